This design comes from an exercise in tuning for small area and a short achievable clock period on the open sky130 flow, not from production work. At most, simulation tests tie the RTL to the original design; equivalence was not proved. Runs are listed by start time; runs that overlapped did not see each other's results, and the first one shown may already differ from the original design. The series may have gaps, and a smaller design here may also do less where the tests do not look. No functional check of the RTL was part of runs 3 to 8, 11, 12, 14, 19, 23, 33, 36, 37, 48 to 50 and 57. Power is estimated from default activity; no workload was simulated.

==> flow/design.v <==
`timescale 1ns / 1ps
module quant_pre(
    input         clk,
    input         rst,
    input  [31:0] i_max,
    input  [31:0] i_activation,
    output [31:0] o_unit,
    output [31:0] o_activation
);
    reg [31:0] r_unit;
    reg [31:0] r_activation;
    always@(posedge clk or posedge rst) begin
        if (rst) begin
		    r_unit       <= 32'd0;
			r_activation <= 32'd0;
        end else begin
            if (i_activation[30:23] > i_max[30:23]) begin 
                r_unit <= 32'h80000000; 
                r_activation <= 32'hff000000; 
            end else if (i_activation[30:23] < (i_max[30:23] - 8'd8)) begin 
                r_unit <= 32'h00000008;
                r_activation <= 32'd0;
            end else begin
                r_unit <= {2'd1, i_max[22:0], 7'd0};
                case (i_max[30:23] - i_activation[30:23])
                    8'd8:    r_activation <= {9'd1, i_activation[22:0]};
                    8'd7:    r_activation <= {8'd1, i_activation[22:0], 1'd0};
                    8'd6:    r_activation <= {7'd1, i_activation[22:0], 2'd0};
                    8'd5:    r_activation <= {6'd1, i_activation[22:0], 3'd0};
                    8'd4:    r_activation <= {5'd1, i_activation[22:0], 4'd0};
                    8'd3:    r_activation <= {4'd1, i_activation[22:0], 5'd0};
                    8'd2:    r_activation <= {3'd1, i_activation[22:0], 6'd0};
                    8'd1:    r_activation <= {2'd1, i_activation[22:0], 7'd0};
                    default: r_activation <= {1'd1, i_activation[22:0], 8'd0};
                endcase
            end
        end
    end
    assign o_unit = r_unit;
    assign o_activation = r_activation;
endmodule
`timescale 1ns / 1ps
module quant_divider(
	input         clk,
	input         rst,
    input  [7:0]  i_index,
	input  [31:0] i_unit,
	input  [31:0] i_activation,
	output [7:0]  o_index,
	output [31:0] o_left,
	output [31:0] o_unit
);
    reg [7:0]  r_index;
    reg [31:0] r_left;
    reg [31:0] r_unit;
    always@(posedge clk or posedge rst) begin
        if (rst) begin
            r_index <=  1'd0;
            r_left  <= 32'd0;
            r_unit  <= 32'd0;
        end else begin
            r_unit  <= {1'd0, i_unit[31:1]};  
            if ((i_activation == 32'd0) | (i_activation < i_unit)) begin 
                r_index <= {i_index[6:0], 1'd0};
                r_left  <= i_activation;
            end else begin
                r_index <= {i_index[6:0], 1'd1};
                r_left  <= i_activation - i_unit;
            end
        end
    end
assign o_index = r_index;
assign o_left  = r_left;
assign o_unit  = r_unit;
endmodule
`timescale 1ns / 1ps
module quantizer(
    input         clk,
    input         rst,
    input  [31:0] i_max,
    input  [31:0] i_activation,
    output [7:0]  o_index
);
    wire [7:0]  w_index[7:0];
    wire [31:0] w_left [7:0];
    wire [31:0] w_unit [7:0];
    quant_pre u_quant_pre(
        .clk(clk),
        .rst(rst),
        .i_max(i_max),
        .i_activation(i_activation),
        .o_unit(w_unit[0]),
        .o_activation(w_left[0])
    );
    quant_divider u_quant_divider_1 (
        .clk(clk), .rst(rst),
        .i_index(8'd0), .i_unit(w_unit[0]), .i_activation(w_left[0]), 
	    .o_index(w_index[0]), .o_left(w_left[1]), .o_unit(w_unit[1])
    );
    quant_divider u_quant_divider_2 (
        .clk(clk), .rst(rst),
        .i_index(w_index[0]), .i_unit(w_unit[1]), .i_activation(w_left[1]), 
	    .o_index(w_index[1]), .o_left(w_left[2]), .o_unit(w_unit[2])
    );
    quant_divider u_quant_divider_3 (
        .clk(clk), .rst(rst),
        .i_index(w_index[1]), .i_unit(w_unit[2]), .i_activation(w_left[2]), 
	    .o_index(w_index[2]), .o_left(w_left[3]), .o_unit(w_unit[3])
    );
    quant_divider u_quant_divider_4 (
        .clk(clk), .rst(rst),
        .i_index(w_index[2]), .i_unit(w_unit[3]), .i_activation(w_left[3]), 
	    .o_index(w_index[3]), .o_left(w_left[4]), .o_unit(w_unit[4])
    );
    quant_divider u_quant_divider_5 (
        .clk(clk), .rst(rst),
        .i_index(w_index[3]), .i_unit(w_unit[4]), .i_activation(w_left[4]), 
	    .o_index(w_index[4]), .o_left(w_left[5]), .o_unit(w_unit[5])
    );
    quant_divider u_quant_divider_6 (
        .clk(clk), .rst(rst),
        .i_index(w_index[4]), .i_unit(w_unit[5]), .i_activation(w_left[5]), 
	    .o_index(w_index[5]), .o_left(w_left[6]), .o_unit(w_unit[6])
    );
    quant_divider u_quant_divider_7 (
        .clk(clk), .rst(rst),
        .i_index(w_index[5]), .i_unit(w_unit[6]), .i_activation(w_left[6]), 
	    .o_index(w_index[6]), .o_left(w_left[7]), .o_unit(w_unit[7])
    );
    quant_divider u_quant_divider_8 (
        .clk(clk), .rst(rst),
        .i_index(w_index[6]), .i_unit(w_unit[7]), .i_activation(w_left[7]), 
	    .o_index(w_index[7]), .o_left(), .o_unit()
    );
    assign o_index = w_index[7];
endmodule
==> flow/constraint.sdc <==
create_clock -name core_clock -period 5.0 [get_ports {clk}]
set_input_delay 1.0000 -clock core_clock [delete_from_list [all_inputs] [get_ports {clk}]]
set_output_delay 1.0000 -clock core_clock [all_outputs]
set_load 0.01 [all_outputs]
==> flow/run.sh <==
#!/bin/bash
# synth_recipe.tcl (not shown) runs the flow's synth.tcl, then flattens the netlist and writes it again
# the make line also repeats each setting of config.mk as NAME=value (left out here)
make -C /OpenROAD-flow-scripts/flow DESIGN_CONFIG=/design/flow/config.mk WORK_HOME=/design/flow/orfs CLKGATE_MAP_FILE= SYNTH_SCRIPT=/design/flow/synth_recipe.tcl finish
==> flow/config.mk <==
export PLATFORM = sky130hd
export DESIGN_NAME = quantizer
export DESIGN_NICKNAME = quantizer
export VERILOG_FILES = /design/flow/design.v
export SDC_FILE = /design/flow/constraint.sdc
export NUM_CORES = 4
export LEC_CHECK = 0
export CAP_MARGIN = 20
export CORE_MARGIN = 2
export CORE_UTILIZATION = 40
export SLEW_MARGIN = 20
==> results of run 1 <==
registers in the layout, indices dropped and copies added, names as in the netlist, 32 cells and up:
name,cells
u_quant_divider_1.r_left,32
u_quant_divider_2.r_left,32
u_quant_divider_3.r_left,32
u_quant_divider_4.r_left,32
u_quant_divider_5.r_left,32
u_quant_divider_6.r_left,32
u_quant_divider_7.r_left,32
u_quant_pre.r_activation,32
per-layer routing:
layer | wire [µm] | vias up | part of all wire, %
met4 | 3080 | 0 | 4.6
met5 | 0 | - | 0
met1 | 26400 | 9832 | 39
met2 | 36100 | 446 | 53
li1 | - | 10101 | -
met3 | 2080 | 167 | 3.1
critical path: cells and delay by family, from the launching register on:
family,cells,cell delay [ps]
compound gates,7,2180
xor+xnor,1,150
fa+ha+maj,2,380
buf+inv,2,320
flops,1,420
simple gates,2,720
final cells by class:
cell class	instances	share of cell area [%]
multi-input combinational	1953	43.7
inverter	288	3.51
sequential	496	40.1
clock buffer	78	5.05
tap	873	3.53
timing repair buffer	108	3.56
clock inverter	16	0.570
per-stage QoR:
stage                     instance area, µm²  hold WS [ps]  setup TNS [ps]  instances  util (%)
after CTS                              30900           334               0       3812      46.0
after global placement                 29200           332               0       3718      43.4
after floorplan                        27300           331        -1353350       2803         -
final                                  30900           344               0       3812      46.0
after global routing                   30900           351               0       3812      46.0
after detailed placement               29200           335               0       3718      43.4
power by group through the flow:
stage	Sequential (mW)	Combinational, mW	Clock, mW
2_1_floorplan	5.91	7.41	0
3_3_place_gp	6.34	9.14	0
3_5_place_dp	6.36	9.39	0
4_1_cts	6.30	9.43	4.01
5_1_grt	6.42	10.7	4.21
6_report	6.28	9.46	3.87
how the worst max path moves through the flow:
stage	depth (start not counted)	endpoint	startpoint
after floorplan	1	u_quant_divider_1.r_index[0]$_DFF_PP0_	rst
after global placement	13	u_quant_pre.r_activation[23]$_DFF_PP0_	i_max[25]
after detailed placement	14	u_quant_pre.r_activation[23]$_DFF_PP0_	i_max[23]
after CTS	13	u_quant_divider_1.r_left[5]$_DFF_PP0_	u_quant_pre.r_activation[3]$_DFF_PP0_
after global routing	14	u_quant_divider_2.r_left[5]$_DFF_PP0_	u_quant_divider_1.r_left[2]$_DFF_PP0_
final	14	u_quant_divider_2.r_left[5]$_DFF_PP0_	u_quant_divider_1.r_left[2]$_DFF_PP0_
logic make-up after synthesis:
logic type      count (synthesis)  share of synthesized area (%)
compound gates                764                           17.8
flops                         496                           45.5
buf+inv                       354                           5.03
mux                            55                           2.20
xor+xnor                      177                           5.69
fa+ha+maj                     229                           10.6
simple gates                  728                           13.2
cell usage in the layout (no fill, tap or decap), types with 19 or more instances in the layout:
master           count
xor2_1              91
nor4_1              66
mux2_2              39
o31ai_1             19
nand4_1             19
ha_1               225
nor2b_1             33
o21ai_0            223
xnor2_1             86
a21oi_1            191
a21o_1              81
o21a_1              36
nand2_1            242
nand3_1             66
inv_1              286
nor3_1              50
and2_1              37
clkdlybuf4s50_1     71
nor2_1             114
and3_1              24
buf_4               28
nand2b_1            19
clkbuf_16           54
dfrtp_1            496
a31oi_1             26
==> flow_summary.toml, run 1 <==
[final_layout]
syn_to_final_growth_pct = 13.5
multi_input_area_um2 = 13500
final-seq-area_um2 = 12400
n_antenna_cell = 0
drive_above_1_share_pct = 6.57
nets = 3196
n_fill_cell = 6178

[timing]
slew_headroom_pct = 30.6
rsz0062_at_grt = "false"
min_period_ps = 4340
tightestPinTransition_ps = 1030
skew_ps = 15.4
setup_viol = 0
min_period_over_period_pct = 86.9
drv_slew = 0
finalWorstSetupSlack_ps = 656
hold_viol_final = 0
fmax_mhz = 230

[run]
max_cap_violations = 0

[drt]
drc = 0
drt-pass1-iter-count = 6
totalWireLength_um = 67700
ant_nets = 0
vias = 20546
wl_per_cell_um = 17.8
drt_iter0_drc = 956
viasPerCell = 5.39

[power_and_ir_drop]
p_leak_nw = 13.5
switching_share_pct = 40.1
power_mw = 19.6
p_clk_share_pct = 19.7
combPwrFrac_pct = 48.3
net-switching-power_mw = 7.85
p_int_mw = 11.8
ir_worst_vdd_v = 0.000305
pwr-share-seq_pct = 32.0
powerDensity_nw_per_um2 = 634

[critical_path]
crit_type = "reg2reg"
r2r_cells = 14
crit_arrival_ps = 4820
cp_data_required_time_ps = 5470
cp_cell_sequence = "inv_1 > ha_1 > ha_1 > nor3b_1 > o21ai_0 > a21oi_1 > o21ai_0 > a221o_1 > a211oi_1 > o21a_1 > a21oi_2 > buf_4 > nor4bb_1 > xor2_1"
reg2reg_from = "u_quant_divider_1.r_left[2]$_DFF_PP0_"
rrSetupSlack_ps = 660
critPathLaunchType = "flip-flop"
r2r_end = "u_quant_divider_2.r_left[5]$_DFF_PP0_"
crit_path_end_kind = "flip-flop"
path_max_fanout = 33
crit_slowest_cell = "nor3b_1"
cpPeakStageDelay_ps = 530

[synthesis]
syn_area_um2 = 27300
ys_ff_latch = 496
synth_edf_count = 0
yosys.area.top_type = "dfrtp_1"
ys_warn_count = 3
synth.distinct_cells = 83
synth_most_common_cell = "dfrtp_1"
syn_avg_cell_area_um2 = 9.72
synth_seq_area_share_pct = 45.5
synth_top_flop_cell = "dfrtp_1"
synthArstFlopShare_pct = 100
synth_area_leaders = "dfrtp_1, ha_1, o21ai_0, inv_1, a21oi_1"
synth_common_cells = "dfrtp_1, inv_1, nand2_1, ha_1, o21ai_0"
syn_inst = 2803
syn-num-nets = 3098
synth_top_area_share_pct = 45.5

[global_route]
grt_antenna_before_repair = 0
grt_use_met1_pct = 21.2
grt_pass1_wl_um = 111000
gr-max-usage-layer = "met2"
grt_util_met2_pct = 37.5
grt_usage_pct = 19.5
use_met3_pct = 2.53
overflow = 0
grt_max_degree = 124
grt_pass1_vias = 21735

[die]
fp-row-count = 95
dieHeight_um = 265
coreArea_um2 = 67300
die_w_um = 265
ios = 74
dieArea_um2 = 70200
start_util_pct = 40.5

[placed_design]
dp_slack_ps = 210
portBuffers = 71
hpwl_um = 52600
gp_congestion = 0.967

[min_path]
min_path_cells = 0
hold_start = "u_quant_divider_6.r_index[3]$_DFF_PP0_"
holdCritPathClass = "reg2reg"
min_to = "u_quant_divider_7.r_index[4]$_DFF_PP0_"

[clock_tree]
root_buffer = "clkbuf_16"
cts.sinks = 496
cts_tree = "yes"
cts_resized = 0
numCtsBuffers = 54
clkLatencyLatePin_ps = 600
clockBufferDepth = 3
htree_levels = 2
postCtsSetupBuffers = 0
hold_buffers = 0
path_clk_slew_ps = 60

[status]
status = "finished clean"
==> inputs of run 2 (changes only) <==
==> flow/design.v (replaced) <==
`timescale 1ns / 1ps
module quant_pre(
    input             clk,
    input             rst,
    input      [31:0] i_max,
    input      [31:0] i_activation,
    output reg [24:0] o_a,      
    output reg [22:0] o_mm,     
    output reg [2:0]  o_sh,     
    output reg        o_big,    
    output reg        o_eq      
);
    wire [7:0] em = i_max[30:23];
    wire [7:0] ea = i_activation[30:23];
    wire [7:0] d  = em - ea;
    wire big  = ea > em;
    wire zero = ea < (em - 8'd8);
    wire eq   = (ea == em);
    always @(posedge clk or posedge rst) begin
        if (rst) begin
            o_a   <= 25'd0;
            o_mm  <= 23'd0;
            o_sh  <= 3'd0;
            o_big <= 1'b0;
            o_eq  <= 1'b0;
        end else begin
            o_mm  <= i_max[22:0];
            o_big <= big;
            o_eq  <= eq & ~zero;
            o_sh  <= eq ? 3'd0 : (d[2:0] - 3'd1);
            if (zero & ~big)
                o_a <= 25'd0;
            else if (eq)
                o_a <= {1'b1, i_activation[22:0], 1'b0};
            else
                o_a <= {2'b01, i_activation[22:0]};
        end
    end
endmodule
`timescale 1ns / 1ps
module quant_divider(
    input  [24:0] i_v,
    input  [22:0] i_mm,
    output        o_bit,
    output [23:0] o_rem
);
    wire [25:0] diff = {1'b0, i_v} - {2'b01, i_mm};
    assign o_bit = ~diff[25];
    assign o_rem = o_bit ? diff[23:0] : i_v[23:0];
endmodule
`timescale 1ns / 1ps
module quantizer(
    input         clk,
    input         rst,
    input  [31:0] i_max,
    input  [31:0] i_activation,
    output [7:0]  o_index
);
    wire [24:0] a0;
    wire [22:0] mm0;
    wire [2:0]  sh0;
    wire        big0, eq0;
    quant_pre u_quant_pre(
        .clk(clk), .rst(rst), .i_max(i_max), .i_activation(i_activation),
        .o_a(a0), .o_mm(mm0), .o_sh(sh0), .o_big(big0), .o_eq(eq0)
    );
    wire        c1;
    wire [23:0] rem1;
    quant_divider u_step1(.i_v(a0), .i_mm(mm0), .o_bit(c1), .o_rem(rem1));
    wire sat1 = big0 | (eq0 & (a0[23:1] >= mm0));
    wire [23:0] rem [1:8];
    wire [22:0] mm  [1:8];
    wire [2:0]  sh  [1:8];
    wire        sat [1:8];
    wire [7:0]  q   [1:8];    
    assign rem[1] = rem1;
    assign mm[1]  = mm0;
    assign sh[1]  = sh0;
    assign sat[1] = sat1;
    assign q[1]   = {7'd0, c1};
    genvar k;
    generate
        for (k = 2; k <= 8; k = k + 1) begin : g_stage
            reg [23:0] r_rem;
            reg [22:0] r_mm;
            reg [2:0]  r_sh;
            reg        r_sat;
            reg [6:0]  r_q;
            always @(posedge clk or posedge rst) begin
                if (rst) begin
                    r_rem <= 24'd0;
                    r_mm  <= 23'd0;
                    r_sh  <= 3'd0;
                    r_sat <= 1'b0;
                    r_q   <= 7'd0;
                end else begin
                    r_rem <= rem[k-1];
                    r_mm  <= mm[k-1];
                    r_sh  <= sh[k-1];
                    r_sat <= sat[k-1];
                    r_q   <= q[k-1][6:0];
                end
            end
            wire        c;
            wire [23:0] nrem;
            quant_divider u_step(.i_v({r_rem, 1'b0}), .i_mm(r_mm), .o_bit(c), .o_rem(nrem));
            assign rem[k] = nrem;
            assign mm[k]  = r_mm;
            assign sh[k]  = r_sh;
            assign sat[k] = r_sat;
            assign q[k]   = {r_q, c};
        end
    endgenerate
    wire [7:0] idx = sat[8] ? 8'hff : (q[8] >> sh[8]);
    reg [7:0] r_index;
    always @(posedge clk or posedge rst) begin
        if (rst) r_index <= 8'd0;
        else     r_index <= idx;
    end
    assign o_index = r_index;
endmodule
==> run 2 against run 1 <==
  * Sequential cell count fell by 50
  * Area after synthesis down 15%
  * Register-to-register slack better by 530 ps
  * Critical path depth decreased by 3
  * Fmax increased by 14%
  * Die area shrank 15%
  * Utilization shrank 0.053 points
  * Hold slack worse by 1.3 ps
  * Final cell count is 18% lower
  * Combinational power fell by 27%
  * Largest power group unchanged
==> flow_summary.toml, run 2 <==
[synthesis]
synth_edf_count = 0
synth_common_cells = "dfrtp_1, inv_1, ha_1, a21oi_1, nor2_1"
yosys.area_share.simple_pct = 10.1
ys_ff_latch = 446
synth_top_area_share_pct = 48.1
synth_most_common_cell = "dfrtp_1"
synth_xor_xnor_area_share_pct = 4.80
syn_avg_cell_area_um2 = 10.4
syn-num-nets = 2509
muxShareOfSynthArea_pct = 5.02
synth_seq_area_share_pct = 48.1
synth_top_flop_cell = "dfrtp_1"
ys_warn_count = 2
syn_area_um2 = 23200
synth_top_family_by_area = "compound AO/OA/AOI/OAI gates"
syn_inst = 2221
synth_compound_area_share_pct = 15.2
synth-adder-area-share_pct = 12.2
synth_area_leaders = "dfrtp_1, ha_1, a21oi_1, mux2_2, inv_1"
synth.distinct_cells = 79
synthArstFlopShare_pct = 100
yosys.area.top_type = "dfrtp_1"

[final_layout]
drive_above_1_share_pct = 8.87
n_fill_cell = 5316
final_area_um2 = 26400
multi_input_area_um2 = 11000
layout_common_cells = "dfrtp_1, inv_1, ha_1"
largest_register_ffs = 168
reg_top3 = "g_stage.r_rem (168), g_stage.r_mm (161), g_stage.r_q (28)"
fin_util_pct = 45.9
syn_to_final_growth_pct = 13.8
final_common_cell = "dfrtp_1"
finalNonFillerCells = 3121
top_register = "g_stage.r_rem"
final-seq-area_um2 = 11200
nets = 2609
n_antenna_cell = 0

[global_route]
grt_pass1_wl_um = 74700
grt_max_degree = 103
grt_antenna_before_repair = 0
grt_pass1_vias = 16120
grt_usage_pct = 14.9
overflow = 0

[placed_design]
gp_congestion = 0.848
portBuffers = 71
dp.cells = 3037
dp_slack_ps = 1170
place_area_um2 = 24900
hpwl_um = 33900

[drt]
totalWireLength_um = 43400
viasPerCell = 5.03
drt_iter0_drc = 745
drt-pass1-iter-count = 5
drc = 0
wl_per_cell_um = 13.9
vias = 15713
ant_nets = 0

[timing]
setup_viol = 0
tns_ps = 0
hold_viol_final = 0
min_period_ps = 3810
slew_headroom_pct = 30.0
rsz0062_at_grt = "false"
fmax_mhz = 262
skew_ps = 16.9
finalWorstSetupSlack_ps = 1190
min_period_over_period_pct = 76.3
tightestPinTransition_ps = 1050
holdWs_ps = 343
drv_slew = 0

[die]
die_w_um = 245
coreArea_um2 = 57500
dieHeight_um = 245
ios = 74
dieArea_um2 = 59900
fp-row-count = 88
start_util_pct = 40.3

[critical_path]
cpPeakStageDelay_ps = 860
cp_cell_sequence = "inv_1 > ha_1 > nor2b_1 > o31a_1 > o311ai_1 > and3_1 > nand4bb_1 > a21boi_0 > o41a_1 > buf_4 > mux2_2"
cp_num_buf_inv = 2
crit_type = "reg2reg"
crit_path_end_kind = "flip-flop"
path_max_fanout = 22
critPathLaunchType = "flip-flop"
path_delay_family = "compound AO/OA/AOI/OAI gates"
crit_slowest_cell = "o41a_1"
crit_arrival_ps = 4280
cp_data_required_time_ps = 5460

[run]
max_cap_violations = 0

[power_and_ir_drop]
power_mw = 15.4
powerDensity_nw_per_um2 = 584
ir_worst_vdd_v = 0.000274
p_leak_nw = 12.5

[clock_tree]
path_clk_slew_ps = 60
hold_buffers = 0
clkLatencyLatePin_ps = 580
postCtsSetupBuffers = 0
cts_resized = 0
root_buffer = "clkbuf_16"
cts.sinks = 446
cts_tree = "yes"
htree_levels = 2
numCtsBuffers = 47
clockBufferDepth = 3

[status]
status = "finished clean"

[min_path]
holdCritPathClass = "reg2reg"
run 2: changes by cell type after synthesis, sizes merged, moves of 22 or more:
cell	before	now
mux2	40	92
nand3	66	29
nor4	67	2
clkbuf	51	19
nand2	242	119
dfrtp	496	446
o21ai	239	109
nor2	114	182
nor3	50	28
and2	37	10
xor2	91	43
inv	288	233
run 2: layer usage:
| metal | share of wire (%) | GRT usage, % | vias up | routed length (µm) |
|---|---|---|---|---|
| li1 | - | - | 7888 | - |
| met2 | 51 | 27.9 | 239 | 22200 |
| met3 | 3.1 | 2.36 | 89 | 1360 |
| met1 | 43 | 17.1 | 7497 | 18500 |
| met5 | 0 | 0 | - | 0 |
| met4 | 3.0 | 5.02 | 0 | 1290 |
run 2: worst reg2reg max path, delay by kind of cell (launching register included):
kind | cells | cell delay (ps)
adders and majority gates | 1 | 280
and+or+nand+nor | 3 | 710
AOI/OAI and AO/OA | 4 | 1550
muxes | 1 | 340
DFF | 1 | 400
buffers and inverters | 2 | 430
run 2: report_power, final:
group / switching [mW] / internal (mW)
clock: 1.36 / 2.04
combinational: 3.69 / 3.25
sequential: 0.515 / 4.55
total: 5.57 / 9.84
run 2: final cells by class:
class | instances | area share (%)
well taps | 765 | 3.63
multi-input cells | 1505 | 41.6
clock buffers | 67 | 5.01
repair buffers | 88 | 3.32
clock inverters | 17 | 0.811
inverters | 233 | 3.33
flip-flops and latches | 446 | 42.3
run 2: path summary, 6_finish.rpt:
path	from	endpoint	slack, ps	cells after the start
min reg2reg	g_stage[2].r_sh[0]$_DFF_PP0_	g_stage[3].r_sh[0]$_DFF_PP0_	340	0
min in group asynchronous	rst	g_stage[3].r_rem[0]$_DFF_PP0_	790	2
max reg2reg	u_quant_pre.o_mm[1]$_DFF_PP0_	g_stage[2].r_rem[5]$_DFF_PP0_	1190	11
max in group asynchronous	rst	g_stage[7].r_q[5]$_DFF_PP0_	3300	3
max	u_quant_pre.o_mm[1]$_DFF_PP0_	g_stage[2].r_rem[5]$_DFF_PP0_	1190	11
min	g_stage[2].r_sh[0]$_DFF_PP0_	g_stage[3].r_sh[0]$_DFF_PP0_	340	0
==> inputs of run 3 (changes only) <==
--- a/flow/design.v
+++ b/flow/design.v
@@ -18,10 +18,4 @@
     wire eq   = (ea == em);
-    always @(posedge clk or posedge rst) begin
-        if (rst) begin
-            o_a   <= 25'd0;
-            o_mm  <= 23'd0;
-            o_sh  <= 3'd0;
-            o_big <= 1'b0;
-            o_eq  <= 1'b0;
-        end else begin
+    always @(posedge clk) begin
+        begin
             o_mm  <= i_max[22:0];
@@ -88,10 +82,4 @@
             reg [6:0]  r_q;
-            always @(posedge clk or posedge rst) begin
-                if (rst) begin
-                    r_rem <= 24'd0;
-                    r_mm  <= 23'd0;
-                    r_sh  <= 3'd0;
-                    r_sat <= 1'b0;
-                    r_q   <= 7'd0;
-                end else begin
+            always @(posedge clk) begin
+                begin
                     r_rem <= rem[k-1];
@@ -114,6 +102,12 @@
     wire [7:0] idx = sat[8] ? 8'hff : (q[8] >> sh[8]);
+    reg [7:0] r_valid;
     reg [7:0] r_index;
     always @(posedge clk or posedge rst) begin
-        if (rst) r_index <= 8'd0;
-        else     r_index <= idx;
+        if (rst) begin
+            r_valid <= 8'd0;
+            r_index <= 8'd0;
+        end else begin
+            r_valid <= {r_valid[6:0], 1'b1};
+            r_index <= idx & {8{r_valid[7]}};
+        end
     end
--- a/flow/config.mk
+++ b/flow/config.mk
@@ -9,3 +9,4 @@
 export CORE_MARGIN = 2
-export CORE_UTILIZATION = 40
+export CORE_UTILIZATION = 60
+export SETUP_SLACK_MARGIN = 2.0
 export SLEW_MARGIN = 20
==> run 3 against run 2 <==
  * Still clean on timing, DRC and antenna
  * Sequential power increased by 2%
  * Area after synthesis fell by 9.6%
  * Synthesized cell count hardly changed
  * Cell area down 5.8%
  * First-iteration DRC count unchanged
  * Via count shrank 2.4%
  * Clock power shrank 5%
  * Non-clock buffer count grew 36
  * Final cell count shrank 8.8%
  * Die area down 39%
  * Critical endpoint is now g_stage[8].r_rem[5]$_DFF_P_
  * Highest routed layer unchanged
==> flow_summary.toml, run 3 <==
[global_route]
overflow = 0
grt_pass1_vias = 14987
grt_antenna_before_repair = 0
grt_max_degree = 41
grt_pass1_wl_um = 67300
grt_usage_pct = 22.4

[drt]
wl_per_cell_um = 14.8
drt_iter0_drc = 745
vias = 15337
totalWireLength_um = 42200
ant_nets = 0
viasPerCell = 5.39
drc = 0
drt-pass1-iter-count = 5

[timing]
hold_viol_final = 0
tightestPinTransition_ps = 1180
min_period_ps = 2970
drv_slew = 0
min_period_over_period_pct = 59.4
skew_ps = 14.6
slew_headroom_pct = 20.5
rsz0062_at_grt = "true"
fmax_mhz = 337
tns_ps = 0
setup_viol = 0

[synthesis]
synth_common_cells = "dfxtp_1, inv_1, a21oi_1, ha_1, nor2_1"
synthArstFlopShare_pct = 3.52
synth_seq_area_share_pct = 43.8
syn_area_um2 = 21000
synth_top_flop_cell = "dfxtp_1"
synth_most_common_cell = "dfxtp_1"
synth_edf_count = 0
ys_warn_count = 2
synth_area_leaders = "dfxtp_1, ha_1, a21oi_1, inv_1, nor2_1"
syn_inst = 2223
syn_avg_cell_area_um2 = 9.42
synth_top_area_share_pct = 41.9
ys_ff_latch = 454
yosys.area.top_type = "dfxtp_1"
synth.distinct_cells = 83
syn-num-nets = 2512

[run]
max_cap_violations = 0

[critical_path]
crit_arrival_ps = 3410
cp_num_buf_inv = 3
cpPeakStageDelay_ps = 500
path_max_fanout = 19
cp_cell_sequence = "inv_1 > ha_1 > nor2b_4 > o31ai_4 > a21oi_2 > o21ai_2 > o21ai_4 > a21oi_4 > o31ai_4 > o41a_1 > buf_4 > clkbuf_16 > nor2_1 > a21oi_1"
r2r_end = "g_stage[8].r_rem[5]$_DFF_P_"
crit_slowest_cell = "o41a_1"
cp_data_required_time_ps = 5450
cp_num_cells = 14
path_delay_family = "compound AO/OA/AOI/OAI gates"
crit_path_end = "g_stage[8].r_rem[5]$_DFF_P_"
crit_path_end_kind = "flip-flop"
r2r_cells = 14
reg2reg_from = "g_stage[7].r_mm[1]$_DFF_P_"
critPathLaunchType = "flip-flop"
crit_type = "reg2reg"
crit_top_cell = "o31ai_4"
startpoint = "g_stage[7].r_mm[1]$_DFF_P_"
rrSetupSlack_ps = 2030

[clock_tree]
numCtsBuffers = 46
clkLatencyLatePin_ps = 560
root_buffer = "clkbuf_16"
clockBufferDepth = 3
htree_levels = 2
cts_tree = "yes"
hold_buffers = 0
path_clk_slew_ps = 60
cts.sinks = 454

[die]
dieHeight_um = 191
dieArea_um2 = 36400
ios = 74
die_w_um = 191
start_util_pct = 60.8
coreArea_um2 = 34500
fp-row-count = 68

[final_layout]
reg_top3 = "g_stage.r_rem (168), g_stage.r_mm (161), g_stage.r_q (28)"
n_antenna_cell = 0
largest_register_ffs = 168
syn_to_final_growth_pct = 18.7
drive_above_1_share_pct = 11.0
n_fill_cell = 2530
nets = 2647
top_register = "g_stage.r_rem"
layout_common_cells = "dfxtp_1, inv_1, a21oi_1"
fin_util_pct = 72.2
final_common_cell = "dfxtp_1"
final-seq-area_um2 = 9180
multi_input_area_um2 = 11500

[power_and_ir_drop]
power_mw = 16.0
ir_worst_vdd_v = 0.000350
p_leak_nw = 11.4
powerDensity_nw_per_um2 = 644

[min_path]
min_path_cells = 0
min_to = "g_stage[8].r_q[2]$_DFF_P_"
holdCritPathClass = "reg2reg"
hold_start = "g_stage[7].r_q[1]$_DFF_P_"

[placed_design]
gp_congestion = 0.910
hpwl_um = 28800
portBuffers = 71

[status]
status = "finished clean"
==> run 3: report_power, final <==
group | total [mW] | leakage [nW] | switching (mW) | internal [mW]
clock network | 3.23 | 0.714 | 1.30 | 1.93
registers | 5.16 | 3.89 | 0.546 | 4.61
logic | 7.62 | 6.81 | 4.02 | 3.60
total | 16.0 | 11.4 | 5.87 | 10.1
==> run 3: cells by family (layout without fill, tap and decap cells) <==
kind of cell	Yosys count	count (layout)	synth area share, %
AO/OA/AOI/OAI	596	601	18.1
AND/OR/NAND/NOR	480	480	10.7
flip-flops	454	454	43.8
buffers and inverters	280	443	5.24
adder cells (fa/ha/maj)	223	223	13.6
XOR/XNOR	125	125	5.23
multiplexers	64	64	3.40
other	1	1	0.0179
==> run 3: cell type report <==
| class | instances | area share [%] |
|---|---|---|
| Clock buffer | 72 | 5.51 |
| Clock inverter | 9 | 0.297 |
| Inverter | 237 | 3.62 |
| Multi-Input combinational cell | 1494 | 46.1 |
| Sequential cell | 454 | 36.9 |
| Tap cell | 455 | 2.29 |
| Timing Repair Buffer | 124 | 5.22 |
| Timing Repair inverter | 1 | 0.0252 |
==> run 3: repair_timing <==
item / CTS / global route
setup buffers: 20 / 20
endpoints found under the setup margin: 192 / 145
gates resized for setup: 68 / 101
pin swaps: 32 / 47
gates cloned: 8 / 5
==> run 3: per-stage QoR <==
step	hold WS (ps)	setup WS (ps)	area [µm²]	std cells
after floorplan	310	2000	21000	2223
after global placement	310	1240	22100	2712
after detailed placement	312	1210	22100	2712
after CTS	325	1980	24100	2821
after global routing	326	1950	24900	2846
final	324	2030	24900	2846
==> run 3: metal layers <==
layer  share of wire [%]  routed length, µm  global-route usage [%]  vias to the layer above
met5                   0                  0                       0                        -
met4                 3.5               1500                    9.75                        0
met3                 3.4               1460                    3.29                       89
met2                  51              21400                    41.6                      306
met1                  42              17900                    25.4                     6984
li1                    -                  -                       -                     7958
==> inputs of run 4 (changes only) <==
--- a/flow/config.mk
+++ b/flow/config.mk
@@ -9,4 +9,3 @@
 export CORE_MARGIN = 2
-export CORE_UTILIZATION = 60
-export SETUP_SLACK_MARGIN = 2.0
+export CORE_UTILIZATION = 40
 export SLEW_MARGIN = 20
==> run 4 against run 3 <==
  * Cell area shrank 3.6%
  * First-iteration DRC count shrank 37%
  * Fmax down 19%
  * Hold slack worse by 5.9 ps
  * Final cell count increased by 6.2%
  * Largest power group unchanged
  * Sequential cell count did not move
  * Register-to-register slack got worse by 710 ps
  * Synthesized cell count unchanged
==> flow_summary.toml, run 4 <==
[status]
status = "finished clean"

[timing]
min_period_ps = 3670
setup_viol = 0
tightestPinTransition_ps = 960
holdWs_ps = 319
skew_ps = 16.6
drv_slew = 0
fmax_mhz = 272
min_period_over_period_pct = 73.5
hold_viol_final = 0
tns_ps = 0
slew_headroom_pct = 35.9
rsz0062_at_grt = "false"

[critical_path]
crit_slowest_cell = "a2111oi_0"
cp_cell_sequence = "inv_1 > ha_1 > a21o_1 > a21o_1 > a2111oi_0 > o21ai_1 > a21oi_1 > o31ai_1 > a21oi_1 > o21ba_2 > buf_4 > inv_2 > mux2_1"
cp_data_required_time_ps = 5450
crit_path_end_kind = "flip-flop"
crit_type = "reg2reg"
cp_num_buf_inv = 3
cpPeakStageDelay_ps = 460
crit_arrival_ps = 4120
path_delay_family = "compound AO/OA/AOI/OAI gates"
path_max_fanout = 37
critPathLaunchType = "flip-flop"

[run]
max_cap_violations = 0

[final_layout]
top_register = "g_stage.r_rem"
largest_register_ffs = 168
fin_util_pct = 46.6
n_antenna_cell = 0
n_fill_cell = 4793
final_common_cell = "dfxtp_1"
nets = 2597
reg_top3 = "g_stage.r_rem (168), g_stage.r_mm (161), g_stage.r_q (28)"
drive_above_1_share_pct = 5.42
layout_common_cells = "dfxtp_1, inv_1, a21oi_1"
syn_to_final_growth_pct = 14.5

[synthesis]
syn_avg_cell_area_um2 = 9.42
synth_area_leaders = "dfxtp_1, ha_1, a21oi_1, inv_1, nor2_1"
synth_common_cells = "dfxtp_1, inv_1, a21oi_1, ha_1, nor2_1"
synth_top_area_share_pct = 41.9
synth_seq_area_share_pct = 43.8
ys_ff_latch = 454
ys_warn_count = 2
synth_most_common_cell = "dfxtp_1"
syn-num-nets = 2512
syn_area_um2 = 21000
yosys.area.top_type = "dfxtp_1"
synth.distinct_cells = 83
synth_edf_count = 0
synth_top_flop_cell = "dfxtp_1"
synthArstFlopShare_pct = 3.52
syn_inst = 2223

[die]
fp-row-count = 83
coreArea_um2 = 51500
ios = 74
die_w_um = 233
dieHeight_um = 233
dieArea_um2 = 54200
start_util_pct = 40.7

[clock_tree]
cts_resized = 0
numCtsBuffers = 47
cts.sinks = 454
root_buffer = "clkbuf_16"
clockBufferDepth = 3
hold_buffers = 0
postCtsSetupBuffers = 0
path_clk_slew_ps = 60
htree_levels = 2
clkLatencyLatePin_ps = 570
cts_tree = "yes"

[global_route]
grt_max_degree = 40
grt_pass1_vias = 14805
overflow = 0
grt_pass1_wl_um = 66500
grt_usage_pct = 14.6
grt_antenna_before_repair = 0

[placed_design]
gp_congestion = 0.932
hpwl_um = 30500
portBuffers = 71

[power_and_ir_drop]
powerDensity_nw_per_um2 = 629
ir_worst_vdd_v = 0.000253
p_leak_nw = 11.1
power_mw = 15.1

[drt]
totalWireLength_um = 39100
drt-pass1-iter-count = 5
drt_iter0_drc = 470
viasPerCell = 4.94
drc = 0
vias = 14941
wl_per_cell_um = 12.9
ant_nets = 0

[min_path]
holdCritPathClass = "reg2reg"
run 4: through the flow:
stage,instances,setup WS (ps),cell area (µm²)
floorplan,2223,1930,21000
global placement,2939,1120,22400
detailed placement,2939,1080,22400
CTS,3023,1310,24000
global route,3023,1050,24000
finish,3023,1330,24000
run 4: final timing paths:
kind / from / endpoint / slack [ps] / depth (start not counted)
worst max-delay path: g_stage[5].r_mm[14]$_DFF_P_ / g_stage[6].r_rem[21]$_DFF_P_ / 1330 / 13
worst min-delay path: g_stage[6].r_q[2]$_DFF_P_ / g_stage[7].r_q[3]$_DFF_P_ / 320 / 0
worst max register to register: g_stage[5].r_mm[14]$_DFF_P_ / g_stage[6].r_rem[21]$_DFF_P_ / 1330 / 13
worst min register to register: g_stage[6].r_q[2]$_DFF_P_ / g_stage[7].r_q[3]$_DFF_P_ / 320 / 0
max in group asynchronous: rst / r_index[1]$_DFF_PP0_ / 3840 / 2
min in group asynchronous: rst / r_valid[7]$_DFF_PP0_ / 780 / 2
run 4: power breakdown:
part           switching [mW]  internal, mW
clock                    1.37          2.15
sequential              0.499          4.61
combinational            3.51          2.92
run 4: cells by family after synthesis:
| group | count (synthesis) | share of synthesized area, % |
|---|---|---|
| adders and majority gates | 223 | 13.6 |
| buffers and inverters | 280 | 5.24 |
| other | 1 | 0.0179 |
| and+or+nand+nor | 480 | 10.7 |
| xor gates and xnor gates | 125 | 5.23 |
| AOI/OAI and AO/OA | 596 | 18.1 |
| muxes | 64 | 3.40 |
| DFF | 454 | 43.8 |
run 4: layout make-up:
type | instances | area [µm²] | share of cell area (%)
multi-input combinational | 1489 | 10700 | 44.7
sequential | 454 | 9170 | 38.2
clock buffer | 60 | 1310 | 5.44
inverter | 237 | 890 | 3.71
tap | 680 | 851 | 3.55
timing repair buffer | 79 | 771 | 3.21
clock inverter | 24 | 285 | 1.19
run 4: routing by layer:
| metal | wire length, µm | global-route usage [%] | part of all wire [%] |
|---|---|---|---|
| met1 | 17400 | 16.8 | 45 |
| met2 | 18700 | 26.4 | 48 |
| met4 | 1460 | 6.17 | 3.7 |
| met5 | 0 | 0 | 0 |
| met3 | 1460 | 2.73 | 3.7 |
==> inputs of run 5 (changes only) <==
--- a/flow/config.mk
+++ b/flow/config.mk
@@ -9,3 +9,4 @@
 export CORE_MARGIN = 2
-export CORE_UTILIZATION = 40
+export CORE_UTILIZATION = 60
+export SETUP_SLACK_MARGIN = 3.2
 export SLEW_MARGIN = 20
==> run 5 against run 4 <==
  * Fmax increased by 24%
  * Die area decreased by 33%
  * Clock-buffer cell count increased by 5
  * Non-clock buffer count increased by 243
  * Clock power increased by 4%
  * Cell area increased by 25%
  * Via count increased by 18%
  * Largest cell class unchanged
  * Largest power group unchanged
==> flow_summary.toml, run 5 <==
[timing]
hold_viol_final = 0
fmax_mhz = 337
min_period_ps = 2960
rsz0062_at_grt = "true"
min_period_over_period_pct = 59.3
tightestPinTransition_ps = 1140
tns_ps = 0
skew_ps = 16.5
drv_slew = 0
holdWs_ps = 322
setup_viol = 0
slew_headroom_pct = 23.4
finalWorstSetupSlack_ps = 2040

[final_layout]
multi_input_area_um2 = 13900
fin_util_pct = 87.1
top_register = "g_stage.r_rem"
drive_above_1_share_pct = 37.3
largest_register_ffs = 168
syn_to_final_growth_pct = 43.3
nets = 2848
final-seq-area_um2 = 9290
reg_top3 = "g_stage.r_rem (168), g_stage.r_mm (161), g_stage.r_q (28)"
n_antenna_cell = 0
layout_common_cells = "dfxtp_1, inv_1, ha_1, buf_4, a21oi_1"
n_fill_cell = 1570
final_area_um2 = 30000
final_common_cell = "dfxtp_1"

[placed_design]
hpwl_um = 29300
dp_slack_ps = 1310
gp_congestion = 0.915
portBuffers = 71
place_area_um2 = 23100

[global_route]
overflow = 0
grt_pass1_wl_um = 86300
grt_usage_pct = 29.8
grt_max_degree = 17
grt_pass1_vias = 17637
grt_antenna_before_repair = 0

[synthesis]
syn_inst = 2223
yosys.area_share.simple_pct = 10.7
synthArstFlopShare_pct = 3.52
synth_seq_area_share_pct = 43.8
synth_top_family_by_area = "compound AO/OA/AOI/OAI gates"
ys_ff_latch = 454
syn-num-nets = 2512
muxShareOfSynthArea_pct = 3.40
synth_top_flop_cell = "dfxtp_1"
yosys.area.top_type = "dfxtp_1"
syn_area_um2 = 21000
synth_xor_xnor_area_share_pct = 5.23
synth_compound_area_share_pct = 18.1
synth_most_common_cell = "dfxtp_1"
synth_top_area_share_pct = 41.9
synth_edf_count = 0
syn_avg_cell_area_um2 = 9.42
synth_common_cells = "dfxtp_1, inv_1, a21oi_1, ha_1, nor2_1"
synth_area_leaders = "dfxtp_1, ha_1, a21oi_1, inv_1, nor2_1"
synth.distinct_cells = 83
ys_warn_count = 2
synth-adder-area-share_pct = 13.6

[power_and_ir_drop]
ir_worst_vdd_v = 0.000579
pwr-share-seq_pct = 25.3
p_int_mw = 13.3
p_leak_nw = 13.3
combPwrFrac_pct = 57.6
p_clk_share_pct = 17.1
net-switching-power_mw = 8.16
powerDensity_nw_per_um2 = 714
switching_share_pct = 38.0

[clock_tree]
hold_buffers = 0
clockBufferDepth = 3
cts_tree = "yes"
path_clk_slew_ps = 60
cts_resized = 539
numCtsBuffers = 46
cts.sinks = 454
postCtsSetupBuffers = 147
clkLatencyLatePin_ps = 580
htree_levels = 2
root_buffer = "clkbuf_16"

[drt]
viasPerCell = 5.77
drt-pass1-iter-count = 8
ant_nets = 0
drc = 0
drt_iter0_drc = 1194
totalWireLength_um = 60900
vias = 17576
wl_per_cell_um = 20.0

[die]
start_util_pct = 60.8
die_w_um = 191
fp-row-count = 68
dieHeight_um = 191
coreArea_um2 = 34500
dieArea_um2 = 36400
ios = 74

[critical_path]
startpoint = "g_stage[5].r_rem[1]$_DFF_P_"
path_max_fanout = 4
crit_type = "reg2reg"
crit_path_end_kind = "flip-flop"
critPathLaunchType = "flip-flop"
cp_data_required_time_ps = 5460
crit_arrival_ps = 3420
reg2reg_from = "g_stage[5].r_rem[1]$_DFF_P_"

[status]
status = "finished clean"

[min_path]
holdCritPathClass = "reg2reg"
hold_start = "g_stage[4].r_q[0]$_DFF_P_"

[run]
max_cap_violations = 0
[run 5: cell type report]
| cell class | instances | share of cell area (%) |
|---|---|---|
| clock buffer | 65 | 4.44 |
| tap | 455 | 1.90 |
| timing repair inverter | 4 | 0.167 |
| clock inverter | 17 | 0.992 |
| multi-input combinational | 1494 | 46.3 |
| timing repair buffer | 322 | 12.2 |
| sequential | 454 | 30.9 |
| inverter | 237 | 3.14 |
[run 5: power by group through the flow]
| stage | clock network [mW] | registers (mW) | logic, mW |
|---|---|---|---|
| 6_report | 3.67 | 5.42 | 12.4 |
| 4_1_cts | 3.67 | 5.29 | 10.8 |
| 3_3_place_gp | 0 | 5.23 | 7.08 |
| 5_1_grt | 3.85 | 5.50 | 13.1 |
| 3_5_place_dp | 0 | 5.24 | 7.27 |
| 2_1_floorplan | 0 | 5.07 | 6.39 |
[run 5: critical path, stage by stage (launching register included)]
cell and delay, ps:
dfxtp_2 390, ha_4 240, nor2b_4 130, o31a_1 280
o41a_1 370, a221o_1 380, a41oi_2 250, a21oi_4 120
a211o_1 320, nand2_2 90, mux2i_1 210, o31ai_2 70
[run 5: layer usage]
metal	routed length [µm]	GRT usage (%)	part of all wire (%)	vias to the layer above
li1	-	-	-	8383
met1	22200	29.4	37	8348
met5	0	0	0	-
met3	2260	3.90	3.7	245
met4	4390	21.9	7.2	0
met2	32000	56.5	53	600
[run 5: stage by stage]
stage / power [mW] / std cells
6_report: 21.4 / 3048
5_1_grt: 22.4 / 3048
4_1_cts: 19.7 / 2983
3_5_place_dp: 12.5 / 2713
3_3_place_gp: 12.3 / 2713
2_1_floorplan: 11.5 / 2223
[run 5: final timing paths]
check	depth (start not counted)	endpoint	slack [ps]
worst max-delay path	11	g_stage[6].r_rem[22]$_DFF_P_	2040
worst min-delay path	0	g_stage[5].r_q[1]$_DFF_P_	320
worst max register to register	11	g_stage[6].r_rem[22]$_DFF_P_	2040
worst min register to register	0	g_stage[5].r_q[1]$_DFF_P_	320
max in group asynchronous	2	r_valid[2]$_DFF_PP0_	3830
min in group asynchronous	2	r_index[2]$_DFF_PP0_	790
==> inputs of run 6 (changes only) <==
--- a/flow/config.mk
+++ b/flow/config.mk
@@ -10,3 +10,3 @@
 export CORE_UTILIZATION = 60
-export SETUP_SLACK_MARGIN = 3.2
+export SETUP_SLACK_MARGIN = 2.6
 export SLEW_MARGIN = 20
==> run 6 against run 5 <==
  * Still clean
  * Cell area is 2.4% lower
  * Combinational power is 9% lower
  * Global-route usage shrank 1.8 points
  * Clock-buffer cell count unchanged
  * First-iteration DRC count shrank 20%
  * Area after synthesis is the same
  * Final cell count down 1.5%
  * Worst setup slack lost 3.3 ps
  * Clock skew rose by 3.1 ps
  * Critical path type unchanged
  * Critical endpoint unchanged
  * Largest cell class unchanged
==> flow_summary.toml, run 6 <==
[final_layout]
layout_common_cells = "dfxtp_1, inv_1, ha_1"
n_fill_cell = 1741
drive_above_1_share_pct = 34.3
largest_register_ffs = 168
reg_top3 = "g_stage.r_rem (168), g_stage.r_mm (161), g_stage.r_q (28)"
final_common_cell = "dfxtp_1"
syn_to_final_growth_pct = 39.8
finalNonFillerCells = 3002
fin_util_pct = 85.0
nets = 2798
top_register = "g_stage.r_rem"
n_antenna_cell = 0

[critical_path]
reg2reg_from = "g_stage[5].r_rem[0]$_SDFF_PP0_"
r2r_cells = 12
crit_type = "reg2reg"
startpoint = "g_stage[5].r_rem[0]$_SDFF_PP0_"
r2r_end = "g_stage[6].r_rem[22]$_DFF_P_"
path_max_fanout = 3
critPathLaunchType = "flip-flop"
crit_arrival_ps = 3410
crit_path_end_kind = "flip-flop"
crit_path_end = "g_stage[6].r_rem[22]$_DFF_P_"
cp_data_required_time_ps = 5440
rrSetupSlack_ps = 2030

[drt]
drt_iter0_drc = 950
viasPerCell = 5.71
drt-pass1-iter-count = 6
totalWireLength_um = 56300
vias = 17151
ant_nets = 0
drc = 0
wl_per_cell_um = 18.7

[clock_tree]
cts_tree = "yes"
htree_levels = 2
clkLatencyLatePin_ps = 570
numCtsBuffers = 47
clockBufferDepth = 3
cts.sinks = 454
root_buffer = "clkbuf_16"
path_clk_slew_ps = 60

[synthesis]
synth_top_flop_cell = "dfxtp_1"
synth_area_leaders = "dfxtp_1, ha_1, a21oi_1, inv_1, nor2_1"
synth_top_area_share_pct = 41.9
synth_seq_area_share_pct = 43.8
synth_edf_count = 0
syn-num-nets = 2512
yosys.area.top_type = "dfxtp_1"
synth_common_cells = "dfxtp_1, inv_1, a21oi_1, ha_1, nor2_1"
synthArstFlopShare_pct = 3.52
ys_warn_count = 2
ys_ff_latch = 454
syn_area_um2 = 21000
syn_inst = 2223
synth_most_common_cell = "dfxtp_1"
syn_avg_cell_area_um2 = 9.42
synth.distinct_cells = 83

[timing]
min_period_ps = 2970
hold_viol_final = 0
setup_viol = 0
min_period_over_period_pct = 59.3
tns_ps = 0
skew_ps = 19.5
tightestPinTransition_ps = 1100
fmax_mhz = 337
slew_headroom_pct = 26.4
drv_slew = 0
rsz0062_at_grt = "true"

[power_and_ir_drop]
ir_worst_vdd_v = 0.000562
powerDensity_nw_per_um2 = 703
power_mw = 20.6
p_leak_nw = 13.0

[die]
ios = 74
coreArea_um2 = 34500
start_util_pct = 60.8
dieArea_um2 = 36400
dieHeight_um = 191
fp-row-count = 68
die_w_um = 191

[min_path]
min_path_cells = 0
min_to = "g_stage[6].r_sh[1]$_DFF_P_"
hold_start = "g_stage[5].r_sh[1]$_DFF_P_"
holdCritPathClass = "reg2reg"

[placed_design]
hpwl_um = 29200
dp.cells = 2715
portBuffers = 71
gp_congestion = 0.909

[global_route]
grt_usage_pct = 27.9
grt_pass1_wl_um = 81800
grt_antenna_before_repair = 0
grt_max_degree = 20
grt_pass1_vias = 17087
overflow = 0

[status]
status = "finished clean"

[run]
max_cap_violations = 0
==> run 6: cell counts after synthesis <==
Identical to the previous run, type by type.
==> run 6: metal layers <==
metal  vias to the layer above  global-route usage, %  wire length [µm]
li1                       8306                      -                 -
met1                      8057                   28.3             20600
met5                         -                      0                 0
met4                         0                   17.2              3950
met2                       549                   53.8             29500
met3                       239                   3.63              2210
==> run 6: area by class of cell <==
class,count,area (µm²),share of cell area (%)
Clock buffer,65,1400,4.77
Multi-Input combinational cell,1496,13700,46.7
Sequential cell,454,9290,31.7
Timing Repair Buffer,270,2990,10.2
Inverter,237,938,3.20
Timing Repair inverter,3,33.8,0.115
Clock inverter,22,387,1.32
Tap cell,455,569,1.94
==> run 6: critical path: stages (launching register included) <==
cell	delay, ps
dfxtp_1	340
inv_1	80
fa_2	250
nor2b_4	60
o31a_1	270
o41a_1	360
a221o_1	380
a41oi_2	190
a21oi_2	130
a211o_1	370
nand2_2	90
mux2i_1	230
o31ai_2	70
==> run 6: cells by family after synthesis <==
kind of cell    count (synthesis)  synth area share [%]
fa+ha+maj                     223                  13.6
compound gates                596                  18.1
mux                            64                  3.40
flops                         454                  43.8
simple gates                  480                  10.7
xor+xnor                      125                  5.23
buf+inv                       280                  5.24
other cells                     1                0.0179
==> run 6: per-stage QoR <==
stage / setup WS (ps) / hold WS [ps] / instance area, µm²
2_1_floorplan: 2130 / 310 / 21800
3_3_place_gp: 1320 / 310 / 22800
3_5_place_dp: 1280 / 312 / 22800
4_1_cts: 2080 / 325 / 27800
5_1_grt: 1980 / 327 / 29300
6_report: 2030 / 323 / 29300
==> run 6: power breakdown <==
group	total [mW]	switching (mW)	internal, mW
clock network	3.91	1.44	2.48
registers	5.40	0.761	4.64
logic	11.3	5.57	5.72
total	20.6	7.76	12.8
==> run 6: repair_timing <==
action | CTS | global route
pin swaps | 142 | 104
setup endpoints to repair | 209 | 202
hold endpoints to repair | 0 | 0
cloned | 32 | 4
resized for setup | 436 | 240
setup buffers | 114 | 50
hold buffers | 0 | 0
==> inputs of run 7 (changes only) <==
--- a/flow/design.v
+++ b/flow/design.v
@@ -34,3 +34,3 @@
 `timescale 1ns / 1ps
-module quant_divider(
+module quant_divider #(parameter ARCH = 0) (
     input  [24:0] i_v,
@@ -40,5 +40,42 @@
 );
-    wire [25:0] diff = {1'b0, i_v} - {2'b01, i_mm};
-    assign o_bit = ~diff[25];
-    assign o_rem = o_bit ? diff[23:0] : i_v[23:0];
+    localparam N = 24;
+    wire [N-1:0] a = i_v[N-1:0];
+    wire [N-1:0] b = ~{1'b1, i_mm};           
+    wire [N-1:0] g = a & b;
+    wire [N-1:0] p = a ^ b;
+    wire [N-1:0] g0 = {g[N-1:1], a[0] | b[0]};
+    localparam L = 5;
+    wire [N-1:0] G [0:L];
+    wire [N-1:0] P [0:L];
+    assign G[0] = g0;
+    assign P[0] = {p[N-1:1], 1'b0};
+    genvar l, i;
+    generate
+        for (l = 0; l < L; l = l + 1) begin : g_lvl
+            for (i = 0; i < N; i = i + 1) begin : g_bit
+                if (ARCH == 0) begin : ks    
+                    if (i >= (1 << l)) begin : m
+                        assign G[l+1][i] = G[l][i] | (P[l][i] & G[l][i - (1 << l)]);
+                        assign P[l+1][i] = P[l][i] & P[l][i - (1 << l)];
+                    end else begin : t
+                        assign G[l+1][i] = G[l][i];
+                        assign P[l+1][i] = P[l][i];
+                    end
+                end else begin : sk         
+                    if ((i >> l) & 1) begin : m
+                        assign G[l+1][i] = G[l][i] | (P[l][i] & G[l][((i >> l) << l) - 1]);
+                        assign P[l+1][i] = P[l][i] & P[l][((i >> l) << l) - 1];
+                    end else begin : t
+                        assign G[l+1][i] = G[l][i];
+                        assign P[l+1][i] = P[l][i];
+                    end
+                end
+            end
+        end
+    endgenerate
+    wire [N-1:0] cy = G[L];                   
+    wire [N-1:0] cin = {cy[N-2:0], 1'b1};     
+    wire [N-1:0] d = p ^ cin;
+    assign o_bit = i_v[24] | cy[N-1];
+    assign o_rem = o_bit ? d : a;
 endmodule
@@ -62,3 +99,3 @@
     wire [23:0] rem1;
-    quant_divider u_step1(.i_v(a0), .i_mm(mm0), .o_bit(c1), .o_rem(rem1));
+    quant_divider #(.ARCH(0)) u_step1(.i_v(a0), .i_mm(mm0), .o_bit(c1), .o_rem(rem1));
     wire sat1 = big0 | (eq0 & (a0[23:1] >= mm0));
@@ -93,3 +130,3 @@
             wire [23:0] nrem;
-            quant_divider u_step(.i_v({r_rem, 1'b0}), .i_mm(r_mm), .o_bit(c), .o_rem(nrem));
+            quant_divider #(.ARCH(0)) u_step(.i_v({r_rem, 1'b0}), .i_mm(r_mm), .o_bit(c), .o_rem(nrem));
             assign rem[k] = nrem;
--- a/flow/config.mk
+++ b/flow/config.mk
@@ -10,3 +10,3 @@
 export CORE_UTILIZATION = 60
-export SETUP_SLACK_MARGIN = 2.6
+export SETUP_SLACK_MARGIN = 2.0
 export SLEW_MARGIN = 20
==> run 7 against run 6 <==
  * Still clean
  * Clock-buffer cell count up 4
  * Worst setup slack worse by 130 ps
  * Hold slack worse by 6.8 ps
  * First-iteration DRC count down 46%
  * Combinational power down 26%
  * Clock skew up 2.9 ps
  * Highest routed layer unchanged
  * Clock power down 12%
  * Critical path type unchanged
  * Fmax down 4.1%
  * Global-route usage down 5.2 points
  * Cell area down 11%
  * Synthesized cell count down 0.90%
  * Via count down 9.6%
==> flow_summary.toml, run 7 <==
[drt]
wl_per_cell_um = 15.3
vias = 15496
ant_nets = 0
drc = 0
drt_iter0_drc = 517
drt-pass1-iter-count = 5
totalWireLength_um = 43800
viasPerCell = 5.41

[synthesis]
syn_inst = 2203
yosys.area.top_type = "dfxtp_1"
synth_area_leaders = "dfxtp_1, ha_1, inv_1, a21oi_1, xnor2_1"
synth_edf_count = 0
synth_top_flop_cell = "dfxtp_1"
synthArstFlopShare_pct = 3.52
synth_xor_xnor_area_share_pct = 5.27
ys_warn_count = 3
syn-num-nets = 2492
synth.distinct_cells = 90
yosys.area_share.simple_pct = 10.4
syn_area_um2 = 21400
synth_top_area_share_pct = 40.9
syn_avg_cell_area_um2 = 9.73
ys_ff_latch = 454
synth_compound_area_share_pct = 16.6
synth-adder-area-share_pct = 13.3
synth_most_common_cell = "dfxtp_1"
synth_top_family_by_area = "compound AO/OA/AOI/OAI gates"
muxShareOfSynthArea_pct = 6.14
synth_seq_area_share_pct = 42.8
synth_common_cells = "dfxtp_1, inv_1, ha_1, a21oi_1, nand2_1"

[die]
dieHeight_um = 193
start_util_pct = 60.5
fp-row-count = 69
die_w_um = 193
ios = 74
coreArea_um2 = 35400
dieArea_um2 = 37200

[critical_path]
cp_data_required_time_ps = 5450
crit_path_end_kind = "flip-flop"
rrSetupSlack_ps = 1910
startpoint = "g_stage[7].r_mm[2]$_DFF_P_"
path_max_fanout = 6
r2r_end = "g_stage[8].r_rem[13]$_DFF_P_"
crit_arrival_ps = 3540
critPathLaunchType = "flip-flop"
crit_type = "reg2reg"
cp_cell_sequence = "inv_2 > ha_4 > nor2b_4 > o31a_1 > o2111ai_2 > a311oi_2 > buf_4 > o221ai_4 > a21oi_2 > or2_1 > a21o_4 > buf_6 > buf_16 > mux2_4"
crit_slowest_cell = "dfxtp_2"
reg2reg_from = "g_stage[7].r_mm[2]$_DFF_P_"
cpPeakStageDelay_ps = 340
crit_path_end = "g_stage[8].r_rem[13]$_DFF_P_"
r2r_cells = 14

[placed_design]
dp_slack_ps = 1210
dp.cells = 2704
place_area_um2 = 22500
gp_congestion = 0.914
portBuffers = 71
hpwl_um = 30000

[clock_tree]
root_buffer = "clkbuf_16"
hold_buffers = 0
cts_tree = "yes"
path_clk_slew_ps = 60
htree_levels = 2
cts.sinks = 454
numCtsBuffers = 47
clockBufferDepth = 3
clkLatencyLatePin_ps = 580

[global_route]
overflow = 0
grt_usage_pct = 22.7
grt_pass1_vias = 15194
grt_antenna_before_repair = 0
grt_max_degree = 29
grt_pass1_wl_um = 68600

[timing]
min_period_over_period_pct = 61.9
finalWorstSetupSlack_ps = 1910
rsz0062_at_grt = "true"
tns_ps = 0
tightestPinTransition_ps = 756
min_period_ps = 3090
skew_ps = 22.5
hold_viol_final = 0
slew_headroom_pct = 48.3
fmax_mhz = 323
setup_viol = 0
drv_slew = 0

[power_and_ir_drop]
combPwrFrac_pct = 49.3
ir_worst_vdd_v = 0.000433
p_int_mw = 11.1
p_clk_share_pct = 20.3
powerDensity_nw_per_um2 = 657
pwr-share-seq_pct = 30.4
p_leak_nw = 11.9
switching_share_pct = 34.9
net-switching-power_mw = 5.95

[min_path]
min_path_cells = 0
hold_start = "g_stage[4].r_q[0]$_DFF_P_"
min_to = "g_stage[5].r_q[1]$_DFF_P_"
holdCritPathClass = "reg2reg"

[final_layout]
final_common_cell = "dfxtp_1"
n_antenna_cell = 0
top_register = "g_stage.r_rem"
finalNonFillerCells = 2862
nets = 2653
drive_above_1_share_pct = 16.9
largest_register_ffs = 168
fin_util_pct = 73.3
syn_to_final_growth_pct = 21.0
final_area_um2 = 25900
layout_common_cells = "dfxtp_1, inv_1, ha_1"
reg_top3 = "g_stage.r_rem (168), g_stage.r_mm (161), g_stage.r_q (28)"

[status]
status = "finished clean"

[run]
max_cap_violations = 0
==> run 7: cell types whose count changed in the layout (fill, tap and decap cells not counted), moves of 53 or more <==
cell	change
a21oi_2	-80
buf_4	-77
dfxtp_1	+63
dfxtp_2	-57
ha_1	+53
nor2_4	-55
==> run 7: logic make-up (layout without fill, tap and decap cells) <==
family | Yosys count | after routing
and+or+nand+nor | 467 | 467
muxes | 105 | 105
buffers and inverters | 287 | 483
AOI/OAI and AO/OA | 537 | 539
DFF | 454 | 454
xor gates and xnor gates | 129 | 129
other | 1 | 1
adders and majority gates | 223 | 223
==> run 7: power groups by stage <==
| stage | Combinational [mW] | Sequential (mW) | Clock, mW |
|---|---|---|---|
| final | 8.41 | 5.18 | 3.45 |
| after detailed placement | 6.77 | 5.21 | 0 |
| after floorplan | 5.75 | 5.03 | 0 |
| after CTS | 7.70 | 5.15 | 3.53 |
| after global placement | 6.62 | 5.20 | 0 |
| after global routing | 9.23 | 5.29 | 3.68 |
==> run 7: worst max-delay path: cells and delay by family (launching register included) <==
kind,cells,cell delay [ps]
buffers and inverters,4,480
and+or+nand+nor,2,360
muxes,1,290
DFF,1,340
AOI/OAI and AO/OA,6,1280
adders and majority gates,1,210
==> run 7: final cells by class <==
class / instances / area [µm²]
Timing Repair Buffer: 150 / 1740
Inverter: 247 / 927
Sequential cell: 454 / 9200
Tap cell: 461 / 577
Clock buffer: 69 / 1400
Clock inverter: 17 / 188
Multi-Input combinational cell: 1464 / 11900
Fill cell: 2581 / 9460
==> run 7: stage by stage <==
stage	power (mW)	hold slack (ps)
after floorplan	10.8	310
after global placement	11.8	310
after detailed placement	12.0	312
after CTS	16.4	320
after global routing	18.2	322
final	17.0	316
==> run 7: repair_timing <==
action                                  in CTS  in global routing
endpoints found under the setup margin     171                181
resized for setup                          106                106
buffers inserted                            33                 22
pin swaps                                   23                 45
gates cloned                                10                  7
==> run 7: layer usage <==
layer	vias to the layer above	track usage, %	part of all wire [%]
met2	316	44.1	53
met3	122	3.67	3.1
li1	7990	-	-
met5	-	0	0
met1	7068	24.4	40
met4	0	8.86	3.7
==> inputs of run 8 (changes only) <==
--- a/flow/design.v
+++ b/flow/design.v
@@ -99,3 +99,3 @@
     wire [23:0] rem1;
-    quant_divider #(.ARCH(0)) u_step1(.i_v(a0), .i_mm(mm0), .o_bit(c1), .o_rem(rem1));
+    quant_divider #(.ARCH(1)) u_step1(.i_v(a0), .i_mm(mm0), .o_bit(c1), .o_rem(rem1));
     wire sat1 = big0 | (eq0 & (a0[23:1] >= mm0));
@@ -130,3 +130,3 @@
             wire [23:0] nrem;
-            quant_divider #(.ARCH(0)) u_step(.i_v({r_rem, 1'b0}), .i_mm(r_mm), .o_bit(c), .o_rem(nrem));
+            quant_divider #(.ARCH(1)) u_step(.i_v({r_rem, 1'b0}), .i_mm(r_mm), .o_bit(c), .o_rem(nrem));
             assign rem[k] = nrem;
==> run 8 against run 7 <==
  * Sequential cell count stayed put
  * Sequential power is essentially flat
  * Critical endpoint is now g_stage[2].r_rem[14]$_DFF_P_
  * Routed wire length decreased by 12%
  * Combinational power shrank 22%
  * Still clean
  * Clock power fell by 2%
  * Clock skew increased by 2.6 ps
==> flow_summary.toml, run 8 <==
[timing]
slew_headroom_pct = 48.1
min_period_ps = 3040
drv_slew = 0
tightestPinTransition_ps = 770
hold_viol_final = 0
setup_viol = 0
skew_ps = 25.1
rsz0062_at_grt = "true"
holdWs_ps = 321
fmax_mhz = 329
min_period_over_period_pct = 60.9
tns_ps = 0
finalWorstSetupSlack_ps = 1960

[drt]
wl_met3_um = 1100
viasPerCell = 5.23
drt_iter0_drc = 437
ant_nets = 0
drc = 0
top_layer_used = "met4"
totalWireLength_um = 38600
vias = 13490
drt-pass1-iter-count = 6
wl_per_cell_um = 15.0
met2_length_um = 20600
met1Wirelength_um = 15500

[clock_tree]
hold_buffers = 0
path_clk_slew_ps = 60
postCtsSetupBuffers = 33
root_buffer = "clkbuf_16"
numCtsBuffers = 47
cts.sinks = 454
clkLatencyLatePin_ps = 550
cts_tree = "yes"
clockBufferDepth = 3
htree_levels = 2
cts_resized = 37

[critical_path]
crit_type = "reg2reg"
crit_path_end_kind = "flip-flop"
r2r_cells = 12
rrSetupSlack_ps = 1960
r2r_end = "g_stage[2].r_rem[14]$_DFF_P_"
reg2reg_from = "u_quant_pre.o_a[0]$_SDFF_PP0_"
path_max_fanout = 8
cp_data_required_time_ps = 5440
crit_arrival_ps = 3480
critPathLaunchType = "flip-flop"

[final_layout]
syn_to_final_growth_pct = 18.5
final-seq-area_um2 = 9170
final_common_cell = "dfxtp_1"
fin_util_pct = 72.0
final_area_um2 = 24100
largest_register_ffs = 168
n_fill_cell = 2387
finalNonFillerCells = 2577
n_antenna_cell = 0
drive_above_1_share_pct = 14.5
top_register = "g_stage.r_rem"
layout_common_cells = "dfxtp_1, inv_1, ha_1"
nets = 2408
multi_input_area_um2 = 10400
reg_top3 = "g_stage.r_rem (168), g_stage.r_mm (161), g_stage.r_q (28)"

[die]
start_util_pct = 60.7
die_w_um = 188
ios = 74
coreArea_um2 = 33400
dieHeight_um = 188
dieArea_um2 = 35400
fp-row-count = 67

[power_and_ir_drop]
powerSeq_mw = 5.16
power_mw = 15.1
p_comb_mw = 6.59
power_leader = "combinational logic"
powerDensity_nw_per_um2 = 628
p_int_mw = 10.0
pg_clk_mw = 3.37
pwr-share-seq_pct = 34.1
combPwrFrac_pct = 43.6
ir_worst_vdd_v = 0.000394
switching_share_pct = 33.6
p_leak_nw = 11.2
net-switching-power_mw = 5.08
p_clk_share_pct = 22.3

[synthesis]
synth_area_leaders = "dfxtp_1, ha_1, inv_1, a21oi_1, fa_1"
synth_top_area_share_pct = 43.2
ys_warn_count = 3
synthArstFlopShare_pct = 3.52
syn_inst = 1941
synth_most_common_cell = "dfxtp_1"
synth.distinct_cells = 80
syn-num-nets = 2251
syn_avg_cell_area_um2 = 10.5
ys_ff_latch = 454
synth_top_flop_cell = "dfxtp_1"
synth_edf_count = 0
syn_area_um2 = 20300
synth_common_cells = "dfxtp_1, inv_1, ha_1, a21oi_1, nor2_1"
synth_seq_area_share_pct = 45.1
yosys.area.top_type = "dfxtp_1"

[placed_design]
portBuffers = 71
hpwl_um = 27700
gp_congestion = 0.798
dp.cells = 2433
dp_slack_ps = 1100
place_area_um2 = 21400

[global_route]
grt_max_degree = 45
grt_usage_pct = 21.5
grt_antenna_before_repair = 0
grt_pass1_vias = 13540
grt_use_met1_pct = 24.0
overflow = 0
use_met3_pct = 3.05
grt_pass1_wl_um = 62900
grt_util_met2_pct = 40.8
gr-max-usage-layer = "met2"

[min_path]
holdCritPathClass = "reg2reg"
min_path_cells = 0
hold_start = "g_stage[5].r_sat$_DFF_P_"
min_to = "g_stage[6].r_sat$_DFF_P_"

[status]
status = "finished clean"

[run]
max_cap_violations = 0
-- run 8: cell count changes after synthesis, moves of 27 or more --
| cell | delta |
|---|---|
| fa_1 | +28 |
| mux2i_1 | +39 |
| nand2_1 | -62 |
| nor2_1 | -27 |
| xnor2_1 | -27 |
-- run 8: kinds of logic after synthesis --
| kind of cell | after synthesis | synth area share (%) |
|---|---|---|
| other | 1 | 0.0185 |
| DFF | 454 | 45.1 |
| buffers and inverters | 292 | 5.92 |
| AOI/OAI and AO/OA | 411 | 13.5 |
| adders and majority gates | 244 | 16.4 |
| and+or+nand+nor | 303 | 7.20 |
| xor gates and xnor gates | 109 | 4.70 |
| muxes | 127 | 7.20 |
-- run 8: worst max-delay path, stage by stage (launching register included) --
cell,delay [ps]
dfxtp_2,330
inv_2,40
ha_4,150
fa_2,410
nor2b_4,140
o2111ai_2,160
a32oi_2,190
buf_4,170
a21oi_4,70
o311a_4,410
o31ai_4,360
buf_12,180
mux2_4,300
-- run 8: worst max-delay path by stage --
stage	startpoint	end	slack, ps	depth (start not counted)
2_1_floorplan	u_quant_pre.o_a[0]$_SDFF_PP0_	g_stage[2].r_rem[11]$_DFF_P_	2020	11
3_3_place_gp	i_max[28]	u_quant_pre.o_a[13]$_SDFF_PP0_	1140	8
3_5_place_dp	i_max[28]	u_quant_pre.o_a[16]$_SDFF_PP0_	1100	8
4_1_cts	g_stage[6].r_rem[0]$_SDFF_PP0_	g_stage[7].r_rem[15]$_DFF_P_	2000	10
5_1_grt	u_quant_pre.o_a[0]$_SDFF_PP0_	g_stage[2].r_rem[14]$_DFF_P_	1870	12
6_report	u_quant_pre.o_a[0]$_SDFF_PP0_	g_stage[2].r_rem[14]$_DFF_P_	1960	12
-- run 8: layout make-up --
| cell class | instances | area share (%) |
|---|---|---|
| Multi-Input combinational cell | 1199 | 43.2 |
| Sequential cell | 454 | 38.1 |
| Timing Repair Buffer | 139 | 6.03 |
| Clock buffer | 70 | 5.75 |
| Inverter | 257 | 4.01 |
| Tap cell | 448 | 2.33 |
| Clock inverter | 10 | 0.603 |
==> inputs of run 9 (changes only) <==
--- a/flow/design.v
+++ b/flow/design.v
@@ -7,3 +7,3 @@
     output reg [24:0] o_a,      
-    output reg [22:0] o_mm,     
+    output reg [22:0] o_nm,     
     output reg [2:0]  o_sh,     
@@ -20,3 +20,3 @@
         begin
-            o_mm  <= i_max[22:0];
+            o_nm  <= ~i_max[22:0];
             o_big <= big;
@@ -36,3 +36,3 @@
     input  [24:0] i_v,
-    input  [22:0] i_mm,
+    input  [22:0] i_nm,       
     output        o_bit,
@@ -42,3 +42,3 @@
     wire [N-1:0] a = i_v[N-1:0];
-    wire [N-1:0] b = ~{1'b1, i_mm};           
+    wire [N-1:0] b = {1'b0, i_nm};           
     wire [N-1:0] g = a & b;
@@ -75,3 +75,31 @@
     endgenerate
-    wire [N-1:0] cy = G[L];                   
+    wire [N-1:0] BG [0:2*L];
+    wire [N-1:0] BP [0:2*L];
+    assign BG[0] = G[0];
+    assign BP[0] = P[0];
+    generate
+        for (l = 0; l < L; l = l + 1) begin : g_up
+            for (i = 0; i < N; i = i + 1) begin : g_bit
+                if (((i + 1) % (2 << l)) == 0) begin : m
+                    assign BG[l+1][i] = BG[l][i] | (BP[l][i] & BG[l][i - (1 << l)]);
+                    assign BP[l+1][i] = BP[l][i] & BP[l][i - (1 << l)];
+                end else begin : t
+                    assign BG[l+1][i] = BG[l][i];
+                    assign BP[l+1][i] = BP[l][i];
+                end
+            end
+        end
+        for (l = L - 2; l >= 0; l = l - 1) begin : g_dn
+            for (i = 0; i < N; i = i + 1) begin : g_bit
+                if (((i + 1) % (2 << l)) == (1 << l) && i > (1 << l)) begin : m
+                    assign BG[2*L-1-l][i] = BG[2*L-2-l][i] | (BP[2*L-2-l][i] & BG[2*L-2-l][i - (1 << l)]);
+                    assign BP[2*L-1-l][i] = BP[2*L-2-l][i] & BP[2*L-2-l][i - (1 << l)];
+                end else begin : t
+                    assign BG[2*L-1-l][i] = BG[2*L-2-l][i];
+                    assign BP[2*L-1-l][i] = BP[2*L-2-l][i];
+                end
+            end
+        end
+    endgenerate
+    wire [N-1:0] cy = (ARCH == 2) ? BG[2*L-1] : G[L];    
     wire [N-1:0] cin = {cy[N-2:0], 1'b1};     
@@ -95,3 +123,3 @@
         .clk(clk), .rst(rst), .i_max(i_max), .i_activation(i_activation),
-        .o_a(a0), .o_mm(mm0), .o_sh(sh0), .o_big(big0), .o_eq(eq0)
+        .o_a(a0), .o_nm(mm0), .o_sh(sh0), .o_big(big0), .o_eq(eq0)
     );
@@ -99,4 +127,4 @@
     wire [23:0] rem1;
-    quant_divider #(.ARCH(1)) u_step1(.i_v(a0), .i_mm(mm0), .o_bit(c1), .o_rem(rem1));
-    wire sat1 = big0 | (eq0 & (a0[23:1] >= mm0));
+    quant_divider #(.ARCH(2)) u_step1(.i_v(a0), .i_nm(mm0), .o_bit(c1), .o_rem(rem1));
+    wire sat1 = big0 | (eq0 & (a0[23:1] >= ~mm0));
     wire [23:0] rem [1:8];
@@ -130,3 +158,3 @@
             wire [23:0] nrem;
-            quant_divider #(.ARCH(1)) u_step(.i_v({r_rem, 1'b0}), .i_mm(r_mm), .o_bit(c), .o_rem(nrem));
+            quant_divider #(.ARCH(2)) u_step(.i_v({r_rem, 1'b0}), .i_nm(r_mm), .o_bit(c), .o_rem(nrem));
             assign rem[k] = nrem;
==> run 9 against run 8 <==
  * Sequential power hardly changed
  * Largest power group unchanged
  * Still clean
  * Critical endpoint is now g_stage[2].r_rem[19]$_DFF_P_
  * Register-to-register slack better by 140 ps
  * Highest routed layer unchanged
  * Critical path depth is 1 higher
==> flow_summary.toml, run 9 <==
[status]
status = "finished clean"

[synthesis]
synth_most_common_cell = "dfxtp_1"
synth_xor_xnor_area_share_pct = 3.25
syn_inst = 1835
synth.distinct_cells = 65
ys_ff_latch = 454
syn_avg_cell_area_um2 = 10.9
muxShareOfSynthArea_pct = 6.28
synth_common_cells = "dfxtp_1, ha_1, inv_1, nand2_1, a21oi_1"
synth_top_area_share_pct = 43.9
syn_area_um2 = 20000
syn-num-nets = 2194
synth_seq_area_share_pct = 46.0
synth_edf_count = 0
synth_compound_area_share_pct = 11.4
yosys.area_share.simple_pct = 7.16
yosys.area.top_type = "dfxtp_1"
synth-adder-area-share_pct = 21.6
synth_area_leaders = "dfxtp_1, ha_1, fa_1, inv_1, a21oi_1"
synthArstFlopShare_pct = 3.52
ys_warn_count = 3
synth_top_family_by_area = "adder cells"
synth_top_flop_cell = "dfxtp_1"

[die]
die_w_um = 186
dieHeight_um = 186
start_util_pct = 61.2
dieArea_um2 = 34700
fp-row-count = 66
nWellTaps = 442
coreArea_um2 = 32600
ios = 74

[global_route]
grt_pass1_wl_um = 59400
grt_max_degree = 34
grt_usage_pct = 20.3
grt_antenna_before_repair = 0
overflow = 0
grt_pass1_vias = 13222

[min_path]
holdCritPathClass = "reg2reg"

[placed_design]
portBuffers = 71
gp_congestion = 0.842
hpwl_um = 25200
place_area_um2 = 21100

[timing]
min_period_over_period_pct = 58.1
rsz0062_at_grt = "true"
tightestPinTransition_ps = 678
slew_headroom_pct = 54.8
fmax_mhz = 344
tns_ps = 0
hold_viol_final = 0
setup_viol = 0
min_period_ps = 2910
skew_ps = 20.7
drv_slew = 0

[final_layout]
final-seq-area_um2 = 9170
multi_input_gates = 1168
final_common_cell = "dfxtp_1"
nFlopsAndLatches = 454
buffer_area_share_pct = 3.97
n_antenna_cell = 0
multi_input_area_share_pct = 44.2
final_area_um2 = 22900
drive_above_1_share_pct = 10.8
largest_cell_class = "multi-input gates"
clkbuf_count = 66
layout_common_cells = "dfxtp_1, ha_1, inv_1"
syn_to_final_growth_pct = 14.9
clk_share_pct = 6.39
n_fill_cell = 2436
multi_input_area_um2 = 10100
seqAreaFraction_pct = 40.0
reg_top3 = "g_stage.r_rem (168), g_stage.r_mm (161), g_stage.r_q (28)"
inv_count = 183
buffers = 95
top_register = "g_stage.r_rem"
largest_register_ffs = 168
nets = 2307

[power_and_ir_drop]
ir_worst_vdd_v = 0.000302
p_leak_nw = 10.5
powerDensity_nw_per_um2 = 604

[clock_tree]
clkLatencyLatePin_ps = 560
hold_buffers = 0
htree_levels = 2
root_buffer = "clkbuf_16"
clockBufferDepth = 3
path_clk_slew_ps = 60
cts.sinks = 454
numCtsBuffers = 46
cts_tree = "yes"

[critical_path]
path_max_fanout = 4
cp_num_buf_inv = 2
path_delay_family = "compound AO/OA/AOI/OAI gates"
critPathLaunchType = "flip-flop"
crit_path_end_kind = "flip-flop"
crit_type = "reg2reg"
crit_arrival_ps = 3350
cp_data_required_time_ps = 5450
rrSetupSlack_ps = 2090
cp_cell_sequence = "inv_2 > ha_4 > inv_2 > fa_2 > a211oi_2 > o21ai_2 > o2111ai_2 > o21ai_2 > a21o_1 > a21o_1 > fa_2 > xor2_1 > mux2_4"
crit_slowest_cell = "fa_2"
cpPeakStageDelay_ps = 400

[drt]
drt_iter0_drc = 457
ant_nets = 0
vias = 12623
totalWireLength_um = 34800
drt-pass1-iter-count = 6
wl_per_cell_um = 14.4
drc = 0
viasPerCell = 5.21

[run]
max_cap_violations = 0
run 9: what timing repair did:
action                                  CTS  global route
cloned                                    3             3
setup buffers                             6             9
gates resized for setup                  15            42
pin swaps                                 4            18
endpoints found under the setup margin  156           109
run 9: routing by layer:
layer	global-route usage, %	wire, µm	vias up
li1	-	-	6469
met1	23.2	14800	5892
met2	37.6	17600	178
met3	3.23	1030	84
met4	8.40	1380	0
met5	0	0	-
run 9: path summary, 6_finish.rpt:
kind / end / start / cells after the start
setup reg to reg: g_stage[2].r_rem[19]$_DFF_P_ / u_quant_pre.o_a[0]$_SDFF_PP0_ / 13
max in group asynchronous: r_valid[3]$_DFF_PP0_ / rst / 2
setup / recovery: g_stage[2].r_rem[19]$_DFF_P_ / u_quant_pre.o_a[0]$_SDFF_PP0_ / 13
hold reg to reg: g_stage[4].r_q[1]$_DFF_P_ / g_stage[3].r_q[0]$_DFF_P_ / 0
min in group asynchronous: r_valid[0]$_DFF_PP0_ / rst / 2
hold / removal: g_stage[4].r_q[1]$_DFF_P_ / g_stage[3].r_q[0]$_DFF_P_ / 0
run 9: where the power goes:
| group | switching (mW) | total [mW] | internal, mW |
|---|---|---|---|
| clock network | 1.32 | 3.25 | 1.93 |
| logic | 2.76 | 5.42 | 2.66 |
| registers | 0.594 | 5.19 | 4.59 |
| total | 4.67 | 13.9 | 9.18 |
run 9: worst register-to-register path, cell delays in order, from the launching register on:
cell	delay [ps]
dfxtp_1	310
inv_2	80
ha_4	130
inv_2	30
fa_2	400
a211oi_2	270
o21ai_2	110
o2111ai_2	240
o21ai_2	140
a21o_1	180
a21o_1	170
fa_2	350
xor2_1	150
mux2_4	250
run 9: stage by stage:
stage | instances | util [%] | setup slack, ps | hold WS, ps | power (mW)
global placement | 2321 | 64.6 | 1340 | 311 | 10.1
global route | 2423 | 70.3 | 1950 | 323 | 15.0
floorplan | 1835 | - | 2000 | 310 | 9.29
detailed placement | 2321 | 64.6 | 1350 | 312 | 10.4
CTS | 2411 | 69.6 | 2000 | 322 | 13.8
finish | 2423 | 70.3 | 2090 | 324 | 13.9
==> inputs of run 10 (changes only) <==
--- a/flow/config.mk
+++ b/flow/config.mk
@@ -10,2 +10,5 @@
 export CORE_UTILIZATION = 60
+export CTS_BUF_LIST = sky130_fd_sc_hd__clkbuf_16
+export CTS_CLUSTER_DIAMETER = 70
+export CTS_CLUSTER_SIZE = 24
 export SETUP_SLACK_MARGIN = 2.0
==> run 10 against run 9 <==
  * Register-to-register slack improved by 40 ps
  * Worst setup slack improved by 41 ps
  * Hold slack improved by 4.1 ps
  * Sequential power barely moved
  * Clock power fell by 27%
  * Area after synthesis did not move
  * Clock skew fell by 1.2 ps
  * Clock-buffer cell count fell by 37
  * Critical endpoint is now g_stage[3].r_rem[12]$_DFF_P_
  * Largest power group unchanged
  * Highest routed layer unchanged
==> flow_summary.toml, run 10 <==
[status]
status = "finished clean"

[global_route]
grt_usage_pct = 19.6
overflow = 0
gr-max-usage-layer = "met2"
use_met3_pct = 2.22
grt_util_met2_pct = 36.0
grt_max_degree = 34
grt_antenna_before_repair = 0
grt_use_met1_pct = 22.5
grt_pass1_vias = 12965
grt_pass1_wl_um = 57800

[critical_path]
path_max_fanout = 17
critPathLaunchType = "flip-flop"
crit_type = "reg2reg"
path_delay_family = "compound AO/OA/AOI/OAI gates"
crit_path_end_kind = "flip-flop"
cpPeakStageDelay_ps = 530
cp_data_required_time_ps = 5470
cp_num_buf_inv = 0
crit_arrival_ps = 3330
crit_slowest_cell = "or4_1"
cp_cell_sequence = "ha_1 > a21oi_1 > o21ai_1 > or4_1 > a31o_2 > a31oi_4 > mux2_2"

[timing]
tightestPinTransition_ps = 666
holdWs_ps = 328
rsz0062_at_grt = "false"
setup_viol = 0
finalWorstSetupSlack_ps = 2140
tns_ps = 0
min_period_over_period_pct = 57.3
drv_slew = 0
slew_headroom_pct = 55.6
fmax_mhz = 349
hold_viol_final = 0
skew_ps = 19.4
min_period_ps = 2860

[drt]
vias = 12433
wl_per_cell_um = 14.0
met2_length_um = 16500
totalWireLength_um = 33500
met1Wirelength_um = 14400
drc = 0
top_layer_used = "met4"
wl_met3_um = 828
viasPerCell = 5.21
drt-pass1-iter-count = 4
ant_nets = 0
drt_iter0_drc = 398

[clock_tree]
clkLatencyLatePin_ps = 580
cts.sinks = 454
cts_tree = "yes"
path_clk_slew_ps = 90
numCtsBuffers = 28
clockBufferDepth = 3
htree_levels = 1
root_buffer = "clkbuf_16"
hold_buffers = 0

[synthesis]
synth_top_flop_cell = "dfxtp_1"
synth_top_area_share_pct = 43.9
syn_inst = 1835
synthArstFlopShare_pct = 3.52
yosys.area.top_type = "dfxtp_1"
synth_area_leaders = "dfxtp_1, ha_1, fa_1, inv_1, a21oi_1"
synth_edf_count = 0
synth_common_cells = "dfxtp_1, ha_1, inv_1, nand2_1, a21oi_1"
syn-num-nets = 2194
synth.distinct_cells = 65
syn_avg_cell_area_um2 = 10.9
ys_warn_count = 3
synth_seq_area_share_pct = 46.0
ys_ff_latch = 454
syn_area_um2 = 20000
synth_most_common_cell = "dfxtp_1"

[final_layout]
top_register = "g_stage.r_rem"
largest_register_ffs = 168
drive_above_1_share_pct = 9.51
final_common_cell = "dfxtp_1"
syn_to_final_growth_pct = 12.1
layout_common_cells = "dfxtp_1, ha_1, inv_1"
nets = 2288
reg_top3 = "g_stage.r_rem (168), g_stage.r_mm (161), g_stage.r_q (28)"
n_fill_cell = 2487
n_antenna_cell = 0

[placed_design]
portBuffers = 71
dp_slack_ps = 1350
gp_congestion = 0.842
hpwl_um = 25200

[die]
die_w_um = 186
coreArea_um2 = 32600
ios = 74
dieArea_um2 = 34700
fp-row-count = 66
start_util_pct = 61.2
dieHeight_um = 186

[power_and_ir_drop]
ir_worst_vdd_v = 0.000321
power_mw = 12.9
p_leak_nw = 10.2
powerDensity_nw_per_um2 = 576

[min_path]
holdCritPathClass = "reg2reg"

[run]
max_cap_violations = 0
## run 10: per-stage QoR
stage | cell area (µm²) | util (%) | cells
after global routing | 22400 | 68.6 | 2388
after detailed placement | 21100 | 64.6 | 2321
final | 22400 | 68.6 | 2388
after global placement | 21100 | 64.6 | 2321
after floorplan | 20000 | - | 1835
after CTS | 22200 | 68.1 | 2382
## run 10: kinds of logic after synthesis
logic type | after synthesis | synth area share [%]
adders and majority gates | 293 | 21.6
and+or+nand+nor | 316 | 7.16
muxes | 112 | 6.28
xor gates and xnor gates | 74 | 3.25
other | 1 | 0.0188
buffers and inverters | 218 | 4.38
DFF | 454 | 46.0
AOI/OAI and AO/OA | 367 | 11.4
## run 10: area by class of cell
type | instances | area, µm² | area share [%]
Timing Repair Buffer | 95 | 915 | 4.09
Tap cell | 442 | 553 | 2.47
Clock inverter | 18 | 194 | 0.867
Multi-Input combinational cell | 1167 | 10100 | 45.2
Sequential cell | 454 | 9170 | 41.0
Inverter | 183 | 689 | 3.08
Clock buffer | 29 | 726 | 3.24
## run 10: worst paths after layout
kind / to / start / depth (start not counted) / slack, ps
min: g_stage[6].r_q[3]$_DFF_P_ / g_stage[5].r_q[2]$_DFF_P_ / 0 / 330
max in group asynchronous: r_valid[3]$_DFF_PP0_ / rst / 2 / 3810
min reg2reg: g_stage[6].r_q[3]$_DFF_P_ / g_stage[5].r_q[2]$_DFF_P_ / 0 / 330
max: g_stage[3].r_rem[12]$_DFF_P_ / g_stage[2].r_rem[16]$_DFF_P_ / 7 / 2140
min in group asynchronous: r_index[5]$_DFF_PP0_ / rst / 2 / 800
max reg2reg: g_stage[3].r_rem[12]$_DFF_P_ / g_stage[2].r_rem[16]$_DFF_P_ / 7 / 2140
## run 10: what timing repair did
action	4_1_cts	5_1_grt
resized for setup	17	39
pin swaps	9	19
setup endpoints to repair	155	107
buffers inserted	11	4
cloned	3	2
## run 10: power by group
group	switching (mW)	internal, mW	total (mW)
Combinational	2.71	2.62	5.33
Clock	1.26	1.12	2.38
Sequential	0.589	4.58	5.17
Total	4.56	8.32	12.9
==> inputs of run 11 (changes only) <==
--- a/flow/design.v
+++ b/flow/design.v
@@ -34,3 +34,3 @@
 `timescale 1ns / 1ps
-module quant_divider #(parameter ARCH = 0) (
+module quant_divider (
     input  [24:0] i_v,
@@ -41,40 +41,12 @@
     localparam N = 24;
+    localparam L = 5;
     wire [N-1:0] a = i_v[N-1:0];
-    wire [N-1:0] b = {1'b0, i_nm};           
+    wire [N-1:0] b = {1'b0, i_nm};
     wire [N-1:0] g = a & b;
-    wire [N-1:0] p = a ^ b;
-    wire [N-1:0] g0 = {g[N-1:1], a[0] | b[0]};
-    localparam L = 5;
-    wire [N-1:0] G [0:L];
-    wire [N-1:0] P [0:L];
-    assign G[0] = g0;
-    assign P[0] = {p[N-1:1], 1'b0};
+    wire [N-1:0] t = a | b;
+    wire [N-1:0] G [0:2*L-1];
+    wire [N-1:0] P [0:2*L-1];
+    assign G[0] = {g[N-1:1], t[0]};
+    assign P[0] = {t[N-1:1], 1'b0};
     genvar l, i;
-    generate
-        for (l = 0; l < L; l = l + 1) begin : g_lvl
-            for (i = 0; i < N; i = i + 1) begin : g_bit
-                if (ARCH == 0) begin : ks    
-                    if (i >= (1 << l)) begin : m
-                        assign G[l+1][i] = G[l][i] | (P[l][i] & G[l][i - (1 << l)]);
-                        assign P[l+1][i] = P[l][i] & P[l][i - (1 << l)];
-                    end else begin : t
-                        assign G[l+1][i] = G[l][i];
-                        assign P[l+1][i] = P[l][i];
-                    end
-                end else begin : sk         
-                    if ((i >> l) & 1) begin : m
-                        assign G[l+1][i] = G[l][i] | (P[l][i] & G[l][((i >> l) << l) - 1]);
-                        assign P[l+1][i] = P[l][i] & P[l][((i >> l) << l) - 1];
-                    end else begin : t
-                        assign G[l+1][i] = G[l][i];
-                        assign P[l+1][i] = P[l][i];
-                    end
-                end
-            end
-        end
-    endgenerate
-    wire [N-1:0] BG [0:2*L];
-    wire [N-1:0] BP [0:2*L];
-    assign BG[0] = G[0];
-    assign BP[0] = P[0];
     generate
@@ -83,7 +55,7 @@
                 if (((i + 1) % (2 << l)) == 0) begin : m
-                    assign BG[l+1][i] = BG[l][i] | (BP[l][i] & BG[l][i - (1 << l)]);
-                    assign BP[l+1][i] = BP[l][i] & BP[l][i - (1 << l)];
-                end else begin : t
-                    assign BG[l+1][i] = BG[l][i];
-                    assign BP[l+1][i] = BP[l][i];
+                    assign G[l+1][i] = G[l][i] | (P[l][i] & G[l][i - (1 << l)]);
+                    assign P[l+1][i] = P[l][i] & P[l][i - (1 << l)];
+                end else begin : k
+                    assign G[l+1][i] = G[l][i];
+                    assign P[l+1][i] = P[l][i];
                 end
@@ -94,7 +66,7 @@
                 if (((i + 1) % (2 << l)) == (1 << l) && i > (1 << l)) begin : m
-                    assign BG[2*L-1-l][i] = BG[2*L-2-l][i] | (BP[2*L-2-l][i] & BG[2*L-2-l][i - (1 << l)]);
-                    assign BP[2*L-1-l][i] = BP[2*L-2-l][i] & BP[2*L-2-l][i - (1 << l)];
-                end else begin : t
-                    assign BG[2*L-1-l][i] = BG[2*L-2-l][i];
-                    assign BP[2*L-1-l][i] = BP[2*L-2-l][i];
+                    assign G[2*L-1-l][i] = G[2*L-2-l][i] | (P[2*L-2-l][i] & G[2*L-2-l][i - (1 << l)]);
+                    assign P[2*L-1-l][i] = P[2*L-2-l][i] & P[2*L-2-l][i - (1 << l)];
+                end else begin : k
+                    assign G[2*L-1-l][i] = G[2*L-2-l][i];
+                    assign P[2*L-1-l][i] = P[2*L-2-l][i];
                 end
@@ -103,7 +75,6 @@
     endgenerate
-    wire [N-1:0] cy = (ARCH == 2) ? BG[2*L-1] : G[L];    
-    wire [N-1:0] cin = {cy[N-2:0], 1'b1};     
-    wire [N-1:0] d = p ^ cin;
+    wire [N-1:0] cy  = G[2*L-1];               
+    wire [N-1:0] cin = {cy[N-2:0], 1'b1};      
     assign o_bit = i_v[24] | cy[N-1];
-    assign o_rem = o_bit ? d : a;
+    assign o_rem = a ^ ({N{o_bit}} & (b ^ cin));
 endmodule
@@ -127,3 +98,3 @@
     wire [23:0] rem1;
-    quant_divider #(.ARCH(2)) u_step1(.i_v(a0), .i_nm(mm0), .o_bit(c1), .o_rem(rem1));
+    quant_divider u_step1(.i_v(a0), .i_nm(mm0), .o_bit(c1), .o_rem(rem1));
     wire sat1 = big0 | (eq0 & (a0[23:1] >= ~mm0));
@@ -158,3 +129,3 @@
             wire [23:0] nrem;
-            quant_divider #(.ARCH(2)) u_step(.i_v({r_rem, 1'b0}), .i_nm(r_mm), .o_bit(c), .o_rem(nrem));
+            quant_divider u_step(.i_v({r_rem, 1'b0}), .i_nm(r_mm), .o_bit(c), .o_rem(nrem));
             assign rem[k] = nrem;
--- a/flow/config.mk
+++ b/flow/config.mk
@@ -10,5 +10,4 @@
 export CORE_UTILIZATION = 60
-export CTS_BUF_LIST = sky130_fd_sc_hd__clkbuf_16
-export CTS_CLUSTER_DIAMETER = 70
-export CTS_CLUSTER_SIZE = 24
+export CTS_CLUSTER_DIAMETER = 100
+export CTS_CLUSTER_SIZE = 30
 export SETUP_SLACK_MARGIN = 2.0
==> run 11 against run 10 <==
  * Synthesized cell count rose by 3.7%
  * Clock skew fell by 4.7 ps
  * Register-to-register slack got worse by 320 ps
  * Highest routed layer unchanged
  * Clock-buffer cell count fell by 8
  * Cell area fell by 1.0%
==> flow_summary.toml, run 11 <==
[min_path]
min_to = "g_stage[8].r_q[2]$_DFF_P_"
holdCritPathClass = "reg2reg"
min_path_cells = 0
hold_start = "g_stage[7].r_q[1]$_DFF_P_"

[timing]
tightestPinTransition_ps = 654
min_period_over_period_pct = 63.7
holdWs_ps = 327
skew_ps = 14.7
hold_viol_final = 0
setup_viol = 0
min_period_ps = 3180
rsz0062_at_grt = "true"
slew_headroom_pct = 56.3
tns_ps = 0
fmax_mhz = 314
drv_slew = 0

[placed_design]
gp_congestion = 0.808
place_area_um2 = 19800
hpwl_um = 22100
portBuffers = 71

[critical_path]
crit_path_end_kind = "flip-flop"
r2r_cells = 13
crit_slowest_cell = "maj3_2"
critPathLaunchType = "flip-flop"
path_delay_family = "adder cells"
reg2reg_from = "g_stage[7].r_mm[1]$_DFF_P_"
r2r_end = "g_stage[8].r_rem[12]$_DFF_P_"
crit_arrival_ps = 3600
crit_top_cell = "maj3_2"
crit_type = "reg2reg"
cpPeakStageDelay_ps = 370
cp_data_required_time_ps = 5420
cp_cell_sequence = "maj3_2 > maj3_2 > o221ai_4 > a211oi_4 > o2111ai_2 > nand3_2 > maj3_2 > maj3_2 > buf_6 > a21oi_4 > buf_6 > nor2_2 > xor2_1"
rrSetupSlack_ps = 1820
path_max_fanout = 7
cp_num_buf_inv = 2

[die]
dieHeight_um = 181
coreArea_um2 = 30700
start_util_pct = 61.1
fp-row-count = 64
die_w_um = 181
ios = 74
dieArea_um2 = 32600

[synthesis]
syn_inst = 1902
synth_compound_area_share_pct = 15.2
synth_seq_area_share_pct = 49.0
yosys.area_share.simple_pct = 10.7
yosys.area.top_type = "dfxtp_1"
synth_edf_count = 0
synth_top_family_by_area = "compound AO/OA/AOI/OAI gates"
ys_warn_count = 3
synth_area_leaders = "dfxtp_1, xnor2_1, xor2_1, maj3_1, nor2_1"
syn-num-nets = 2007
synth-adder-area-share_pct = 7.98
synth_top_flop_cell = "dfxtp_1"
syn_area_um2 = 18700
synth_common_cells = "dfxtp_1, nor2_1, xnor2_1, nand2_1, xor2_1"
syn_avg_cell_area_um2 = 9.85
synth.distinct_cells = 77
ys_ff_latch = 454
muxShareOfSynthArea_pct = 0.441
synth_top_area_share_pct = 46.8
synth_xor_xnor_area_share_pct = 14.2
synth_most_common_cell = "dfxtp_1"
synthArstFlopShare_pct = 3.52

[drt]
viasPerCell = 5.35
drc = 0
drt_iter0_drc = 550
wl_per_cell_um = 13.7
totalWireLength_um = 33500
ant_nets = 0
vias = 13112
drt-pass1-iter-count = 5

[final_layout]
drive_above_1_share_pct = 17.7
n_antenna_cell = 0
nets = 2160
top_register = "g_stage.r_rem"
fin_util_pct = 72.2
final_common_cell = "dfxtp_1"
layout_common_cells = "dfxtp_1, xnor2_1, nand2_1"
syn_to_final_growth_pct = 18.2
largest_register_ffs = 168
final_area_um2 = 22100
reg_top3 = "g_stage.r_rem (168), g_stage.r_mm (161), g_stage.r_q (28)"

[clock_tree]
clkLatencyLatePin_ps = 520
cts.sinks = 454
root_buffer = "clkbuf_16"
path_clk_slew_ps = 110
numCtsBuffers = 19
htree_levels = 1
clockBufferDepth = 3
hold_buffers = 0
cts_tree = "yes"

[power_and_ir_drop]
p_int_mw = 8.22
switching_share_pct = 35.8
p_clk_share_pct = 13.4
pwr-share-seq_pct = 43.4
net-switching-power_mw = 4.59
ir_worst_vdd_v = 0.000305
powerDensity_nw_per_um2 = 578
p_leak_nw = 8.95
combPwrFrac_pct = 43.2

[global_route]
grt_pass1_vias = 12296
grt_max_degree = 32
grt_usage_pct = 19.1
grt_pass1_wl_um = 53600
grt_antenna_before_repair = 0
overflow = 0

[run]
max_cap_violations = 0

[status]
status = "finished clean"
run 11: cell types whose count changed in the layout (fill, tap and decap cells not counted), moves of 49 or more:
cell,change
buf_4,+49
mux2_2,-55
ha_1,-170
inv_1,-113
maj3_1,+50
nor2_1,+71
xnor2_1,+129
xor2_1,+96
fa_1,-78
run 11: layout make-up:
type | count | area, µm²
inverters | 74 | 283
repair buffers | 162 | 1560
multi-input cells | 1344 | 10100
clock inverters | 2 | 37.5
flip-flops and latches | 454 | 9220
well taps | 396 | 495
fillers | 2265 | 8520
clock buffers | 21 | 483
run 11: through the flow:
stage / worst slack (ps) / power [mW] / instances
floorplan: 2000 / 8.88 / 1902
global placement: 935 / 9.49 / 2337
detailed placement: 913 / 9.62 / 2337
CTS: 1900 / 12.2 / 2421
global route: 1660 / 13.7 / 2453
finish: 1820 / 12.8 / 2453
run 11: worst max path at each step:
stage	from	end	cells past startpoint
floorplan	g_stage[6].r_mm[0]$_DFF_P_	g_stage[7].r_rem[15]$_DFF_P_	11
global placement	i_max[24]	u_quant_pre.o_a[0]$_SDFF_PP0_	14
detailed placement	i_max[24]	u_quant_pre.o_a[5]$_SDFF_PP0_	14
CTS	g_stage[7].r_mm[0]$_DFF_P_	g_stage[8].r_rem[16]$_DFF_P_	13
global route	g_stage[7].r_mm[1]$_DFF_P_	g_stage[8].r_rem[15]$_DFF_P_	13
finish	g_stage[7].r_mm[1]$_DFF_P_	g_stage[8].r_rem[12]$_DFF_P_	13
run 11: power groups by stage:
stage	combinational, mW	clock (mW)	sequential [mW]
5_1_grt	6.08	1.92	5.71
4_1_cts	4.89	1.79	5.52
3_5_place_dp	4.05	0	5.57
6_report	5.53	1.72	5.56
3_3_place_gp	3.96	0	5.53
2_1_floorplan	3.56	0	5.33
run 11: routing by layer:
metal	vias up	wire, µm	track usage, %
li1	6870	-	-
met1	6022	13900	20.7
met2	162	17700	37.4
met3	58	820	2.12
met4	0	1100	7.61
met5	-	0	0
run 11: repair_timing:
action                     4_1_cts  5_1_grt
pin swaps                       63      111
setup endpoints to repair      191      187
resized for setup              138      173
cloned                           7        5
buffers inserted                54       27
==> inputs of run 12 (changes only) <==
--- a/flow/config.mk
+++ b/flow/config.mk
@@ -12,3 +12,3 @@
 export CTS_CLUSTER_SIZE = 30
-export SETUP_SLACK_MARGIN = 2.0
+export SETUP_SLACK_MARGIN = 2.4
 export SLEW_MARGIN = 20
==> run 12 against run 11 <==
  * Synthesized cell count unchanged
  * Final cell count increased by 2.5%
  * Sequential share of layout area decreased by 3.1 points
  * Cell area increased by 8.3%
  * Clock power about the same
  * Clock skew increased by 18 ps
  * Area after synthesis unchanged
  * Utilization increased by 6.0 points
  * Largest power group is now combinational logic
  * Clock-buffer cell count increased by 1
  * Critical path type unchanged
  * First-iteration DRC count increased by 5.1%
  * Total power increased by 11%
==> flow_summary.toml, run 12 <==
[final_layout]
drive_above_1_share_pct = 28.8
top_register = "g_stage.r_rem"
final_area_um2 = 24000
layout_common_cells = "dfxtp_1, xnor2_1, nor2_1"
largest_register_ffs = 168
final_common_cell = "dfxtp_1"
fin_util_pct = 78.2
syn_to_final_growth_pct = 28.0
n_antenna_cell = 0
finalNonFillerCells = 2514
nets = 2221
reg_top3 = "g_stage.r_rem (168), g_stage.r_mm (161), g_stage.r_q (28)"

[power_and_ir_drop]
p_int_mw = 8.94
p_comb_mw = 6.78
ir_worst_vdd_v = 0.000325
pwr-share-seq_pct = 40.0
power_leader = "combinational logic"
powerDensity_nw_per_um2 = 592
p_leak_nw = 9.81
combPwrFrac_pct = 47.8
power_mw = 14.2
net-switching-power_mw = 5.27
switching_share_pct = 37.1
powerSeq_mw = 5.68
pg_clk_mw = 1.74
p_clk_share_pct = 12.2

[placed_design]
dp_slack_ps = 1190
place_area_um2 = 20300
hpwl_um = 22800
portBuffers = 71
dp.cells = 2337
gp_congestion = 0.827

[timing]
tightestPinTransition_ps = 889
min_period_ps = 3100
setup_viol = 0
holdWs_ps = 331
rsz0062_at_grt = "true"
slew_headroom_pct = 40.7
fmax_mhz = 322
min_period_over_period_pct = 62.1
hold_viol_final = 0
skew_ps = 32.6
tns_ps = 0
drv_slew = 0
finalWorstSetupSlack_ps = 1900

[synthesis]
synth_top_flop_cell = "dfxtp_1"
synth_xor_xnor_area_share_pct = 14.2
synth_compound_area_share_pct = 15.2
synth_most_common_cell = "dfxtp_1"
syn_inst = 1902
yosys.area_share.simple_pct = 10.7
synth-adder-area-share_pct = 7.98
muxShareOfSynthArea_pct = 0.441
synth_top_area_share_pct = 46.8
synth_edf_count = 0
yosys.area.top_type = "dfxtp_1"
syn_avg_cell_area_um2 = 9.85
synth_area_leaders = "dfxtp_1, xnor2_1, xor2_1, maj3_1, nor2_1"
synth_top_family_by_area = "compound AO/OA/AOI/OAI gates"
syn_area_um2 = 18700
ys_ff_latch = 454
synth_seq_area_share_pct = 49.0
synth.distinct_cells = 77
syn-num-nets = 2007
synth_common_cells = "dfxtp_1, nor2_1, xnor2_1, nand2_1, xor2_1"
ys_warn_count = 3
synthArstFlopShare_pct = 3.52

[status]
status = "finished clean"

[die]
dieHeight_um = 181
ios = 74
dieArea_um2 = 32600
fp-row-count = 64
start_util_pct = 61.1
die_w_um = 181
coreArea_um2 = 30700

[critical_path]
startpoint = "g_stage[4].r_mm[0]$_DFF_P_"
reg2reg_from = "g_stage[4].r_mm[0]$_DFF_P_"
crit_arrival_ps = 3530
crit_type = "reg2reg"
crit_path_end_kind = "flip-flop"
critPathLaunchType = "flip-flop"
cp_data_required_time_ps = 5420
path_max_fanout = 11

[drt]
drc = 0
totalWireLength_um = 37400
drt-pass1-iter-count = 5
viasPerCell = 5.43
wl_per_cell_um = 14.9
drt_iter0_drc = 578
vias = 13642
ant_nets = 0

[min_path]
holdCritPathClass = "reg2reg"
hold_start = "g_stage[7].r_q[1]$_DFF_P_"

[run]
max_cap_violations = 0

[global_route]
overflow = 0
grt_antenna_before_repair = 0
grt_usage_pct = 22.0
grt_pass1_vias = 13330
grt_pass1_wl_um = 60700
grt_max_degree = 32

[clock_tree]
numCtsBuffers = 19
root_buffer = "clkbuf_16"
cts_tree = "yes"
cts.sinks = 454
path_clk_slew_ps = 110
clkLatencyLatePin_ps = 540
clockBufferDepth = 3
htree_levels = 1
run 12: logic make-up (layout without fill, tap and decap cells):
family | Yosys count | after routing
AOI/OAI and AO/OA | 432 | 435
xor gates and xnor gates | 303 | 303
adders and majority gates | 136 | 136
buffers and inverters | 110 | 320
DFF | 454 | 454
muxes | 8 | 8
other | 1 | 1
and+or+nand+nor | 458 | 461
run 12: path summary, 6_finish.rpt:
check	to	slack (ps)	cells past startpoint
worst max-delay path	g_stage[5].r_rem[1]$_DFF_P_	1900	13
worst min register to register	g_stage[8].r_q[2]$_DFF_P_	330	0
worst max register to register	g_stage[5].r_rem[1]$_DFF_P_	1900	13
min in group asynchronous	r_index[0]$_DFF_PP0_	830	2
max in group asynchronous	r_valid[4]$_DFF_PP0_	3790	2
worst min-delay path	g_stage[8].r_q[2]$_DFF_P_	330	0
run 12: routing by layer:
layer | GRT usage (%) | up-vias | wire [µm]
met5 | 0 | - | 0
met4 | 9.13 | 0 | 1590
met3 | 2.30 | 77 | 947
met2 | 43.7 | 199 | 20400
met1 | 23.3 | 6376 | 14500
li1 | - | 6990 | -
run 12: cell type report:
| class | instances | area [µm²] |
|---|---|---|
| Tap cell | 396 | 495 |
| Timing Repair inverter | 1 | 16.3 |
| Fill cell | 2005 | 6700 |
| Multi-Input combinational cell | 1344 | 11100 |
| Inverter | 74 | 303 |
| Timing Repair Buffer | 222 | 2260 |
| Sequential cell | 454 | 9250 |
| Clock buffer | 22 | 487 |
| Clock inverter | 1 | 30.0 |
run 12: repair_timing:
item | CTS | global route
hold buffers | 0 | 0
buffers inserted | 109 | 31
endpoints found under the setup margin | 200 | 200
pin swaps | 143 | 98
gates cloned | 13 | 1
gates resized for setup | 284 | 146
run 12: worst max-delay path: stages, from the launching register on:
cell	delay, ps
dfxtp_2	340
maj3_2	320
maj3_2	330
o21a_4	240
o31ai_4	290
a31oi_4	150
o221ai_2	110
a41oi_2	170
maj3_2	390
buf_12	150
a21oi_4	130
buf_12	180
nor2_1	60
xor2_1	140
==> inputs of run 13 (changes only) <==
==> flow/design.v: back to that of run 9 <==
==> run 13 against run 12 <==
  * Routed wire length rose by 3.0%
  * Still clean
  * Area after synthesis rose by 6.5%
  * Largest power group unchanged
  * Critical path type unchanged
  * Combinational power rose by 3.4%
  * Sequential share of layout area fell by 0.57 points
  * Highest routed layer unchanged
  * Global-route usage barely moved
  * Die area rose by 6.4%
==> flow_summary.toml, run 13 <==
[status]
status = "finished clean"

[global_route]
grt_pass1_wl_um = 63600
grt_usage_pct = 22.0
grt_pass1_vias = 13568
grt_antenna_before_repair = 0
grt_max_degree = 34
overflow = 0

[synthesis]
syn-num-nets = 2194
ys_warn_count = 3
synth_area_leaders = "dfxtp_1, ha_1, fa_1, inv_1, a21oi_1"
synthArstFlopShare_pct = 3.52
syn_area_um2 = 20000
syn_avg_cell_area_um2 = 10.9
synth_most_common_cell = "dfxtp_1"
syn_inst = 1835
synth_top_flop_cell = "dfxtp_1"
synth_edf_count = 0
ys_ff_latch = 454
synth_seq_area_share_pct = 46.0
synth_common_cells = "dfxtp_1, ha_1, inv_1, nand2_1, a21oi_1"
yosys.area.top_type = "dfxtp_1"
synth_top_area_share_pct = 43.9
synth.distinct_cells = 65

[final_layout]
finalNonFillerCells = 2459
reg_top3 = "g_stage.r_rem (168), g_stage.r_mm (161), g_stage.r_q (28)"
nets = 2373
final_common_cell = "dfxtp_1"
n_fill_cell = 2263
largest_register_ffs = 168
syn_to_final_growth_pct = 21.5
n_antenna_cell = 0
top_register = "g_stage.r_rem"
fin_util_pct = 74.3
layout_common_cells = "dfxtp_1, ha_1, inv_1"
final_area_um2 = 24300
drive_above_1_share_pct = 23.0

[power_and_ir_drop]
power_mw = 14.1
ir_worst_vdd_v = 0.000316
powerDensity_nw_per_um2 = 580
p_leak_nw = 10.7

[placed_design]
place_area_um2 = 21200
hpwl_um = 25300
gp_congestion = 0.841
dp.cells = 2321
dp_slack_ps = 1350
portBuffers = 71

[drt]
vias = 12980
drc = 0
wl_per_cell_um = 15.7
ant_nets = 0
viasPerCell = 5.28
totalWireLength_um = 38500
drt_iter0_drc = 436
drt-pass1-iter-count = 4

[timing]
fmax_mhz = 355
tns_ps = 0
min_period_over_period_pct = 56.3
rsz0062_at_grt = "true"
slew_headroom_pct = 52.7
setup_viol = 0
hold_viol_final = 0
drv_slew = 0
holdWs_ps = 331
finalWorstSetupSlack_ps = 2180
tightestPinTransition_ps = 709
skew_ps = 33.6
min_period_ps = 2820

[critical_path]
cp_data_required_time_ps = 5420
cp_cell_sequence = "inv_2 > fa_2 > nor2b_1 > o21a_1 > o31a_2 > o21ai_4 > o41a_1 > buf_6 > o21ai_2 > fa_2 > mux2_2"
path_delay_family = "compound AO/OA/AOI/OAI gates"
critPathLaunchType = "flip-flop"
path_max_fanout = 4
crit_type = "reg2reg"
crit_arrival_ps = 3240
crit_top_cell = "fa_2"
cp_num_buf_inv = 2
crit_slowest_cell = "fa_2"
cpPeakStageDelay_ps = 460
crit_path_end_kind = "flip-flop"

[clock_tree]
clockBufferDepth = 3
cts_resized = 188
clkLatencyLatePin_ps = 550
path_clk_slew_ps = 110
hold_buffers = 0
postCtsSetupBuffers = 64
htree_levels = 1
cts.sinks = 454
numCtsBuffers = 19
root_buffer = "clkbuf_16"
cts_tree = "yes"

[die]
start_util_pct = 61.2
die_w_um = 186
dieHeight_um = 186
dieArea_um2 = 34700
fp-row-count = 66
ios = 74
coreArea_um2 = 32600

[min_path]
holdCritPathClass = "reg2reg"

[run]
max_cap_violations = 0
[run 13: changes by cell type in the layout (fill, tap and decap cells not counted), sizes merged, moves of 39 or more]
cell   previous run  this run
inv              73       185
fa                1        85
maj3             97         0
buf             153       105
mux2i             6        45
ha               38       208
xnor2           173        40
nor2            175        65
mux2              2        66
xor2            130        34
[run 13: logic make-up after synthesis]
group                    share of synthesized area (%)
multiplexers                                      6.28
AO/OA/AOI/OAI                                     11.4
adder cells (fa/ha/maj)                           21.6
flip-flops                                        46.0
buffers and inverters                             4.38
other                                           0.0188
XOR/XNOR                                          3.25
AND/OR/NAND/NOR                                   7.16
[run 13: metal layers]
| layer | global-route usage [%] | wire, µm | vias up |
|---|---|---|---|
| li1 | - | - | 6583 |
| met1 | 25.0 | 15400 | 6126 |
| met2 | 41.6 | 20200 | 184 |
| met3 | 2.28 | 875 | 87 |
| met4 | 9.35 | 2010 | 0 |
| met5 | 0 | 0 | - |
[run 13: worst paths after layout]
check	slack (ps)	end	cells past startpoint	start
hold reg to reg	330	g_stage[6].r_q[3]$_DFF_P_	0	g_stage[5].r_q[2]$_DFF_P_
setup reg to reg	2180	g_stage[7].r_rem[20]$_DFF_P_	11	g_stage[6].r_rem[0]$_SDFF_PP0_
max in group asynchronous	3790	r_valid[7]$_DFF_PP0_	2	rst
min in group asynchronous	820	r_index[1]$_DFF_PP0_	2	rst
setup / recovery	2180	g_stage[7].r_rem[20]$_DFF_P_	11	g_stage[6].r_rem[0]$_SDFF_PP0_
hold / removal	330	g_stage[6].r_q[3]$_DFF_P_	0	g_stage[5].r_q[2]$_DFF_P_
[run 13: power by group]
part / total [mW] / switching (mW) / internal [mW]
combinational: 7.01 / 3.43 / 3.58
clock: 1.76 / 1.05 / 0.714
sequential: 5.29 / 0.692 / 4.60
[run 13: layout make-up]
type                            count  area, µm²  share of cell area [%]
Sequential cell                   454       9220                    38.0
Multi-Input combinational cell   1173      11200                    46.3
Timing Repair inverter              4       77.6                   0.320
Tap cell                          442        553                    2.28
Clock inverter                      2       38.8                   0.160
Timing Repair Buffer              179       1910                    7.87
Inverter                          183        731                    3.01
Clock buffer                       22        487                    2.01
==> inputs of run 14 (changes only) <==
--- a/flow/design.v
+++ b/flow/design.v
@@ -127,3 +127,3 @@
     wire [23:0] rem1;
-    quant_divider #(.ARCH(2)) u_step1(.i_v(a0), .i_nm(mm0), .o_bit(c1), .o_rem(rem1));
+    quant_divider #(.ARCH(0)) u_step1(.i_v(a0), .i_nm(mm0), .o_bit(c1), .o_rem(rem1));
     wire sat1 = big0 | (eq0 & (a0[23:1] >= ~mm0));
@@ -158,3 +158,3 @@
             wire [23:0] nrem;
-            quant_divider #(.ARCH(2)) u_step(.i_v({r_rem, 1'b0}), .i_nm(r_mm), .o_bit(c), .o_rem(nrem));
+            quant_divider #(.ARCH(0)) u_step(.i_v({r_rem, 1'b0}), .i_nm(r_mm), .o_bit(c), .o_rem(nrem));
             assign rem[k] = nrem;
--- a/flow/config.mk
+++ b/flow/config.mk
@@ -12,3 +12,3 @@
 export CTS_CLUSTER_SIZE = 30
-export SETUP_SLACK_MARGIN = 2.4
+export SETUP_SLACK_MARGIN = 2.0
 export SLEW_MARGIN = 20
==> run 14 against run 13 <==
  * Utilization shrank 3.8 points
  * Critical path type unchanged
  * Combinational power grew 11%
  * Critical endpoint is now g_stage[4].r_rem[12]$_DFF_P_
  * Sequential cell count is the same
  * Area after synthesis grew 3.1%
  * Largest cell class unchanged
==> flow_summary.toml, run 14 <==
[drt]
drt-pass1-iter-count = 5
ant_nets = 0
vias = 15016
viasPerCell = 5.63
wl_per_cell_um = 15.6
drc = 0
drt_iter0_drc = 857
totalWireLength_um = 41500

[min_path]
hold_start = "g_stage[7].r_sh[0]$_DFF_P_"
holdCritPathClass = "reg2reg"
min_path_cells = 0
min_to = "g_stage[8].r_sh[0]$_DFF_P_"

[synthesis]
synth_seq_area_share_pct = 44.6
synth_common_cells = "dfxtp_1, ha_1, nand2_1, o21ai_0, a21oi_1"
synth_top_flop_cell = "dfxtp_1"
ys_ff_latch = 454
synth.distinct_cells = 85
syn_avg_cell_area_um2 = 9.73
yosys.area.top_type = "dfxtp_1"
ys_warn_count = 3
synthArstFlopShare_pct = 3.52
synth_most_common_cell = "dfxtp_1"
syn_inst = 2113
synth_edf_count = 0
syn-num-nets = 2402
syn_area_um2 = 20600
synth_area_leaders = "dfxtp_1, ha_1, o21ai_0, a21oi_1, nand2_1"
synth_top_area_share_pct = 42.6

[critical_path]
crit_arrival_ps = 3520
rrSetupSlack_ps = 1950
path_delay_family = "compound AO/OA/AOI/OAI gates"
startpoint = "g_stage[3].r_rem[0]$_SDFF_PP0_"
path_max_fanout = 6
r2r_cells = 13
crit_slowest_cell = "a2111oi_4"
cpPeakStageDelay_ps = 420
crit_path_end_kind = "flip-flop"
crit_type = "reg2reg"
cp_data_required_time_ps = 5470
cp_cell_sequence = "inv_2 > fa_2 > nor2b_2 > o211ai_1 > buf_4 > a2111oi_4 > o2111ai_4 > a311oi_4 > a311o_2 > buf_12 > a21oi_4 > buf_6 > o31ai_2"
critPathLaunchType = "flip-flop"
cp_num_buf_inv = 4
r2r_end = "g_stage[4].r_rem[12]$_DFF_P_"
reg2reg_from = "g_stage[3].r_rem[0]$_SDFF_PP0_"

[timing]
drv_slew = 0
finalWorstSetupSlack_ps = 1950
rsz0062_at_grt = "true"
min_period_over_period_pct = 61.0
skew_ps = 30.6
fmax_mhz = 328
slew_headroom_pct = 61.2
hold_viol_final = 0
setup_viol = 0
tns_ps = 0
tightestPinTransition_ps = 576
min_period_ps = 3050

[die]
dieHeight_um = 189
start_util_pct = 61.2
ios = 74
fp-row-count = 67
coreArea_um2 = 33600
dieArea_um2 = 35800
die_w_um = 189

[final_layout]
n_antenna_cell = 0
reg_top3 = "g_stage.r_rem (168), g_stage.r_mm (161), g_stage.r_q (28)"
top_register = "g_stage.r_rem"
syn_to_final_growth_pct = 15.3
drive_above_1_share_pct = 11.9
layout_common_cells = "dfxtp_1, ha_1, nand2_1"
nets = 2508
final_common_cell = "dfxtp_1"
largest_register_ffs = 168
finalNonFillerCells = 2668

[placed_design]
dp.cells = 2591
dp_slack_ps = 1030
gp_congestion = 0.932
portBuffers = 71
hpwl_um = 28400

[power_and_ir_drop]
power_mw = 14.7
p_leak_nw = 10.5
powerDensity_nw_per_um2 = 619
ir_worst_vdd_v = 0.000373

[clock_tree]
cts.sinks = 454
cts_tree = "yes"
htree_levels = 1
clockBufferDepth = 3
clkLatencyLatePin_ps = 540
numCtsBuffers = 19
root_buffer = "clkbuf_16"
path_clk_slew_ps = 110

[global_route]
grt_max_degree = 43
grt_usage_pct = 22.3
grt_pass1_wl_um = 66700
grt_antenna_before_repair = 0
overflow = 0
grt_pass1_vias = 14715

[status]
status = "finished clean"

[run]
max_cap_violations = 0
==> run 14: logic make-up (layout without fill, tap and decap cells) <==
kind of cell	count (synthesis)	in the layout	share of synthesized area, %
fa+ha+maj	223	223	13.9
buf+inv	148	249	3.02
xor+xnor	130	130	5.54
other cells	1	1	0.0182
flops	454	454	44.6
simple gates	476	478	10.5
compound gates	644	648	20.5
mux	37	37	2.01
==> run 14: stage by stage <==
step / utilization (%) / hold WS, ps / cell area [µm²]
after floorplan: - / 310 / 20600
after global placement: 64.4 / 312 / 21700
after detailed placement: 64.4 / 312 / 21700
after CTS: 68.4 / 334 / 23000
after global routing: 70.5 / 337 / 23700
final: 70.5 / 332 / 23700
==> run 14: layout make-up <==
type,instances,area (µm²)
clock inverter,1,30.0
inverter,100,394
timing repair inverter,2,36.3
tap,448,561
sequential,454,9190
fill,2512,9900
clock buffer,21,483
multi-input combinational,1517,11600
timing repair buffer,125,1430
==> run 14: worst max-delay path by stage <==
stage / cells after the start / end
floorplan: 13 / u_quant_pre.o_a[10]$_SDFF_PP0_
global placement: 12 / u_quant_pre.o_a[1]$_SDFF_PP0_
detailed placement: 12 / u_quant_pre.o_a[5]$_SDFF_PP0_
CTS: 13 / g_stage[4].r_rem[12]$_DFF_P_
global route: 13 / g_stage[4].r_rem[12]$_DFF_P_
finish: 13 / g_stage[4].r_rem[12]$_DFF_P_
==> run 14: metal layers <==
layer / GRT usage, % / share of wire (%)
met2: 42.8 / 52
met3: 2.02 / 2.5
met5: 0 / 0
met1: 25.3 / 42
met4: 8.44 / 3.7
==> run 14: power breakdown <==
group	switching (mW)	total, mW	internal (mW)
registers	0.586	5.18	4.59
clock network	1.04	1.75	0.706
logic	4.09	7.75	3.66
total	5.71	14.7	8.96
==> run 14: repair_timing <==
action                     4_1_cts  5_1_grt
gates cloned                    12        5
buffers inserted                26       12
setup endpoints to repair      146      147
hold buffers                     0        0
pin swaps                       24       46
resized for setup               71      179
==> inputs of run 15 (changes only) <==
--- a/flow/design.v
+++ b/flow/design.v
@@ -127,3 +127,3 @@
     wire [23:0] rem1;
-    quant_divider #(.ARCH(0)) u_step1(.i_v(a0), .i_nm(mm0), .o_bit(c1), .o_rem(rem1));
+    quant_divider #(.ARCH(2)) u_step1(.i_v(a0), .i_nm(mm0), .o_bit(c1), .o_rem(rem1));
     wire sat1 = big0 | (eq0 & (a0[23:1] >= ~mm0));
@@ -158,3 +158,3 @@
             wire [23:0] nrem;
-            quant_divider #(.ARCH(0)) u_step(.i_v({r_rem, 1'b0}), .i_nm(r_mm), .o_bit(c), .o_rem(nrem));
+            quant_divider #(.ARCH(2)) u_step(.i_v({r_rem, 1'b0}), .i_nm(r_mm), .o_bit(c), .o_rem(nrem));
             assign rem[k] = nrem;
==> flow/flow/run.sh (new file) <==
#!/bin/bash
# The standard ORFS layout, run whole; the only change is the cell used
# for the input and output port buffers (a plain buffer instead of the
# delay buffer the resizer picks by default).
set -euo pipefail
export BUFFER_PORTS_ARGS="-buffer_cell sky130_fd_sc_hd__buf_2"
bash standard.sh > standard.log 2>&1
==> flow/standard.sh (new file) <==
#!/bin/bash
# synth_recipe.tcl (not shown) runs the flow's synth.tcl, then flattens the netlist and writes it again
# the make line also repeats each setting of config.mk as NAME=value (left out here)
make -C /OpenROAD-flow-scripts/flow DESIGN_CONFIG=/design/flow/config.mk WORK_HOME=/design/flow/orfs CLKGATE_MAP_FILE= SYNTH_SCRIPT=/design/flow/synth_recipe.tcl "${@:-finish}"
removed: flow/run.sh
==> run 15 against run 14 <==
  * Sequential power is essentially flat
  * Area after synthesis down 3.0%
  * Global-route usage down 2.8 points
  * Cell area down 8.6%
  * Final cell count decreased by 11%
  * Critical endpoint is now g_stage[7].r_rem[9]$_DFF_P_
==> flow_summary.toml, run 15 <==
[drt]
drc = 0
viasPerCell = 5.16
wl_per_cell_um = 14.0
drt-pass1-iter-count = 4
totalWireLength_um = 33100
met1Wirelength_um = 14600
drt_iter0_drc = 450
met2_length_um = 16800
ant_nets = 0
top_layer_used = "met4"
vias = 12227
wl_met3_um = 620

[synthesis]
synth_edf_count = 0
yosys.area.top_type = "dfxtp_1"
synth_top_area_share_pct = 43.9
synth_common_cells = "dfxtp_1, ha_1, inv_1, nand2_1, a21oi_1"
synth.distinct_cells = 65
ys_warn_count = 3
syn_avg_cell_area_um2 = 10.9
synth_most_common_cell = "dfxtp_1"
syn_area_um2 = 20000
ys_ff_latch = 454
syn-num-nets = 2194
synth_area_leaders = "dfxtp_1, ha_1, fa_1, inv_1, a21oi_1"
synthArstFlopShare_pct = 3.52
syn_inst = 1835
synth_top_flop_cell = "dfxtp_1"
synth_seq_area_share_pct = 46.0

[global_route]
grt_usage_pct = 19.4
grt_pass1_vias = 12843
use_met3_pct = 1.82
grt_use_met1_pct = 23.5
grt_pass1_wl_um = 57900
grt_max_degree = 34
overflow = 0
grt_util_met2_pct = 36.4
grt_antenna_before_repair = 0
gr-max-usage-layer = "met2"

[final_layout]
final_common_cell = "dfxtp_1"
drive_above_1_share_pct = 12.2
n_antenna_cell = 0
reg_top3 = "g_stage.r_rem (168), g_stage.r_mm (161), g_stage.r_q (28)"
syn_to_final_growth_pct = 8.62
largest_register_ffs = 168
multi_input_area_um2 = 10200
nets = 2283
layout_common_cells = "dfxtp_1, ha_1, inv_1"
top_register = "g_stage.r_rem"
n_fill_cell = 2603
final-seq-area_um2 = 9170

[die]
start_util_pct = 61.2
coreArea_um2 = 32600
die_w_um = 186
dieArea_um2 = 34700
ios = 74
fp-row-count = 66
dieHeight_um = 186

[timing]
setup_viol = 0
hold_viol_final = 0
drv_slew = 0
skew_ps = 21.8
fmax_mhz = 344
min_period_ps = 2900
rsz0062_at_grt = "true"
slew_headroom_pct = 55.3
tns_ps = 0
tightestPinTransition_ps = 663
min_period_over_period_pct = 58.1

[power_and_ir_drop]
p_leak_nw = 10.0
powerDensity_nw_per_um2 = 566
power_mw = 12.3
ir_worst_vdd_v = 0.000254

[clock_tree]
clkLatencyLatePin_ps = 540
hold_buffers = 0
numCtsBuffers = 19
cts.sinks = 454
path_clk_slew_ps = 100
clockBufferDepth = 3
cts_tree = "yes"
root_buffer = "clkbuf_16"
htree_levels = 1

[critical_path]
path_max_fanout = 5
cp_num_buf_inv = 2
path_delay_family = "compound AO/OA/AOI/OAI gates"
cp_data_required_time_ps = 5420
crit_slowest_cell = "o41a_4"
crit_type = "reg2reg"
cpPeakStageDelay_ps = 490
cp_cell_sequence = "inv_2 > fa_2 > nor2b_1 > o21a_1 > o31a_2 > o21ai_4 > o41a_1 > buf_6 > o41a_4 > mux2_4"
crit_arrival_ps = 3320
critPathLaunchType = "flip-flop"
crit_path_end_kind = "flip-flop"

[placed_design]
portBuffers = 71
hpwl_um = 24800
gp_congestion = 0.855

[run]
max_cap_violations = 0

[min_path]
holdCritPathClass = "reg2reg"

[status]
status = "finished clean"
==> run 15: cell count changes after synthesis, moves of 37 or more <==
cell,previous run,this run
inv_1,95,182
fa_1,8,85
o21ai_0,171,94
nor2_1,114,65
nand2_1,193,154
mux2i_1,8,45
==> run 15: kinds of logic after synthesis <==
family / synth area share, %
compound gates: 11.4
other cells: 0.0188
simple gates: 7.16
mux: 6.28
buf+inv: 4.38
xor+xnor: 3.25
flops: 46.0
fa+ha+maj: 21.6
==> run 15: cell type report <==
class	count	area share, %
clock buffer	21	2.23
clock inverter	2	0.144
inverter	183	3.18
multi-input combinational	1169	46.9
sequential	454	42.3
tap	442	2.55
timing repair buffer	97	2.71
==> run 15: through the flow <==
stage	cells	area, µm²	hold WS, ps	setup slack [ps]	util, %
after floorplan	1835	20000	310	2000	-
after global placement	2320	20700	311	1620	63.5
after detailed placement	2320	20700	312	1560	63.5
after CTS	2351	21400	335	2000	65.6
after global routing	2368	21700	339	1940	66.4
final	2368	21700	333	2100	66.4
==> run 15: worst paths after layout <==
path                       slack (ps)  depth (start not counted)                        from                          end
hold reg to reg                   330                          0    g_stage[6].r_sat$_DFF_P_     g_stage[7].r_sat$_DFF_P_
hold / removal                    330                          0    g_stage[6].r_sat$_DFF_P_     g_stage[7].r_sat$_DFF_P_
max in group asynchronous        4090                          2                         rst         r_index[3]$_DFF_PP0_
setup reg to reg                 2100                         10  g_stage[6].r_mm[1]$_DFF_P_  g_stage[7].r_rem[9]$_DFF_P_
min in group asynchronous         520                          2                         rst         r_valid[7]$_DFF_PP0_
setup / recovery                 2100                         10  g_stage[6].r_mm[1]$_DFF_P_  g_stage[7].r_rem[9]$_DFF_P_
==> run 15: power by group <==
group / internal [mW] / leakage, nW / switching, mW
registers: 4.58 / 3.88 / 0.587
logic: 2.63 / 5.88 / 2.73
clock network: 0.711 / 0.252 / 1.03
==> run 15: what timing repair did <==
action	4_1_cts	5_1_grt
cloned	3	3
resized for setup	18	31
buffers inserted	5	14
pin swaps	5	18
endpoints found under the setup margin	121	78
==> inputs of run 16 (changes only) <==
==> flow/run.sh (new file) <==
#!/bin/bash
# synth_recipe.tcl (not shown) runs the flow's synth.tcl, then flattens the netlist and writes it again
# the make line also repeats each setting of config.mk as NAME=value (left out here)
make -C /OpenROAD-flow-scripts/flow DESIGN_CONFIG=/design/flow/config.mk WORK_HOME=/design/flow/orfs CLKGATE_MAP_FILE= SYNTH_SCRIPT=/design/flow/synth_recipe.tcl finish
removed: flow/flow/run.sh
removed: flow/standard.sh
==> run 16 against run 15 <==
  * Via count rose by 0.81%
  * Sequential cell count did not move
  * Still clean
  * Clock skew rose by 7.7 ps
  * Routed wire length rose by 0.90%
  * Global-route usage barely moved
  * Utilization rose by 0.86 points
  * Fmax rose by 0.81%
  * Sequential power barely moved
  * Non-clock buffer count fell by 4
  * Combinational power fell by 0.7%
  * Area after synthesis did not move
==> flow_summary.toml, run 16 <==
[placed_design]
portBuffers = 71
dp_slack_ps = 1350
hpwl_um = 25200
gp_congestion = 0.842

[synthesis]
synth_seq_area_share_pct = 46.0
syn_avg_cell_area_um2 = 10.9
yosys.area.top_type = "dfxtp_1"
syn_inst = 1835
synth_most_common_cell = "dfxtp_1"
syn-num-nets = 2194
synth_common_cells = "dfxtp_1, ha_1, inv_1, nand2_1, a21oi_1"
synth_top_flop_cell = "dfxtp_1"
synth_edf_count = 0
synth_top_area_share_pct = 43.9
ys_ff_latch = 454
synthArstFlopShare_pct = 3.52
synth_area_leaders = "dfxtp_1, ha_1, fa_1, inv_1, a21oi_1"
synth.distinct_cells = 65
syn_area_um2 = 20000
ys_warn_count = 3

[die]
fp-row-count = 66
start_util_pct = 61.2
dieArea_um2 = 34700
ios = 74
coreArea_um2 = 32600
die_w_um = 186
dieHeight_um = 186

[clock_tree]
cts.sinks = 454
cts_tree = "yes"
path_clk_slew_ps = 110
htree_levels = 1
postCtsSetupBuffers = 8
clockBufferDepth = 3
hold_buffers = 0
root_buffer = "clkbuf_16"
clkLatencyLatePin_ps = 550
numCtsBuffers = 19
cts_resized = 20

[critical_path]
path_max_fanout = 3
cp_data_required_time_ps = 5450
startpoint = "g_stage[2].r_mm[0]$_DFF_P_"
critPathLaunchType = "flip-flop"
crit_type = "reg2reg"
crit_arrival_ps = 3330
cp_num_cells = 11
path_delay_family = "compound AO/OA/AOI/OAI gates"
cp_cell_sequence = "inv_1 > fa_1 > nand2b_1 > a21oi_4 > o211ai_1 > a211oi_4 > or3_1 > a31oi_2 > fa_1 > o21ai_0 > nand2_1"
cpPeakStageDelay_ps = 420
r2r_cells = 11
crit_path_end_kind = "flip-flop"
crit_slowest_cell = "fa_1"
crit_top_cell = "fa_1"
cp_num_buf_inv = 1
reg2reg_from = "g_stage[2].r_mm[0]$_DFF_P_"

[drt]
drc = 0
ant_nets = 0
vias = 12326
totalWireLength_um = 33400
drt-pass1-iter-count = 5
viasPerCell = 5.22
drt_iter0_drc = 407
wl_per_cell_um = 14.1

[final_layout]
final_common_cell = "dfxtp_1"
top_register = "g_stage.r_rem"
reg_top3 = "g_stage.r_rem (168), g_stage.r_mm (161), g_stage.r_q (28)"
syn_to_final_growth_pct = 10.0
fin_util_pct = 67.3
layout_common_cells = "dfxtp_1, ha_1, inv_1"
drive_above_1_share_pct = 8.33
largest_register_ffs = 168
nets = 2277
n_fill_cell = 2546
n_antenna_cell = 0

[timing]
min_period_ps = 2880
fmax_mhz = 347
skew_ps = 29.4
hold_viol_final = 0
tns_ps = 0
drv_slew = 0
rsz0062_at_grt = "false"
tightestPinTransition_ps = 700
finalWorstSetupSlack_ps = 2120
slew_headroom_pct = 53.3
setup_viol = 0
min_period_over_period_pct = 57.6

[power_and_ir_drop]
powerDensity_nw_per_um2 = 558
ir_worst_vdd_v = 0.000247
p_leak_nw = 9.97

[global_route]
grt_max_degree = 34
grt_use_met1_pct = 22.7
gr-max-usage-layer = "met2"
use_met3_pct = 2.01
overflow = 0
grt_util_met2_pct = 37.3
grt_pass1_wl_um = 57400
grt_usage_pct = 19.4
grt_pass1_vias = 12780
grt_antenna_before_repair = 0

[min_path]
hold_start = "g_stage[6].r_q[0]$_DFF_P_"
min_path_cells = 0
holdCritPathClass = "reg2reg"

[status]
status = "finished clean"

[run]
max_cap_violations = 0
-- run 16: cell counts after synthesis --
No cell type changed its count.
-- run 16: metrics by stage --
step / cells / power (mW) / hold WS, ps / instance area, µm²
floorplan: 1835 / 9.29 / 310 / 20000
global route: 2362 / 13.3 / 336 / 22000
global placement: 2321 / 10.1 / 311 / 21100
CTS: 2355 / 12.3 / 329 / 21800
finish: 2362 / 12.3 / 330 / 22000
detailed placement: 2321 / 10.4 / 312 / 21100
-- run 16: power by group --
group	internal, mW	total [mW]	switching, mW
Sequential	4.58	5.17	0.590
Clock	0.710	1.75	1.04
Combinational	2.62	5.32	2.71
-- run 16: per-layer routing --
| metal | vias up | routed length, µm |
|---|---|---|
| li1 | 6366 | - |
| met1 | 5751 | 14500 |
| met2 | 152 | 17000 |
| met3 | 57 | 813 |
| met4 | 0 | 1180 |
| met5 | - | 0 |
-- run 16: path summary, 6_finish.rpt --
path	end	slack, ps
min in group asynchronous	r_valid[4]$_DFF_PP0_	830
min reg2reg	g_stage[7].r_q[1]$_DFF_P_	330
max reg2reg	g_stage[3].r_rem[23]$_DFF_P_	2120
max in group asynchronous	r_valid[3]$_DFF_PP0_	3780
min	g_stage[7].r_q[1]$_DFF_P_	330
max	g_stage[3].r_rem[23]$_DFF_P_	2120
-- run 16: area by class of cell --
cell class | instances | area, µm² | share of cell area, %
Timing Repair Buffer | 93 | 896 | 4.08
Inverter | 183 | 692 | 3.15
Multi-Input combinational cell | 1167 | 10100 | 46.1
Tap cell | 442 | 553 | 2.52
Clock inverter | 2 | 38.8 | 0.177
Sequential cell | 454 | 9180 | 41.8
Clock buffer | 21 | 483 | 2.20
-- run 16: logic make-up after synthesis --
kind of cell,count (synthesis),synth area share [%]
flip-flops,454,46.0
AO/OA/AOI/OAI,367,11.4
AND/OR/NAND/NOR,316,7.16
adder cells (fa/ha/maj),293,21.6
buffers and inverters,218,4.38
multiplexers,112,6.28
XOR/XNOR,74,3.25
other,1,0.0188
==> inputs of run 17 (changes only) <==
==> flow/flow/run.sh (new file) <==
#!/bin/bash
# The standard ORFS layout, run whole; the only change is the cell used
# for the input and output port buffers (a plain buffer instead of the
# delay buffer the resizer picks by default).
set -euo pipefail
export BUFFER_PORTS_ARGS="-buffer_cell sky130_fd_sc_hd__buf_2"
bash standard.sh > standard.log 2>&1
==> flow/standard.sh (new file) <==
#!/bin/bash
# synth_recipe.tcl (not shown) runs the flow's synth.tcl, then flattens the netlist and writes it again
# the make line also repeats each setting of config.mk as NAME=value (left out here)
make -C /OpenROAD-flow-scripts/flow DESIGN_CONFIG=/design/flow/config.mk WORK_HOME=/design/flow/orfs CLKGATE_MAP_FILE= SYNTH_SCRIPT=/design/flow/synth_recipe.tcl "${@:-finish}"
--- a/flow/config.mk
+++ b/flow/config.mk
@@ -12,3 +12,3 @@
 export CTS_CLUSTER_SIZE = 30
-export SETUP_SLACK_MARGIN = 2.0
+export SETUP_SLACK_MARGIN = 1.7
 export SLEW_MARGIN = 20
removed: flow/run.sh
==> run 17 against run 16 <==
  * Sequential share of layout area up 1.3 points
  * First-iteration DRC count is 3.7% higher
  * Final cell count is 0.80% lower
  * Non-clock buffer count shrank 15
  * Largest cell class unchanged
==> flow_summary.toml, run 17 <==
[die]
ios = 74
fp-row-count = 66
start_util_pct = 61.2
coreArea_um2 = 32600
dieArea_um2 = 34700
dieHeight_um = 186
die_w_um = 186

[global_route]
grt_pass1_vias = 12666
grt_antenna_before_repair = 0
grt_usage_pct = 18.8
grt_max_degree = 43
grt_pass1_wl_um = 56300
overflow = 0

[placed_design]
dp_slack_ps = 1560
portBuffers = 71
dp.cells = 2320
gp_congestion = 0.855
place_area_um2 = 20700
hpwl_um = 24800

[drt]
viasPerCell = 5.14
drc = 0
totalWireLength_um = 31000
drt-pass1-iter-count = 4
ant_nets = 0
vias = 12046
wl_per_cell_um = 13.2
drt_iter0_drc = 422

[power_and_ir_drop]
ir_worst_vdd_v = 0.000254
powerDensity_nw_per_um2 = 561
p_leak_nw = 9.87
power_mw = 11.9

[clock_tree]
path_clk_slew_ps = 100
clkLatencyLatePin_ps = 530
htree_levels = 1
hold_buffers = 0
numCtsBuffers = 19
postCtsSetupBuffers = 0
cts_tree = "yes"
root_buffer = "clkbuf_16"
cts.sinks = 454
cts_resized = 3
clockBufferDepth = 3

[status]
status = "finished clean"

[timing]
setup_viol = 0
hold_viol_final = 0
finalWorstSetupSlack_ps = 1880
tns_ps = 0
fmax_mhz = 321
drv_slew = 0
skew_ps = 20.2
slew_headroom_pct = 32.5
holdWs_ps = 330
rsz0062_at_grt = "true"
tightestPinTransition_ps = 1010
min_period_over_period_pct = 62.3
min_period_ps = 3120

[synthesis]
synth_seq_area_share_pct = 46.0
synth_top_flop_cell = "dfxtp_1"
syn_inst = 1835
synth_edf_count = 0
synth_top_area_share_pct = 43.9
synthArstFlopShare_pct = 3.52
syn-num-nets = 2194
syn_area_um2 = 20000
synth_area_leaders = "dfxtp_1, ha_1, fa_1, inv_1, a21oi_1"
ys_warn_count = 3
ys_ff_latch = 454
synth.distinct_cells = 65
yosys.area.top_type = "dfxtp_1"
synth_common_cells = "dfxtp_1, ha_1, inv_1, nand2_1, a21oi_1"
synth_most_common_cell = "dfxtp_1"
syn_avg_cell_area_um2 = 10.9

[final_layout]
multi_input_area_um2 = 9930
n_antenna_cell = 0
syn_to_final_growth_pct = 6.57
finalNonFillerCells = 2343
top_register = "g_stage.r_rem"
n_fill_cell = 2648
largest_register_ffs = 168
drive_above_1_share_pct = 9.84
final_area_um2 = 21300
fin_util_pct = 65.2
nets = 2258
layout_common_cells = "dfxtp_1, ha_1, inv_1"
final-seq-area_um2 = 9170
final_common_cell = "dfxtp_1"
reg_top3 = "g_stage.r_rem (168), g_stage.r_mm (161), g_stage.r_q (28)"

[min_path]
min_path_cells = 0
hold_start = "g_stage[6].r_sat$_DFF_P_"
holdCritPathClass = "reg2reg"

[critical_path]
crit_arrival_ps = 3540
crit_type = "reg2reg"
cp_data_required_time_ps = 5430
reg2reg_from = "g_stage[2].r_rem[16]$_DFF_P_"
critPathLaunchType = "flip-flop"
r2r_cells = 7
path_max_fanout = 34
startpoint = "g_stage[2].r_rem[16]$_DFF_P_"
crit_path_end_kind = "flip-flop"

[run]
max_cap_violations = 0
[run 17: changes by cell type in the layout (fill, tap and decap cells not counted), moves of 3 or more]
cell	previous run	this run
buf_2	0	71
dfxtp_2	5	0
dfxtp_1	433	438
clkdlybuf4s50_1	71	0
buf_4	19	7
fa_1	80	85
o21ai_1	10	4
fa_2	5	0
a21oi_1	130	134
o21ai_0	84	93
a21oi_2	3	0
[run 17: layer usage]
metal  GRT usage [%]  share of wire (%)  vias to the layer above
li1                -                  -                     6318
met4            5.14                3.0                        0
met1            23.2                 46                     5567
met3            1.81                2.0                       41
met5               0                  0                        -
met2            34.9                 49                      120
[run 17: path summary, 6_finish.rpt]
| check | endpoint | slack (ps) |
|---|---|---|
| setup / recovery | g_stage[3].r_rem[16]$_DFF_P_ | 1880 |
| hold / removal | g_stage[7].r_sat$_DFF_P_ | 330 |
| setup reg to reg | g_stage[3].r_rem[16]$_DFF_P_ | 1880 |
| hold reg to reg | g_stage[7].r_sat$_DFF_P_ | 330 |
| max in group asynchronous | r_index[3]$_DFF_PP0_ | 4090 |
| min in group asynchronous | r_valid[7]$_DFF_PP0_ | 530 |
[run 17: power by group]
part	total (mW)	switching (mW)	internal [mW]
combinational	5.04	2.56	2.48
clock	1.73	1.02	0.710
sequential	5.15	0.570	4.58
total	11.9	4.15	7.78
[run 17: logic make-up (layout without fill, tap and decap cells)]
family	count (synthesis)	after routing	share of synthesized area, %
buf+inv	218	284	4.38
simple gates	316	316	7.16
other cells	1	1	0.0188
compound gates	367	367	11.4
flops	454	454	46.0
mux	112	112	6.28
fa+ha+maj	293	293	21.6
xor+xnor	74	74	3.25
[run 17: final cells by class]
| type | instances | share of cell area (%) |
|---|---|---|
| clock buffers | 21 | 2.27 |
| clock inverters | 2 | 0.147 |
| inverters | 183 | 3.24 |
| multi-input cells | 1163 | 46.7 |
| flip-flops and latches | 454 | 43.1 |
| well taps | 442 | 2.60 |
| repair buffers | 78 | 1.92 |
[run 17: critical path, stage by stage, from the launching register on]
cell and delay (ps):
dfxtp_1 330, ha_1 350, a21oi_1 200, o21ai_1 110
or4_1 520, a31o_2 280, a31oi_4 790, mux2_2 420
==> inputs of run 18 (changes only) <==
--- a/flow/config.mk
+++ b/flow/config.mk
@@ -12,3 +12,3 @@
 export CTS_CLUSTER_SIZE = 30
-export SETUP_SLACK_MARGIN = 1.7
+export SETUP_SLACK_MARGIN = 2.2
 export SLEW_MARGIN = 20
==> run 18 against run 17 <==
  * Hold slack hardly changed
  * Die area stayed put
  * Synthesized cell count stayed put
  * Via count is 3.4% higher
  * Clock power hardly changed
  * Clock skew is 5.5 ps higher
  * Largest power group is now combinational logic
  * Highest routed layer unchanged
==> flow_summary.toml, run 18 <==
[global_route]
grt_antenna_before_repair = 0
overflow = 0
grt_pass1_vias = 12995
grt_pass1_wl_um = 59900
grt_max_degree = 34
grt_usage_pct = 20.5

[synthesis]
syn_area_um2 = 20000
synth_area_leaders = "dfxtp_1, ha_1, fa_1, inv_1, a21oi_1"
synthArstFlopShare_pct = 3.52
synth_seq_area_share_pct = 46.0
ys_ff_latch = 454
syn-num-nets = 2194
synth.distinct_cells = 65
synth_top_family_by_area = "adder cells"
ys_warn_count = 3
synth_most_common_cell = "dfxtp_1"
muxShareOfSynthArea_pct = 6.28
syn_inst = 1835
synth_xor_xnor_area_share_pct = 3.25
synth_common_cells = "dfxtp_1, ha_1, inv_1, nand2_1, a21oi_1"
yosys.area.top_type = "dfxtp_1"
synth_edf_count = 0
synth_compound_area_share_pct = 11.4
synth_top_flop_cell = "dfxtp_1"
syn_avg_cell_area_um2 = 10.9
synth_top_area_share_pct = 43.9
synth-adder-area-share_pct = 21.6
yosys.area_share.simple_pct = 7.16

[critical_path]
crit_path_end_kind = "flip-flop"
cp_data_required_time_ps = 5420
crit_arrival_ps = 3280
rrSetupSlack_ps = 2140
r2r_end = "g_stage[2].r_rem[19]$_DFF_P_"
reg2reg_from = "u_quant_pre.o_nm[0]$_DFF_P_"
crit_type = "reg2reg"
path_max_fanout = 3
cp_num_buf_inv = 2
cp_cell_sequence = "inv_2 > ha_4 > inv_2 > fa_2 > a211oi_2 > o21ai_2 > o2111ai_2 > o21ai_2 > a21o_1 > a21o_1 > fa_2 > xor2_1 > mux2_4"
critPathLaunchType = "flip-flop"
path_delay_family = "compound AO/OA/AOI/OAI gates"
r2r_cells = 13
crit_slowest_cell = "dfxtp_2"
cpPeakStageDelay_ps = 340

[final_layout]
finalNonFillerCells = 2405
fin_util_pct = 68.6
reg_top3 = "g_stage.r_rem (168), g_stage.r_mm (161), g_stage.r_q (28)"
nets = 2320
top_register = "g_stage.r_rem"
final_common_cell = "dfxtp_1"
layout_common_cells = "dfxtp_1, ha_1, inv_1"
drive_above_1_share_pct = 16.6
syn_to_final_growth_pct = 12.1
n_antenna_cell = 0
largest_register_ffs = 168

[drt]
wl_met3_um = 913
totalWireLength_um = 34700
drc = 0
drt_iter0_drc = 418
met1Wirelength_um = 14600
top_layer_used = "met4"
met2_length_um = 17600
drt-pass1-iter-count = 5
ant_nets = 0
wl_per_cell_um = 14.4
vias = 12455
viasPerCell = 5.18

[clock_tree]
clkLatencyLatePin_ps = 540
path_clk_slew_ps = 110
htree_levels = 1
cts_tree = "yes"
cts.sinks = 454
clockBufferDepth = 3
root_buffer = "clkbuf_16"
numCtsBuffers = 19

[min_path]
min_path_cells = 0
min_to = "g_stage[7].r_q[3]$_DFF_P_"
hold_start = "g_stage[6].r_q[2]$_DFF_P_"
holdCritPathClass = "reg2reg"

[die]
dieArea_um2 = 34700
fp-row-count = 66
start_util_pct = 61.2
coreArea_um2 = 32600
ios = 74
dieHeight_um = 186
die_w_um = 186

[timing]
min_period_ps = 2860
tns_ps = 0
hold_viol_final = 0
slew_headroom_pct = 51.5
drv_slew = 0
fmax_mhz = 350
skew_ps = 25.7
tightestPinTransition_ps = 727
setup_viol = 0
rsz0062_at_grt = "true"
min_period_over_period_pct = 57.1

[power_and_ir_drop]
powerDensity_nw_per_um2 = 572
power_mw = 12.8
p_leak_nw = 10.3
ir_worst_vdd_v = 0.000272

[placed_design]
hpwl_um = 24400
portBuffers = 71
dp.cells = 2319
gp_congestion = 0.856

[run]
max_cap_violations = 0

[status]
status = "finished clean"
run 18: changes by cell type in the layout (fill, tap and decap cells not counted), moves of 9 or more:
cell     delta
buf_6      +15
o21ai_0    -14
a21oi_1    -13
dfxtp_1    -11
buf_4      +31
fa_2       +14
a21oi_2     +9
fa_1       -14
dfxtp_2    +11
run 18: worst max path at each step:
stage	startpoint	to	slack (ps)	depth (start not counted)
after floorplan	i_max[26]	u_quant_pre.o_a[0]$_SDFF_PP0_	2200	11
after global placement	g_stage[7].r_rem[0]$_SDFF_PP0_	g_stage[8].r_rem[13]$_DFF_P_	1630	9
after detailed placement	g_stage[7].r_rem[0]$_SDFF_PP0_	g_stage[8].r_rem[13]$_DFF_P_	1580	9
after CTS	u_quant_pre.o_nm[0]$_DFF_P_	g_stage[2].r_rem[19]$_DFF_P_	2090	13
after global routing	g_stage[6].r_mm[0]$_DFF_P_	g_stage[7].r_rem[17]$_DFF_P_	2070	10
final	u_quant_pre.o_nm[0]$_DFF_P_	g_stage[2].r_rem[19]$_DFF_P_	2140	13
run 18: timing repair:
item | CTS | global route
cloned | 8 | 3
pin swaps | 32 | 48
setup buffers | 39 | 13
setup endpoints to repair | 168 | 137
hold buffers | 0 | 0
resized for setup | 71 | 74
run 18: final cells by class:
class / instances / area (µm²)
Clock buffer: 21 / 483
Clock inverter: 2 / 38.8
Fill cell: 2498 / 10200
Inverter: 183 / 699
Multi-Input combinational cell: 1173 / 10500
Sequential cell: 454 / 9180
Tap cell: 442 / 553
Timing Repair Buffer: 129 / 910
Timing Repair inverter: 1 / 8.76
run 18: metrics by stage:
stage	area, µm²	hold slack [ps]	worst slack [ps]
2_1_floorplan	20000	310	2200
3_3_place_gp	20700	311	1630
3_5_place_dp	20700	312	1580
4_1_cts	21900	329	2090
5_1_grt	22400	336	2070
6_report	22400	329	2140
run 18: report_power, final:
part | switching, mW | internal (mW)
logic | 2.95 | 2.89
clock network | 1.04 | 0.710
registers | 0.613 | 4.58
total | 4.60 | 8.19
run 18: per-layer routing:
layer  vias up  track usage (%)
li1       6474                -
met1      5749             24.0
met2       165             37.8
met3        67             2.05
met4         0             9.32
met5         -                0
==> inputs of run 19 (changes only) <==
--- a/flow/design.v
+++ b/flow/design.v
@@ -34,3 +34,3 @@
 `timescale 1ns / 1ps
-module quant_divider #(parameter ARCH = 0) (
+module quant_divider (
     input  [24:0] i_v,
@@ -41,40 +41,12 @@
     localparam N = 24;
+    localparam L = 5;
     wire [N-1:0] a = i_v[N-1:0];
-    wire [N-1:0] b = {1'b0, i_nm};           
+    wire [N-1:0] b = {1'b0, i_nm};
     wire [N-1:0] g = a & b;
     wire [N-1:0] p = a ^ b;
-    wire [N-1:0] g0 = {g[N-1:1], a[0] | b[0]};
-    localparam L = 5;
-    wire [N-1:0] G [0:L];
-    wire [N-1:0] P [0:L];
-    assign G[0] = g0;
+    wire [N-1:0] G [0:2*L-1];
+    wire [N-1:0] P [0:2*L-1];
+    assign G[0] = {g[N-1:1], a[0] | b[0]};
     assign P[0] = {p[N-1:1], 1'b0};
     genvar l, i;
-    generate
-        for (l = 0; l < L; l = l + 1) begin : g_lvl
-            for (i = 0; i < N; i = i + 1) begin : g_bit
-                if (ARCH == 0) begin : ks    
-                    if (i >= (1 << l)) begin : m
-                        assign G[l+1][i] = G[l][i] | (P[l][i] & G[l][i - (1 << l)]);
-                        assign P[l+1][i] = P[l][i] & P[l][i - (1 << l)];
-                    end else begin : t
-                        assign G[l+1][i] = G[l][i];
-                        assign P[l+1][i] = P[l][i];
-                    end
-                end else begin : sk         
-                    if ((i >> l) & 1) begin : m
-                        assign G[l+1][i] = G[l][i] | (P[l][i] & G[l][((i >> l) << l) - 1]);
-                        assign P[l+1][i] = P[l][i] & P[l][((i >> l) << l) - 1];
-                    end else begin : t
-                        assign G[l+1][i] = G[l][i];
-                        assign P[l+1][i] = P[l][i];
-                    end
-                end
-            end
-        end
-    endgenerate
-    wire [N-1:0] BG [0:2*L];
-    wire [N-1:0] BP [0:2*L];
-    assign BG[0] = G[0];
-    assign BP[0] = P[0];
     generate
@@ -83,7 +55,7 @@
                 if (((i + 1) % (2 << l)) == 0) begin : m
-                    assign BG[l+1][i] = BG[l][i] | (BP[l][i] & BG[l][i - (1 << l)]);
-                    assign BP[l+1][i] = BP[l][i] & BP[l][i - (1 << l)];
-                end else begin : t
-                    assign BG[l+1][i] = BG[l][i];
-                    assign BP[l+1][i] = BP[l][i];
+                    assign G[l+1][i] = G[l][i] | (P[l][i] & G[l][i - (1 << l)]);
+                    assign P[l+1][i] = P[l][i] & P[l][i - (1 << l)];
+                end else begin : k
+                    assign G[l+1][i] = G[l][i];
+                    assign P[l+1][i] = P[l][i];
                 end
@@ -94,7 +66,7 @@
                 if (((i + 1) % (2 << l)) == (1 << l) && i > (1 << l)) begin : m
-                    assign BG[2*L-1-l][i] = BG[2*L-2-l][i] | (BP[2*L-2-l][i] & BG[2*L-2-l][i - (1 << l)]);
-                    assign BP[2*L-1-l][i] = BP[2*L-2-l][i] & BP[2*L-2-l][i - (1 << l)];
-                end else begin : t
-                    assign BG[2*L-1-l][i] = BG[2*L-2-l][i];
-                    assign BP[2*L-1-l][i] = BP[2*L-2-l][i];
+                    assign G[2*L-1-l][i] = G[2*L-2-l][i] | (P[2*L-2-l][i] & G[2*L-2-l][i - (1 << l)]);
+                    assign P[2*L-1-l][i] = P[2*L-2-l][i] & P[2*L-2-l][i - (1 << l)];
+                end else begin : k
+                    assign G[2*L-1-l][i] = G[2*L-2-l][i];
+                    assign P[2*L-1-l][i] = P[2*L-2-l][i];
                 end
@@ -103,5 +75,5 @@
     endgenerate
-    wire [N-1:0] cy = (ARCH == 2) ? BG[2*L-1] : G[L];    
-    wire [N-1:0] cin = {cy[N-2:0], 1'b1};     
-    wire [N-1:0] d = p ^ cin;
+    wire [N-1:0] cy  = G[2*L-1];               
+    wire [N-1:0] cin = {cy[N-2:0], 1'b1};      
+    wire [N-1:0] d   = p ^ cin;                
     assign o_bit = i_v[24] | cy[N-1];
@@ -127,3 +99,3 @@
     wire [23:0] rem1;
-    quant_divider #(.ARCH(2)) u_step1(.i_v(a0), .i_nm(mm0), .o_bit(c1), .o_rem(rem1));
+    quant_divider u_step1(.i_v(a0), .i_nm(mm0), .o_bit(c1), .o_rem(rem1));
     wire sat1 = big0 | (eq0 & (a0[23:1] >= ~mm0));
@@ -158,3 +130,3 @@
             wire [23:0] nrem;
-            quant_divider #(.ARCH(2)) u_step(.i_v({r_rem, 1'b0}), .i_nm(r_mm), .o_bit(c), .o_rem(nrem));
+            quant_divider u_step(.i_v({r_rem, 1'b0}), .i_nm(r_mm), .o_bit(c), .o_rem(nrem));
             assign rem[k] = nrem;
@@ -167,3 +139,3 @@
     wire [7:0] idx = sat[8] ? 8'hff : (q[8] >> sh[8]);
-    reg [7:0] r_valid;
+    reg [3:0] r_cnt;
     reg [7:0] r_index;
@@ -171,7 +143,8 @@
         if (rst) begin
-            r_valid <= 8'd0;
+            r_cnt   <= 4'd0;
             r_index <= 8'd0;
         end else begin
-            r_valid <= {r_valid[6:0], 1'b1};
-            r_index <= idx & {8{r_valid[7]}};
+            if (!r_cnt[3])
+                r_cnt <= r_cnt + 4'd1;
+            r_index <= idx & {8{r_cnt[3]}};
         end
--- a/flow/config.mk
+++ b/flow/config.mk
@@ -12,3 +12,3 @@
 export CTS_CLUSTER_SIZE = 30
-export SETUP_SLACK_MARGIN = 2.2
+export SETUP_SLACK_MARGIN = 2.0
 export SLEW_MARGIN = 20
==> run 19 against run 18 <==
  * Sequential share of layout area fell by 1.3 points
  * Area after synthesis rose by 5.7%
  * Cell area rose by 2.2%
  * Largest power group unchanged
  * Synthesized cell count rose by 4.9%
  * Still clean on timing, DRC and antenna
==> flow_summary.toml, run 19 <==
[timing]
hold_viol_final = 0
setup_viol = 0
min_period_ps = 2930
rsz0062_at_grt = "false"
tightestPinTransition_ps = 887
min_period_over_period_pct = 58.5
skew_ps = 24.8
slew_headroom_pct = 40.7
tns_ps = 0
fmax_mhz = 342
drv_slew = 0

[global_route]
gr-max-usage-layer = "met2"
grt_pass1_wl_um = 62900
grt_usage_pct = 20.7
grt_antenna_before_repair = 0
grt_max_degree = 57
use_met3_pct = 2.22
grt_pass1_vias = 13592
overflow = 0
grt_util_met2_pct = 39.3
grt_use_met1_pct = 24.4

[power_and_ir_drop]
net-switching-power_mw = 4.98
p_leak_nw = 10.4
pwr-share-seq_pct = 38.6
combPwrFrac_pct = 48.9
power_mw = 13.5
pg_clk_mw = 1.68
switching_share_pct = 37.0
p_clk_share_pct = 12.5
p_int_mw = 8.48
powerDensity_nw_per_um2 = 589
power_leader = "combinational logic"
p_comb_mw = 6.58
powerSeq_mw = 5.20
ir_worst_vdd_v = 0.000402

[synthesis]
synth_most_common_cell = "dfxtp_1"
synth.distinct_cells = 76
synthArstFlopShare_pct = 2.67
syn_avg_cell_area_um2 = 11.0
synth_top_flop_cell = "dfxtp_1"
ys_ff_latch = 450
syn_area_um2 = 21100
synth_area_leaders = "dfxtp_1, ha_1, fa_1, mux2i_1, inv_1"
syn-num-nets = 2285
synth_seq_area_share_pct = 43.0
synth_top_area_share_pct = 41.6
yosys.area.top_type = "dfxtp_1"
synth_edf_count = 0
syn_inst = 1925
synth_common_cells = "dfxtp_1, ha_1, inv_1, a21oi_1, fa_1"
ys_warn_count = 3

[final_layout]
n_antenna_cell = 0
drive_above_1_share_pct = 11.6
nets = 2359
top_register = "g_stage.r_rem"
final_common_cell = "dfxtp_1"
n_fill_cell = 2770
syn_to_final_growth_pct = 8.41
final_area_um2 = 22900
largest_register_ffs = 168
layout_common_cells = "dfxtp_1, ha_1, inv_1"
reg_top3 = "g_stage.r_rem (168), g_stage.r_mm (161), g_stage.r_q (28)"

[die]
dieHeight_um = 191
coreArea_um2 = 34500
fp-row-count = 68
ios = 74
dieArea_um2 = 36700
start_util_pct = 61.0
die_w_um = 191

[clock_tree]
cts.sinks = 450
path_clk_slew_ps = 110
clkLatencyLatePin_ps = 540
cts_tree = "yes"
htree_levels = 1
numCtsBuffers = 18
cts_resized = 28
clockBufferDepth = 3
hold_buffers = 0
root_buffer = "clkbuf_16"
postCtsSetupBuffers = 6

[placed_design]
gp_congestion = 0.833
place_area_um2 = 21900
portBuffers = 71
hpwl_um = 28500

[drt]
drt_iter0_drc = 428
drt-pass1-iter-count = 5
totalWireLength_um = 36800
vias = 13403
ant_nets = 0
drc = 0
viasPerCell = 5.46
wl_per_cell_um = 15.0

[critical_path]
cpPeakStageDelay_ps = 470
crit_path_end_kind = "flip-flop"
r2r_cells = 11
crit_slowest_cell = "fa_1"
crit_arrival_ps = 3370
cp_cell_sequence = "ha_1 > nor2b_4 > o2111ai_4 > a21boi_2 > buf_4 > or2_2 > a21o_1 > a21oi_2 > fa_1 > o311a_1 > o311ai_1"
path_delay_family = "compound AO/OA/AOI/OAI gates"
cp_data_required_time_ps = 5440
critPathLaunchType = "flip-flop"
cp_num_buf_inv = 1
crit_type = "reg2reg"
cp_num_cells = 11
path_max_fanout = 3

[min_path]
holdCritPathClass = "reg2reg"
min_path_cells = 0

[status]
status = "finished clean"

[run]
max_cap_violations = 0
run 19: cell types whose count changed in the layout (fill, tap and decap cells not counted), moves of 14 or more:
cell / delta
nor3_1: +17
nand3_1: +25
nand2b_1: +29
mux2_2: -33
nand2_1: -84
o21ai_0: -44
mux2i_1: +28
buf_6: -14
a22oi_1: +14
o211ai_1: +15
mux2_1: +59
run 19: final cells by class:
| cell class | count | area, µm² | area share, % |
|---|---|---|---|
| clock inverter | 1 | 16.3 | 0.0712 |
| inverter | 181 | 679 | 2.97 |
| timing repair buffer | 102 | 592 | 2.59 |
| clock buffer | 20 | 458 | 2.00 |
| sequential | 450 | 9080 | 39.7 |
| tap | 455 | 569 | 2.49 |
| multi-input combinational | 1246 | 11500 | 50.2 |
run 19: through the flow:
stage | hold slack, ps | std cells | util (%) | setup WS, ps
global placement | 310 | 2415 | 63.3 | 1600
CTS | 331 | 2444 | 65.3 | 1990
floorplan | 310 | 1925 | - | 2060
finish | 327 | 2455 | 66.2 | 2070
detailed placement | 312 | 2415 | 63.3 | 1530
global route | 332 | 2455 | 66.2 | 1970
run 19: final timing paths:
path                                             from  slack (ps)                            to
max in group asynchronous                         rst        4220          r_index[7]$_DFF_PP0_
setup / recovery           g_stage[5].r_mm[2]$_DFF_P_        2070  g_stage[6].r_rem[14]$_DFF_P_
setup reg to reg           g_stage[5].r_mm[2]$_DFF_P_        2070  g_stage[6].r_rem[14]$_DFF_P_
hold reg to reg             g_stage[5].r_q[1]$_DFF_P_         330     g_stage[6].r_q[2]$_DFF_P_
min in group asynchronous                         rst         450          r_index[0]$_DFF_PP0_
hold / removal              g_stage[5].r_q[1]$_DFF_P_         330     g_stage[6].r_q[2]$_DFF_P_
run 19: per-layer routing:
layer | part of all wire (%) | up-vias
li1 | - | 6856
met1 | 44 | 6348
met2 | 51 | 165
met3 | 2.7 | 34
met4 | 2.2 | 0
met5 | 0 | -
run 19: cells by family after synthesis:
kind of cell    synth area share [%]
flops                           43.0
compound gates                  13.0
simple gates                    7.43
fa+ha+maj                       20.5
buf+inv                         4.39
mux                             8.56
xor+xnor                        3.16
==> inputs of run 20 (changes only) <==
==> flow/design.v: back to that of run 9 <==
--- a/flow/config.mk
+++ b/flow/config.mk
@@ -9,3 +9,3 @@
 export CORE_MARGIN = 2
-export CORE_UTILIZATION = 60
+export CORE_UTILIZATION = 70
 export CTS_CLUSTER_DIAMETER = 100
==> run 20 against run 19 <==
  * Critical endpoint is now g_stage[7].r_rem[19]$_DFF_P_
  * Sequential power about the same
  * Synthesized cell count is 4.7% lower
  * Cell area decreased by 5.5%
  * Hold slack got worse by 23 ps
  * Clock skew barely moved
  * Sequential share of layout area grew 2.8 points
  * Worst setup slack improved by 30 ps
  * Highest routed layer unchanged
  * Via count shrank 8.0%
  * Critical path depth did not move
  * Routed wire length shrank 12%
==> flow_summary.toml, run 20 <==
[final_layout]
finalNonFillerCells = 2301
fin_util_pct = 77.3
nets = 2280
drive_above_1_share_pct = 12.6
n_fill_cell = 1891
final-seq-area_um2 = 9180
syn_to_final_growth_pct = 8.27
multi_input_area_um2 = 10100
reg_top3 = "g_stage.r_rem (168), g_stage.r_mm (161), g_stage.r_q (28)"
layout_common_cells = "dfxtp_1, ha_1, inv_1"
top_register = "g_stage.r_rem"
largest_register_ffs = 168
n_antenna_cell = 0
final_common_cell = "dfxtp_1"

[synthesis]
syn_area_um2 = 20000
synth_top_area_share_pct = 43.9
synth_area_leaders = "dfxtp_1, ha_1, fa_1, inv_1, a21oi_1"
syn_avg_cell_area_um2 = 10.9
yosys.area.top_type = "dfxtp_1"
synth_seq_area_share_pct = 46.0
ys_warn_count = 3
synth_edf_count = 0
synth_common_cells = "dfxtp_1, ha_1, inv_1, nand2_1, a21oi_1"
synth_top_flop_cell = "dfxtp_1"
synthArstFlopShare_pct = 3.52
synth.distinct_cells = 65
synth_most_common_cell = "dfxtp_1"
ys_ff_latch = 454
syn_inst = 1835
syn-num-nets = 2194

[die]
dieHeight_um = 173
fp-row-count = 61
start_util_pct = 71.4
coreArea_um2 = 27900
die_w_um = 173
ios = 74
dieArea_um2 = 29900

[status]
status = "finished clean"

[global_route]
use_met3_pct = 2.64
grt_pass1_wl_um = 57000
grt_usage_pct = 22.4
gr-max-usage-layer = "met2"
grt_util_met2_pct = 40.8
grt_use_met1_pct = 26.7
grt_pass1_vias = 12833
overflow = 0
grt_antenna_before_repair = 0
grt_max_degree = 34

[critical_path]
cp_data_required_time_ps = 5430
crit_type = "reg2reg"
path_max_fanout = 5
cp_num_buf_inv = 1
cpPeakStageDelay_ps = 400
critPathLaunchType = "flip-flop"
cp_num_cells = 11
r2r_cells = 11
crit_slowest_cell = "fa_1"
crit_arrival_ps = 3330
cp_cell_sequence = "ha_1 > nor2b_1 > o21a_1 > o31a_2 > o21ai_4 > o41a_1 > buf_4 > nand2_1 > fa_1 > xor2_1 > mux2_2"
crit_path_end_kind = "flip-flop"
path_delay_family = "compound AO/OA/AOI/OAI gates"

[clock_tree]
root_buffer = "clkbuf_16"
path_clk_slew_ps = 110
htree_levels = 1
cts_tree = "yes"
clockBufferDepth = 3
clkLatencyLatePin_ps = 540
cts.sinks = 454
numCtsBuffers = 19

[drt]
viasPerCell = 5.36
drc = 0
ant_nets = 0
wl_per_cell_um = 14.1
vias = 12327
drt-pass1-iter-count = 5
totalWireLength_um = 32600
drt_iter0_drc = 543

[timing]
min_period_ps = 2900
tightestPinTransition_ps = 629
slew_headroom_pct = 58.1
tns_ps = 0
rsz0062_at_grt = "false"
hold_viol_final = 0
fmax_mhz = 345
holdWs_ps = 304
drv_slew = 0
min_period_over_period_pct = 57.9
setup_viol = 0
skew_ps = 25.0

[placed_design]
hpwl_um = 24200
dp.cells = 2255
gp_congestion = 0.851
portBuffers = 71

[min_path]
holdCritPathClass = "reg2reg"
min_path_cells = 0

[power_and_ir_drop]
power_mw = 12.3
powerDensity_nw_per_um2 = 569
ir_worst_vdd_v = 0.000280
p_leak_nw = 10.0

[run]
max_cap_violations = 0
## run 20: final cells by class
type	count	area share, %
Inverter	183	3.19
Clock buffer	21	2.24
Clock inverter	2	0.180
Multi-Input combinational cell	1167	47.0
Tap cell	378	2.19
Timing Repair Buffer	96	2.75
Sequential cell	454	42.5
## run 20: power breakdown
part | total [mW] | switching [mW] | internal (mW)
sequential | 5.17 | 0.589 | 4.58
combinational | 5.39 | 2.75 | 2.64
clock | 1.74 | 1.03 | 0.710
## run 20: what timing repair did
item,CTS,global route
pin swaps,9,20
buffers inserted,6,13
gates resized for setup,20,46
hold buffers,0,0
gates cloned,3,1
endpoints found under the setup margin,119,133
## run 20: final timing paths
kind,slack [ps],end,startpoint
worst max-delay path,2100,g_stage[7].r_rem[19]$_DFF_P_,g_stage[6].r_rem[1]$_DFF_P_
worst max register to register,2100,g_stage[7].r_rem[19]$_DFF_P_,g_stage[6].r_rem[1]$_DFF_P_
max in group asynchronous,4120,r_index[3]$_DFF_PP0_,rst
worst min-delay path,300,g_stage[2].r_sh[1]$_DFF_P_,u_quant_pre.o_sh[1]$_SDFF_PP0_
min in group asynchronous,500,r_index[0]$_DFF_PP0_,rst
worst min register to register,300,g_stage[2].r_sh[1]$_DFF_P_,u_quant_pre.o_sh[1]$_SDFF_PP0_
## run 20: cell families after synthesis
group	count (synthesis)	synth area share, %
flip-flops	454	46.0
AO/OA/AOI/OAI	367	11.4
AND/OR/NAND/NOR	316	7.16
adder cells (fa/ha/maj)	293	21.6
buffers and inverters	218	4.38
multiplexers	112	6.28
XOR/XNOR	74	3.25
other	1	0.0188
## run 20: metrics by stage
step	cell area, µm²	worst slack [ps]
6_report	21600	2100
5_1_grt	21600	2000
4_1_cts	21300	1940
3_5_place_dp	20600	1510
3_3_place_gp	20600	1620
2_1_floorplan	20000	2000
## run 20: routing by layer
| metal | share of wire, % | vias to the layer above |
|---|---|---|
| li1 | - | 6388 |
| met2 | 50 | 160 |
| met3 | 2.6 | 61 |
| met4 | 4.0 | 0 |
| met5 | 0 | - |
| met1 | 43 | 5718 |
==> inputs of run 21 (changes only) <==
--- a/flow/design.v
+++ b/flow/design.v
@@ -34,3 +34,3 @@
 `timescale 1ns / 1ps
-module quant_divider #(parameter ARCH = 0) (
+module quant_divider (
     input  [24:0] i_v,
@@ -41,40 +41,12 @@
     localparam N = 24;
+    localparam L = 5;
     wire [N-1:0] a = i_v[N-1:0];
-    wire [N-1:0] b = {1'b0, i_nm};           
+    wire [N-1:0] b = {1'b0, i_nm};
     wire [N-1:0] g = a & b;
     wire [N-1:0] p = a ^ b;
-    wire [N-1:0] g0 = {g[N-1:1], a[0] | b[0]};
-    localparam L = 5;
-    wire [N-1:0] G [0:L];
-    wire [N-1:0] P [0:L];
-    assign G[0] = g0;
+    wire [N-1:0] G [0:2*L-1];
+    wire [N-1:0] P [0:2*L-1];
+    assign G[0] = {g[N-1:1], a[0] | b[0]};
     assign P[0] = {p[N-1:1], 1'b0};
     genvar l, i;
-    generate
-        for (l = 0; l < L; l = l + 1) begin : g_lvl
-            for (i = 0; i < N; i = i + 1) begin : g_bit
-                if (ARCH == 0) begin : ks    
-                    if (i >= (1 << l)) begin : m
-                        assign G[l+1][i] = G[l][i] | (P[l][i] & G[l][i - (1 << l)]);
-                        assign P[l+1][i] = P[l][i] & P[l][i - (1 << l)];
-                    end else begin : t
-                        assign G[l+1][i] = G[l][i];
-                        assign P[l+1][i] = P[l][i];
-                    end
-                end else begin : sk         
-                    if ((i >> l) & 1) begin : m
-                        assign G[l+1][i] = G[l][i] | (P[l][i] & G[l][((i >> l) << l) - 1]);
-                        assign P[l+1][i] = P[l][i] & P[l][((i >> l) << l) - 1];
-                    end else begin : t
-                        assign G[l+1][i] = G[l][i];
-                        assign P[l+1][i] = P[l][i];
-                    end
-                end
-            end
-        end
-    endgenerate
-    wire [N-1:0] BG [0:2*L];
-    wire [N-1:0] BP [0:2*L];
-    assign BG[0] = G[0];
-    assign BP[0] = P[0];
     generate
@@ -83,7 +55,7 @@
                 if (((i + 1) % (2 << l)) == 0) begin : m
-                    assign BG[l+1][i] = BG[l][i] | (BP[l][i] & BG[l][i - (1 << l)]);
-                    assign BP[l+1][i] = BP[l][i] & BP[l][i - (1 << l)];
-                end else begin : t
-                    assign BG[l+1][i] = BG[l][i];
-                    assign BP[l+1][i] = BP[l][i];
+                    assign G[l+1][i] = G[l][i] | (P[l][i] & G[l][i - (1 << l)]);
+                    assign P[l+1][i] = P[l][i] & P[l][i - (1 << l)];
+                end else begin : k
+                    assign G[l+1][i] = G[l][i];
+                    assign P[l+1][i] = P[l][i];
                 end
@@ -94,7 +66,7 @@
                 if (((i + 1) % (2 << l)) == (1 << l) && i > (1 << l)) begin : m
-                    assign BG[2*L-1-l][i] = BG[2*L-2-l][i] | (BP[2*L-2-l][i] & BG[2*L-2-l][i - (1 << l)]);
-                    assign BP[2*L-1-l][i] = BP[2*L-2-l][i] & BP[2*L-2-l][i - (1 << l)];
-                end else begin : t
-                    assign BG[2*L-1-l][i] = BG[2*L-2-l][i];
-                    assign BP[2*L-1-l][i] = BP[2*L-2-l][i];
+                    assign G[2*L-1-l][i] = G[2*L-2-l][i] | (P[2*L-2-l][i] & G[2*L-2-l][i - (1 << l)]);
+                    assign P[2*L-1-l][i] = P[2*L-2-l][i] & P[2*L-2-l][i - (1 << l)];
+                end else begin : k
+                    assign G[2*L-1-l][i] = G[2*L-2-l][i];
+                    assign P[2*L-1-l][i] = P[2*L-2-l][i];
                 end
@@ -103,7 +75,6 @@
     endgenerate
-    wire [N-1:0] cy = (ARCH == 2) ? BG[2*L-1] : G[L];    
-    wire [N-1:0] cin = {cy[N-2:0], 1'b1};     
-    wire [N-1:0] d = p ^ cin;
+    wire [N-1:0] cy  = G[2*L-1];               
+    wire [N-1:0] cin = {cy[N-2:0], 1'b1};      
     assign o_bit = i_v[24] | cy[N-1];
-    assign o_rem = o_bit ? d : a;
+    assign o_rem = a ^ ({N{o_bit}} & (b ^ cin));
 endmodule
@@ -127,3 +98,3 @@
     wire [23:0] rem1;
-    quant_divider #(.ARCH(2)) u_step1(.i_v(a0), .i_nm(mm0), .o_bit(c1), .o_rem(rem1));
+    quant_divider u_step1(.i_v(a0), .i_nm(mm0), .o_bit(c1), .o_rem(rem1));
     wire sat1 = big0 | (eq0 & (a0[23:1] >= ~mm0));
@@ -158,3 +129,3 @@
             wire [23:0] nrem;
-            quant_divider #(.ARCH(2)) u_step(.i_v({r_rem, 1'b0}), .i_nm(r_mm), .o_bit(c), .o_rem(nrem));
+            quant_divider u_step(.i_v({r_rem, 1'b0}), .i_nm(r_mm), .o_bit(c), .o_rem(nrem));
             assign rem[k] = nrem;
@@ -167,3 +138,3 @@
     wire [7:0] idx = sat[8] ? 8'hff : (q[8] >> sh[8]);
-    reg [7:0] r_valid;
+    reg [3:0] r_cnt;
     reg [7:0] r_index;
@@ -171,7 +142,8 @@
         if (rst) begin
-            r_valid <= 8'd0;
+            r_cnt   <= 4'd0;
             r_index <= 8'd0;
         end else begin
-            r_valid <= {r_valid[6:0], 1'b1};
-            r_index <= idx & {8{r_valid[7]}};
+            if (!r_cnt[3])
+                r_cnt <= r_cnt + 4'd1;
+            r_index <= idx & {8{r_cnt[3]}};
         end
==> run 21 against run 20 <==
  * Cell area down 1.6%
  * Global-route usage down 0.36 points
  * Synthesized cell count up 6.1%
  * First-iteration DRC count down 3.7%
  * Worst setup slack better by 18 ps
  * Via count up 6.1%
  * Sequential cell count down 4
  * Utilization down 0.80 points
  * Critical path type unchanged
==> flow_summary.toml, run 21 <==
[status]
status = "finished clean"

[synthesis]
synth.distinct_cells = 73
synth_common_cells = "dfxtp_1, nand2_1, xnor2_1, ha_1, a21oi_1"
synth_most_common_cell = "dfxtp_1"
ys_ff_latch = 450
ys_warn_count = 3
synth_xor_xnor_area_share_pct = 13.3
synthArstFlopShare_pct = 2.67
synth-adder-area-share_pct = 13.7
synth_top_flop_cell = "dfxtp_1"
syn_area_um2 = 19800
yosys.area.top_type = "dfxtp_1"
synth_area_leaders = "dfxtp_1, ha_1, xnor2_1, nand2_1, a21oi_1"
muxShareOfSynthArea_pct = 0.633
syn_avg_cell_area_um2 = 10.1
syn-num-nets = 2229
yosys.area_share.simple_pct = 11.4
syn_inst = 1947
synth_compound_area_share_pct = 12.8
synth_edf_count = 0
synth_top_area_share_pct = 44.4
synth_seq_area_share_pct = 45.9
synth_top_family_by_area = "adder cells"

[critical_path]
critPathLaunchType = "flip-flop"
rrSetupSlack_ps = 2120
path_max_fanout = 12
crit_type = "reg2reg"
startpoint = "u_quant_pre.o_nm[1]$_DFF_P_"
crit_path_end_kind = "flip-flop"
cp_data_required_time_ps = 5420
crit_arrival_ps = 3290
r2r_cells = 11
reg2reg_from = "u_quant_pre.o_nm[1]$_DFF_P_"

[final_layout]
n_fill_cell = 1956
reg_top3 = "g_stage.r_rem (168), g_stage.r_mm (161), g_stage.r_q (28)"
largest_register_ffs = 168
clkbuf_count = 20
final-seq-area_um2 = 9070
final_area_um2 = 21300
drive_above_1_share_pct = 8.46
clk_share_pct = 2.23
fin_util_pct = 76.5
multi_input_gates = 1390
nFlopsAndLatches = 450
multi_input_area_um2 = 10400
buffer_area_share_pct = 2.52
final_common_cell = "dfxtp_1"
nets = 2314
syn_to_final_growth_pct = 7.62
multi_input_area_share_pct = 48.9
seqAreaFraction_pct = 42.7
largest_cell_class = "multi-input gates"
layout_common_cells = "dfxtp_1, nand2_1, xnor2_1"
finalNonFillerCells = 2411
buffers = 89
top_register = "g_stage.r_rem"
n_antenna_cell = 0
inv_count = 83

[drt]
drc = 0
ant_nets = 0
totalWireLength_um = 32400
drt_iter0_drc = 523
vias = 13078
wl_per_cell_um = 13.4
viasPerCell = 5.42
drt-pass1-iter-count = 5

[global_route]
grt_pass1_wl_um = 54700
grt_usage_pct = 22.1
grt_pass1_vias = 12650
grt_antenna_before_repair = 0
grt_max_degree = 32
overflow = 0

[timing]
hold_viol_final = 0
drv_slew = 0
holdWs_ps = 324
finalWorstSetupSlack_ps = 2120
setup_viol = 0
skew_ps = 28.8
min_period_over_period_pct = 57.5
slew_headroom_pct = 31.0
tns_ps = 0
min_period_ps = 2880
fmax_mhz = 348
rsz0062_at_grt = "true"
tightestPinTransition_ps = 1030

[clock_tree]
clockBufferDepth = 3
path_clk_slew_ps = 100
clkLatencyLatePin_ps = 540
numCtsBuffers = 18
cts_tree = "yes"
cts.sinks = 450
root_buffer = "clkbuf_16"
htree_levels = 1

[placed_design]
dp.cells = 2377
place_area_um2 = 20500
dp_slack_ps = 1690
hpwl_um = 24900
gp_congestion = 0.902
portBuffers = 71

[min_path]
hold_start = "g_stage[6].r_sat$_DFF_P_"
holdCritPathClass = "reg2reg"
min_path_cells = 0

[die]
start_util_pct = 71.1
dieArea_um2 = 29600
dieHeight_um = 172
coreArea_um2 = 27800
ios = 74
die_w_um = 172
fp-row-count = 61
nWellTaps = 378

[run]
max_cap_violations = 0

[power_and_ir_drop]
power_mw = 12.2
powerDensity_nw_per_um2 = 574
ir_worst_vdd_v = 0.000279
p_leak_nw = 9.54
-- run 21: cell types whose count changed in the layout (fill, tap and decap cells not counted), sizes merged, moves of 12 or more --
cell / previous run / this run
a21o: 31 / 58
a21oi: 134 / 152
fa: 85 / 1
inv: 184 / 83
mux2: 66 / 2
mux2i: 45 / 8
nand2: 154 / 247
nand3: 12 / 33
nand4: 14 / 27
o21ai: 102 / 60
o21bai: 10 / 22
xnor2: 40 / 223
xor2: 34 / 77
-- run 21: layer usage --
layer	share of wire [%]	track usage (%)	vias up	routed length [µm]
li1	-	-	6876	-
met5	0	0	-	0
met2	51	42.7	188	16600
met1	43	24.9	5955	13800
met3	2.7	2.11	59	876
met4	3.4	8.33	0	1110
-- run 21: worst paths after layout --
check / to
min in group asynchronous: r_index[2]$_DFF_PP0_
worst max-delay path: g_stage[2].r_rem[22]$_DFF_P_
worst min register to register: g_stage[7].r_sat$_DFF_P_
worst max register to register: g_stage[2].r_rem[22]$_DFF_P_
worst min-delay path: g_stage[7].r_sat$_DFF_P_
max in group asynchronous: r_index[1]$_DFF_PP0_
-- run 21: worst max-delay path, stage by stage, from the launching register on --
cell      delay [ps]
dfxtp_1          380
ha_1             290
o21ai_0          110
a22oi_1          360
nand4_1          320
a31oi_2          280
o41a_1           200
nand2_1          160
o21bai_4         230
buf_6            190
o21ai_0          110
xnor2_1          130
-- run 21: where the power goes --
group	total, mW	internal, mW	switching (mW)
combinational	5.38	2.61	2.78
clock	1.63	0.664	0.969
sequential	5.19	4.56	0.632
-- run 21: logic make-up (layout without fill, tap and decap cells) --
| kind of cell | after synthesis | count (layout) |
|---|---|---|
| AO/OA/AOI/OAI | 386 | 389 |
| XOR/XNOR | 300 | 300 |
| adder cells (fa/ha/maj) | 216 | 216 |
| buffers and inverters | 110 | 193 |
| flip-flops | 450 | 450 |
| multiplexers | 11 | 11 |
| AND/OR/NAND/NOR | 474 | 474 |
-- run 21: repair_timing --
action | 4_1_cts | 5_1_grt
hold buffers | 0 | 0
setup endpoints to repair | 48 | 90
pin swaps | 2 | 6
gates cloned | 2 | 2
buffers inserted | 4 | 5
gates resized for setup | 7 | 18
==> inputs of run 22 (changes only) <==
--- a/flow/config.mk
+++ b/flow/config.mk
@@ -9,3 +9,3 @@
 export CORE_MARGIN = 2
-export CORE_UTILIZATION = 70
+export CORE_UTILIZATION = 60
 export CTS_CLUSTER_DIAMETER = 100
==> run 22 against run 21 <==
  * Combinational power fell by 0.7%
  * Critical path depth did not move
  * Total power fell by 0.16%
==> flow_summary.toml, run 22 <==
[timing]
tns_ps = 0
finalWorstSetupSlack_ps = 2160
fmax_mhz = 352
holdWs_ps = 335
drv_slew = 0
skew_ps = 13.8
hold_viol_final = 0
setup_viol = 0
slew_headroom_pct = 32.5
min_period_over_period_pct = 56.9
rsz0062_at_grt = "false"
min_period_ps = 2840
tightestPinTransition_ps = 1010

[critical_path]
critPathLaunchType = "flip-flop"
path_max_fanout = 23
crit_arrival_ps = 3270
cp_data_required_time_ps = 5420
r2r_cells = 11
cpPeakStageDelay_ps = 370
cp_cell_sequence = "ha_1 > and4_1 > and2_1 > nand4_1 > a31oi_2 > o41a_1 > nand2_1 > o21bai_1 > buf_6 > o21ai_0 > xnor2_1"
crit_type = "reg2reg"
path_delay_family = "simple AND/OR/NAND/NOR gates"
crit_slowest_cell = "dfxtp_1"
rrSetupSlack_ps = 2160
cp_num_buf_inv = 1
cp_num_cells = 11
crit_path_end_kind = "flip-flop"

[die]
dieHeight_um = 185
fp-row-count = 66
start_util_pct = 60.9
ios = 74
coreArea_um2 = 32500
die_w_um = 185
dieArea_um2 = 34400

[status]
status = "finished clean"

[synthesis]
synth_top_area_share_pct = 44.4
ys_ff_latch = 450
synth_area_leaders = "dfxtp_1, ha_1, xnor2_1, nand2_1, a21oi_1"
syn_inst = 1947
synth_most_common_cell = "dfxtp_1"
synthArstFlopShare_pct = 2.67
synth_seq_area_share_pct = 45.9
yosys.area.top_type = "dfxtp_1"
ys_warn_count = 3
synth.distinct_cells = 73
synth_edf_count = 0
syn_area_um2 = 19800
synth_common_cells = "dfxtp_1, nand2_1, xnor2_1, ha_1, a21oi_1"
synth_top_flop_cell = "dfxtp_1"
syn-num-nets = 2229
syn_avg_cell_area_um2 = 10.1

[final_layout]
final_common_cell = "dfxtp_1"
layout_common_cells = "dfxtp_1, nand2_1, xnor2_1"
fin_util_pct = 65.7
syn_to_final_growth_pct = 7.89
final_area_um2 = 21300
n_antenna_cell = 0
finalNonFillerCells = 2472
top_register = "g_stage.r_rem"
drive_above_1_share_pct = 8.37
largest_register_ffs = 168
nets = 2311
reg_top3 = "g_stage.r_rem (168), g_stage.r_mm (161), g_stage.r_q (28)"

[clock_tree]
hold_buffers = 0
numCtsBuffers = 18
clkLatencyLatePin_ps = 530
clockBufferDepth = 3
path_clk_slew_ps = 100
htree_levels = 1
cts.sinks = 450
root_buffer = "clkbuf_16"
cts_tree = "yes"

[placed_design]
hpwl_um = 25300
portBuffers = 71
dp_slack_ps = 1680
gp_congestion = 0.885
dp.cells = 2440
place_area_um2 = 20600

[global_route]
grt_usage_pct = 19.4
overflow = 0
grt_pass1_wl_um = 55600
grt_use_met1_pct = 22.6
grt_max_degree = 32
gr-max-usage-layer = "met2"
grt_util_met2_pct = 36.5
use_met3_pct = 2.29
grt_pass1_vias = 12417
grt_antenna_before_repair = 0

[min_path]
min_path_cells = 0
holdCritPathClass = "reg2reg"

[drt]
vias = 12810
ant_nets = 0
drt_iter0_drc = 489
totalWireLength_um = 32300
drc = 0
wl_per_cell_um = 13.1
viasPerCell = 5.18
drt-pass1-iter-count = 4

[power_and_ir_drop]
p_leak_nw = 9.52
power_mw = 12.2
ir_worst_vdd_v = 0.000314
powerDensity_nw_per_um2 = 572

[run]
max_cap_violations = 0
-- run 22: layout make-up --
type | count | area [µm²]
Clock buffer | 21 | 483
Multi-Input combinational cell | 1390 | 10400
Fill cell | 2619 | 11100
Timing Repair Buffer | 86 | 488
Sequential cell | 450 | 9070
Inverter | 83 | 312
Tap cell | 442 | 553
-- run 22: power breakdown --
| group | switching, mW | internal (mW) | total, mW |
|---|---|---|---|
| clock network | 0.965 | 0.691 | 1.66 |
| logic | 2.76 | 2.58 | 5.34 |
| registers | 0.634 | 4.56 | 5.19 |
| total | 4.36 | 7.83 | 12.2 |
-- run 22: layer usage --
layer / wire [µm] / share of wire (%)
met2: 16100 / 50
met3: 790 / 2.4
met1: 14400 / 45
met5: 0 / 0
met4: 1000 / 3.1
-- run 22: timing repair --
item                                    in CTS  in global routing
cloned                                       3                  0
buffers inserted                             2                  6
hold endpoints to repair                     0                  0
gates resized for setup                      7                 14
pin swaps                                    3                  5
endpoints found under the setup margin      46                 87
-- run 22: cells by family after synthesis --
group	after synthesis	share of synthesized area, %
AND/OR/NAND/NOR	474	11.4
flip-flops	450	45.9
AO/OA/AOI/OAI	386	12.8
XOR/XNOR	300	13.3
adder cells (fa/ha/maj)	216	13.7
buffers and inverters	110	2.28
multiplexers	11	0.633
-- run 22: worst paths after layout --
check	start	end
worst max-delay path	u_quant_pre.o_nm[9]$_DFF_P_	g_stage[2].r_rem[22]$_DFF_P_
worst min-delay path	g_stage[3].r_q[1]$_DFF_P_	g_stage[4].r_q[2]$_DFF_P_
worst max register to register	u_quant_pre.o_nm[9]$_DFF_P_	g_stage[2].r_rem[22]$_DFF_P_
worst min register to register	g_stage[3].r_q[1]$_DFF_P_	g_stage[4].r_q[2]$_DFF_P_
max in group asynchronous	rst	r_index[6]$_DFF_PP0_
min in group asynchronous	rst	r_index[0]$_DFF_PP0_
==> inputs of run 23 (changes only) <==
--- a/flow/design.v
+++ b/flow/design.v
@@ -45,7 +45,7 @@
     wire [N-1:0] g = a & b;
-    wire [N-1:0] p = a ^ b;
+    wire [N-1:0] t = a | b;
     wire [N-1:0] G [0:2*L-1];
     wire [N-1:0] P [0:2*L-1];
-    assign G[0] = {g[N-1:1], a[0] | b[0]};
-    assign P[0] = {p[N-1:1], 1'b0};
+    assign G[0] = {g[N-1:1], t[0]};
+    assign P[0] = {t[N-2:0], 1'b0};
     genvar l, i;
@@ -75,3 +75,3 @@
     endgenerate
-    wire [N-1:0] cy  = G[2*L-1];               
+    wire [N-1:0] cy  = t & G[2*L-1];           
     wire [N-1:0] cin = {cy[N-2:0], 1'b1};      
==> run 23 against run 22 <==
  * Routed wire length is 5.6% higher
  * Critical path type unchanged
  * Combinational power is 37% higher
  * Still clean
  * Global-route usage is 1.5 points higher
  * Area after synthesis is 9.0% lower
  * Register-to-register slack worse by 660 ps
==> flow_summary.toml, run 23 <==
[clock_tree]
numCtsBuffers = 18
cts_resized = 331
clockBufferDepth = 3
clkLatencyLatePin_ps = 520
root_buffer = "clkbuf_16"
cts.sinks = 450
htree_levels = 1
cts_tree = "yes"
postCtsSetupBuffers = 129
hold_buffers = 0
path_clk_slew_ps = 100

[global_route]
overflow = 0
grt_pass1_wl_um = 54700
grt_use_met1_pct = 22.8
gr-max-usage-layer = "met2"
grt_antenna_before_repair = 0
grt_usage_pct = 20.9
grt_pass1_vias = 12239
use_met3_pct = 2.17
grt_max_degree = 32
grt_util_met2_pct = 41.8

[drt]
wl_met3_um = 758
wl_per_cell_um = 14.0
viasPerCell = 5.24
drt-pass1-iter-count = 4
drc = 0
ant_nets = 0
met2_length_um = 18400
top_layer_used = "met4"
totalWireLength_um = 34100
met1Wirelength_um = 14100
vias = 12724
drt_iter0_drc = 384

[final_layout]
nets = 2145
largest_register_ffs = 168
drive_above_1_share_pct = 31.3
finalNonFillerCells = 2429
syn_to_final_growth_pct = 28.6
layout_common_cells = "dfxtp_1, xor2_1, nor2_1"
top_register = "g_stage.r_rem"
final_area_um2 = 23100
n_antenna_cell = 0
final_common_cell = "dfxtp_1"
reg_top3 = "g_stage.r_rem (168), g_stage.r_mm (161), g_stage.r_q (28)"

[timing]
fmax_mhz = 285
tightestPinTransition_ps = 607
holdWs_ps = 331
skew_ps = 9.13
min_period_over_period_pct = 70.1
hold_viol_final = 0
tns_ps = 0
slew_headroom_pct = 59.2
setup_viol = 0
min_period_ps = 3510
drv_slew = 0
rsz0062_at_grt = "true"

[run]
max_cap_violations = 0

[critical_path]
critPathLaunchType = "flip-flop"
crit_arrival_ps = 3920
rrSetupSlack_ps = 1490
cp_num_buf_inv = 8
path_delay_family = "compound AO/OA/AOI/OAI gates"
crit_type = "reg2reg"
cp_cell_sequence = "maj3_2 > a211o_1 > a211oi_2 > o211ai_1 > o2bb2ai_2 > nor3b_4 > o31ai_4 > buf_4 > buf_4 > buf_4 > buf_6 > buf_6 > buf_6 > buf_6 > buf_6 > nand2_4 > xnor2_2 > nor2_2 > xor2_1"
crit_slowest_cell = "dfxtp_4"
crit_top_cell = "buf_6"
cp_data_required_time_ps = 5410
cpPeakStageDelay_ps = 360
path_max_fanout = 3
crit_path_end_kind = "flip-flop"

[synthesis]
synth_compound_area_share_pct = 13.3
synth_top_flop_cell = "dfxtp_1"
synth_xor_xnor_area_share_pct = 14.9
synth_most_common_cell = "dfxtp_1"
syn-num-nets = 1882
syn_inst = 1776
yosys.area_share.simple_pct = 10.7
synth_top_area_share_pct = 48.8
syn_area_um2 = 18000
ys_warn_count = 3
synth_seq_area_share_pct = 50.4
synth-adder-area-share_pct = 8.51
synth_edf_count = 0
synth_common_cells = "dfxtp_1, nor2_1, xor2_1, xnor2_1, maj3_1"
synth_area_leaders = "dfxtp_1, xor2_1, xnor2_1, nor2_1, maj3_1"
yosys.area.top_type = "dfxtp_1"
synth_top_family_by_area = "XOR/XNOR gates"
synth.distinct_cells = 64
muxShareOfSynthArea_pct = 0.418
ys_ff_latch = 450
synthArstFlopShare_pct = 2.67
syn_avg_cell_area_um2 = 10.1

[die]
dieHeight_um = 177
ios = 74
start_util_pct = 60.8
die_w_um = 177
coreArea_um2 = 29600
fp-row-count = 63
dieArea_um2 = 31400

[min_path]
holdCritPathClass = "reg2reg"

[placed_design]
place_area_um2 = 19100
hpwl_um = 19900
dp.cells = 2219
gp_congestion = 0.838
portBuffers = 71

[power_and_ir_drop]
switching_share_pct = 36.7
p_comb_mw = 7.29
net-switching-power_mw = 5.32
powerDensity_nw_per_um2 = 627
ir_worst_vdd_v = 0.000280
pwr-share-seq_pct = 38.3
p_int_mw = 9.17
pg_clk_mw = 1.65
p_clk_share_pct = 11.4
powerSeq_mw = 5.55
p_leak_nw = 9.52
power_leader = "combinational logic"
combPwrFrac_pct = 50.3

[status]
status = "finished clean"
## run 23: cell count changes in the layout (fill, tap and decap cells not counted), moves of 47 or more
cell	delta
ha_1	-176
nand2_1	-174
nor2_4	+103
buf_4	+102
xnor2_1	-89
a21oi_1	-86
nor2_1	+80
xor2_1	+76
maj3_1	+62
dfxtp_1	-54
a21o_1	-47
## run 23: final timing paths
path	cells past startpoint	startpoint	end
setup / recovery	19	g_stage[4].r_mm[0]$_DFF_P_	g_stage[5].r_rem[21]$_DFF_P_
hold / removal	0	g_stage[4].r_q[0]$_DFF_P_	g_stage[5].r_q[1]$_DFF_P_
setup reg to reg	19	g_stage[4].r_mm[0]$_DFF_P_	g_stage[5].r_rem[21]$_DFF_P_
hold reg to reg	0	g_stage[4].r_q[0]$_DFF_P_	g_stage[5].r_q[1]$_DFF_P_
max in group asynchronous	2	rst	r_cnt[1]$_DFFE_PP0N_
min in group asynchronous	2	rst	r_cnt[0]$_DFFE_PP0N_
## run 23: worst reg2reg max path, delay by kind of cell, from the launching register on
kind                       cells  cell delay (ps)
adders and majority gates      1              310
buffers and inverters          8              770
and+or+nand+nor                3              290
AOI/OAI and AO/OA              5             1290
xor gates and xnor gates       2              380
DFF                            1              360
## run 23: cell type report
cell class	count	area [µm²]
multi-input cells	1256	10400
flip-flops and latches	450	9170
fillers	1932	6440
repair buffers	260	2330
well taps	390	488
clock buffers	20	479
inverters	53	206
## run 23: per-stage QoR
| step | util [%] | worst slack [ps] | total power [mW] |
|---|---|---|---|
| after detailed placement | 64.5 | 1230 | 9.56 |
| after CTS | 74.6 | 1590 | 13.5 |
| after global placement | 64.5 | 1270 | 9.43 |
| after global routing | 78.2 | 1390 | 15.4 |
| after floorplan | - | 1640 | 8.90 |
| final | 78.2 | 1490 | 14.5 |
## run 23: cells by family (layout without fill, tap and decap cells)
group / count (synthesis) / count (layout)
AOI/OAI and AO/OA: 355 / 361
xor gates and xnor gates: 306 / 306
adders and majority gates: 141 / 141
buffers and inverters: 76 / 333
DFF: 450 / 450
muxes: 6 / 6
and+or+nand+nor: 442 / 442
==> inputs of run 24 (changes only) <==
--- a/flow/design.v
+++ b/flow/design.v
@@ -45,7 +45,7 @@
     wire [N-1:0] g = a & b;
-    wire [N-1:0] t = a | b;
+    wire [N-1:0] p = a ^ b;
     wire [N-1:0] G [0:2*L-1];
     wire [N-1:0] P [0:2*L-1];
-    assign G[0] = {g[N-1:1], t[0]};
-    assign P[0] = {t[N-2:0], 1'b0};
+    assign G[0] = {g[N-1:1], a[0] | b[0]};
+    assign P[0] = {p[N-1:1], 1'b0};
     genvar l, i;
@@ -75,3 +75,3 @@
     endgenerate
-    wire [N-1:0] cy  = t & G[2*L-1];           
+    wire [N-1:0] cy  = G[2*L-1];               
     wire [N-1:0] cin = {cy[N-2:0], 1'b1};      
--- a/flow/config.mk
+++ b/flow/config.mk
@@ -10,4 +10,4 @@
 export CORE_UTILIZATION = 60
-export CTS_CLUSTER_DIAMETER = 100
-export CTS_CLUSTER_SIZE = 30
+export CTS_CLUSTER_DIAMETER = 120
+export CTS_CLUSTER_SIZE = 36
 export SETUP_SLACK_MARGIN = 2.0
==> run 24 against run 23 <==
  * Still clean
  * Utilization fell by 13 points
  * Via count rose by 0.54%
  * First-iteration DRC count rose by 36%
  * Sequential power fell by 6.5%
  * Die area rose by 9.7%
  * Global-route usage fell by 1.6 points
  * Fmax rose by 22%
  * Cell area fell by 7.8%
  * Sequential cell count did not move
  * Largest cell class unchanged
==> flow_summary.toml, run 24 <==
[status]
status = "finished clean"

[final_layout]
syn_to_final_growth_pct = 7.85
drive_above_1_share_pct = 8.47
n_fill_cell = 2616
reg_top3 = "g_stage.r_rem (168), g_stage.r_mm (161), g_stage.r_q (28)"
nets = 2311
finalNonFillerCells = 2473
final_area_um2 = 21300
fin_util_pct = 65.6
largest_register_ffs = 168
top_register = "g_stage.r_rem"
final_common_cell = "dfxtp_1"
layout_common_cells = "dfxtp_1, nand2_1, xnor2_1"
n_antenna_cell = 0

[placed_design]
hpwl_um = 25300
place_area_um2 = 20600
dp_slack_ps = 1680
dp.cells = 2440
gp_congestion = 0.885
portBuffers = 71

[die]
dieHeight_um = 185
coreArea_um2 = 32500
die_w_um = 185
dieArea_um2 = 34400
ios = 74
start_util_pct = 60.9
fp-row-count = 66

[critical_path]
crit_slowest_cell = "dfxtp_1"
cp_cell_sequence = "ha_1 > and4_1 > and2_1 > nand4_1 > a31oi_2 > o41a_1 > nand2_2 > o21bai_4 > clkbuf_4 > nand2_1 > xnor2_1"
rrSetupSlack_ps = 2120
cp_num_buf_inv = 1
path_delay_family = "simple AND/OR/NAND/NOR gates"
r2r_end = "g_stage[2].r_rem[16]$_DFF_P_"
path_max_fanout = 11
critPathLaunchType = "flip-flop"
reg2reg_from = "u_quant_pre.o_nm[9]$_DFF_P_"
startpoint = "u_quant_pre.o_nm[9]$_DFF_P_"
r2r_cells = 11
crit_path_end_kind = "flip-flop"
cp_data_required_time_ps = 5410
cpPeakStageDelay_ps = 380
crit_arrival_ps = 3300
cp_num_cells = 11
crit_type = "reg2reg"
crit_path_end = "g_stage[2].r_rem[16]$_DFF_P_"

[synthesis]
syn_area_um2 = 19800
muxShareOfSynthArea_pct = 0.633
synth_most_common_cell = "dfxtp_1"
synth-adder-area-share_pct = 13.7
synth_top_family_by_area = "adder cells"
synth_edf_count = 0
syn-num-nets = 2229
synth_top_area_share_pct = 44.4
synth_seq_area_share_pct = 45.9
synth_common_cells = "dfxtp_1, nand2_1, xnor2_1, ha_1, a21oi_1"
synthArstFlopShare_pct = 2.67
synth_xor_xnor_area_share_pct = 13.3
ys_warn_count = 3
syn_inst = 1947
yosys.area_share.simple_pct = 11.4
ys_ff_latch = 450
synth_compound_area_share_pct = 12.8
synth.distinct_cells = 73
syn_avg_cell_area_um2 = 10.1
synth_top_flop_cell = "dfxtp_1"
yosys.area.top_type = "dfxtp_1"
synth_area_leaders = "dfxtp_1, ha_1, xnor2_1, nand2_1, a21oi_1"

[timing]
tns_ps = 0
min_period_over_period_pct = 57.7
rsz0062_at_grt = "false"
drv_slew = 0
fmax_mhz = 347
skew_ps = 19.4
hold_viol_final = 0
slew_headroom_pct = 27.5
holdWs_ps = 325
setup_viol = 0
finalWorstSetupSlack_ps = 2120
min_period_ps = 2880
tightestPinTransition_ps = 1090

[global_route]
grt_pass1_wl_um = 55600
grt_antenna_before_repair = 0
grt_pass1_vias = 12422
grt_usage_pct = 19.3
grt_max_degree = 38
overflow = 0

[drt]
totalWireLength_um = 32600
vias = 12793
drt_iter0_drc = 522
wl_per_cell_um = 13.2
viasPerCell = 5.17
ant_nets = 0
drt-pass1-iter-count = 6
drc = 0

[power_and_ir_drop]
powerDensity_nw_per_um2 = 571
power_leader = "combinational logic"
combPwrFrac_pct = 44.0
p_clk_share_pct = 13.3
net-switching-power_mw = 4.39
powerSeq_mw = 5.19
p_leak_nw = 9.52
ir_worst_vdd_v = 0.000240
pg_clk_mw = 1.62
power_mw = 12.2
pwr-share-seq_pct = 42.7
p_comb_mw = 5.35
p_int_mw = 7.78
switching_share_pct = 36.1

[clock_tree]
cts_tree = "yes"
cts.sinks = 450
numCtsBuffers = 16
clkLatencyLatePin_ps = 530
path_clk_slew_ps = 110
root_buffer = "clkbuf_16"
hold_buffers = 0
clockBufferDepth = 3
htree_levels = 1

[run]
max_cap_violations = 0

[min_path]
holdCritPathClass = "reg2reg"
## run 24: cell types whose count changed after synthesis, moves of 23 or more
cell / previous run / this run
nor2_1: 264 / 57
a21o_1: 11 / 58
ha_1: 39 / 215
nand4_1: 4 / 27
a21oi_1: 81 / 149
xor2_1: 158 / 77
xnor2_1: 148 / 223
a31oi_1: 42 / 10
o22ai_1: 23 / 0
maj3_1: 93 / 0
nand2_1: 61 / 229
inv_1: 53 / 83
nand3_1: 7 / 33
## run 24: repair_timing
action | 4_1_cts | 5_1_grt
pin swaps | 3 | 6
resized for setup | 7 | 17
setup endpoints to repair | 47 | 89
endpoints found under the hold margin | 0 | 0
cloned | 3 | 1
setup buffers | 2 | 7
## run 24: worst min-delay path by stage
| stage | from | to | slack (ps) | cells after the start |
|---|---|---|---|---|
| 5_1_grt | g_stage[3].r_q[1]$_DFF_P_ | g_stage[4].r_q[2]$_DFF_P_ | 330 | 0 |
| 4_1_cts | g_stage[3].r_q[1]$_DFF_P_ | g_stage[4].r_q[2]$_DFF_P_ | 330 | 0 |
| 3_3_place_gp | g_stage[6].r_q[1]$_DFF_P_ | g_stage[7].r_q[2]$_DFF_P_ | 310 | 0 |
| 6_report | g_stage[2].r_sh[0]$_DFF_P_ | g_stage[3].r_sh[0]$_DFF_P_ | 320 | 0 |
| 2_1_floorplan | u_quant_pre.o_sh[0]$_SDFF_PP0_ | g_stage[2].r_sh[0]$_DFF_P_ | 310 | 0 |
| 3_5_place_dp | g_stage[2].r_q$_DFF_P_ | g_stage[3].r_q[1]$_DFF_P_ | 310 | 0 |
## run 24: cell type report
class	instances	area (µm²)	share of cell area [%]
Inverter	83	312	1.46
Multi-Input combinational cell	1390	10400	48.9
Tap cell	442	553	2.60
Timing Repair Buffer	88	503	2.36
Sequential cell	450	9070	42.6
Clock inverter	1	20.0	0.0940
Clock buffer	19	433	2.03
## run 24: metal layers
layer | vias up | track usage, % | part of all wire [%]
met1 | 5735 | 22.4 | 44
met5 | - | 0 | 0
met2 | 164 | 36.5 | 50
li1 | 6851 | - | -
met3 | 43 | 2.31 | 2.8
met4 | 0 | 6.63 | 2.9
==> inputs of run 25 (changes only) <==
--- a/flow/config.mk
+++ b/flow/config.mk
@@ -10,5 +10,5 @@
 export CORE_UTILIZATION = 60
-export CTS_CLUSTER_DIAMETER = 120
-export CTS_CLUSTER_SIZE = 36
-export SETUP_SLACK_MARGIN = 2.0
+export CTS_CLUSTER_DIAMETER = 100
+export CTS_CLUSTER_SIZE = 30
+export SETUP_SLACK_MARGIN = 2.4
 export SLEW_MARGIN = 20
==> run 25 against run 24 <==
  * Still clean
  * Combinational power up about 20%
  * Routed wire length up 13%
  * Clock skew up 0.56 ps
  * Register-to-register slack better by 240 ps
  * Utilization up 6.2 points
  * Clock power up 4%
  * Non-clock buffer count up 76
==> flow_summary.toml, run 25 <==
[status]
status = "finished clean"

[drt]
wl_per_cell_um = 14.4
drt_iter0_drc = 538
vias = 13479
drc = 0
totalWireLength_um = 36800
drt-pass1-iter-count = 6
ant_nets = 0
viasPerCell = 5.29

[die]
dieArea_um2 = 34400
die_w_um = 185
ios = 74
dieHeight_um = 185
start_util_pct = 60.9
coreArea_um2 = 32500
fp-row-count = 66

[synthesis]
yosys.area_share.simple_pct = 11.4
syn_avg_cell_area_um2 = 10.1
syn_inst = 1947
synthArstFlopShare_pct = 2.67
synth_top_area_share_pct = 44.4
synth_area_leaders = "dfxtp_1, ha_1, xnor2_1, nand2_1, a21oi_1"
yosys.area.top_type = "dfxtp_1"
synth_most_common_cell = "dfxtp_1"
synth_edf_count = 0
ys_ff_latch = 450
synth_top_flop_cell = "dfxtp_1"
synth_xor_xnor_area_share_pct = 13.3
muxShareOfSynthArea_pct = 0.633
ys_warn_count = 3
synth-adder-area-share_pct = 13.7
syn_area_um2 = 19800
synth_seq_area_share_pct = 45.9
synth_compound_area_share_pct = 12.8
synth_top_family_by_area = "adder cells"
synth.distinct_cells = 73
synth_common_cells = "dfxtp_1, nand2_1, xnor2_1, ha_1, a21oi_1"
syn-num-nets = 2229

[final_layout]
final_area_um2 = 23300
drive_above_1_share_pct = 21.3
syn_to_final_growth_pct = 18.1
finalNonFillerCells = 2550
fin_util_pct = 71.9
top_register = "g_stage.r_rem"
n_fill_cell = 2401
final_common_cell = "dfxtp_1"
largest_register_ffs = 168
final-seq-area_um2 = 9180
n_antenna_cell = 0
multi_input_area_um2 = 11400
reg_top3 = "g_stage.r_rem (168), g_stage.r_mm (161), g_stage.r_q (28)"
layout_common_cells = "dfxtp_1, nand2_1, xnor2_1"
nets = 2389

[placed_design]
dp.cells = 2441
portBuffers = 71
place_area_um2 = 20700
hpwl_um = 25100
gp_congestion = 0.886

[critical_path]
crit_path_end_kind = "flip-flop"
cp_num_buf_inv = 2
cp_cell_sequence = "ha_4 > and4_1 > and2_4 > nand4_1 > a31oi_2 > o41a_1 > nand2_2 > o21bai_4 > buf_12 > buf_8 > o21ai_0 > xnor2_1"
critPathLaunchType = "flip-flop"
cpPeakStageDelay_ps = 380
crit_slowest_cell = "dfxtp_2"
path_max_fanout = 6
path_delay_family = "compound AO/OA/AOI/OAI gates"
cp_data_required_time_ps = 5430
crit_arrival_ps = 3070
crit_type = "reg2reg"

[clock_tree]
htree_levels = 1
clkLatencyLatePin_ps = 530
hold_buffers = 0
cts.sinks = 450
path_clk_slew_ps = 110
root_buffer = "clkbuf_16"
clockBufferDepth = 3
numCtsBuffers = 18
cts_tree = "yes"

[global_route]
grt_pass1_wl_um = 57700
overflow = 0
grt_pass1_vias = 12933
grt_usage_pct = 20.1
grt_max_degree = 32
grt_antenna_before_repair = 0

[timing]
skew_ps = 20.0
tightestPinTransition_ps = 766
setup_viol = 0
hold_viol_final = 0
drv_slew = 0
slew_headroom_pct = 49.0
rsz0062_at_grt = "true"
tns_ps = 0
min_period_ps = 2640
min_period_over_period_pct = 52.9
fmax_mhz = 378

[power_and_ir_drop]
ir_worst_vdd_v = 0.000293
p_leak_nw = 10.2
powerDensity_nw_per_um2 = 573

[min_path]
holdCritPathClass = "reg2reg"

[run]
max_cap_violations = 0
==> run 25: final cells by class <==
cell class	count	area share, %
tap	442	2.37
clock buffer	21	2.07
sequential	450	39.4
inverter	83	1.36
timing repair buffer	164	5.77
multi-input combinational	1390	49.1
==> run 25: report_power, final <==
part / internal (mW) / switching (mW) / leakage [nW]
registers: 4.58 / 0.700 / 3.84
logic: 3.27 / 3.15 / 6.16
clock network: 0.691 / 0.986 / 0.237
==> run 25: worst paths after layout <==
path                                           startpoint                           end  slack (ps)  depth (start not counted)
setup / recovery           u_quant_pre.o_a[13]$_SDFF_PP0_  g_stage[2].r_rem[22]$_DFF_P_        2360                         12
hold / removal                  g_stage[7].r_q[3]$_DFF_P_     g_stage[8].r_q[4]$_DFF_P_         330                          0
setup reg to reg           u_quant_pre.o_a[13]$_SDFF_PP0_  g_stage[2].r_rem[22]$_DFF_P_        2360                         12
hold reg to reg                 g_stage[7].r_q[3]$_DFF_P_     g_stage[8].r_q[4]$_DFF_P_         330                          0
max in group asynchronous                             rst          r_index[5]$_DFF_PP0_        4230                          2
min in group asynchronous                             rst          r_index[0]$_DFF_PP0_         460                          2
==> run 25: repair_timing <==
item | 4_1_cts | 5_1_grt
setup endpoints to repair | 145 | 183
gates resized for setup | 94 | 189
pin swaps | 39 | 78
setup buffers | 39 | 37
cloned | 7 | 5
==> run 25: per-stage QoR <==
step | hold WS, ps | power (mW) | setup slack [ps]
2_1_floorplan | 310 | 9.40 | 2050
3_3_place_gp | 310 | 10.2 | 1660
3_5_place_dp | 312 | 10.4 | 1650
4_1_cts | 336 | 12.7 | 2340
5_1_grt | 340 | 14.4 | 2290
6_report | 333 | 13.4 | 2360
==> run 25: layer usage <==
metal | vias up | part of all wire, % | global-route usage, % | routed length [µm]
met4 | 0 | 2.3 | 4.41 | 852
li1 | 7028 | - | - | -
met5 | - | 0 | 0 | 0
met1 | 6212 | 42 | 22.7 | 15300
met3 | 60 | 2.7 | 2.47 | 996
met2 | 179 | 53 | 39.7 | 19600
==> inputs of run 26 (changes only) <==
--- a/flow/config.mk
+++ b/flow/config.mk
@@ -12,3 +12,3 @@
 export CTS_CLUSTER_SIZE = 30
-export SETUP_SLACK_MARGIN = 2.4
+export SETUP_SLACK_MARGIN = 2.6
 export SLEW_MARGIN = 20
==> run 26 against run 25 <==
  * Still clean on timing, DRC and antenna
  * Non-clock buffer count increased by 57
  * Sequential share of layout area down 2.5 points
  * Clock-buffer cell count is the same
  * First-iteration DRC count is 0.56% higher
  * Die area unchanged
  * Via count is 2.7% higher
  * Combinational power grew 22%
  * Utilization increased by 5.4 points
  * Total power up 11%
  * Routed wire length up 8.9%
==> flow_summary.toml, run 26 <==
[timing]
hold_viol_final = 0
slew_headroom_pct = 59.2
rsz0062_at_grt = "true"
drv_slew = 0
tns_ps = 0
fmax_mhz = 364
setup_viol = 0
skew_ps = 11.3
finalWorstSetupSlack_ps = 2250
min_period_ps = 2750
min_period_over_period_pct = 54.9
tightestPinTransition_ps = 611

[clock_tree]
cts_tree = "yes"
htree_levels = 1
clockBufferDepth = 3
root_buffer = "clkbuf_16"
cts_resized = 236
hold_buffers = 0
path_clk_slew_ps = 100
numCtsBuffers = 18
cts.sinks = 450
clkLatencyLatePin_ps = 530
postCtsSetupBuffers = 81

[final_layout]
top_register = "g_stage.r_rem"
syn_to_final_growth_pct = 26.9
drive_above_1_share_pct = 31.5
n_antenna_cell = 0
reg_top3 = "g_stage.r_rem (168), g_stage.r_mm (161), g_stage.r_q (28)"
nets = 2446
largest_register_ffs = 168
final_common_cell = "dfxtp_1"
layout_common_cells = "dfxtp_1, xnor2_1, ha_1"

[global_route]
grt_antenna_before_repair = 0
grt_pass1_wl_um = 61100
grt_max_degree = 32
grt_pass1_vias = 13431
overflow = 0
grt_usage_pct = 21.5

[die]
fp-row-count = 66
ios = 74
die_w_um = 185
dieArea_um2 = 34400
dieHeight_um = 185
start_util_pct = 60.9
coreArea_um2 = 32500

[critical_path]
cp_data_required_time_ps = 5420
cp_cell_sequence = "ha_4 > and4_4 > and2_4 > nand4_1 > a31oi_2 > o41a_1 > nand2_4 > o21bai_4 > clkbuf_16 > nand2_1 > xnor2_1"
reg2reg_from = "u_quant_pre.o_a[9]$_SDFF_PP0_"
rrSetupSlack_ps = 2250
cp_num_cells = 11
path_delay_family = "simple AND/OR/NAND/NOR gates"
r2r_end = "g_stage[2].r_rem[1]$_DFF_P_"
crit_type = "reg2reg"
cpPeakStageDelay_ps = 380
crit_arrival_ps = 3170
crit_path_end_kind = "flip-flop"
crit_path_end = "g_stage[2].r_rem[1]$_DFF_P_"
path_max_fanout = 5
cp_num_buf_inv = 1
critPathLaunchType = "flip-flop"
startpoint = "u_quant_pre.o_a[9]$_SDFF_PP0_"
r2r_cells = 11
crit_slowest_cell = "dfxtp_4"

[synthesis]
synth_seq_area_share_pct = 45.9
synth_most_common_cell = "dfxtp_1"
synth_edf_count = 0
synth_top_area_share_pct = 44.4
synth_area_leaders = "dfxtp_1, ha_1, xnor2_1, nand2_1, a21oi_1"
syn_area_um2 = 19800
ys_warn_count = 3
yosys.area.top_type = "dfxtp_1"
syn-num-nets = 2229
synth_top_flop_cell = "dfxtp_1"
ys_ff_latch = 450
synth.distinct_cells = 73
synth_common_cells = "dfxtp_1, nand2_1, xnor2_1, ha_1, a21oi_1"
syn_avg_cell_area_um2 = 10.1
syn_inst = 1947
synthArstFlopShare_pct = 2.67

[placed_design]
hpwl_um = 25200
gp_congestion = 0.892
portBuffers = 71
dp_slack_ps = 1540

[drt]
vias = 13843
drc = 0
ant_nets = 0
viasPerCell = 5.31
totalWireLength_um = 40100
drt_iter0_drc = 541
wl_per_cell_um = 15.4
drt-pass1-iter-count = 5

[run]
max_cap_violations = 0

[power_and_ir_drop]
ir_worst_vdd_v = 0.000299
p_leak_nw = 11.1
powerDensity_nw_per_um2 = 591

[min_path]
holdCritPathClass = "reg2reg"

[status]
status = "finished clean"
run 26: final cells by class:
cell class              instances  area [µm²]
repair buffers                221        1920
flip-flops and latches        450        9230
well taps                     442         553
inverters                      83         317
clock buffers                  21         483
fillers                      2153        7370
multi-input cells            1390       12600
run 26: cells by family after synthesis:
kind of cell	count (synthesis)	synth area share, %
fa+ha+maj	216	13.7
compound gates	386	12.8
mux	11	0.633
buf+inv	110	2.28
simple gates	474	11.4
flops	450	45.9
xor+xnor	300	13.3
run 26: power breakdown:
part / internal (mW) / switching, mW / total, mW
Clock: 0.692 / 0.986 / 1.68
Combinational: 4.03 / 3.78 / 7.81
Sequential: 4.60 / 0.747 / 5.34
run 26: worst min path at each step:
stage,from,to,slack (ps),cells after the start
final,g_stage[7].r_sh[1]$_DFF_P_,g_stage[8].r_sh[1]$_DFF_P_,330,0
after global routing,g_stage[3].r_q[1]$_DFF_P_,g_stage[4].r_q[2]$_DFF_P_,340,0
after CTS,g_stage[6].r_sat$_DFF_P_,g_stage[7].r_sat$_DFF_P_,330,0
after detailed placement,u_quant_pre.o_sh[1]$_SDFF_PP0_,g_stage[2].r_sh[1]$_DFF_P_,310,0
after global placement,u_quant_pre.o_sh[0]$_SDFF_PP0_,g_stage[2].r_sh[0]$_DFF_P_,310,0
after floorplan,u_quant_pre.o_sh[0]$_SDFF_PP0_,g_stage[2].r_sh[0]$_DFF_P_,310,0
run 26: metal layers:
layer	share of wire (%)	up-vias	track usage [%]	wire length [µm]
li1	-	7130	-	-
met1	40	6434	23.9	15900
met2	54	208	41.8	21700
met3	2.1	71	1.84	860
met4	3.8	0	9.05	1520
met5	0	-	0	0
run 26: through the flow:
step           hold slack (ps)  utilization (%)  instances  instance area, µm²  power, mW
2_1_floorplan              310                -       1947               19900       9.43
3_3_place_gp               311             63.8       2440               20700       10.2
3_5_place_dp               312             63.8       2440               20700       10.4
4_1_cts                    332             70.9       2550               23000       13.2
5_1_grt                    342             77.3       2607               25100       15.8
6_report                   331             77.3       2607               25100       14.8
==> inputs of run 27 (changes only) <==
--- a/flow/config.mk
+++ b/flow/config.mk
@@ -12,3 +12,3 @@
 export CTS_CLUSTER_SIZE = 30
-export SETUP_SLACK_MARGIN = 2.6
+export SETUP_SLACK_MARGIN = 2.2
 export SLEW_MARGIN = 20
==> run 27 against run 26 <==
  * Routed wire length down 19%
  * Via count fell by 6.1%
  * Global-route usage down 2.4 points
  * Largest power group unchanged
  * Sequential power down 3%
  * Sequential share of layout area up 5.1 points
  * Sequential cell count stayed put
  * Area after synthesis unchanged
==> flow_summary.toml, run 27 <==
[power_and_ir_drop]
pwr-share-seq_pct = 41.9
ir_worst_vdd_v = 0.000301
switching_share_pct = 35.6
power_mw = 12.4
powerDensity_nw_per_um2 = 572
net-switching-power_mw = 4.41
p_int_mw = 7.97
p_clk_share_pct = 13.4
combPwrFrac_pct = 44.7
p_leak_nw = 9.64

[final_layout]
n_antenna_cell = 0
nets = 2329
largest_register_ffs = 168
reg_top3 = "g_stage.r_rem (168), g_stage.r_mm (161), g_stage.r_q (28)"
finalNonFillerCells = 2490
top_register = "g_stage.r_rem"
drive_above_1_share_pct = 10.7
layout_common_cells = "dfxtp_1, nand2_1, xnor2_1"
syn_to_final_growth_pct = 9.53
final_common_cell = "dfxtp_1"

[timing]
finalWorstSetupSlack_ps = 2300
min_period_over_period_pct = 54.0
fmax_mhz = 371
tns_ps = 0
slew_headroom_pct = 31.6
holdWs_ps = 332
skew_ps = 14.9
hold_viol_final = 0
drv_slew = 0
setup_viol = 0
tightestPinTransition_ps = 1030
min_period_ps = 2700
rsz0062_at_grt = "true"

[synthesis]
synth_edf_count = 0
syn_area_um2 = 19800
synth_top_flop_cell = "dfxtp_1"
syn_avg_cell_area_um2 = 10.1
synth_common_cells = "dfxtp_1, nand2_1, xnor2_1, ha_1, a21oi_1"
syn_inst = 1947
synthArstFlopShare_pct = 2.67
yosys.area.top_type = "dfxtp_1"
ys_ff_latch = 450
synth_area_leaders = "dfxtp_1, ha_1, xnor2_1, nand2_1, a21oi_1"
synth_top_area_share_pct = 44.4
synth.distinct_cells = 73
synth_seq_area_share_pct = 45.9
synth_most_common_cell = "dfxtp_1"
ys_warn_count = 3
syn-num-nets = 2229

[drt]
drt_iter0_drc = 425
viasPerCell = 5.22
drc = 0
vias = 12992
wl_per_cell_um = 13.1
ant_nets = 0
totalWireLength_um = 32500
drt-pass1-iter-count = 5

[placed_design]
dp_slack_ps = 1650
dp.cells = 2441
portBuffers = 71
gp_congestion = 0.886
hpwl_um = 25100

[clock_tree]
clockBufferDepth = 3
root_buffer = "clkbuf_16"
numCtsBuffers = 18
postCtsSetupBuffers = 10
clkLatencyLatePin_ps = 530
cts_tree = "yes"
cts.sinks = 450
htree_levels = 1
path_clk_slew_ps = 100
cts_resized = 21
hold_buffers = 0

[critical_path]
crit_slowest_cell = "dfxtp_1"
r2r_cells = 11
crit_path_end_kind = "flip-flop"
cp_cell_sequence = "ha_1 > and4_1 > and2_4 > nand4_1 > a31oi_2 > o41a_1 > nand2_2 > o21bai_4 > buf_8 > o21ai_0 > xnor2_1"
cp_num_buf_inv = 1
critPathLaunchType = "flip-flop"
path_max_fanout = 12
reg2reg_from = "u_quant_pre.o_nm[10]$_DFF_P_"
crit_type = "reg2reg"
rrSetupSlack_ps = 2300
startpoint = "u_quant_pre.o_nm[10]$_DFF_P_"
r2r_end = "g_stage[2].r_rem[22]$_DFF_P_"
path_delay_family = "compound AO/OA/AOI/OAI gates"
crit_arrival_ps = 3120
cpPeakStageDelay_ps = 370
cp_data_required_time_ps = 5420

[min_path]
hold_start = "g_stage[7].r_q[3]$_DFF_P_"
holdCritPathClass = "reg2reg"
min_path_cells = 0
min_to = "g_stage[8].r_q[4]$_DFF_P_"

[die]
dieHeight_um = 185
start_util_pct = 60.9
ios = 74
fp-row-count = 66
dieArea_um2 = 34400
die_w_um = 185
coreArea_um2 = 32500

[status]
status = "finished clean"

[global_route]
grt_antenna_before_repair = 0
grt_pass1_wl_um = 55400
grt_usage_pct = 19.2
grt_max_degree = 32
overflow = 0
grt_pass1_vias = 12642

[run]
max_cap_violations = 0
==> run 27: cell counts after synthesis <==
Identical to the previous run, type by type.
==> run 27: worst max-delay path by stage <==
stage / cells past startpoint / slack, ps / endpoint
detailed placement: 10 / 1650 / g_stage[5].r_rem[18]$_DFF_P_
finish: 11 / 2300 / g_stage[2].r_rem[22]$_DFF_P_
global placement: 8 / 1660 / r_index[0]$_DFF_PP0_
CTS: 11 / 2200 / g_stage[5].r_rem[2]$_DFF_P_
global route: 11 / 2160 / g_stage[5].r_rem[2]$_DFF_P_
floorplan: 11 / 2050 / u_quant_pre.o_a[10]$_SDFF_PP0_
==> run 27: per-stage QoR <==
step | util, % | area, µm²
after floorplan | - | 19900
after global placement | 63.7 | 20700
after detailed placement | 63.7 | 20700
after CTS | 66.1 | 21400
after global routing | 66.7 | 21600
final | 66.7 | 21600
==> run 27: area by class of cell <==
type	instances	area, µm²
Sequential cell	450	9070
Inverter	83	317
Fill cell	2658	10800
Clock buffer	21	483
Timing Repair Buffer	104	676
Multi-Input combinational cell	1390	10500
Tap cell	442	553
==> run 27: logic make-up after synthesis <==
| group | Yosys count | synth area share, % |
|---|---|---|
| and+or+nand+nor | 474 | 11.4 |
| DFF | 450 | 45.9 |
| AOI/OAI and AO/OA | 386 | 12.8 |
| xor gates and xnor gates | 300 | 13.3 |
| adders and majority gates | 216 | 13.7 |
| buffers and inverters | 110 | 2.28 |
| muxes | 11 | 0.633 |
==> run 27: routing by layer <==
layer  share of wire [%]  vias up  GRT usage, %  wire length (µm)
li1                    -     6895             -                 -
met1                  44     5886          22.0             14400
met2                  51      171          37.2             16700
met3                 2.9       40          2.47               952
met4                 1.7        0          4.83               555
met5                   0        -             0                 0
==> run 27: power by group through the flow <==
stage	logic (mW)	clock network, mW	registers [mW]
after global placement	4.93	0	5.26
after detailed placement	5.10	0	5.28
after floorplan	4.30	0	5.10
after global routing	6.27	1.87	5.30
final	5.53	1.66	5.19
after CTS	5.45	1.73	5.19
==> inputs of run 28 (changes only) <==
==> flow/design.v (replaced) <==
`timescale 1ns / 1ps
module quant_pre(
    input             clk,
    input             rst,
    input      [31:0] i_max,
    input      [31:0] i_activation,
    output reg [23:0] o_p,      
    output reg        o_a24,    
    output reg [22:0] o_nm,     
    output reg [2:0]  o_sh,     
    output reg        o_sat     
);
    wire [7:0]  em = i_max[30:23];
    wire [7:0]  ea = i_activation[30:23];
    wire [22:0] mm = i_max[22:0];
    wire [22:0] ma = i_activation[22:0];
    wire [7:0]  d  = em - ea;
    wire big  = ea > em;
    wire zero = ea < (em - 8'd8);
    wire eq   = (ea == em);
    reg [24:0] a;
    always @(*) begin
        if (zero & ~big)
            a = 25'd0;
        else if (eq)
            a = {1'b1, ma, 1'b0};
        else
            a = {2'b01, ma};
    end
    always @(posedge clk) begin
        o_p   <= a[23:0] ^ {1'b0, ~mm};
        o_a24 <= a[24];
        o_nm  <= ~mm;
        o_sh  <= eq ? 3'd0 : (d[2:0] - 3'd1);
        o_sat <= big | (eq & ~zero & (ma >= mm));
    end
endmodule
`timescale 1ns / 1ps
module quant_divider (
    input  [23:0] i_p,
    input         i_v24,
    input  [22:0] i_nm,
    output        o_bit,
    output [23:1] o_p,
    output        o_r23
);
    localparam N = 24;
    localparam L = 5;
    wire [N-1:0] b = {1'b0, i_nm};
    wire [N-1:0] p = i_p;
    wire [N-1:0] g = ~p & b;                   
    wire [N-1:0] G [0:2*L-1];
    wire [N-1:0] P [0:2*L-1];
    assign G[0] = {g[N-1:1], p[0] | b[0]};
    assign P[0] = {p[N-1:1], 1'b0};
    genvar l, i;
    generate
        for (l = 0; l < L; l = l + 1) begin : g_up
            for (i = 0; i < N; i = i + 1) begin : g_bit
                if (((i + 1) % (2 << l)) == 0) begin : m
                    assign G[l+1][i] = G[l][i] | (P[l][i] & G[l][i - (1 << l)]);
                    assign P[l+1][i] = P[l][i] & P[l][i - (1 << l)];
                end else begin : k
                    assign G[l+1][i] = G[l][i];
                    assign P[l+1][i] = P[l][i];
                end
            end
        end
        for (l = L - 2; l >= 0; l = l - 1) begin : g_dn
            for (i = 0; i < N; i = i + 1) begin : g_bit
                if (((i + 1) % (2 << l)) == (1 << l) && i > (1 << l)) begin : m
                    assign G[2*L-1-l][i] = G[2*L-2-l][i] | (P[2*L-2-l][i] & G[2*L-2-l][i - (1 << l)]);
                    assign P[2*L-1-l][i] = P[2*L-2-l][i] & P[2*L-2-l][i - (1 << l)];
                end else begin : k
                    assign G[2*L-1-l][i] = G[2*L-2-l][i];
                    assign P[2*L-1-l][i] = P[2*L-2-l][i];
                end
            end
        end
    endgenerate
    wire [N-1:0] cy  = G[2*L-1];               
    wire [N-1:0] cin = {cy[N-2:0], 1'b1};      
    assign o_bit = i_v24 | cy[N-1];
    wire [N:0]   bn  = {2'b00, i_nm};          
    wire [N-1:0] x   = p ^ bn[N:1];
    wire [N-1:0] sel = o_bit ? cin : b;
    wire [N-1:0] r   = x ^ sel ^ bn[N:1];
    assign o_r23 = r[N-1];
    assign o_p   = x[N-2:0] ^ sel[N-2:0];
endmodule
`timescale 1ns / 1ps
module quantizer(
    input         clk,
    input         rst,
    input  [31:0] i_max,
    input  [31:0] i_activation,
    output [7:0]  o_index
);
    wire [23:0] p0;
    wire        a24;
    wire [22:0] nm0;
    wire [2:0]  sh0;
    wire        sat0;
    quant_pre u_quant_pre(
        .clk(clk), .rst(rst), .i_max(i_max), .i_activation(i_activation),
        .o_p(p0), .o_a24(a24), .o_nm(nm0), .o_sh(sh0), .o_sat(sat0)
    );
    wire [23:1] p   [1:8];
    wire        r23 [1:8];
    wire [22:0] nm  [1:8];
    wire [2:0]  sh  [1:8];
    wire        sat [1:8];
    wire [7:0]  q   [1:8];    
    wire c1;
    quant_divider u_step1(.i_p(p0), .i_v24(a24), .i_nm(nm0),
                          .o_bit(c1), .o_p(p[1]), .o_r23(r23[1]));
    assign nm[1]  = nm0;
    assign sh[1]  = sh0;
    assign sat[1] = sat0;
    assign q[1]   = {7'd0, c1};
    genvar k;
    generate
        for (k = 2; k <= 8; k = k + 1) begin : g_stage
            reg [23:1] r_p;
            reg        r_r23;
            reg [22:0] r_nm;
            reg [2:0]  r_sh;
            reg        r_sat;
            reg [6:0]  r_q;
            always @(posedge clk) begin
                r_p   <= p[k-1];
                r_r23 <= r23[k-1];
                r_nm  <= nm[k-1];
                r_sh  <= sh[k-1];
                r_sat <= sat[k-1];
                r_q   <= q[k-1][6:0];
            end
            wire c;
            quant_divider u_step(.i_p({r_p, r_nm[0]}), .i_v24(r_r23), .i_nm(r_nm),
                                 .o_bit(c), .o_p(p[k]), .o_r23(r23[k]));
            assign nm[k]  = r_nm;
            assign sh[k]  = r_sh;
            assign sat[k] = r_sat;
            assign q[k]   = {r_q, c};
        end
    endgenerate
    wire [7:0] idx = sat[8] ? 8'hff : (q[8] >> sh[8]);
    reg [3:0] r_cnt;
    reg [7:0] r_index;
    always @(posedge clk or posedge rst) begin
        if (rst) begin
            r_cnt   <= 4'd0;
            r_index <= 8'd0;
        end else begin
            if (!r_cnt[3])
                r_cnt <= r_cnt + 4'd1;
            r_index <= idx & {8{r_cnt[3]}};
        end
    end
    assign o_index = r_index;
endmodule
==> run 28 against run 27 <==
  * Clock power is essentially flat
  * Area after synthesis shrank 1.8%
  * Critical path depth fell by 3
  * Highest routed layer unchanged
  * Sequential cell count fell by 1
  * Worst setup slack worse by 27 ps
  * Global-route usage fell by 1.3 points
  * Die area is 1.7% lower
  * Total power up 3.6%
  * Still clean on timing, DRC and antenna
==> flow_summary.toml, run 28 <==
[synthesis]
syn_avg_cell_area_um2 = 10.3
syn_area_um2 = 19400
synth_most_common_cell = "dfxtp_1"
synth_top_flop_cell = "dfxtp_1"
yosys.area.top_type = "dfxtp_1"
ys_ff_latch = 449
synth_common_cells = "dfxtp_1, xnor2_1, mux2i_1, xor2_1, a21oi_1"
synth_seq_area_share_pct = 46.6
synth_edf_count = 0
syn-num-nets = 1997
syn_inst = 1892
synth_top_area_share_pct = 45.1
synth.distinct_cells = 79
synth_area_leaders = "dfxtp_1, xnor2_1, mux2i_1, xor2_1, a21oi_1"
synthArstFlopShare_pct = 2.67
ys_warn_count = 3

[drt]
totalWireLength_um = 30500
ant_nets = 0
drt_iter0_drc = 387
drt-pass1-iter-count = 5
wl_per_cell_um = 12.9
viasPerCell = 5.26
vias = 12482
drc = 0

[final_layout]
n_antenna_cell = 0
final_common_cell = "dfxtp_1"
nets = 2073
n_fill_cell = 2679
layout_common_cells = "dfxtp_1, xnor2_1, mux2i_1"
reg_top3 = "g_stage.r_nm (161), g_stage.r_p (161), g_stage.r_q (28)"
drive_above_1_share_pct = 9.75
multi_input_area_um2 = 10100
syn_to_final_growth_pct = 7.80
final-seq-area_um2 = 9050

[die]
die_w_um = 184
dieHeight_um = 184
start_util_pct = 61.2
fp-row-count = 65
coreArea_um2 = 31700
ios = 74
dieArea_um2 = 33800

[clock_tree]
path_clk_slew_ps = 100
hold_buffers = 0
postCtsSetupBuffers = 2
cts_tree = "yes"
clkLatencyLatePin_ps = 530
numCtsBuffers = 18
cts_resized = 2
cts.sinks = 449
root_buffer = "clkbuf_16"
htree_levels = 1
clockBufferDepth = 3

[timing]
min_period_ps = 2730
setup_viol = 0
tns_ps = 0
drv_slew = 0
slew_headroom_pct = 30.5
hold_viol_final = 0
skew_ps = 21.9
rsz0062_at_grt = "true"
tightestPinTransition_ps = 1040
finalWorstSetupSlack_ps = 2270
min_period_over_period_pct = 54.5
fmax_mhz = 367

[power_and_ir_drop]
ir_worst_vdd_v = 0.000276
switching_share_pct = 35.9
p_int_mw = 8.22
powerSeq_mw = 5.68
net-switching-power_mw = 4.61
p_clk_share_pct = 12.7
power_mw = 12.8
power_leader = "registers"
powerDensity_nw_per_um2 = 613
combPwrFrac_pct = 43.0
pg_clk_mw = 1.63
p_leak_nw = 8.78
pwr-share-seq_pct = 44.3
p_comb_mw = 5.52

[placed_design]
gp_congestion = 0.878
portBuffers = 71
dp_slack_ps = 1740
hpwl_um = 23300

[critical_path]
critPathLaunchType = "flip-flop"
cp_num_buf_inv = 0
reg2reg_from = "g_stage[7].r_nm[0]$_DFF_P_"
crit_path_end_kind = "flip-flop"
crit_slowest_cell = "dfxtp_1"
crit_type = "reg2reg"
crit_arrival_ps = 3140
rrSetupSlack_ps = 2270
cp_cell_sequence = "mux2_4 > a311oi_4 > o221ai_2 > a41o_1 > nand4_2 > nand3_4 > mux2i_2 > xnor2_1"
cp_data_required_time_ps = 5420
cpPeakStageDelay_ps = 420
r2r_end = "g_stage[8].r_p[14]$_DFF_P_"
startpoint = "g_stage[7].r_nm[0]$_DFF_P_"
r2r_cells = 8
path_max_fanout = 10
path_delay_family = "compound AO/OA/AOI/OAI gates"

[min_path]
hold_start = "g_stage[4].r_q[2]$_DFF_P_"
min_to = "g_stage[5].r_q[3]$_DFF_P_"
min_path_cells = 0
holdCritPathClass = "reg2reg"

[global_route]
grt_usage_pct = 17.8
grt_max_degree = 32
grt_antenna_before_repair = 0
overflow = 0
grt_pass1_wl_um = 51200
grt_pass1_vias = 11808

[run]
max_cap_violations = 0

[status]
status = "finished clean"
## run 28: area by class of cell
type	instances	share of cell area (%)
Tap cell	402	2.40
Timing Repair Buffer	80	2.19
Clock buffer	21	2.21
Sequential cell	449	43.3
Inverter	91	1.69
Clock inverter	1	0.0778
Multi-Input combinational cell	1328	48.2
## run 28: stage by stage
step                      util [%]  area (µm²)  hold slack, ps  instances
after global placement        63.9       20300             311       2344
after floorplan                  -       19600             310       1892
after detailed placement      63.9       20300             312       2344
final                         66.0       20900             330       2372
after global routing          66.0       20900             339       2372
after CTS                     65.6       20800             332       2370
## run 28: cells by family (layout without fill, tap and decap cells)
| logic type | count (synthesis) | count (layout) | share of synthesized area [%] |
|---|---|---|---|
| AOI/OAI and AO/OA | 371 | 373 | 12.9 |
| xor gates and xnor gates | 340 | 340 | 15.3 |
| adders and majority gates | 39 | 39 | 2.55 |
| buffers and inverters | 119 | 193 | 2.62 |
| DFF | 449 | 449 | 46.6 |
| muxes | 174 | 174 | 9.10 |
| and+or+nand+nor | 400 | 402 | 10.9 |
## run 28: metal layers
layer | share of wire [%] | track usage, % | wire [µm] | vias up
met5 | 0 | 0 | 0 | -
met4 | 3.5 | 6.78 | 1080 | 0
met3 | 2.6 | 1.92 | 808 | 55
met2 | 50 | 34.4 | 15400 | 151
met1 | 43 | 20.0 | 13200 | 5568
li1 | - | - | - | 6708
## run 28: worst max path at each step
stage / end / slack [ps] / cells past startpoint
2_1_floorplan: u_quant_pre.o_p[10]$_DFF_P_ / 2170 / 13
3_3_place_gp: u_quant_pre.o_p[0]$_DFF_P_ / 1790 / 13
3_5_place_dp: u_quant_pre.o_p[0]$_DFF_P_ / 1740 / 13
4_1_cts: g_stage[8].r_p[11]$_DFF_P_ / 2190 / 8
5_1_grt: g_stage[8].r_p[10]$_DFF_P_ / 2170 / 8
6_report: g_stage[8].r_p[14]$_DFF_P_ / 2270 / 8
## run 28: worst reg2reg max path: stages, from the launching register on
cell	delay (ps)
dfxtp_1	420
mux2_4	330
a311oi_4	410
o221ai_2	210
a41o_1	340
nand4_2	250
nand3_4	260
mux2i_2	270
xnor2_1	130
==> inputs of run 29 (changes only) <==
--- a/flow/config.mk
+++ b/flow/config.mk
@@ -12,3 +12,3 @@
 export CTS_CLUSTER_SIZE = 30
-export SETUP_SLACK_MARGIN = 2.2
+export SETUP_SLACK_MARGIN = 2.0
 export SLEW_MARGIN = 20
==> run 29 against run 28 <==
  * Worst setup slack lost 78 ps
  * Critical path depth shrank 1
  * Register-to-register slack lost 80 ps
  * Still clean
  * Clock power is essentially flat
  * Final cell count shrank 0.13%
  * Critical path type unchanged
  * Clock-buffer cell count grew 1
  * Area after synthesis is the same
  * Clock skew shrank 13 ps
  * Sequential share of layout area grew 0.40 points
==> flow_summary.toml, run 29 <==
[status]
status = "finished clean"

[synthesis]
synth_common_cells = "dfxtp_1, xnor2_1, mux2i_1, xor2_1, a21oi_1"
syn_avg_cell_area_um2 = 10.3
syn_area_um2 = 19400
synth.distinct_cells = 79
synth_top_flop_cell = "dfxtp_1"
synth_seq_area_share_pct = 46.6
synth_edf_count = 0
ys_warn_count = 3
syn-num-nets = 1997
synth_top_area_share_pct = 45.1
synthArstFlopShare_pct = 2.67
yosys.area.top_type = "dfxtp_1"
ys_ff_latch = 449
syn_inst = 1892
synth_most_common_cell = "dfxtp_1"
synth_area_leaders = "dfxtp_1, xnor2_1, mux2i_1, xor2_1, a21oi_1"

[placed_design]
gp_congestion = 0.884
portBuffers = 71
place_area_um2 = 20200
dp.cells = 2343
dp_slack_ps = 1650
hpwl_um = 23300

[clock_tree]
hold_buffers = 0
clkLatencyLatePin_ps = 520
htree_levels = 1
cts.sinks = 449
cts_tree = "yes"
path_clk_slew_ps = 100
clockBufferDepth = 3
root_buffer = "clkbuf_16"
numCtsBuffers = 18

[final_layout]
n_antenna_cell = 0
multi_input_area_um2 = 9910
layout_common_cells = "dfxtp_1, xnor2_1, mux2i_1"
fin_util_pct = 65.3
finalNonFillerCells = 2369
drive_above_1_share_pct = 8.13
reg_top3 = "g_stage.r_nm (161), g_stage.r_p (161), g_stage.r_q (28)"
n_fill_cell = 2634
nets = 2070
syn_to_final_growth_pct = 6.81
final_area_um2 = 20700
final-seq-area_um2 = 9050
final_common_cell = "dfxtp_1"

[drt]
viasPerCell = 5.27
vias = 12481
drt_iter0_drc = 469
totalWireLength_um = 30400
ant_nets = 0
wl_per_cell_um = 12.8
drt-pass1-iter-count = 5
drc = 0

[critical_path]
critPathLaunchType = "flip-flop"
path_delay_family = "simple AND/OR/NAND/NOR gates"
r2r_cells = 7
crit_path_end_kind = "flip-flop"
r2r_end = "g_stage[2].r_p[1]$_DFF_P_"
cp_num_buf_inv = 0
cp_num_cells = 7
crit_arrival_ps = 3180
reg2reg_from = "u_quant_pre.o_nm[0]$_DFF_P_"
crit_top_cell = "a211oi_2"
crit_slowest_cell = "nor4_1"
crit_path_end = "g_stage[2].r_p[1]$_DFF_P_"
path_max_fanout = 5
rrSetupSlack_ps = 2200
cp_cell_sequence = "nor2_1 > a211oi_2 > o2111ai_1 > a211o_1 > a211oi_2 > nor4_1 > xnor2_1"
startpoint = "u_quant_pre.o_nm[0]$_DFF_P_"
cp_data_required_time_ps = 5370
cpPeakStageDelay_ps = 930
crit_type = "reg2reg"

[timing]
finalWorstSetupSlack_ps = 2200
slew_headroom_pct = 24.0
hold_viol_final = 0
drv_slew = 0
min_period_ps = 2800
holdWs_ps = 332
fmax_mhz = 357
skew_ps = 9.27
rsz0062_at_grt = "false"
min_period_over_period_pct = 56.1
setup_viol = 0
tightestPinTransition_ps = 1130
tns_ps = 0

[power_and_ir_drop]
ir_worst_vdd_v = 0.000284
p_leak_nw = 8.75
powerDensity_nw_per_um2 = 616
power_mw = 12.8

[global_route]
overflow = 0
grt_usage_pct = 18.2
grt_pass1_wl_um = 52500
grt_antenna_before_repair = 0
grt_pass1_vias = 12071
grt_max_degree = 32

[die]
start_util_pct = 61.2
dieArea_um2 = 33800
dieHeight_um = 184
fp-row-count = 65
die_w_um = 184
ios = 74
coreArea_um2 = 31700

[run]
max_cap_violations = 0

[min_path]
holdCritPathClass = "reg2reg"
min_path_cells = 0
==> run 29: cell families (layout without fill, tap and decap cells) <==
kind of cell,Yosys count,after routing,synth area share [%]
compound gates,371,373,12.9
xor+xnor,340,340,15.3
buf+inv,119,192,2.62
flops,449,449,46.6
simple gates,400,400,10.9
fa+ha+maj,39,39,2.55
mux,174,174,9.10
==> run 29: worst min-delay path by stage <==
stage                                         startpoint                         end  slack (ps)
final                           g_stage[7].r_sat$_DFF_P_    g_stage[8].r_sat$_DFF_P_         330
after global routing           g_stage[7].r_q[4]$_DFF_P_   g_stage[8].r_q[5]$_DFF_P_         340
after CTS                      g_stage[6].r_q[2]$_DFF_P_   g_stage[7].r_q[3]$_DFF_P_         340
after detailed placement        g_stage[3].r_sat$_DFF_P_    g_stage[4].r_sat$_DFF_P_         310
after global placement    u_quant_pre.o_sh[1]$_SDFF_PP0_  g_stage[2].r_sh[1]$_DFF_P_         310
after floorplan                u_quant_pre.o_sat$_DFF_P_    g_stage[2].r_sat$_DFF_P_         310
==> run 29: routing by layer <==
layer / vias up / global-route usage (%) / routed length [µm]
met1: 5562 / 20.4 / 13300
li1: 6702 / - / -
met2: 165 / 35.0 / 15200
met3: 52 / 2.02 / 798
met4: 0 / 7.36 / 1160
met5: - / 0 / 0
==> run 29: worst reg2reg max path, stage by stage (launching register included) <==
cell	delay, ps
dfxtp_1	400
nor2_1	220
a211oi_2	130
o2111ai_1	390
a211o_1	310
a211oi_2	140
nor4_1	930
xnor2_1	150
==> run 29: power breakdown <==
part	total, mW	internal (mW)	switching, mW	leakage, nW
registers	5.68	4.67	1.00	3.83
logic	5.43	2.84	2.60	4.68
clock network	1.65	0.693	0.955	0.238
total	12.8	8.20	4.56	8.75
==> run 29: timing repair <==
item / CTS / global route
pin swaps: 2 / 2
gates cloned: 2 / 0
resized for setup: 0 / 4
setup buffers: 0 / 2
endpoints found under the setup margin: 10 / 55
==> run 29: final cells by class <==
class	instances	area share (%)
tap	402	2.43
sequential	449	43.7
multi-input combinational	1326	47.8
clock buffer	22	2.35
timing repair buffer	79	2.12
inverter	91	1.65
==> inputs of run 30 (changes only) <==
--- a/flow/config.mk
+++ b/flow/config.mk
@@ -12,3 +12,3 @@
 export CTS_CLUSTER_SIZE = 30
-export SETUP_SLACK_MARGIN = 2.0
+export SETUP_SLACK_MARGIN = 2.7
 export SLEW_MARGIN = 20
==> run 30 against run 29 <==
  * Still clean on timing, DRC and antenna
  * Critical path depth rose by 8
  * Global-route usage rose by 2.1 points
  * Clock power barely moved
  * First-iteration DRC count rose by 3.2%
  * Fmax rose by 12%
  * Critical path type is now in2reg
==> flow_summary.toml, run 30 <==
[status]
status = "finished clean"

[min_path]
hold_start = "g_stage[7].r_q[4]$_DFF_P_"
holdCritPathClass = "reg2reg"

[die]
dieArea_um2 = 33800
fp-row-count = 65
die_w_um = 184
coreArea_um2 = 31700
start_util_pct = 61.2
ios = 74
nWellTaps = 402
dieHeight_um = 184

[power_and_ir_drop]
combPwrFrac_pct = 51.2
switching_share_pct = 36.3
net-switching-power_mw = 5.54
power_leader = "combinational logic"
power_mw = 15.3
ir_worst_vdd_v = 0.000297
powerDensity_nw_per_um2 = 641
powerSeq_mw = 5.80
pwr-share-seq_pct = 38.0
pg_clk_mw = 1.66
p_clk_share_pct = 10.9
p_leak_nw = 9.72
p_comb_mw = 7.81
p_int_mw = 9.73

[timing]
fmax_mhz = 399
hold_viol_final = 0
rsz0062_at_grt = "true"
slew_headroom_pct = 40.1
setup_viol = 0
drv_slew = 0
tns_ps = 0
tightestPinTransition_ps = 895
min_period_over_period_pct = 50.1
skew_ps = 17.9
min_period_ps = 2510

[global_route]
overflow = 0
grt_pass1_vias = 12603
grt_use_met1_pct = 21.4
gr-max-usage-layer = "met2"
grt_util_met2_pct = 40.3
use_met3_pct = 2.50
grt_pass1_wl_um = 57000
grt_max_degree = 32
grt_antenna_before_repair = 0
grt_usage_pct = 20.3

[run]
max_cap_violations = 0

[synthesis]
syn_avg_cell_area_um2 = 10.3
synth_most_common_cell = "dfxtp_1"
synth_seq_area_share_pct = 46.6
yosys.area.top_type = "dfxtp_1"
synth_compound_area_share_pct = 12.9
synth-adder-area-share_pct = 2.55
synth_top_area_share_pct = 45.1
synth_top_flop_cell = "dfxtp_1"
yosys.area_share.simple_pct = 10.9
syn_area_um2 = 19400
synth_area_leaders = "dfxtp_1, xnor2_1, mux2i_1, xor2_1, a21oi_1"
ys_warn_count = 3
synth_xor_xnor_area_share_pct = 15.3
synth_top_family_by_area = "XOR/XNOR gates"
syn-num-nets = 1997
muxShareOfSynthArea_pct = 9.10
synth.distinct_cells = 79
syn_inst = 1892
synth_common_cells = "dfxtp_1, xnor2_1, mux2i_1, xor2_1, a21oi_1"
ys_ff_latch = 449
synth_edf_count = 0
synthArstFlopShare_pct = 2.67

[final_layout]
reg_top3 = "g_stage.r_nm (161), g_stage.r_p (161), g_stage.r_q (28)"
inv_count = 91
fin_util_pct = 75.1
buffer_area_share_pct = 8.12
clkbuf_count = 21
multi_input_area_share_pct = 47.6
largest_cell_class = "multi-input gates"
nFlopsAndLatches = 449
n_antenna_cell = 0
final-seq-area_um2 = 9210
seqAreaFraction_pct = 38.7
layout_common_cells = "dfxtp_1, xnor2_1, xor2_1"
n_fill_cell = 2193
multi_input_area_um2 = 11300
nets = 2204
final_common_cell = "dfxtp_1"
clk_share_pct = 2.01
multi_input_gates = 1329
buffers = 210
syn_to_final_growth_pct = 22.7
drive_above_1_share_pct = 27.0

[placed_design]
hpwl_um = 23100
gp_congestion = 0.879
portBuffers = 71

[critical_path]
crit_arrival_ps = 2970
startpoint = "i_activation[23]"
path_max_fanout = 6
reg2reg_from = "u_quant_pre.o_p[2]$_DFF_P_"
cpPeakStageDelay_ps = 340
crit_path_end_kind = "flip-flop"
crit_slowest_cell = "fa_2"
cp_num_buf_inv = 5
path_delay_family = "compound AO/OA/AOI/OAI gates"
cp_cell_sequence = "buf_8 > inv_12 > ha_4 > fa_2 > nor2b_2 > buf_4 > o21a_1 > o21a_1 > o21ai_2 > a21oi_2 > o21ai_2 > buf_12 > clkbuf_16 > a21oi_4 > xnor2_1"
critPathLaunchType = "input port"
crit_type = "in2reg"
cp_data_required_time_ps = 5460
rrSetupSlack_ps = 2500

[clock_tree]
clkLatencyLatePin_ps = 540
cts.sinks = 449
path_clk_slew_ps = 100
cts_tree = "yes"
htree_levels = 1
root_buffer = "clkbuf_16"
numCtsBuffers = 18
clockBufferDepth = 3

[drt]
ant_nets = 0
totalWireLength_um = 37400
vias = 13451
drt_iter0_drc = 484
drc = 0
viasPerCell = 5.37
wl_per_cell_um = 14.9
drt-pass1-iter-count = 5
[run 30: cell count changes in the layout (fill, tap and decap cells not counted), moves of 13 or more]
cell | previous run | this run
buf_12 | 2 | 15
dfxtp_2 | 0 | 51
buf_6 | 0 | 16
mux2i_1 | 157 | 96
buf_4 | 6 | 90
dfxtp_4 | 0 | 27
mux2i_2 | 0 | 49
a21oi_2 | 2 | 22
a21oi_1 | 116 | 79
dfxtp_1 | 437 | 359
a21oi_4 | 0 | 17
[run 30: stage by stage]
| step | instance area, µm² | std cells | setup WS, ps | hold WS, ps |
|---|---|---|---|---|
| floorplan | 19600 | 1892 | 2170 | 310 |
| global placement | 20300 | 2344 | 1790 | 311 |
| detailed placement | 20300 | 2344 | 1760 | 312 |
| CTS | 22100 | 2433 | 2540 | 333 |
| global route | 23800 | 2503 | 2400 | 336 |
| finish | 23800 | 2503 | 2490 | 329 |
[run 30: metal layers]
metal / share of wire (%) / vias up
met4: 4.6 / 0
met2: 53 / 203
met5: 0 / -
met1: 40 / 6196
li1: - / 6975
met3: 2.7 / 77
[run 30: worst paths after layout]
kind | end | cells past startpoint
min in group asynchronous | r_index[4]$_DFF_PP0_ | 2
max reg2reg | g_stage[2].r_p[16]$_DFF_P_ | 11
max in group asynchronous | r_index[6]$_DFF_PP0_ | 2
max | u_quant_pre.o_p[13]$_DFF_P_ | 15
min reg2reg | g_stage[8].r_q[5]$_DFF_P_ | 0
min | g_stage[8].r_q[5]$_DFF_P_ | 0
[run 30: kinds of logic (layout without fill, tap and decap cells)]
| logic type | count (synthesis) | after routing |
|---|---|---|
| compound gates | 371 | 373 |
| xor+xnor | 340 | 340 |
| fa+ha+maj | 39 | 39 |
| buf+inv | 119 | 323 |
| flops | 449 | 449 |
| mux | 174 | 174 |
| simple gates | 400 | 403 |
[run 30: repair_timing]
action | 4_1_cts | 5_1_grt
gates cloned | 15 | 7
setup endpoints to repair | 199 | 185
hold endpoints to repair | 0 | 0
setup buffers | 52 | 63
hold buffers | 0 | 0
resized for setup | 153 | 267
pin swaps | 66 | 111
==> inputs of run 31 (changes only) <==
--- a/flow/config.mk
+++ b/flow/config.mk
@@ -12,3 +12,3 @@
 export CTS_CLUSTER_SIZE = 30
-export SETUP_SLACK_MARGIN = 2.7
+export SETUP_SLACK_MARGIN = 2.9
 export SLEW_MARGIN = 20
==> run 31 against run 30 <==
  * Still clean on timing, DRC and antenna
  * Routed wire length is 4.5% higher
  * Area after synthesis stayed put
  * Synthesized cell count stayed put
  * Hold slack hardly changed
  * Utilization is 3.9 points higher
  * Sequential power is 0.7% higher
  * Critical endpoint is now u_quant_pre.o_p[20]$_DFF_P_
  * Largest cell class unchanged
==> flow_summary.toml, run 31 <==
[clock_tree]
root_buffer = "clkbuf_16"
cts_tree = "yes"
cts.sinks = 449
path_clk_slew_ps = 100
clkLatencyLatePin_ps = 540
clockBufferDepth = 3
numCtsBuffers = 18
htree_levels = 1

[timing]
tns_ps = 0
slew_headroom_pct = 48.2
drv_slew = 0
hold_viol_final = 0
setup_viol = 0
finalWorstSetupSlack_ps = 2550
rsz0062_at_grt = "true"
fmax_mhz = 408
min_period_over_period_pct = 49.0
skew_ps = 19.9
holdWs_ps = 330
min_period_ps = 2450
tightestPinTransition_ps = 773

[drt]
met2_length_um = 21600
viasPerCell = 5.42
met1Wirelength_um = 15500
wl_per_cell_um = 15.4
ant_nets = 0
drt-pass1-iter-count = 5
wl_met3_um = 878
drc = 0
vias = 13734
top_layer_used = "met4"
drt_iter0_drc = 510
totalWireLength_um = 39000

[final_layout]
reg_top3 = "g_stage.r_nm (161), g_stage.r_p (161), g_stage.r_q (28)"
final_common_cell = "dfxtp_1"
final-seq-area_um2 = 9210
layout_common_cells = "dfxtp_1, xnor2_1, xor2_1"
drive_above_1_share_pct = 32.5
n_antenna_cell = 0
syn_to_final_growth_pct = 29.2
final_area_um2 = 25100
nets = 2235
finalNonFillerCells = 2534
n_fill_cell = 1979
multi_input_area_um2 = 12200
fin_util_pct = 79.0

[die]
ios = 74
coreArea_um2 = 31700
dieArea_um2 = 33800
start_util_pct = 61.2
dieHeight_um = 184
fp-row-count = 65
die_w_um = 184

[run]
max_cap_violations = 0

[synthesis]
yosys.area.top_type = "dfxtp_1"
syn_inst = 1892
ys_ff_latch = 449
synth_top_area_share_pct = 45.1
ys_warn_count = 3
syn_avg_cell_area_um2 = 10.3
synth_common_cells = "dfxtp_1, xnor2_1, mux2i_1, xor2_1, a21oi_1"
synth_top_flop_cell = "dfxtp_1"
syn_area_um2 = 19400
synth.distinct_cells = 79
synth_edf_count = 0
syn-num-nets = 1997
synth_most_common_cell = "dfxtp_1"
synthArstFlopShare_pct = 2.67
synth_seq_area_share_pct = 46.6
synth_area_leaders = "dfxtp_1, xnor2_1, mux2i_1, xor2_1, a21oi_1"

[global_route]
grt_antenna_before_repair = 0
grt_usage_pct = 21.6
overflow = 0
grt_pass1_wl_um = 60600
grt_max_degree = 32
grt_pass1_vias = 13301

[power_and_ir_drop]
ir_worst_vdd_v = 0.000374
powerDensity_nw_per_um2 = 660
p_leak_nw = 10.0
power_mw = 16.5

[placed_design]
dp.cells = 2344
place_area_um2 = 20400
hpwl_um = 23000
dp_slack_ps = 1750
gp_congestion = 0.887
portBuffers = 71

[critical_path]
cp_data_required_time_ps = 5470
crit_arrival_ps = 2910
path_max_fanout = 24
crit_path_end_kind = "flip-flop"
crit_type = "in2reg"
critPathLaunchType = "input port"

[min_path]
holdCritPathClass = "reg2reg"

[status]
status = "finished clean"
[run 31: timing repair]
action                     4_1_cts  5_1_grt
hold buffers                     0        0
cloned                          21        2
setup endpoints to repair      201      203
pin swaps                      158      131
resized for setup              269      285
setup buffers                  105       40
[run 31: area by class of cell]
| type | count | share of cell area (%) |
|---|---|---|
| clock buffer | 21 | 1.84 |
| clock inverter | 1 | 0.0649 |
| inverter | 91 | 1.47 |
| multi-input combinational | 1332 | 48.6 |
| sequential | 449 | 36.7 |
| tap | 402 | 2.01 |
| timing repair buffer | 238 | 9.28 |
[run 31: final timing paths]
path                                                  from                     endpoint  slack, ps  depth (start not counted)
min in group asynchronous                              rst         r_index[0]$_DFF_PP0_        440                          2
worst min register to register   g_stage[7].r_q[4]$_DFF_P_    g_stage[8].r_q[5]$_DFF_P_        330                          0
worst max-delay path                      i_activation[23]  u_quant_pre.o_p[20]$_DFF_P_       2550                         13
worst max register to register  g_stage[3].r_p[12]$_DFF_P_    g_stage[4].r_p[2]$_DFF_P_       2560                         11
max in group asynchronous                              rst         r_index[1]$_DFF_PP0_       4240                          2
worst min-delay path             g_stage[7].r_q[4]$_DFF_P_    g_stage[8].r_q[5]$_DFF_P_        330                          0
[run 31: power by group]
group	internal, mW	leakage [nW]	switching [mW]
sequential	4.74	3.83	1.10
clock	0.667	0.232	0.993
combinational	5.03	5.98	4.02
[run 31: critical path, cell delays in order]
cell and delay, ps:
buf_8 90, inv_12 30, ha_4 140, fa_2 340, nor2b_2 130, o21a_1 110, o21a_1 90, o21ai_0 70
a21oi_1 250, o21ai_2 100, buf_12 200, a21oi_4 200, xnor2_2 120
[run 31: cells by family after synthesis]
kind of cell / Yosys count / share of synthesized area, %
XOR/XNOR: 340 / 15.3
buffers and inverters: 119 / 2.62
flip-flops: 449 / 46.6
AO/OA/AOI/OAI: 371 / 12.9
multiplexers: 174 / 9.10
adder cells (fa/ha/maj): 39 / 2.55
AND/OR/NAND/NOR: 400 / 10.9
[run 31: routing by layer]
layer | vias up | track usage [%]
li1 | 7065 | -
met1 | 6429 | 22.7
met2 | 181 | 43.7
met3 | 59 | 2.26
met4 | 0 | 7.71
met5 | - | 0
==> inputs of run 32 (changes only) <==
--- a/flow/config.mk
+++ b/flow/config.mk
@@ -12,3 +12,3 @@
 export CTS_CLUSTER_SIZE = 30
-export SETUP_SLACK_MARGIN = 2.9
+export SETUP_SLACK_MARGIN = 2.5
 export SLEW_MARGIN = 20
==> run 32 against run 31 <==
  * Final cell count down 4.6%
  * Hold slack worse by 2.4 ps
  * Synthesized cell count unchanged
  * Total power down 17%
  * Critical path type is now reg2reg
==> flow_summary.toml, run 32 <==
[final_layout]
final_area_um2 = 22100
drive_above_1_share_pct = 16.0
final_common_cell = "dfxtp_1"
nets = 2119
layout_common_cells = "dfxtp_1, xnor2_1, mux2i_1"
syn_to_final_growth_pct = 13.8
reg_top3 = "g_stage.r_nm (161), g_stage.r_p (161), g_stage.r_q (28)"
n_fill_cell = 2471
n_antenna_cell = 0
fin_util_pct = 69.7

[synthesis]
synth_top_area_share_pct = 45.1
synth_area_leaders = "dfxtp_1, xnor2_1, mux2i_1, xor2_1, a21oi_1"
synth_edf_count = 0
synth-adder-area-share_pct = 2.55
syn_avg_cell_area_um2 = 10.3
synth_xor_xnor_area_share_pct = 15.3
synth.distinct_cells = 79
synthArstFlopShare_pct = 2.67
synth_top_family_by_area = "XOR/XNOR gates"
yosys.area.top_type = "dfxtp_1"
syn_area_um2 = 19400
syn_inst = 1892
synth_top_flop_cell = "dfxtp_1"
muxShareOfSynthArea_pct = 9.10
synth_compound_area_share_pct = 12.9
yosys.area_share.simple_pct = 10.9
synth_seq_area_share_pct = 46.6
ys_warn_count = 3
syn-num-nets = 1997
synth_common_cells = "dfxtp_1, xnor2_1, mux2i_1, xor2_1, a21oi_1"
synth_most_common_cell = "dfxtp_1"
ys_ff_latch = 449

[global_route]
grt_antenna_before_repair = 0
grt_use_met1_pct = 20.5
use_met3_pct = 1.90
grt_pass1_wl_um = 53400
grt_util_met2_pct = 36.9
grt_pass1_vias = 12237
overflow = 0
grt_max_degree = 32
gr-max-usage-layer = "met2"
grt_usage_pct = 18.7

[drt]
wl_per_cell_um = 14.1
ant_nets = 0
totalWireLength_um = 34000
drc = 0
drt_iter0_drc = 472
vias = 12882
drt-pass1-iter-count = 5
viasPerCell = 5.33

[placed_design]
hpwl_um = 23200
place_area_um2 = 20300
gp_congestion = 0.880
portBuffers = 71

[min_path]
min_path_cells = 0
holdCritPathClass = "reg2reg"
hold_start = "g_stage[6].r_q[0]$_DFF_P_"
min_to = "g_stage[7].r_q[1]$_DFF_P_"

[timing]
hold_viol_final = 0
setup_viol = 0
drv_slew = 0
tightestPinTransition_ps = 871
fmax_mhz = 394
rsz0062_at_grt = "true"
tns_ps = 0
min_period_ps = 2540
skew_ps = 17.5
slew_headroom_pct = 41.7
min_period_over_period_pct = 50.8

[status]
status = "finished clean"

[critical_path]
r2r_end = "g_stage[8].r_p[3]$_DFF_P_"
rrSetupSlack_ps = 2460
crit_arrival_ps = 2970
reg2reg_from = "g_stage[7].r_p[1]$_DFF_P_"
cp_data_required_time_ps = 5430
crit_path_end_kind = "flip-flop"
path_max_fanout = 6
crit_type = "reg2reg"
r2r_cells = 8
critPathLaunchType = "flip-flop"

[clock_tree]
htree_levels = 1
cts.sinks = 449
path_clk_slew_ps = 110
hold_buffers = 0
clkLatencyLatePin_ps = 530
clockBufferDepth = 3
cts_tree = "yes"
root_buffer = "clkbuf_16"
numCtsBuffers = 18

[die]
dieHeight_um = 184
fp-row-count = 65
start_util_pct = 61.2
die_w_um = 184
coreArea_um2 = 31700
ios = 74
dieArea_um2 = 33800

[power_and_ir_drop]
p_clk_share_pct = 12.0
combPwrFrac_pct = 46.4
pwr-share-seq_pct = 41.6
ir_worst_vdd_v = 0.000379
net-switching-power_mw = 4.99
switching_share_pct = 36.3
p_int_mw = 8.76
powerSeq_mw = 5.72
p_leak_nw = 9.14
p_comb_mw = 6.38
powerDensity_nw_per_um2 = 622
power_mw = 13.7
pg_clk_mw = 1.64
power_leader = "combinational logic"

[run]
max_cap_violations = 0
run 32: final cells by class:
cell class | instances | area (µm²) | share of cell area [%]
multi-input cells | 1329 | 10600 | 47.9
flip-flops and latches | 449 | 9090 | 41.2
repair buffers | 125 | 1070 | 4.86
well taps | 402 | 503 | 2.28
clock buffers | 21 | 462 | 2.09
inverters | 91 | 354 | 1.60
clock inverters | 1 | 16.3 | 0.0736
run 32: what timing repair did:
action / CTS / global route
gates resized for setup: 47 / 108
pin swaps: 16 / 54
setup endpoints to repair: 182 / 174
cloned: 6 / 11
buffers inserted: 12 / 23
run 32: critical path, cell delays in order, from the launching register on:
cell      delay [ps]
dfxtp_2          360
mux2_4           330
a311oi_4         410
o221ai_4         180
a41o_4           330
nand4_4          170
nand3_4          220
mux2i_4          300
xnor2_1          140
run 32: worst max path at each step:
stage                         startpoint                          end  slack [ps]  depth (start not counted)
2_1_floorplan           i_activation[23]  u_quant_pre.o_p[10]$_DFF_P_        2170                         13
3_3_place_gp            i_activation[23]   u_quant_pre.o_p[0]$_DFF_P_        1790                         13
3_5_place_dp            i_activation[23]   u_quant_pre.o_p[0]$_DFF_P_        1760                         13
4_1_cts        g_stage[3].r_p[1]$_DFF_P_   g_stage[4].r_p[20]$_DFF_P_        2410                         10
5_1_grt        g_stage[7].r_p[1]$_DFF_P_    g_stage[8].r_p[3]$_DFF_P_        2380                          8
6_report       g_stage[7].r_p[1]$_DFF_P_    g_stage[8].r_p[3]$_DFF_P_        2460                          8
run 32: cell families (layout without fill, tap and decap cells):
logic type,after synthesis,after routing
buffers and inverters,119,238
multiplexers,174,174
AO/OA/AOI/OAI,371,373
AND/OR/NAND/NOR,400,403
flip-flops,449,449
XOR/XNOR,340,340
adder cells (fa/ha/maj),39,39
run 32: per-stage QoR:
stage                     worst slack [ps]  hold WS, ps  std cells
after floorplan                       2170          310       1892
after global placement                1790          311       2344
after detailed placement              1760          312       2344
after CTS                             2410          333       2384
after global routing                  2380          340       2418
final                                 2460          327       2418
run 32: layer usage:
layer / vias up / wire [µm]
met5: - / 0
met4: 0 / 1400
met3: 60 / 803
met2: 178 / 17900
met1: 5837 / 13900
li1: 6807 / -
==> inputs of run 33 (changes only) <==
--- a/flow/design.v
+++ b/flow/design.v
@@ -9,4 +9,3 @@
     output reg [22:0] o_nm,     
-    output reg [2:0]  o_sh,     
-    output reg        o_sat     
+    output reg [2:0]  o_sh      
 );
@@ -20,5 +19,8 @@
     wire eq   = (ea == em);
+    wire sat  = big | (eq & ~zero & (ma >= mm));
     reg [24:0] a;
     always @(*) begin
-        if (zero & ~big)
+        if (sat)
+            a = {1'b1, mm, 1'b0};
+        else if (zero)
             a = 25'd0;
@@ -33,4 +35,3 @@
         o_nm  <= ~mm;
-        o_sh  <= eq ? 3'd0 : (d[2:0] - 3'd1);
-        o_sat <= big | (eq & ~zero & (ma >= mm));
+        o_sh  <= (eq | big) ? 3'd0 : (d[2:0] - 3'd1);
     end
@@ -102,6 +103,5 @@
     wire [2:0]  sh0;
-    wire        sat0;
     quant_pre u_quant_pre(
         .clk(clk), .rst(rst), .i_max(i_max), .i_activation(i_activation),
-        .o_p(p0), .o_a24(a24), .o_nm(nm0), .o_sh(sh0), .o_sat(sat0)
+        .o_p(p0), .o_a24(a24), .o_nm(nm0), .o_sh(sh0)
     );
@@ -111,3 +111,2 @@
     wire [2:0]  sh  [1:8];
-    wire        sat [1:8];
     wire [7:0]  q   [1:8];    
@@ -118,3 +117,2 @@
     assign sh[1]  = sh0;
-    assign sat[1] = sat0;
     assign q[1]   = {7'd0, c1};
@@ -127,3 +125,2 @@
             reg [2:0]  r_sh;
-            reg        r_sat;
             reg [6:0]  r_q;
@@ -134,3 +131,2 @@
                 r_sh  <= sh[k-1];
-                r_sat <= sat[k-1];
                 r_q   <= q[k-1][6:0];
@@ -142,3 +138,2 @@
             assign sh[k]  = r_sh;
-            assign sat[k] = r_sat;
             assign q[k]   = {r_q, c};
@@ -146,3 +141,3 @@
     endgenerate
-    wire [7:0] idx = sat[8] ? 8'hff : (q[8] >> sh[8]);
+    wire [7:0] idx = q[8] >> sh[8];
     reg [3:0] r_cnt;
==> run 33 against run 32 <==
  * Still clean on timing, DRC and antenna
  * Critical path depth up 8
  * Final cell count up 1.7%
  * Sequential cell count down 8
  * Die area down 1.5%
  * Critical endpoint is now u_quant_pre.o_p[23]$_DFF_P_
  * Largest cell class unchanged
==> flow_summary.toml, run 33 <==
[die]
coreArea_um2 = 31500
dieArea_um2 = 33300
dieHeight_um = 182
start_util_pct = 60.7
fp-row-count = 65
ios = 74
die_w_um = 182

[timing]
slew_headroom_pct = 45.1
fmax_mhz = 350
drv_slew = 0
min_period_ps = 2860
hold_viol_final = 0
finalWorstSetupSlack_ps = 2140
rsz0062_at_grt = "true"
min_period_over_period_pct = 57.2
tns_ps = 0
skew_ps = 9.81
setup_viol = 0
holdWs_ps = 335
tightestPinTransition_ps = 823

[clock_tree]
clkLatencyLatePin_ps = 530
htree_levels = 1
cts_tree = "yes"
cts.sinks = 441
clockBufferDepth = 3
root_buffer = "clkbuf_16"
hold_buffers = 0
numCtsBuffers = 18
path_clk_slew_ps = 100

[final_layout]
syn_to_final_growth_pct = 19.6
nets = 2161
finalNonFillerCells = 2459
final_common_cell = "dfxtp_1"
layout_common_cells = "dfxtp_1, xnor2_1, nand2_1"
drive_above_1_share_pct = 23.5
fin_util_pct = 72.6
reg_top3 = "g_stage.r_nm (161), g_stage.r_p (161), g_stage.r_q (28)"
final_area_um2 = 22900
n_antenna_cell = 0

[min_path]
min_path_cells = 0
min_to = "g_stage[8].r_sh[1]$_DFF_P_"
holdCritPathClass = "reg2reg"
hold_start = "g_stage[7].r_sh[1]$_DFF_P_"

[global_route]
grt_pass1_vias = 12249
overflow = 0
grt_usage_pct = 19.1
grt_antenna_before_repair = 0
grt_pass1_wl_um = 54200
grt_max_degree = 34

[synthesis]
syn_inst = 1885
synth_common_cells = "dfxtp_1, xnor2_1, mux2i_1, nand2_1, xor2_1"
synth_area_leaders = "dfxtp_1, xnor2_1, mux2i_1, xor2_1, a21oi_1"
syn_avg_cell_area_um2 = 10.1
syn-num-nets = 1990
yosys.area.top_type = "dfxtp_1"
synthArstFlopShare_pct = 2.72
synth_most_common_cell = "dfxtp_1"
synth_top_flop_cell = "dfxtp_1"
synth.distinct_cells = 77
synth_edf_count = 0
ys_ff_latch = 441
synth_seq_area_share_pct = 46.5
synth_top_area_share_pct = 44.9
ys_warn_count = 3
syn_area_um2 = 19100

[critical_path]
rrSetupSlack_ps = 2380
crit_path_end = "u_quant_pre.o_p[23]$_DFF_P_"
reg2reg_from = "g_stage[7].r_p[1]$_DFF_P_"
cp_data_required_time_ps = 5420
r2r_end = "g_stage[8].r_p[23]$_DFF_P_"
crit_arrival_ps = 3290
critPathLaunchType = "input port"
path_max_fanout = 5
crit_type = "in2reg"
crit_path_end_kind = "flip-flop"
startpoint = "i_activation[23]"
r2r_cells = 12

[run]
max_cap_violations = 0

[placed_design]
dp_slack_ps = 1050
hpwl_um = 21900
place_area_um2 = 19900
portBuffers = 71
gp_congestion = 0.850
dp.cells = 2332

[drt]
ant_nets = 0
wl_per_cell_um = 14.3
viasPerCell = 5.30
drc = 0
drt_iter0_drc = 494
vias = 13043
drt-pass1-iter-count = 5
totalWireLength_um = 35200

[status]
status = "finished clean"

[power_and_ir_drop]
p_leak_nw = 9.38
powerDensity_nw_per_um2 = 658
power_mw = 15.0
ir_worst_vdd_v = 0.000306
run 33: cell count changes after synthesis, sizes merged, moves of 9 or more:
cell,change
a211oi,-9
a21oi,-15
inv,-11
nand2,+59
nor2,-11
nor2b,-15
o21a,-12
o21ai,+17
run 33: final cells by class:
cell class,instances,area [µm²]
flip-flops and latches,441,8980
well taps,402,503
inverters,80,320
fillers,2323,8620
multi-input cells,1339,11000
repair inverters,3,28.8
clock buffers,20,479
repair buffers,173,1550
clock inverters,1,11.3
run 33: logic make-up (layout without fill, tap and decap cells):
| kind of cell | Yosys count | after routing | synth area share, % |
|---|---|---|---|
| DFF | 441 | 441 | 46.5 |
| and+or+nand+nor | 428 | 429 | 11.2 |
| AOI/OAI and AO/OA | 347 | 353 | 11.9 |
| xor gates and xnor gates | 338 | 338 | 15.5 |
| muxes | 180 | 180 | 9.67 |
| buffers and inverters | 112 | 277 | 2.61 |
| adders and majority gates | 39 | 39 | 2.59 |
run 33: power breakdown:
| group | internal (mW) | switching (mW) |
|---|---|---|
| clock network | 0.694 | 0.970 |
| logic | 4.24 | 3.38 |
| registers | 4.66 | 1.08 |
| total | 9.60 | 5.43 |
run 33: repair_timing:
| action | 4_1_cts | 5_1_grt |
|---|---|---|
| gates cloned | 12 | 12 |
| pin swaps | 46 | 83 |
| setup buffers | 39 | 43 |
| setup endpoints to repair | 189 | 176 |
| resized for setup | 101 | 238 |
run 33: layer usage:
metal,up-vias,global-route usage [%],routed length [µm]
li1,6855,-,-
met1,5961,21.3,14300
met2,161,37.5,19100
met3,66,2.04,835
met4,0,6.35,976
met5,-,0,0
run 33: critical path, cell delays in order:
cell and delay (ps):
buf_8 80, inv_8 30, ha_4 140, fa_2 340
nand2b_4 170, a21oi_4 120, o21a_1 140, o21ai_2 80
a211o_4 370, a21oi_4 200, buf_12 150, o21ai_4 90
buf_6 160, buf_6 110, nand2_2 40, o21ai_1 60
==> inputs of run 34 (changes only) <==
--- a/flow/design.v
+++ b/flow/design.v
@@ -9,3 +9,4 @@
     output reg [22:0] o_nm,     
-    output reg [2:0]  o_sh      
+    output reg [2:0]  o_sh,     
+    output reg        o_sat     
 );
@@ -19,8 +20,5 @@
     wire eq   = (ea == em);
-    wire sat  = big | (eq & ~zero & (ma >= mm));
     reg [24:0] a;
     always @(*) begin
-        if (sat)
-            a = {1'b1, mm, 1'b0};
-        else if (zero)
+        if (zero & ~big)
             a = 25'd0;
@@ -35,3 +33,4 @@
         o_nm  <= ~mm;
-        o_sh  <= (eq | big) ? 3'd0 : (d[2:0] - 3'd1);
+        o_sh  <= eq ? 3'd0 : (d[2:0] - 3'd1);
+        o_sat <= big | (eq & ~zero & (ma >= mm));
     end
@@ -103,5 +102,6 @@
     wire [2:0]  sh0;
+    wire        sat0;
     quant_pre u_quant_pre(
         .clk(clk), .rst(rst), .i_max(i_max), .i_activation(i_activation),
-        .o_p(p0), .o_a24(a24), .o_nm(nm0), .o_sh(sh0)
+        .o_p(p0), .o_a24(a24), .o_nm(nm0), .o_sh(sh0), .o_sat(sat0)
     );
@@ -111,2 +111,3 @@
     wire [2:0]  sh  [1:8];
+    wire        sat [1:8];
     wire [7:0]  q   [1:8];    
@@ -117,2 +118,3 @@
     assign sh[1]  = sh0;
+    assign sat[1] = sat0;
     assign q[1]   = {7'd0, c1};
@@ -125,2 +127,3 @@
             reg [2:0]  r_sh;
+            reg        r_sat;
             reg [6:0]  r_q;
@@ -131,2 +134,3 @@
                 r_sh  <= sh[k-1];
+                r_sat <= sat[k-1];
                 r_q   <= q[k-1][6:0];
@@ -138,2 +142,3 @@
             assign sh[k]  = r_sh;
+            assign sat[k] = r_sat;
             assign q[k]   = {r_q, c};
@@ -141,3 +146,3 @@
     endgenerate
-    wire [7:0] idx = q[8] >> sh[8];
+    wire [7:0] idx = sat[8] ? 8'hff : (q[8] >> sh[8]);
     reg [3:0] r_cnt;
--- a/flow/config.mk
+++ b/flow/config.mk
@@ -10,4 +10,5 @@
 export CORE_UTILIZATION = 60
-export CTS_CLUSTER_DIAMETER = 100
-export CTS_CLUSTER_SIZE = 30
+export CTS_BUF_LIST = sky130_fd_sc_hd__clkbuf_8
+export CTS_CLUSTER_DIAMETER = 70
+export CTS_CLUSTER_SIZE = 18
 export SETUP_SLACK_MARGIN = 2.5
==> run 34 against run 33 <==
  * Still clean
  * Clock power fell by 3%
  * Hold slack got worse by 8.4 ps
  * Die area rose by 1.5%
  * Largest cell class unchanged
  * Largest power group unchanged
==> flow_summary.toml, run 34 <==
[global_route]
grt_max_degree = 27
overflow = 0
gr-max-usage-layer = "met2"
grt_pass1_wl_um = 53600
grt_pass1_vias = 12281
grt_antenna_before_repair = 0
use_met3_pct = 2.32
grt_util_met2_pct = 36.8
grt_use_met1_pct = 20.5
grt_usage_pct = 18.8

[drt]
drc = 0
drt_iter0_drc = 491
totalWireLength_um = 33500
viasPerCell = 5.31
met1Wirelength_um = 13700
drt-pass1-iter-count = 5
top_layer_used = "met4"
wl_per_cell_um = 13.8
vias = 12941
met2_length_um = 17900
wl_met3_um = 941
ant_nets = 0

[timing]
setup_viol = 0
min_period_over_period_pct = 50.8
tns_ps = 0
min_period_ps = 2540
skew_ps = 32.9
rsz0062_at_grt = "true"
fmax_mhz = 393
slew_headroom_pct = 20.4
drv_slew = 0
hold_viol_final = 0
tightestPinTransition_ps = 1190

[die]
coreArea_um2 = 31700
die_w_um = 184
start_util_pct = 61.2
fp-row-count = 65
dieHeight_um = 184
ios = 74
dieArea_um2 = 33800

[clock_tree]
root_buffer = "clkbuf_8"
clockBufferDepth = 3
numCtsBuffers = 29
htree_levels = 1
cts_tree = "yes"
path_clk_slew_ps = 100
clkLatencyLatePin_ps = 620
cts.sinks = 449

[placed_design]
gp_congestion = 0.880
dp.cells = 2344
hpwl_um = 23200
portBuffers = 71

[critical_path]
cp_data_required_time_ps = 5560
cp_num_buf_inv = 1
crit_path_end_kind = "flip-flop"
path_delay_family = "compound AO/OA/AOI/OAI gates"
cp_cell_sequence = "mux2_4 > a311oi_4 > o221ai_4 > a41o_4 > nand4_4 > nand3_4 > buf_12 > mux2i_2 > xnor2_1"
crit_slowest_cell = "a311oi_4"
crit_type = "reg2reg"
cpPeakStageDelay_ps = 430
path_max_fanout = 11
crit_arrival_ps = 3100
critPathLaunchType = "flip-flop"

[final_layout]
reg_top3 = "g_stage.r_nm (161), g_stage.r_p (161), g_stage.r_q (28)"
final_common_cell = "dfxtp_1"
n_antenna_cell = 0
layout_common_cells = "dfxtp_1, xnor2_1, mux2i_1"
drive_above_1_share_pct = 17.7
nets = 2134
syn_to_final_growth_pct = 14.0
finalNonFillerCells = 2439

[power_and_ir_drop]
powerDensity_nw_per_um2 = 628
ir_worst_vdd_v = 0.000290
p_leak_nw = 9.15
power_mw = 13.9

[synthesis]
synth_area_leaders = "dfxtp_1, xnor2_1, mux2i_1, xor2_1, a21oi_1"
synth_top_area_share_pct = 45.1
syn_inst = 1892
syn-num-nets = 1997
yosys.area.top_type = "dfxtp_1"
synth.distinct_cells = 79
synth_edf_count = 0
synth_most_common_cell = "dfxtp_1"
synth_top_flop_cell = "dfxtp_1"
synth_common_cells = "dfxtp_1, xnor2_1, mux2i_1, xor2_1, a21oi_1"
ys_warn_count = 3
syn_area_um2 = 19400
ys_ff_latch = 449
synthArstFlopShare_pct = 2.67
syn_avg_cell_area_um2 = 10.3
synth_seq_area_share_pct = 46.6

[status]
status = "finished clean"

[min_path]
holdCritPathClass = "reg2reg"

[run]
max_cap_violations = 0
==> run 34: cell type report <==
cell class | count | area (µm²)
fill | 2459 | 9600
clock buffer | 30 | 413
inverter | 91 | 354
sequential | 449 | 9100
clock inverter | 9 | 73.8
tap | 402 | 503
timing repair buffer | 130 | 1100
multi-input combinational | 1328 | 10600
==> run 34: report_power, final <==
part           total, mW  internal (mW)  switching [mW]  leakage [nW]
logic               6.57           3.55            3.01          5.06
clock network       1.61          0.604            1.00         0.271
registers           5.73           4.69            1.03          3.83
total               13.9           8.85            5.05          9.15
==> run 34: what timing repair did <==
item	CTS	global route
gates cloned	6	8
pin swaps	16	43
hold endpoints to repair	0	0
hold buffers	0	0
gates resized for setup	40	128
setup buffers	17	25
setup endpoints to repair	160	174
==> run 34: worst paths after layout <==
kind                                             from                        end  slack, ps  cells after the start
max                        g_stage[7].r_nm[0]$_DFF_P_  g_stage[8].r_p[3]$_DFF_P_       2460                      9
min                         g_stage[7].r_q[4]$_DFF_P_  g_stage[8].r_q[5]$_DFF_P_        330                      0
max reg2reg                g_stage[7].r_nm[0]$_DFF_P_  g_stage[8].r_p[3]$_DFF_P_       2460                      9
min reg2reg                 g_stage[7].r_q[4]$_DFF_P_  g_stage[8].r_q[5]$_DFF_P_        330                      0
max in group asynchronous                         rst       r_index[7]$_DFF_PP0_       4350                      2
min in group asynchronous                         rst       r_cnt[1]$_DFFE_PP0N_        350                      2
==> run 34: logic make-up after synthesis <==
family | synth area share [%]
xor gates and xnor gates | 15.3
and+or+nand+nor | 10.9
buffers and inverters | 2.62
muxes | 9.10
AOI/OAI and AO/OA | 12.9
DFF | 46.6
adders and majority gates | 2.55
==> run 34: through the flow <==
step / hold WS, ps / worst slack [ps] / instance area [µm²] / util [%]
2_1_floorplan: 310 / 2170 / 19600 / -
3_3_place_gp: 311 / 1790 / 20300 / 63.9
3_5_place_dp: 312 / 1760 / 20300 / 63.9
4_1_cts: 308 / 2480 / 21300 / 67.0
5_1_grt: 338 / 2370 / 22100 / 69.7
6_report: 327 / 2460 / 22100 / 69.7
==> inputs of run 35 (changes only) <==
==> flow/flow/run.sh (replaced) <==
#!/bin/bash
# The standard ORFS layout, run whole; the only change is the cell used
# for the input and output port buffers (the smallest plain buffer instead of the
# delay buffer the resizer picks by default).
set -euo pipefail
export BUFFER_PORTS_ARGS="-buffer_cell sky130_fd_sc_hd__buf_1"
bash standard.sh > standard.log 2>&1
--- a/flow/config.mk
+++ b/flow/config.mk
@@ -10,5 +10,4 @@
 export CORE_UTILIZATION = 60
-export CTS_BUF_LIST = sky130_fd_sc_hd__clkbuf_8
-export CTS_CLUSTER_DIAMETER = 70
-export CTS_CLUSTER_SIZE = 18
+export CTS_CLUSTER_DIAMETER = 100
+export CTS_CLUSTER_SIZE = 30
 export SETUP_SLACK_MARGIN = 2.5
==> run 35 against run 34 <==
  * Still clean on timing, DRC and antenna
  * Via count shrank 1.1%
  * Combinational power shrank 6.1%
  * Utilization fell by 1.1 points
  * Sequential power about the same
  * Worst setup slack improved by 59 ps
  * Clock power rose by 3%
  * Sequential share of layout area up 0.58 points
  * Area after synthesis unchanged
  * Routed wire length down 2.1%
  * Final cell count is 1.5% lower
  * First-iteration DRC count down 11%
  * Largest power group unchanged
==> flow_summary.toml, run 35 <==
[die]
die_w_um = 184
fp-row-count = 65
start_util_pct = 61.2
coreArea_um2 = 31700
ios = 74
dieArea_um2 = 33800
dieHeight_um = 184

[timing]
tightestPinTransition_ps = 801
hold_viol_final = 0
setup_viol = 0
skew_ps = 11.6
drv_slew = 0
fmax_mhz = 403
tns_ps = 0
finalWorstSetupSlack_ps = 2520
slew_headroom_pct = 46.4
holdWs_ps = 332
min_period_over_period_pct = 49.7
min_period_ps = 2480
rsz0062_at_grt = "true"

[clock_tree]
path_clk_slew_ps = 100
numCtsBuffers = 18
cts.sinks = 449
cts_tree = "yes"
clockBufferDepth = 3
root_buffer = "clkbuf_16"
htree_levels = 1
clkLatencyLatePin_ps = 520

[global_route]
grt_pass1_wl_um = 53600
grt_pass1_vias = 12145
grt_max_degree = 32
overflow = 0
grt_antenna_before_repair = 0
grt_usage_pct = 18.8

[synthesis]
synth_edf_count = 0
syn_inst = 1892
syn_area_um2 = 19400
synth.distinct_cells = 79
syn-num-nets = 1997
synth_top_area_share_pct = 45.1
synth_compound_area_share_pct = 12.9
synthArstFlopShare_pct = 2.67
synth_seq_area_share_pct = 46.6
synth_most_common_cell = "dfxtp_1"
synth_area_leaders = "dfxtp_1, xnor2_1, mux2i_1, xor2_1, a21oi_1"
yosys.area_share.simple_pct = 10.9
syn_avg_cell_area_um2 = 10.3
synth-adder-area-share_pct = 2.55
muxShareOfSynthArea_pct = 9.10
synth_common_cells = "dfxtp_1, xnor2_1, mux2i_1, xor2_1, a21oi_1"
ys_warn_count = 3
synth_xor_xnor_area_share_pct = 15.3
synth_top_flop_cell = "dfxtp_1"
ys_ff_latch = 449
yosys.area.top_type = "dfxtp_1"
synth_top_family_by_area = "XOR/XNOR gates"

[power_and_ir_drop]
pwr-share-seq_pct = 42.2
power_mw = 13.5
combPwrFrac_pct = 45.5
pg_clk_mw = 1.66
powerDensity_nw_per_um2 = 623
switching_share_pct = 36.2
p_comb_mw = 6.17
p_clk_share_pct = 12.3
powerSeq_mw = 5.72
ir_worst_vdd_v = 0.000295
power_leader = "combinational logic"
net-switching-power_mw = 4.90
p_leak_nw = 8.85
p_int_mw = 8.65

[min_path]
hold_start = "g_stage[3].r_sh[2]$_DFF_P_"
holdCritPathClass = "reg2reg"
min_path_cells = 0
min_to = "g_stage[4].r_sh[2]$_DFF_P_"

[critical_path]
crit_path_end_kind = "flip-flop"
crit_arrival_ps = 2940
cp_num_buf_inv = 4
rrSetupSlack_ps = 2520
cp_num_cells = 14
r2r_cells = 9
cp_cell_sequence = "buf_8 > inv_12 > ha_4 > fa_2 > nor2b_2 > o21a_1 > o21a_1 > o21ai_2 > a21oi_2 > o21ai_4 > buf_12 > clkbuf_16 > a21oi_2 > xnor2_1"
cpPeakStageDelay_ps = 370
crit_type = "in2reg"
path_delay_family = "compound AO/OA/AOI/OAI gates"
r2r_end = "g_stage[3].r_p[2]$_DFF_P_"
reg2reg_from = "g_stage[2].r_nm[0]$_DFF_P_"
crit_slowest_cell = "fa_2"
path_max_fanout = 6
cp_data_required_time_ps = 5460
critPathLaunchType = "input port"

[drt]
vias = 12805
drc = 0
totalWireLength_um = 32900
wl_per_cell_um = 13.7
ant_nets = 0
drt_iter0_drc = 435
viasPerCell = 5.33
drt-pass1-iter-count = 5

[final_layout]
reg_top3 = "g_stage.r_nm (161), g_stage.r_p (161), g_stage.r_q (28)"
final_common_cell = "dfxtp_1"
fin_util_pct = 68.6
n_antenna_cell = 0
syn_to_final_growth_pct = 12.1
finalNonFillerCells = 2402
layout_common_cells = "dfxtp_1, xnor2_1, mux2i_1"
drive_above_1_share_pct = 11.2
nets = 2103
final_area_um2 = 21800
n_fill_cell = 2469

[run]
max_cap_violations = 0

[placed_design]
dp_slack_ps = 1680
dp.cells = 2344
portBuffers = 71
place_area_um2 = 20200
gp_congestion = 0.881
hpwl_um = 23200

[status]
status = "finished clean"
[run 35: cell count changes in the layout (fill, tap and decap cells not counted), sizes merged]
cell / previous run / this run
buf: 125 / 105
clkbuf: 35 / 25
inv: 98 / 91
a31oi: 39 / 40
bufinv: 1 / 0
clkinv: 1 / 0
nand3: 19 / 20
[run 35: cell type report]
| class | instances | area, µm² | area share [%] |
|---|---|---|---|
| well taps | 402 | 503 | 2.31 |
| repair buffers | 108 | 785 | 3.61 |
| clock buffers | 22 | 487 | 2.24 |
| multi-input cells | 1330 | 10600 | 48.5 |
| flip-flops and latches | 449 | 9080 | 41.7 |
| inverters | 91 | 354 | 1.63 |
[run 35: cells by family after synthesis]
family	Yosys count
AO/OA/AOI/OAI	371
multiplexers	174
flip-flops	449
AND/OR/NAND/NOR	400
adder cells (fa/ha/maj)	39
buffers and inverters	119
XOR/XNOR	340
[run 35: layer usage]
layer | global-route usage, % | up-vias | part of all wire (%)
met2 | 36.2 | 163 | 52
li1 | - | 6771 | -
met5 | 0 | - | 0
met3 | 1.94 | 57 | 2.3
met4 | 7.46 | 0 | 3.5
met1 | 21.1 | 5814 | 42
[run 35: worst max-delay path by stage]
| stage | startpoint | to | slack [ps] |
|---|---|---|---|
| after floorplan | i_activation[23] | u_quant_pre.o_p[10]$_DFF_P_ | 2170 |
| after global placement | i_activation[23] | u_quant_pre.o_p[0]$_DFF_P_ | 1680 |
| after detailed placement | i_activation[23] | u_quant_pre.o_p[0]$_DFF_P_ | 1680 |
| after CTS | g_stage[3].r_p[1]$_DFF_P_ | g_stage[4].r_p[4]$_DFF_P_ | 2380 |
| after global routing | g_stage[2].r_nm[0]$_DFF_P_ | g_stage[3].r_p[8]$_DFF_P_ | 2400 |
| final | i_activation[23] | u_quant_pre.o_p[4]$_DFF_P_ | 2520 |
[run 35: what timing repair did]
item / 4_1_cts / 5_1_grt
resized for setup: 48 / 91
cloned: 7 / 5
hold buffers: 0 / 0
pin swaps: 16 / 60
setup endpoints to repair: 182 / 176
buffers inserted: 11 / 13
==> inputs of run 36 (changes only) <==
--- a/flow/design.v
+++ b/flow/design.v
@@ -51,4 +51,4 @@
     wire [N-1:0] g = ~p & b;                   
-    wire [N-1:0] G [0:2*L-1];
-    wire [N-1:0] P [0:2*L-1];
+    wire [N-1:0] G [0:L];
+    wire [N-1:0] P [0:L];
     assign G[0] = {g[N-1:1], p[0] | b[0]};
@@ -57,7 +57,7 @@
     generate
-        for (l = 0; l < L; l = l + 1) begin : g_up
+        for (l = 0; l < L; l = l + 1) begin : g_lvl
             for (i = 0; i < N; i = i + 1) begin : g_bit
-                if (((i + 1) % (2 << l)) == 0) begin : m
-                    assign G[l+1][i] = G[l][i] | (P[l][i] & G[l][i - (1 << l)]);
-                    assign P[l+1][i] = P[l][i] & P[l][i - (1 << l)];
+                if ((i >> l) & 1) begin : m
+                    assign G[l+1][i] = G[l][i] | (P[l][i] & G[l][((i >> l) << l) - 1]);
+                    assign P[l+1][i] = P[l][i] & P[l][((i >> l) << l) - 1];
                 end else begin : k
@@ -68,15 +68,4 @@
         end
-        for (l = L - 2; l >= 0; l = l - 1) begin : g_dn
-            for (i = 0; i < N; i = i + 1) begin : g_bit
-                if (((i + 1) % (2 << l)) == (1 << l) && i > (1 << l)) begin : m
-                    assign G[2*L-1-l][i] = G[2*L-2-l][i] | (P[2*L-2-l][i] & G[2*L-2-l][i - (1 << l)]);
-                    assign P[2*L-1-l][i] = P[2*L-2-l][i] & P[2*L-2-l][i - (1 << l)];
-                end else begin : k
-                    assign G[2*L-1-l][i] = G[2*L-2-l][i];
-                    assign P[2*L-1-l][i] = P[2*L-2-l][i];
-                end
-            end
-        end
     endgenerate
-    wire [N-1:0] cy  = G[2*L-1];               
+    wire [N-1:0] cy  = G[L];               
     wire [N-1:0] cin = {cy[N-2:0], 1'b1};      
==> run 36 against run 35 <==
  * Fmax down 6.7%
  * Die area rose by 0.20%
  * Cell area fell by 0.51%
  * Routed wire length fell by 1.6%
  * Worst setup slack got worse by 180 ps
  * Register-to-register slack got worse by 180 ps
  * Clock skew up 12 ps
  * Final cell count rose by 1.6%
  * Total power down 1.4%
  * Synthesized cell count increased by 2.2%
  * Area after synthesis up 0.21%
  * Largest cell class unchanged
==> flow_summary.toml, run 36 <==
[final_layout]
layout_common_cells = "dfxtp_1, xnor2_1, mux2i_1"
final_common_cell = "dfxtp_1"
n_fill_cell = 2582
multi_input_area_um2 = 10400
reg_top3 = "g_stage.r_nm (161), g_stage.r_p (161), g_stage.r_q (28)"
fin_util_pct = 68.2
final-seq-area_um2 = 9090
syn_to_final_growth_pct = 11.3
finalNonFillerCells = 2440
final_area_um2 = 21600
n_antenna_cell = 0
drive_above_1_share_pct = 12.6
nets = 2142

[critical_path]
crit_path_end_kind = "flip-flop"
rrSetupSlack_ps = 2340
path_max_fanout = 6
critPathLaunchType = "flip-flop"
crit_type = "reg2reg"
crit_arrival_ps = 3110
cp_data_required_time_ps = 5450

[global_route]
grt_antenna_before_repair = 0
grt_use_met1_pct = 21.1
grt_max_degree = 32
overflow = 0
gr-max-usage-layer = "met2"
use_met3_pct = 2.10
grt_pass1_wl_um = 53300
grt_usage_pct = 18.6
grt_util_met2_pct = 35.9
grt_pass1_vias = 12183

[timing]
holdWs_ps = 317
rsz0062_at_grt = "true"
min_period_over_period_pct = 53.2
min_period_ps = 2660
finalWorstSetupSlack_ps = 2340
drv_slew = 0
setup_viol = 0
skew_ps = 23.4
tightestPinTransition_ps = 676
tns_ps = 0
slew_headroom_pct = 53.8
hold_viol_final = 0
fmax_mhz = 376

[synthesis]
synth_top_area_share_pct = 45.0
synth_seq_area_share_pct = 46.5
syn_inst = 1934
synth_common_cells = "dfxtp_1, xnor2_1, mux2i_1, xor2_1, nand2_1"
syn_avg_cell_area_um2 = 10.1
syn-num-nets = 2039
ys_warn_count = 3
ys_ff_latch = 449
synth.distinct_cells = 80
synth_edf_count = 0
synthArstFlopShare_pct = 2.67
synth_top_flop_cell = "dfxtp_1"
synth_area_leaders = "dfxtp_1, xnor2_1, mux2i_1, xor2_1, a21oi_1"
yosys.area.top_type = "dfxtp_1"
synth_most_common_cell = "dfxtp_1"
syn_area_um2 = 19400

[run]
max_cap_violations = 0

[die]
ios = 74
coreArea_um2 = 31700
dieHeight_um = 184
die_w_um = 184
start_util_pct = 61.3
dieArea_um2 = 33900
fp-row-count = 65

[clock_tree]
numCtsBuffers = 18
cts.sinks = 449
clockBufferDepth = 3
htree_levels = 1
clkLatencyLatePin_ps = 520
cts_tree = "yes"
hold_buffers = 0
path_clk_slew_ps = 110
root_buffer = "clkbuf_16"

[power_and_ir_drop]
p_leak_nw = 8.95
ir_worst_vdd_v = 0.000292
powerDensity_nw_per_um2 = 617
power_mw = 13.4

[drt]
vias = 12843
ant_nets = 0
wl_per_cell_um = 13.2
viasPerCell = 5.26
drc = 0
drt-pass1-iter-count = 5
totalWireLength_um = 32300
drt_iter0_drc = 439

[min_path]
holdCritPathClass = "reg2reg"

[placed_design]
dp.cells = 2371
hpwl_um = 23400
place_area_um2 = 20300
dp_slack_ps = 1560
gp_congestion = 0.907
portBuffers = 71

[status]
status = "finished clean"
## run 36: cell count changes after synthesis, sizes merged, moves of 9 or more
cell    before  now
mux2        17   28
mux2i      157  142
a211oi      18    9
clkbuf      12   22
nor2b       46   33
nand2       72  115
## run 36: final cells by class
type / instances / share of cell area (%)
multi-input combinational: 1351 / 48.0
sequential: 449 / 42.0
timing repair buffer: 122 / 3.60
tap: 402 / 2.32
clock buffer: 21 / 2.23
inverter: 95 / 1.82
## run 36: per-layer routing
layer	vias to the layer above	wire [µm]
met5	-	0
met4	0	772
met3	45	772
met2	137	17000
met1	5823	13800
li1	6838	-
## run 36: power breakdown
group | switching (mW) | internal (mW)
combinational | 2.70 | 3.25
sequential | 1.05 | 4.70
clock | 0.964 | 0.691
## run 36: path summary, 6_finish.rpt
kind | start | to | cells past startpoint
max | g_stage[5].r_p[1]$_DFF_P_ | g_stage[6].r_p[10]$_DFF_P_ | 10
min | g_stage[6].r_q[0]$_DFF_P_ | g_stage[7].r_q[1]$_DFF_P_ | 0
max reg2reg | g_stage[5].r_p[1]$_DFF_P_ | g_stage[6].r_p[10]$_DFF_P_ | 10
min reg2reg | g_stage[6].r_q[0]$_DFF_P_ | g_stage[7].r_q[1]$_DFF_P_ | 0
max in group asynchronous | rst | r_cnt[2]$_DFFE_PP0N_ | 2
min in group asynchronous | rst | r_cnt[3]$_DFF_PP0_ | 2
## run 36: what timing repair did
action                     in CTS  in global routing
buffers inserted               21                 20
cloned                          4                  3
setup endpoints to repair     185                115
gates resized for setup        72                 57
pin swaps                      23                 22
## run 36: critical path, stage by stage (launching register included)
cell and delay, ps:
dfxtp_2 360, mux2_4 320, a2111oi_4 360, o211a_1 290, or3_4 170, a2111oi_4 60, buf_4 170, buf_4 130
nor4_2 470, a31oi_4 50, xnor2_1 190
## run 36: cells by family (layout without fill, tap and decap cells)
group	count (synthesis)	count (layout)	synth area share [%]
buf+inv	138	238	3.02
fa+ha+maj	39	39	2.55
simple gates	451	455	12.0
flops	449	449	46.5
compound gates	353	353	11.9
xor+xnor	333	333	15.0
mux	171	171	9.07
==> inputs of run 37 (changes only) <==
--- a/flow/design.v
+++ b/flow/design.v
@@ -59,5 +59,5 @@
             for (i = 0; i < N; i = i + 1) begin : g_bit
-                if ((i >> l) & 1) begin : m
-                    assign G[l+1][i] = G[l][i] | (P[l][i] & G[l][((i >> l) << l) - 1]);
-                    assign P[l+1][i] = P[l][i] & P[l][((i >> l) << l) - 1];
+                if (i >= (1 << l)) begin : m
+                    assign G[l+1][i] = G[l][i] | (P[l][i] & G[l][i - (1 << l)]);
+                    assign P[l+1][i] = P[l][i] & P[l][i - (1 << l)];
                 end else begin : k
==> run 37 against run 36 <==
  * Via count grew 12%
  * Sequential cell count unchanged
  * Utilization fell by 1.3 points
  * Hold slack gained 15 ps
  * Clock skew down 8.5 ps
  * Routed wire length up 14%
  * Sequential power rose by 3%
  * First-iteration DRC count rose by 95%
  * Combinational power grew 9.4%
  * Area after synthesis grew 4.7%
  * Clock-buffer cell count grew 1
  * Cell area increased by 3.5%
  * Highest routed layer unchanged
==> flow_summary.toml, run 37 <==
[status]
status = "finished clean"

[final_layout]
finalNonFillerCells = 2644
multi_input_area_um2 = 11200
layout_common_cells = "dfxtp_1, xnor2_1, nand2_1"
final_area_um2 = 22400
nets = 2299
reg_top3 = "g_stage.r_nm (161), g_stage.r_p (161), g_stage.r_q (28)"
final_common_cell = "dfxtp_1"
n_antenna_cell = 0
final-seq-area_um2 = 9090
drive_above_1_share_pct = 9.61
syn_to_final_growth_pct = 10.1
n_fill_cell = 2668

[clock_tree]
cts_resized = 27
clockBufferDepth = 3
cts_tree = "yes"
htree_levels = 1
cts.sinks = 449
root_buffer = "clkbuf_16"
numCtsBuffers = 18
hold_buffers = 0
path_clk_slew_ps = 100
postCtsSetupBuffers = 10
clkLatencyLatePin_ps = 530

[power_and_ir_drop]
ir_worst_vdd_v = 0.000279
net-switching-power_mw = 5.31
p_leak_nw = 9.02
p_int_mw = 8.77
combPwrFrac_pct = 46.3
p_clk_share_pct = 11.9
power_mw = 14.1
pwr-share-seq_pct = 41.8
switching_share_pct = 37.7
powerDensity_nw_per_um2 = 629

[placed_design]
dp_slack_ps = 1690
portBuffers = 71
dp.cells = 2588
place_area_um2 = 21100
gp_congestion = 0.942
hpwl_um = 27300

[synthesis]
syn_avg_cell_area_um2 = 9.60
synth_most_common_cell = "dfxtp_1"
synth_area_leaders = "dfxtp_1, xnor2_1, mux2i_1, xor2_1, a21oi_1"
synth_common_cells = "dfxtp_1, xnor2_1, nand2_1, a21oi_1"
synth_top_area_share_pct = 43.0
synth_top_flop_cell = "dfxtp_1"
synth_seq_area_share_pct = 44.5
syn_area_um2 = 20400
synth_edf_count = 0
syn_inst = 2121
yosys.area.top_type = "dfxtp_1"
ys_warn_count = 3
synthArstFlopShare_pct = 2.67
ys_ff_latch = 449
syn-num-nets = 2226
synth.distinct_cells = 84

[critical_path]
crit_slowest_cell = "and3_4"
crit_type = "in2reg"
path_max_fanout = 6
path_delay_family = "compound AO/OA/AOI/OAI gates"
cp_data_required_time_ps = 5420
crit_arrival_ps = 2930
cpPeakStageDelay_ps = 330
crit_path_end_kind = "flip-flop"
cp_cell_sequence = "buf_1 > ha_4 > fa_2 > nand2b_4 > a21oi_2 > o21a_1 > o21a_1 > o211ai_1 > and3_4 > clkbuf_16 > a21oi_2 > xnor2_1"
cp_num_buf_inv = 2
critPathLaunchType = "input port"

[drt]
met1Wirelength_um = 15200
met2_length_um = 19200
drt-pass1-iter-count = 7
drc = 0
top_layer_used = "met4"
drt_iter0_drc = 855
wl_met3_um = 910
viasPerCell = 5.45
totalWireLength_um = 36900
ant_nets = 0
vias = 14401
wl_per_cell_um = 13.9

[global_route]
grt_use_met1_pct = 22.0
overflow = 0
grt_pass1_wl_um = 60600
use_met3_pct = 1.83
gr-max-usage-layer = "met2"
grt_pass1_vias = 13652
grt_max_degree = 36
grt_util_met2_pct = 38.8
grt_antenna_before_repair = 0
grt_usage_pct = 19.9

[die]
dieHeight_um = 188
dieArea_um2 = 35400
start_util_pct = 60.8
coreArea_um2 = 33400
die_w_um = 188
ios = 74
fp-row-count = 67

[run]
max_cap_violations = 0

[timing]
skew_ps = 15.0
fmax_mhz = 398
min_period_ps = 2510
rsz0062_at_grt = "true"
tightestPinTransition_ps = 623
slew_headroom_pct = 57.4
hold_viol_final = 0
setup_viol = 0
min_period_over_period_pct = 50.2
finalWorstSetupSlack_ps = 2490
tns_ps = 0
drv_slew = 0

[min_path]
holdCritPathClass = "reg2reg"
==> run 37: cells by family after synthesis <==
family                   Yosys count  synth area share, %
buffers and inverters            153                 3.12
XOR/XNOR                         337                 14.5
AO/OA/AOI/OAI                    481                 15.6
flip-flops                       449                 44.5
multiplexers                     135                 6.81
adder cells (fa/ha/maj)           39                 2.43
AND/OR/NAND/NOR                  527                 13.1
==> run 37: cell type report <==
class                      count  area share, %
multi-input combinational   1522           49.8
sequential                   449           40.6
timing repair buffer         109           3.14
tap                          448           2.50
clock buffer                  22           2.17
inverter                      94           1.77
==> run 37: worst paths after layout <==
kind	from	to	slack (ps)	cells past startpoint
worst max-delay path	i_max[23]	u_quant_pre.o_p[15]$_DFF_P_	2490	12
min in group asynchronous	rst	r_index[3]$_DFF_PP0_	450	2
worst max register to register	g_stage[5].r_p[1]$_DFF_P_	g_stage[6].r_p[10]$_DFF_P_	2580	9
worst min-delay path	g_stage[4].r_q[0]$_DFF_P_	g_stage[5].r_q[1]$_DFF_P_	330	0
worst min register to register	g_stage[4].r_q[0]$_DFF_P_	g_stage[5].r_q[1]$_DFF_P_	330	0
max in group asynchronous	rst	r_cnt[3]$_DFF_PP0_	4240	2
==> run 37: through the flow <==
step	util (%)	hold slack, ps
after floorplan	-	310
after CTS	65.1	330
after global placement	63.0	311
after global routing	67.0	340
final	67.0	331
after detailed placement	63.0	312
==> run 37: worst register-to-register path, cell delays in order (launching register included) <==
cell and delay [ps]:
dfxtp_2 340, mux2i_2 170, o211ai_1 260, nand4_1 150
a211o_1 390, and2_4 180, o21ai_4 270, clkbuf_16 240
mux2i_2 230, xnor2_1 140
==> run 37: power groups by stage <==
stage / Sequential, mW / Combinational (mW) / Clock [mW]
6_report: 5.89 / 6.52 / 1.67
5_1_grt: 6.08 / 7.24 / 1.87
4_1_cts: 5.84 / 6.08 / 1.73
3_5_place_dp: 5.92 / 5.86 / 0
3_3_place_gp: 5.89 / 5.76 / 0
2_1_floorplan: 5.48 / 5.29 / 0
==> inputs of run 38 (changes only) <==
--- a/flow/design.v
+++ b/flow/design.v
@@ -51,4 +51,4 @@
     wire [N-1:0] g = ~p & b;                   
-    wire [N-1:0] G [0:L];
-    wire [N-1:0] P [0:L];
+    wire [N-1:0] G [0:2*L-1];
+    wire [N-1:0] P [0:2*L-1];
     assign G[0] = {g[N-1:1], p[0] | b[0]};
@@ -57,5 +57,5 @@
     generate
-        for (l = 0; l < L; l = l + 1) begin : g_lvl
+        for (l = 0; l < L; l = l + 1) begin : g_up
             for (i = 0; i < N; i = i + 1) begin : g_bit
-                if (i >= (1 << l)) begin : m
+                if (((i + 1) % (2 << l)) == 0) begin : m
                     assign G[l+1][i] = G[l][i] | (P[l][i] & G[l][i - (1 << l)]);
@@ -68,4 +68,15 @@
         end
+        for (l = L - 2; l >= 0; l = l - 1) begin : g_dn
+            for (i = 0; i < N; i = i + 1) begin : g_bit
+                if (((i + 1) % (2 << l)) == (1 << l) && i > (1 << l)) begin : m
+                    assign G[2*L-1-l][i] = G[2*L-2-l][i] | (P[2*L-2-l][i] & G[2*L-2-l][i - (1 << l)]);
+                    assign P[2*L-1-l][i] = P[2*L-2-l][i] & P[2*L-2-l][i - (1 << l)];
+                end else begin : k
+                    assign G[2*L-1-l][i] = G[2*L-2-l][i];
+                    assign P[2*L-1-l][i] = P[2*L-2-l][i];
+                end
+            end
+        end
     endgenerate
-    wire [N-1:0] cy  = G[L];               
+    wire [N-1:0] cy  = G[2*L-1];               
     wire [N-1:0] cin = {cy[N-2:0], 1'b1};      
--- a/flow/config.mk
+++ b/flow/config.mk
@@ -12,3 +12,3 @@
 export CTS_CLUSTER_SIZE = 30
-export SETUP_SLACK_MARGIN = 2.5
+export SETUP_SLACK_MARGIN = 2.4
 export SLEW_MARGIN = 20
==> run 38 against run 37 <==
  * Sequential share of layout area increased by 1.6 points
  * Die area shrank 4.5%
  * Sequential cell count unchanged
  * Critical path depth down 2
  * Clock-buffer cell count stayed put
  * Clock power hardly changed
  * Utilization up 0.82 points
  * Total power is 4.6% lower
  * Via count fell by 12%
  * Non-clock buffer count is 10 lower
  * First-iteration DRC count decreased by 55%
  * Critical path type is now reg2reg
==> flow_summary.toml, run 38 <==
[timing]
drv_slew = 0
holdWs_ps = 333
finalWorstSetupSlack_ps = 2440
tightestPinTransition_ps = 797
hold_viol_final = 0
min_period_over_period_pct = 51.2
fmax_mhz = 391
slew_headroom_pct = 46.7
setup_viol = 0
min_period_ps = 2560
rsz0062_at_grt = "false"
tns_ps = 0
skew_ps = 10.6

[critical_path]
cp_cell_sequence = "mux2i_1 > o211ai_1 > a31oi_2 > o21ai_2 > a21oi_4 > o31ai_4 > buf_6 > buf_12 > mux2i_2 > xnor2_1"
cpPeakStageDelay_ps = 390
crit_type = "reg2reg"
cp_data_required_time_ps = 5450
path_max_fanout = 6
critPathLaunchType = "flip-flop"
crit_path_end_kind = "flip-flop"
crit_slowest_cell = "dfxtp_4"
crit_arrival_ps = 3010
path_delay_family = "compound AO/OA/AOI/OAI gates"
cp_num_buf_inv = 2

[drt]
drt_iter0_drc = 387
vias = 12663
drc = 0
wl_per_cell_um = 13.6
met2_length_um = 16700
viasPerCell = 5.29
wl_met3_um = 772
totalWireLength_um = 32500
top_layer_used = "met4"
ant_nets = 0
met1Wirelength_um = 13900
drt-pass1-iter-count = 5

[power_and_ir_drop]
power_mw = 13.4
ir_worst_vdd_v = 0.000267
p_leak_nw = 8.77
powerDensity_nw_per_um2 = 625

[synthesis]
synth.distinct_cells = 79
synth_most_common_cell = "dfxtp_1"
syn_avg_cell_area_um2 = 10.3
synth_common_cells = "dfxtp_1, xnor2_1, mux2i_1, xor2_1, a21oi_1"
synth_seq_area_share_pct = 46.6
synth_top_area_share_pct = 45.1
synthArstFlopShare_pct = 2.67
synth_top_flop_cell = "dfxtp_1"
ys_ff_latch = 449
syn_inst = 1892
syn-num-nets = 1997
syn_area_um2 = 19400
synth_edf_count = 0
yosys.area.top_type = "dfxtp_1"
synth_area_leaders = "dfxtp_1, xnor2_1, mux2i_1, xor2_1, a21oi_1"
ys_warn_count = 3

[clock_tree]
root_buffer = "clkbuf_16"
hold_buffers = 0
cts.sinks = 449
path_clk_slew_ps = 100
cts_tree = "yes"
htree_levels = 1
numCtsBuffers = 18
clockBufferDepth = 3
clkLatencyLatePin_ps = 520

[placed_design]
place_area_um2 = 20200
dp_slack_ps = 1680
portBuffers = 71
dp.cells = 2344
hpwl_um = 23200
gp_congestion = 0.881

[die]
coreArea_um2 = 31700
start_util_pct = 61.2
ios = 74
dieArea_um2 = 33800
dieHeight_um = 184
fp-row-count = 65
die_w_um = 184

[final_layout]
drive_above_1_share_pct = 9.59
fin_util_pct = 67.8
finalNonFillerCells = 2393
final_common_cell = "dfxtp_1"
nets = 2094
n_antenna_cell = 0
syn_to_final_growth_pct = 10.8
reg_top3 = "g_stage.r_nm (161), g_stage.r_p (161), g_stage.r_q (28)"
layout_common_cells = "dfxtp_1, xnor2_1, mux2i_1"
final_area_um2 = 21500

[global_route]
grt_pass1_vias = 11998
overflow = 0
grt_usage_pct = 18.4
use_met3_pct = 1.92
grt_antenna_before_repair = 0
grt_util_met2_pct = 35.7
grt_pass1_wl_um = 52700
gr-max-usage-layer = "met2"
grt_use_met1_pct = 20.8
grt_max_degree = 32

[status]
status = "finished clean"

[min_path]
holdCritPathClass = "reg2reg"

[run]
max_cap_violations = 0
## run 38: changes by cell type in the layout (fill, tap and decap cells not counted), moves of 12 or more
cell,before,now
a21oi_1,105,93
a31oi_1,45,28
buf_4,27,10
dfxtp_1,410,425
dfxtp_2,25,11
mux2i_1,107,145
nand2_1,138,72
nand3_1,29,16
nand3b_1,45,26
nor2_1,122,103
o211ai_1,29,9
o21ai_0,69,47
o21ai_1,29,7
## run 38: area by class of cell
cell class              count  area [µm²]
inverters                  91         354
well taps                 402         503
flip-flops and latches    449        9070
multi-input cells        1330       10400
repair buffers             99         692
clock buffers              22         487
fillers                  2518       10200
## run 38: worst paths after layout
path,from,endpoint,slack (ps),depth (start not counted)
max,g_stage[2].r_nm[1]$_DFF_P_,g_stage[3].r_p[2]$_DFF_P_,2440,10
min,g_stage[3].r_sh[2]$_DFF_P_,g_stage[4].r_sh[2]$_DFF_P_,330,0
max reg2reg,g_stage[2].r_nm[1]$_DFF_P_,g_stage[3].r_p[2]$_DFF_P_,2440,10
min reg2reg,g_stage[3].r_sh[2]$_DFF_P_,g_stage[4].r_sh[2]$_DFF_P_,330,0
max in group asynchronous,rst,r_index[1]$_DFF_PP0_,4270,2
min in group asynchronous,rst,r_index[4]$_DFF_PP0_,430,2
## run 38: where the power goes
group	total [mW]	internal (mW)	switching, mW	leakage, nW
clock	1.66	0.694	0.967	0.238
sequential	5.70	4.68	1.02	3.83
combinational	6.08	3.21	2.86	4.70
## run 38: kinds of logic (layout without fill, tap and decap cells)
logic type / after synthesis / after routing / synth area share [%]
buffers and inverters: 119 / 212 / 2.62
AOI/OAI and AO/OA: 371 / 374 / 12.9
xor gates and xnor gates: 340 / 340 / 15.3
adders and majority gates: 39 / 39 / 2.55
DFF: 449 / 449 / 46.6
and+or+nand+nor: 400 / 403 / 10.9
muxes: 174 / 174 / 9.10
## run 38: timing repair
item / 4_1_cts / 5_1_grt
resized for setup: 19 / 78
gates cloned: 5 / 8
pin swaps: 5 / 23
setup endpoints to repair: 173 / 162
setup buffers: 3 / 11
==> inputs of run 39 (changes only) <==
--- a/flow/config.mk
+++ b/flow/config.mk
@@ -12,3 +12,3 @@
 export CTS_CLUSTER_SIZE = 30
-export SETUP_SLACK_MARGIN = 2.4
+export SETUP_SLACK_MARGIN = 2.6
 export SLEW_MARGIN = 20
==> run 39 against run 38 <==
  * Final cell count grew 2.9%
  * Fmax down 2.0%
  * Hold slack got worse by 0.56 ps
  * First-iteration DRC count grew 2.6%
  * Global-route usage grew 1.5 points
  * Clock power about the same
  * Area after synthesis did not move
  * Worst setup slack got worse by 52 ps
  * Clock-buffer cell count unchanged
  * Via count grew 4.4%
  * Still clean
  * Critical endpoint is now u_quant_pre.o_p[8]$_DFF_P_
  * Utilization grew 4.9 points
  * Register-to-register slack about the same
==> flow_summary.toml, run 39 <==
[status]
status = "finished clean"

[power_and_ir_drop]
power_mw = 14.6
powerDensity_nw_per_um2 = 632
p_leak_nw = 9.28
ir_worst_vdd_v = 0.000306

[synthesis]
synth_most_common_cell = "dfxtp_1"
synth_top_flop_cell = "dfxtp_1"
synth_top_area_share_pct = 45.1
yosys.area.top_type = "dfxtp_1"
ys_warn_count = 3
syn-num-nets = 1997
ys_ff_latch = 449
synthArstFlopShare_pct = 2.67
synth_area_leaders = "dfxtp_1, xnor2_1, mux2i_1, xor2_1, a21oi_1"
synth.distinct_cells = 79
syn_area_um2 = 19400
synth_seq_area_share_pct = 46.6
synth_common_cells = "dfxtp_1, xnor2_1, mux2i_1, xor2_1, a21oi_1"
syn_inst = 1892
syn_avg_cell_area_um2 = 10.3
synth_edf_count = 0

[placed_design]
hpwl_um = 23200
place_area_um2 = 20200
portBuffers = 71
gp_congestion = 0.881
dp_slack_ps = 1680

[drt]
drt-pass1-iter-count = 4
totalWireLength_um = 36100
drt_iter0_drc = 397
ant_nets = 0
drc = 0
wl_per_cell_um = 14.7
viasPerCell = 5.37
vias = 13220

[clock_tree]
clkLatencyLatePin_ps = 520
path_clk_slew_ps = 100
htree_levels = 1
cts.sinks = 449
numCtsBuffers = 18
root_buffer = "clkbuf_16"
cts_tree = "yes"
clockBufferDepth = 3

[timing]
holdWs_ps = 333
fmax_mhz = 383
slew_headroom_pct = 50.8
hold_viol_final = 0
tightestPinTransition_ps = 736
rsz0062_at_grt = "true"
setup_viol = 0
tns_ps = 0
min_period_over_period_pct = 52.2
finalWorstSetupSlack_ps = 2390
min_period_ps = 2610
skew_ps = 10.4
drv_slew = 0

[global_route]
grt_util_met2_pct = 39.9
grt_pass1_vias = 12391
grt_pass1_wl_um = 56000
grt_usage_pct = 19.9
grt_max_degree = 32
gr-max-usage-layer = "met2"
grt_use_met1_pct = 21.4
grt_antenna_before_repair = 0
overflow = 0
use_met3_pct = 2.04

[min_path]
min_path_cells = 0
hold_start = "g_stage[4].r_sh[1]$_DFF_P_"
holdCritPathClass = "reg2reg"
min_to = "g_stage[5].r_sh[1]$_DFF_P_"

[final_layout]
layout_common_cells = "dfxtp_1, xnor2_1, xor2_1"
reg_top3 = "g_stage.r_nm (161), g_stage.r_p (161), g_stage.r_q (28)"
syn_to_final_growth_pct = 18.9
final_area_um2 = 23100
drive_above_1_share_pct = 18.7
final_common_cell = "dfxtp_1"
nets = 2163
n_antenna_cell = 0
n_fill_cell = 2335

[critical_path]
crit_type = "in2reg"
r2r_cells = 10
startpoint = "i_activation[23]"
path_max_fanout = 6
critPathLaunchType = "input port"
r2r_end = "g_stage[3].r_p[14]$_DFF_P_"
crit_path_end = "u_quant_pre.o_p[8]$_DFF_P_"
reg2reg_from = "g_stage[2].r_p[1]$_DFF_P_"
cp_data_required_time_ps = 5450
crit_path_end_kind = "flip-flop"
rrSetupSlack_ps = 2450
crit_arrival_ps = 3060

[die]
fp-row-count = 65
start_util_pct = 61.2
ios = 74
dieHeight_um = 184
dieArea_um2 = 33800
die_w_um = 184
coreArea_um2 = 31700

[run]
max_cap_violations = 0
## run 39: layout make-up
cell class / count / area, µm² / share of cell area (%)
clock buffers: 22 / 487 / 2.11
flip-flops and latches: 449 / 9150 / 39.7
repair buffers: 168 / 1510 / 6.53
multi-input cells: 1330 / 11100 / 48.0
well taps: 402 / 503 / 2.18
inverters: 91 / 354 / 1.54
## run 39: kinds of logic after synthesis
| kind of cell | synth area share, % |
|---|---|
| xor gates and xnor gates | 15.3 |
| muxes | 9.10 |
| and+or+nand+nor | 10.9 |
| buffers and inverters | 2.62 |
| AOI/OAI and AO/OA | 12.9 |
| adders and majority gates | 2.55 |
| DFF | 46.6 |
## run 39: critical path: stages
cell     delay (ps)
buf_8            90
inv_12           30
ha_4            140
fa_2            370
nor2b_2         130
buf_4           110
o21a_1           90
o21a_1          120
o21ai_2          60
a21oi_2         160
o21ai_2          70
buf_6           150
buf_12          130
buf_16          140
a21oi_4         120
xnor2_1         130
## run 39: routing by layer
layer	wire (µm)	vias up
met5	0	-
met4	1160	0
met3	825	56
met2	19600	166
met1	14500	6095
li1	-	6903
## run 39: stage by stage
stage | utilization (%) | instances
finish | 72.7 | 2462
floorplan | - | 1892
global placement | 63.6 | 2344
global route | 72.7 | 2462
CTS | 68.6 | 2420
detailed placement | 63.6 | 2344
## run 39: what timing repair did
action | CTS | global route
pin swaps | 55 | 98
setup endpoints to repair | 188 | 179
hold buffers | 0 | 0
gates resized for setup | 118 | 195
gates cloned | 15 | 8
buffers inserted | 39 | 34
## run 39: power breakdown
group	leakage (nW)	switching (mW)	total (mW)	internal, mW
Clock	0.238	0.977	1.67	0.694
Combinational	5.21	3.26	7.16	3.90
Sequential	3.83	1.05	5.75	4.71
Total	9.28	5.28	14.6	9.30
==> inputs of run 40 (changes only) <==
--- a/flow/config.mk
+++ b/flow/config.mk
@@ -9,6 +9,6 @@
 export CORE_MARGIN = 2
-export CORE_UTILIZATION = 60
+export CORE_UTILIZATION = 70
 export CTS_CLUSTER_DIAMETER = 100
 export CTS_CLUSTER_SIZE = 30
-export SETUP_SLACK_MARGIN = 2.6
+export SETUP_SLACK_MARGIN = 2.5
 export SLEW_MARGIN = 20
==> run 40 against run 39 <==
  * Global-route usage up 1.8 points
  * Clock power barely moved
  * Combinational power is 8.0% lower
  * Critical path depth fell by 7
  * Cell area is 4.0% lower
  * Synthesized cell count did not move
  * Clock-buffer cell count shrank 1
  * Fmax down 2.2%
  * Die area fell by 14%
  * Critical path type is now reg2reg
==> flow_summary.toml, run 40 <==
[timing]
slew_headroom_pct = 51.6
fmax_mhz = 375
rsz0062_at_grt = "true"
setup_viol = 0
drv_slew = 0
hold_viol_final = 0
tightestPinTransition_ps = 724
min_period_ps = 2670
skew_ps = 15.7
tns_ps = 0
min_period_over_period_pct = 53.4

[critical_path]
path_delay_family = "compound AO/OA/AOI/OAI gates"
crit_slowest_cell = "o31ai_4"
crit_path_end_kind = "flip-flop"
path_max_fanout = 12
cp_cell_sequence = "nand3b_1 > a31oi_2 > a31o_2 > a21oi_2 > o31a_4 > o31ai_4 > clkbuf_16 > mux2i_1 > xnor2_1"
cp_data_required_time_ps = 5460
critPathLaunchType = "flip-flop"
cpPeakStageDelay_ps = 470
crit_arrival_ps = 3130
cp_num_buf_inv = 1
crit_type = "reg2reg"

[synthesis]
synth_compound_area_share_pct = 12.9
synth_top_flop_cell = "dfxtp_1"
synth-adder-area-share_pct = 2.55
synth_top_area_share_pct = 45.1
yosys.area.top_type = "dfxtp_1"
syn_area_um2 = 19400
synth_xor_xnor_area_share_pct = 15.3
synth_most_common_cell = "dfxtp_1"
syn_inst = 1892
synth_common_cells = "dfxtp_1, xnor2_1, mux2i_1, xor2_1, a21oi_1"
synth.distinct_cells = 79
syn-num-nets = 1997
yosys.area_share.simple_pct = 10.9
synth_seq_area_share_pct = 46.6
muxShareOfSynthArea_pct = 9.10
syn_avg_cell_area_um2 = 10.3
ys_ff_latch = 449
synth_edf_count = 0
synth_top_family_by_area = "XOR/XNOR gates"
ys_warn_count = 3
synth_area_leaders = "dfxtp_1, xnor2_1, mux2i_1, xor2_1, a21oi_1"
synthArstFlopShare_pct = 2.67

[global_route]
grt_pass1_vias = 12246
grt_usage_pct = 21.7
grt_antenna_before_repair = 0
overflow = 0
grt_max_degree = 32
grt_pass1_wl_um = 53300

[die]
fp-row-count = 60
coreArea_um2 = 27100
start_util_pct = 71.6
ios = 74
dieHeight_um = 171
die_w_um = 171
dieArea_um2 = 29100

[final_layout]
n_fill_cell = 1667
final-seq-area_um2 = 9110
finalNonFillerCells = 2392
reg_top3 = "g_stage.r_nm (161), g_stage.r_p (161), g_stage.r_q (28)"
drive_above_1_share_pct = 14.4
final_common_cell = "dfxtp_1"
n_antenna_cell = 0
syn_to_final_growth_pct = 14.2
nets = 2124
fin_util_pct = 81.7
layout_common_cells = "dfxtp_1, xnor2_1, mux2i_1"
multi_input_area_um2 = 10800
final_area_um2 = 22200

[drt]
vias = 13195
drc = 0
drt-pass1-iter-count = 5
viasPerCell = 5.52
ant_nets = 0
totalWireLength_um = 35300
wl_per_cell_um = 14.8
drt_iter0_drc = 614

[power_and_ir_drop]
pwr-share-seq_pct = 41.1
power_mw = 14.0
powerDensity_nw_per_um2 = 632
switching_share_pct = 36.8
p_clk_share_pct = 11.8
ir_worst_vdd_v = 0.000263
combPwrFrac_pct = 47.1
net-switching-power_mw = 5.14
p_int_mw = 8.85
p_leak_nw = 8.97

[clock_tree]
cts_tree = "yes"
path_clk_slew_ps = 110
htree_levels = 1
clockBufferDepth = 3
root_buffer = "clkbuf_16"
numCtsBuffers = 18
clkLatencyLatePin_ps = 530
cts.sinks = 449
hold_buffers = 0

[placed_design]
portBuffers = 71
hpwl_um = 22900
place_area_um2 = 20100
dp.cells = 2314
gp_congestion = 0.886

[status]
status = "finished clean"

[min_path]
holdCritPathClass = "reg2reg"

[run]
max_cap_violations = 0
==> run 40: cell counts after synthesis <==
Identical to the previous run, type by type.
==> run 40: cell type report <==
| class | instances | share of cell area [%] |
|---|---|---|
| flip-flops and latches | 449 | 41.1 |
| multi-input cells | 1329 | 48.6 |
| repair buffers | 130 | 4.42 |
| clock buffers | 21 | 2.18 |
| inverters | 91 | 1.60 |
| well taps | 372 | 2.10 |
==> run 40: repair_timing <==
action	CTS	global route
pin swaps	17	80
setup endpoints to repair	183	175
resized for setup	47	157
buffers inserted	9	32
gates cloned	5	11
==> run 40: per-layer routing <==
layer | vias to the layer above | wire [µm] | global-route usage [%]
li1 | 6831 | - | -
met1 | 6104 | 14200 | 23.9
met2 | 202 | 19000 | 43.0
met3 | 58 | 912 | 2.27
met4 | 0 | 1290 | 7.36
met5 | - | 0 | 0
==> run 40: final timing paths <==
check | to | slack (ps) | cells after the start | startpoint
min | g_stage[5].r_q[1]$_DFF_P_ | 330 | 0 | g_stage[4].r_q[0]$_DFF_P_
min in group asynchronous | r_index[4]$_DFF_PP0_ | 430 | 2 | rst
max | g_stage[4].r_p[15]$_DFF_P_ | 2330 | 9 | g_stage[3].r_p[12]$_DFF_P_
max reg2reg | g_stage[4].r_p[15]$_DFF_P_ | 2330 | 9 | g_stage[3].r_p[12]$_DFF_P_
min reg2reg | g_stage[5].r_q[1]$_DFF_P_ | 330 | 0 | g_stage[4].r_q[0]$_DFF_P_
max in group asynchronous | r_cnt[2]$_DFFE_PP0N_ | 4260 | 2 | rst
==> run 40: metrics by stage <==
| stage | worst slack [ps] | hold WS (ps) |
|---|---|---|
| floorplan | 2170 | 310 |
| finish | 2330 | 330 |
| detailed placement | 1580 | 312 |
| global route | 2280 | 325 |
| global placement | 1620 | 312 |
| CTS | 2500 | 335 |
==> run 40: power groups by stage <==
stage | Clock [mW] | Sequential (mW) | Combinational, mW
global route | 1.82 | 5.92 | 7.20
CTS | 1.69 | 5.68 | 5.69
global placement | 0 | 5.71 | 5.20
floorplan | 0 | 5.52 | 4.74
finish | 1.66 | 5.75 | 6.59
detailed placement | 0 | 5.75 | 5.32
==> inputs of run 41 (changes only) <==
--- a/flow/config.mk
+++ b/flow/config.mk
@@ -9,5 +9,6 @@
 export CORE_MARGIN = 2
-export CORE_UTILIZATION = 70
+export CORE_UTILIZATION = 60
 export CTS_CLUSTER_DIAMETER = 100
 export CTS_CLUSTER_SIZE = 30
+export PLACE_DENSITY = 0.75
 export SETUP_SLACK_MARGIN = 2.5
==> run 41 against run 40 <==
  * Hold slack worse by 0.81 ps
  * Combinational power down 3%
  * Largest cell class unchanged
  * Critical endpoint is now g_stage[8].r_p[14]$_DFF_P_
  * Largest power group unchanged
  * Area after synthesis is the same
==> flow_summary.toml, run 41 <==
[timing]
holdWs_ps = 329
hold_viol_final = 0
finalWorstSetupSlack_ps = 2500
setup_viol = 0
rsz0062_at_grt = "true"
slew_headroom_pct = 41.0
tightestPinTransition_ps = 882
drv_slew = 0
tns_ps = 0
fmax_mhz = 399
skew_ps = 15.1
min_period_over_period_pct = 50.1
min_period_ps = 2500

[synthesis]
synth_seq_area_share_pct = 46.6
yosys.area.top_type = "dfxtp_1"
synth_most_common_cell = "dfxtp_1"
synthArstFlopShare_pct = 2.67
synth_top_flop_cell = "dfxtp_1"
synth.distinct_cells = 79
synth_top_area_share_pct = 45.1
ys_ff_latch = 449
synth_common_cells = "dfxtp_1, xnor2_1, mux2i_1, xor2_1, a21oi_1"
synth_edf_count = 0
ys_warn_count = 3
syn_avg_cell_area_um2 = 10.3
synth_area_leaders = "dfxtp_1, xnor2_1, mux2i_1, xor2_1, a21oi_1"
syn_inst = 1892
syn_area_um2 = 19400
syn-num-nets = 1997

[drt]
vias = 13043
viasPerCell = 5.41
top_layer_used = "met4"
wl_met3_um = 795
wl_per_cell_um = 14.1
ant_nets = 0
met2_length_um = 17800
drt-pass1-iter-count = 5
met1Wirelength_um = 14100
totalWireLength_um = 34000
drt_iter0_drc = 587
drc = 0

[status]
status = "finished clean"

[final_layout]
final_area_um2 = 22000
finalNonFillerCells = 2411
fin_util_pct = 69.3
nets = 2111
reg_top3 = "g_stage.r_nm (161), g_stage.r_p (161), g_stage.r_q (28)"
syn_to_final_growth_pct = 13.3
layout_common_cells = "dfxtp_1, xnor2_1, mux2i_1"
drive_above_1_share_pct = 12.1
n_antenna_cell = 0
final_common_cell = "dfxtp_1"

[die]
fp-row-count = 65
dieHeight_um = 184
die_w_um = 184
coreArea_um2 = 31700
dieArea_um2 = 33800
ios = 74
start_util_pct = 61.2

[placed_design]
hpwl_um = 23300
dp.cells = 2344
place_area_um2 = 20200
dp_slack_ps = 1530
gp_congestion = 0.863
portBuffers = 71

[critical_path]
crit_arrival_ps = 2920
crit_type = "reg2reg"
cpPeakStageDelay_ps = 440
crit_path_end_kind = "flip-flop"
cp_cell_sequence = "mux2_4 > a311oi_4 > o221ai_4 > a41o_4 > nand4_4 > nand3_4 > mux2i_2 > xnor2_1"
cp_data_required_time_ps = 5410
critPathLaunchType = "flip-flop"
path_delay_family = "compound AO/OA/AOI/OAI gates"
crit_slowest_cell = "a311oi_4"
cp_num_buf_inv = 0
path_max_fanout = 6

[min_path]
holdCritPathClass = "reg2reg"

[global_route]
use_met3_pct = 1.78
grt_max_degree = 32
grt_use_met1_pct = 21.3
grt_pass1_vias = 12313
overflow = 0
grt_pass1_wl_um = 53900
gr-max-usage-layer = "met2"
grt_usage_pct = 18.7
grt_util_met2_pct = 36.0
grt_antenna_before_repair = 0

[clock_tree]
clockBufferDepth = 3
hold_buffers = 0
numCtsBuffers = 18
htree_levels = 1
root_buffer = "clkbuf_16"
path_clk_slew_ps = 100
clkLatencyLatePin_ps = 530
cts.sinks = 449
cts_tree = "yes"

[power_and_ir_drop]
p_leak_nw = 8.91
power_mw = 13.8
ir_worst_vdd_v = 0.000299
powerDensity_nw_per_um2 = 628

[run]
max_cap_violations = 0
==> run 41: cell count changes in the layout (fill, tap and decap cells not counted), sizes merged <==
| cell | delta |
|---|---|
| buf | -11 |
==> run 41: worst paths after layout <==
| kind | cells after the start | start | to | slack (ps) |
|---|---|---|---|---|
| min reg2reg | 0 | g_stage[6].r_sh[2]$_DFF_P_ | g_stage[7].r_sh[2]$_DFF_P_ | 330 |
| min in group asynchronous | 2 | rst | r_index[5]$_DFF_PP0_ | 430 |
| min | 0 | g_stage[6].r_sh[2]$_DFF_P_ | g_stage[7].r_sh[2]$_DFF_P_ | 330 |
| max reg2reg | 8 | g_stage[7].r_nm[0]$_DFF_P_ | g_stage[8].r_p[14]$_DFF_P_ | 2500 |
| max | 8 | g_stage[7].r_nm[0]$_DFF_P_ | g_stage[8].r_p[14]$_DFF_P_ | 2500 |
| max in group asynchronous | 2 | rst | r_cnt[1]$_DFFE_PP0N_ | 4270 |
==> run 41: power by group <==
part	switching (mW)	internal, mW	leakage, nW
Combinational	3.00	3.41	4.85
Clock	0.970	0.697	0.239
Sequential	1.04	4.69	3.83
Total	5.01	8.79	8.91
==> run 41: repair_timing <==
action | CTS | global route
gates cloned | 5 | 8
setup buffers | 12 | 19
gates resized for setup | 40 | 124
pin swaps | 14 | 79
endpoints found under the setup margin | 183 | 172
==> run 41: cell type report <==
| type | instances | area [µm²] |
|---|---|---|
| clock buffer | 23 | 490 |
| fill | 2366 | 9730 |
| inverter | 91 | 354 |
| multi-input combinational | 1329 | 10700 |
| sequential | 449 | 9080 |
| tap | 402 | 503 |
| timing repair buffer | 117 | 895 |
==> run 41: cells by family (layout without fill, tap and decap cells) <==
kind of cell | count (synthesis) | after routing | synth area share (%)
AND/OR/NAND/NOR | 400 | 403 | 10.9
AO/OA/AOI/OAI | 371 | 373 | 12.9
multiplexers | 174 | 174 | 9.10
buffers and inverters | 119 | 231 | 2.62
flip-flops | 449 | 449 | 46.6
adder cells (fa/ha/maj) | 39 | 39 | 2.55
XOR/XNOR | 340 | 340 | 15.3
==> inputs of run 42 (changes only) <==
--- a/flow/config.mk
+++ b/flow/config.mk
@@ -7,2 +7,3 @@
 export LEC_CHECK = 0
+export ABC_AREA = 1
 export CAP_MARGIN = 20
@@ -12,3 +13,2 @@
 export CTS_CLUSTER_SIZE = 30
-export PLACE_DENSITY = 0.75
 export SETUP_SLACK_MARGIN = 2.5
==> run 42 against run 41 <==
  * Still clean
  * First-iteration DRC count down 11%
  * Fmax up 3.1%
  * Worst setup slack improved by 74 ps
  * Utilization shrank 5.0 points
  * Clock power hardly changed
  * Area after synthesis rose by 13%
  * Largest power group unchanged
==> flow_summary.toml, run 42 <==
[timing]
fmax_mhz = 412
hold_viol_final = 0
min_period_ps = 2430
min_period_over_period_pct = 48.6
tightestPinTransition_ps = 455
setup_viol = 0
skew_ps = 14.9
rsz0062_at_grt = "false"
tns_ps = 0
drv_slew = 0
slew_headroom_pct = 69.7
finalWorstSetupSlack_ps = 2570

[critical_path]
crit_type = "in2reg"
cp_data_required_time_ps = 5420
crit_path_end = "u_quant_pre.o_p[22]$_DFF_P_"
rrSetupSlack_ps = 2790
cp_cell_sequence = "clkbuf_2 > inv_16 > ha_4 > nand3_2 > xor2_1 > ha_1 > a21oi_1 > o221a_4 > nand2_2 > nand3_1 > nand2_1"
path_max_fanout = 11
r2r_cells = 13
cp_num_buf_inv = 2
startpoint = "i_max[27]"
r2r_end = "g_stage[2].r_p[5]$_DFF_P_"
reg2reg_from = "u_quant_pre.o_nm[3]$_DFF_P_"
path_delay_family = "simple AND/OR/NAND/NOR gates"
cp_num_cells = 11
cpPeakStageDelay_ps = 330
crit_arrival_ps = 2850
crit_path_end_kind = "flip-flop"
crit_slowest_cell = "ha_1"
critPathLaunchType = "input port"

[final_layout]
reg_top3 = "g_stage.r_nm (161), g_stage.r_p (161), g_stage.r_q (28)"
finalNonFillerCells = 3551
n_antenna_cell = 0
drive_above_1_share_pct = 6.08
nets = 3193
layout_common_cells = "nand2_1, dfxtp_1, inv_1"
final_common_cell = "nand2_1"
n_fill_cell = 3165
syn_to_final_growth_pct = 5.21

[synthesis]
syn_avg_cell_area_um2 = 7.21
yosys.area.top_type = "dfxtp_1"
synth.distinct_cells = 46
ys_ff_latch = 449
synth_seq_area_share_pct = 41.4
syn_area_um2 = 21800
synth_area_leaders = "dfxtp_1, nand2_1, inv_1, xnor2_1, nand3b_1"
ys_warn_count = 3
synth_edf_count = 0
syn-num-nets = 3136
synth_common_cells = "nand2_1, dfxtp_1, inv_1, nand3_1, xnor2_1"
syn_inst = 3031
synth_top_flop_cell = "dfxtp_1"
synth_most_common_cell = "nand2_1"
synthArstFlopShare_pct = 2.67
synth_top_area_share_pct = 40.1

[placed_design]
dp.cells = 3526
hpwl_um = 27500
portBuffers = 71
gp_congestion = 0.867
dp_slack_ps = 1840

[clock_tree]
root_buffer = "clkbuf_16"
numCtsBuffers = 18
postCtsSetupBuffers = 0
htree_levels = 1
path_clk_slew_ps = 100
hold_buffers = 0
cts_tree = "yes"
clkLatencyLatePin_ps = 530
cts.sinks = 449
clockBufferDepth = 3

[die]
fp-row-count = 69
start_util_pct = 61.1
dieArea_um2 = 37900
ios = 74
coreArea_um2 = 35700
die_w_um = 195
dieHeight_um = 195

[power_and_ir_drop]
pwr-share-seq_pct = 41.8
p_clk_share_pct = 12.9
net-switching-power_mw = 5.26
combPwrFrac_pct = 45.3
p_leak_nw = 11.9
power_mw = 12.9
p_int_mw = 7.62
ir_worst_vdd_v = 0.000278
powerDensity_nw_per_um2 = 561
switching_share_pct = 40.8

[global_route]
grt_pass1_vias = 15631
grt_antenna_before_repair = 0
use_met3_pct = 1.87
grt_usage_pct = 18.4
grt_pass1_wl_um = 62300
overflow = 0
gr-max-usage-layer = "met2"
grt_util_met2_pct = 36.2
grt_use_met1_pct = 21.2
grt_max_degree = 47

[min_path]
holdCritPathClass = "reg2reg"

[drt]
totalWireLength_um = 35100
wl_per_cell_um = 9.89
wl_met3_um = 730
drc = 0
drt_iter0_drc = 523
met1Wirelength_um = 16100
viasPerCell = 4.78
met2_length_um = 17600
vias = 16977
ant_nets = 0
drt-pass1-iter-count = 5
top_layer_used = "met4"

[run]
max_cap_violations = 0

[status]
status = "finished clean"
run 42: kinds of logic after synthesis:
| family | count (synthesis) | synth area share (%) |
|---|---|---|
| simple gates | 1586 | 32.0 |
| buf+inv | 487 | 9.54 |
| flops | 449 | 41.4 |
| compound gates | 309 | 8.29 |
| xor+xnor | 160 | 6.42 |
| fa+ha+maj | 39 | 2.27 |
| mux | 1 | 0.0458 |
run 42: per-stage QoR:
stage	hold slack, ps	area [µm²]	utilization, %
global placement	311	22400	62.6
global route	332	23000	64.3
CTS	329	22900	64.0
floorplan	310	21900	-
detailed placement	312	22400	62.6
finish	327	23000	64.3
run 42: power by group through the flow:
stage	Clock [mW]	Sequential, mW	Combinational [mW]
after CTS	1.73	5.40	5.79
final	1.66	5.39	5.83
after floorplan	0	5.31	5.22
after global placement	0	5.45	5.59
after global routing	1.86	5.55	6.84
after detailed placement	0	5.49	5.76
run 42: cell type report:
cell class                 count  area, µm²  area share (%)
clock buffer                  22        487            2.12
inverter                     444       1710            7.43
multi-input combinational   2098      10800            47.2
sequential                   449       9050            39.4
tap                          461        577            2.51
timing repair buffer          77        313            1.36
run 42: worst min path at each step:
| stage | startpoint | end | depth (start not counted) |
|---|---|---|---|
| after floorplan | u_quant_pre.o_sat$_DFF_P_ | g_stage[2].r_sat$_DFF_P_ | 0 |
| after global placement | g_stage[6].r_q[1]$_DFF_P_ | g_stage[7].r_q[2]$_DFF_P_ | 0 |
| after detailed placement | g_stage[4].r_sh[2]$_DFF_P_ | g_stage[5].r_sh[2]$_DFF_P_ | 0 |
| after CTS | g_stage[6].r_sh[0]$_DFF_P_ | g_stage[7].r_sh[0]$_DFF_P_ | 0 |
| after global routing | g_stage[6].r_sh[0]$_DFF_P_ | g_stage[7].r_sh[0]$_DFF_P_ | 0 |
| final | g_stage[6].r_sh[0]$_DFF_P_ | g_stage[7].r_sh[0]$_DFF_P_ | 0 |
run 42: repair_timing:
item	4_1_cts	5_1_grt
setup endpoints to repair	32	126
hold endpoints to repair	0	0
pin swaps	0	3
resized for setup	3	20
cloned	0	3
==> inputs of run 43 (changes only) <==
--- a/flow/config.mk
+++ b/flow/config.mk
@@ -7,6 +7,5 @@
 export LEC_CHECK = 0
-export ABC_AREA = 1
 export CAP_MARGIN = 20
 export CORE_MARGIN = 2
-export CORE_UTILIZATION = 60
+export CORE_UTILIZATION = 55
 export CTS_CLUSTER_DIAMETER = 100
==> run 43 against run 42 <==
  * Still clean on timing, DRC and antenna
  * Clock skew grew 5.5 ps
  * Die area down 3.0%
  * Area after synthesis decreased by 11%
  * Fmax shrank 4.5%
  * Routed wire length fell by 0.84%
  * Synthesized cell count shrank 38%
  * Worst setup slack worse by 110 ps
  * Register-to-register slack got worse by 280 ps
  * Cell area down 3.0%
  * Via count is 25% lower
  * Sequential power rose by 6.1%
  * Highest routed layer unchanged
==> flow_summary.toml, run 43 <==
[critical_path]
cpPeakStageDelay_ps = 390
cp_data_required_time_ps = 5430
path_max_fanout = 7
crit_type = "in2reg"
rrSetupSlack_ps = 2510
path_delay_family = "compound AO/OA/AOI/OAI gates"
cp_num_buf_inv = 3
r2r_cells = 10
crit_slowest_cell = "fa_2"
cp_num_cells = 13
crit_arrival_ps = 2980
critPathLaunchType = "input port"
crit_path_end_kind = "flip-flop"
cp_cell_sequence = "buf_8 > inv_12 > ha_4 > fa_2 > nor2b_2 > nor2_1 > o21bai_1 > a21o_1 > a21oi_2 > o21a_4 > buf_12 > a211oi_4 > xnor2_1"

[timing]
tns_ps = 0
tightestPinTransition_ps = 853
drv_slew = 0
holdWs_ps = 332
min_period_ps = 2540
slew_headroom_pct = 42.9
rsz0062_at_grt = "true"
hold_viol_final = 0
min_period_over_period_pct = 50.8
finalWorstSetupSlack_ps = 2460
fmax_mhz = 393
skew_ps = 20.4
setup_viol = 0

[power_and_ir_drop]
power_mw = 14.0
p_clk_share_pct = 11.8
p_leak_nw = 9.02
pwr-share-seq_pct = 40.9
ir_worst_vdd_v = 0.000374
powerDensity_nw_per_um2 = 627
net-switching-power_mw = 5.07
combPwrFrac_pct = 47.3
p_int_mw = 8.92
switching_share_pct = 36.2

[synthesis]
ys_warn_count = 3
ys_ff_latch = 449
synthArstFlopShare_pct = 2.67
synth.distinct_cells = 79
syn_area_um2 = 19400
syn_avg_cell_area_um2 = 10.3
syn-num-nets = 1997
synth_area_leaders = "dfxtp_1, xnor2_1, mux2i_1, xor2_1, a21oi_1"
syn_inst = 1892
synth_edf_count = 0
synth_most_common_cell = "dfxtp_1"
synth_common_cells = "dfxtp_1, xnor2_1, mux2i_1, xor2_1, a21oi_1"
yosys.area.top_type = "dfxtp_1"
synth_top_flop_cell = "dfxtp_1"
synth_seq_area_share_pct = 46.6
synth_top_area_share_pct = 45.1

[final_layout]
final_common_cell = "dfxtp_1"
n_fill_cell = 2835
finalNonFillerCells = 2476
fin_util_pct = 64.4
final_area_um2 = 22300
drive_above_1_share_pct = 14.1
layout_common_cells = "dfxtp_1, xnor2_1, mux2i_1"
reg_top3 = "g_stage.r_nm (161), g_stage.r_p (161), g_stage.r_q (28)"
multi_input_area_um2 = 10700
final-seq-area_um2 = 9110
syn_to_final_growth_pct = 14.9
nets = 2125
n_antenna_cell = 0

[die]
dieHeight_um = 192
coreArea_um2 = 34600
dieArea_um2 = 36800
die_w_um = 192
ios = 74
start_util_pct = 56.0
fp-row-count = 68

[global_route]
grt_usage_pct = 18.2
grt_pass1_wl_um = 56000
grt_max_degree = 32
overflow = 0
grt_pass1_vias = 12284
grt_antenna_before_repair = 0

[clock_tree]
path_clk_slew_ps = 100
root_buffer = "clkbuf_16"
hold_buffers = 0
htree_levels = 1
clkLatencyLatePin_ps = 540
numCtsBuffers = 18
cts.sinks = 449
clockBufferDepth = 3
cts_tree = "yes"

[min_path]
min_path_cells = 0
holdCritPathClass = "reg2reg"

[drt]
viasPerCell = 5.17
vias = 12807
drt-pass1-iter-count = 5
wl_per_cell_um = 14.1
ant_nets = 0
totalWireLength_um = 34800
drc = 0
drt_iter0_drc = 449

[placed_design]
place_area_um2 = 20200
dp_slack_ps = 1610
portBuffers = 71
dp.cells = 2397
hpwl_um = 24100
gp_congestion = 0.868

[run]
max_cap_violations = 0

[status]
status = "finished clean"
-- run 43: final cells by class --
cell class	count	area share (%)
inverters	91	1.59
clock inverters	1	0.0730
repair buffers	131	4.91
multi-input cells	1329	47.9
clock buffers	20	2.05
well taps	455	2.55
flip-flops and latches	449	40.9
-- run 43: routing by layer --
layer	vias up	global-route usage (%)	routed length, µm
met1	5763	20.7	14300
met3	63	1.96	894
met5	-	0	0
li1	6800	-	-
met4	0	6.12	1440
met2	181	35.0	18200
-- run 43: path summary, 6_finish.rpt --
kind | from | endpoint
hold reg to reg | g_stage[3].r_sh[1]$_DFF_P_ | g_stage[4].r_sh[1]$_DFF_P_
hold / removal | g_stage[3].r_sh[1]$_DFF_P_ | g_stage[4].r_sh[1]$_DFF_P_
max in group asynchronous | rst | r_cnt[3]$_DFF_PP0_
setup reg to reg | g_stage[2].r_p[1]$_DFF_P_ | g_stage[3].r_p[16]$_DFF_P_
setup / recovery | i_activation[23] | u_quant_pre.o_p[0]$_DFF_P_
min in group asynchronous | rst | r_cnt[0]$_DFFE_PP0N_
-- run 43: kinds of logic (layout without fill, tap and decap cells) --
| family | after synthesis | in the layout | synth area share [%] |
|---|---|---|---|
| compound gates | 371 | 373 | 12.9 |
| xor+xnor | 340 | 340 | 15.3 |
| fa+ha+maj | 39 | 39 | 2.55 |
| buf+inv | 119 | 243 | 2.62 |
| flops | 449 | 449 | 46.6 |
| mux | 174 | 174 | 9.10 |
| simple gates | 400 | 403 | 10.9 |
-- run 43: power groups by stage --
| stage | Clock [mW] | Combinational [mW] | Sequential, mW |
|---|---|---|---|
| 3_3_place_gp | 0 | 5.31 | 5.74 |
| 5_1_grt | 1.85 | 7.29 | 5.91 |
| 4_1_cts | 1.72 | 6.04 | 5.69 |
| 2_1_floorplan | 0 | 4.74 | 5.52 |
| 3_5_place_dp | 0 | 5.38 | 5.76 |
| 6_report | 1.65 | 6.61 | 5.72 |
-- run 43: timing repair --
action	CTS	global route
gates resized for setup	71	128
cloned	7	11
endpoints found under the setup margin	185	176
pin swaps	19	43
hold endpoints to repair	0	0
buffers inserted	22	18
==> inputs of run 44 (changes only) <==
--- a/flow/config.mk
+++ b/flow/config.mk
@@ -7,8 +7,9 @@
 export LEC_CHECK = 0
+export ABC_AREA = 1
 export CAP_MARGIN = 20
 export CORE_MARGIN = 2
-export CORE_UTILIZATION = 55
+export CORE_UTILIZATION = 60
 export CTS_CLUSTER_DIAMETER = 100
 export CTS_CLUSTER_SIZE = 30
-export SETUP_SLACK_MARGIN = 2.5
+export SETUP_SLACK_MARGIN = 2.7
 export SLEW_MARGIN = 20
==> run 44 against run 43 <==
  * Worst setup slack better by 230 ps
  * Clock skew decreased by 11 ps
  * Register-to-register slack gained 390 ps
  * Global-route usage up 0.52 points
  * Critical path type unchanged
  * Largest cell class unchanged
  * Largest power group unchanged
==> flow_summary.toml, run 44 <==
[clock_tree]
path_clk_slew_ps = 100
root_buffer = "clkbuf_16"
cts.sinks = 449
clockBufferDepth = 3
cts_tree = "yes"
htree_levels = 1
numCtsBuffers = 18
clkLatencyLatePin_ps = 530
hold_buffers = 0

[drt]
drt-pass1-iter-count = 5
drt_iter0_drc = 589
totalWireLength_um = 37000
wl_per_cell_um = 10.4
vias = 17275
ant_nets = 0
viasPerCell = 4.83
drc = 0

[final_layout]
n_antenna_cell = 0
final_common_cell = "nand2_1"
nets = 3215
drive_above_1_share_pct = 7.36
layout_common_cells = "nand2_1, dfxtp_1, inv_1"
syn_to_final_growth_pct = 7.08
multi_input_area_um2 = 11000
final-seq-area_um2 = 9050
n_fill_cell = 3159
reg_top3 = "g_stage.r_nm (161), g_stage.r_p (161), g_stage.r_q (28)"

[synthesis]
synth_top_flop_cell = "dfxtp_1"
ys_ff_latch = 449
synth_xor_xnor_area_share_pct = 6.42
synth.distinct_cells = 46
syn-num-nets = 3136
syn_area_um2 = 21800
synth_edf_count = 0
synth_most_common_cell = "nand2_1"
syn_avg_cell_area_um2 = 7.21
synth_area_leaders = "dfxtp_1, nand2_1, inv_1, xnor2_1, nand3b_1"
syn_inst = 3031
yosys.area.top_type = "dfxtp_1"
synth_seq_area_share_pct = 41.4
synth_compound_area_share_pct = 8.29
synthArstFlopShare_pct = 2.67
muxShareOfSynthArea_pct = 0.0458
yosys.area_share.simple_pct = 32.0
synth_top_area_share_pct = 40.1
ys_warn_count = 3
synth_top_family_by_area = "simple AND/OR/NAND/NOR gates"
synth-adder-area-share_pct = 2.27
synth_common_cells = "nand2_1, dfxtp_1, inv_1, nand3_1, xnor2_1"

[global_route]
grt_max_degree = 39
grt_use_met1_pct = 21.4
overflow = 0
grt_antenna_before_repair = 0
use_met3_pct = 2.05
grt_pass1_wl_um = 63200
grt_util_met2_pct = 37.0
grt_usage_pct = 18.7
grt_pass1_vias = 15798
gr-max-usage-layer = "met2"

[placed_design]
gp_congestion = 0.868
hpwl_um = 27600
portBuffers = 71

[timing]
tightestPinTransition_ps = 431
fmax_mhz = 433
skew_ps = 9.51
tns_ps = 0
drv_slew = 0
hold_viol_final = 0
slew_headroom_pct = 71.2
setup_viol = 0
rsz0062_at_grt = "true"
holdWs_ps = 335
min_period_over_period_pct = 46.2
min_period_ps = 2310

[critical_path]
path_delay_family = "compound AO/OA/AOI/OAI gates"
cp_data_required_time_ps = 5430
crit_arrival_ps = 2740
critPathLaunchType = "input port"
crit_path_end_kind = "flip-flop"
cp_cell_sequence = "buf_6 > inv_8 > ha_4 > nand3_2 > xor2_1 > ha_1 > a21oi_2 > o221a_4 > buf_12 > nand2_8 > nand3_1 > nand2_1"
crit_slowest_cell = "o221a_4"
cp_num_buf_inv = 3
cpPeakStageDelay_ps = 350
crit_type = "in2reg"
path_max_fanout = 11

[min_path]
holdCritPathClass = "reg2reg"

[power_and_ir_drop]
powerDensity_nw_per_um2 = 562
p_int_mw = 7.73
pwr-share-seq_pct = 41.1
combPwrFrac_pct = 46.3
p_leak_nw = 12.0
p_comb_mw = 6.08
p_clk_share_pct = 12.7
power_leader = "combinational logic"
power_mw = 13.1
ir_worst_vdd_v = 0.000234
switching_share_pct = 41.1
pg_clk_mw = 1.67
net-switching-power_mw = 5.40
powerSeq_mw = 5.39

[die]
coreArea_um2 = 35700
die_w_um = 195
start_util_pct = 61.1
ios = 74
dieArea_um2 = 37900
fp-row-count = 69
dieHeight_um = 195

[status]
status = "finished clean"

[run]
max_cap_violations = 0
## run 44: changes by cell type after synthesis, sizes merged, moves of 75 or more
cell    delta
inv      +350
nand3    +146
nand3b    +75
xor2     -110
mux2i    -156
o21ai    +128
nand2   +1093
## run 44: area by class of cell
class	count	share of cell area (%)
Multi-Input combinational cell	2106	47.2
Sequential cell	449	38.7
Inverter	444	7.33
Tap cell	461	2.47
Timing Repair Buffer	91	2.21
Clock buffer	22	2.08
## run 44: through the flow
stage	cells	worst slack [ps]	utilization [%]	instance area, µm²
after global placement	3526	1890	62.6	22400
final	3573	2690	65.4	23400
after detailed placement	3526	1820	62.6	22400
after CTS	3549	2710	64.3	23000
after global routing	3573	2620	65.4	23400
after floorplan	3031	2490	-	21900
## run 44: cells by family (layout without fill, tap and decap cells)
logic type | count (synthesis) | in the layout
AOI/OAI and AO/OA | 309 | 309
xor gates and xnor gates | 160 | 160
adders and majority gates | 39 | 39
buffers and inverters | 487 | 557
DFF | 449 | 449
muxes | 1 | 1
and+or+nand+nor | 1586 | 1597
## run 44: what timing repair did
action | CTS | global route
pin swaps | 2 | 17
endpoints found under the setup margin | 124 | 115
resized for setup | 18 | 44
gates cloned | 1 | 10
setup buffers | 0 | 14
## run 44: routing by layer
layer / vias up / routed length, µm / part of all wire [%]
met5: - / 0 / 0
met3: 51 / 938 / 2.5
li1: 9625 / - / -
met4: 0 / 822 / 2.2
met1: 7414 / 16300 / 44
met2: 185 / 19000 / 51
## run 44: worst paths after layout
path                            slack (ps)                           to  cells past startpoint                           start
worst max-delay path                  2690  u_quant_pre.o_p[11]$_DFF_P_                     12                       i_max[26]
worst min-delay path                   340   g_stage[2].r_sh[2]$_DFF_P_                      0  u_quant_pre.o_sh[2]$_SDFF_PP0_
worst max register to register        2900    g_stage[5].r_p[1]$_DFF_P_                      9     g_stage[4].r_nm[21]$_DFF_P_
worst min register to register         340   g_stage[2].r_sh[2]$_DFF_P_                      0  u_quant_pre.o_sh[2]$_SDFF_PP0_
max in group asynchronous             4280         r_index[6]$_DFF_PP0_                      2                             rst
min in group asynchronous              420         r_index[4]$_DFF_PP0_                      2                             rst
==> inputs of run 45 (changes only) <==
--- a/flow/config.mk
+++ b/flow/config.mk
@@ -13,3 +13,3 @@
 export CTS_CLUSTER_SIZE = 30
-export SETUP_SLACK_MARGIN = 2.7
+export SETUP_SLACK_MARGIN = 2.3
 export SLEW_MARGIN = 20
==> run 45 against run 44 <==
  * Still clean on timing, DRC and antenna
  * Cell area down 2.4%
  * Sequential share of layout area up 0.95 points
  * Sequential power about the same
  * Critical endpoint is now u_quant_pre.o_p[2]$_DFF_P_
==> flow_summary.toml, run 45 <==
[power_and_ir_drop]
p_leak_nw = 11.8
power_mw = 12.8
ir_worst_vdd_v = 0.000254
powerDensity_nw_per_um2 = 560

[final_layout]
n_fill_cell = 3297
final_area_um2 = 22800
syn_to_final_growth_pct = 4.51
finalNonFillerCells = 3547
nets = 3190
drive_above_1_share_pct = 5.67
fin_util_pct = 63.9
final_common_cell = "nand2_1"
layout_common_cells = "nand2_1, dfxtp_1, inv_1"
reg_top3 = "g_stage.r_nm (161), g_stage.r_p (161), g_stage.r_q (28)"
n_antenna_cell = 0

[die]
dieArea_um2 = 37900
fp-row-count = 69
die_w_um = 195
start_util_pct = 61.1
dieHeight_um = 195
coreArea_um2 = 35700
ios = 74

[synthesis]
syn_avg_cell_area_um2 = 7.21
ys_warn_count = 3
syn-num-nets = 3136
synth_most_common_cell = "nand2_1"
ys_ff_latch = 449
synth_common_cells = "nand2_1, dfxtp_1, inv_1, nand3_1, xnor2_1"
synth-adder-area-share_pct = 2.27
synth_top_flop_cell = "dfxtp_1"
yosys.area_share.simple_pct = 32.0
synthArstFlopShare_pct = 2.67
synth_top_family_by_area = "simple AND/OR/NAND/NOR gates"
synth_seq_area_share_pct = 41.4
synth_edf_count = 0
syn_area_um2 = 21800
muxShareOfSynthArea_pct = 0.0458
syn_inst = 3031
synth_compound_area_share_pct = 8.29
synth_xor_xnor_area_share_pct = 6.42
synth_area_leaders = "dfxtp_1, nand2_1, inv_1, xnor2_1, nand3b_1"
synth_top_area_share_pct = 40.1
yosys.area.top_type = "dfxtp_1"
synth.distinct_cells = 46

[placed_design]
gp_congestion = 0.840
place_area_um2 = 22300
dp.cells = 3526
portBuffers = 71
dp_slack_ps = 1760
hpwl_um = 27900

[critical_path]
path_max_fanout = 46
crit_path_end_kind = "flip-flop"
cp_data_required_time_ps = 5430
crit_arrival_ps = 2900
critPathLaunchType = "input port"
crit_type = "in2reg"

[clock_tree]
clkLatencyLatePin_ps = 540
numCtsBuffers = 18
root_buffer = "clkbuf_16"
path_clk_slew_ps = 110
postCtsSetupBuffers = 0
cts.sinks = 449
cts_tree = "yes"
clockBufferDepth = 3
htree_levels = 1

[global_route]
grt_antenna_before_repair = 0
overflow = 0
grt_pass1_vias = 15506
grt_pass1_wl_um = 61800
grt_max_degree = 47
grt_usage_pct = 18.4

[timing]
fmax_mhz = 405
tns_ps = 0
min_period_over_period_pct = 49.4
tightestPinTransition_ps = 522
rsz0062_at_grt = "false"
setup_viol = 0
skew_ps = 14.9
drv_slew = 0
hold_viol_final = 0
min_period_ps = 2470
slew_headroom_pct = 65.1
holdWs_ps = 323
finalWorstSetupSlack_ps = 2530

[drt]
ant_nets = 0
totalWireLength_um = 34100
drt-pass1-iter-count = 5
vias = 16955
viasPerCell = 4.78
drt_iter0_drc = 533
wl_per_cell_um = 9.62
drc = 0

[min_path]
holdCritPathClass = "reg2reg"

[status]
status = "finished clean"

[run]
max_cap_violations = 0
## run 45: layout make-up
| cell class | count | area, µm² | share of cell area [%] |
|---|---|---|---|
| Clock buffer | 21 | 483 | 2.12 |
| Inverter | 444 | 1670 | 7.33 |
| Multi-Input combinational cell | 2095 | 10700 | 47.0 |
| Sequential cell | 449 | 9050 | 39.6 |
| Tap cell | 461 | 577 | 2.53 |
| Timing Repair Buffer | 77 | 312 | 1.36 |
## run 45: power breakdown
part | internal, mW | switching, mW | total [mW]
registers | 4.58 | 0.811 | 5.39
logic | 2.32 | 3.41 | 5.74
clock network | 0.691 | 0.968 | 1.66
## run 45: path summary, 6_finish.rpt
kind                                           start                         end  slack (ps)  depth (start not counted)
setup / recovery                           i_max[26]  u_quant_pre.o_p[2]$_DFF_P_        2530                         12
hold / removal             g_stage[6].r_q[1]$_DFF_P_   g_stage[7].r_q[2]$_DFF_P_         320                          0
setup reg to reg           g_stage[3].r_p[2]$_DFF_P_   g_stage[4].r_p[3]$_DFF_P_        2620                         15
hold reg to reg            g_stage[6].r_q[1]$_DFF_P_   g_stage[7].r_q[2]$_DFF_P_         320                          0
max in group asynchronous                        rst        r_cnt[0]$_DFFE_PP0N_        4250                          2
min in group asynchronous                        rst        r_index[0]$_DFF_PP0_         420                          2
## run 45: logic make-up (layout without fill, tap and decap cells)
logic type | count (synthesis) | after routing
simple gates | 1586 | 1586
mux | 1 | 1
compound gates | 309 | 309
buf+inv | 487 | 542
flops | 449 | 449
xor+xnor | 160 | 160
fa+ha+maj | 39 | 39
## run 45: what timing repair did
action	in CTS	in global routing
setup endpoints to repair	0	42
hold buffers	0	0
resized for setup	0	5
endpoints found under the hold margin	0	0
## run 45: worst max-delay path, cell delays in order
cell	delay, ps
buf_1	80
inv_1	100
ha_1	200
nand3_1	110
xor2_1	160
ha_1	310
nand4_1	80
o221a_2	290
nand2_4	320
nand2_1	110
nand2_1	70
nand2_1	40
## run 45: metal layers
layer	part of all wire, %	global-route usage, %	vias up
met5	0	0	-
li1	-	-	9544
met4	1.5	4.58	0
met2	51	36.6	119
met3	1.9	1.63	29
met1	46	20.8	7263
==> inputs of run 46 (changes only) <==
--- a/flow/config.mk
+++ b/flow/config.mk
@@ -13,3 +13,3 @@
 export CTS_CLUSTER_SIZE = 30
-export SETUP_SLACK_MARGIN = 2.3
+export SETUP_SLACK_MARGIN = 2.9
 export SLEW_MARGIN = 20
==> run 46 against run 45 <==
  * Still clean
  * Worst setup slack gained 200 ps
  * Sequential cell count stayed put
  * Register-to-register slack improved by 390 ps
  * Critical path type unchanged
==> flow_summary.toml, run 46 <==
[status]
status = "finished clean"

[final_layout]
fin_util_pct = 67.2
drive_above_1_share_pct = 10.0
finalNonFillerCells = 3617
reg_top3 = "g_stage.r_nm (161), g_stage.r_p (161), g_stage.r_q (28)"
layout_common_cells = "nand2_1, dfxtp_1, inv_1"
final_common_cell = "nand2_1"
syn_to_final_growth_pct = 9.91
final_area_um2 = 24000
n_fill_cell = 3075
n_antenna_cell = 0
nets = 3259

[critical_path]
cpPeakStageDelay_ps = 340
cp_num_buf_inv = 2
path_max_fanout = 8
cp_cell_sequence = "buf_8 > inv_4 > ha_4 > fa_2 > nor2_2 > nor2_1 > nor2_1 > o21ai_1 > o211ai_1 > nand2_8 > nand2_8 > nand2_2 > nand2_1 > nand2_1"
path_delay_family = "simple AND/OR/NAND/NOR gates"
crit_arrival_ps = 2700
crit_type = "in2reg"
critPathLaunchType = "input port"
crit_path_end_kind = "flip-flop"
cp_data_required_time_ps = 5430
crit_slowest_cell = "fa_2"

[synthesis]
syn_inst = 3031
ys_ff_latch = 449
synth_top_area_share_pct = 40.1
synth_seq_area_share_pct = 41.4
syn_avg_cell_area_um2 = 7.21
synthArstFlopShare_pct = 2.67
syn-num-nets = 3136
yosys.area.top_type = "dfxtp_1"
synth_most_common_cell = "nand2_1"
synth.distinct_cells = 46
synth_common_cells = "nand2_1, dfxtp_1, inv_1, nand3_1, xnor2_1"
synth_edf_count = 0
ys_warn_count = 3
synth_area_leaders = "dfxtp_1, nand2_1, inv_1, xnor2_1, nand3b_1"
synth_top_flop_cell = "dfxtp_1"
syn_area_um2 = 21800

[drt]
drt-pass1-iter-count = 5
wl_per_cell_um = 10.6
totalWireLength_um = 38500
drc = 0
drt_iter0_drc = 546
vias = 17505
ant_nets = 0
viasPerCell = 4.84

[die]
ios = 74
dieArea_um2 = 37900
dieHeight_um = 195
start_util_pct = 61.1
die_w_um = 195
fp-row-count = 69
coreArea_um2 = 35700

[placed_design]
gp_congestion = 0.849
portBuffers = 71
dp_slack_ps = 1440
hpwl_um = 27600
place_area_um2 = 22400
dp.cells = 3525

[power_and_ir_drop]
power_mw = 13.6
p_leak_nw = 12.3
ir_worst_vdd_v = 0.000245
powerDensity_nw_per_um2 = 568

[global_route]
overflow = 0
grt_max_degree = 32
grt_antenna_before_repair = 0
grt_pass1_wl_um = 65100
grt_pass1_vias = 15926
grt_usage_pct = 19.5

[clock_tree]
numCtsBuffers = 18
cts.sinks = 449
htree_levels = 1
root_buffer = "clkbuf_16"
path_clk_slew_ps = 100
cts_tree = "yes"
clockBufferDepth = 3
clkLatencyLatePin_ps = 530

[timing]
min_period_over_period_pct = 45.4
tightestPinTransition_ps = 483
skew_ps = 11.1
tns_ps = 0
finalWorstSetupSlack_ps = 2730
holdWs_ps = 327
drv_slew = 0
slew_headroom_pct = 67.5
fmax_mhz = 441
min_period_ps = 2270
hold_viol_final = 0
setup_viol = 0
rsz0062_at_grt = "true"

[min_path]
holdCritPathClass = "reg2reg"

[run]
max_cap_violations = 0
[run 46: cell counts after synthesis]
No cell type changed its count.
[run 46: per-layer routing]
layer | up-vias | track usage, % | routed length, µm
met5 | - | 0 | 0
met4 | 0 | 5.71 | 975
met3 | 74 | 1.80 | 843
met2 | 187 | 39.2 | 20200
met1 | 7543 | 21.4 | 16500
li1 | 9701 | - | -
[run 46: final timing paths]
check / depth (start not counted) / end / start / slack, ps
worst min register to register: 0 / g_stage[7].r_q[5]$_DFF_P_ / g_stage[6].r_q[4]$_DFF_P_ / 330
worst min-delay path: 0 / g_stage[7].r_q[5]$_DFF_P_ / g_stage[6].r_q[4]$_DFF_P_ / 330
worst max-delay path: 14 / u_quant_pre.o_p[6]$_DFF_P_ / i_activation[23] / 2730
min in group asynchronous: 2 / r_index[7]$_DFF_PP0_ / rst / 430
worst max register to register: 10 / g_stage[3].r_p[22]$_DFF_P_ / g_stage[2].r_nm[17]$_DFF_P_ / 3010
max in group asynchronous: 2 / r_index[1]$_DFF_PP0_ / rst / 4270
[run 46: layout make-up]
| cell class | count | area, µm² | share of cell area, % |
|---|---|---|---|
| flip-flops and latches | 449 | 9070 | 37.8 |
| clock buffers | 22 | 487 | 2.03 |
| repair buffers | 126 | 846 | 3.52 |
| inverters | 444 | 1740 | 7.24 |
| multi-input cells | 2113 | 11300 | 47.0 |
| well taps | 461 | 577 | 2.40 |
| repair inverters | 2 | 17.5 | 0.0730 |
[run 46: where the power goes]
| group | internal, mW | switching [mW] | total, mW |
|---|---|---|---|
| clock network | 0.694 | 0.973 | 1.67 |
| logic | 2.76 | 3.80 | 6.57 |
| registers | 4.58 | 0.815 | 5.40 |
[run 46: repair_timing]
action,CTS,global route
pin swaps,13,25
hold buffers,0,0
buffers inserted,7,42
gates resized for setup,65,75
gates cloned,12,9
endpoints found under the setup margin,179,182
[run 46: kinds of logic after synthesis]
kind of cell | synth area share (%)
xor gates and xnor gates | 6.42
DFF | 41.4
muxes | 0.0458
buffers and inverters | 9.54
adders and majority gates | 2.27
AOI/OAI and AO/OA | 8.29
and+or+nand+nor | 32.0
==> inputs of run 47 (changes only) <==
--- a/flow/config.mk
+++ b/flow/config.mk
@@ -13,3 +13,3 @@
 export CTS_CLUSTER_SIZE = 30
-export SETUP_SLACK_MARGIN = 2.9
+export SETUP_SLACK_MARGIN = 3.1
 export SLEW_MARGIN = 20
==> run 47 against run 46 <==
  * Routed wire length rose by 21%
  * Die area is the same
  * Clock-buffer cell count is the same
  * Clock skew hardly changed
  * Register-to-register slack better by 20 ps
  * Non-clock buffer count grew 119
  * Total power increased by 19%
  * Sequential cell count unchanged
  * Critical path type unchanged
  * Largest power group unchanged
==> flow_summary.toml, run 47 <==
[status]
status = "finished clean"

[global_route]
grt_antenna_before_repair = 0
grt_max_degree = 32
grt_pass1_wl_um = 67900
overflow = 0
grt_pass1_vias = 16262
grt_usage_pct = 20.6

[final_layout]
finalNonFillerCells = 3743
reg_top3 = "g_stage.r_nm (161), g_stage.r_p (161), g_stage.r_q (28)"
layout_common_cells = "nand2_1, inv_1, dfxtp_1"
drive_above_1_share_pct = 26.4
n_antenna_cell = 0
n_fill_cell = 2565
final_common_cell = "nand2_1"
syn_to_final_growth_pct = 24.8
nets = 3385

[clock_tree]
numCtsBuffers = 18
htree_levels = 1
path_clk_slew_ps = 100
postCtsSetupBuffers = 43
clockBufferDepth = 3
hold_buffers = 0
cts_resized = 135
clkLatencyLatePin_ps = 540
cts.sinks = 449
root_buffer = "clkbuf_16"
cts_tree = "yes"

[power_and_ir_drop]
power_leader = "combinational logic"
combPwrFrac_pct = 55.8
net-switching-power_mw = 6.93
ir_worst_vdd_v = 0.000306
pg_clk_mw = 1.69
powerSeq_mw = 5.51
p_int_mw = 9.35
p_leak_nw = 13.8
switching_share_pct = 42.6
p_comb_mw = 9.09
powerDensity_nw_per_um2 = 597
p_clk_share_pct = 10.4
pwr-share-seq_pct = 33.8
power_mw = 16.3

[synthesis]
synth_edf_count = 0
synth_top_area_share_pct = 40.1
synth_top_flop_cell = "dfxtp_1"
syn_area_um2 = 21800
synth_common_cells = "nand2_1, dfxtp_1, inv_1, nand3_1, xnor2_1"
synth_area_leaders = "dfxtp_1, nand2_1, inv_1, xnor2_1, nand3b_1"
ys_warn_count = 3
synth.distinct_cells = 46
yosys.area.top_type = "dfxtp_1"
synth_seq_area_share_pct = 41.4
syn_inst = 3031
syn-num-nets = 3136
syn_avg_cell_area_um2 = 7.21
ys_ff_latch = 449
synth_most_common_cell = "nand2_1"
synthArstFlopShare_pct = 2.67

[drt]
drc = 0
vias = 18776
drt_iter0_drc = 617
wl_per_cell_um = 12.4
totalWireLength_um = 46500
viasPerCell = 5.02
ant_nets = 0
drt-pass1-iter-count = 5

[timing]
drv_slew = 0
min_period_ps = 2260
slew_headroom_pct = 69.9
tightestPinTransition_ps = 451
holdWs_ps = 333
finalWorstSetupSlack_ps = 2740
hold_viol_final = 0
tns_ps = 0
skew_ps = 11.2
fmax_mhz = 442
rsz0062_at_grt = "true"
setup_viol = 0
min_period_over_period_pct = 45.3

[placed_design]
dp_slack_ps = 1920
dp.cells = 3525
hpwl_um = 27900
portBuffers = 71
gp_congestion = 0.842

[die]
coreArea_um2 = 35700
die_w_um = 195
ios = 74
dieHeight_um = 195
start_util_pct = 61.1
dieArea_um2 = 37900
fp-row-count = 69

[critical_path]
crit_arrival_ps = 2700
reg2reg_from = "g_stage[3].r_nm[3]$_DFF_P_"
r2r_end = "g_stage[4].r_p[10]$_DFF_P_"
critPathLaunchType = "input port"
cp_data_required_time_ps = 5430
crit_path_end_kind = "flip-flop"
cpPeakStageDelay_ps = 330
path_max_fanout = 12
crit_type = "in2reg"
crit_slowest_cell = "ha_1"
rrSetupSlack_ps = 3030
r2r_cells = 13
crit_top_cell = "buf_12"
cp_cell_sequence = "buf_12 > inv_12 > ha_4 > nand3_2 > xor2_1 > ha_1 > a21oi_2 > o221a_4 > buf_12 > nand2_8 > nand3_1 > nand2_1"

[min_path]
holdCritPathClass = "reg2reg"
min_path_cells = 0
min_to = "g_stage[3].r_sh[2]$_DFF_P_"
hold_start = "g_stage[2].r_sh[2]$_DFF_P_"

[run]
max_cap_violations = 0
[run 47: cell counts after synthesis]
No cell type changed its count.
[run 47: kinds of logic (layout without fill, tap and decap cells)]
family / Yosys count / after routing / synth area share [%]
flops: 449 / 449 / 41.4
xor+xnor: 160 / 160 / 6.42
simple gates: 1586 / 1604 / 32.0
compound gates: 309 / 309 / 8.29
fa+ha+maj: 39 / 39 / 2.27
mux: 1 / 1 / 0.0458
buf+inv: 487 / 720 / 9.54
[run 47: layout make-up]
type / count / area, µm² / area share (%)
repair buffers: 245 / 2160 / 7.91
inverters: 444 / 1830 / 6.73
well taps: 461 / 577 / 2.12
flip-flops and latches: 449 / 9350 / 34.3
repair inverters: 9 / 133 / 0.487
multi-input cells: 2113 / 12700 / 46.7
clock buffers: 22 / 487 / 1.79
[run 47: metrics by stage]
stage,utilization (%),area [µm²]
after global placement,62.8,22400
after floorplan,-,22000
final,76.3,27300
after global routing,76.3,27300
after detailed placement,62.8,22400
after CTS,67.2,24000
[run 47: how the worst max path moves through the flow]
| stage | from | end | slack (ps) | cells after the start |
|---|---|---|---|---|
| 2_1_floorplan | i_activation[23] | u_quant_pre.o_p[10]$_DFF_P_ | 2490 | 13 |
| 3_3_place_gp | i_max[27] | u_quant_pre.o_p[0]$_DFF_P_ | 1960 | 11 |
| 3_5_place_dp | i_max[27] | u_quant_pre.o_p[0]$_DFF_P_ | 1920 | 11 |
| 4_1_cts | i_max[26] | u_quant_pre.o_p[22]$_DFF_P_ | 2780 | 13 |
| 5_1_grt | i_max[26] | u_quant_pre.o_p[22]$_DFF_P_ | 2680 | 13 |
| 6_report | i_max[26] | u_quant_pre.o_p[22]$_DFF_P_ | 2740 | 12 |
[run 47: routing by layer]
metal  vias up  GRT usage [%]  part of all wire, %
li1      10001              -                    -
met1      8363           22.2                   39
met2       293           40.8                   54
met3       119           2.19                  2.5
met4         0           7.58                  4.3
met5         -              0                    0
[run 47: critical path, delay by kind of cell]
kind                       cells  cell delay, ps
adders and majority gates      2             470
AOI/OAI and AO/OA              2             410
and+or+nand+nor                4             310
buffers and inverters          3             330
xor gates and xnor gates       1             160
==> inputs of run 48 (changes only) <==
--- a/flow/design.v
+++ b/flow/design.v
@@ -16,18 +16,14 @@
     wire [22:0] ma = i_activation[22:0];
-    wire [7:0]  d  = em - ea;
-    wire big  = ea > em;
-    wire zero = ea < (em - 8'd8);
+    wire [8:0]  dd = {1'b0, em} - {1'b0, ea};
+    wire [7:0]  d  = dd[7:0];
+    wire big  = dd[8];                    
     wire eq   = (ea == em);
-    reg [24:0] a;
-    always @(*) begin
-        if (zero & ~big)
-            a = 25'd0;
-        else if (eq)
-            a = {1'b1, ma, 1'b0};
-        else
-            a = {2'b01, ma};
-    end
+    wire zero = (em[7:3] == 5'd0) | (d[7:4] != 4'd0) | (d[3] & (d[2:0] != 3'd0));
+    wire [23:0] b    = {1'b0, ~mm};
+    wire [23:0] p_eq = {ma, 1'b0} ^ b;
+    wire [23:0] p_ne = {1'b1, ma} ^ b;
+    wire [23:0] p    = zero ? b : (eq ? p_eq : p_ne);
     always @(posedge clk) begin
-        o_p   <= a[23:0] ^ {1'b0, ~mm};
-        o_a24 <= a[24];
+        o_p   <= p;
+        o_a24 <= eq & ~zero;
         o_nm  <= ~mm;
--- a/flow/config.mk
+++ b/flow/config.mk
@@ -13,3 +13,3 @@
 export CTS_CLUSTER_SIZE = 30
-export SETUP_SLACK_MARGIN = 3.1
+export SETUP_SLACK_MARGIN = 2.7
 export SLEW_MARGIN = 20
==> run 48 against run 47 <==
  * Sequential power decreased by 4.4%
  * Fmax down 9.5%
  * Still clean on timing, DRC and antenna
  * First-iteration DRC count is 7.6% higher
  * Die area up 0.36%
  * Non-clock buffer count down 149
  * Clock skew up 5.6 ps
  * Synthesized cell count about the same
  * Hold slack lost 2.9 ps
  * Largest power group unchanged
  * Routed wire length down 21%
  * Critical path depth rose by 3
  * Worst setup slack got worse by 240 ps
==> flow_summary.toml, run 48 <==
[status]
status = "finished clean"

[clock_tree]
hold_buffers = 0
root_buffer = "clkbuf_16"
clkLatencyLatePin_ps = 530
clockBufferDepth = 3
path_clk_slew_ps = 100
htree_levels = 1
cts.sinks = 449
numCtsBuffers = 18
cts_tree = "yes"

[critical_path]
cpPeakStageDelay_ps = 450
cp_num_buf_inv = 5
crit_arrival_ps = 2940
crit_path_end_kind = "flip-flop"
crit_type = "in2reg"
crit_slowest_cell = "fa_2"
critPathLaunchType = "input port"
path_max_fanout = 6
path_delay_family = "adder cells"
rrSetupSlack_ps = 2850
reg2reg_from = "g_stage[4].r_p[16]$_DFF_P_"
crit_top_cell = "ha_4"
cp_data_required_time_ps = 5440
r2r_end = "g_stage[5].r_p[16]$_DFF_P_"
cp_cell_sequence = "buf_8 > inv_12 > ha_4 > fa_2 > ha_4 > ha_4 > a21oi_2 > o21ai_1 > o211ai_1 > buf_4 > nor2_4 > buf_4 > buf_12 > nand3_1 > nand2_1"
r2r_cells = 11

[drt]
drt-pass1-iter-count = 5
viasPerCell = 4.81
wl_per_cell_um = 10.3
ant_nets = 0
drt_iter0_drc = 664
drc = 0
vias = 17223
totalWireLength_um = 36900

[power_and_ir_drop]
combPwrFrac_pct = 44.4
p_comb_mw = 5.54
power_leader = "combinational logic"
switching_share_pct = 40.1
ir_worst_vdd_v = 0.000337
pg_clk_mw = 1.66
p_leak_nw = 12.0
p_int_mw = 7.46
power_mw = 12.5
powerSeq_mw = 5.27
net-switching-power_mw = 5.00
powerDensity_nw_per_um2 = 532
p_clk_share_pct = 13.3
pwr-share-seq_pct = 42.3

[timing]
min_period_ps = 2500
holdWs_ps = 330
fmax_mhz = 400
drv_slew = 0
tightestPinTransition_ps = 483
min_period_over_period_pct = 50.0
hold_viol_final = 0
tns_ps = 0
skew_ps = 16.8
setup_viol = 0
slew_headroom_pct = 67.8
rsz0062_at_grt = "true"

[synthesis]
synth.distinct_cells = 48
yosys.area.top_type = "dfxtp_1"
syn_inst = 3032
synth_common_cells = "nand2_1, dfxtp_1, inv_1, nand3_1, xnor2_1"
synth_area_leaders = "dfxtp_1, nand2_1, inv_1, xnor2_1, nand3_1"
syn_avg_cell_area_um2 = 7.23
synth_top_area_share_pct = 39.9
synth_top_flop_cell = "dfxtp_1"
synth_edf_count = 0
syn_area_um2 = 21900
synthArstFlopShare_pct = 2.67
synth_seq_area_share_pct = 41.3
synth_most_common_cell = "nand2_1"
ys_ff_latch = 449
syn-num-nets = 3133
ys_warn_count = 3

[final_layout]
finalNonFillerCells = 3580
n_fill_cell = 3206
syn_to_final_growth_pct = 6.80
reg_top3 = "g_stage.r_nm (161), g_stage.r_p (161), g_stage.r_q (28)"
n_antenna_cell = 0
final_common_cell = "nand2_1"
nets = 3212
final_area_um2 = 23400
layout_common_cells = "nand2_1, dfxtp_1, inv_1"
drive_above_1_share_pct = 7.33

[placed_design]
portBuffers = 71
gp_congestion = 0.825
place_area_um2 = 22400
dp.cells = 3531
hpwl_um = 27600

[global_route]
grt_pass1_vias = 15679
grt_usage_pct = 18.8
grt_max_degree = 47
grt_pass1_wl_um = 63300
grt_antenna_before_repair = 0
overflow = 0

[die]
fp-row-count = 70
coreArea_um2 = 36300
ios = 74
start_util_pct = 60.5
dieArea_um2 = 38100
dieHeight_um = 195
die_w_um = 195

[min_path]
hold_start = "g_stage[6].r_q[0]$_DFF_P_"
holdCritPathClass = "reg2reg"
min_to = "g_stage[7].r_q[1]$_DFF_P_"
min_path_cells = 0

[run]
max_cap_violations = 0
## run 48: cell types whose count changed after synthesis, sizes merged, moves of 4 or more
| cell | before | now |
|---|---|---|
| xor2 | 17 | 41 |
| inv | 441 | 419 |
| o211ai | 53 | 48 |
| ha | 38 | 34 |
| nor2 | 64 | 68 |
| xnor2 | 143 | 139 |
## run 48: cell families after synthesis
family,Yosys count,share of synthesized area [%]
AND/OR/NAND/NOR,1595,31.9
buffers and inverters,466,9.11
flip-flops,449,41.3
AO/OA/AOI/OAI,305,8.33
XOR/XNOR,180,7.23
adder cells (fa/ha/maj),35,2.03
multiplexers,2,0.0913
## run 48: timing repair
action,in CTS,in global routing
hold endpoints to repair,0,0
gates cloned,4,6
endpoints found under the setup margin,50,160
pin swaps,9,13
resized for setup,26,27
buffers inserted,7,11
## run 48: routing by layer
layer | vias to the layer above | part of all wire, % | global-route usage [%]
li1 | 9633 | - | -
met3 | 51 | 2.1 | 1.93
met2 | 148 | 52 | 37.2
met1 | 7391 | 44 | 21.0
met4 | 0 | 2.3 | 5.40
met5 | - | 0 | 0
## run 48: worst max path at each step
stage / start / to / slack [ps] / depth (start not counted)
after global placement: i_max[23] / u_quant_pre.o_p[2]$_DFF_P_ / 1370 / 13
after detailed placement: i_max[23] / u_quant_pre.o_p[1]$_DFF_P_ / 1350 / 13
final: i_max[23] / u_quant_pre.o_p[22]$_DFF_P_ / 2500 / 15
after CTS: i_max[23] / u_quant_pre.o_p[4]$_DFF_P_ / 2520 / 15
after global routing: i_max[23] / u_quant_pre.o_sat$_DFF_P_ / 2430 / 14
after floorplan: i_max[23] / u_quant_pre.o_p[10]$_DFF_P_ / 2200 / 13
## run 48: metrics by stage
stage          worst slack, ps  util (%)
3_5_place_dp              1350      61.9
2_1_floorplan             2200         -
5_1_grt                   2430      64.6
4_1_cts                   2520      63.9
6_report                  2500      64.6
3_3_place_gp              1370      61.9
## run 48: area by class of cell
type	instances	area (µm²)	share of cell area, %
multi-input cells	2126	11100	47.6
flip-flops and latches	449	9050	38.6
inverters	420	1610	6.89
well taps	468	586	2.50
repair buffers	96	539	2.30
clock buffers	21	483	2.06
==> inputs of run 49 (changes only) <==
--- a/flow/design.v
+++ b/flow/design.v
@@ -9,3 +9,3 @@
     output reg [22:0] o_nm,     
-    output reg [2:0]  o_sh,     
+    output reg [3:0]  o_sh,     
     output reg        o_sat     
@@ -24,8 +24,8 @@
     wire [23:0] p_ne = {1'b1, ma} ^ b;
-    wire [23:0] p    = zero ? b : (eq ? p_eq : p_ne);
+    wire [23:0] p    = eq ? p_eq : p_ne;
     always @(posedge clk) begin
         o_p   <= p;
-        o_a24 <= eq & ~zero;
+        o_a24 <= eq;
         o_nm  <= ~mm;
-        o_sh  <= eq ? 3'd0 : (d[2:0] - 3'd1);
+        o_sh  <= zero ? 4'd8 : eq ? 4'd0 : {1'b0, d[2:0] - 3'd1};
         o_sat <= big | (eq & ~zero & (ma >= mm));
@@ -97,3 +97,3 @@
     wire [22:0] nm0;
-    wire [2:0]  sh0;
+    wire [3:0]  sh0;
     wire        sat0;
@@ -106,3 +106,3 @@
     wire [22:0] nm  [1:8];
-    wire [2:0]  sh  [1:8];
+    wire [3:0]  sh  [1:8];
     wire        sat [1:8];
@@ -122,3 +122,3 @@
             reg [22:0] r_nm;
-            reg [2:0]  r_sh;
+            reg [3:0]  r_sh;
             reg        r_sat;
--- a/flow/config.mk
+++ b/flow/config.mk
@@ -13,3 +13,3 @@
 export CTS_CLUSTER_SIZE = 30
-export SETUP_SLACK_MARGIN = 2.7
+export SETUP_SLACK_MARGIN = 2.9
 export SLEW_MARGIN = 20
==> run 49 against run 48 <==
  * Via count is 0.40% lower
  * Area after synthesis is 0.80% lower
  * Fmax up 9.0%
  * Sequential cell count is 8 higher
  * Global-route usage rose by 0.90 points
  * Combinational power up 17%
  * Non-clock buffer count rose by 12
  * Critical path depth down 2
  * Clock skew up 5.6 ps
  * Sequential power grew 3%
  * Routed wire length is 6.0% higher
  * Largest cell class unchanged
==> flow_summary.toml, run 49 <==
[timing]
min_period_over_period_pct = 45.9
min_period_ps = 2300
skew_ps = 22.4
tns_ps = 0
fmax_mhz = 436
drv_slew = 0
hold_viol_final = 0
slew_headroom_pct = 66.3
finalWorstSetupSlack_ps = 2700
tightestPinTransition_ps = 501
setup_viol = 0
holdWs_ps = 326
rsz0062_at_grt = "true"

[clock_tree]
clockBufferDepth = 3
cts_resized = 46
numCtsBuffers = 19
root_buffer = "clkbuf_16"
postCtsSetupBuffers = 9
clkLatencyLatePin_ps = 530
cts_tree = "yes"
htree_levels = 1
hold_buffers = 0
path_clk_slew_ps = 100
cts.sinks = 457

[final_layout]
drive_above_1_share_pct = 10.6
nets = 3148
reg_top3 = "g_stage.r_nm (161), g_stage.r_p (161)"
final_common_cell = "nand2_1"
layout_common_cells = "nand2_1, dfxtp_1, inv_1"
n_fill_cell = 3124
n_antenna_cell = 0
syn_to_final_growth_pct = 9.97

[run]
max_cap_violations = 0

[drt]
vias = 17154
drc = 0
met1Wirelength_um = 16400
totalWireLength_um = 39100
viasPerCell = 4.89
ant_nets = 0
wl_per_cell_um = 11.1
met2_length_um = 20500
top_layer_used = "met4"
wl_met3_um = 979
drt_iter0_drc = 714
drt-pass1-iter-count = 5

[synthesis]
syn-num-nets = 3043
synth_seq_area_share_pct = 42.3
syn_inst = 2942
synth_common_cells = "nand2_1, dfxtp_1, inv_1, o21ai_0, xnor2_1"
synth_area_leaders = "dfxtp_1, nand2_1, inv_1, xnor2_1, o21ai_0"
synth_top_flop_cell = "dfxtp_1"
synth_edf_count = 0
yosys.area.top_type = "dfxtp_1"
synth.distinct_cells = 45
syn_avg_cell_area_um2 = 7.39
synth_most_common_cell = "nand2_1"
ys_ff_latch = 457
synthArstFlopShare_pct = 2.63
syn_area_um2 = 21700
ys_warn_count = 3
synth_top_area_share_pct = 41.0

[min_path]
holdCritPathClass = "reg2reg"

[power_and_ir_drop]
power_mw = 13.6
ir_worst_vdd_v = 0.000266
p_leak_nw = 12.0
powerDensity_nw_per_um2 = 570

[global_route]
grt_util_met2_pct = 39.3
gr-max-usage-layer = "met2"
use_met3_pct = 2.24
overflow = 0
grt_usage_pct = 19.7
grt_max_degree = 32
grt_pass1_wl_um = 64700
grt_pass1_vias = 15510
grt_antenna_before_repair = 0
grt_use_met1_pct = 21.6

[placed_design]
portBuffers = 71
hpwl_um = 27300
gp_congestion = 0.849
dp_slack_ps = 1900

[critical_path]
cp_num_buf_inv = 3
path_max_fanout = 5
cp_cell_sequence = "buf_8 > inv_12 > ha_4 > fa_2 > ha_4 > ha_4 > a21oi_2 > o21ai_1 > nand4_1 > nor2_1 > nand4_1 > buf_6 > o21ai_2"
critPathLaunchType = "input port"
crit_slowest_cell = "fa_2"
path_delay_family = "adder cells"
crit_path_end_kind = "flip-flop"
cp_data_required_time_ps = 5470
crit_top_cell = "ha_4"
crit_type = "in2reg"
cpPeakStageDelay_ps = 540
crit_arrival_ps = 2770

[die]
dieArea_um2 = 37800
coreArea_um2 = 35700
ios = 74
dieHeight_um = 194
fp-row-count = 69
start_util_pct = 61.0
die_w_um = 194

[status]
status = "finished clean"
run 49: cell types whose count changed in the layout (fill, tap and decap cells not counted), sizes merged, moves of 8 or more:
cell and delta:
nand2 -83, o21ai +15, nand3 -14, buf +11, nor2 -11, dfxtp +8, nand3b -8, o211ai +8
run 49: final timing paths:
kind	start	end	slack, ps	depth (start not counted)
worst max-delay path	i_max[23]	u_quant_pre.o_sat$_DFF_P_	2700	13
worst min-delay path	g_stage[6].r_q[1]$_DFF_P_	g_stage[7].r_q[2]$_DFF_P_	330	0
worst max register to register	g_stage[3].r_nm[7]$_DFF_P_	g_stage[4].r_p[2]$_DFF_P_	3020	14
worst min register to register	g_stage[6].r_q[1]$_DFF_P_	g_stage[7].r_q[2]$_DFF_P_	330	0
max in group asynchronous	rst	r_index[3]$_DFF_PP0_	4290	2
min in group asynchronous	rst	r_cnt[3]$_DFF_PP0_	420	2
run 49: metrics by stage:
stage                     instance area (µm²)  util, %  cells
after CTS                               23300     65.2   3480
after global routing                    23900     67.1   3509
after global placement                  22300     62.7   3438
after detailed placement                22300     62.7   3438
final                                   23900     67.1   3509
after floorplan                         21800        -   2942
run 49: final cells by class:
cell class	instances	area (µm²)	share of cell area, %
Timing Repair inverter	2	17.5	0.0732
Timing Repair Buffer	108	684	2.86
Multi-Input combinational cell	2043	11300	47.1
Clock buffer	20	479	2.00
Clock inverter	2	25.0	0.105
Inverter	416	1640	6.84
Tap cell	461	577	2.41
Sequential cell	457	9240	38.6
run 49: cells by family (layout without fill, tap and decap cells):
kind of cell,Yosys count,count (layout),share of synthesized area [%]
muxes,4,4,0.184
DFF,457,457,42.3
and+or+nand+nor,1473,1488,29.6
xor gates and xnor gates,180,180,7.25
AOI/OAI and AO/OA,336,336,9.79
buffers and inverters,457,548,8.76
adders and majority gates,35,35,2.05
run 49: power by group:
| group | leakage [nW] | total [mW] | internal [mW] | switching (mW) |
|---|---|---|---|---|
| logic | 7.92 | 6.49 | 2.68 | 3.81 |
| clock network | 0.249 | 1.72 | 0.703 | 1.02 |
| registers | 3.88 | 5.42 | 4.61 | 0.810 |
==> inputs of run 50 (changes only) <==
--- a/flow/config.mk
+++ b/flow/config.mk
@@ -13,3 +13,3 @@
 export CTS_CLUSTER_SIZE = 30
-export SETUP_SLACK_MARGIN = 2.9
+export SETUP_SLACK_MARGIN = 2.7
 export SLEW_MARGIN = 20
==> run 50 against run 49 <==
  * Still clean
  * Non-clock buffer count shrank 10
  * Clock power about the same
  * First-iteration DRC count down 8.5%
  * Synthesized cell count unchanged
  * Die area unchanged
  * Critical path depth did not move
  * Worst setup slack worse by 52 ps
  * Sequential share of layout area up 0.69 points
  * Global-route usage decreased by 0.97 points
  * Area after synthesis did not move
==> flow_summary.toml, run 50 <==
[placed_design]
dp_slack_ps = 1870
portBuffers = 71
hpwl_um = 27200
gp_congestion = 0.809

[final_layout]
n_antenna_cell = 0
drive_above_1_share_pct = 8.18
layout_common_cells = "nand2_1, dfxtp_1, inv_1"
final_common_cell = "nand2_1"
nets = 3133
syn_to_final_growth_pct = 7.66
reg_top3 = "g_stage.r_nm (161), g_stage.r_p (161)"

[clock_tree]
htree_levels = 1
cts_tree = "yes"
cts.sinks = 457
clockBufferDepth = 3
path_clk_slew_ps = 110
numCtsBuffers = 19
clkLatencyLatePin_ps = 530
root_buffer = "clkbuf_16"

[power_and_ir_drop]
p_int_mw = 7.83
p_comb_mw = 6.15
powerDensity_nw_per_um2 = 567
power_leader = "combinational logic"
pwr-share-seq_pct = 40.7
net-switching-power_mw = 5.44
pg_clk_mw = 1.71
switching_share_pct = 41.0
powerSeq_mw = 5.40
p_leak_nw = 11.9
combPwrFrac_pct = 46.4
ir_worst_vdd_v = 0.000253
p_clk_share_pct = 12.9

[run]
max_cap_violations = 0

[global_route]
grt_util_met2_pct = 36.7
overflow = 0
grt_use_met1_pct = 21.9
grt_pass1_wl_um = 62500
gr-max-usage-layer = "met2"
grt_max_degree = 47
grt_pass1_vias = 15168
grt_usage_pct = 18.7
use_met3_pct = 2.10
grt_antenna_before_repair = 0

[drt]
met1Wirelength_um = 16300
wl_met3_um = 977
drc = 0
vias = 16952
viasPerCell = 4.85
top_layer_used = "met4"
ant_nets = 0
totalWireLength_um = 37500
met2_length_um = 19300
drt-pass1-iter-count = 5
wl_per_cell_um = 10.7
drt_iter0_drc = 653

[die]
dieHeight_um = 194
die_w_um = 194
dieArea_um2 = 37800
coreArea_um2 = 35700
ios = 74
fp-row-count = 69
start_util_pct = 61.0

[synthesis]
ys_warn_count = 3
synth_most_common_cell = "nand2_1"
ys_ff_latch = 457
synth.distinct_cells = 45
syn-num-nets = 3043
synth_area_leaders = "dfxtp_1, nand2_1, inv_1, xnor2_1, o21ai_0"
synth_edf_count = 0
synth_common_cells = "nand2_1, dfxtp_1, inv_1, o21ai_0, xnor2_1"
synth_seq_area_share_pct = 42.3
yosys.area.top_type = "dfxtp_1"
syn_avg_cell_area_um2 = 7.39
synthArstFlopShare_pct = 2.63
syn_area_um2 = 21700
synth_top_flop_cell = "dfxtp_1"
synth_top_area_share_pct = 41.0
syn_inst = 2942

[critical_path]
critPathLaunchType = "input port"
reg2reg_from = "u_quant_pre.o_p[16]$_DFF_P_"
cp_data_required_time_ps = 5460
crit_type = "in2reg"
path_delay_family = "adder cells"
cp_num_buf_inv = 3
crit_slowest_cell = "fa_2"
crit_top_cell = "ha_4"
crit_arrival_ps = 2810
startpoint = "i_max[23]"
path_max_fanout = 4
cpPeakStageDelay_ps = 540
crit_path_end_kind = "flip-flop"
cp_cell_sequence = "buf_8 > inv_12 > ha_4 > fa_2 > ha_4 > ha_4 > a21oi_2 > o21ai_1 > nand4_1 > nor2_1 > nand4_1 > buf_6 > nor3_4"

[timing]
setup_viol = 0
min_period_ps = 2350
drv_slew = 0
skew_ps = 19.0
slew_headroom_pct = 67.3
rsz0062_at_grt = "true"
min_period_over_period_pct = 46.9
holdWs_ps = 325
fmax_mhz = 426
tightestPinTransition_ps = 491
hold_viol_final = 0
tns_ps = 0
finalWorstSetupSlack_ps = 2650

[min_path]
hold_start = "g_stage[6].r_q[1]$_DFF_P_"
holdCritPathClass = "reg2reg"

[status]
status = "finished clean"
[run 50: stage by stage]
stage | cell area, µm² | utilization, % | power (mW) | cells
after floorplan | 21800 | - | 10.4 | 2942
after global placement | 22300 | 62.6 | 10.9 | 3438
after detailed placement | 22300 | 62.6 | 11.1 | 3438
after CTS | 23000 | 64.5 | 12.9 | 3463
after global routing | 23400 | 65.7 | 14.6 | 3494
final | 23400 | 65.7 | 13.3 | 3494
[run 50: worst paths after layout]
| path | end | slack (ps) | cells after the start |
|---|---|---|---|
| worst max-delay path | u_quant_pre.o_sh[2]$_SDFF_PP0_ | 2650 | 13 |
| worst min-delay path | g_stage[7].r_q[2]$_DFF_P_ | 320 | 0 |
| worst max register to register | g_stage[2].r_p[2]$_DFF_P_ | 2890 | 11 |
| worst min register to register | g_stage[7].r_q[2]$_DFF_P_ | 320 | 0 |
| max in group asynchronous | r_index[4]$_DFF_PP0_ | 4270 | 2 |
| min in group asynchronous | r_cnt[2]$_DFFE_PP0N_ | 420 | 2 |
[run 50: final cells by class]
type | count | area (µm²)
Sequential cell | 457 | 9210
Tap cell | 461 | 577
Fill cell | 3156 | 12200
Multi-Input combinational cell | 2040 | 11000
Timing Repair Buffer | 98 | 554
Inverter | 416 | 1600
Clock buffer | 20 | 479
Clock inverter | 2 | 25.0
[run 50: cell families after synthesis]
| kind of cell | Yosys count | synth area share (%) |
|---|---|---|
| XOR/XNOR | 180 | 7.25 |
| AO/OA/AOI/OAI | 336 | 9.79 |
| buffers and inverters | 457 | 8.76 |
| multiplexers | 4 | 0.184 |
| flip-flops | 457 | 42.3 |
| adder cells (fa/ha/maj) | 35 | 2.05 |
| AND/OR/NAND/NOR | 1473 | 29.6 |
[run 50: repair_timing]
| action | in CTS | in global routing |
|---|---|---|
| endpoints found under the setup margin | 149 | 147 |
| gates resized for setup | 29 | 36 |
| cloned | 2 | 11 |
| setup buffers | 1 | 20 |
| pin swaps | 3 | 10 |
| hold buffers | 0 | 0 |
==> inputs of run 51 (changes only) <==
--- a/flow/design.v
+++ b/flow/design.v
@@ -16,7 +16,7 @@
     wire [22:0] ma = i_activation[22:0];
-    wire [8:0]  dd = {1'b0, em} - {1'b0, ea};
-    wire [7:0]  d  = dd[7:0];
-    wire big  = dd[8];                    
+    wire big  = ea > em;
     wire eq   = (ea == em);
-    wire zero = (em[7:3] == 5'd0) | (d[7:4] != 4'd0) | (d[3] & (d[2:0] != 3'd0));
+    wire zero = ea < (em - 8'd8);
+    wire sat  = big | (eq & (em[7:3] != 5'd0) & (ma >= mm));
+    wire [2:0] dm1 = em[2:0] - ea[2:0] - 3'd1;
     wire [23:0] b    = {1'b0, ~mm};
@@ -29,4 +29,4 @@
         o_nm  <= ~mm;
-        o_sh  <= zero ? 4'd8 : eq ? 4'd0 : {1'b0, d[2:0] - 3'd1};
-        o_sat <= big | (eq & ~zero & (ma >= mm));
+        o_sh  <= zero ? 4'd8 : eq ? 4'd0 : {1'b0, dm1};
+        o_sat <= sat;
     end
--- a/flow/config.mk
+++ b/flow/config.mk
@@ -13,3 +13,3 @@
 export CTS_CLUSTER_SIZE = 30
-export SETUP_SLACK_MARGIN = 2.7
+export SETUP_SLACK_MARGIN = 3.1
 export SLEW_MARGIN = 20
==> run 51 against run 50 <==
  * Hold slack gained 7.2 ps
  * Still clean on timing, DRC and antenna
  * Critical path type unchanged
  * Largest power group unchanged
  * Sequential cell count did not move
  * Critical endpoint unchanged
  * Fmax is 14% higher
==> flow_summary.toml, run 51 <==
[power_and_ir_drop]
powerDensity_nw_per_um2 = 585
p_leak_nw = 13.6
ir_worst_vdd_v = 0.000272
power_mw = 16.1

[drt]
ant_nets = 0
drc = 0
viasPerCell = 5.05
vias = 18279
totalWireLength_um = 46900
drt-pass1-iter-count = 5
drt_iter0_drc = 792
wl_per_cell_um = 13.0

[die]
dieHeight_um = 194
die_w_um = 194
start_util_pct = 61.0
dieArea_um2 = 37800
fp-row-count = 69
ios = 74
coreArea_um2 = 35700

[critical_path]
critPathLaunchType = "input port"
crit_path_end_kind = "flip-flop"
crit_arrival_ps = 2480
reg2reg_from = "g_stage[7].r_p[4]$_DFF_P_"
path_delay_family = "compound AO/OA/AOI/OAI gates"
r2r_end = "g_stage[8].r_p[1]$_DFF_P_"
r2r_cells = 14
cpPeakStageDelay_ps = 300
cp_cell_sequence = "buf_8 > inv_8 > ha_4 > nand3_2 > xor2_1 > ha_1 > a21oi_1 > o21a_1 > o31a_1 > or2_4 > nor2_2"
cp_num_buf_inv = 2
crit_type = "in2reg"
cp_data_required_time_ps = 5430
rrSetupSlack_ps = 3000
cp_num_cells = 11
path_max_fanout = 3
crit_slowest_cell = "ha_1"

[global_route]
grt_usage_pct = 21.1
grt_max_degree = 32
grt_antenna_before_repair = 0
grt_pass1_vias = 15977
overflow = 0
grt_pass1_wl_um = 68800

[run]
max_cap_violations = 0

[synthesis]
syn-num-nets = 3028
yosys.area.top_type = "dfxtp_1"
muxShareOfSynthArea_pct = 0.184
synth_compound_area_share_pct = 9.33
synth_top_family_by_area = "simple AND/OR/NAND/NOR gates"
syn_inst = 2922
synth-adder-area-share_pct = 2.33
synth_seq_area_share_pct = 42.3
syn_avg_cell_area_um2 = 7.45
synth_top_area_share_pct = 40.9
yosys.area_share.simple_pct = 29.8
ys_ff_latch = 457
synth.distinct_cells = 45
synth_top_flop_cell = "dfxtp_1"
synthArstFlopShare_pct = 2.63
synth_edf_count = 0
ys_warn_count = 3
synth_most_common_cell = "nand2_1"
syn_area_um2 = 21800
synth_common_cells = "nand2_1, dfxtp_1, inv_1, o21ai_0, xnor2_1"
synth_area_leaders = "dfxtp_1, nand2_1, inv_1, xnor2_1, o21ai_0"
synth_xor_xnor_area_share_pct = 7.33

[timing]
drv_slew = 0
fmax_mhz = 487
hold_viol_final = 0
min_period_over_period_pct = 41.1
skew_ps = 31.2
slew_headroom_pct = 63.7
rsz0062_at_grt = "true"
tns_ps = 0
min_period_ps = 2050
setup_viol = 0
tightestPinTransition_ps = 544

[final_layout]
layout_common_cells = "nand2_1, inv_1, dfxtp_1"
syn_to_final_growth_pct = 26.6
drive_above_1_share_pct = 29.9
n_antenna_cell = 0
reg_top3 = "g_stage.r_nm (161), g_stage.r_p (161)"
nets = 3264
final_common_cell = "nand2_1"

[clock_tree]
path_clk_slew_ps = 100
cts.sinks = 457
cts_tree = "yes"
clkLatencyLatePin_ps = 530
numCtsBuffers = 19
root_buffer = "clkbuf_16"
htree_levels = 1
clockBufferDepth = 3

[placed_design]
portBuffers = 71
hpwl_um = 27000
gp_congestion = 0.850

[min_path]
min_to = "g_stage[6].r_q[2]$_DFF_P_"
min_path_cells = 0
hold_start = "g_stage[5].r_q[1]$_DFF_P_"
holdCritPathClass = "reg2reg"

[status]
status = "finished clean"
[run 51: where the power goes]
part | leakage (nW) | total, mW | switching, mW | internal [mW]
registers | 3.91 | 5.55 | 0.820 | 4.73
clock network | 0.248 | 1.75 | 1.05 | 0.707
logic | 9.44 | 8.81 | 4.97 | 3.84
total | 13.6 | 16.1 | 6.84 | 9.28
[run 51: timing repair]
item	4_1_cts	5_1_grt
setup buffers	44	98
pin swaps	52	196
hold buffers	0	0
gates resized for setup	179	752
setup endpoints to repair	188	182
cloned	20	19
[run 51: area by class of cell]
type                            instances  area (µm²)
Inverter                              404        1680
Clock buffer                           21         483
Timing Repair inverter                  6         103
Fill cell                            2533        8100
Tap cell                              461         577
Multi-Input combinational cell       2035       12900
Timing Repair Buffer                  235        2270
Clock inverter                          1        30.0
Sequential cell                       457        9530
[run 51: per-stage QoR]
step	worst slack (ps)	cell area (µm²)	std cells	hold WS [ps]	util, %
5_1_grt	2870	27600	3620	340	77.3
6_report	2950	27600	3620	332	77.3
3_5_place_dp	2030	22400	3417	312	62.9
4_1_cts	2930	24300	3503	333	68.2
3_3_place_gp	2070	22400	3417	311	62.9
2_1_floorplan	2640	22000	2922	310	-
[run 51: metal layers]
layer | track usage (%) | wire length, µm
met1 | 22.9 | 18000
met2 | 42.3 | 25200
met3 | 1.87 | 1170
met4 | 7.35 | 2530
met5 | 0 | 0
[run 51: worst max path at each step]
stage | start | end | slack (ps)
after detailed placement | i_max[27] | u_quant_pre.o_sh[1]$_SDFF_PP0_ | 2030
after floorplan | i_max[27] | u_quant_pre.o_sh[1]$_SDFF_PP0_ | 2640
after global placement | i_max[27] | u_quant_pre.o_sh[1]$_SDFF_PP0_ | 2070
after CTS | r_index[0]$_DFF_PP0_ | o_index[0] | 2930
final | i_max[26] | u_quant_pre.o_sh[2]$_SDFF_PP0_ | 2950
after global routing | g_stage[7].r_p[4]$_DFF_P_ | g_stage[8].r_p[13]$_DFF_P_ | 2870
[run 51: cells by family after synthesis]
family / after synthesis
adders and majority gates: 40
buffers and inverters: 446
and+or+nand+nor: 1466
AOI/OAI and AO/OA: 327
DFF: 457
muxes: 4
xor gates and xnor gates: 182
==> inputs of run 52 (changes only) <==
--- a/flow/config.mk
+++ b/flow/config.mk
@@ -13,3 +13,3 @@
 export CTS_CLUSTER_SIZE = 30
-export SETUP_SLACK_MARGIN = 3.1
+export SETUP_SLACK_MARGIN = 2.9
 export SLEW_MARGIN = 20
==> run 52 against run 51 <==
  * Non-clock buffer count shrank 120
  * Clock-buffer cell count is the same
  * Largest cell class unchanged
  * Still clean
  * Critical path depth is the same
  * Largest power group unchanged
  * Sequential share of layout area grew 4.0 points
  * Cell area shrank 13%
==> flow_summary.toml, run 52 <==
[global_route]
grt_pass1_wl_um = 64100
grt_pass1_vias = 15467
grt_antenna_before_repair = 0
overflow = 0
grt_usage_pct = 19.4
grt_max_degree = 49

[final_layout]
nets = 3138
reg_top3 = "g_stage.r_nm (161), g_stage.r_p (161)"
syn_to_final_growth_pct = 9.95
fin_util_pct = 67.1
final_common_cell = "nand2_1"
n_antenna_cell = 0
drive_above_1_share_pct = 10.1
layout_common_cells = "nand2_1, dfxtp_1, inv_1"
finalNonFillerCells = 3494

[power_and_ir_drop]
p_comb_mw = 6.57
p_leak_nw = 12.1
ir_worst_vdd_v = 0.000246
power_leader = "combinational logic"
pwr-share-seq_pct = 39.6
p_int_mw = 8.08
p_clk_share_pct = 12.6
switching_share_pct = 41.3
pg_clk_mw = 1.74
powerDensity_nw_per_um2 = 575
net-switching-power_mw = 5.68
powerSeq_mw = 5.45
combPwrFrac_pct = 47.7

[synthesis]
yosys.area.top_type = "dfxtp_1"
synth.distinct_cells = 45
synthArstFlopShare_pct = 2.63
syn_avg_cell_area_um2 = 7.45
synth_edf_count = 0
synth_top_area_share_pct = 40.9
synth_top_flop_cell = "dfxtp_1"
synth_seq_area_share_pct = 42.3
synth_common_cells = "nand2_1, dfxtp_1, inv_1, o21ai_0, xnor2_1"
syn_inst = 2922
synth_most_common_cell = "nand2_1"
synth_area_leaders = "dfxtp_1, nand2_1, inv_1, xnor2_1, o21ai_0"
ys_ff_latch = 457
syn-num-nets = 3028
ys_warn_count = 3
syn_area_um2 = 21800

[clock_tree]
htree_levels = 1
numCtsBuffers = 19
cts_tree = "yes"
path_clk_slew_ps = 110
cts.sinks = 457
hold_buffers = 0
clockBufferDepth = 3
clkLatencyLatePin_ps = 540
root_buffer = "clkbuf_16"

[critical_path]
crit_slowest_cell = "ha_1"
reg2reg_from = "g_stage[6].r_nm[20]$_DFF_P_"
path_delay_family = "simple AND/OR/NAND/NOR gates"
cpPeakStageDelay_ps = 310
r2r_end = "g_stage[7].r_p[17]$_DFF_P_"
cp_cell_sequence = "buf_6 > inv_8 > ha_4 > nand3_4 > xor2_1 > ha_1 > nand2_2 > o21a_1 > o31a_1 > or2_4 > nor2_1"
crit_arrival_ps = 2540
critPathLaunchType = "input port"
rrSetupSlack_ps = 3020
cp_data_required_time_ps = 5470
path_max_fanout = 3
crit_path_end_kind = "flip-flop"
r2r_cells = 12
crit_type = "in2reg"
cp_num_buf_inv = 2

[timing]
setup_viol = 0
drv_slew = 0
skew_ps = 16.9
min_period_over_period_pct = 41.2
fmax_mhz = 485
hold_viol_final = 0
holdWs_ps = 326
rsz0062_at_grt = "true"
tns_ps = 0
min_period_ps = 2060
slew_headroom_pct = 67.0
tightestPinTransition_ps = 493

[placed_design]
hpwl_um = 27200
portBuffers = 71
gp_congestion = 0.858
dp.cells = 3417

[min_path]
hold_start = "g_stage[7].r_q[4]$_DFF_P_"
min_to = "g_stage[8].r_q[5]$_DFF_P_"
holdCritPathClass = "reg2reg"
min_path_cells = 0

[die]
die_w_um = 194
ios = 74
dieHeight_um = 194
fp-row-count = 69
dieArea_um2 = 37800
coreArea_um2 = 35700
start_util_pct = 61.0

[drt]
totalWireLength_um = 39700
drc = 0
drt_iter0_drc = 855
wl_per_cell_um = 11.4
viasPerCell = 4.91
ant_nets = 0
vias = 17142
drt-pass1-iter-count = 5

[status]
status = "finished clean"

[run]
max_cap_violations = 0
-- run 52: cell counts after synthesis --
Identical to the previous run, type by type.
-- run 52: repair_timing --
item                                    4_1_cts  5_1_grt
gates cloned                                  7       14
resized for setup                            30      105
endpoints found under the setup margin      148      163
setup buffers                                 3       31
pin swaps                                     2       27
-- run 52: worst max-delay path by stage --
stage	slack [ps]	cells after the start	to	start
after global routing	2840	13	g_stage[5].r_p[15]$_DFF_P_	g_stage[4].r_p[20]$_DFF_P_
after floorplan	2640	10	u_quant_pre.o_sh[1]$_SDFF_PP0_	i_max[27]
after detailed placement	2040	10	u_quant_pre.o_sh[1]$_SDFF_PP0_	i_max[27]
after CTS	2890	15	g_stage[4].r_p[23]$_DFF_P_	g_stage[3].r_p[2]$_DFF_P_
final	2940	11	u_quant_pre.o_sh[2]$_SDFF_PP0_	i_max[26]
after global placement	2070	10	u_quant_pre.o_sh[1]$_SDFF_PP0_	i_max[27]
-- run 52: cell families after synthesis --
| logic type | Yosys count | synth area share [%] |
|---|---|---|
| mux | 4 | 0.184 |
| compound gates | 327 | 9.33 |
| fa+ha+maj | 40 | 2.33 |
| flops | 457 | 42.3 |
| buf+inv | 446 | 8.68 |
| simple gates | 1466 | 29.8 |
| xor+xnor | 182 | 7.33 |
-- run 52: final cells by class --
cell class / instances / area (µm²)
Timing Repair inverter: 1 / 8.76
Fill cell: 3083 / 11700
Sequential cell: 457 / 9230
Tap cell: 461 / 577
Clock buffer: 21 / 483
Multi-Input combinational cell: 2034 / 11200
Inverter: 404 / 1600
Clock inverter: 1 / 30.0
Timing Repair Buffer: 115 / 813
-- run 52: metal layers --
metal | global-route usage (%) | wire [µm]
met1 | 21.4 | 16600
met4 | 5.81 | 1160
met2 | 38.7 | 21100
met3 | 2.17 | 909
met5 | 0 | 0
-- run 52: metrics by stage --
step / area, µm² / setup slack [ps] / power, mW
detailed placement: 22300 / 2040 / 11.2
CTS: 23100 / 2890 / 13.1
floorplan: 21800 / 2640 / 10.4
finish: 23900 / 2940 / 13.8
global route: 23900 / 2840 / 15.0
global placement: 22300 / 2070 / 11.0
==> inputs of run 53 (changes only) <==
--- a/flow/config.mk
+++ b/flow/config.mk
@@ -13,3 +13,3 @@
 export CTS_CLUSTER_SIZE = 30
-export SETUP_SLACK_MARGIN = 2.9
+export SETUP_SLACK_MARGIN = 2.7
 export SLEW_MARGIN = 20
==> run 53 against run 52 <==
  * First-iteration DRC count shrank 13%
  * Non-clock buffer count shrank 33
  * Critical path depth is the same
  * Area after synthesis is the same
  * Fmax shrank 6.7%
  * Routed wire length shrank 9.4%
  * Sequential cell count is the same
  * Global-route usage shrank 1.3 points
  * Synthesized cell count is the same
  * Clock skew shrank 0.99 ps
  * Clock power is essentially flat
  * Sequential share of layout area grew 1.2 points
==> flow_summary.toml, run 53 <==
[timing]
min_period_ps = 2210
fmax_mhz = 452
min_period_over_period_pct = 44.2
tightestPinTransition_ps = 478
slew_headroom_pct = 67.8
holdWs_ps = 331
setup_viol = 0
hold_viol_final = 0
skew_ps = 16.0
rsz0062_at_grt = "true"
drv_slew = 0
tns_ps = 0
finalWorstSetupSlack_ps = 2790

[die]
ios = 74
fp-row-count = 69
dieArea_um2 = 37800
start_util_pct = 61.0
coreArea_um2 = 35700
die_w_um = 194
dieHeight_um = 194

[drt]
vias = 16654
wl_per_cell_um = 10.4
drt_iter0_drc = 742
totalWireLength_um = 36000
ant_nets = 0
drt-pass1-iter-count = 5
viasPerCell = 4.82
drc = 0

[critical_path]
crit_path_end = "u_quant_pre.o_sh[1]$_SDFF_PP0_"
r2r_end = "g_stage[8].r_p[23]$_DFF_P_"
crit_slowest_cell = "ha_1"
cp_num_buf_inv = 2
critPathLaunchType = "input port"
cpPeakStageDelay_ps = 310
crit_type = "in2reg"
cp_cell_sequence = "clkbuf_2 > inv_16 > ha_4 > nand3_2 > xor2_1 > ha_1 > nand2_1 > o21a_1 > o31a_1 > or2_4 > nor2_1"
path_delay_family = "simple AND/OR/NAND/NOR gates"
r2r_cells = 11
rrSetupSlack_ps = 2880
cp_num_cells = 11
reg2reg_from = "g_stage[7].r_p[16]$_DFF_P_"
cp_data_required_time_ps = 5470
crit_path_end_kind = "flip-flop"
startpoint = "i_max[27]"
crit_arrival_ps = 2680
path_max_fanout = 3

[run]
max_cap_violations = 0

[synthesis]
synth_seq_area_share_pct = 42.3
syn_inst = 2922
synthArstFlopShare_pct = 2.63
synth_top_flop_cell = "dfxtp_1"
synth.distinct_cells = 45
syn-num-nets = 3028
syn_area_um2 = 21800
synth_area_leaders = "dfxtp_1, nand2_1, inv_1, xnor2_1, o21ai_0"
synth_most_common_cell = "nand2_1"
ys_ff_latch = 457
ys_warn_count = 3
yosys.area.top_type = "dfxtp_1"
synth_common_cells = "nand2_1, dfxtp_1, inv_1, o21ai_0, xnor2_1"
syn_avg_cell_area_um2 = 7.45
synth_edf_count = 0
synth_top_area_share_pct = 40.9

[clock_tree]
htree_levels = 1
hold_buffers = 0
clkLatencyLatePin_ps = 530
root_buffer = "clkbuf_16"
cts_tree = "yes"
cts.sinks = 457
clockBufferDepth = 3
numCtsBuffers = 19
path_clk_slew_ps = 100

[final_layout]
fin_util_pct = 64.9
drive_above_1_share_pct = 7.35
syn_to_final_growth_pct = 6.34
reg_top3 = "g_stage.r_nm (161), g_stage.r_p (161)"
final_area_um2 = 23100
layout_common_cells = "nand2_1, dfxtp_1, inv_1"
finalNonFillerCells = 3454
nets = 3098
n_fill_cell = 3162
n_antenna_cell = 0
final_common_cell = "nand2_1"

[power_and_ir_drop]
power_mw = 13.1
ir_worst_vdd_v = 0.000247
p_leak_nw = 11.7
powerDensity_nw_per_um2 = 566

[placed_design]
gp_congestion = 0.823
dp.cells = 3416
dp_slack_ps = 2040
portBuffers = 71
place_area_um2 = 22300
hpwl_um = 26900

[global_route]
overflow = 0
grt_usage_pct = 18.1
grt_max_degree = 49
grt_pass1_wl_um = 60700
grt_antenna_before_repair = 0
grt_pass1_vias = 15106

[status]
status = "finished clean"

[min_path]
holdCritPathClass = "reg2reg"
[run 53: cell counts after synthesis]
Identical to the previous run, type by type.
[run 53: power by group]
| part | internal [mW] | switching (mW) |
|---|---|---|
| Sequential | 4.63 | 0.821 |
| Clock | 0.719 | 1.00 |
| Combinational | 2.40 | 3.51 |
[run 53: timing repair]
action                                  CTS  global route
endpoints found under the setup margin  109           133
buffers inserted                          0             7
gates cloned                              0             9
resized for setup                        10            25
pin swaps                                 0             3
[run 53: logic make-up (layout without fill, tap and decap cells)]
logic type	count (synthesis)	after routing	synth area share [%]
adder cells (fa/ha/maj)	40	40	2.33
AND/OR/NAND/NOR	1466	1475	29.8
AO/OA/AOI/OAI	327	327	9.33
multiplexers	4	4	0.184
flip-flops	457	457	42.3
buffers and inverters	446	508	8.68
XOR/XNOR	182	182	7.33
[run 53: metal layers]
metal | GRT usage (%) | up-vias | share of wire, %
met4 | 4.56 | 0 | 2.4
met5 | 0 | - | 0
met1 | 20.9 | 7153 | 44
met3 | 1.74 | 55 | 2.1
li1 | - | 9296 | -
met2 | 35.6 | 150 | 52
[run 53: worst min-delay path by stage]
stage                                    startpoint                        end  slack, ps  cells after the start
final                     g_stage[7].r_q[3]$_DFF_P_  g_stage[8].r_q[4]$_DFF_P_        330                      0
after global routing      g_stage[6].r_q[1]$_DFF_P_  g_stage[7].r_q[2]$_DFF_P_        330                      0
after CTS                 g_stage[7].r_q[3]$_DFF_P_  g_stage[8].r_q[4]$_DFF_P_        330                      0
after detailed placement  g_stage[4].r_q[0]$_DFF_P_  g_stage[5].r_q[1]$_DFF_P_        310                      0
after global placement    g_stage[6].r_q[0]$_DFF_P_  g_stage[7].r_q[1]$_DFF_P_        310                      0
after floorplan           u_quant_pre.o_sat$_DFF_P_   g_stage[2].r_sat$_DFF_P_        310                      0
[run 53: cell type report]
type                    instances  area (µm²)  area share [%]
well taps                     461         577            2.49
inverters                     404        1570            6.77
repair buffers                 82         388            1.68
clock buffers                  21         493            2.13
clock inverters                 1        30.0           0.130
multi-input cells            2028       10900            47.0
flip-flops and latches        457        9210            39.8
==> inputs of run 54 (changes only) <==
--- a/flow/config.mk
+++ b/flow/config.mk
@@ -10,6 +10,6 @@
 export CORE_MARGIN = 2
-export CORE_UTILIZATION = 60
+export CORE_UTILIZATION = 65
 export CTS_CLUSTER_DIAMETER = 100
 export CTS_CLUSTER_SIZE = 30
-export SETUP_SLACK_MARGIN = 2.7
+export SETUP_SLACK_MARGIN = 2.9
 export SLEW_MARGIN = 20
==> run 54 against run 53 <==
  * Still clean
  * Global-route usage is 2.3 points higher
  * Total power up 3.1%
  * Cell area rose by 2.3%
  * Final cell count rose by 0.41%
==> flow_summary.toml, run 54 <==
[critical_path]
cp_num_buf_inv = 2
cpPeakStageDelay_ps = 310
crit_arrival_ps = 2580
crit_slowest_cell = "o31a_1"
cp_data_required_time_ps = 5470
critPathLaunchType = "input port"
path_max_fanout = 3
r2r_cells = 15
crit_type = "in2reg"
cp_num_cells = 10
path_delay_family = "simple AND/OR/NAND/NOR gates"
cp_cell_sequence = "buf_8 > inv_8 > ha_4 > nand3_4 > xor2_1 > ha_1 > nand2_1 > o31a_1 > or2_4 > nor2_2"
crit_path_end_kind = "flip-flop"

[final_layout]
nFlopsAndLatches = 457
multi_input_gates = 2028
final-seq-area_um2 = 9250
seqAreaFraction_pct = 39.1
multi_input_area_um2 = 11100
clk_share_pct = 2.17
nets = 3125
inv_count = 404
n_fill_cell = 2753
n_antenna_cell = 0
syn_to_final_growth_pct = 8.80
reg_top3 = "g_stage.r_nm (161), g_stage.r_p (161)"
final_common_cell = "nand2_1"
drive_above_1_share_pct = 9.83
largest_cell_class = "multi-input gates"
buffer_area_share_pct = 3.05
multi_input_area_share_pct = 46.7
clkbuf_count = 21
buffers = 109
layout_common_cells = "nand2_1, dfxtp_1, inv_1"

[timing]
min_period_ps = 2110
setup_viol = 0
min_period_over_period_pct = 42.2
tns_ps = 0
slew_headroom_pct = 69.5
drv_slew = 0
hold_viol_final = 0
finalWorstSetupSlack_ps = 2890
fmax_mhz = 474
skew_ps = 19.0
tightestPinTransition_ps = 456
rsz0062_at_grt = "true"

[synthesis]
yosys.area_share.simple_pct = 29.8
syn-num-nets = 3028
synth_top_area_share_pct = 40.9
synth_most_common_cell = "nand2_1"
synth_top_family_by_area = "simple AND/OR/NAND/NOR gates"
syn_area_um2 = 21800
synth_area_leaders = "dfxtp_1, nand2_1, inv_1, xnor2_1, o21ai_0"
ys_ff_latch = 457
yosys.area.top_type = "dfxtp_1"
synthArstFlopShare_pct = 2.63
synth-adder-area-share_pct = 2.33
synth_top_flop_cell = "dfxtp_1"
synth_xor_xnor_area_share_pct = 7.33
ys_warn_count = 3
synth_seq_area_share_pct = 42.3
muxShareOfSynthArea_pct = 0.184
synth_compound_area_share_pct = 9.33
syn_avg_cell_area_um2 = 7.45
synth_common_cells = "nand2_1, dfxtp_1, inv_1, o21ai_0, xnor2_1"
synth_edf_count = 0
synth.distinct_cells = 45
syn_inst = 2922

[global_route]
use_met3_pct = 2.01
grt_max_degree = 49
grt_antenna_before_repair = 0
grt_use_met1_pct = 22.6
gr-max-usage-layer = "met2"
grt_util_met2_pct = 40.8
grt_usage_pct = 20.5
overflow = 0
grt_pass1_wl_um = 62900
grt_pass1_vias = 15451

[power_and_ir_drop]
p_int_mw = 7.99
pwr-share-seq_pct = 40.5
p_leak_nw = 11.9
powerDensity_nw_per_um2 = 570
combPwrFrac_pct = 46.8
net-switching-power_mw = 5.50
ir_worst_vdd_v = 0.000324
p_clk_share_pct = 12.7
switching_share_pct = 40.8

[clock_tree]
path_clk_slew_ps = 100
root_buffer = "clkbuf_16"
htree_levels = 1
cts_tree = "yes"
clockBufferDepth = 3
clkLatencyLatePin_ps = 530
cts.sinks = 457
numCtsBuffers = 19

[die]
fp-row-count = 67
dieArea_um2 = 35000
dieHeight_um = 187
ios = 74
nWellTaps = 448
coreArea_um2 = 33300
die_w_um = 187
start_util_pct = 65.4

[drt]
totalWireLength_um = 36700
drt-pass1-iter-count = 5
vias = 16923
drt_iter0_drc = 731
ant_nets = 0
met2_length_um = 19200
wl_met3_um = 893
wl_per_cell_um = 10.6
drc = 0
top_layer_used = "met4"
viasPerCell = 4.88
met1Wirelength_um = 15600

[min_path]
holdCritPathClass = "reg2reg"
min_path_cells = 0

[placed_design]
portBuffers = 71
hpwl_um = 26800
dp_slack_ps = 2040
gp_congestion = 0.831

[status]
status = "finished clean"

[run]
max_cap_violations = 0
[run 54: cell counts after synthesis]
Identical to the previous run, type by type.
[run 54: cells by family after synthesis]
kind of cell	Yosys count
adder cells (fa/ha/maj)	40
AND/OR/NAND/NOR	1466
XOR/XNOR	182
AO/OA/AOI/OAI	327
multiplexers	4
buffers and inverters	446
flip-flops	457
[run 54: power groups by stage]
stage          sequential (mW)  clock, mW  combinational (mW)
5_1_grt                   5.61       1.90                7.28
2_1_floorplan             5.35          0                5.09
3_5_place_dp              5.54          0                5.68
3_3_place_gp              5.50          0                5.48
4_1_cts                   5.44       1.78                5.91
6_report                  5.46       1.72                6.31
[run 54: worst register-to-register path, delay by kind of cell (launching register included)]
kind / cells / cell delay (ps)
and+or+nand+nor: 14 / 1420
DFF: 1 / 340
buffers and inverters: 1 / 140
[run 54: what timing repair did]
action / in CTS / in global routing
pin swaps: 1 / 30
cloned: 5 / 7
hold buffers: 0 / 0
setup endpoints to repair: 144 / 144
buffers inserted: 7 / 22
gates resized for setup: 28 / 98
[run 54: per-stage QoR]
stage               utilization, %  cell area (µm²)  std cells  power, mW  hold slack (ps)
finish                        71.1            23700       3468       13.5              331
global route                  71.1            23700       3468       14.8              337
CTS                           69.3            23100       3439       13.1              334
detailed placement            67.0            22300       3405       11.2              312
global placement              67.0            22300       3405       11.0              311
floorplan                        -            21800       2922       10.4              310
[run 54: path summary, 6_finish.rpt]
| kind | from | endpoint | slack, ps |
|---|---|---|---|
| worst max-delay path | i_max[26] | u_quant_pre.o_sh[0]$_SDFF_PP0_ | 2890 |
| worst max register to register | u_quant_pre.o_p[0]$_DFF_P_ | g_stage[2].r_p[15]$_DFF_P_ | 3010 |
| worst min-delay path | g_stage[6].r_sh[3]$_DFF_P_ | g_stage[7].r_sh[3]$_DFF_P_ | 330 |
| max in group asynchronous | rst | r_index[1]$_DFF_PP0_ | 4260 |
| worst min register to register | g_stage[6].r_sh[3]$_DFF_P_ | g_stage[7].r_sh[3]$_DFF_P_ | 330 |
| min in group asynchronous | rst | r_index[7]$_DFF_PP0_ | 430 |
==> inputs of run 55 (changes only) <==
--- a/flow/config.mk
+++ b/flow/config.mk
@@ -10,6 +10,6 @@
 export CORE_MARGIN = 2
-export CORE_UTILIZATION = 65
+export CORE_UTILIZATION = 60
 export CTS_CLUSTER_DIAMETER = 100
 export CTS_CLUSTER_SIZE = 30
-export SETUP_SLACK_MARGIN = 2.9
+export SETUP_SLACK_MARGIN = 2.8
 export SLEW_MARGIN = 20
==> run 55 against run 54 <==
  * Synthesized cell count stayed put
  * Sequential power about the same
  * Sequential cell count unchanged
  * Worst setup slack worse by 26 ps
  * Still clean on timing, DRC and antenna
  * Critical path depth grew 1
  * Sequential share of layout area increased by 0.20 points
  * Die area increased by 8.2%
==> flow_summary.toml, run 55 <==
[die]
start_util_pct = 61.0
dieArea_um2 = 37800
dieHeight_um = 194
ios = 74
fp-row-count = 69
die_w_um = 194
coreArea_um2 = 35700

[power_and_ir_drop]
p_clk_share_pct = 12.9
combPwrFrac_pct = 46.3
net-switching-power_mw = 5.48
powerDensity_nw_per_um2 = 569
switching_share_pct = 41.0
power_leader = "combinational logic"
p_comb_mw = 6.18
p_leak_nw = 11.9
powerSeq_mw = 5.45
pg_clk_mw = 1.72
p_int_mw = 7.87
pwr-share-seq_pct = 40.8
ir_worst_vdd_v = 0.000301
power_mw = 13.4

[synthesis]
syn_area_um2 = 21800
synth.distinct_cells = 45
synth_edf_count = 0
syn_inst = 2922
synthArstFlopShare_pct = 2.63
synth_top_area_share_pct = 40.9
ys_ff_latch = 457
syn-num-nets = 3028
synth_top_flop_cell = "dfxtp_1"
synth_most_common_cell = "nand2_1"
syn_avg_cell_area_um2 = 7.45
yosys.area.top_type = "dfxtp_1"
synth_common_cells = "nand2_1, dfxtp_1, inv_1, o21ai_0, xnor2_1"
synth_area_leaders = "dfxtp_1, nand2_1, inv_1, xnor2_1, o21ai_0"
synth_seq_area_share_pct = 42.3
ys_warn_count = 3

[clock_tree]
clockBufferDepth = 3
cts.sinks = 457
htree_levels = 1
root_buffer = "clkbuf_16"
postCtsSetupBuffers = 1
cts_resized = 19
numCtsBuffers = 19
cts_tree = "yes"
clkLatencyLatePin_ps = 540
path_clk_slew_ps = 100
hold_buffers = 0

[critical_path]
path_max_fanout = 3
cp_num_buf_inv = 2
cp_cell_sequence = "buf_6 > inv_8 > ha_4 > nand3_4 > xor2_1 > ha_1 > nand2_2 > o21a_1 > o31a_1 > or2_4 > nor2_2"
path_delay_family = "simple AND/OR/NAND/NOR gates"
crit_path_end_kind = "flip-flop"
crit_type = "in2reg"
crit_slowest_cell = "ha_1"
cpPeakStageDelay_ps = 330
crit_arrival_ps = 2610
critPathLaunchType = "input port"
cp_data_required_time_ps = 5470

[final_layout]
n_antenna_cell = 0
final_common_cell = "nand2_1"
finalNonFillerCells = 3476
layout_common_cells = "nand2_1, dfxtp_1, inv_1"
syn_to_final_growth_pct = 7.87
drive_above_1_share_pct = 8.42
nets = 3120
reg_top3 = "g_stage.r_nm (161), g_stage.r_p (161)"

[drt]
vias = 16965
ant_nets = 0
totalWireLength_um = 37800
wl_per_cell_um = 10.9
drt_iter0_drc = 672
drt-pass1-iter-count = 5
viasPerCell = 4.88
drc = 0

[timing]
hold_viol_final = 0
slew_headroom_pct = 68.0
tns_ps = 0
rsz0062_at_grt = "false"
fmax_mhz = 468
skew_ps = 19.0
min_period_ps = 2140
setup_viol = 0
min_period_over_period_pct = 42.7
tightestPinTransition_ps = 476
drv_slew = 0
finalWorstSetupSlack_ps = 2860

[global_route]
grt_antenna_before_repair = 0
overflow = 0
grt_pass1_vias = 15511
grt_max_degree = 49
grt_usage_pct = 19.0
grt_pass1_wl_um = 63100

[placed_design]
hpwl_um = 27200
gp_congestion = 0.822
dp_slack_ps = 2020
portBuffers = 71
dp.cells = 3416

[run]
max_cap_violations = 0

[status]
status = "finished clean"

[min_path]
holdCritPathClass = "reg2reg"
## run 55: cell count changes in the layout (fill, tap and decap cells not counted), sizes merged
cell,previous run,this run
inv,402,403
nand3,154,159
clkbuf,25,22
buf,105,97
## run 55: cell families (layout without fill, tap and decap cells)
kind of cell	Yosys count	in the layout	share of synthesized area [%]
xor gates and xnor gates	182	182	7.33
and+or+nand+nor	1466	1480	29.8
buffers and inverters	446	525	8.68
adders and majority gates	40	40	2.33
AOI/OAI and AO/OA	327	327	9.33
muxes	4	4	0.184
DFF	457	457	42.3
## run 55: area by class of cell
| type | instances | area, µm² |
|---|---|---|
| Inverter | 404 | 1580 |
| Timing Repair inverter | 1 | 6.26 |
| Multi-Input combinational cell | 2033 | 11000 |
| Sequential cell | 457 | 9210 |
| Timing Repair Buffer | 98 | 559 |
| Clock buffer | 21 | 483 |
| Tap cell | 461 | 577 |
| Fill cell | 3145 | 12200 |
| Clock inverter | 1 | 30.0 |
## run 55: metrics by stage
step / instance area, µm² / hold WS, ps / util, %
floorplan: 21800 / 310 / -
global placement: 22300 / 311 / 62.6
detailed placement: 22300 / 312 / 62.6
CTS: 22900 / 335 / 64.4
global route: 23500 / 337 / 65.8
finish: 23500 / 331 / 65.8
## run 55: path summary, 6_finish.rpt
| check | from | end | slack (ps) | depth (start not counted) |
|---|---|---|---|---|
| setup / recovery | i_max[26] | u_quant_pre.o_sh[0]$_SDFF_PP0_ | 2860 | 11 |
| hold / removal | g_stage[4].r_sh[3]$_DFF_P_ | g_stage[5].r_sh[3]$_DFF_P_ | 330 | 0 |
| setup reg to reg | g_stage[3].r_p[16]$_DFF_P_ | g_stage[4].r_p[16]$_DFF_P_ | 2960 | 11 |
| hold reg to reg | g_stage[4].r_sh[3]$_DFF_P_ | g_stage[5].r_sh[3]$_DFF_P_ | 330 | 0 |
| max in group asynchronous | rst | r_index[5]$_DFF_PP0_ | 4290 | 2 |
| min in group asynchronous | rst | r_index[1]$_DFF_PP0_ | 410 | 2 |
## run 55: routing by layer
metal	part of all wire [%]	GRT usage [%]
met2	53	38.0
met1	42	21.0
met5	0	0
met4	2.6	4.84
met3	2.4	2.13
==> inputs of run 56 (changes only) <==
--- a/flow/design.v
+++ b/flow/design.v
@@ -18,3 +18,16 @@
     wire eq   = (ea == em);
-    wire zero = ea < (em - 8'd8);
+    wire [4:0] eh = em[7:3];
+    wire [4:0] ah = ea[7:3];
+    wire       hi_lt = ah < eh;
+    reg        hi_inc;                    
+    integer    j;
+    always @(*) begin
+        hi_inc = 1'b0;
+        for (j = 0; j < 5; j = j + 1)
+            if (eh[j] & ~ah[j] & ((eh >> (j + 1)) == (ah >> (j + 1))) &
+                ((ah & ((5'd1 << j) - 5'd1)) == ((5'd1 << j) - 5'd1)) &
+                ((eh & ((5'd1 << j) - 5'd1)) == 5'd0))
+                hi_inc = 1'b1;
+    end
+    wire zero = (eh == 5'd0) | (hi_lt & ~hi_inc) | (hi_inc & (ea[2:0] < em[2:0]));
     wire sat  = big | (eq & (em[7:3] != 5'd0) & (ma >= mm));
==> run 56 against run 55 <==
  * Critical path type is now reg2reg
  * Clock-buffer cell count unchanged
  * Total power is 0.51% lower
  * Cell area shrank 0.33%
  * Sequential share of layout area up 0.13 points
  * Via count fell by 0.64%
  * Worst setup slack improved by 48 ps
  * Fmax rose by 2.3%
  * Still clean on timing, DRC and antenna
  * Largest cell class unchanged
  * Global-route usage up 0.26 points
  * Area after synthesis shrank 0.13%
  * Final cell count increased by 0.46%
  * Utilization down 0.22 points
  * Die area fell by 0.12%
==> flow_summary.toml, run 56 <==
[power_and_ir_drop]
p_leak_nw = 11.9
ir_worst_vdd_v = 0.000262
powerDensity_nw_per_um2 = 568

[final_layout]
final_common_cell = "nand2_1"
nets = 3134
layout_common_cells = "nand2_1, dfxtp_1, inv_1"
reg_top3 = "g_stage.r_nm (161), g_stage.r_p (161)"
fin_util_pct = 65.6
n_antenna_cell = 0
drive_above_1_share_pct = 8.02
final_area_um2 = 23400
n_fill_cell = 3159
syn_to_final_growth_pct = 7.65

[critical_path]
cp_num_buf_inv = 2
path_delay_family = "simple AND/OR/NAND/NOR gates"
path_max_fanout = 20
startpoint = "u_quant_pre.o_nm[21]$_DFF_P_"
crit_arrival_ps = 2520
critPathLaunchType = "flip-flop"
crit_slowest_cell = "dfxtp_1"
cp_cell_sequence = "inv_1 > o21ai_0 > nor2_1 > nor3_1 > a21oi_4 > buf_4 > nand3_4 > nand3_1 > nand3b_1 > nand2_1"
crit_path_end_kind = "flip-flop"
reg2reg_from = "u_quant_pre.o_nm[21]$_DFF_P_"
cp_data_required_time_ps = 5430
cpPeakStageDelay_ps = 420
crit_type = "reg2reg"

[drt]
drt_iter0_drc = 744
wl_per_cell_um = 10.5
viasPerCell = 4.83
vias = 16857
drc = 0
totalWireLength_um = 36700
drt-pass1-iter-count = 5
ant_nets = 0

[die]
dieArea_um2 = 37800
ios = 74
dieHeight_um = 194
coreArea_um2 = 35700
die_w_um = 194
fp-row-count = 69
start_util_pct = 60.9

[timing]
min_period_over_period_pct = 41.8
drv_slew = 0
hold_viol_final = 0
setup_viol = 0
finalWorstSetupSlack_ps = 2910
min_period_ps = 2090
slew_headroom_pct = 65.5
tns_ps = 0
tightestPinTransition_ps = 514
rsz0062_at_grt = "true"
fmax_mhz = 479
skew_ps = 23.2

[min_path]
hold_start = "g_stage[7].r_sh[1]$_DFF_P_"
holdCritPathClass = "reg2reg"

[placed_design]
hpwl_um = 26900
dp_slack_ps = 2220
portBuffers = 71
gp_congestion = 0.836
place_area_um2 = 22300

[synthesis]
syn_inst = 2943
synth_top_area_share_pct = 41.0
synthArstFlopShare_pct = 2.63
synth_top_flop_cell = "dfxtp_1"
synth_area_leaders = "dfxtp_1, nand2_1, inv_1, xnor2_1, o21ai_0"
ys_ff_latch = 457
syn-num-nets = 3047
synth_seq_area_share_pct = 42.4
yosys.area.top_type = "dfxtp_1"
syn_area_um2 = 21700
synth.distinct_cells = 43
synth_common_cells = "nand2_1, dfxtp_1, inv_1, o21ai_0, xnor2_1"
synth_most_common_cell = "nand2_1"
synth_edf_count = 0
ys_warn_count = 3
syn_avg_cell_area_um2 = 7.38

[run]
max_cap_violations = 0

[clock_tree]
numCtsBuffers = 19
root_buffer = "clkbuf_16"
htree_levels = 1
cts_tree = "yes"
hold_buffers = 0
clockBufferDepth = 3
cts.sinks = 457
clkLatencyLatePin_ps = 530
path_clk_slew_ps = 100

[global_route]
grt_pass1_vias = 15111
grt_pass1_wl_um = 63500
overflow = 0
grt_max_degree = 52
grt_antenna_before_repair = 0
grt_usage_pct = 19.2

[status]
status = "finished clean"
run 56: logic make-up (layout without fill, tap and decap cells):
family / count (synthesis) / count (layout) / synth area share [%]
AND/OR/NAND/NOR: 1476 / 1486 / 29.7
buffers and inverters: 460 / 538 / 8.84
flip-flops: 457 / 457 / 42.4
AO/OA/AOI/OAI: 328 / 328 / 9.44
XOR/XNOR: 180 / 180 / 7.25
adder cells (fa/ha/maj): 38 / 38 / 2.22
multiplexers: 4 / 4 / 0.184
run 56: final timing paths:
path | cells past startpoint | end | slack, ps
hold reg to reg | 0 | g_stage[8].r_sh[1]$_DFF_P_ | 330
max in group asynchronous | 2 | r_cnt[0]$_DFFE_PP0N_ | 4270
min in group asynchronous | 2 | r_index[6]$_DFF_PP0_ | 420
setup reg to reg | 10 | g_stage[2].r_p[20]$_DFF_P_ | 2910
setup / recovery | 10 | g_stage[2].r_p[20]$_DFF_P_ | 2910
hold / removal | 0 | g_stage[8].r_sh[1]$_DFF_P_ | 330
run 56: metrics by stage:
stage | cells | hold WS, ps | total power, mW
after floorplan | 2943 | 310 | 10.4
final | 3492 | 327 | 13.3
after global placement | 3438 | 311 | 11.0
after global routing | 3492 | 330 | 14.6
after detailed placement | 3438 | 312 | 11.2
after CTS | 3474 | 325 | 13.2
run 56: power breakdown:
part	leakage (nW)	switching, mW	internal, mW
logic	7.80	3.60	2.52
registers	3.89	0.820	4.63
clock network	0.248	1.01	0.706
run 56: final cells by class:
class	count	area [µm²]	area share [%]
repair inverters	1	6.26	0.0267
clock inverters	1	30.0	0.128
multi-input cells	2036	11000	46.8
inverters	418	1600	6.84
flip-flops and latches	457	9210	39.4
clock buffers	21	483	2.06
well taps	461	577	2.47
repair buffers	97	528	2.26
run 56: per-layer routing:
metal	up-vias	part of all wire (%)	global-route usage, %
met5	-	0	0
met4	0	2.8	5.58
met3	58	2.2	1.89
met2	159	51	37.3
met1	7239	44	22.3
li1	9401	-	-
run 56: repair_timing:
action | in CTS | in global routing
setup endpoints to repair | 159 | 158
cloned | 6 | 5
pin swaps | 4 | 7
endpoints found under the hold margin | 0 | 0
resized for setup | 25 | 38
setup buffers | 8 | 13
==> inputs of run 57 (changes only) <==
--- a/flow/design.v
+++ b/flow/design.v
@@ -9,3 +9,3 @@
     output reg [22:0] o_nm,     
-    output reg [3:0]  o_sh,     
+    output reg [2:0]  o_sh,     
     output reg        o_sat     
@@ -37,8 +37,8 @@
     wire [23:0] p_ne = {1'b1, ma} ^ b;
-    wire [23:0] p    = eq ? p_eq : p_ne;
+    wire [23:0] p    = zero ? b : (eq ? p_eq : p_ne);
     always @(posedge clk) begin
         o_p   <= p;
-        o_a24 <= eq;
+        o_a24 <= eq & ~zero;
         o_nm  <= ~mm;
-        o_sh  <= zero ? 4'd8 : eq ? 4'd0 : {1'b0, dm1};
+        o_sh  <= eq ? 3'd0 : dm1;
         o_sat <= sat;
@@ -110,3 +110,3 @@
     wire [22:0] nm0;
-    wire [3:0]  sh0;
+    wire [2:0]  sh0;
     wire        sat0;
@@ -119,3 +119,3 @@
     wire [22:0] nm  [1:8];
-    wire [3:0]  sh  [1:8];
+    wire [2:0]  sh  [1:8];
     wire        sat [1:8];
@@ -135,3 +135,3 @@
             reg [22:0] r_nm;
-            reg [3:0]  r_sh;
+            reg [2:0]  r_sh;
             reg        r_sat;
--- a/flow/config.mk
+++ b/flow/config.mk
@@ -13,3 +13,3 @@
 export CTS_CLUSTER_SIZE = 30
-export SETUP_SLACK_MARGIN = 2.8
+export SETUP_SLACK_MARGIN = 2.9
 export SLEW_MARGIN = 20
==> run 57 against run 56 <==
  * Worst setup slack lost 79 ps
  * Area after synthesis about the same
  * Largest power group unchanged
  * Critical endpoint is now u_quant_pre.o_p[21]$_DFF_P_
  * Sequential cell count fell by 8
  * Sequential power about the same
  * Via count grew 4.8%
  * Fmax decreased by 3.6%
==> flow_summary.toml, run 57 <==
[power_and_ir_drop]
pg_clk_mw = 1.68
p_clk_share_pct = 12.1
powerDensity_nw_per_um2 = 573
net-switching-power_mw = 5.80
p_comb_mw = 6.81
p_leak_nw = 12.4
ir_worst_vdd_v = 0.000272
pwr-share-seq_pct = 39.1
switching_share_pct = 41.7
p_int_mw = 8.13
powerSeq_mw = 5.44
power_leader = "combinational logic"
power_mw = 13.9
combPwrFrac_pct = 48.9

[synthesis]
synth_seq_area_share_pct = 41.6
syn_inst = 3026
synthArstFlopShare_pct = 2.67
syn-num-nets = 3130
ys_ff_latch = 449
synth_common_cells = "nand2_1, dfxtp_1, inv_1, nand3_1, o21ai_0"
synth_most_common_cell = "nand2_1"
synth_top_flop_cell = "dfxtp_1"
syn_avg_cell_area_um2 = 7.18
ys_warn_count = 3
synth_edf_count = 0
synth.distinct_cells = 44
synth_area_leaders = "dfxtp_1, nand2_1, inv_1, xnor2_1, nand3_1"
synth_top_area_share_pct = 40.3
syn_area_um2 = 21700
yosys.area.top_type = "dfxtp_1"

[timing]
tns_ps = 0
hold_viol_final = 0
min_period_ps = 2170
fmax_mhz = 462
drv_slew = 0
setup_viol = 0
skew_ps = 16.2
holdWs_ps = 330
finalWorstSetupSlack_ps = 2830
rsz0062_at_grt = "true"
min_period_over_period_pct = 43.3
tightestPinTransition_ps = 548
slew_headroom_pct = 63.4

[critical_path]
critPathLaunchType = "input port"
crit_type = "in2reg"
cp_data_required_time_ps = 5420
crit_arrival_ps = 2590
crit_path_end_kind = "flip-flop"
path_max_fanout = 23

[drt]
drt_iter0_drc = 548
drc = 0
wl_met3_um = 1010
totalWireLength_um = 41700
met1Wirelength_um = 16900
top_layer_used = "met4"
viasPerCell = 4.90
vias = 17664
ant_nets = 0
wl_per_cell_um = 11.6
met2_length_um = 21900
drt-pass1-iter-count = 6

[final_layout]
nets = 3246
multi_input_area_um2 = 11600
reg_top3 = "g_stage.r_nm (161), g_stage.r_p (161), g_stage.r_q (28)"
syn_to_final_growth_pct = 11.8
n_fill_cell = 2964
finalNonFillerCells = 3604
final_area_um2 = 24300
layout_common_cells = "nand2_1, dfxtp_1, inv_1"
fin_util_pct = 68.1
final-seq-area_um2 = 9090
n_antenna_cell = 0
drive_above_1_share_pct = 10.5
final_common_cell = "nand2_1"

[placed_design]
dp.cells = 3518
portBuffers = 71
place_area_um2 = 22300
gp_congestion = 0.846
hpwl_um = 28000
dp_slack_ps = 1830

[global_route]
grt_max_degree = 48
grt_pass1_vias = 16393
grt_antenna_before_repair = 0
gr-max-usage-layer = "met2"
grt_usage_pct = 21.0
use_met3_pct = 2.08
overflow = 0
grt_util_met2_pct = 42.6
grt_use_met1_pct = 22.0
grt_pass1_wl_um = 68600

[clock_tree]
cts.sinks = 449
numCtsBuffers = 18
hold_buffers = 0
clockBufferDepth = 3
cts_tree = "yes"
path_clk_slew_ps = 100
clkLatencyLatePin_ps = 530
htree_levels = 1
root_buffer = "clkbuf_16"

[die]
dieHeight_um = 194
die_w_um = 194
coreArea_um2 = 35700
ios = 74
fp-row-count = 69
dieArea_um2 = 37700
start_util_pct = 60.9

[run]
max_cap_violations = 0

[status]
status = "finished clean"

[min_path]
holdCritPathClass = "reg2reg"
-- run 57: cell types whose count changed after synthesis, sizes merged, moves of 3 or more --
cell / delta
xor2: -3
o211ai: -6
a21boi: -3
o21ai: -9
a21oi: -7
nand2: +68
dfxtp: -8
nand3b: +8
nand4: +4
nand3: +24
inv: +6
-- run 57: final cells by class --
type                            instances  area share, %
Timing Repair Buffer                  124           3.79
Timing Repair inverter                  1         0.0361
Sequential cell                       449           37.4
Tap cell                              461           2.37
Clock buffer                           21           1.99
Inverter                              424           6.81
Multi-Input combinational cell       2124           47.6
-- run 57: kinds of logic (layout without fill, tap and decap cells) --
family          count (synthesis)  after routing  share of synthesized area, %
simple gates                 1588           1605                          31.7
buf+inv                       470            570                          9.13
flops                         449            449                          41.6
compound gates                301            301                          8.05
xor+xnor                      178            178                          7.18
fa+ha+maj                      38             38                          2.22
mux                             2              2                        0.0921
-- run 57: timing repair --
item / in CTS / in global routing
buffers inserted: 16 / 26
endpoints found under the setup margin: 166 / 194
gates cloned: 10 / 13
resized for setup: 43 / 182
pin swaps: 10 / 49
-- run 57: path summary, 6_finish.rpt --
path	cells past startpoint	slack [ps]	end	startpoint
hold / removal	0	330	g_stage[6].r_q[2]$_DFF_P_	g_stage[5].r_q[1]$_DFF_P_
setup reg to reg	14	3010	g_stage[3].r_p[2]$_DFF_P_	g_stage[2].r_p[8]$_DFF_P_
hold reg to reg	0	330	g_stage[6].r_q[2]$_DFF_P_	g_stage[5].r_q[1]$_DFF_P_
setup / recovery	12	2830	u_quant_pre.o_p[21]$_DFF_P_	i_max[24]
min in group asynchronous	2	420	r_index[7]$_DFF_PP0_	rst
max in group asynchronous	2	4270	r_index[6]$_DFF_PP0_	rst
-- run 57: worst max-delay path, cell delays in order --
cell and delay (ps):
clkbuf_2 130, inv_4 40, ha_4 250, inv_2 40, nor4_4 280, nand2_2 160, buf_12 170, clkbuf_16 170
nand2_1 70, o21ai_0 120, nand3_2 100, nand2_1 40
==> inputs of run 58 (changes only) <==
--- a/flow/design.v
+++ b/flow/design.v
@@ -9,3 +9,3 @@
     output reg [22:0] o_nm,     
-    output reg [2:0]  o_sh,     
+    output reg [3:0]  o_sh,     
     output reg        o_sat     
@@ -37,8 +37,8 @@
     wire [23:0] p_ne = {1'b1, ma} ^ b;
-    wire [23:0] p    = zero ? b : (eq ? p_eq : p_ne);
+    wire [23:0] p    = eq ? p_eq : p_ne;
     always @(posedge clk) begin
         o_p   <= p;
-        o_a24 <= eq & ~zero;
+        o_a24 <= eq;
         o_nm  <= ~mm;
-        o_sh  <= eq ? 3'd0 : dm1;
+        o_sh  <= zero ? 4'd8 : eq ? 4'd0 : {1'b0, dm1};
         o_sat <= sat;
@@ -110,3 +110,3 @@
     wire [22:0] nm0;
-    wire [2:0]  sh0;
+    wire [3:0]  sh0;
     wire        sat0;
@@ -119,3 +119,3 @@
     wire [22:0] nm  [1:8];
-    wire [2:0]  sh  [1:8];
+    wire [3:0]  sh  [1:8];
     wire        sat [1:8];
@@ -135,3 +135,3 @@
             reg [22:0] r_nm;
-            reg [2:0]  r_sh;
+            reg [3:0]  r_sh;
             reg        r_sat;
==> run 58 against run 57 <==
  * Utilization decreased by 1.5 points
  * Clock power increased by 2%
  * Synthesized cell count decreased by 2.7%
  * Worst setup slack improved by 110 ps
  * Via count decreased by 4.1%
  * Largest power group unchanged
  * Global-route usage decreased by 1.4 points
  * First-iteration DRC count increased by 25%
  * Final cell count decreased by 2.6%
  * Total power decreased by 2.4%
  * Cell area decreased by 2.1%
==> flow_summary.toml, run 58 <==
[status]
status = "finished clean"

[final_layout]
fin_util_pct = 66.7
layout_common_cells = "nand2_1, dfxtp_1, inv_1"
n_fill_cell = 3101
drive_above_1_share_pct = 9.84
nets = 3152
syn_to_final_growth_pct = 9.39
n_antenna_cell = 0
reg_top3 = "g_stage.r_nm (161), g_stage.r_p (161)"
final_common_cell = "nand2_1"

[drt]
wl_per_cell_um = 10.7
vias = 16939
totalWireLength_um = 37600
viasPerCell = 4.83
ant_nets = 0
met1Wirelength_um = 16200
top_layer_used = "met4"
met2_length_um = 19400
drc = 0
wl_met3_um = 918
drt_iter0_drc = 686
drt-pass1-iter-count = 5

[clock_tree]
postCtsSetupBuffers = 13
clkLatencyLatePin_ps = 540
path_clk_slew_ps = 110
numCtsBuffers = 19
root_buffer = "clkbuf_16"
hold_buffers = 0
htree_levels = 1
cts_resized = 37
clockBufferDepth = 3
cts.sinks = 457
cts_tree = "yes"

[critical_path]
cp_data_required_time_ps = 4000
r2r_end = "g_stage[2].r_p[7]$_DFF_P_"
path_max_fanout = 1
path_delay_family = "flip-flops"
r2r_cells = 15
cpPeakStageDelay_ps = 390
crit_path_end_kind = "output port"
cp_cell_sequence = "buf_1"
crit_arrival_ps = 1060
reg2reg_from = "u_quant_pre.o_p[4]$_DFF_P_"
cp_num_buf_inv = 1
crit_type = "reg2out"
crit_slowest_cell = "dfrtp_1"
rrSetupSlack_ps = 3040
critPathLaunchType = "flip-flop"

[global_route]
grt_usage_pct = 19.6
grt_pass1_vias = 15482
grt_max_degree = 52
overflow = 0
grt_util_met2_pct = 38.4
grt_pass1_wl_um = 64300
grt_antenna_before_repair = 0
grt_use_met1_pct = 21.8
gr-max-usage-layer = "met2"
use_met3_pct = 1.98

[timing]
min_period_ps = 2060
min_period_over_period_pct = 41.1
skew_ps = 27.4
drv_slew = 0
tightestPinTransition_ps = 476
tns_ps = 0
hold_viol_final = 0
setup_viol = 0
fmax_mhz = 487
rsz0062_at_grt = "true"
slew_headroom_pct = 68.2

[synthesis]
synth_seq_area_share_pct = 42.4
syn_area_um2 = 21700
yosys.area.top_type = "dfxtp_1"
syn_avg_cell_area_um2 = 7.38
syn_inst = 2943
synthArstFlopShare_pct = 2.63
ys_warn_count = 3
synth.distinct_cells = 43
syn-num-nets = 3047
synth_top_flop_cell = "dfxtp_1"
ys_ff_latch = 457
synth_edf_count = 0
synth_area_leaders = "dfxtp_1, nand2_1, inv_1, xnor2_1, o21ai_0"
synth_common_cells = "nand2_1, dfxtp_1, inv_1, o21ai_0, xnor2_1"
synth_top_area_share_pct = 41.0
synth_most_common_cell = "nand2_1"

[run]
max_cap_violations = 0

[die]
die_w_um = 194
dieArea_um2 = 37800
ios = 74
start_util_pct = 60.9
dieHeight_um = 194
coreArea_um2 = 35700
fp-row-count = 69

[power_and_ir_drop]
pwr-share-seq_pct = 40.1
powerDensity_nw_per_um2 = 572
p_clk_share_pct = 12.7
ir_worst_vdd_v = 0.000272
p_int_mw = 8.04
combPwrFrac_pct = 47.2
switching_share_pct = 40.8
net-switching-power_mw = 5.55
p_leak_nw = 12.1

[min_path]
hold_start = "g_stage[6].r_q[1]$_DFF_P_"
min_path_cells = 0
holdCritPathClass = "reg2reg"
min_to = "g_stage[7].r_q[2]$_DFF_P_"

[placed_design]
gp_congestion = 0.841
hpwl_um = 26900
portBuffers = 71
-- run 58: kinds of logic after synthesis --
family / synth area share (%)
flops: 42.4
compound gates: 9.44
buf+inv: 8.84
simple gates: 29.7
xor+xnor: 7.25
mux: 0.184
fa+ha+maj: 2.22
-- run 58: power groups by stage --
stage	Sequential (mW)	Combinational [mW]	Clock (mW)
2_1_floorplan	5.35	5.04	0
3_3_place_gp	5.50	5.48	0
3_5_place_dp	5.53	5.64	0
4_1_cts	5.45	6.08	1.80
5_1_grt	5.62	7.39	1.92
6_report	5.46	6.42	1.72
-- run 58: layout make-up --
class | instances | area, µm² | area share (%)
Timing Repair Buffer | 115 | 731 | 3.07
Inverter | 418 | 1610 | 6.79
Clock buffer | 21 | 483 | 2.03
Sequential cell | 457 | 9240 | 38.9
Tap cell | 461 | 577 | 2.43
Timing Repair inverter | 1 | 6.26 | 0.0263
Multi-Input combinational cell | 2036 | 11100 | 46.7
Clock inverter | 1 | 30.0 | 0.126
-- run 58: how the worst max path moves through the flow --
stage / startpoint / endpoint / slack [ps] / cells past startpoint
after floorplan: i_max[30] / u_quant_pre.o_p[23]$_SDFF_PN1_ / 2810 / 9
after global placement: i_max[22] / u_quant_pre.o_sat$_DFF_P_ / 2260 / 13
after detailed placement: g_stage[7].r_nm[3]$_DFF_P_ / g_stage[8].r_p[2]$_DFF_P_ / 2250 / 13
after CTS: g_stage[6].r_nm[3]$_DFF_P_ / g_stage[7].r_p[16]$_DFF_P_ / 2880 / 14
after global routing: g_stage[5].r_p[12]$_DFF_P_ / g_stage[6].r_p[6]$_DFF_P_ / 2870 / 14
final: r_index[7]$_DFF_PP0_ / o_index[7] / 2940 / 1
-- run 58: per-stage QoR --
stage	setup WS, ps	total power, mW	instance area [µm²]	instances	hold WS, ps
after global placement	2260	11.0	22300	3438	311
after CTS	2880	13.3	23200	3480	326
final	2940	13.6	23800	3510	328
after floorplan	2810	10.4	21800	2943	310
after global routing	2870	14.9	23800	3510	333
after detailed placement	2250	11.2	22300	3438	312
==> inputs of run 59 (changes only) <==
--- a/flow/config.mk
+++ b/flow/config.mk
@@ -13,3 +13,3 @@
 export CTS_CLUSTER_SIZE = 30
-export SETUP_SLACK_MARGIN = 2.9
+export SETUP_SLACK_MARGIN = 3.0
 export SLEW_MARGIN = 20
==> run 59 against run 58 <==
  * Still clean on timing, DRC and antenna
  * Clock power is essentially flat
  * Clock skew shrank 6.6 ps
  * Sequential cell count is the same
  * Combinational power grew 16%
  * Largest power group unchanged
==> flow_summary.toml, run 59 <==
[global_route]
grt_pass1_wl_um = 65700
overflow = 0
grt_max_degree = 52
grt_usage_pct = 19.8
grt_antenna_before_repair = 0
grt_pass1_vias = 15645

[synthesis]
syn-num-nets = 3047
syn_area_um2 = 21700
synth_top_flop_cell = "dfxtp_1"
synth_edf_count = 0
synth_seq_area_share_pct = 42.4
synth_top_family_by_area = "simple AND/OR/NAND/NOR gates"
synth-adder-area-share_pct = 2.22
ys_ff_latch = 457
synth_area_leaders = "dfxtp_1, nand2_1, inv_1, xnor2_1, o21ai_0"
yosys.area_share.simple_pct = 29.7
ys_warn_count = 3
yosys.area.top_type = "dfxtp_1"
synthArstFlopShare_pct = 2.63
synth_xor_xnor_area_share_pct = 7.25
synth_compound_area_share_pct = 9.44
synth_most_common_cell = "nand2_1"
synth.distinct_cells = 43
synth_top_area_share_pct = 41.0
syn_avg_cell_area_um2 = 7.38
synth_common_cells = "nand2_1, dfxtp_1, inv_1, o21ai_0, xnor2_1"
syn_inst = 2943
muxShareOfSynthArea_pct = 0.184

[placed_design]
portBuffers = 71
hpwl_um = 27100
dp_slack_ps = 2230
place_area_um2 = 22300
gp_congestion = 0.845

[timing]
drv_slew = 0
fmax_mhz = 489
min_period_ps = 2040
hold_viol_final = 0
holdWs_ps = 331
slew_headroom_pct = 65.6
skew_ps = 20.7
rsz0062_at_grt = "true"
tns_ps = 0
tightestPinTransition_ps = 514
setup_viol = 0
finalWorstSetupSlack_ps = 2960
min_period_over_period_pct = 40.9

[drt]
drt_iter0_drc = 858
drt-pass1-iter-count = 5
totalWireLength_um = 41700
viasPerCell = 4.91
ant_nets = 0
vias = 17638
wl_per_cell_um = 11.6
drc = 0

[final_layout]
final_area_um2 = 25400
layout_common_cells = "nand2_1, inv_1, dfxtp_1"
n_fill_cell = 2845
multi_input_area_um2 = 11700
nets = 3233
final_common_cell = "nand2_1"
drive_above_1_share_pct = 18.1
n_antenna_cell = 0
syn_to_final_growth_pct = 17.0
final-seq-area_um2 = 9380
reg_top3 = "g_stage.r_nm (161), g_stage.r_p (161)"

[clock_tree]
hold_buffers = 0
numCtsBuffers = 19
path_clk_slew_ps = 100
clkLatencyLatePin_ps = 530
cts_tree = "yes"
root_buffer = "clkbuf_16"
clockBufferDepth = 3
cts.sinks = 457
htree_levels = 1

[critical_path]
cpPeakStageDelay_ps = 390
path_max_fanout = 1
reg2reg_from = "g_stage[4].r_p[8]$_DFF_P_"
crit_type = "reg2out"
critPathLaunchType = "flip-flop"
startpoint = "r_index[4]$_DFF_PP0_"
rrSetupSlack_ps = 3060
path_delay_family = "flip-flops"
cp_data_required_time_ps = 4000
cp_cell_sequence = "buf_1"
crit_slowest_cell = "dfrtp_1"
crit_arrival_ps = 1040
crit_path_end_kind = "output port"
cp_num_buf_inv = 1

[run]
max_cap_violations = 0

[min_path]
holdCritPathClass = "reg2reg"
hold_start = "g_stage[6].r_q[1]$_DFF_P_"

[power_and_ir_drop]
ir_worst_vdd_v = 0.000263
p_leak_nw = 12.8
powerDensity_nw_per_um2 = 578
power_mw = 14.7

[status]
status = "finished clean"

[die]
fp-row-count = 69
dieHeight_um = 194
dieArea_um2 = 37800
coreArea_um2 = 35700
ios = 74
die_w_um = 194
start_util_pct = 60.9
run 59: area by class of cell:
type	count	share of cell area (%)
Timing Repair inverter	1	0.0345
Sequential cell	457	36.9
Timing Repair Buffer	192	6.35
Tap cell	461	2.27
Clock inverter	1	0.118
Multi-Input combinational cell	2040	45.9
Inverter	418	6.49
Clock buffer	21	1.90
run 59: metrics by stage:
stage               utilization [%]  cells
global route                   71.3   3591
global placement               62.6   3438
detailed placement             62.6   3438
floorplan                         -   2943
CTS                            66.0   3495
finish                         71.3   3591
run 59: logic make-up (layout without fill, tap and decap cells):
group                      Yosys count  after routing
xor gates and xnor gates           180            180
AOI/OAI and AO/OA                  328            328
adders and majority gates           38             38
buffers and inverters              460            633
and+or+nand+nor                   1476           1490
muxes                                4              4
DFF                                457            457
run 59: per-layer routing:
metal / routed length [µm] / part of all wire [%] / up-vias / track usage, %
met1: 17000 / 41 / 7717 / 21.9
li1: - / - / 9611 / -
met2: 22200 / 53 / 228 / 40.0
met5: 0 / 0 / - / 0
met3: 1140 / 2.7 / 82 / 2.19
met4: 1330 / 3.2 / 0 / 5.07
run 59: repair_timing:
| item | 4_1_cts | 5_1_grt |
|---|---|---|
| endpoints found under the setup margin | 208 | 184 |
| pin swaps | 12 | 81 |
| gates resized for setup | 60 | 342 |
| gates cloned | 10 | 13 |
| buffers inserted | 25 | 83 |
run 59: worst paths after layout:
check                                              to  depth (start not counted)
max in group asynchronous        r_index[5]$_DFF_PP0_                          2
hold reg to reg             g_stage[7].r_q[2]$_DFF_P_                          0
hold / removal              g_stage[7].r_q[2]$_DFF_P_                          0
setup reg to reg           g_stage[5].r_p[14]$_DFF_P_                         14
setup / recovery                           o_index[4]                          1
min in group asynchronous        r_index[4]$_DFF_PP0_                          2
run 59: report_power, final:
part | internal (mW) | switching (mW)
registers | 4.69 | 0.815
clock network | 0.706 | 1.02
logic | 3.29 | 4.15

-- port drivers added, routing unchanged --
Ports are ideal in the flow. The routed layouts listed here were re-timed in OpenROAD. Step 1 sets driving cells, clkbuf_16 on the clock port and buf_2 on the other inputs (assumed; they add their load-dependent delay and slew). Step 2 also shifts input and output timing later by t, the mid clock arrival at the registers, as if the neighbouring blocks saw the same clock. Three values: ideal, step 1, step 2; two values: the first two.
| run | t (ns) | setup slack, ns | hold WS [ns] | worst setup path at the end |
|---|---|---|---|---|
| run 1 | 0.655 | 0.656 / 0.656 / 0.195 | 0.344 / 0.344 / 0.344 | input to register |
| run 2 | 0.631 | 1.187 / 1.187 / 1.187 | 0.343 / 0.343 / 0.343 | register to register |
| run 3 | 0.613 | 2.032 / 2.032 / 1.484 | 0.324 / 0.324 / 0.324 | input to register |
| run 4 | 0.617 | 1.325 / 1.325 / 1.061 | 0.319 / 0.319 / 0.319 | input to register |
| run 5 | 0.625 | 2.036 / 2.036 / 1.786 | 0.322 / 0.322 / 0.322 | input to register |
| run 6 | 0.610 | 2.033 / 2.033 / 1.852 | 0.323 / 0.323 / 0.323 | input to register |
| run 7 | 0.617 | 1.906 / 1.906 / 1.533 | 0.316 / 0.316 / 0.316 | input to register |
| run 8 | 0.599 | 1.957 / 1.957 / 1.621 | 0.321 / 0.321 / 0.321 | input to register |
| run 9 | 0.598 | 2.094 / 2.094 / 1.534 | 0.324 / 0.324 / 0.324 | input to register |
| run 10 | 0.619 | 2.136 / 2.136 / 1.572 | 0.328 / 0.328 / 0.328 | input to register |
| run 11 | 0.564 | 1.816 / 1.816 / 1.604 | 0.327 / 0.327 / 0.327 | input to register |
| run 12 | 0.570 | 1.897 / 1.897 / 1.897 | 0.331 / 0.331 / 0.331 | register to register |
| run 13 | 0.582 | 2.184 / 2.184 / 1.917 | 0.331 / 0.331 / 0.331 | input to register |
| run 14 | 0.583 | 1.950 / 1.950 / 1.537 | 0.332 / 0.332 / 0.332 | input to register |
| run 15 | 0.576 | 2.096 / 2.096 / 1.644 | 0.333 / 0.333 / 0.333 | input to register |
| run 16 | 0.585 | 2.120 / 2.120 / 1.609 | 0.330 / 0.330 / 0.330 | input to register |
| run 17 | 0.573 | 1.884 / 1.884 / 1.646 | 0.330 / 0.330 / 0.330 | input to register |
| run 18 | 0.581 | 2.144 / 2.144 / 1.936 | 0.329 / 0.329 / 0.329 | input to register |
| run 19 | 0.587 | 2.075 / 2.075 / 1.943 | 0.327 / 0.327 / 0.327 | input to register |
| run 20 | 0.579 | 2.105 / 2.105 / 1.660 | 0.304 / 0.304 / 0.304 | input to register |
| run 21 | 0.572 | 2.123 / 2.123 / 1.753 | 0.324 / 0.324 / 0.324 | input to register |
| run 22 | 0.579 | 2.156 / 2.156 / 1.725 | 0.335 / 0.335 / 0.335 | input to register |
| run 23 | 0.569 | 1.495 / 1.495 / 1.495 | 0.331 / 0.331 / 0.331 | register to register |
| run 24 | 0.577 | 2.115 / 2.115 / 1.729 | 0.325 / 0.325 / 0.325 | input to register |
| run 25 | 0.572 | 2.357 / 2.357 / 1.818 | 0.333 / 0.333 / 0.333 | input to register |
| run 26 | 0.579 | 2.253 / 2.253 / 1.772 | 0.331 / 0.331 / 0.331 | input to register |
| run 27 | 0.570 | 2.302 / 2.302 / 1.793 | 0.332 / 0.332 / 0.332 | input to register |
| run 28 | 0.568 | 2.275 / 2.275 / 1.810 | 0.330 / 0.330 / 0.330 | input to register |
| run 29 | 0.568 | 2.197 / 2.197 / 1.855 | 0.332 / 0.332 / 0.332 | input to register |
| run 30 | 0.577 | 2.494 / 2.481 / 1.905 | 0.329 / 0.329 / 0.329 | input to register |
| run 31 | 0.576 | 2.552 / 2.546 / 1.970 | 0.330 / 0.330 / 0.330 | input to register |
| run 32 | 0.575 | 2.460 / 2.460 / 1.947 | 0.327 / 0.327 / 0.327 | input to register |
| run 33 | 0.568 | 2.139 / 2.134 / 1.566 | 0.335 / 0.335 / 0.335 | input to register |
| run 34 | 0.657 | 2.458 / 2.458 / 1.914 | 0.327 / 0.322 / 0.327 | input to register |
| run 35 | 0.568 | 2.517 / 2.518 / 1.950 | 0.332 / 0.332 / 0.332 | input to register |
| run 36 | 0.558 | 2.340 / 2.340 / 2.042 | 0.317 / 0.317 / 0.317 | input to register |
| run 37 | 0.569 | 2.489 / 2.515 / 1.947 | 0.331 / 0.331 / 0.331 | input to register |
| run 38 | 0.569 | 2.442 / 2.442 / 1.926 | 0.333 / 0.333 / 0.333 | input to register |
| run 39 | 0.571 | 2.390 / 2.392 / 1.822 | 0.333 / 0.333 / 0.333 | input to register |
| run 40 | 0.575 | 2.331 / 2.331 / 1.901 | 0.330 / 0.330 / 0.330 | input to register |
| run 41 | 0.568 | 2.497 / 2.497 / 1.933 | 0.329 / 0.329 / 0.329 | input to register |
| run 42 | 0.571 | 2.571 / 2.599 / 2.028 | 0.327 / 0.327 / 0.327 | input to register |
| run 43 | 0.577 | 2.458 / 2.445 / 1.867 | 0.332 / 0.332 / 0.332 | input to register |
| run 44 | 0.581 | 2.690 / 2.686 / 2.105 | 0.335 / 0.335 / 0.335 | input to register |
| run 45 | 0.586 | 2.531 / 2.563 / 1.977 | 0.323 / 0.323 / 0.323 | input to register |
| run 46 | 0.573 | 2.732 / 2.732 / 2.159 | 0.327 / 0.327 / 0.327 | input to register |
| run 47 | 0.580 | 2.735 / 2.739 / 2.159 | 0.333 / 0.333 / 0.333 | input to register |
| run 48 | 0.579 | 2.498 / 2.502 / 1.923 | 0.330 / 0.330 / 0.330 | input to register |
| run 49 | 0.575 | 2.704 / 2.691 / 2.116 | 0.326 / 0.326 / 0.326 | input to register |
| run 50 | 0.573 | 2.653 / 2.648 / 2.076 | 0.325 / 0.325 / 0.325 | input to register |
| run 51 | 0.575 | 2.947 / 2.899 / 2.388 | 0.332 / 0.332 / 0.332 | input to register |
| run 52 | 0.578 | 2.939 / 2.892 / 2.379 | 0.326 / 0.326 / 0.326 | input to register |
| run 53 | 0.577 | 2.790 / 2.819 / 2.242 | 0.331 / 0.331 / 0.331 | input to register |
| run 54 | 0.570 | 2.890 / 2.901 / 2.331 | 0.331 / 0.331 / 0.331 | input to register |
| run 55 | 0.579 | 2.864 / 2.884 / 2.306 | 0.331 / 0.331 / 0.331 | input to register |
| run 56 | 0.569 | 2.912 / 2.904 / 2.394 | 0.327 / 0.327 / 0.327 | input to register |
| run 57 | 0.577 | 2.834 / 2.850 / 2.273 | 0.330 / 0.330 / 0.330 | input to register |
| run 58 | 0.573 | 2.945 / 2.896 / 2.483 | 0.328 / 0.328 / 0.328 | input to register |
| run 59 | 0.574 | 2.955 / 2.906 / 2.509 | 0.331 / 0.331 / 0.331 | input to register |
After both steps setup and hold are still met in every run listed. The setup slack of run 43, which loses most, moves by -0.013 ns with the drivers and by -0.591 ns with both steps.
